Background: an optimization exercise with open tools, aiming at small area, a short achievable clock period and few clock cycles. Do not read the settings as production practice.
RTL that was checked went through simulation tests only; none was proved equivalent to the original.
Order is by start time. A run may have started before the one above it ended, and the first run may already hold edits.
The series may have gaps, and a smaller design here may also do less where the tests do not look.
Only the layout flow was run in runs 2 to 6, 11 to 16, 18, 19, 21, 25, 30, 31 and 34 to 39; the RTL was not checked for function there.
Power figures rest on the tool's default switching activity, not on a simulated workload.

--- design/flow/run.sh ---
#!/bin/bash
# synth_recipe.tcl (not shown) runs the flow's synth.tcl, then flattens the netlist and writes it again
# the make line also repeats each setting of config.mk as NAME=value (left out here)
make -C /OpenROAD-flow-scripts/flow DESIGN_CONFIG=/design/flow/config.mk WORK_HOME=/design/flow/orfs CLKGATE_MAP_FILE= SYNTH_SCRIPT=/design/flow/synth_recipe.tcl finish
--- design/flow/config.mk ---
export PLATFORM = sky130hd
export DESIGN_NAME = taylor_sine
export DESIGN_NICKNAME = taylor_sine
export VERILOG_FILES = /design/flow/design.v
export SDC_FILE = /design/flow/constraint.sdc
export NUM_CORES = 4
export LEC_CHECK = 0
export CAP_MARGIN = 20
export CORE_MARGIN = 2
export CORE_UTILIZATION = 40
export SLEW_MARGIN = 20
--- design/flow/constraint.sdc ---
create_clock -name core_clock -period 10.0 [get_ports {clock}]
set_input_delay 2.0000 -clock core_clock [delete_from_list [all_inputs] [get_ports {clock}]]
set_output_delay 2.0000 -clock core_clock [all_outputs]
set_load 0.01 [all_outputs]
--- design/flow/design.v ---
`timescale 1ns / 1ps
module taylor_sine(
    input clock,
    input reset,
    input start_in,
    input signed [11:0] x_in,  
    output reg ready_out,  
    output reg signed [11:0] sin_out  
);
parameter FXP_SCALE = 1024;  
parameter FXP_SHIFT = 10;  
parameter integer W = 12;
parameter S1 = 4'h1, S2 = 4'h2, S3 = 4'h3, S4 = 4'h4, S5 = 4'h5,
          S6 = 4'h6, S7 = 4'h7, S8 = 4'h8, S9 = 4'h9, S10 = 4'ha,
          S11 = 4'hb, S12 = 4'hc;
reg [3:0] state;
reg signed [W-1:0] sin;
reg signed [W-1:0] x_base, n_x_2, x_tmp;
reg signed [2*W-1:0] n_x_2_mul, x_tmp_mul;
reg [2:0] i;
reg [0:0] sum_rdy;
reg signed [W-1:0] i_coef;
always @(*) begin
    case (i)
        3'd0: i_coef = 12'sd171;
        3'd1: i_coef = 12'sd51;
        3'd2: i_coef = 12'sd24;
        3'd3: i_coef = 12'sd14;
        default: i_coef = 12'sd9;
    endcase
end
always @(posedge clock) begin
    if (reset == 1'b1) begin
        ready_out <= 1'b0;
        state <= S1;
    end else begin
        case(state)
            S1: begin
                if (start_in == 1'b1) 
                begin
                    ready_out <= 0;
                    state <= S2;
                end
                else 
                    state <= S1;
            end
            S2: begin
                x_base <= x_in;
                sin <= 0;             
                state <= S3;
            end
            S3: begin
                n_x_2_mul <= x_base * x_base;
                sin <= x_base;
                state <= S4;
            end
            S4: begin
                n_x_2_mul <= ~n_x_2_mul;
                state <= S5;
            end
            S5: begin
                n_x_2 <= n_x_2_mul >>> FXP_SHIFT;
                state <= S6;
            end
            S6: begin                
                x_tmp_mul <= x_base * n_x_2;
                i <= 0;
                sum_rdy <= 0;
                state <= S7;
            end
            S7: begin
                x_tmp <= x_tmp_mul >>> FXP_SHIFT;
                if (sum_rdy == 1)
                    state <= S10;
                else
                    state <= S8;
            end
            S8: begin
                x_tmp_mul <= x_tmp * i_coef;
                sum_rdy <= 1;
                state <= S7;
            end
            S9: begin
                x_tmp_mul <= x_tmp * n_x_2;
                state <= S7;
            end
            S10: begin
                sin <= sin + x_tmp;  
                i <= i + 1;
                sum_rdy <= 0;
                if (i < 4)
                    state <= S9;
                else
                    state <= S11;
            end
            S11: begin
                sin_out <= sin;
                ready_out <= 1;
                state <= S12;
            end
            S12: begin
                if (start_in == 1'b0) 
                    state <= S1; 
                else 
                    state <= S12;
            end
        endcase
    end
end
endmodule
==> qor.csv, run 1 <==
metric,value,unit
synthesis.area,20850,sq um
p_leak,10.74,nW
rsz0062_at_grt,no,
met3_usage,1.658,%
critical_path_arrival,6710,ps
outcome,"complete, no violations",
ctsHoldBuffers,0,
worst_path_max_delay_cell,nand3b_1,
drc,0,
period_share,66.01,%
drv_cap,0,
numCtsBuffers,9,
insertion_delay,370,ps
async_flop_share,0,%
cts_setup_buffers,0,
dr.first_iter.drc_count,618,
initial_utilization,40.57,%
post-place-ws,3387,ps
vdd_drop_max,0.0001859,V
gr-usage-met2,32.19,%
synth-edff-count,88,
yosys_warnings,1,
gp_congestion,0.7815,
crit_fanout,25,
critPathTopFamily,adder cells,
ant_nets,0,
num_vias,14130,
critPathLaunch,i[0],
final_cell_mix,"537 x inv_1, 429 x fa_1, 276 x nand2_1, 195 x ha_1, 158 x and2_1",
seq_area_frac_synth,13.15,%
h-tree-depth,3,
use_met1,23.91,%
p_per_area,190.8,nW/um^2
worstSetupEndpointType,register,
dieHeight,232.3,um
io_pins,28,
worstPathCellList,ha_1 > ha_1 > nand3b_1 > and2_1 > fa_1 > fa_1 > fa_1 > inv_1 > fa_1 > inv_1 > ha_1 > nand4_1 > a211oi_1 > nor2_1 > a211oi_1 > a21bo_1 > a21oi_1 > xnor2_1 > nand2_1 > o221ai_1,
synth_flop_cell,edfxtp_1,
finalMaxSlewViolations,0,
synthTopCellsByArea,"fa_1 41%, edfxtp_1 13%, ha_1 12%",
die_area,53980,sq um
critical_path.max_stage_delay,610,ps
fillCellCount,5005,
multi_input_area,15760,sq um
dp_hpwl,34320,um
syn_nets,2842,
min_from,x_tmp_mul[10],
vias_per_cell,4.947,
num_rows,83,
core-area,51410,sq um
antenna_found_initial,0,
grt_max_degree,34,
max_freq,151.5,MHz
root_buffer,clkbuf_16,
ys_ff_latch,93,
fin_nets,2811,
reg2reg_from,i[0],
die_w,232.3,um
setup_viol,0,
layout.area.seq,2743,sq um
dp_cells,2838,
antenna_cells,0,
grt_pass1_wl,78410,um
setup_slack,3399,ps
hold_viol,0,
ctsResizeCount,0,
drtPass1Iterations,5,
required,10110,ps
overflow,0,
synthesis.instances,2203,
wl_per_cell,15.37,um
wl,43920,um
tightest_slew,1098,ps
yosys.area.top_type,fa_1,
cts_sinks,93,
busiest_layer,met2,
slew_headroom,26.81,%
stdcell_count,2857,
cp_num_buf_inv,2,
period_needed,6601,ps
start_kind,register,
tns,0,ps
grt_pass1_vias,15770,
synthToLayoutAreaGrowth,6.168,%
synth_cell_types,63,
synth.avg_cell_area,9.466,sq um
finalClockSkew,20.01,ps
cpMostUsedCell,fa_1,
synth_top_area_share,41.18,%
worst-setup-path-type,reg -> reg,
hold_class,reg -> reg,
grt_usage,18.10,%
tritoncts,yes,
drive_gt1_share,2.618,%
port_buffers,27,
final_common_cell,inv_1,
clk_pin_slew_worst_paths,90,ps
clock_tree.buffer_depth,2,
[logic make-up (layout without fill, tap and decap cells)]
| family | Yosys count | in the layout | synth area share [%] |
|---|---|---|---|
| adders and majority gates | 624 | 624 | 52.88 |
| muxes | 4 | 4 | 0.1980 |
| and+or+nand+nor | 596 | 596 | 13.61 |
| xor gates and xnor gates | 80 | 80 | 3.360 |
| AOI/OAI and AO/OA | 174 | 174 | 5.418 |
| buffers and inverters | 632 | 606 | 11.38 |
| DFF | 93 | 93 | 13.15 |
[cells in the mapped netlist, drive strengths merged (3+ instances only)]
library cell  number
o31ai              7
xor2              16
clkbuf            91
fa               429
dfxtp              5
o22ai              4
a21o              12
o221ai             3
and3               7
ha               195
a21oi             51
inv              539
a211oi             9
nor2              70
o21a              12
and2             158
nand3              6
a31oi              4
nand2b            15
nor2b             14
o21ai             48
nand4              3
xnor2             64
nand2            276
edfxtp            88
nor3              28
o211ai             4
mux2i              3
or3                8
[final cells by class]
class,count,area share [%]
multi-input combinational,1478,71.20
sequential,93,12.39
inverter,539,9.138
tap,680,3.843
timing repair buffer,51,2.136
clock buffer,9,1.017
clock inverter,7,0.2826
[path summary, 6_finish.rpt]
path	cells past startpoint	end	slack, ps
max	20	x_tmp_mul[20]	3400
min	0	x_tmp[0]	420
max reg2reg	20	x_tmp_mul[20]	3400
min reg2reg	0	x_tmp[0]	420
[worst reg2reg max path, delay by kind of cell (launching register included)]
family | cells | cell delay (ps)
adders and majority gates | 7 | 2970
buffers and inverters | 2 | 90
AOI/OAI and AO/OA | 5 | 1310
xor gates and xnor gates | 1 | 130
and+or+nand+nor | 5 | 1390
DFF | 1 | 450
[state kept, by name, indices dropped and copies added (netlist names)]
| name | cells |
|---|---|
| state | 4 |
| n_x_2_mul | 12 |
| x_tmp_mul | 12 |
| i | 3 |
| x_base | 12 |
| n_x_2 | 12 |
| sin | 12 |
| sin_out | 12 |
| sum_rdy | 1 |
| x_tmp | 12 |
| ready_out | 1 |
[layer usage]
layer	vias to the layer above	part of all wire [%]	wire length, um
li1	6527	-	-
met1	7315	44	19410
met2	251	51	22200
met3	40	3.4	1499
met4	0	1.8	805
met5	-	0	0
[metrics by stage]
step	power [mW]	area, sq um	hold slack, ps	utilization [%]
finish	4.224	22140	417.1	43.07
global route	4.810	22140	418.7	43.07
CTS	4.300	22090	421.3	42.98
detailed placement	3.930	21800	405.2	42.42
global placement	3.852	21800	400.7	42.42
floorplan	3.192	20850	400.3	-
[power breakdown]
group	internal [mW]	leakage [nW]	switching, mW
combinational	1.47	9.76	1.79
sequential	0.574	0.840	0.0410
clock	0.175	0.145	0.173
total	2.22	10.7	2.01
Testbench counts, summed over its fixed seeds: cycles 51,192.
==> run 2, diff against run 1 <==
==> design/flow/design.v (replaced) <==
module taylor_sine(
    input clock,
    input reset,
    input start_in,
    input signed [11:0] x_in,
    output reg ready_out,
    output signed [11:0] sin_out
);
reg armed;
reg signed [11:0] x_r, n2_r;
reg signed [9:0]  c0_r;
wire signed [23:0] sq  = x_in * x_in;
wire signed [23:0] nsq = ~sq;
wire signed [11:0] n2  = nsq[21:10];
wire signed [23:0] m0  = x_in * n2;
wire signed [11:0] p0  = m0[21:10];
wire signed [21:0] m0c = p0 * 10'sd171;
wire signed [9:0]  c0  = m0c[19:10];
always @(posedge clock) begin
    if (reset) begin
        ready_out <= 1'b0;
        armed <= 1'b1;
    end else if (armed && start_in) begin
        ready_out <= 1'b1;
        armed <= 1'b0;
    end else if (!start_in) begin
        armed <= 1'b1;
    end
end
always @(posedge clock) begin
    if (!reset && armed && start_in) begin
        x_r  <= x_in;
        n2_r <= n2;
        c0_r <= c0;
    end
end
wire signed [21:0] m1  = c0_r * n2_r;
wire signed [10:0] p1  = m1[20:10];
wire signed [17:0] m1c = p1 * 8'sd51;
wire signed [5:0]  c1  = m1c[15:10];
wire signed [17:0] m2  = c1 * n2_r;
wire signed [6:0]  p2  = m2[16:10];
wire signed [1:0]  c2  = (p2 >= 7'sd43) ? 2'sd1 :
                         (p2 >= 7'sd0)  ? 2'sd0 :
                         (p2 >= -7'sd42) ? -2'sd1 : -2'sd2;
wire n2_pos = !n2_r[11] && (n2_r != 12'sd0);
wire n2_neg = n2_r[11];
wire signed [1:0]  tl  = (c2[1] && n2_pos) ? -2'sd2 :
                         (c2 == 2'sd1 && n2_neg) ? -2'sd1 : 2'sd0;
assign sin_out = x_r + c0_r + c1 + c2 + tl;
endmodule
==> run 2 against run 1 <==
  * Now fails the layout checks on setup timing
  * Synthesized cell count up 1.3%
  * Non-clock buffer count up 426
  * Cell area up 21%
  * Wire length up 8.9%
  * Critical path type is now reg -> out
  * Largest cell class unchanged
==> qor.csv, run 2 <==
metric,value,unit,change
outcome,finished with violations,,"was complete, no violations"
violations,setup timing,,
antenna_found_initial,0,,unchanged
synth.avg_cell_area,9.452,sq um,was 9.466 sq um
required,8000,ps,was 10110 ps
holdPathStages,1,,was 0
final_common_cell,inv_1,,unchanged
setup_viol,22,,was 0
gp_congestion,0.8693,,was 0.7815
clock_tree.buffer_depth,2,,unchanged
dr.first_iter.drc_count,492,,was 618
syn_nets,2983,,was 2842
initial_utilization,40.31,%,was 40.57%
max_freq,57.10,MHz,was 151.5 MHz
synth_flop_cell,edfxtp_1,,unchanged
synthToLayoutAreaGrowth,27.12,%,was 6.168%
vias_per_cell,4.733,,was 4.947
dp_hpwl,41900,um,was 34320 um
grt_pass1_wl,83960,um,was 78410 um
ant_nets,0,,unchanged
dieHeight,233.7,um,was 232.3 um
start_kind,register,,unchanged
wl,47840,um,was 43920 um
rsz0062_at_grt,yes,,was no
period_needed,17510,ps,was 6601 ps
grt_max_degree,36,,was 34
crit_fanout,5,,was 25
ys_ff_latch,36,,was 93
synthTopCellsByCount,"549 x inv_1, 455 x fa_1, 281 x ha_1, 204 x nand2_1, 172 x and2_1",,"was 537 x inv_1, 429 x fa_1, 276 x nand2_1, 195 x ha_1, 158 x and2_1"
cpMostUsedCell,fa_1,,unchanged
synth_cell_types,71,,was 63
die_w,233.7,um,was 232.3 um
gr-usage-met2,35.15,%,was 32.19%
final_cell_mix,"533 x inv_1, 442 x fa_1, 423 x buf_4, 244 x ha_1, 190 x nand2_1",,"was 537 x inv_1, 429 x fa_1, 276 x nand2_1, 195 x ha_1, 158 x and2_1"
grt_usage,18.78,%,was 18.10%
tritoncts,yes,,unchanged
met3_usage,0.6836,%,was 1.658%
drc,0,,unchanged
h-tree-depth,2,,was 3
die_area,54590,sq um,was 53980 sq um
tightest_slew,493.0,ps,was 1098 ps
setup_slack,-7513,ps,was 3399 ps
rrSetupSlack,8780,ps,was 3400 ps
critical_path_arrival,15510,ps,was 6710 ps
yosys_warnings,1,,unchanged
ctsHoldBuffers,0,,unchanged
worst-setup-path-type,reg -> out,,was reg -> reg
antenna_cells,0,,unchanged
overflow,0,,unchanged
synth_top_area_share,43.18,%,was 41.18%
insertion_delay,290,ps,was 370 ps
slew_headroom,67.13,%,was 26.81%
yosysMostFrequentCell,inv_1,,unchanged
r2r_end,x_r[10],,was x_tmp_mul[20]
period_share,175.1,%,was 66.01%
numCtsBuffers,5,,was 9
busiest_layer,met2,,unchanged
fin_nets,3402,,was 2811
worstSetupEndpointType,output port,,was register
drive_gt1_share,27.19,%,was 2.618%
synthTopCellsByArea,"fa_1 43%, ha_1 17%, inv_1 9.8%",,"was fa_1 41%, edfxtp_1 13%, ha_1 12%"
synthesis.area,21100,sq um,was 20850 sq um
io_pins,28,,unchanged
grt_pass1_vias,17910,,was 15770
synthesis.instances,2232,,was 2203
seq_area_frac_synth,5.029,%,was 13.15%
hold_viol,0,,unchanged
root_buffer,clkbuf_16,,unchanged
min_from,ready_out,,was x_tmp_mul[10]
finalClockSkew,6.713,ps,was 20.01 ps
drtPass1Iterations,5,,unchanged
async_flop_share,0,%,unchanged
hold_class,reg -> reg,,unchanged
critical_path.max_stage_delay,560,ps,was 610 ps
port_buffers,27,,unchanged
reg2reg_from,armed,,was i[0]
yosys.area.top_type,fa_1,,unchanged
clk_pin_slew_worst_paths,60,ps,was 90 ps
largestRegisters,"n2_r: 12 flops, x_r: 12 flops, c0_r: 10 flops",,
use_met1,23.42,%,was 23.91%
cts_sinks,36,,was 93
num_vias,15810,,was 14130
worst_path_max_delay_cell,fa_1,,was nand3b_1
synth-edff-count,34,,was 88
drv_cap,0,,unchanged
num_rows,84,,was 83
core-area,52340,sq um,was 51410 sq um
reg2reg_depth,2,,was 20
hold_end,ready_out,,was x_tmp[0]
wl_per_cell,14.32,um,was 15.37 um
post-place-ws,-7891,ps,was 3387 ps
finalMaxSlewViolations,0,,unchanged
## run 2: changes by cell type in the layout (fill, tap and decap cells not counted), sizes merged, moves of 12 or more
cell / change
edfxtp: -54
fa: +26
clkdlybuf4s50: -24
o21ai: -29
xnor2: +23
and2: +15
nor3: -12
nand2: -72
ha: +86
xor2: +16
buf: +446
a21o: +16
## run 2: how the worst max path moves through the flow
| stage | start | endpoint | depth (start not counted) |
|---|---|---|---|
| floorplan | n2_r[5] | sin_out[11] | 69 |
| global placement | c0_r[3] | sin_out[11] | 67 |
| detailed placement | c0_r[3] | sin_out[11] | 67 |
| CTS | c0_r[1] | sin_out[11] | 66 |
| global route | c0_r[2] | sin_out[11] | 69 |
| finish | n2_r[6] | sin_out[11] | 63 |
## run 2: critical path, delay by kind of cell, from the launching register on
family,cells,cell delay (ps)
and+or+nand+nor,4,750
buffers and inverters,12,1180
xor gates and xnor gates,9,1590
adders and majority gates,19,7670
AOI/OAI and AO/OA,19,3530
DFF,1,480
## run 2: stage by stage
stage | cells | setup TNS, ps | utilization (%) | cell area [sq um] | hold WS (ps)
floorplan | 2232 | -114610 | - | 21660 | 497.3
global placement | 3277 | -125800 | 48.52 | 25390 | 439.3
detailed placement | 3277 | -130370 | 48.52 | 25390 | 463.2
CTS | 3327 | -116750 | 50.24 | 26300 | 476.8
global route | 3340 | -128570 | 51.24 | 26820 | 488.5
finish | 3340 | -116110 | 51.24 | 26820 | 470.3
## run 2: area by class of cell
| cell class | instances | area [sq um] |
|---|---|---|
| multi-input combinational | 1578 | 18970 |
| timing repair buffer | 477 | 3696 |
| clock inverter | 3 | 18.77 |
| sequential | 36 | 1061 |
| fill | 4779 | 25520 |
| clock buffer | 5 | 125.1 |
| inverter | 553 | 2082 |
| tap | 688 | 860.8 |
## run 2: what timing repair did
item                       4_1_cts  5_1_grt
setup endpoints to repair       22       22
resized for setup              222       93
pin swaps                      107       66
cloned                           1        0
buffers inserted                42       13
## run 2: layer usage
layer	share of wire, %	routed length, um
met1	42	20320
met2	53	25260
met3	1.9	917
met4	2.8	1345
met5	0	0
## run 2: cells by family after synthesis
group	after synthesis	synth area share [%]
compound gates	169	5.593
xor+xnor	121	5.225
fa+ha+maj	736	59.84
buf+inv	618	11.05
flops	36	5.029
mux	6	0.3202
simple gates	546	12.94
Power of run 2 is left out: the tool's default activity adds up to more than one toggle a clock period on the data nets, which glitch-free logic cannot reach.
==> run 3, diff against run 2 <==
==> design/flow/design.v (replaced) <==
module taylor_sine(
    input clock,
    input reset,
    input start_in,
    input signed [11:0] x_in,
    output reg ready_out,
    output signed [11:0] sin_out
);
reg armed;
reg [2:0] st;
reg signed [11:0] t, n2, s;
reg signed [11:0] mb;
always @(*) begin
    case (st)
        3'd1: mb = t;
        3'd3: mb = 12'sd171;
        3'd5: mb = 12'sd51;
        default: mb = n2;
    endcase
end
wire signed [23:0] prod = t * mb;
wire signed [11:0] ph = prod[21:10];
always @(posedge clock) begin
    if (reset) begin
        ready_out <= 1'b0;
        armed <= 1'b1;
        st <= 3'd0;
    end else begin
        case (st)
            3'd0: begin
                if (armed && start_in) begin
                    ready_out <= 1'b0;
                    armed <= 1'b0;
                    st <= 3'd1;
                end else if (!start_in) begin
                    armed <= 1'b1;
                end
            end
            3'd6: begin
                ready_out <= 1'b1;
                st <= 3'd0;
            end
            default: st <= st + 3'd1;
        endcase
    end
end
always @(posedge clock) begin
    case (st)
        3'd0: if (armed && start_in) begin
            t <= x_in;
            s <= x_in;
        end
        3'd1: n2 <= ~ph;
        3'd2, 3'd3, 3'd5: t <= ph;
        3'd4, 3'd6: begin
            t <= ph;
            s <= s + t;
        end
        default: ;
    endcase
end
wire signed [6:0] p2 = t[6:0];
wire signed [1:0] c2 = (p2 >= 7'sd43) ? 2'sd1 :
                       (p2 >= 7'sd0)  ? 2'sd0 :
                       (p2 >= -7'sd42) ? -2'sd1 : -2'sd2;
wire n2_pos = !n2[11] && (n2 != 12'sd0);
wire n2_neg = n2[11];
wire signed [1:0] tl = (c2[1] && n2_pos) ? -2'sd2 :
                       (c2 == 2'sd1 && n2_neg) ? -2'sd1 : 2'sd0;
assign sin_out = s + c2 + tl;
endmodule
==> run 3 against run 2 <==
  * Now clean on timing, DRC and antenna
  * Critical path depth decreased by 45
  * Cell count fell by 67%
  * Global-route usage down 0.24 points
  * Clock-buffer cell count stayed put
  * Non-clock buffer count is 444 lower
  * Cell area fell by 68%
  * Synthesized area shrank 63%
  * Wire length is 64% lower
  * Die area decreased by 62%
  * Flip-flop and latch count grew 5
  * Largest cell class unchanged
==> qor.csv, run 3 <==
metric,value,unit,change
holdPathStages,2,,was 1
cpMostUsedCell,o21ai_0,,was fa_1
initial_utilization,40.44,%,was 40.31%
core-area,19270,sq um,was 52340 sq um
cts_setup_buffers,0,,was 42
wl_per_cell,15.58,um,was 14.32 um
die_w,143.6,um,was 233.7 um
fillCellCount,1945,,was 4779
ctsHoldBuffers,0,,unchanged
clock_tree.buffer_depth,2,,unchanged
ys_ff_latch,41,,was 36
synthToLayoutAreaGrowth,9.281,%,was 27.12%
tns,0,ps,was -116110 ps
synthTopCellsByCount,"164 x inv_1, 139 x fa_1, 111 x nand2_1, 71 x ha_1, 57 x and2_1",,"was 549 x inv_1, 455 x fa_1, 281 x ha_1, 204 x nand2_1, 172 x and2_1"
synth_cell_types,52,,was 71
overflow,0,,unchanged
synth.avg_cell_area,9.468,sq um,was 9.452 sq um
yosys_warnings,1,,unchanged
numCtsBuffers,5,,unchanged
drtPass1Iterations,5,,unchanged
outcome,"complete, no violations",,was finished with violations
die_area,20610,sq um,was 54590 sq um
dp_hpwl,13890,um,was 41900 um
port_buffers,27,,unchanged
tritoncts,yes,,unchanged
multi_input_area,5866,sq um,was 18970 sq um
ant_nets,0,,unchanged
synthesis.instances,823,,was 2232
grt_pass1_vias,5880,,was 17910
rsz0062_at_grt,no,,was yes
cts_sinks,41,,was 36
reg2reg_depth,21,,was 2
worstPathCellList,a21oi_1 > nor2b_1 > o21ai_0 > nor3b_1 > a21o_1 > fa_1 > ha_1 > inv_1 > fa_1 > nor2b_1 > o21ai_0 > a21boi_0 > o21ai_0 > nand2b_1 > a31oi_1 > o21ai_0 > xor2_1 > clkdlybuf4s50_1,,
drive_gt1_share,3.717,%,was 27.19%
io_pins,28,,unchanged
dr.first_iter.drc_count,268,,was 492
reg2reg_from,st[1],,was armed
synthesis.area,7792,sq um,was 21100 sq um
h-tree-depth,2,,unchanged
synth-edff-count,36,,was 34
finalMaxSlewViolations,0,,unchanged
drv_cap,0,,unchanged
ctsResizeCount,0,,was 222
crit_fanout,16,,was 5
antenna_found_initial,0,,unchanged
critPathLaunch,t[1],,was n2_r[6]
syn_nets,1048,,was 2983
num_vias,5376,,was 15810
wl,17130,um,was 47840 um
synthTopCellsByArea,"fa_1 36%, edfxtp_1 14%, ha_1 11%",,"was fa_1 43%, ha_1 17%, inv_1 9.8%"
fin_nets,1058,,was 3402
finalClockSkew,8.862,ps,was 6.713 ps
grt_max_degree,28,,was 36
largestRegisters,"n2: 12 flops, s: 12 flops, t: 12 flops",,"was n2_r: 12 flops, x_r: 12 flops, c0_r: 10 flops"
rrSetupSlack,3270,ps,was 8780 ps
grt_pass1_wl,29990,um,was 83960 um
seq_area_frac_synth,15.16,%,was 5.029%
grt_usage,18.54,%,was 18.78%
critical_path_arrival,5200,ps,was 15510 ps
hold_viol,0,,unchanged
insertion_delay,290,ps,about the same
hold_end,ready_out,,unchanged
setup_viol,0,,was 22
yosysMostFrequentCell,inv_1,,unchanged
layout.area.seq,1181,sq um,was 1061 sq um
worst_path_max_delay_cell,edfxtp_1,,was fa_1
setup_slack,2800,ps,was -7513 ps
drc,0,,unchanged
r2r_end,t[11],,was x_r[10]
num_rows,51,,was 84
period_share,72.00,%,was 175.1%
worstSetupEndpointType,output port,,unchanged
yosys.area.top_type,fa_1,,unchanged
dieHeight,143.6,um,was 233.7 um
final_common_cell,inv_1,,unchanged
final_cell_mix,"164 x inv_1, 139 x fa_1, 111 x nand2_1, 71 x ha_1, 57 x and2_1",,"was 533 x inv_1, 442 x fa_1, 423 x buf_4, 244 x ha_1, 190 x nand2_1"
antenna_cells,0,,unchanged
min_from,ready_out,,unchanged
root_buffer,clkbuf_16,,unchanged
synth_flop_cell,edfxtp_1,,unchanged
hold_class,reg -> reg,,unchanged
clk_pin_slew_worst_paths,60,ps,about the same
vias_per_cell,4.892,,was 4.733
slew_headroom,32.10,%,was 67.13%
post-place-ws,3161,ps,was -7891 ps
max_freq,138.9,MHz,was 57.10 MHz
synth_top_area_share,35.71,%,was 43.18%
tightest_slew,1018,ps,was 493.0 ps
period_needed,7200,ps,was 17510 ps
critical_path.max_stage_delay,670,ps,was 560 ps
required,8000,ps,about the same
worst-setup-path-type,reg -> out,,unchanged
gp_congestion,0.8219,,was 0.8693
async_flop_share,0,%,unchanged
start_kind,register,,unchanged
## run 3: cell types whose count changed after synthesis, sizes merged, moves of 27 or more
| cell | change |
|---|---|
| fa | -316 |
| ha | -210 |
| nand2 | -92 |
| a21oi | -27 |
| clkbuf | -29 |
| xnor2 | -62 |
| nor2 | -50 |
| and2 | -116 |
| inv | -384 |
## run 3: logic make-up after synthesis
family,after synthesis,synth area share [%]
simple gates,222,13.66
flops,41,15.16
xor+xnor,42,4.721
mux,3,0.4014
buf+inv,197,9.650
fa+ha+maj,210,47.11
compound gates,108,9.297
## run 3: final cells by class
cell class | count | area share [%]
Timing Repair Buffer | 33 | 3.703
Tap cell | 265 | 3.894
Clock inverter | 3 | 0.7640
Inverter | 167 | 7.420
Clock buffer | 5 | 1.469
Multi-Input combinational cell | 585 | 68.88
Sequential cell | 41 | 13.87
## run 3: critical path: cells and delay by family (launching register included)
family / cells / cell delay (ps)
buffers and inverters: 2 / 620
AND/OR/NAND/NOR: 4 / 740
adder cells (fa/ha/maj): 3 / 940
XOR/XNOR: 1 / 160
AO/OA/AOI/OAI: 8 / 1760
flip-flops: 1 / 670
## run 3: routing by layer
layer | share of wire, % | global-route usage (%)
met2 | 47 | 30.60
met4 | 0.66 | 2.167
met5 | 0 | 0
met3 | 4.3 | 2.599
met1 | 48 | 26.88
## run 3: how the worst max path moves through the flow
stage,endpoint,depth (start not counted)
floorplan,t[11],23
global placement,sin_out[11],18
detailed placement,sin_out[11],18
CTS,sin_out[11],18
global route,sin_out[11],18
finish,sin_out[11],18
## run 3: stage by stage
step | std cells | hold WS (ps) | cell area [sq um] | utilization [%]
2_1_floorplan | 823 | 459.2 | 7792 | -
3_5_place_dp | 1091 | 480.6 | 8325 | 43.20
5_1_grt | 1099 | 506.3 | 8516 | 44.19
6_report | 1099 | 476.5 | 8516 | 44.19
4_1_cts | 1099 | 489.4 | 8516 | 44.19
3_3_place_gp | 1091 | 476.5 | 8325 | 43.20
Power of run 3 is left out for the same reason.
==> run 4, diff against run 3 <==
==> design/flow/design.v (replaced) <==
module taylor_sine(
    input clock,
    input reset,
    input start_in,
    input signed [11:0] x_in,
    output reg ready_out,
    output signed [11:0] sin_out
);
reg armed;
reg [5:1] ph;           
reg signed [11:0] t, n2, s;
wire idle = ~|ph;
wire acc  = idle && armed && start_in;
wire signed [11:0] mb = ph[3] ? 12'sd171 : ph[5] ? 12'sd51 : n2;
reg [21:0] prod;
reg [12:0] v, e;
reg one, two, neg, bm1;
integer i;
always @(*) begin
    prod = 22'h2ab000;   
    for (i = 0; i < 6; i = i + 1) begin
        bm1 = (i == 0) ? 1'b0 : mb[2*i-1];
        one = mb[2*i] ^ bm1;
        two = (mb[2*i+1] & ~mb[2*i] & ~bm1) | (~mb[2*i+1] & mb[2*i] & bm1);
        neg = mb[2*i+1];
        v = one ? {t[11], t} : two ? {t, 1'b0} : 13'd0;
        e = v ^ {13{neg}};
        prod = prod + ({9'd0, ~e[12], e[11:0]} << (2*i)) + ({21'd0, neg} << (2*i));
    end
end
wire signed [11:0] res = prod[21:10];
always @(posedge clock) begin
    if (reset) begin
        ready_out <= 1'b0;
        armed <= 1'b1;
        ph <= 5'd0;
    end else begin
        ph <= {ph[4:1], acc};
        if (acc) begin
            ready_out <= 1'b0;
            armed <= 1'b0;
        end else if (ph[5]) begin
            ready_out <= 1'b1;
        end else if (idle && !start_in) begin
            armed <= 1'b1;
        end
    end
end
always @(posedge clock) begin
    if (acc) begin
        t  <= x_in;
        n2 <= x_in;
        s  <= x_in;
    end
    if (ph[1]) n2 <= ~res;
    if (ph[2] | ph[3] | ph[4] | ph[5]) t <= res;
    if (ph[4]) s <= s + t;
end
wire c1_neg = t[11];
wire c1_pos = !t[11] && (t[10:0] != 11'd0);
wire n2_neg = n2[11];
wire n2_pos = !n2[11] && (n2[10:0] != 11'd0);
wire [10:0] nn2 = ~n2[10:0];    
reg big;
always @(*) begin
    case (t[4:0])
        5'd22: big = nn2 >= 11'd1954;
        5'd23: big = nn2 >= 11'd1869;
        5'd24: big = nn2 >= 11'd1792;
        5'd25: big = nn2 >= 11'd1720;
        5'd26: big = nn2 >= 11'd1654;
        5'd27: big = nn2 >= 11'd1592;
        5'd28: big = nn2 >= 11'd1536;
        5'd29: big = nn2 >= 11'd1483;
        5'd30: big = nn2 >= 11'd1433;
        5'd31: big = nn2 >= 11'd1387;
        default: big = 1'b0;
    endcase
end
wire signed [2:0] corr = (c1_neg && n2_pos) ? -3'sd3 :
                         (c1_pos && n2_neg) ? (big ? -3'sd2 : -3'sd1) : 3'sd0;
assign sin_out = s + t + corr;
endmodule
==> run 4 against run 3 <==
  * Still clean on timing, DRC and antenna
  * First-iteration DRC count up 140%
  * Clock-buffer cell count unchanged
  * Hold slack improved by 23 ps
  * Wire length increased by 27%
  * Register-to-register slack lost 90 ps
  * Non-clock buffer count increased by 12
  * Sequential share of layout area is 1.3 points higher
  * Maximum frequency rose by 0.71%
  * Cell area decreased by 5.4%
  * Synthesized cell count rose by 17%
  * Critical path depth rose by 2
  * Worst setup slack improved by 51 ps
  * Critical path type unchanged
  * Largest cell class unchanged
==> qor.csv, run 4 <==
metric,value,unit,change
outcome,"complete, no violations",,unchanged
synth_cell_types,64,,was 52
fin_nets,1066,,was 1058
period_share,71.49,%,was 72.00%
antenna_found_initial,0,,unchanged
largestRegisters,"n2: 12 flops, s: 12 flops, t: 12 flops",,unchanged
worstSetupEndpointType,output port,,unchanged
vias_per_cell,5.924,,was 4.892
dieHeight,141.0,um,was 143.6 um
final_cell_area,8059,sq um,was 8516 sq um
clk_pin_slew_worst_paths,70,ps,was 60 ps
grt_usage,21.95,%,was 18.54%
required,8000,ps,about the same
drc,0,,unchanged
die_area,19870,sq um,was 20610 sq um
ant_nets,0,,unchanged
grt_pass1_vias,6358,,was 5880
critical_path_arrival,5150,ps,was 5200 ps
dr.first_iter.drc_count,632,,was 268
dp_cells,1162,,was 1091
synth_flop_cell,edfxtp_1,,unchanged
hold_viol,0,,unchanged
num_vias,6931,,was 5376
period_needed,7149,ps,was 7200 ps
multi_input_area,5685,sq um,was 5866 sq um
die_w,141.0,um,was 143.6 um
finalMaxSlewViolations,0,,unchanged
synthTopCellsByArea,"edfxtp_1 14%, ha_1 13%, fa_1 11%",,"was fa_1 36%, edfxtp_1 14%, ha_1 11%"
seq_area_frac_synth,16.27,%,was 15.16%
worst-setup-path-type,reg -> out,,unchanged
cts_setup_buffers,0,,unchanged
numCtsBuffers,5,,unchanged
wl,21670,um,was 17130 um
synth.avg_cell_area,7.784,sq um,was 9.468 sq um
overflow,0,,unchanged
slew_headroom,27.44,%,was 32.10%
grt_pass1_wl,34960,um,was 29990 um
synth-edff-count,36,,unchanged
start_kind,register,,unchanged
ys_ff_latch,43,,was 41
drtPass1Iterations,7,,was 5
hold_class,reg -> reg,,unchanged
layout.area.seq,1221,sq um,was 1181 sq um
yosys.area.top_type,edfxtp_1,,was fa_1
post-place-ws,3183,ps,was 3161 ps
gp_congestion,0.9476,,was 0.8219
finalClockSkew,9.984,ps,was 8.862 ps
final_common_cell,o21ai_0,,was inv_1
tritoncts,yes,,unchanged
clock_tree.buffer_depth,2,,unchanged
synthesis.area,7503,sq um,was 7792 sq um
rsz0062_at_grt,no,,unchanged
root_buffer,clkbuf_16,,unchanged
yosys_warnings,1,,unchanged
num_rows,50,,was 51
dp_hpwl,15860,um,was 13890 um
tns,0,ps,unchanged
h-tree-depth,2,,unchanged
async_flop_share,0,%,unchanged
synthesis.instances,964,,was 823
drive_gt1_share,6.197,%,was 3.717%
tightest_slew,1088,ps,was 1018 ps
wl_per_cell,18.52,um,was 15.58 um
placed_area,7886,sq um,was 8325 sq um
drv_cap,0,,unchanged
fillCellCount,1873,,was 1945
max_freq,139.9,MHz,was 138.9 MHz
final_cell_mix,"91 x o21ai_0, 90 x nand2_1, 89 x nor2_1, 75 x ha_1, 74 x inv_1",,"was 164 x inv_1, 139 x fa_1, 111 x nand2_1, 71 x ha_1, 57 x and2_1"
ctsHoldBuffers,0,,unchanged
synth_top_area_share,14.41,%,was 35.71%
crit_fanout,33,,was 16
antenna_cells,0,,unchanged
grt_max_degree,35,,was 28
io_pins,28,,unchanged
stdcell_count,1170,,was 1099
initial_utilization,40.38,%,was 40.44%
setup_viol,0,,unchanged
cts_sinks,43,,was 41
syn_nets,1095,,was 1048
setup_slack,2851,ps,was 2800 ps
synthToLayoutAreaGrowth,7.404,%,was 9.281%
synthTopCellsByCount,"92 x o21ai_0, 90 x nand2_1, 89 x nor2_1, 75 x ha_1, 74 x inv_1",,"was 164 x inv_1, 139 x fa_1, 111 x nand2_1, 71 x ha_1, 57 x and2_1"
ctsResizeCount,0,,unchanged
yosysMostFrequentCell,o21ai_0,,was inv_1
core-area,18580,sq um,was 19270 sq um
port_buffers,27,,unchanged
insertion_delay,290,ps,about the same
-- run 4: metrics by stage --
stage	hold WS (ps)	utilization (%)
after floorplan	453.0	-
after global placement	472.6	42.44
after detailed placement	483.6	42.44
after CTS	493.0	43.37
after global routing	509.2	43.37
final	499.1	43.37
-- run 4: critical path: stages (launching register included) --
cell and delay (ps):
edfxtp_1 1040, inv_1 180, o21ai_0 250, maj3_1 200, a31oi_1 80, a31oi_1 180
o22ai_1 110, a311o_1 370, nand2_1 70, ha_1 160, inv_1 50, fa_1 400
nor2b_1 120, o21ai_0 90, a21boi_0 260, o21ai_0 140, a21oi_1 200, o21a_1 190
nand3_1 80, o211ai_1 90, clkdlybuf4s50_1 560
-- run 4: layer usage --
metal	vias to the layer above	wire length (um)	share of wire [%]	global-route usage (%)
met1	3310	10260	47	32.93
met4	0	281	1.3	3.842
met5	-	0	0	0
met2	236	9883	46	34.27
met3	21	1242	5.7	2.649
li1	3364	-	-	-
-- run 4: final timing paths --
| kind | startpoint | endpoint | slack, ps | depth (start not counted) |
|---|---|---|---|---|
| max | n2[3] | sin_out[10] | 2850 | 20 |
| min | ph[2] | ph[3] | 500 | 1 |
| max reg2reg | ph[5] | t[11] | 3180 | 22 |
| min reg2reg | ph[2] | ph[3] | 500 | 1 |
-- run 4: kinds of logic after synthesis --
logic type | Yosys count | share of synthesized area, %
AOI/OAI and AO/OA | 294 | 24.70
and+or+nand+nor | 263 | 15.92
buffers and inverters | 156 | 8.021
adders and majority gates | 117 | 23.58
xor gates and xnor gates | 59 | 6.887
DFF | 43 | 16.27
muxes | 32 | 4.619
-- run 4: cell type report --
| cell class | instances | share of cell area (%) |
|---|---|---|
| multi-input cells | 765 | 70.55 |
| flip-flops and latches | 43 | 15.15 |
| repair buffers | 45 | 5.030 |
| well taps | 234 | 3.633 |
| inverters | 75 | 3.493 |
| clock buffers | 5 | 1.553 |
| clock inverters | 3 | 0.5900 |
Power of run 4 is left out for the same reason.
==> run 5, diff against run 4 <==
--- a/design/flow/design.v
+++ b/design/flow/design.v
@@ -14,8 +14,9 @@
 wire signed [11:0] mb = ph[3] ? 12'sd171 : ph[5] ? 12'sd51 : n2;
-reg [21:0] prod;
+reg [21:0] r0, r1, r2, r3, r4, r5, rc;
 reg [12:0] v, e;
 reg one, two, neg, bm1;
+reg [5:0] negs;
+reg [21:0] pp [0:5];
 integer i;
 always @(*) begin
-    prod = 22'h2ab000;   
     for (i = 0; i < 6; i = i + 1) begin
@@ -27,5 +28,23 @@
         e = v ^ {13{neg}};
-        prod = prod + ({9'd0, ~e[12], e[11:0]} << (2*i)) + ({21'd0, neg} << (2*i));
+        negs[i] = neg;
+        pp[i] = {9'd0, ~e[12], e[11:0]} << (2*i);
     end
+    r0 = pp[0];
+    r1 = pp[1] | {21'd0, negs[0]};
+    r2 = pp[2] | ({21'd0, negs[1]} << 2);
+    r3 = pp[3] | ({21'd0, negs[2]} << 4);
+    r4 = pp[4] | ({21'd0, negs[3]} << 6);
+    r5 = pp[5] | ({21'd0, negs[4]} << 8);
+    rc = 22'h2ab000 | ({21'd0, negs[5]} << 10);
 end
+function [43:0] csa(input [21:0] a, input [21:0] b, input [21:0] c);
+    csa = {a ^ b ^ c, ((a & b) | (a & c) | (b & c)) << 1};
+endfunction
+wire [21:0] s1, c1, s2, c2, s3, c3, s4, c4, s5, c5;
+assign {s1, c1} = csa(r0, r1, r2);
+assign {s2, c2} = csa(r3, r4, r5);
+assign {s3, c3} = csa(s1, c1, rc);
+assign {s4, c4} = csa(s2, c2, s3);
+assign {s5, c5} = csa(s4, c4, c3);
+wire [21:0] prod = s5 + c5;
 wire signed [11:0] res = prod[21:10];
==> run 5 against run 4 <==
  * Still clean on timing, DRC and antenna
  * Hold slack worse by 10 ps
  * Sequential share of layout area down 0.14 points
  * Non-clock buffer count down 3
  * Flip-flop and latch count unchanged
  * Worst setup slack better by 230 ps
  * Cell area up 0.90%
==> qor.csv, run 5 <==
metric,value,unit,change
outcome,"complete, no violations",,unchanged
fillCellCount,1887,,was 1873
synth_cell_types,79,,was 64
ctsHoldBuffers,0,,unchanged
final_core_util,43.47,%,was 43.37%
clk_pin_slew_worst_paths,60,ps,was 70 ps
dr.first_iter.drc_count,693,,was 632
io_pins,28,,unchanged
wl_per_cell,19.23,um,was 18.52 um
grt_pass1_vias,6211,,was 6358
final_common_cell,nor2_1,,was o21ai_0
insertion_delay,290,ps,about the same
period_share,69.22,%,was 71.49%
initial_utilization,40.72,%,was 40.38%
final_cell_mix,"95 x nor2_1, 94 x inv_1, 78 x nand2_1, 70 x ha_1, 68 x a21oi_1",,"was 91 x o21ai_0, 90 x nand2_1, 89 x nor2_1, 75 x ha_1, 74 x inv_1"
worst-setup-path-type,reg -> out,,unchanged
synth_top_family_by_area,adder cells,,was compound AO/OA/AOI/OAI gates
hold_class,reg -> reg,,unchanged
worstSetupEndpointType,output port,,unchanged
ant_nets,0,,unchanged
h-tree-depth,2,,unchanged
cts_sinks,43,,unchanged
ctsResizeCount,0,,unchanged
core-area,18710,sq um,was 18580 sq um
synthesis.instances,961,,was 964
vias_per_cell,5.885,,was 5.924
hold_viol,0,,unchanged
dieHeight,142.0,um,was 141.0 um
drtPass1Iterations,6,,was 7
yosys.area.top_type,edfxtp_1,,unchanged
synthesis.area,7617,sq um,was 7503 sq um
ys_ff_latch,43,,unchanged
slew_headroom,30.20,%,was 27.44%
fin_nets,1062,,was 1066
grt_usage,22.49,%,was 21.95%
numCtsBuffers,5,,unchanged
period_needed,6922,ps,was 7149 ps
wl,22510,um,was 21670 um
setup_viol,0,,unchanged
synth_fa_ha_area_share,23.19,%,was 23.58%
synthXorXnorAreaFrac,8.049,%,was 6.887%
grt_pass1_wl,35100,um,was 34960 um
yosysMostFrequentCell,nor2_1,,was o21ai_0
start_kind,register,,unchanged
synth_flop_cell,edfxtp_1,,unchanged
num_vias,6891,,was 6931
port_buffers,27,,unchanged
hold_slack,488.7,ps,was 499.1 ps
synth_compound_area_share,22.06,%,was 24.70%
finalClockSkew,3.466,ps,was 9.984 ps
synthTopCellsByArea,"edfxtp_1 14%, ha_1 11%, fa_1 11%",,"was edfxtp_1 14%, ha_1 13%, fa_1 11%"
yosys_warnings,2,,was 1
num_rows,50,,unchanged
yosys.area_share.simple,16.85,%,was 15.92%
die_area,20160,sq um,was 19870 sq um
synthToLayoutAreaGrowth,6.751,%,was 7.404%
muxShareOfSynthArea,5.043,%,was 4.619%
drc,0,,unchanged
antenna_cells,0,,unchanged
dp_hpwl,16820,um,was 15860 um
synthTopCellsByCount,"95 x nor2_1, 94 x inv_1, 78 x nand2_1, 70 x ha_1, 68 x a21oi_1",,"was 92 x o21ai_0, 90 x nand2_1, 89 x nor2_1, 75 x ha_1, 74 x inv_1"
tns,0,ps,unchanged
rsz0062_at_grt,no,,unchanged
antenna_found_initial,0,,unchanged
largestRegisters,"n2: 12 flops, s: 12 flops, t: 12 flops",,unchanged
clock_tree.buffer_depth,2,,unchanged
gp_congestion,0.8953,,was 0.9476
syn_nets,1087,,was 1095
required,8000,ps,about the same
max_freq,144.5,MHz,was 139.9 MHz
critical_path_arrival,4920,ps,was 5150 ps
cts_setup_buffers,0,,unchanged
synth.avg_cell_area,7.926,sq um,was 7.784 sq um
synth_top_area_share,14.19,%,was 14.41%
tightest_slew,1047,ps,was 1088 ps
root_buffer,clkbuf_16,,unchanged
drv_cap,0,,unchanged
tritoncts,yes,,unchanged
seq_area_frac_synth,16.03,%,was 16.27%
finalMaxSlewViolations,0,,unchanged
crit_fanout,22,,was 33
synth-edff-count,36,,unchanged
multi_input_area,5733,sq um,was 5685 sq um
drive_gt1_share,6.403,%,was 6.197%
grt_max_degree,33,,was 35
overflow,0,,unchanged
async_flop_share,0,%,unchanged
die_w,142.0,um,was 141.0 um
layout.area.seq,1221,sq um,unchanged
[run 5: final timing paths]
| path | endpoint | cells past startpoint | slack [ps] | start |
|---|---|---|---|---|
| worst max-delay path | sin_out[10] | 18 | 3080 | n2[1] |
| worst max register to register | t[11] | 21 | 3400 | n2[1] |
| worst min-delay path | ph[3] | 1 | 490 | ph[2] |
| worst min register to register | ph[3] | 1 | 490 | ph[2] |
[run 5: stage by stage]
stage	setup WS, ps	cell area, sq um	std cells
6_report	3078	8132	1171
5_1_grt	2650	8132	1171
4_1_cts	3077	8132	1171
3_5_place_dp	3405	7990	1163
3_3_place_gp	3430	7990	1163
2_1_floorplan	4481	7617	961
[run 5: cell families (layout without fill, tap and decap cells)]
group	count (synthesis)	count (layout)
AND/OR/NAND/NOR	272	272
AO/OA/AOI/OAI	252	252
buffers and inverters	170	146
adder cells (fa/ha/maj)	118	118
XOR/XNOR	70	70
flip-flops	43	43
multiplexers	36	36
[run 5: cell type report]
cell class                 instances  share of cell area [%]
clock buffer                       6                   1.585
clock inverter                     2                  0.1539
inverter                          96                   4.431
multi-input combinational        748                   70.50
sequential                        43                   15.02
tap                              234                   3.601
timing repair buffer              42                   4.708
[run 5: metal layers]
metal	vias to the layer above	GRT usage (%)	wire [um]
met1	3284	31.48	10110
met5	-	0	0
li1	3316	-	-
met3	37	3.297	1532
met4	0	6.684	551
met2	254	36.03	10320
[run 5: worst max-delay path, cell delays in order (launching register included)]
cell and delay [ps]:
edfxtp_1 750, a311o_1 480, a41oi_1 210, a31oi_1 60, nor3b_1 190, o21ai_0 90
a2111oi_0 470, o21ai_1 130, ha_1 230, inv_1 70, fa_1 200, nor2b_1 50
o21ai_0 190, a21boi_0 150, o21ai_0 240, a21oi_1 150, o21a_1 220, o211ai_1 170
clkdlybuf4s50_1 560
Power of run 5 is left out for the same reason.
==> run 6, diff against run 5 <==
==> design/flow/design.v (replaced) <==
module taylor_sine(
    input clock,
    input reset,
    input start_in,
    input signed [11:0] x_in,
    output reg ready_out,
    output [11:0] sin_out
);
reg armed;
reg [5:1] ph;           
reg signed [11:0] t, n2, acc;
reg [1:0] m;
wire idle = ~|ph;
wire go   = idle && armed && start_in;
function in_range(input signed [11:0] v, input signed [11:0] lo, input signed [11:0] hi);
    in_range = (v >= lo) && (v <= hi);
endfunction
wire m3 = in_range(x_in, -12'sd2047, -12'sd1716) | in_range(x_in, 12'sd1449, 12'sd1715);
wire m2 = in_range(x_in, -12'sd1417, -12'sd1415) | (x_in == -12'sd1401) |
          in_range(x_in, -12'sd1399, -12'sd1384) | in_range(x_in, -12'sd1381, -12'sd1302) |
          in_range(x_in, -12'sd1292, -12'sd1290);
wire m1 = in_range(x_in, -12'sd1448, -12'sd1290) | in_range(x_in, 12'sd670, 12'sd1289);
wire [1:0] m_x = m3 ? 2'd3 : m2 ? 2'd2 : m1 ? 2'd1 : 2'd0;
wire [11:0] mb = ph[3] ? 12'd171 : ph[5] ? 12'd51 : n2;
reg [21:0] r0, r1, r2, r3, r4, r5, rc, ra, rm;
reg [12:0] v, e;
reg one, two, neg, bm1;
reg [5:0] negs;
reg [21:0] pp [0:5];
integer i;
always @(*) begin
    for (i = 0; i < 6; i = i + 1) begin
        bm1 = (i == 0) ? 1'b0 : mb[2*i-1];
        one = mb[2*i] ^ bm1;
        two = (mb[2*i+1] & ~mb[2*i] & ~bm1) | (~mb[2*i+1] & mb[2*i] & bm1);
        neg = mb[2*i+1];
        v = one ? {t[11], t} : two ? {t, 1'b0} : 13'd0;
        e = v ^ {13{neg}};
        negs[i] = neg;
        pp[i] = {9'd0, ~e[12], e[11:0]} << (2*i);
    end
    r0 = pp[0];
    r1 = pp[1] | {21'd0, negs[0]};
    r2 = pp[2] | ({21'd0, negs[1]} << 2);
    r3 = pp[3] | ({21'd0, negs[2]} << 4);
    r4 = pp[4] | ({21'd0, negs[3]} << 6);
    r5 = pp[5] | ({21'd0, negs[4]} << 8);
    ra = {acc, 10'd0};
    rm = ({20'd0, ~m} + {21'd0, negs[5]}) << 10;
    rc = 22'h2aa400;
end
function [43:0] csa(input [21:0] a, input [21:0] b, input [21:0] c);
    csa = {a ^ b ^ c, ((a & b) | (a & c) | (b & c)) << 1};
endfunction
wire [21:0] s1, c1, s2, c2, s3, c3, s4, c4, s5, c5, s6, c6;
assign {s1, c1} = csa(r0, r1, r2);
assign {s2, c2} = csa(r3, r4, r5);
assign {s3, c3} = csa(rc, ra, rm);
assign {s4, c4} = csa(s1, c1, s2);
assign {s5, c5} = csa(c2, s3, c3);
assign {s6, c6} = csa(s4, c4, s5);
wire [21:0] s7, c7;
assign {s7, c7} = csa(s6, c6, c5);
wire [21:0] prod = s7 + c7;
wire [11:0] res = prod[21:10];
always @(posedge clock) begin
    if (reset) begin
        ready_out <= 1'b0;
        armed <= 1'b1;
        ph <= 5'd0;
    end else begin
        ph <= {ph[4:1], go};
        if (go) begin
            ready_out <= 1'b0;
            armed <= 1'b0;
        end else if (ph[5]) begin
            ready_out <= 1'b1;
        end else if (idle && !start_in) begin
            armed <= 1'b1;
        end
    end
end
always @(posedge clock) begin
    if (go) begin
        t   <= x_in;
        n2  <= x_in;
        acc <= 12'd0;
        m   <= 2'd0;
    end
    if (ph[1]) n2 <= ~res;
    if (ph[2] | ph[3] | ph[4] | ph[5]) t <= res;
    if (ph[4]) begin
        acc <= x_in + t;
        m   <= m_x;
    end
end
assign sin_out = t;
endmodule
==> run 6 against run 5 <==
  * Critical path depth up 2
  * Clock-buffer cell count down 1
  * Maximum frequency down 5.1%
  * Clock skew up 8.9 ps
  * Via count down 7.6%
  * Cell count down 2.9%
  * Flip-flop and latch count up 2
  * Wire length down 2.4%
  * Synthesized area down 1.9%
  * Non-clock buffer count down 1
  * Die area down 1.8%
  * Synthesized cell count down 4.6%
  * Critical path type is now reg -> reg
  * Highest routed layer unchanged
==> qor.csv, run 6 <==
metric,value,unit,change
syn_nets,1047,,was 1087
synth_cell_types,68,,was 79
port_buffers,27,,unchanged
cts_setup_buffers,0,,unchanged
num_rows,49,,was 50
drc,0,,unchanged
root_buffer,clkbuf_16,,unchanged
finalClockSkew,12.40,ps,was 3.466 ps
slew_headroom,34.23,%,was 30.20%
synth.avg_cell_area,8.153,sq um,was 7.926 sq um
seq_area_frac_synth,17.14,%,was 16.03%
finalMaxSlewViolations,0,,unchanged
wl_per_cell,19.32,um,was 19.23 um
largestRegisters,"acc: 12 flops, n2: 12 flops, t: 12 flops",,"was n2: 12 flops, s: 12 flops, t: 12 flops"
synthToLayoutAreaGrowth,8.100,%,was 6.751%
max_freq,137.1,MHz,was 144.5 MHz
ant_nets,0,,unchanged
antenna_found_initial,0,,unchanged
drtPass1Iterations,6,,unchanged
grt_max_degree,27,,was 33
synth-edff-count,38,,was 36
dieHeight,140.7,um,was 142.0 um
ctsHoldBuffers,0,,unchanged
period_share,72.96,%,was 69.22%
insertion_delay,290,ps,about the same
dr.first_iter.drc_count,420,,was 693
ys_ff_latch,45,,was 43
multi_input_area,5568,sq um,was 5733 sq um
rsz0062_at_grt,no,,unchanged
dp_hpwl,16510,um,was 16820 um
start_kind,register,,unchanged
antenna_cells,0,,unchanged
tightest_slew,986.5,ps,was 1047 ps
die_area,19800,sq um,was 20160 sq um
grt_pass1_vias,6172,,was 6211
drive_gt1_share,5.286,%,was 6.403%
h-tree-depth,2,,unchanged
gp_congestion,0.9182,,was 0.8953
yosysMostFrequentCell,inv_1,,was nor2_1
tritoncts,yes,,unchanged
cts_sinks,45,,was 43
async_flop_share,0,%,unchanged
num_vias,6368,,was 6891
final_cell_mix,"105 x inv_1, 94 x nor2_1, 74 x nand2_1, 63 x a21oi_1, 60 x xnor2_1",,"was 95 x nor2_1, 94 x inv_1, 78 x nand2_1, 70 x ha_1, 68 x a21oi_1"
fin_nets,1037,,was 1062
yosys.area.top_type,edfxtp_1,,unchanged
layout.area.seq,1281,sq um,was 1221 sq um
crit_fanout,22,,unchanged
synthTopCellsByArea,"edfxtp_1 15%, fa_1 15%, ha_1 9.9%",,"was edfxtp_1 14%, ha_1 11%, fa_1 11%"
hold_viol,0,,unchanged
die_w,140.7,um,was 142.0 um
fillCellCount,1820,,was 1887
worst-setup-path-type,reg -> reg,,was reg -> out
clock_tree.buffer_depth,2,,unchanged
io_pins,28,,unchanged
wl,21970,um,was 22510 um
clk_pin_slew_worst_paths,70,ps,was 60 ps
critical_path_arrival,7340,ps,was 4920 ps
grt_usage,22.83,%,was 22.49%
worstSetupEndpointType,register,,was output port
grt_pass1_wl,35330,um,was 35100 um
synthesis.instances,917,,was 961
synth_top_area_share,15.26,%,was 14.19%
numCtsBuffers,5,,unchanged
period_needed,7296,ps,was 6922 ps
setup_viol,0,,unchanged
synthesis.area,7476,sq um,was 7617 sq um
vias_per_cell,5.601,,was 5.885
initial_utilization,41.20,%,was 40.72%
hold_class,reg -> reg,,unchanged
synthTopCellsByCount,"105 x inv_1, 94 x nor2_1, 74 x nand2_1, 64 x a21oi_1, 60 x xnor2_1",,"was 95 x nor2_1, 94 x inv_1, 78 x nand2_1, 70 x ha_1, 68 x a21oi_1"
final_common_cell,inv_1,,was nor2_1
synth_flop_cell,edfxtp_1,,unchanged
core-area,18150,sq um,was 18710 sq um
tns,0,ps,unchanged
ctsResizeCount,0,,unchanged
drv_cap,0,,unchanged
overflow,0,,unchanged
outcome,"complete, no violations",,unchanged
required,10040,ps,was 8000 ps
yosys_warnings,2,,unchanged
-- run 6: path summary, 6_finish.rpt --
check | depth (start not counted) | slack (ps) | start | endpoint
max | 20 | 2700 | ph[5] | n2[9]
min | 1 | 500 | ph[2] | ph[3]
max reg2reg | 20 | 2700 | ph[5] | n2[9]
min reg2reg | 1 | 500 | ph[2] | ph[3]
-- run 6: metal layers --
metal  vias to the layer above  share of wire (%)  GRT usage (%)
met1                      3036                 47          32.32
met4                         0                2.1          6.684
met3                        33                4.5          2.344
li1                       3107                  -              -
met5                         -                  0              0
met2                       192                 46          37.10
-- run 6: final cells by class --
class / count / area share [%]
clock buffer: 5 / 1.548
clock inverter: 3 / 0.5883
timing repair buffer: 41 / 4.645
tap: 229 / 3.545
sequential: 45 / 15.85
multi-input combinational: 708 / 68.90
inverter: 106 / 4.923
-- run 6: critical path: stages (launching register included) --
cell and delay, ps:
dfxtp_1 410, or2_2 580, nor2_2 790, nand2_1 120
a21oi_1 650, a22oi_1 180, xor2_1 200, fa_1 530
inv_1 60, fa_1 510, fa_1 520, fa_1 560
inv_1 50, ha_1 370, nand2_1 60, o21ai_0 370
a21oi_1 180, a41oi_2 310, o22ai_1 130, xor2_1 180
mux2_4 270
-- run 6: cell families after synthesis --
kind of cell	after synthesis	synth area share, %
AO/OA/AOI/OAI	210	18.11
XOR/XNOR	78	9.138
adder cells (fa/ha/maj)	121	25.67
buffers and inverters	164	8.435
flip-flops	45	17.14
multiplexers	37	5.238
AND/OR/NAND/NOR	262	16.27
-- run 6: through the flow --
step / instance area (sq um) / worst slack, ps / hold WS, ps / instances / util [%]
2_1_floorplan: 7476 / 4100 / 453.1 / 917 / -
3_3_place_gp: 7909 / 2901 / 474.0 / 1129 / 43.58
3_5_place_dp: 7909 / 2858 / 482.3 / 1129 / 43.58
4_1_cts: 8082 / 2804 / 491.6 / 1137 / 44.53
5_1_grt: 8082 / 2321 / 512.9 / 1137 / 44.53
6_report: 8082 / 2704 / 495.5 / 1137 / 44.53
Power of run 6 is left out for the same reason.
==> run 7, diff against run 6 <==
--- a/design/flow/design.v
+++ b/design/flow/design.v
@@ -10,4 +10,5 @@
 reg [5:1] ph;           
-reg signed [11:0] t, n2, acc;
+reg [11:0] t, n2, acc;
 reg [1:0] m;
+reg [5:0] b_one, b_two, b_neg;    
 wire idle = ~|ph;
@@ -23,8 +24,5 @@
 wire [1:0] m_x = m3 ? 2'd3 : m2 ? 2'd2 : m1 ? 2'd1 : 2'd0;
-wire [11:0] mb = ph[3] ? 12'd171 : ph[5] ? 12'd51 : n2;
-reg [21:0] r0, r1, r2, r3, r4, r5, rc, ra, rm;
-reg [12:0] v, e;
-reg one, two, neg, bm1;
-reg [5:0] negs;
-reg [21:0] pp [0:5];
+wire [11:0] bnext = (idle | ph[1]) ? x_in : ph[2] ? 12'd171 : ph[3] ? n2 : 12'd51;
+reg [5:0] e_one, e_two, e_neg;
+reg bm1;
 integer i;
@@ -32,9 +30,15 @@
     for (i = 0; i < 6; i = i + 1) begin
-        bm1 = (i == 0) ? 1'b0 : mb[2*i-1];
-        one = mb[2*i] ^ bm1;
-        two = (mb[2*i+1] & ~mb[2*i] & ~bm1) | (~mb[2*i+1] & mb[2*i] & bm1);
-        neg = mb[2*i+1];
-        v = one ? {t[11], t} : two ? {t, 1'b0} : 13'd0;
-        e = v ^ {13{neg}};
-        negs[i] = neg;
+        bm1 = (i == 0) ? 1'b0 : bnext[2*i-1];
+        e_one[i] = bnext[2*i] ^ bm1;
+        e_two[i] = (bnext[2*i+1] & ~bnext[2*i] & ~bm1) | (~bnext[2*i+1] & bnext[2*i] & bm1);
+        e_neg[i] = bnext[2*i+1];
+    end
+end
+reg [21:0] r0, r1, r2, r3, r4, r5, rc, ra, rm;
+reg [12:0] v, e;
+reg [21:0] pp [0:5];
+always @(*) begin
+    for (i = 0; i < 6; i = i + 1) begin
+        v = b_one[i] ? {t[11], t} : b_two[i] ? {t, 1'b0} : 13'd0;
+        e = v ^ {13{b_neg[i]}};
         pp[i] = {9'd0, ~e[12], e[11:0]} << (2*i);
@@ -42,9 +46,9 @@
     r0 = pp[0];
-    r1 = pp[1] | {21'd0, negs[0]};
-    r2 = pp[2] | ({21'd0, negs[1]} << 2);
-    r3 = pp[3] | ({21'd0, negs[2]} << 4);
-    r4 = pp[4] | ({21'd0, negs[3]} << 6);
-    r5 = pp[5] | ({21'd0, negs[4]} << 8);
+    r1 = pp[1] | {21'd0, b_neg[0]};
+    r2 = pp[2] | ({21'd0, b_neg[1]} << 2);
+    r3 = pp[3] | ({21'd0, b_neg[2]} << 4);
+    r4 = pp[4] | ({21'd0, b_neg[3]} << 6);
+    r5 = pp[5] | ({21'd0, b_neg[4]} << 8);
     ra = {acc, 10'd0};
-    rm = ({20'd0, ~m} + {21'd0, negs[5]}) << 10;
+    rm = ({20'd0, ~m} + {21'd0, b_neg[5]}) << 10;
     rc = 22'h2aa400;
@@ -54,3 +58,3 @@
 endfunction
-wire [21:0] s1, c1, s2, c2, s3, c3, s4, c4, s5, c5, s6, c6;
+wire [21:0] s1, c1, s2, c2, s3, c3, s4, c4, s5, c5, s6, c6, s7, c7;
 assign {s1, c1} = csa(r0, r1, r2);
@@ -61,3 +65,2 @@
 assign {s6, c6} = csa(s4, c4, s5);
-wire [21:0] s7, c7;
 assign {s7, c7} = csa(s6, c6, c5);
@@ -83,5 +86,7 @@
 always @(posedge clock) begin
+    b_one <= e_one;
+    b_two <= e_two;
+    b_neg <= e_neg;
     if (go) begin
         t   <= x_in;
-        n2  <= x_in;
         acc <= 12'd0;
@@ -90,3 +95,3 @@
     if (ph[1]) n2 <= ~res;
-    if (ph[2] | ph[3] | ph[4] | ph[5]) t <= res;
+    if (ph[1] | ph[2] | ph[3] | ph[4] | ph[5]) t <= res ^ {12{ph[1]}};
     if (ph[4]) begin
==> run 7 against run 6 <==
  * Maximum frequency rose by 24%
  * Register-to-register slack improved by 1400 ps
  * Synthesized area decreased by 2.7%
  * Via count decreased by 8.7%
  * Sequential share of layout area grew 4.9 points
  * Clock-buffer cell count increased by 6
  * Critical endpoint is now t[10]
  * Critical path type unchanged
  * Wire length shrank 12%
  * Cell area fell by 2.1%
  * Still clean on timing, DRC and antenna
  * Die area down 2.6%
  * Global-route usage down 2.2 points
==> qor.csv, run 7 <==
metric,value,unit,change
fin_nets,968,,was 1037
dieHeight,138.9,um,was 140.7 um
wl_per_cell,18.13,um,was 19.32 um
drtPass1Iterations,7,,was 6
synth_top_area_share,15.69,%,was 15.26%
rsz0062_at_grt,no,,unchanged
slew_headroom,37.97,%,was 34.23%
ctsHoldBuffers,0,,unchanged
dp_hpwl,14340,um,was 16510 um
cts_sinks,63,,was 45
tightest_slew,927.0,ps,was 986.5 ps
io_pins,28,,unchanged
crit_fanout,18,,was 22
clock_tree.buffer_depth,2,,unchanged
ant_nets,0,,unchanged
final_cell_mix,"107 x nand2_1, 107 x inv_1, 68 x o21ai_0, 58 x xnor2_1, 58 x ha_1",,"was 105 x inv_1, 94 x nor2_1, 74 x nand2_1, 63 x a21oi_1, 60 x xnor2_1"
worstSetupEndpointType,register,,unchanged
antenna_cells,0,,unchanged
wl,19430,um,was 21970 um
synth_cell_types,63,,was 68
vias_per_cell,5.421,,was 5.601
dr.first_iter.drc_count,457,,was 420
ctsResizeCount,0,,unchanged
synthToLayoutAreaGrowth,8.772,%,was 8.100%
ys_ff_latch,63,,was 45
max_freq,169.4,MHz,was 137.1 MHz
finalMaxSlewViolations,0,,unchanged
port_buffers,27,,unchanged
grt_usage,20.66,%,was 22.83%
antenna_found_initial,0,,unchanged
period_needed,5902,ps,was 7296 ps
clk_pin_slew_worst_paths,60,ps,was 70 ps
gp_congestion,0.8741,,was 0.9182
overflow,0,,unchanged
root_buffer,clkbuf_16,,unchanged
insertion_delay,340,ps,was 290 ps
synthTopCellsByCount,"107 x inv_1, 107 x nand2_1, 68 x o21ai_0, 58 x ha_1, 58 x xnor2_1",,"was 105 x inv_1, 94 x nor2_1, 74 x nand2_1, 64 x a21oi_1, 60 x xnor2_1"
initial_utilization,40.63,%,was 41.20%
synthTopCellsByArea,"fa_1 16%, edfxtp_1 16%, ha_1 10%",,"was edfxtp_1 15%, fa_1 15%, ha_1 9.9%"
drc,0,,unchanged
fillCellCount,1806,,was 1820
yosys_warnings,2,,unchanged
synth.avg_cell_area,8.548,sq um,was 8.153 sq um
required,10100,ps,was 10040 ps
grt_pass1_vias,5697,,was 6172
synthesis.instances,851,,was 917
outcome,"complete, no violations",,unchanged
drive_gt1_share,3.321,%,was 5.286%
h-tree-depth,3,,was 2
finalClockSkew,5.818,ps,was 12.40 ps
grt_max_degree,30,,was 27
num_rows,49,,unchanged
hold_viol,0,,unchanged
cts_setup_buffers,0,,unchanged
synth_flop_cell,edfxtp_1,,unchanged
tritoncts,yes,,unchanged
die_w,138.9,um,was 140.7 um
critical_path_arrival,6000,ps,was 7340 ps
synthesis.area,7274,sq um,was 7476 sq um
worst-setup-path-type,reg -> reg,,unchanged
tns,0,ps,unchanged
numCtsBuffers,9,,was 5
synth-edff-count,38,,unchanged
holdPathStages,1,,unchanged
syn_nets,981,,was 1047
drv_cap,0,,unchanged
seq_area_frac_synth,22.57,%,was 17.14%
largestRegisters,"acc: 12 flops, n2: 12 flops, t: 12 flops",,unchanged
num_vias,5811,,was 6368
reg2reg_depth,18,,was 20
hold_class,reg -> reg,,unchanged
start_kind,register,,unchanged
yosys.area.top_type,fa_1,,was edfxtp_1
grt_pass1_wl,31620,um,was 35330 um
core-area,17900,sq um,was 18150 sq um
period_share,59.02,%,was 72.96%
async_flop_share,0,%,unchanged
die_area,19280,sq um,was 19800 sq um
setup_viol,0,,unchanged
[run 7: worst paths after layout]
path                  from         to  slack [ps]
setup / recovery  b_one[1]      t[10]        4100
hold / removal       armed  ready_out         510
setup reg to reg  b_one[1]      t[10]        4100
hold reg to reg      armed  ready_out         510
[run 7: cells by family after synthesis]
family / synth area share [%]
compound gates: 16.91
xor+xnor: 12.16
fa+ha+maj: 25.66
buf+inv: 8.703
flops: 22.57
mux: 0.4472
simple gates: 13.55
[run 7: worst max-delay path, cell delays in order (launching register included)]
cell	delay, ps
dfxtp_1	510
nor2b_1	580
a22oi_1	160
xnor2_1	190
fa_1	530
inv_1	50
fa_1	500
fa_1	510
fa_1	550
inv_1	60
ha_1	310
a21oi_1	190
nor3b_1	70
a31oi_1	270
a21oi_1	140
o31a_1	270
or3_1	340
a32o_1	250
a21o_1	140
[run 7: area by class of cell]
class                           count  area, sq um  share of cell area (%)
Multi-Input combinational cell    627         5000                   63.19
Timing Repair Buffer               29        285.3                   3.605
Sequential cell                    63         1642                   20.75
Inverter                          108        405.4                   5.123
Clock buffer                       11        254.0                   3.210
Clock inverter                      5        40.04                  0.5060
Tap cell                          229        286.5                   3.621
[run 7: routing by layer]
layer	GRT usage [%]	vias to the layer above	part of all wire [%]
li1	-	2825	-
met1	30.46	2785	47
met2	31.71	174	45
met3	2.452	27	5.2
met4	6.645	0	2.4
met5	0	-	0
[run 7: per-stage QoR]
| stage | std cells | area, sq um | setup WS [ps] | hold slack [ps] | util (%) |
|---|---|---|---|---|---|
| 6_report | 1072 | 7913 | 4098 | 514.2 | 44.20 |
| 5_1_grt | 1072 | 7913 | 3685 | 523.5 | 44.20 |
| 4_1_cts | 1072 | 7913 | 4112 | 512.5 | 44.20 |
| 3_5_place_dp | 1056 | 7619 | 4157 | 500.4 | 42.56 |
| 3_3_place_gp | 1056 | 7619 | 4136 | 501.0 | 42.56 |
| 2_1_floorplan | 851 | 7274 | 4652 | 458.6 | - |
Testbench counts for the RTL of run 7, summed over its fixed seeds: cycles 11,192.
Power of run 7 is left out for the same reason.
==> run 8, diff against run 7 <==
--- a/design/flow/config.mk
+++ b/design/flow/config.mk
@@ -10,2 +10,3 @@
 export CORE_UTILIZATION = 40
+export SETUP_SLACK_MARGIN = 4
 export SLEW_MARGIN = 20
==> run 8 against run 7 <==
  * Largest cell class unchanged
  * Core utilization up 0.89 points
  * Synthesized area unchanged
  * Critical endpoint unchanged
  * Hold slack got worse by 5.1 ps
  * Clock-buffer cell count unchanged
  * Wire length is 0.77% higher
  * Maximum frequency is 4.4% higher
  * Critical path depth shrank 1
==> qor.csv, run 8 <==
metric,value,unit,change
path_depth,17,,was 18
slew_headroom,35.60,%,was 37.97%
grt_pass1_wl,31620,um,unchanged
gp_congestion,0.8741,,unchanged
crit_fanout,14,,was 18
cp_num_buf_inv,2,,unchanged
outcome,"complete, no violations",,unchanged
synth_cell_types,63,,unchanged
holdPathStages,1,,unchanged
grt_usage,20.66,%,unchanged
dp_hpwl,14340,um,unchanged
io_pins,28,,unchanged
antenna_cells,0,,unchanged
critPathTopFamily,adder cells,,unchanged
drc,0,,unchanged
ant_nets,0,,unchanged
synth_flop_cell,edfxtp_1,,unchanged
numCtsBuffers,9,,unchanged
hold_viol,0,,unchanged
ys_ff_latch,63,,unchanged
async_flop_share,0,%,unchanged
synthTopCellsByCount,"107 x inv_1, 107 x nand2_1, 68 x o21ai_0, 58 x ha_1, 58 x xnor2_1",,unchanged
grt_max_degree,30,,unchanged
final_cell_mix,"107 x nand2_1, 107 x inv_1, 68 x o21ai_0, 58 x xnor2_1, 58 x ha_1",,unchanged
root_buffer,clkbuf_16,,unchanged
wl,19580,um,was 19430 um
cpMostUsedCell,fa_1,,unchanged
setup_viol,0,,unchanged
h-tree-depth,3,,unchanged
drtPass1Iterations,6,,was 7
synthToLayoutAreaGrowth,10.96,%,was 8.772%
required,10100,ps,about the same
tightest_slew,962.4,ps,was 927.0 ps
initial_utilization,40.63,%,unchanged
num_rows,49,,unchanged
worstSetupEndpointType,register,,unchanged
antenna_found_initial,0,,unchanged
yosys.area.top_type,fa_1,,unchanged
largestRegisters,"acc: 12 flops, n2: 12 flops, t: 12 flops",,unchanged
dieHeight,138.9,um,unchanged
worstPathCellList,a22oi_1 > xnor2_1 > fa_1 > inv_1 > fa_1 > fa_1 > fa_1 > inv_1 > ha_1 > a21oi_1 > nor3b_1 > a31oi_1 > a21oi_1 > o31a_1 > or3_1 > a32o_1 > a21o_1,,was nor2b_1 > a22oi_1 > xnor2_1 > fa_1 > inv_1 > fa_1 > fa_1 > fa_1 > inv_1 > ha_1 > a21oi_1 > nor3b_1 > a31oi_1 > a21oi_1 > o31a_1 > or3_1 > a32o_1 > a21o_1
worst-setup-path-type,reg -> reg,,unchanged
grt_pass1_vias,5697,,unchanged
fin_nets,981,,was 968
synthTopCellsByArea,"fa_1 16%, edfxtp_1 16%, ha_1 10%",,unchanged
max_freq,176.9,MHz,was 169.4 MHz
finalMaxSlewViolations,0,,unchanged
tns,0,ps,unchanged
synthesis.instances,851,,unchanged
dr.first_iter.drc_count,541,,was 457
drv_cap,0,,unchanged
die_w,138.9,um,unchanged
synth-edff-count,38,,unchanged
synth_top_area_share,15.69,%,unchanged
drive_gt1_share,5.958,%,was 3.321%
port_buffers,27,,unchanged
num_vias,5867,,was 5811
period_needed,5652,ps,was 5902 ps
critical_path.max_stage_delay,820,ps,was 580 ps
overflow,0,,unchanged
core-area,17900,sq um,unchanged
syn_nets,981,,unchanged
clk_pin_slew_worst_paths,60,ps,about the same
rsz0062_at_grt,no,,unchanged
vias_per_cell,5.407,,was 5.421
yosys_warnings,2,,unchanged
synthesis.area,7274,sq um,unchanged
insertion_delay,340,ps,about the same
seq_area_frac_synth,22.57,%,unchanged
finalClockSkew,6.292,ps,was 5.818 ps
die_area,19280,sq um,unchanged
clock_tree.buffer_depth,2,,unchanged
period_share,56.52,%,was 59.02%
reg2reg_depth,17,,was 18
synth.avg_cell_area,8.548,sq um,unchanged
tritoncts,yes,,unchanged
cts_sinks,63,,unchanged
start_kind,register,,unchanged
hold_class,reg -> reg,,unchanged
critical_path_arrival,5750,ps,was 6000 ps
wl_per_cell,18.05,um,was 18.13 um
worst_path_max_delay_cell,edfxtp_1,,was nor2b_1
[run 8: cell counts after synthesis]
No cell type changed its count.
[run 8: final cells by class]
cell class,instances,area (sq um)
clock buffer,11,254.0
clock inverter,5,40.04
fill,1802,9831
inverter,108,405.4
multi-input combinational,627,5017
sequential,63,1648
tap,229,286.5
timing repair buffer,42,420.4
[run 8: per-stage QoR]
| step | setup slack (ps) | utilization [%] | std cells | instance area (sq um) | hold WS, ps |
|---|---|---|---|---|---|
| after global routing | 4004 | 45.09 | 1085 | 8071 | 523.5 |
| final | 4348 | 45.09 | 1085 | 8071 | 509.1 |
| after floorplan | 4652 | - | 851 | 7274 | 458.6 |
| after global placement | 4136 | 42.56 | 1056 | 7619 | 501.0 |
| after CTS | 4112 | 44.20 | 1072 | 7913 | 512.5 |
| after detailed placement | 4157 | 42.56 | 1056 | 7619 | 500.4 |
[run 8: layer usage]
layer / track usage (%) / up-vias / part of all wire, %
li1: - / 2852 / -
met1: 30.46 / 2790 / 47
met2: 31.71 / 195 / 45
met3: 2.452 / 30 / 5.9
met4: 6.645 / 0 / 2.4
met5: 0 / - / 0
[run 8: timing repair]
| item | in CTS | in global routing |
|---|---|---|
| buffers inserted | 0 | 13 |
| endpoints found under the setup margin | 0 | 7 |
| resized for setup | 0 | 11 |
| hold buffers | 0 | 0 |
[run 8: worst paths after layout]
path         startpoint        end  slack [ps]
max reg2reg        t[8]      t[10]        4350
min               armed  ready_out         510
min reg2reg       armed  ready_out         510
max                t[8]      t[10]        4350
[run 8: logic make-up after synthesis]
group                    count (synthesis)  share of synthesized area [%]
adder cells (fa/ha/maj)                115                          25.66
AND/OR/NAND/NOR                        213                          13.55
buffers and inverters                  161                          8.703
AO/OA/AOI/OAI                          195                          16.91
XOR/XNOR                               101                          12.16
flip-flops                              63                          22.57
multiplexers                             3                         0.4472
Power of run 8 is left out for the same reason.
==> run 9, diff against run 8 <==
--- a/design/flow/config.mk
+++ b/design/flow/config.mk
@@ -9,3 +9,3 @@
 export CORE_MARGIN = 2
-export CORE_UTILIZATION = 40
+export CORE_UTILIZATION = 60
 export SETUP_SLACK_MARGIN = 4
==> run 9 against run 8 <==
  * Hold slack worse by 11 ps
  * Die area down 32%
  * Maximum frequency down 0.82%
  * Via count up 3.3%
  * Critical path type unchanged
  * Global-route usage up 11 points
  * Register-to-register slack worse by 50 ps
  * Flip-flop and latch count unchanged
  * Wire length up 1.4%
  * Worst setup slack worse by 47 ps
  * Clock-buffer cell count unchanged
==> qor.csv, run 9 <==
metric,value,unit,change
outcome,"complete, no violations",,unchanged
tns,0,ps,unchanged
gp_congestion,0.9353,,was 0.8741
drive_gt1_share,6.620,%,was 5.958%
vias_per_cell,6.014,,was 5.407
initial_utilization,61.07,%,was 40.63%
crit_fanout,14,,unchanged
ant_nets,0,,unchanged
grt_usage,32.07,%,was 20.66%
largestRegisters,"acc: 12 flops, n2: 12 flops, t: 12 flops",,unchanged
cts_sinks,63,,unchanged
die_area,13020,sq um,was 19280 sq um
num_vias,6062,,was 5867
overflow,0,,unchanged
post-place-ws,4108,ps,was 4157 ps
tritoncts,yes,,unchanged
clock_tree.buffer_depth,2,,unchanged
tightest_slew,886.3,ps,was 962.4 ps
met3_usage,5.453,%,was 2.452%
setup_slack,4301,ps,was 4348 ps
hold_viol,0,,unchanged
root_buffer,clkbuf_16,,unchanged
yosys.area.top_type,fa_1,,unchanged
antenna_cells,0,,unchanged
synthTopCellsByCount,"107 x inv_1, 107 x nand2_1, 68 x o21ai_0, 58 x ha_1, 58 x xnor2_1",,unchanged
grt_pass1_vias,6062,,was 5697
clk_pin_slew_worst_paths,60,ps,about the same
worst_path_max_delay_cell,edfxtp_1,,unchanged
worstPathCellList,a22oi_1 > xnor2_1 > fa_1 > inv_1 > fa_1 > fa_1 > fa_1 > inv_1 > ha_1 > a21oi_1 > nor3b_1 > a31oi_1 > a21oi_1 > o31a_1 > or3_1 > a32o_1 > a21o_1,,unchanged
synth_cell_types,63,,unchanged
drv_cap,0,,unchanged
critical_path.max_stage_delay,800,ps,was 820 ps
required,10090,ps,was 10100 ps
wl,19850,um,was 19580 um
finalClockSkew,5.517,ps,was 6.292 ps
yosys_warnings,2,,unchanged
worst-setup-path-type,reg -> reg,,unchanged
cpMostUsedCell,fa_1,,unchanged
numCtsBuffers,9,,unchanged
synth-edff-count,38,,unchanged
synthToLayoutAreaGrowth,10.84,%,was 10.96%
max_freq,175.5,MHz,was 176.9 MHz
synthTopCellsByArea,"fa_1 16%, edfxtp_1 16%, ha_1 10%",,unchanged
critical_path_arrival,5790,ps,was 5750 ps
io_pins,28,,unchanged
antenna_found_initial,0,,unchanged
final_cell_mix,"107 x nand2_1, 107 x inv_1, 68 x o21ai_0, 58 x xnor2_1, 58 x ha_1",,unchanged
period_needed,5699,ps,was 5652 ps
h-tree-depth,3,,unchanged
gr-usage-met2,52.38,%,was 31.71%
syn_nets,981,,unchanged
synthesis.instances,851,,unchanged
slew_headroom,40.83,%,was 35.60%
cp_num_buf_inv,2,,unchanged
grt_pass1_wl,31860,um,was 31620 um
hold_class,reg -> reg,,unchanged
synth_flop_cell,edfxtp_1,,unchanged
synth_top_area_share,15.69,%,unchanged
dp_hpwl,14800,um,was 14340 um
worstSetupEndpointType,register,,unchanged
rsz0062_at_grt,no,,unchanged
start_kind,register,,unchanged
busiest_layer,met2,,unchanged
dr.first_iter.drc_count,630,,was 541
die_w,114.1,um,was 138.9 um
ctsHoldBuffers,0,,unchanged
num_rows,40,,was 49
grt_max_degree,30,,unchanged
drc,0,,unchanged
fin_nets,986,,was 981
async_flop_share,0,%,unchanged
use_met1,42.72,%,was 30.46%
synthesis.area,7274,sq um,unchanged
finalMaxSlewViolations,0,,unchanged
wl_per_cell,19.69,um,was 18.05 um
ys_ff_latch,63,,unchanged
period_share,56.99,%,was 56.52%
dieHeight,114.1,um,was 138.9 um
seq_area_frac_synth,22.57,%,unchanged
core-area,11910,sq um,was 17900 sq um
insertion_delay,340,ps,about the same
port_buffers,27,,unchanged
critPathTopFamily,adder cells,,unchanged
synth.avg_cell_area,8.548,sq um,unchanged
drtPass1Iterations,5,,was 6
setup_viol,0,,unchanged
[run 9: cell counts after synthesis]
Identical to the previous run, type by type.
[run 9: worst reg2reg max path, cell delays in order (launching register included)]
cell      delay [ps]
edfxtp_1         800
a22oi_1          180
xnor2_1          200
fa_1             550
inv_1             60
fa_1             500
fa_1             520
fa_1             560
inv_1             50
ha_1             310
a21oi_1          180
nor3b_1           70
a31oi_1          310
a21oi_1          160
o31a_1           280
or3_1            340
a32o_1           250
a21o_1           140
[run 9: what timing repair did]
action	in CTS	in global routing
gates resized for setup	0	11
endpoints found under the setup margin	0	6
setup buffers	0	17
[run 9: logic make-up (layout without fill, tap and decap cells)]
group                    after synthesis  after routing  share of synthesized area (%)
adder cells (fa/ha/maj)              115            115                          25.66
AO/OA/AOI/OAI                        195            195                          16.91
buffers and inverters                161            171                          8.703
multiplexers                           3              3                         0.4472
XOR/XNOR                             101            101                          12.16
flip-flops                            63             63                          22.57
AND/OR/NAND/NOR                      213            213                          13.55
[run 9: worst paths after layout]
check              end  slack [ps]      start  cells past startpoint
max reg2reg      t[10]        4300       t[8]                     17
min          ready_out         500  ready_out                      2
max              t[10]        4300       t[8]                     17
min reg2reg  ready_out         500  ready_out                      2
[run 9: cell type report]
type	count	area [sq um]
multi-input cells	627	5017
fillers	991	3849
flip-flops and latches	63	1648
repair buffers	47	457.9
inverters	108	405.4
clock buffers	11	264.0
well taps	147	183.9
clock inverters	5	86.33
[run 9: metrics by stage]
step	area (sq um)	hold WS (ps)	util, %	instances
finish	8063	498.2	67.69	1008
global route	8063	528.0	67.69	1008
CTS	7874	502.4	66.10	991
detailed placement	7523	497.4	63.16	975
global placement	7523	476.4	63.16	975
floorplan	7274	458.6	-	851
[run 9: layer usage]
layer / vias to the layer above / share of wire [%]
met3: 34 / 6.5
met4: 0 / 2.6
met1: 2933 / 42
met5: - / 0
met2: 235 / 49
li1: 2860 / -
Power of run 9 is left out for the same reason.
==> run 10, diff against run 9 <==
--- a/design/flow/config.mk
+++ b/design/flow/config.mk
@@ -9,4 +9,4 @@
 export CORE_MARGIN = 2
-export CORE_UTILIZATION = 60
-export SETUP_SLACK_MARGIN = 4
+export CORE_UTILIZATION = 40
+export SETUP_SLACK_MARGIN = 5
 export SLEW_MARGIN = 20
==> run 10 against run 9 <==
  * Still clean on timing, DRC and antenna
  * Critical path depth up 2
  * Flip-flop and latch count unchanged
  * Sequential share of layout area is 2.2 points lower
  * Wire length up 11%
==> qor.csv, run 10 <==
metric,value,unit,change
num_rows,49,,was 40
setup_viol,0,,unchanged
grt_pass1_wl,33910,um,was 31860 um
cp_num_buf_inv,3,,was 2
period_share,50.99,%,was 56.99%
drc,0,,unchanged
final_cell_mix,"101 x nand2_1, 100 x inv_1, 57 x buf_4, 52 x o21ai_0, 52 x xnor2_1",,"was 107 x nand2_1, 107 x inv_1, 68 x o21ai_0, 58 x xnor2_1, 58 x ha_1"
dieHeight,138.9,um,was 114.1 um
r2r_end,t[10],,unchanged
start_kind,register,,unchanged
finalClockSkew,14.43,ps,was 5.517 ps
fin_nets,1042,,was 986
tns,0,ps,unchanged
outcome,"complete, no violations",,unchanged
critical_path_arrival,5190,ps,was 5790 ps
finalMaxSlewViolations,0,,unchanged
stdcell_count,1146,,was 1008
cpMostUsedCell,fa_1,,unchanged
synth_top_area_share,15.69,%,unchanged
overflow,0,,unchanged
required,10090,ps,about the same
drive_gt1_share,22.25,%,was 6.620%
h-tree-depth,3,,unchanged
synthTopCellsByCount,"107 x inv_1, 107 x nand2_1, 68 x o21ai_0, 58 x ha_1, 58 x xnor2_1",,unchanged
multi_input_area,5535,sq um,was 5017 sq um
min_from,armed,,was ready_out
rrSetupSlack,4900,ps,was 4300 ps
async_flop_share,0,%,unchanged
fillCellCount,1635,,was 991
dr.first_iter.drc_count,425,,was 630
synth.avg_cell_area,8.548,sq um,unchanged
slew_headroom,41.22,%,was 40.83%
hold_class,reg -> reg,,unchanged
cts_sinks,63,,unchanged
worst-setup-path-type,reg -> reg,,unchanged
largestRegisters,"acc: 12 flops, n2: 12 flops, t: 12 flops",,unchanged
die_w,138.9,um,was 114.1 um
reg2reg_depth,19,,was 17
endpoint,t[10],,unchanged
gp_congestion,0.8512,,was 0.9353
synth-edff-count,38,,unchanged
yosys_warnings,2,,unchanged
path_depth,19,,was 17
insertion_delay,340,ps,about the same
synthTopCellsByArea,"fa_1 16%, edfxtp_1 16%, ha_1 10%",,unchanged
tightest_slew,878.5,ps,was 886.3 ps
syn_nets,981,,unchanged
wl_per_cell,19.18,um,was 19.69 um
numCtsBuffers,9,,unchanged
synthesis.area,7274,sq um,unchanged
synth_cell_types,63,,unchanged
critPathTopFamily,adder cells,,unchanged
period_needed,5099,ps,was 5699 ps
ant_nets,0,,unchanged
root_buffer,clkbuf_16,,unchanged
drv_cap,0,,unchanged
hold_viol,0,,unchanged
ctsHoldBuffers,0,,unchanged
final_common_cell,nand2_1,,
clock_tree.buffer_depth,2,,unchanged
antenna_cells,0,,unchanged
layout.area.seq,1682,sq um,was 1648 sq um
clk_pin_slew_worst_paths,60,ps,about the same
max_freq,196.1,MHz,was 175.5 MHz
num_vias,6277,,was 6062
dp_hpwl,14430,um,was 14800 um
grt_pass1_vias,6100,,was 6062
io_pins,28,,unchanged
worst_path_max_delay_cell,fa_1,,was edfxtp_1
synthesis.instances,851,,unchanged
rsz0062_at_grt,yes,,was no
port_buffers,27,,unchanged
seq_area_frac_synth,22.57,%,unchanged
antenna_found_initial,0,,unchanged
die_area,19280,sq um,was 13020 sq um
tritoncts,yes,,unchanged
ys_ff_latch,63,,unchanged
yosys.area.top_type,fa_1,,unchanged
worstSetupEndpointType,register,,unchanged
drtPass1Iterations,5,,unchanged
synthToLayoutAreaGrowth,26.73,%,was 10.84%
dp_cells,1055,,was 975
crit_fanout,3,,was 14
critPathLaunch,t[11],,was t[8]
initial_utilization,40.63,%,was 61.07%
grt_max_degree,30,,unchanged
core-area,17900,sq um,was 11910 sq um
synth_flop_cell,edfxtp_1,,unchanged
vias_per_cell,5.477,,was 6.014
reg2reg_from,t[11],,was t[8]
wl,21990,um,was 19850 um
worstPathCellList,buf_6 > nand2_2 > o21ai_2 > xor2_2 > fa_1 > inv_1 > fa_2 > fa_1 > fa_1 > inv_2 > ha_4 > a21oi_4 > nor3b_2 > a31oi_4 > a21oi_4 > o31a_1 > or3_1 > a32o_1 > a21o_1,,was a22oi_1 > xnor2_1 > fa_1 > inv_1 > fa_1 > fa_1 > fa_1 > inv_1 > ha_1 > a21oi_1 > nor3b_1 > a31oi_1 > a21oi_1 > o31a_1 > or3_1 > a32o_1 > a21o_1
critical_path.max_stage_delay,560,ps,was 800 ps
grt_usage,22.39,%,was 32.07%
==> run 10: layout make-up <==
type,instances,area share [%]
clock buffer,10,2.714
inverter,108,4.397
multi-input combinational,627,60.04
tap,229,3.108
sequential,63,18.24
clock inverter,6,0.6786
timing repair buffer,103,10.82
==> run 10: worst min-delay path by stage <==
stage	to	cells after the start	slack [ps]
floorplan	ready_out	1	460
global placement	ready_out	1	480
detailed placement	b_one[0]	2	490
CTS	ready_out	1	500
global route	ready_out	1	530
finish	ready_out	1	500
==> run 10: timing repair <==
item	CTS	global route
cloned	2	0
endpoints found under the setup margin	22	17
pin swaps	62	30
buffers inserted	66	7
gates resized for setup	103	41
==> run 10: cells by family after synthesis <==
group           Yosys count  synth area share, %
simple gates            213                13.55
mux                       3               0.4472
flops                    63                22.57
compound gates          195                16.91
xor+xnor                101                12.16
fa+ha+maj               115                25.66
buf+inv                 161                8.703
==> run 10: metrics by stage <==
stage	cell area, sq um	setup WS, ps	hold WS, ps	util [%]
floorplan	7442	5005	458.6	-
global placement	7697	4301	479.8	43.00
detailed placement	7697	4321	492.1	43.00
CTS	8994	4936	502.5	50.24
global route	9219	4712	526.9	51.50
finish	9219	4901	504.5	51.50
==> run 10: routing by layer <==
metal / track usage, % / up-vias / wire [um]
met3: 2.831 / 36 / 932
met1: 30.40 / 3077 / 9825
li1: - / 2976 / -
met4: 7.283 / 0 / 527
met2: 37.28 / 188 / 10700
met5: 0 / - / 0
Power of run 10 is left out for the same reason.
==> run 11, diff against run 10 <==
--- a/design/flow/design.v
+++ b/design/flow/design.v
@@ -11,3 +11,3 @@
 reg [11:0] t, n2, acc;
-reg [1:0] m;
+reg [1:0] m;            
 reg [5:0] b_one, b_two, b_neg;    
@@ -36,3 +36,3 @@
 end
-reg [21:0] r0, r1, r2, r3, r4, r5, rc, ra, rm;
+reg [21:0] r0, r1, r2, r3, r4, r5, rn;
 reg [12:0] v, e;
@@ -45,3 +45,4 @@
     end
-    r0 = pp[0];
+    r0 = {1'b1, 1'b0, 1'b1, 1'b0, 1'b1, 1'b0, 1'b1, ~pp[0][12], ~pp[0][12], ~pp[0][12], pp[0][11:0]};
+    r0[14] = pp[0][12];
     r1 = pp[1] | {21'd0, b_neg[0]};
@@ -50,6 +51,4 @@
     r4 = pp[4] | ({21'd0, b_neg[3]} << 6);
-    r5 = pp[5] | ({21'd0, b_neg[4]} << 8);
-    ra = {acc, 10'd0};
-    rm = ({20'd0, ~m} + {21'd0, b_neg[5]}) << 10;
-    rc = 22'h2aa400;
+    r5 = pp[5] | {acc, 10'd0} | ({21'd0, b_neg[4]} << 8);
+    rn = {21'd0, b_neg[5]} << 10;
 end
@@ -58,11 +57,9 @@
 endfunction
-wire [21:0] s1, c1, s2, c2, s3, c3, s4, c4, s5, c5, s6, c6, s7, c7;
+wire [21:0] s1, c1, s2, c2, s3, c3, s4, c4, s5, c5;
 assign {s1, c1} = csa(r0, r1, r2);
 assign {s2, c2} = csa(r3, r4, r5);
-assign {s3, c3} = csa(rc, ra, rm);
-assign {s4, c4} = csa(s1, c1, s2);
-assign {s5, c5} = csa(c2, s3, c3);
-assign {s6, c6} = csa(s4, c4, s5);
-assign {s7, c7} = csa(s6, c6, c5);
-wire [21:0] prod = s7 + c7;
+assign {s3, c3} = csa(s1, c1, s2);
+assign {s4, c4} = csa(c2, rn, s3);
+assign {s5, c5} = csa(s4, c4, c3);
+wire [21:0] prod = s5 + c5;
 wire [11:0] res = prod[21:10];
@@ -89,2 +86,3 @@
     b_neg <= e_neg;
+    m <= m_x;
     if (go) begin
@@ -92,3 +90,2 @@
         acc <= 12'd0;
-        m   <= 2'd0;
     end
@@ -97,4 +94,3 @@
     if (ph[4]) begin
-        acc <= x_in + t;
-        m   <= m_x;
+        acc <= x_in + t - {10'd0, m};
     end
--- a/design/flow/config.mk
+++ b/design/flow/config.mk
@@ -10,3 +10,3 @@
 export CORE_UTILIZATION = 40
-export SETUP_SLACK_MARGIN = 5
+export SETUP_SLACK_MARGIN = 4
 export SLEW_MARGIN = 20
==> run 11 against run 10 <==
  * Worst setup slack got worse by 530 ps
  * Clock skew decreased by 5.9 ps
  * Wire length decreased by 11%
  * Non-clock buffer count decreased by 73
  * Critical path depth decreased by 1
  * Cell area decreased by 13%
  * Via count decreased by 5.6%
  * Cell count decreased by 4.4%
  * Still clean on timing, DRC and antenna
  * Critical path type unchanged
  * Synthesized area increased by 0.19%
==> qor.csv, run 11 <==
metric,value,unit,change
outcome,"complete, no violations",,unchanged
async_flop_share,0,%,unchanged
synth-edff-count,36,,was 38
grt_max_degree,29,,was 30
antenna_cells,0,,unchanged
dieHeight,139.0,um,was 138.9 um
setup_slack,4371,ps,was 4901 ps
cts_setup_buffers,0,,was 66
max_freq,177.6,MHz,was 196.1 MHz
yosys_warnings,2,,unchanged
grt_pass1_vias,5704,,was 6100
synthToLayoutAreaGrowth,9.476,%,was 26.73%
synthesis.instances,874,,was 851
hold_viol,0,,unchanged
hold_class,reg -> reg,,unchanged
ctsHoldBuffers,0,,unchanged
crit_fanout,15,,was 3
reg2reg_from,b_one[4],,was t[11]
syn_nets,997,,was 981
gp_congestion,0.9148,,was 0.8512
dr.first_iter.drc_count,455,,was 425
ys_ff_latch,63,,unchanged
hold_slack,504.0,ps,was 504.5 ps
drv_cap,0,,unchanged
cts_sinks,63,,unchanged
fillCellCount,1812,,was 1635
fin_nets,985,,was 1042
synth_flop_cell,edfxtp_1,,unchanged
synthTopCellsByArea,"edfxtp_1 15%, fa_1 13%, ha_1 11%",,"was fa_1 16%, edfxtp_1 16%, ha_1 10%"
critPathLaunch,b_one[4],,was t[11]
finalClockSkew,8.563,ps,was 14.43 ps
io_pins,28,,unchanged
h-tree-depth,3,,unchanged
tightest_slew,843.7,ps,was 878.5 ps
final_cell_mix,"106 x nand2_1, 105 x inv_1, 68 x xnor2_1, 63 x o21ai_0, 62 x ha_1",,"was 101 x nand2_1, 100 x inv_1, 57 x buf_4, 52 x o21ai_0, 52 x xnor2_1"
synthTopCellsByCount,"106 x nand2_1, 105 x inv_1, 68 x xnor2_1, 63 x o21ai_0, 62 x ha_1",,"was 107 x inv_1, 107 x nand2_1, 68 x o21ai_0, 58 x ha_1, 58 x xnor2_1"
yosys.area.top_type,edfxtp_1,,was fa_1
synth_top_area_share,14.83,%,was 15.69%
overflow,0,,unchanged
wl_per_cell,17.80,um,was 19.18 um
die_area,19320,sq um,was 19280 sq um
period_share,56.29,%,was 50.99%
tns,0,ps,unchanged
clock_tree.buffer_depth,2,,unchanged
antenna_found_initial,0,,unchanged
core-area,17900,sq um,unchanged
grt_pass1_wl,31660,um,was 33910 um
tritoncts,yes,,unchanged
synth.avg_cell_area,8.339,sq um,was 8.548 sq um
worst-setup-path-type,reg -> reg,,unchanged
die_w,139.0,um,was 138.9 um
drtPass1Iterations,5,,unchanged
dp_hpwl,14680,um,was 14430 um
ant_nets,0,,unchanged
num_rows,49,,unchanged
synthesis.area,7288,sq um,was 7274 sq um
final_common_cell,nand2_1,,unchanged
drc,0,,unchanged
critical_path_arrival,5710,ps,was 5190 ps
vias_per_cell,5.408,,was 5.477
clk_pin_slew_worst_paths,60,ps,about the same
rsz0062_at_grt,no,,was yes
synth_cell_types,62,,was 63
rrSetupSlack,4370,ps,was 4900 ps
wl,19510,um,was 21990 um
period_needed,5629,ps,was 5099 ps
port_buffers,27,,unchanged
ctsResizeCount,0,,was 103
slew_headroom,43.75,%,was 41.22%
min_from,ready_out,,was armed
finalMaxSlewViolations,0,,unchanged
grt_usage,20.66,%,was 22.39%
seq_area_frac_synth,22.25,%,was 22.57%
required,10080,ps,was 10090 ps
num_vias,5927,,was 6277
insertion_delay,340,ps,about the same
initial_utilization,40.71,%,was 40.63%
root_buffer,clkbuf_16,,unchanged
post-place-ws,4449,ps,was 4321 ps
yosysMostFrequentCell,nand2_1,,
numCtsBuffers,9,,unchanged
worstSetupEndpointType,register,,unchanged
setup_viol,0,,unchanged
drive_gt1_share,4.729,%,was 22.25%
largestRegisters,"acc: 12 flops, n2: 12 flops, t: 12 flops",,unchanged
start_kind,register,,unchanged
[run 11: cell count changes after synthesis, sizes merged, moves of 5 or more]
cell	before	now
clkbuf	37	46
fa	57	46
o21ai	71	66
buf	16	7
xor2	43	29
xnor2	58	69
nand2b	4	11
nand4	3	10
a22oi	46	40
a21oi	32	46
nor2	34	41
[run 11: worst paths after layout]
| check | end | cells after the start |
|---|---|---|
| min | ready_out | 2 |
| max reg2reg | t[10] | 18 |
| min reg2reg | ready_out | 2 |
| max | t[10] | 18 |
[run 11: area by class of cell]
cell class                 instances  area (sq um)  share of cell area, %
inverter                         108         405.4                  5.081
clock buffer                      12         289.0                  3.622
sequential                        63          1622                  20.32
tap                              229         286.5                  3.591
clock inverter                     4         30.03                 0.3764
multi-input combinational        650          5054                  63.34
timing repair buffer              30         292.8                  3.669
[run 11: cell families after synthesis]
family          count (synthesis)  share of synthesized area, %
simple gates                  235                         15.21
compound gates                206                         18.51
buf+inv                       161                         8.412
fa+ha+maj                     108                         23.28
xor+xnor                       98                         11.88
flops                          63                         22.25
mux                             3                        0.4635
[run 11: worst max-delay path, stage by stage (launching register included)]
cell and delay [ps]:
dfxtp_1 460, nor2b_1 660, a22oi_1 180, xnor2_1 250, fa_1 490, fa_1 500
inv_1 50, fa_1 470, inv_1 60, fa_1 490, ha_1 340, o21ai_0 220
a21oi_1 110, o221ai_1 310, o221ai_2 150, a41oi_2 230, xor2_1 110, a22oi_1 180
o21ai_0 100
[run 11: metrics by stage]
step,util (%),instances,area [sq um]
6_report,44.57,1096,7979
5_1_grt,44.57,1096,7979
4_1_cts,44.57,1096,7979
3_5_place_dp,42.79,1080,7660
3_3_place_gp,42.79,1080,7660
2_1_floorplan,-,874,7288
[run 11: routing by layer]
layer	track usage [%]	routed length (um)	vias to the layer above
met2	33.37	9128	197
met1	28.76	8754	2764
met3	2.831	1206	27
li1	-	-	2939
met5	0	0	-
met4	6.592	424	0
Power of run 11 is left out for the same reason.
==> run 12, diff against run 11 <==
--- a/design/flow/design.v
+++ b/design/flow/design.v
@@ -11,3 +11,2 @@
 reg [11:0] t, n2, acc;
-reg [1:0] m;            
 reg [5:0] b_one, b_two, b_neg;    
@@ -15,11 +14,10 @@
 wire go   = idle && armed && start_in;
-function in_range(input signed [11:0] v, input signed [11:0] lo, input signed [11:0] hi);
-    in_range = (v >= lo) && (v <= hi);
-endfunction
-wire m3 = in_range(x_in, -12'sd2047, -12'sd1716) | in_range(x_in, 12'sd1449, 12'sd1715);
-wire m2 = in_range(x_in, -12'sd1417, -12'sd1415) | (x_in == -12'sd1401) |
-          in_range(x_in, -12'sd1399, -12'sd1384) | in_range(x_in, -12'sd1381, -12'sd1302) |
-          in_range(x_in, -12'sd1292, -12'sd1290);
-wire m1 = in_range(x_in, -12'sd1448, -12'sd1290) | in_range(x_in, 12'sd670, 12'sd1289);
-wire [1:0] m_x = m3 ? 2'd3 : m2 ? 2'd2 : m1 ? 2'd1 : 2'd0;
+wire [10:0] u = ~n2[10:0];
+wire big = (u >= 11'd1624 && u < 11'd1632) || (u >= 11'd1654 && u < 11'd1864) ||
+           (u >= 11'd1868 && u < 11'd1912) || (u >= 11'd1916 && u < 11'd1918) ||
+           (u >= 11'd1954 && u < 11'd1962);
+wire n2_pos = !n2[11] && (n2[10:0] != 11'd0);
+wire m3 = n2_pos && t[11];
+wire m12 = n2[11] && ($signed(t) <= -12'sd49);
+wire [1:0] m = m3 ? 2'd3 : m12 ? (big ? 2'd2 : 2'd1) : 2'd0;
 wire [11:0] bnext = (idle | ph[1]) ? x_in : ph[2] ? 12'd171 : ph[3] ? n2 : 12'd51;
@@ -86,3 +84,2 @@
     b_neg <= e_neg;
-    m <= m_x;
     if (go) begin
==> run 12 against run 11 <==
  * Flip-flop and latch count shrank 2
  * Die area shrank 5.5%
  * Wire length shrank 8.0%
  * Synthesized area shrank 5.7%
  * Worst setup slack lost 27 ps
  * Via count shrank 9.3%
  * First-iteration DRC count shrank 1.8%
  * Synthesized cell count shrank 9.6%
  * Maximum frequency shrank 0.48%
  * Critical endpoint is now t[7]
==> qor.csv, run 12 <==
metric,value,unit,change
use_met1,31.14,%,was 28.76%
tightest_slew,798.1,ps,was 843.7 ps
cp_num_buf_inv,2,,unchanged
yosys.area.top_type,edfxtp_1,,unchanged
tritoncts,yes,,unchanged
min_from,armed,,was ready_out
stdcell_count,1013,,was 1096
final_core_util,45.21,%,was 44.57%
syn_nets,913,,was 997
wl,17950,um,was 19510 um
num_vias,5374,,was 5927
clk_pin_slew_worst_paths,60,ps,about the same
required,10060,ps,was 10080 ps
rsz0062_at_grt,no,,unchanged
synth_cell_types,60,,was 62
yosys_warnings,2,,unchanged
met3_usage,2.477,%,was 2.831%
initial_utilization,41.16,%,was 40.71%
start_kind,register,,unchanged
cpMostUsedCell,fa_1,,unchanged
ant_nets,0,,unchanged
insertion_delay,340,ps,about the same
antenna_found_initial,0,,unchanged
synth.avg_cell_area,8.701,sq um,was 8.339 sq um
hold_end,ph[1],,was ready_out
grt_max_degree,30,,was 29
hold_class,reg -> reg,,unchanged
wl_per_cell,17.72,um,was 17.80 um
hold_viol,0,,unchanged
synthesis.instances,790,,was 874
synth_flop_cell,edfxtp_1,,unchanged
io_pins,28,,unchanged
max_freq,176.8,MHz,was 177.6 MHz
ys_ff_latch,61,,was 63
setup_viol,0,,unchanged
critical_path_arrival,5710,ps,about the same
clock_tree.buffer_depth,2,,unchanged
worstPathCellList,nor2b_1 > a22oi_1 > xnor2_1 > fa_1 > fa_1 > inv_1 > fa_1 > inv_1 > fa_1 > ha_1 > nor2_1 > nor2b_1 > a211oi_1 > nor2_1 > o21ai_1 > o21bai_1 > xnor2_1 > a22oi_1 > o21ai_0,,was nor2b_1 > a22oi_1 > xnor2_1 > fa_1 > fa_1 > inv_1 > fa_1 > inv_1 > fa_1 > ha_1 > o21ai_0 > a21oi_1 > o221ai_1 > o221ai_2 > a41oi_2 > xor2_1 > a22oi_1 > o21ai_0
port_buffers,27,,unchanged
post-place-ws,4457,ps,was 4449 ps
drc,0,,unchanged
reg2reg_depth,19,,was 18
drtPass1Iterations,6,,was 5
grt_pass1_wl,28690,um,was 31660 um
dp_cells,997,,was 1080
slew_headroom,46.72,%,was 43.75%
yosysMostFrequentCell,inv_1,,was nand2_1
ctsHoldBuffers,0,,unchanged
numCtsBuffers,9,,unchanged
worst_path_max_delay_cell,nor2b_1,,unchanged
reg2reg_from,b_one[3],,was b_one[4]
num_rows,47,,was 49
worst-setup-path-type,reg -> reg,,unchanged
synth-edff-count,36,,unchanged
holdPathStages,2,,unchanged
period_needed,5656,ps,was 5629 ps
period_share,56.56,%,was 56.29%
dr.first_iter.drc_count,447,,was 455
gr-usage-met2,31.75,%,was 33.37%
die_area,18250,sq um,was 19320 sq um
synthTopCellsByCount,"99 x inv_1, 89 x nand2_1, 71 x xnor2_1, 62 x ha_1, 56 x o21ai_0",,"was 106 x nand2_1, 105 x inv_1, 68 x xnor2_1, 63 x o21ai_0, 62 x ha_1"
critical_path.max_stage_delay,610,ps,was 660 ps
grt_usage,20.77,%,was 20.66%
gp_congestion,0.9602,,was 0.9148
grt_pass1_vias,5117,,was 5704
cts_sinks,61,,was 63
final_cell_mix,"99 x inv_1, 89 x nand2_1, 71 x xnor2_1, 62 x ha_1, 56 x o21ai_0",,"was 106 x nand2_1, 105 x inv_1, 68 x xnor2_1, 63 x o21ai_0, 62 x ha_1"
worstSetupEndpointType,register,,unchanged
r2r_end,t[7],,was t[10]
async_flop_share,0,%,unchanged
final_common_cell,inv_1,,was nand2_1
synthesis.area,6874,sq um,was 7288 sq um
finalMaxSlewViolations,0,,unchanged
ctsResizeCount,0,,unchanged
critPathTopFamily,adder cells,,unchanged
drive_gt1_share,4.161,%,was 4.729%
die_w,135.1,um,was 139.0 um
setup_slack,4344,ps,was 4371 ps
drv_cap,0,,unchanged
largestRegisters,"acc: 12 flops, n2: 12 flops, t: 12 flops",,unchanged
busiest_layer,met2,,unchanged
overflow,0,,unchanged
fin_nets,911,,was 985
root_buffer,clkbuf_16,,unchanged
core-area,16700,sq um,was 17900 sq um
outcome,"complete, no violations",,unchanged
synth_top_area_share,15.73,%,was 14.83%
h-tree-depth,3,,unchanged
antenna_cells,0,,unchanged
crit_fanout,14,,was 15
rrSetupSlack,4340,ps,was 4370 ps
dp_hpwl,13760,um,was 14680 um
finalClockSkew,9.497,ps,was 8.563 ps
seq_area_frac_synth,23.01,%,was 22.25%
tns,0,ps,unchanged
path_depth,19,,was 18
synthToLayoutAreaGrowth,9.829,%,was 9.476%
cts_setup_buffers,0,,unchanged
dieHeight,135.1,um,was 139.0 um
synthTopCellsByArea,"edfxtp_1 16%, fa_1 13%, ha_1 11%",,"was edfxtp_1 15%, fa_1 13%, ha_1 11%"
vias_per_cell,5.305,,was 5.408
[run 12: layout make-up]
cell class	count	area (sq um)
Timing Repair Buffer	30	292.8
Multi-Input combinational cell	586	4732
Fill cell	1632	9151
Sequential cell	61	1582
Clock buffer	10	229.0
Inverter	100	375.4
Tap cell	220	275.3
Clock inverter	6	63.81
[run 12: cells by family (layout without fill, tap and decap cells)]
family                   Yosys count  in the layout  share of synthesized area, %
buffers and inverters            143            146                         8.154
AO/OA/AOI/OAI                    182            182                         17.26
AND/OR/NAND/NOR                  190            190                         13.32
XOR/XNOR                         104            104                         13.25
multiplexers                       2              2                        0.3276
adder cells (fa/ha/maj)          108            108                         24.68
flip-flops                        61             61                         23.01
[run 12: routing by layer]
| metal | vias to the layer above | wire, um |
|---|---|---|
| met4 | 0 | 284 |
| met2 | 175 | 7892 |
| met5 | - | 0 |
| met3 | 15 | 1084 |
| met1 | 2526 | 8690 |
| li1 | 2658 | - |
[run 12: tightest hold or removal path, cell delays in order, from the launching register on]
cell,delay [ps]
dfxtp_1,330
nand3_1,100
nor2_1,40
[run 12: worst max-delay path by stage]
| stage | startpoint | endpoint | slack [ps] |
|---|---|---|---|
| global placement | b_one[3] | t[9] | 4510 |
| floorplan | b_neg[2] | t[10] | 4820 |
| CTS | b_one[3] | t[10] | 4440 |
| finish | b_one[3] | t[7] | 4340 |
| global route | b_one[3] | t[10] | 4040 |
| detailed placement | b_one[3] | t[10] | 4460 |
[run 12: per-stage QoR]
| step | hold WS (ps) | area [sq um] |
|---|---|---|
| after floorplan | 458.6 | 6874 |
| after global placement | 488.9 | 7257 |
| after detailed placement | 488.5 | 7257 |
| after CTS | 507.9 | 7550 |
| after global routing | 534.9 | 7550 |
| final | 505.4 | 7550 |
Power of run 12 is left out for the same reason.
==> run 13, diff against run 12 <==
--- a/design/flow/design.v
+++ b/design/flow/design.v
@@ -84,11 +84,6 @@
     b_neg <= e_neg;
-    if (go) begin
-        t   <= x_in;
-        acc <= 12'd0;
-    end
+    acc <= ph[4] ? x_in + t - {10'd0, m} : 12'd0;
+    if (go) t <= x_in;
     if (ph[1]) n2 <= ~res;
     if (ph[1] | ph[2] | ph[3] | ph[4] | ph[5]) t <= res ^ {12{ph[1]}};
-    if (ph[4]) begin
-        acc <= x_in + t - {10'd0, m};
-    end
 end
--- a/design/flow/config.mk
+++ b/design/flow/config.mk
@@ -9,3 +9,4 @@
 export CORE_MARGIN = 2
-export CORE_UTILIZATION = 40
+export CORE_UTILIZATION = 65
+export CTS_BUF_LIST = sky130_fd_sc_hd__clkbuf_4
 export SETUP_SLACK_MARGIN = 4
==> run 13 against run 12 <==
  * Worst setup slack lost 6.5 ps
  * First-iteration DRC count increased by 21%
  * Synthesized cell count up 3.4%
  * Global-route usage grew 13 points
  * Sequential share of layout area is 1.2 points lower
  * Maximum frequency fell by 0.11%
  * Non-clock buffer count is 21 higher
  * Highest routed layer unchanged
  * Core utilization is 27 points higher
  * Critical endpoint is now t[10]
  * Cell count fell by 3.3%
  * Clock skew is 13 ps higher
  * Cell area shrank 1.5%
==> qor.csv, run 13 <==
metric,value,unit,change
antenna_cells,0,,unchanged
hold_class,reg -> reg,,unchanged
h-tree-depth,3,,unchanged
tritoncts,yes,,unchanged
rsz0062_at_grt,no,,unchanged
worst-setup-path-type,reg -> reg,,unchanged
num_vias,5921,,was 5374
slew_headroom,27.35,%,was 46.72%
overflow,0,,unchanged
ctsHoldBuffers,0,,unchanged
numCtsBuffers,9,,unchanged
port_buffers,27,,unchanged
critical_path_arrival,5850,ps,was 5710 ps
yosys.area.top_type,fa_1,,was edfxtp_1
post-place-ws,4242,ps,was 4457 ps
fin_nets,962,,was 911
final_cell_mix,"116 x nand2_1, 102 x inv_1, 70 x xnor2_1, 62 x o21ai_0, 62 x ha_1",,"was 99 x inv_1, 89 x nand2_1, 71 x xnor2_1, 62 x ha_1, 56 x o21ai_0"
largestRegisters,"acc: 12 flops, n2: 12 flops, t: 12 flops",,unchanged
die_w,106.0,um,was 135.1 um
grt_usage,33.59,%,was 20.77%
final_cell_area,7437,sq um,was 7550 sq um
hold_viol,0,,unchanged
yosysMostFrequentCell,nand2_1,,was inv_1
dr.first_iter.drc_count,541,,was 447
critical_path.max_stage_delay,550,ps,was 610 ps
core-area,10230,sq um,was 16700 sq um
cpMostUsedCell,fa_1,,unchanged
synthesis.area,6766,sq um,was 6874 sq um
root_buffer,clkbuf_4,,was clkbuf_16
fillCellCount,825,,was 1632
grt_pass1_wl,29190,um,was 28690 um
io_pins,28,,unchanged
synthesis.instances,817,,was 790
clock_tree.buffer_depth,2,,unchanged
finalClockSkew,22.60,ps,was 9.497 ps
cts_sinks,61,,unchanged
synth_flop_cell,dfxtp_1,,was edfxtp_1
max_freq,176.6,MHz,was 176.8 MHz
finalMaxSlewViolations,0,,unchanged
synthTopCellsByCount,"116 x nand2_1, 102 x inv_1, 70 x xnor2_1, 62 x ha_1, 62 x o21ai_0",,"was 99 x inv_1, 89 x nand2_1, 71 x xnor2_1, 62 x ha_1, 56 x o21ai_0"
start_kind,register,,unchanged
synth.avg_cell_area,8.282,sq um,was 8.701 sq um
gp_congestion,0.9599,,was 0.9602
drv_cap,0,,unchanged
syn_nets,940,,was 913
synth_top_area_share,13.61,%,was 15.73%
synth_cell_types,57,,was 60
drive_gt1_share,6.991,%,was 4.161%
vias_per_cell,6.042,,was 5.305
crit_fanout,7,,was 14
drc,0,,unchanged
drtPass1Iterations,5,,was 6
worstPathCellList,nor2b_1 > a22oi_1 > xnor2_1 > fa_1 > fa_1 > inv_1 > fa_1 > inv_1 > fa_1 > ha_1 > a21oi_1 > nand2_1 > o22ai_1 > o2111ai_2 > nor3b_1 > or4_1 > a32oi_1 > o21ai_1,,was nor2b_1 > a22oi_1 > xnor2_1 > fa_1 > fa_1 > inv_1 > fa_1 > inv_1 > fa_1 > ha_1 > nor2_1 > nor2b_1 > a211oi_1 > nor2_1 > o21ai_1 > o21bai_1 > xnor2_1 > a22oi_1 > o21ai_0
ant_nets,0,,unchanged
num_rows,37,,was 47
synthTopCellsByArea,"fa_1 14%, ha_1 11%, dfxtp_1 11%",,"was edfxtp_1 16%, fa_1 13%, ha_1 11%"
worst_path_max_delay_cell,fa_1,,was nor2b_1
antenna_found_initial,0,,unchanged
dieHeight,106.0,um,was 135.1 um
period_needed,5663,ps,was 5656 ps
insertion_delay,450,ps,was 340 ps
setup_viol,0,,unchanged
initial_utilization,66.14,%,was 41.16%
clk_pin_slew_worst_paths,120,ps,was 60 ps
placed_area,7078,sq um,was 7257 sq um
tightest_slew,1088,ps,was 798.1 ps
grt_pass1_vias,5740,,was 5117
synthToLayoutAreaGrowth,9.911,%,was 9.829%
grt_max_degree,28,,was 30
yosys_warnings,2,,unchanged
tns,0,ps,unchanged
required,10190,ps,was 10060 ps
seq_area_frac_synth,21.60,%,was 23.01%
period_share,56.63,%,was 56.56%
die_area,11240,sq um,was 18250 sq um
dp_hpwl,13740,um,was 13760 um
async_flop_share,0,%,unchanged
layout.area.seq,1470,sq um,was 1582 sq um
synth-edff-count,24,,was 36
worstSetupEndpointType,register,,unchanged
ys_ff_latch,61,,unchanged
wl,18110,um,was 17950 um
multi_input_area,4770,sq um,was 4732 sq um
outcome,"complete, no violations",,unchanged
setup_slack,4337,ps,was 4344 ps
final_common_cell,nand2_1,,was inv_1
wl_per_cell,18.48,um,was 17.72 um
-- run 13: changes by cell type in the layout (fill, tap and decap cells not counted), sizes merged, moves of 4 or more --
cell and change:
buf +21, o211ai +4, nand2 +27, nand3 +5, o21ai +5, nor2b -5, edfxtp -12, a21oi +9
a22oi -17, dfxtp +12
-- run 13: logic make-up after synthesis --
logic type | synth area share [%]
simple gates | 15.37
compound gates | 16.12
buf+inv | 7.951
fa+ha+maj | 25.07
xor+xnor | 12.94
flops | 21.60
mux | 0.9430
-- run 13: metal layers --
metal  part of all wire, %  global-route usage (%)
met1                    39                   42.13
met2                    49                   58.06
met3                   7.7                   6.009
met4                   3.6                   12.31
met5                     0                       0
-- run 13: critical path: cells and delay by family, from the launching register on --
kind / cells / cell delay (ps)
fa+ha+maj: 5 / 2310
flops: 1 / 450
xor+xnor: 1 / 200
compound gates: 6 / 1180
simple gates: 4 / 1160
buf+inv: 2 / 110
-- run 13: cell type report --
class / count / area share (%)
clock inverter: 6 / 0.8748
tap: 136 / 2.288
sequential: 61 / 19.77
inverter: 103 / 5.199
clock buffer: 10 / 1.009
multi-input combinational: 613 / 64.13
timing repair buffer: 51 / 6.729
-- run 13: what timing repair did --
| item | CTS | global route |
|---|---|---|
| buffers inserted | 0 | 21 |
| setup endpoints to repair | 0 | 3 |
| gates resized for setup | 0 | 8 |
-- run 13: worst paths after layout --
check | cells past startpoint | slack [ps] | from | to
setup / recovery | 18 | 4340 | b_two[3] | t[10]
setup reg to reg | 18 | 4340 | b_two[3] | t[10]
hold reg to reg | 2 | 480 | armed | ph[1]
hold / removal | 2 | 480 | armed | ph[1]
-- run 13: stage by stage --
step	utilization, %	hold WS, ps	cells
after CTS	70.55	489.4	959
final	72.69	484.4	980
after global placement	69.18	458.6	943
after global routing	72.69	513.9	980
after floorplan	-	436.1	817
after detailed placement	69.18	472.3	943
Power of run 13 is left out for the same reason.
==> run 14, diff against run 13 <==
--- a/design/flow/design.v
+++ b/design/flow/design.v
@@ -34,5 +34,4 @@
 end
-reg [21:0] r0, r1, r2, r3, r4, r5, rn;
-reg [12:0] v, e;
-reg [21:0] pp [0:5];
+reg [12:0] e0, e1, e2, e3, e4, e5;
+reg [12:0] v;
 always @(*) begin
@@ -40,24 +39,137 @@
         v = b_one[i] ? {t[11], t} : b_two[i] ? {t, 1'b0} : 13'd0;
-        e = v ^ {13{b_neg[i]}};
-        pp[i] = {9'd0, ~e[12], e[11:0]} << (2*i);
+        case (i)
+            0: e0 = v ^ {13{b_neg[i]}};
+            1: e1 = v ^ {13{b_neg[i]}};
+            2: e2 = v ^ {13{b_neg[i]}};
+            3: e3 = v ^ {13{b_neg[i]}};
+            4: e4 = v ^ {13{b_neg[i]}};
+            default: e5 = v ^ {13{b_neg[i]}};
+        endcase
     end
-    r0 = {1'b1, 1'b0, 1'b1, 1'b0, 1'b1, 1'b0, 1'b1, ~pp[0][12], ~pp[0][12], ~pp[0][12], pp[0][11:0]};
-    r0[14] = pp[0][12];
-    r1 = pp[1] | {21'd0, b_neg[0]};
-    r2 = pp[2] | ({21'd0, b_neg[1]} << 2);
-    r3 = pp[3] | ({21'd0, b_neg[2]} << 4);
-    r4 = pp[4] | ({21'd0, b_neg[3]} << 6);
-    r5 = pp[5] | {acc, 10'd0} | ({21'd0, b_neg[4]} << 8);
-    rn = {21'd0, b_neg[5]} << 10;
-end
-function [43:0] csa(input [21:0] a, input [21:0] b, input [21:0] c);
-    csa = {a ^ b ^ c, ((a & b) | (a & c) | (b & c)) << 1};
-endfunction
-wire [21:0] s1, c1, s2, c2, s3, c3, s4, c4, s5, c5;
-assign {s1, c1} = csa(r0, r1, r2);
-assign {s2, c2} = csa(r3, r4, r5);
-assign {s3, c3} = csa(s1, c1, s2);
-assign {s4, c4} = csa(c2, rn, s3);
-assign {s5, c5} = csa(s4, c4, c3);
-wire [21:0] prod = s5 + c5;
+end
+wire hs0 = e0[10] ^ e1[8];
+wire hc0 = e0[10] & e1[8];
+wire hs1 = e0[11] ^ e1[9];
+wire hc1 = e0[11] & e1[9];
+wire hs2 = e0[12] ^ e1[10];
+wire hc2 = e0[12] & e1[10];
+wire hs3 = e0[12] ^ e1[11];
+wire hc3 = e0[12] & e1[11];
+wire hs4 = ~e0[12] ^ ~e1[12];
+wire hc4 = ~e0[12] & ~e1[12];
+wire hs5 = e0[6] ^ e1[4];
+wire hc5 = e0[6] & e1[4];
+wire hs6 = e0[7] ^ e1[5];
+wire hc6 = e0[7] & e1[5];
+wire fs7 = e0[8] ^ e1[6] ^ e2[4];
+wire fc7 = (e0[8] & e1[6]) | (e0[8] & e2[4]) | (e1[6] & e2[4]);
+wire hs8 = e3[2] ^ e4[0];
+wire hc8 = e3[2] & e4[0];
+wire fs9 = e0[9] ^ e1[7] ^ e2[5];
+wire fc9 = (e0[9] & e1[7]) | (e0[9] & e2[5]) | (e1[7] & e2[5]);
+wire hs10 = e3[3] ^ e4[1];
+wire hc10 = e3[3] & e4[1];
+wire fs11 = hs0 ^ e2[6] ^ e3[4];
+wire fc11 = (hs0 & e2[6]) | (hs0 & e3[4]) | (e2[6] & e3[4]);
+wire fs12 = e4[2] ^ (e5[0] | acc[0]) ^ b_neg[5];
+wire fc12 = (e4[2] & (e5[0] | acc[0])) | (e4[2] & b_neg[5]) | ((e5[0] | acc[0]) & b_neg[5]);
+wire fs13 = hs1 ^ e2[7] ^ e3[5];
+wire fc13 = (hs1 & e2[7]) | (hs1 & e3[5]) | (e2[7] & e3[5]);
+wire fs14 = e4[3] ^ (e5[1] | acc[1]) ^ hc0;
+wire fc14 = (e4[3] & (e5[1] | acc[1])) | (e4[3] & hc0) | ((e5[1] | acc[1]) & hc0);
+wire fs15 = hs2 ^ e2[8] ^ e3[6];
+wire fc15 = (hs2 & e2[8]) | (hs2 & e3[6]) | (e2[8] & e3[6]);
+wire fs16 = e4[4] ^ (e5[2] | acc[2]) ^ hc1;
+wire fc16 = (e4[4] & (e5[2] | acc[2])) | (e4[4] & hc1) | ((e5[2] | acc[2]) & hc1);
+wire fs17 = hs3 ^ e2[9] ^ e3[7];
+wire fc17 = (hs3 & e2[9]) | (hs3 & e3[7]) | (e2[9] & e3[7]);
+wire fs18 = e4[5] ^ (e5[3] | acc[3]) ^ hc2;
+wire fc18 = (e4[5] & (e5[3] | acc[3])) | (e4[5] & hc2) | ((e5[3] | acc[3]) & hc2);
+wire fs19 = hs4 ^ e2[10] ^ e3[8];
+wire fc19 = (hs4 & e2[10]) | (hs4 & e3[8]) | (e2[10] & e3[8]);
+wire fs20 = e4[6] ^ (e5[4] | acc[4]) ^ hc3;
+wire fc20 = (e4[6] & (e5[4] | acc[4])) | (e4[6] & hc3) | ((e5[4] | acc[4]) & hc3);
+wire fs21 = 1'b1 ^ e2[11] ^ e3[9];
+wire fc21 = (1'b1 & e2[11]) | (1'b1 & e3[9]) | (e2[11] & e3[9]);
+wire fs22 = e4[7] ^ (e5[5] | acc[5]) ^ hc4;
+wire fc22 = (e4[7] & (e5[5] | acc[5])) | (e4[7] & hc4) | ((e5[5] | acc[5]) & hc4);
+wire fs23 = ~e2[12] ^ e3[10] ^ e4[8];
+wire fc23 = (~e2[12] & e3[10]) | (~e2[12] & e4[8]) | (e3[10] & e4[8]);
+wire hs24 = 1'b1 ^ e3[11];
+wire hc24 = 1'b1 & e3[11];
+wire hs25 = e0[4] ^ e1[2];
+wire hc25 = e0[4] & e1[2];
+wire hs26 = e0[5] ^ e1[3];
+wire hc26 = e0[5] & e1[3];
+wire fs27 = hs5 ^ e2[2] ^ e3[0];
+wire fc27 = (hs5 & e2[2]) | (hs5 & e3[0]) | (e2[2] & e3[0]);
+wire fs28 = hs6 ^ e2[3] ^ e3[1];
+wire fc28 = (hs6 & e2[3]) | (hs6 & e3[1]) | (e2[3] & e3[1]);
+wire fs29 = fs7 ^ hs8 ^ b_neg[4];
+wire fc29 = (fs7 & hs8) | (fs7 & b_neg[4]) | (hs8 & b_neg[4]);
+wire fs30 = fs9 ^ hs10 ^ fc7;
+wire fc30 = (fs9 & hs10) | (fs9 & fc7) | (hs10 & fc7);
+wire fs31 = fs11 ^ fs12 ^ fc9;
+wire fc31 = (fs11 & fs12) | (fs11 & fc9) | (fs12 & fc9);
+wire fs32 = fs13 ^ fs14 ^ fc11;
+wire fc32 = (fs13 & fs14) | (fs13 & fc11) | (fs14 & fc11);
+wire fs33 = fs15 ^ fs16 ^ fc13;
+wire fc33 = (fs15 & fs16) | (fs15 & fc13) | (fs16 & fc13);
+wire fs34 = fs17 ^ fs18 ^ fc15;
+wire fc34 = (fs17 & fs18) | (fs17 & fc15) | (fs18 & fc15);
+wire fs35 = fs19 ^ fs20 ^ fc17;
+wire fc35 = (fs19 & fs20) | (fs19 & fc17) | (fs20 & fc17);
+wire fs36 = fs21 ^ fs22 ^ fc19;
+wire fc36 = (fs21 & fs22) | (fs21 & fc19) | (fs22 & fc19);
+wire fs37 = fs23 ^ (e5[6] | acc[6]) ^ fc21;
+wire fc37 = (fs23 & (e5[6] | acc[6])) | (fs23 & fc21) | ((e5[6] | acc[6]) & fc21);
+wire fs38 = hs24 ^ e4[9] ^ (e5[7] | acc[7]);
+wire fc38 = (hs24 & e4[9]) | (hs24 & (e5[7] | acc[7])) | (e4[9] & (e5[7] | acc[7]));
+wire fs39 = ~e3[12] ^ e4[10] ^ (e5[8] | acc[8]);
+wire fc39 = (~e3[12] & e4[10]) | (~e3[12] & (e5[8] | acc[8])) | (e4[10] & (e5[8] | acc[8]));
+wire hs40 = 1'b1 ^ e4[11];
+wire hc40 = 1'b1 & e4[11];
+wire hs41 = e0[2] ^ e1[0];
+wire hc41 = e0[2] & e1[0];
+wire hs42 = e0[3] ^ e1[1];
+wire hc42 = e0[3] & e1[1];
+wire fs43 = hs25 ^ e2[0] ^ b_neg[2];
+wire fc43 = (hs25 & e2[0]) | (hs25 & b_neg[2]) | (e2[0] & b_neg[2]);
+wire fs44 = hs26 ^ e2[1] ^ hc25;
+wire fc44 = (hs26 & e2[1]) | (hs26 & hc25) | (e2[1] & hc25);
+wire fs45 = fs27 ^ b_neg[3] ^ hc26;
+wire fc45 = (fs27 & b_neg[3]) | (fs27 & hc26) | (b_neg[3] & hc26);
+wire fs46 = fs28 ^ hc5 ^ fc27;
+wire fc46 = (fs28 & hc5) | (fs28 & fc27) | (hc5 & fc27);
+wire fs47 = fs29 ^ hc6 ^ fc28;
+wire fc47 = (fs29 & hc6) | (fs29 & fc28) | (hc6 & fc28);
+wire fs48 = fs30 ^ hc8 ^ fc29;
+wire fc48 = (fs30 & hc8) | (fs30 & fc29) | (hc8 & fc29);
+wire fs49 = fs31 ^ hc10 ^ fc30;
+wire fc49 = (fs31 & hc10) | (fs31 & fc30) | (hc10 & fc30);
+wire fs50 = fs32 ^ fc12 ^ fc31;
+wire fc50 = (fs32 & fc12) | (fs32 & fc31) | (fc12 & fc31);
+wire fs51 = fs33 ^ fc14 ^ fc32;
+wire fc51 = (fs33 & fc14) | (fs33 & fc32) | (fc14 & fc32);
+wire fs52 = fs34 ^ fc16 ^ fc33;
+wire fc52 = (fs34 & fc16) | (fs34 & fc33) | (fc16 & fc33);
+wire fs53 = fs35 ^ fc18 ^ fc34;
+wire fc53 = (fs35 & fc18) | (fs35 & fc34) | (fc18 & fc34);
+wire fs54 = fs36 ^ fc20 ^ fc35;
+wire fc54 = (fs36 & fc20) | (fs36 & fc35) | (fc20 & fc35);
+wire fs55 = fs37 ^ fc22 ^ fc36;
+wire fc55 = (fs37 & fc22) | (fs37 & fc36) | (fc22 & fc36);
+wire fs56 = fs38 ^ fc23 ^ fc37;
+wire fc56 = (fs38 & fc23) | (fs38 & fc37) | (fc23 & fc37);
+wire fs57 = fs39 ^ hc24 ^ fc38;
+wire fc57 = (fs39 & hc24) | (fs39 & fc38) | (hc24 & fc38);
+wire fs58 = hs40 ^ (e5[9] | acc[9]) ^ fc39;
+wire fc58 = (hs40 & (e5[9] | acc[9])) | (hs40 & fc39) | ((e5[9] | acc[9]) & fc39);
+wire fs59 = ~e4[12] ^ (e5[10] | acc[10]) ^ hc40;
+wire fc59 = (~e4[12] & (e5[10] | acc[10])) | (~e4[12] & hc40) | ((e5[10] | acc[10]) & hc40);
+wire hs60 = 1'b1 ^ (e5[11] | acc[11]);
+wire hc60 = 1'b1 & (e5[11] | acc[11]);
+wire [21:0] ps = {hs60, fs59, fs58, fs57, fs56, fs55, fs54, fs53, fs52, fs51, fs50, fs49, fs48, fs47, fs46, fs45, fs44, fs43, hs42, hs41, e0[1], e0[0]};
+wire [21:0] pc = {fc59, fc58, fc57, fc56, fc55, fc54, fc53, fc52, fc51, fc50, fc49, fc48, fc47, fc46, fc45, fc44, fc43, hc42, hc41, b_neg[1], 1'b0, b_neg[0]};
+wire [21:0] prod = ps + pc;
 wire [11:0] res = prod[21:10];
--- a/design/flow/config.mk
+++ b/design/flow/config.mk
@@ -10,3 +10,3 @@
 export CORE_UTILIZATION = 65
-export CTS_BUF_LIST = sky130_fd_sc_hd__clkbuf_4
+export CTS_BUF_LIST = sky130_fd_sc_hd__clkbuf_8
 export SETUP_SLACK_MARGIN = 4
==> run 14 against run 13 <==
  * Flip-flop and latch count is the same
  * First-iteration DRC count shrank 15%
  * Wire length grew 2.3%
  * Critical path depth shrank 1
  * Core utilization shrank 1.7 points
  * Worst setup slack gained 360 ps
  * Clock skew shrank 8.5 ps
  * Non-clock buffer count shrank 23
  * Die area shrank 0.57%
  * Maximum frequency grew 6.9%
  * Via count shrank 1.5%
  * Global-route usage grew 1.2 points
==> qor.csv, run 14 <==
metric,value,unit,change
worst_path_max_delay_cell,edfxtp_1,,was fa_1
crit_fanout,14,,was 7
finalClockSkew,14.12,ps,was 22.60 ps
finalMaxSlewViolations,0,,unchanged
fin_nets,950,,was 962
ctsResizeCount,0,,unchanged
min_from,armed,,unchanged
vias_per_cell,5.972,,was 6.042
grt_pass1_wl,29760,um,was 29190 um
critical_path_arrival,5410,ps,was 5850 ps
dp_hpwl,13780,um,was 13740 um
cp_num_buf_inv,2,,unchanged
cts_sinks,61,,unchanged
drtPass1Iterations,5,,unchanged
antenna_found_initial,0,,unchanged
hold_viol,0,,unchanged
tritoncts,yes,,unchanged
yosysMostFrequentCell,nand2_1,,unchanged
synth_cell_types,55,,was 57
wl_per_cell,18.97,um,was 18.48 um
syn_nets,956,,was 940
final_cell_mix,"148 x nand2_1, 93 x inv_1, 78 x o21ai_0, 54 x ha_1, 50 x xor2_1",,"was 116 x nand2_1, 102 x inv_1, 70 x xnor2_1, 62 x o21ai_0, 62 x ha_1"
drc,0,,unchanged
clock_tree.buffer_depth,2,,unchanged
holdPathStages,2,,unchanged
seq_area_frac_synth,21.73,%,was 21.60%
hold_class,reg -> reg,,unchanged
critical_path.max_stage_delay,760,ps,was 550 ps
initial_utilization,66.04,%,was 66.14%
num_vias,5835,,was 5921
worstPathCellList,nand2_1 > o21ai_0 > xor2_1 > ha_1 > fa_1 > inv_1 > fa_1 > inv_1 > fa_1 > ha_1 > a21oi_1 > and2_1 > a22oi_1 > nand2_1 > a211oi_1 > o21ai_1 > o21a_1,,was nor2b_1 > a22oi_1 > xnor2_1 > fa_1 > fa_1 > inv_1 > fa_1 > inv_1 > fa_1 > ha_1 > a21oi_1 > nand2_1 > o22ai_1 > o2111ai_2 > nor3b_1 > or4_1 > a32oi_1 > o21ai_1
grt_pass1_vias,5837,,was 5740
numCtsBuffers,9,,unchanged
async_flop_share,0,%,unchanged
synthesis.instances,842,,was 817
fillCellCount,848,,was 825
ys_ff_latch,61,,unchanged
ctsHoldBuffers,0,,unchanged
overflow,0,,unchanged
synth.avg_cell_area,7.989,sq um,was 8.282 sq um
num_rows,37,,unchanged
outcome,"complete, no violations",,unchanged
max_freq,188.7,MHz,was 176.6 MHz
rsz0062_at_grt,no,,unchanged
worstSetupEndpointType,register,,unchanged
clk_pin_slew_worst_paths,70,ps,was 120 ps
dieHeight,105.7,um,was 106.0 um
synth-edff-count,24,,unchanged
largestRegisters,"acc: 12 flops, n2: 12 flops, t: 12 flops",,unchanged
yosys.area.top_type,fa_1,,unchanged
synthToLayoutAreaGrowth,7.478,%,was 9.911%
yosys_warnings,1,,was 2
synthTopCellsByArea,"fa_1 13%, dfxtp_1 11%, edfxtp_1 11%",,"was fa_1 14%, ha_1 11%, dfxtp_1 11%"
h-tree-depth,3,,unchanged
tightest_slew,1111,ps,was 1088 ps
rrSetupSlack,4700,ps,was 4340 ps
slew_headroom,25.84,%,was 27.35%
drive_gt1_share,2.973,%,was 6.991%
synthesis.area,6726,sq um,was 6766 sq um
synthTopCellsByCount,"148 x nand2_1, 91 x inv_1, 78 x o21ai_0, 54 x ha_1, 50 x xor2_1",,"was 116 x nand2_1, 102 x inv_1, 70 x xnor2_1, 62 x ha_1, 62 x o21ai_0"
synth_top_area_share,13.39,%,was 13.61%
wl,18530,um,was 18110 um
critPathTopFamily,adder cells,,unchanged
die_w,105.7,um,was 106.0 um
core-area,10180,sq um,was 10230 sq um
final_common_cell,nand2_1,,unchanged
reg2reg_depth,17,,was 18
root_buffer,clkbuf_8,,was clkbuf_4
r2r_end,t[11],,was t[10]
reg2reg_from,t[9],,was b_two[3]
grt_max_degree,28,,unchanged
grt_usage,34.79,%,was 33.59%
start_kind,register,,unchanged
synth_flop_cell,dfxtp_1,,unchanged
worst-setup-path-type,reg -> reg,,unchanged
antenna_cells,0,,unchanged
port_buffers,27,,unchanged
die_area,11180,sq um,was 11240 sq um
tns,0,ps,unchanged
hold_end,ph[1],,unchanged
cpMostUsedCell,fa_1,,unchanged
setup_viol,0,,unchanged
ant_nets,0,,unchanged
insertion_delay,360,ps,was 450 ps
dr.first_iter.drc_count,460,,was 541
period_needed,5299,ps,was 5663 ps
cts_setup_buffers,0,,unchanged
io_pins,28,,unchanged
period_share,52.99,%,was 56.63%
drv_cap,0,,unchanged
gp_congestion,0.9398,,was 0.9599
required,10110,ps,was 10190 ps
[run 14: worst reg2reg max path, cell delays in order, from the launching register on]
cell	delay, ps
edfxtp_1	760
nand2_1	100
o21ai_0	210
xor2_1	240
ha_1	300
fa_1	540
inv_1	50
fa_1	530
inv_1	50
fa_1	420
ha_1	420
a21oi_1	130
and2_1	160
a22oi_1	380
nand2_1	160
a211oi_1	380
o21ai_1	110
o21a_1	110
[run 14: area by class of cell]
cell class | count | area [sq um] | share of cell area, %
clock buffers | 11 | 151.4 | 2.094
clock inverters | 5 | 76.32 | 1.056
inverters | 93 | 349.1 | 4.829
multi-input cells | 643 | 4743 | 65.61
flip-flops and latches | 61 | 1461 | 20.21
well taps | 136 | 170.2 | 2.354
repair buffers | 28 | 277.8 | 3.842
[run 14: logic make-up after synthesis]
group,after synthesis,synth area share [%]
multiplexers,3,0.4650
flip-flops,61,21.73
adder cells (fa/ha/maj),99,23.44
XOR/XNOR,97,12.63
AND/OR/NAND/NOR,258,17.63
buffers and inverters,138,7.757
AO/OA/AOI/OAI,186,16.35
[run 14: how the worst max path moves through the flow]
stage / start / endpoint / slack [ps] / depth (start not counted)
final: t[9] / t[11] / 4700 / 17
after global routing: b_one[0] / t[11] / 4400 / 17
after CTS: t[9] / t[11] / 4750 / 17
after detailed placement: t[9] / t[8] / 4760 / 15
after global placement: t[9] / t[8] / 4850 / 16
after floorplan: b_neg[1] / t[8] / 5050 / 17
[run 14: through the flow]
stage / instance area, sq um / instances / utilization [%] / hold WS (ps) / worst slack [ps]
after floorplan: 6726 / 842 / - / 436.1 / 5051
after global placement: 7002 / 961 / 68.75 / 451.8 / 4851
after detailed placement: 7002 / 961 / 68.75 / 476.8 / 4760
after CTS: 7229 / 977 / 70.98 / 491.1 / 4754
after global routing: 7229 / 977 / 70.98 / 549.9 / 4397
final: 7229 / 977 / 70.98 / 492.4 / 4701
[run 14: routing by layer]
layer  track usage, %  share of wire (%)
met4            16.92                4.1
met3            4.947                6.1
met1            42.28                 40
met5                0                  0
met2            60.46                 49
Power of run 14 is left out for the same reason.
==> run 15, diff against run 14 <==
--- a/design/flow/config.mk
+++ b/design/flow/config.mk
@@ -10,3 +10,3 @@
 export CORE_UTILIZATION = 65
-export CTS_BUF_LIST = sky130_fd_sc_hd__clkbuf_8
+export CTS_BUF_LIST = sky130_fd_sc_hd__clkbuf_4 sky130_fd_sc_hd__clkbuf_8
 export SETUP_SLACK_MARGIN = 4
==> run 15 against run 14 <==
  * Synthesized area is the same
  * Core utilization grew 0.074 points
  * Cell area is 0.10% higher
  * Maximum frequency grew 0.15%
  * Cell count is the same
  * Die area did not move
  * Global-route usage stayed put
  * Hold slack is essentially flat
  * Flip-flop and latch count did not move
  * Highest routed layer unchanged
==> qor.csv, run 15 <==
metric,value,unit,change
outcome,"complete, no violations",,unchanged
clock_tree.buffer_depth,2,,unchanged
crit_fanout,14,,unchanged
async_flop_share,0,%,unchanged
tns,0,ps,unchanged
syn_nets,956,,unchanged
multi_input_area,4743,sq um,unchanged
synth-edff-count,24,,unchanged
numCtsBuffers,9,,unchanged
layout.area.seq,1461,sq um,unchanged
tightest_slew,1079,ps,was 1111 ps
synthesis.instances,842,,unchanged
dp_hpwl,13780,um,unchanged
critical_path_arrival,5410,ps,about the same
die_w,105.7,um,unchanged
cpMostUsedCell,fa_1,,unchanged
drtPass1Iterations,5,,unchanged
dr.first_iter.drc_count,476,,was 460
drc,0,,unchanged
final_cell_area,7237,sq um,was 7229 sq um
worstSetupEndpointType,register,,unchanged
drv_cap,0,,unchanged
fin_nets,950,,unchanged
wl,18510,um,was 18530 um
worst_path_max_delay_cell,edfxtp_1,,unchanged
final_core_util,71.06,%,was 70.98%
synthTopCellsByCount,"148 x nand2_1, 91 x inv_1, 78 x o21ai_0, 54 x ha_1, 50 x xor2_1",,unchanged
max_freq,189.0,MHz,was 188.7 MHz
finalMaxSlewViolations,0,,unchanged
hold_slack,492.2,ps,was 492.4 ps
drive_gt1_share,3.210,%,was 2.973%
critPathTopFamily,adder cells,,unchanged
hold_viol,0,,unchanged
placed_area,7002,sq um,unchanged
synthesis.area,6726,sq um,unchanged
final_common_cell,nand2_1,,unchanged
seq_area_frac_synth,21.73,%,unchanged
required,10120,ps,was 10110 ps
synthTopCellsByArea,"fa_1 13%, dfxtp_1 11%, edfxtp_1 11%",,unchanged
clk_pin_slew_worst_paths,80,ps,was 70 ps
start_kind,register,,unchanged
fillCellCount,846,,was 848
cp_num_buf_inv,0,,was 2
grt_pass1_vias,5837,,unchanged
overflow,0,,unchanged
num_vias,5835,,unchanged
ant_nets,0,,unchanged
worst-setup-path-type,reg -> reg,,unchanged
largestRegisters,"acc: 12 flops, n2: 12 flops, t: 12 flops",,unchanged
initial_utilization,66.04,%,unchanged
ys_ff_latch,61,,unchanged
critical_path.max_stage_delay,760,ps,about the same
period_needed,5291,ps,was 5299 ps
ctsResizeCount,0,,unchanged
grt_usage,34.79,%,unchanged
num_rows,37,,unchanged
cts_sinks,61,,unchanged
worstPathCellList,nand2_1 > o21ai_0 > xor2_1 > ha_1 > fa_1 > fa_1 > fa_1 > ha_1 > nand4_1 > a311o_1 > a21oi_1 > o2111a_1 > nor3_1 > or2_1 > a211o_1,,was nand2_1 > o21ai_0 > xor2_1 > ha_1 > fa_1 > inv_1 > fa_1 > inv_1 > fa_1 > ha_1 > a21oi_1 > and2_1 > a22oi_1 > nand2_1 > a211oi_1 > o21ai_1 > o21a_1
finalClockSkew,12.63,ps,was 14.12 ps
grt_max_degree,28,,unchanged
antenna_found_initial,0,,unchanged
synth.avg_cell_area,7.989,sq um,unchanged
synthToLayoutAreaGrowth,7.589,%,was 7.478%
cts_setup_buffers,0,,unchanged
die_area,11180,sq um,unchanged
gp_congestion,0.9398,,unchanged
rsz0062_at_grt,no,,unchanged
tritoncts,yes,,unchanged
vias_per_cell,5.972,,unchanged
dieHeight,105.7,um,unchanged
grt_pass1_wl,29760,um,unchanged
ctsHoldBuffers,0,,unchanged
final_cell_mix,"148 x nand2_1, 91 x inv_1, 78 x o21ai_0, 54 x ha_1, 50 x xor2_1",,"was 148 x nand2_1, 93 x inv_1, 78 x o21ai_0, 54 x ha_1, 50 x xor2_1"
h-tree-depth,3,,unchanged
setup_viol,0,,unchanged
io_pins,28,,unchanged
core-area,10180,sq um,unchanged
port_buffers,27,,unchanged
yosys.area.top_type,fa_1,,unchanged
synth_cell_types,55,,unchanged
yosysMostFrequentCell,nand2_1,,unchanged
yosys_warnings,1,,unchanged
hold_class,reg -> reg,,unchanged
slew_headroom,27.96,%,was 25.84%
synth_flop_cell,dfxtp_1,,unchanged
period_share,52.91,%,was 52.99%
root_buffer,clkbuf_8,,unchanged
synth_top_area_share,13.39,%,unchanged
insertion_delay,360,ps,about the same
antenna_cells,0,,unchanged
wl_per_cell,18.94,um,was 18.97 um
## run 15: final timing paths
check / startpoint / end / slack (ps) / cells after the start
max: t[9] / t[8] / 4710 / 15
min: armed / ph[1] / 490 / 2
max reg2reg: t[9] / t[8] / 4710 / 15
min reg2reg: armed / ph[1] / 490 / 2
## run 15: cells by family after synthesis
| family | Yosys count | share of synthesized area, % |
|---|---|---|
| AOI/OAI and AO/OA | 186 | 16.35 |
| xor gates and xnor gates | 97 | 12.63 |
| adders and majority gates | 99 | 23.44 |
| buffers and inverters | 138 | 7.757 |
| DFF | 61 | 21.73 |
| muxes | 3 | 0.4650 |
| and+or+nand+nor | 258 | 17.63 |
## run 15: layer usage
layer | vias up | GRT usage [%] | part of all wire [%]
li1 | 2771 | - | -
met1 | 2776 | 42.28 | 40
met2 | 243 | 60.46 | 50
met3 | 45 | 4.947 | 6.4
met4 | 0 | 16.92 | 4.0
met5 | - | 0 | 0
## run 15: cell type report
class	instances	share of cell area [%]
multi-input cells	643	65.54
clock inverters	3	0.9509
inverters	93	4.824
flip-flops and latches	61	20.19
well taps	136	2.351
repair buffers	28	3.838
clock buffers	13	2.299
## run 15: tightest hold or removal path, cell delays in order (launching register included)
cell     delay (ps)
dfxtp_1         330
nand2_1          80
nor4_1           40
## run 15: through the flow
step / std cells / setup WS, ps
2_1_floorplan: 842 / 5051
3_3_place_gp: 961 / 4851
3_5_place_dp: 961 / 4760
4_1_cts: 977 / 4754
5_1_grt: 977 / 4397
6_report: 977 / 4709
Power of run 15 is left out for the same reason.
==> run 16, diff against run 15 <==
--- a/design/flow/design.v
+++ b/design/flow/design.v
@@ -173,4 +173,205 @@
 wire [21:0] pc = {fc59, fc58, fc57, fc56, fc55, fc54, fc53, fc52, fc51, fc50, fc49, fc48, fc47, fc46, fc45, fc44, fc43, hc42, hc41, b_neg[1], 1'b0, b_neg[0]};
-wire [21:0] prod = ps + pc;
-wire [11:0] res = prod[21:10];
+wire res_g0 = ps[0] & pc[0];
+wire res_p0 = ps[0] ^ pc[0];
+wire res_g1 = ps[1] & pc[1];
+wire res_p1 = ps[1] ^ pc[1];
+wire res_g2 = ps[2] & pc[2];
+wire res_p2 = ps[2] ^ pc[2];
+wire res_g3 = ps[3] & pc[3];
+wire res_p3 = ps[3] ^ pc[3];
+wire res_g4 = ps[4] & pc[4];
+wire res_p4 = ps[4] ^ pc[4];
+wire res_g5 = ps[5] & pc[5];
+wire res_p5 = ps[5] ^ pc[5];
+wire res_g6 = ps[6] & pc[6];
+wire res_p6 = ps[6] ^ pc[6];
+wire res_g7 = ps[7] & pc[7];
+wire res_p7 = ps[7] ^ pc[7];
+wire res_g8 = ps[8] & pc[8];
+wire res_p8 = ps[8] ^ pc[8];
+wire res_g9 = ps[9] & pc[9];
+wire res_p9 = ps[9] ^ pc[9];
+wire res_g10 = ps[10] & pc[10];
+wire res_p10 = ps[10] ^ pc[10];
+wire res_g11 = ps[11] & pc[11];
+wire res_p11 = ps[11] ^ pc[11];
+wire res_g12 = ps[12] & pc[12];
+wire res_p12 = ps[12] ^ pc[12];
+wire res_g13 = ps[13] & pc[13];
+wire res_p13 = ps[13] ^ pc[13];
+wire res_g14 = ps[14] & pc[14];
+wire res_p14 = ps[14] ^ pc[14];
+wire res_g15 = ps[15] & pc[15];
+wire res_p15 = ps[15] ^ pc[15];
+wire res_g16 = ps[16] & pc[16];
+wire res_p16 = ps[16] ^ pc[16];
+wire res_g17 = ps[17] & pc[17];
+wire res_p17 = ps[17] ^ pc[17];
+wire res_g18 = ps[18] & pc[18];
+wire res_p18 = ps[18] ^ pc[18];
+wire res_g19 = ps[19] & pc[19];
+wire res_p19 = ps[19] ^ pc[19];
+wire res_g20 = ps[20] & pc[20];
+wire res_p20 = ps[20] ^ pc[20];
+wire res_g21 = ps[21] & pc[21];
+wire res_p21 = ps[21] ^ pc[21];
+wire res_G0 = res_g1 | (res_p1 & res_g0);
+wire res_P0 = res_p1 & res_p0;
+wire res_G1 = res_g3 | (res_p3 & res_g2);
+wire res_P1 = res_p3 & res_p2;
+wire res_G2 = res_g5 | (res_p5 & res_g4);
+wire res_P2 = res_p5 & res_p4;
+wire res_G3 = res_g7 | (res_p7 & res_g6);
+wire res_P3 = res_p7 & res_p6;
+wire res_G4 = res_g9 | (res_p9 & res_g8);
+wire res_P4 = res_p9 & res_p8;
+wire res_G5 = res_g11 | (res_p11 & res_g10);
+wire res_P5 = res_p11 & res_p10;
+wire res_G6 = res_g13 | (res_p13 & res_g12);
+wire res_P6 = res_p13 & res_p12;
+wire res_G7 = res_g15 | (res_p15 & res_g14);
+wire res_P7 = res_p15 & res_p14;
+wire res_G8 = res_g17 | (res_p17 & res_g16);
+wire res_P8 = res_p17 & res_p16;
+wire res_G9 = res_g19 | (res_p19 & res_g18);
+wire res_P9 = res_p19 & res_p18;
+wire res_G10 = res_g21 | (res_p21 & res_g20);
+wire res_P10 = res_p21 & res_p20;
+wire res_G11 = res_g2 | (res_p2 & res_G0);
+wire res_P11 = res_p2 & res_P0;
+wire res_G12 = res_G1 | (res_P1 & res_G0);
+wire res_P12 = res_P1 & res_P0;
+wire res_G13 = res_g6 | (res_p6 & res_G2);
+wire res_P13 = res_p6 & res_P2;
+wire res_G14 = res_G3 | (res_P3 & res_G2);
+wire res_P14 = res_P3 & res_P2;
+wire res_G15 = res_g10 | (res_p10 & res_G4);
+wire res_P15 = res_p10 & res_P4;
+wire res_G16 = res_G5 | (res_P5 & res_G4);
+wire res_P16 = res_P5 & res_P4;
+wire res_G17 = res_g14 | (res_p14 & res_G6);
+wire res_P17 = res_p14 & res_P6;
+wire res_G18 = res_G7 | (res_P7 & res_G6);
+wire res_P18 = res_P7 & res_P6;
+wire res_G19 = res_g18 | (res_p18 & res_G8);
+wire res_P19 = res_p18 & res_P8;
+wire res_G20 = res_G9 | (res_P9 & res_G8);
+wire res_P20 = res_P9 & res_P8;
+wire res_G21 = res_g4 | (res_p4 & res_G12);
+wire res_P21 = res_p4 & res_P12;
+wire res_G22 = res_G2 | (res_P2 & res_G12);
+wire res_P22 = res_P2 & res_P12;
+wire res_G23 = res_G13 | (res_P13 & res_G12);
+wire res_P23 = res_P13 & res_P12;
+wire res_G24 = res_G14 | (res_P14 & res_G12);
+wire res_P24 = res_P14 & res_P12;
+wire res_G25 = res_g12 | (res_p12 & res_G16);
+wire res_P25 = res_p12 & res_P16;
+wire res_G26 = res_G6 | (res_P6 & res_G16);
+wire res_P26 = res_P6 & res_P16;
+wire res_G27 = res_G17 | (res_P17 & res_G16);
+wire res_P27 = res_P17 & res_P16;
+wire res_G28 = res_G18 | (res_P18 & res_G16);
+wire res_P28 = res_P18 & res_P16;
+wire res_G29 = res_g20 | (res_p20 & res_G20);
+wire res_P29 = res_p20 & res_P20;
+wire res_G30 = res_G10 | (res_P10 & res_G20);
+wire res_P30 = res_P10 & res_P20;
+wire res_G31 = res_g8 | (res_p8 & res_G24);
+wire res_P31 = res_p8 & res_P24;
+wire res_G32 = res_G4 | (res_P4 & res_G24);
+wire res_P32 = res_P4 & res_P24;
+wire res_G33 = res_G15 | (res_P15 & res_G24);
+wire res_P33 = res_P15 & res_P24;
+wire res_G34 = res_G16 | (res_P16 & res_G24);
+wire res_P34 = res_P16 & res_P24;
+wire res_G35 = res_G25 | (res_P25 & res_G24);
+wire res_P35 = res_P25 & res_P24;
+wire res_G36 = res_G26 | (res_P26 & res_G24);
+wire res_P36 = res_P26 & res_P24;
+wire res_G37 = res_G27 | (res_P27 & res_G24);
+wire res_P37 = res_P27 & res_P24;
+wire res_G38 = res_G28 | (res_P28 & res_G24);
+wire res_P38 = res_P28 & res_P24;
+wire res_G39 = res_g16 | (res_p16 & res_G38);
+wire res_P39 = res_p16 & res_P38;
+wire res_G40 = res_G8 | (res_P8 & res_G38);
+wire res_P40 = res_P8 & res_P38;
+wire res_G41 = res_G19 | (res_P19 & res_G38);
+wire res_P41 = res_P19 & res_P38;
+wire res_G42 = res_G20 | (res_P20 & res_G38);
+wire res_P42 = res_P20 & res_P38;
+wire res_G43 = res_G29 | (res_P29 & res_G38);
+wire res_P43 = res_P29 & res_P38;
+wire res_G44 = res_G30 | (res_P30 & res_G38);
+wire res_P44 = res_P30 & res_P38;
+wire [11:0] res = {(res_p21 ^ res_G43), (res_p20 ^ res_G42), (res_p19 ^ res_G41), (res_p18 ^ res_G40), (res_p17 ^ res_G39), (res_p16 ^ res_G38), (res_p15 ^ res_G37), (res_p14 ^ res_G36), (res_p13 ^ res_G35), (res_p12 ^ res_G34), (res_p11 ^ res_G33), (res_p10 ^ res_G32)};
+wire [11:0] acc_k = {10'h3ff, ~m};
+wire [11:0] acc_a = x_in ^ t ^ acc_k;
+wire [11:0] acc_b = {(x_in[10:0] & t[10:0]) | (x_in[10:0] & acc_k[10:0]) | (t[10:0] & acc_k[10:0]), 1'b0};
+wire acc_sum_g0 = (acc_a[0] & acc_b[0]) | ((acc_a[0] ^ acc_b[0]) & 1'b1);
+wire acc_sum_p0 = acc_a[0] ^ acc_b[0];
+wire acc_sum_g1 = acc_a[1] & acc_b[1];
+wire acc_sum_p1 = acc_a[1] ^ acc_b[1];
+wire acc_sum_g2 = acc_a[2] & acc_b[2];
+wire acc_sum_p2 = acc_a[2] ^ acc_b[2];
+wire acc_sum_g3 = acc_a[3] & acc_b[3];
+wire acc_sum_p3 = acc_a[3] ^ acc_b[3];
+wire acc_sum_g4 = acc_a[4] & acc_b[4];
+wire acc_sum_p4 = acc_a[4] ^ acc_b[4];
+wire acc_sum_g5 = acc_a[5] & acc_b[5];
+wire acc_sum_p5 = acc_a[5] ^ acc_b[5];
+wire acc_sum_g6 = acc_a[6] & acc_b[6];
+wire acc_sum_p6 = acc_a[6] ^ acc_b[6];
+wire acc_sum_g7 = acc_a[7] & acc_b[7];
+wire acc_sum_p7 = acc_a[7] ^ acc_b[7];
+wire acc_sum_g8 = acc_a[8] & acc_b[8];
+wire acc_sum_p8 = acc_a[8] ^ acc_b[8];
+wire acc_sum_g9 = acc_a[9] & acc_b[9];
+wire acc_sum_p9 = acc_a[9] ^ acc_b[9];
+wire acc_sum_g10 = acc_a[10] & acc_b[10];
+wire acc_sum_p10 = acc_a[10] ^ acc_b[10];
+wire acc_sum_g11 = acc_a[11] & acc_b[11];
+wire acc_sum_p11 = acc_a[11] ^ acc_b[11];
+wire acc_sum_G0 = acc_sum_g1 | (acc_sum_p1 & acc_sum_g0);
+wire acc_sum_P0 = acc_sum_p1 & acc_sum_p0;
+wire acc_sum_G1 = acc_sum_g3 | (acc_sum_p3 & acc_sum_g2);
+wire acc_sum_P1 = acc_sum_p3 & acc_sum_p2;
+wire acc_sum_G2 = acc_sum_g5 | (acc_sum_p5 & acc_sum_g4);
+wire acc_sum_P2 = acc_sum_p5 & acc_sum_p4;
+wire acc_sum_G3 = acc_sum_g7 | (acc_sum_p7 & acc_sum_g6);
+wire acc_sum_P3 = acc_sum_p7 & acc_sum_p6;
+wire acc_sum_G4 = acc_sum_g9 | (acc_sum_p9 & acc_sum_g8);
+wire acc_sum_P4 = acc_sum_p9 & acc_sum_p8;
+wire acc_sum_G5 = acc_sum_g11 | (acc_sum_p11 & acc_sum_g10);
+wire acc_sum_P5 = acc_sum_p11 & acc_sum_p10;
+wire acc_sum_G6 = acc_sum_g2 | (acc_sum_p2 & acc_sum_G0);
+wire acc_sum_P6 = acc_sum_p2 & acc_sum_P0;
+wire acc_sum_G7 = acc_sum_G1 | (acc_sum_P1 & acc_sum_G0);
+wire acc_sum_P7 = acc_sum_P1 & acc_sum_P0;
+wire acc_sum_G8 = acc_sum_g6 | (acc_sum_p6 & acc_sum_G2);
+wire acc_sum_P8 = acc_sum_p6 & acc_sum_P2;
+wire acc_sum_G9 = acc_sum_G3 | (acc_sum_P3 & acc_sum_G2);
+wire acc_sum_P9 = acc_sum_P3 & acc_sum_P2;
+wire acc_sum_G10 = acc_sum_g10 | (acc_sum_p10 & acc_sum_G4);
+wire acc_sum_P10 = acc_sum_p10 & acc_sum_P4;
+wire acc_sum_G11 = acc_sum_G5 | (acc_sum_P5 & acc_sum_G4);
+wire acc_sum_P11 = acc_sum_P5 & acc_sum_P4;
+wire acc_sum_G12 = acc_sum_g4 | (acc_sum_p4 & acc_sum_G7);
+wire acc_sum_P12 = acc_sum_p4 & acc_sum_P7;
+wire acc_sum_G13 = acc_sum_G2 | (acc_sum_P2 & acc_sum_G7);
+wire acc_sum_P13 = acc_sum_P2 & acc_sum_P7;
+wire acc_sum_G14 = acc_sum_G8 | (acc_sum_P8 & acc_sum_G7);
+wire acc_sum_P14 = acc_sum_P8 & acc_sum_P7;
+wire acc_sum_G15 = acc_sum_G9 | (acc_sum_P9 & acc_sum_G7);
+wire acc_sum_P15 = acc_sum_P9 & acc_sum_P7;
+wire acc_sum_G16 = acc_sum_g8 | (acc_sum_p8 & acc_sum_G15);
+wire acc_sum_P16 = acc_sum_p8 & acc_sum_P15;
+wire acc_sum_G17 = acc_sum_G4 | (acc_sum_P4 & acc_sum_G15);
+wire acc_sum_P17 = acc_sum_P4 & acc_sum_P15;
+wire acc_sum_G18 = acc_sum_G10 | (acc_sum_P10 & acc_sum_G15);
+wire acc_sum_P18 = acc_sum_P10 & acc_sum_P15;
+wire acc_sum_G19 = acc_sum_G11 | (acc_sum_P11 & acc_sum_G15);
+wire acc_sum_P19 = acc_sum_P11 & acc_sum_P15;
+wire [11:0] acc_sum = {(acc_sum_p11 ^ acc_sum_G18), (acc_sum_p10 ^ acc_sum_G17), (acc_sum_p9 ^ acc_sum_G16), (acc_sum_p8 ^ acc_sum_G15), (acc_sum_p7 ^ acc_sum_G14), (acc_sum_p6 ^ acc_sum_G13), (acc_sum_p5 ^ acc_sum_G12), (acc_sum_p4 ^ acc_sum_G7), (acc_sum_p3 ^ acc_sum_G6), (acc_sum_p2 ^ acc_sum_G0), (acc_sum_p1 ^ acc_sum_g0), (acc_sum_p0 ^ 1'b1)};
 always @(posedge clock) begin
@@ -196,3 +397,3 @@
     b_neg <= e_neg;
-    acc <= ph[4] ? x_in + t - {10'd0, m} : 12'd0;
+    acc <= ph[4] ? acc_sum : 12'd0;
     if (go) t <= x_in;
--- a/design/flow/config.mk
+++ b/design/flow/config.mk
@@ -10,3 +10,3 @@
 export CORE_UTILIZATION = 65
-export CTS_BUF_LIST = sky130_fd_sc_hd__clkbuf_4 sky130_fd_sc_hd__clkbuf_8
+export CTS_BUF_LIST = sky130_fd_sc_hd__clkbuf_8
 export SETUP_SLACK_MARGIN = 4
==> run 16 against run 15 <==
  * Global-route usage fell by 1.7 points
  * Synthesized cell count fell by 9.1%
  * Cell count fell by 7.8%
  * Sequential share of layout area rose by 0.71 points
  * Wire length fell by 7.1%
  * Clock-buffer cell count fell by 4
  * Worst setup slack got worse by 370 ps
  * Critical path type unchanged
==> qor.csv, run 16 <==
metric,value,unit,change
drtPass1Iterations,5,,unchanged
grt_pass1_vias,5257,,was 5837
async_flop_share,0,%,unchanged
grt_usage,33.06,%,was 34.79%
vias_per_cell,6.033,,was 5.972
worstSetupEndpointType,register,,unchanged
gp_congestion,0.9358,,was 0.9398
overflow,0,,unchanged
io_pins,28,,unchanged
drc,0,,unchanged
num_vias,5436,,was 5835
ctsResizeCount,0,,unchanged
wl,17190,um,was 18510 um
synth.avg_cell_area,8.525,sq um,was 7.989 sq um
final_common_cell,inv_1,,was nand2_1
tritoncts,yes,,unchanged
drive_gt1_share,4.297,%,was 3.210%
synthesis.instances,765,,was 842
crit_fanout,15,,was 14
clock_tree.buffer_depth,2,,unchanged
critical_path.max_stage_delay,760,ps,about the same
fillCellCount,787,,was 846
largestRegisters,"acc: 12 flops, n2: 12 flops, t: 12 flops",,unchanged
yosys.area.top_type,fa_1,,unchanged
root_buffer,clkbuf_8,,unchanged
dp_hpwl,13040,um,was 13780 um
grt_max_degree,29,,was 28
grt_pass1_wl,27990,um,was 29760 um
cts_sinks,61,,unchanged
tightest_slew,904.7,ps,was 1079 ps
cts_setup_buffers,0,,unchanged
finalMaxSlewViolations,0,,unchanged
synthTopCellsByCount,"98 x inv_1, 89 x nand2_1, 68 x xnor2_1, 53 x o21ai_0, 51 x ha_1",,"was 148 x nand2_1, 91 x inv_1, 78 x o21ai_0, 54 x ha_1, 50 x xor2_1"
die_w,104.2,um,was 105.7 um
yosys_warnings,1,,unchanged
wl_per_cell,19.08,um,was 18.94 um
drv_cap,0,,unchanged
synth-edff-count,24,,unchanged
start_kind,register,,unchanged
clk_pin_slew_worst_paths,80,ps,about the same
setup_viol,0,,unchanged
ctsHoldBuffers,0,,unchanged
synth_cell_types,56,,was 55
worst_path_max_delay_cell,edfxtp_1,,unchanged
synthToLayoutAreaGrowth,7.195,%,was 7.589%
critical_path_arrival,5740,ps,was 5410 ps
max_freq,176.5,MHz,was 189.0 MHz
antenna_cells,0,,unchanged
critPathTopFamily,adder cells,,unchanged
port_buffers,27,,unchanged
die_area,10850,sq um,was 11180 sq um
synthesis.area,6521,sq um,was 6726 sq um
hold_class,reg -> reg,,unchanged
dieHeight,104.2,um,was 105.7 um
yosysMostFrequentCell,inv_1,,was nand2_1
dp_cells,885,,was 961
fin_nets,879,,was 950
numCtsBuffers,9,,unchanged
finalClockSkew,9.932,ps,was 12.63 ps
layout.area.seq,1461,sq um,unchanged
worst-setup-path-type,reg -> reg,,unchanged
ant_nets,0,,unchanged
multi_input_area,4508,sq um,was 4743 sq um
period_needed,5665,ps,was 5291 ps
h-tree-depth,3,,unchanged
insertion_delay,350,ps,was 360 ps
core-area,9774,sq um,was 10180 sq um
syn_nets,881,,was 956
num_rows,36,,was 37
period_share,56.65,%,was 52.91%
required,10080,ps,was 10120 ps
hold_viol,0,,unchanged
tns,0,ps,unchanged
synth_flop_cell,dfxtp_1,,unchanged
stdcell_count,901,,was 977
seq_area_frac_synth,22.41,%,was 21.73%
worstPathCellList,o21ai_0 > xnor2_1 > inv_1 > ha_1 > fa_1 > inv_1 > fa_1 > inv_1 > fa_1 > ha_1 > and3_1 > and3_1 > nand3_1 > o21ai_0 > a21oi_1 > xor2_1 > a22oi_1 > o21ai_0,,was nand2_1 > o21ai_0 > xor2_1 > ha_1 > fa_1 > fa_1 > fa_1 > ha_1 > nand4_1 > a311o_1 > a21oi_1 > o2111a_1 > nor3_1 > or2_1 > a211o_1
antenna_found_initial,0,,unchanged
outcome,"complete, no violations",,unchanged
initial_utilization,66.72,%,was 66.04%
rsz0062_at_grt,no,,unchanged
cp_num_buf_inv,3,,was 0
slew_headroom,39.60,%,was 27.96%
ys_ff_latch,61,,unchanged
final_cell_mix,"98 x inv_1, 89 x nand2_1, 68 x xnor2_1, 53 x o21ai_0, 51 x ha_1",,"was 148 x nand2_1, 91 x inv_1, 78 x o21ai_0, 54 x ha_1, 50 x xor2_1"
dr.first_iter.drc_count,522,,was 476
synth_top_area_share,15.35,%,was 13.39%
synthTopCellsByArea,"fa_1 15%, dfxtp_1 11%, edfxtp_1 11%",,"was fa_1 13%, dfxtp_1 11%, edfxtp_1 11%"
run 16: worst register-to-register path, cell delays in order, from the launching register on:
cell	delay, ps
edfxtp_1	760
o21ai_0	240
xnor2_1	320
inv_1	100
ha_1	330
fa_1	550
inv_1	60
fa_1	530
inv_1	60
fa_1	470
ha_1	390
and3_1	230
and3_1	190
nand3_1	80
o21ai_0	470
a21oi_1	180
xor2_1	200
a22oi_1	140
o21ai_0	110
run 16: per-layer routing:
layer  part of all wire, %  GRT usage [%]  up-vias
met2                    48          54.65      254
met3                   8.2          3.947       40
li1                      -              -     2530
met5                     0              0        -
met1                    40          44.12     2612
met4                   3.3          13.90        0
run 16: area by class of cell:
class	instances	share of cell area [%]
Multi-Input combinational cell	562	64.49
Timing Repair Buffer	28	3.974
Sequential cell	61	20.91
Clock buffer	9	1.772
Clock inverter	7	1.056
Inverter	101	5.423
Tap cell	133	2.381
run 16: kinds of logic after synthesis:
family,share of synthesized area [%]
DFF,22.41
muxes,0.4797
adders and majority gates,25.13
AOI/OAI and AO/OA,16.12
buffers and inverters,8.461
and+or+nand+nor,14.37
xor gates and xnor gates,13.03
run 16: path summary, 6_finish.rpt:
path | slack, ps | start | end | depth (start not counted)
setup reg to reg | 4340 | t[11] | t[9] | 18
hold reg to reg | 480 | armed | ready_out | 1
hold / removal | 480 | armed | ready_out | 1
setup / recovery | 4340 | t[11] | t[9] | 18
run 16: through the flow:
stage               cell area [sq um]  util (%)  hold WS [ps]  worst slack, ps
floorplan                        6521         -         436.1             4932
global placement                 6793     69.50         454.0             4553
detailed placement               6793     69.50         468.9             4455
CTS                              6990     71.52         480.4             4445
global route                     6990     71.52         509.5             4001
finish                           6990     71.52         480.5             4335
Power of run 16 is left out for the same reason.
==> run 17, diff against run 16 <==
==> design/flow/design.v (replaced) <==
module taylor_sine(
    input clock,
    input reset,
    input start_in,
    input signed [11:0] x_in,
    output reg ready_out,
    output [11:0] sin_out
);
reg armed;
reg [5:1] ph;           
reg [11:0] t, n2, acc;
reg [5:0] b_one, b_two, b_neg;    
wire idle = ~|ph;
wire go   = idle && armed && start_in;
wire [10:0] u = ~n2[10:0];
wire big = (u >= 11'd1624 && u < 11'd1632) || (u >= 11'd1654 && u < 11'd1864) ||
           (u >= 11'd1868 && u < 11'd1912) || (u >= 11'd1916 && u < 11'd1918) ||
           (u >= 11'd1954 && u < 11'd1962);
wire n2_pos = !n2[11] && (n2[10:0] != 11'd0);
wire m3 = n2_pos && t[11];
wire signed [11:0] c0 = t;
wire m12 = n2[11] && (c0 <= -12'sd49);
wire [1:0] m = m3 ? 2'd3 : m12 ? (big ? 2'd2 : 2'd1) : 2'd0;
wire [11:0] bnext = (idle | ph[1]) ? x_in : ph[2] ? 12'd171 : ph[3] ? n2 : 12'd51;
reg [5:0] e_one, e_two, e_neg;
reg bm1;
integer i;
always @(*) begin
    for (i = 0; i < 6; i = i + 1) begin
        bm1 = (i == 0) ? 1'b0 : bnext[2*i-1];
        e_one[i] = bnext[2*i] ^ bm1;
        e_two[i] = (bnext[2*i+1] & ~bnext[2*i] & ~bm1) | (~bnext[2*i+1] & bnext[2*i] & bm1);
        e_neg[i] = bnext[2*i+1];
    end
end
reg [12:0] e0, e1, e2, e3, e4, e5;
reg [12:0] v;
always @(*) begin
    for (i = 0; i < 6; i = i + 1) begin
        v = b_one[i] ? {t[11], t} : b_two[i] ? {t, 1'b0} : 13'd0;
        case (i)
            0: e0 = v ^ {13{b_neg[i]}};
            1: e1 = v ^ {13{b_neg[i]}};
            2: e2 = v ^ {13{b_neg[i]}};
            3: e3 = v ^ {13{b_neg[i]}};
            4: e4 = v ^ {13{b_neg[i]}};
            default: e5 = v ^ {13{b_neg[i]}};
        endcase
    end
end
wire hs0 = e0[10] ^ e1[8];
wire hc0 = e0[10] & e1[8];
wire hs1 = e0[11] ^ e1[9];
wire hc1 = e0[11] & e1[9];
wire hs2 = e0[12] ^ e1[10];
wire hc2 = e0[12] & e1[10];
wire hs3 = e0[12] ^ e1[11];
wire hc3 = e0[12] & e1[11];
wire hs4 = ~e0[12] ^ ~e1[12];
wire hc4 = ~e0[12] & ~e1[12];
wire hs5 = e0[6] ^ e1[4];
wire hc5 = e0[6] & e1[4];
wire hs6 = e0[7] ^ e1[5];
wire hc6 = e0[7] & e1[5];
wire fs7 = e0[8] ^ e1[6] ^ e2[4];
wire fc7 = (e0[8] & e1[6]) | (e0[8] & e2[4]) | (e1[6] & e2[4]);
wire hs8 = e3[2] ^ e4[0];
wire hc8 = e3[2] & e4[0];
wire fs9 = e0[9] ^ e1[7] ^ e2[5];
wire fc9 = (e0[9] & e1[7]) | (e0[9] & e2[5]) | (e1[7] & e2[5]);
wire hs10 = e3[3] ^ e4[1];
wire hc10 = e3[3] & e4[1];
wire fs11 = hs0 ^ e2[6] ^ e3[4];
wire fc11 = (hs0 & e2[6]) | (hs0 & e3[4]) | (e2[6] & e3[4]);
wire fs12 = e4[2] ^ (e5[0] | acc[0]) ^ b_neg[5];
wire fc12 = (e4[2] & (e5[0] | acc[0])) | (e4[2] & b_neg[5]) | ((e5[0] | acc[0]) & b_neg[5]);
wire fs13 = hs1 ^ e2[7] ^ e3[5];
wire fc13 = (hs1 & e2[7]) | (hs1 & e3[5]) | (e2[7] & e3[5]);
wire fs14 = e4[3] ^ (e5[1] | acc[1]) ^ hc0;
wire fc14 = (e4[3] & (e5[1] | acc[1])) | (e4[3] & hc0) | ((e5[1] | acc[1]) & hc0);
wire fs15 = hs2 ^ e2[8] ^ e3[6];
wire fc15 = (hs2 & e2[8]) | (hs2 & e3[6]) | (e2[8] & e3[6]);
wire fs16 = e4[4] ^ (e5[2] | acc[2]) ^ hc1;
wire fc16 = (e4[4] & (e5[2] | acc[2])) | (e4[4] & hc1) | ((e5[2] | acc[2]) & hc1);
wire fs17 = hs3 ^ e2[9] ^ e3[7];
wire fc17 = (hs3 & e2[9]) | (hs3 & e3[7]) | (e2[9] & e3[7]);
wire fs18 = e4[5] ^ (e5[3] | acc[3]) ^ hc2;
wire fc18 = (e4[5] & (e5[3] | acc[3])) | (e4[5] & hc2) | ((e5[3] | acc[3]) & hc2);
wire fs19 = hs4 ^ e2[10] ^ e3[8];
wire fc19 = (hs4 & e2[10]) | (hs4 & e3[8]) | (e2[10] & e3[8]);
wire fs20 = e4[6] ^ (e5[4] | acc[4]) ^ hc3;
wire fc20 = (e4[6] & (e5[4] | acc[4])) | (e4[6] & hc3) | ((e5[4] | acc[4]) & hc3);
wire fs21 = 1'b1 ^ e2[11] ^ e3[9];
wire fc21 = (1'b1 & e2[11]) | (1'b1 & e3[9]) | (e2[11] & e3[9]);
wire fs22 = e4[7] ^ (e5[5] | acc[5]) ^ hc4;
wire fc22 = (e4[7] & (e5[5] | acc[5])) | (e4[7] & hc4) | ((e5[5] | acc[5]) & hc4);
wire fs23 = ~e2[12] ^ e3[10] ^ e4[8];
wire fc23 = (~e2[12] & e3[10]) | (~e2[12] & e4[8]) | (e3[10] & e4[8]);
wire hs24 = 1'b1 ^ e3[11];
wire hc24 = 1'b1 & e3[11];
wire hs25 = e0[4] ^ e1[2];
wire hc25 = e0[4] & e1[2];
wire hs26 = e0[5] ^ e1[3];
wire hc26 = e0[5] & e1[3];
wire fs27 = hs5 ^ e2[2] ^ e3[0];
wire fc27 = (hs5 & e2[2]) | (hs5 & e3[0]) | (e2[2] & e3[0]);
wire fs28 = hs6 ^ e2[3] ^ e3[1];
wire fc28 = (hs6 & e2[3]) | (hs6 & e3[1]) | (e2[3] & e3[1]);
wire fs29 = fs7 ^ hs8 ^ b_neg[4];
wire fc29 = (fs7 & hs8) | (fs7 & b_neg[4]) | (hs8 & b_neg[4]);
wire fs30 = fs9 ^ hs10 ^ fc7;
wire fc30 = (fs9 & hs10) | (fs9 & fc7) | (hs10 & fc7);
wire fs31 = fs11 ^ fs12 ^ fc9;
wire fc31 = (fs11 & fs12) | (fs11 & fc9) | (fs12 & fc9);
wire fs32 = fs13 ^ fs14 ^ fc11;
wire fc32 = (fs13 & fs14) | (fs13 & fc11) | (fs14 & fc11);
wire fs33 = fs15 ^ fs16 ^ fc13;
wire fc33 = (fs15 & fs16) | (fs15 & fc13) | (fs16 & fc13);
wire fs34 = fs17 ^ fs18 ^ fc15;
wire fc34 = (fs17 & fs18) | (fs17 & fc15) | (fs18 & fc15);
wire fs35 = fs19 ^ fs20 ^ fc17;
wire fc35 = (fs19 & fs20) | (fs19 & fc17) | (fs20 & fc17);
wire fs36 = fs21 ^ fs22 ^ fc19;
wire fc36 = (fs21 & fs22) | (fs21 & fc19) | (fs22 & fc19);
wire fs37 = fs23 ^ (e5[6] | acc[6]) ^ fc21;
wire fc37 = (fs23 & (e5[6] | acc[6])) | (fs23 & fc21) | ((e5[6] | acc[6]) & fc21);
wire fs38 = hs24 ^ e4[9] ^ (e5[7] | acc[7]);
wire fc38 = (hs24 & e4[9]) | (hs24 & (e5[7] | acc[7])) | (e4[9] & (e5[7] | acc[7]));
wire fs39 = ~e3[12] ^ e4[10] ^ (e5[8] | acc[8]);
wire fc39 = (~e3[12] & e4[10]) | (~e3[12] & (e5[8] | acc[8])) | (e4[10] & (e5[8] | acc[8]));
wire hs40 = 1'b1 ^ e4[11];
wire hc40 = 1'b1 & e4[11];
wire hs41 = e0[2] ^ e1[0];
wire hc41 = e0[2] & e1[0];
wire hs42 = e0[3] ^ e1[1];
wire hc42 = e0[3] & e1[1];
wire fs43 = hs25 ^ e2[0] ^ b_neg[2];
wire fc43 = (hs25 & e2[0]) | (hs25 & b_neg[2]) | (e2[0] & b_neg[2]);
wire fs44 = hs26 ^ e2[1] ^ hc25;
wire fc44 = (hs26 & e2[1]) | (hs26 & hc25) | (e2[1] & hc25);
wire fs45 = fs27 ^ b_neg[3] ^ hc26;
wire fc45 = (fs27 & b_neg[3]) | (fs27 & hc26) | (b_neg[3] & hc26);
wire fs46 = fs28 ^ hc5 ^ fc27;
wire fc46 = (fs28 & hc5) | (fs28 & fc27) | (hc5 & fc27);
wire fs47 = fs29 ^ hc6 ^ fc28;
wire fc47 = (fs29 & hc6) | (fs29 & fc28) | (hc6 & fc28);
wire fs48 = fs30 ^ hc8 ^ fc29;
wire fc48 = (fs30 & hc8) | (fs30 & fc29) | (hc8 & fc29);
wire fs49 = fs31 ^ hc10 ^ fc30;
wire fc49 = (fs31 & hc10) | (fs31 & fc30) | (hc10 & fc30);
wire fs50 = fs32 ^ fc12 ^ fc31;
wire fc50 = (fs32 & fc12) | (fs32 & fc31) | (fc12 & fc31);
wire fs51 = fs33 ^ fc14 ^ fc32;
wire fc51 = (fs33 & fc14) | (fs33 & fc32) | (fc14 & fc32);
wire fs52 = fs34 ^ fc16 ^ fc33;
wire fc52 = (fs34 & fc16) | (fs34 & fc33) | (fc16 & fc33);
wire fs53 = fs35 ^ fc18 ^ fc34;
wire fc53 = (fs35 & fc18) | (fs35 & fc34) | (fc18 & fc34);
wire fs54 = fs36 ^ fc20 ^ fc35;
wire fc54 = (fs36 & fc20) | (fs36 & fc35) | (fc20 & fc35);
wire fs55 = fs37 ^ fc22 ^ fc36;
wire fc55 = (fs37 & fc22) | (fs37 & fc36) | (fc22 & fc36);
wire fs56 = fs38 ^ fc23 ^ fc37;
wire fc56 = (fs38 & fc23) | (fs38 & fc37) | (fc23 & fc37);
wire fs57 = fs39 ^ hc24 ^ fc38;
wire fc57 = (fs39 & hc24) | (fs39 & fc38) | (hc24 & fc38);
wire fs58 = hs40 ^ (e5[9] | acc[9]) ^ fc39;
wire fc58 = (hs40 & (e5[9] | acc[9])) | (hs40 & fc39) | ((e5[9] | acc[9]) & fc39);
wire fs59 = ~e4[12] ^ (e5[10] | acc[10]) ^ hc40;
wire fc59 = (~e4[12] & (e5[10] | acc[10])) | (~e4[12] & hc40) | ((e5[10] | acc[10]) & hc40);
wire hs60 = 1'b1 ^ (e5[11] | acc[11]);
wire hc60 = 1'b1 & (e5[11] | acc[11]);
wire [21:0] ps = {hs60, fs59, fs58, fs57, fs56, fs55, fs54, fs53, fs52, fs51, fs50, fs49, fs48, fs47, fs46, fs45, fs44, fs43, hs42, hs41, e0[1], e0[0]};
wire [21:0] pc = {fc59, fc58, fc57, fc56, fc55, fc54, fc53, fc52, fc51, fc50, fc49, fc48, fc47, fc46, fc45, fc44, fc43, hc42, hc41, b_neg[1], 1'b0, b_neg[0]};
wire [21:0] prod = ps + pc;
wire [11:0] res = prod[21:10];
always @(posedge clock) begin
    if (reset) begin
        ready_out <= 1'b0;
        armed <= 1'b1;
        ph <= 5'd0;
    end else begin
        ph <= {ph[4:1], go};
        if (go) begin
            ready_out <= 1'b0;
            armed <= 1'b0;
        end else if (ph[5]) begin
            ready_out <= 1'b1;
        end else if (idle && !start_in) begin
            armed <= 1'b1;
        end
    end
end
always @(posedge clock) begin
    b_one <= e_one;
    b_two <= e_two;
    b_neg <= e_neg;
    acc <= ph[4] ? x_in + t - {10'd0, m} : 12'd0;
    if (go) t <= x_in;
    if (ph[1]) n2 <= ~res;
    if (ph[1] | ph[2] | ph[3] | ph[4] | ph[5]) t <= res ^ {12{ph[1]}};
end
assign sin_out = t;
endmodule
==> run 17 against run 16 <==
  * Worst setup slack improved by 370 ps
  * Clock-buffer cell count rose by 2
  * Cell count rose by 8.4%
  * Maximum frequency rose by 6.9%
  * Non-clock buffer count did not move
  * Die area rose by 3.0%
  * First-iteration DRC count fell by 12%
  * Wire length rose by 7.8%
  * Cell area rose by 3.4%
  * Synthesized cell count rose by 10%
==> qor.csv, run 17 <==
metric,value,unit,change
outcome,"complete, no violations",,unchanged
initial_utilization,66.04,%,was 66.72%
vias_per_cell,5.972,,was 6.033
tritoncts,yes,,unchanged
drive_gt1_share,2.973,%,was 4.297%
insertion_delay,360,ps,was 350 ps
synth_flop_cell,dfxtp_1,,unchanged
cts_setup_buffers,0,,unchanged
yosys_warnings,1,,unchanged
grt_pass1_vias,5837,,was 5257
required,10110,ps,was 10080 ps
yosys.area.top_type,fa_1,,unchanged
hold_class,reg -> reg,,unchanged
async_flop_share,0,%,unchanged
period_needed,5299,ps,was 5665 ps
core-area,10180,sq um,was 9774 sq um
synth_top_area_share,13.39,%,was 15.35%
root_buffer,clkbuf_8,,unchanged
drv_cap,0,,unchanged
synthesis.instances,842,,was 765
reg2reg_depth,17,,was 18
antenna_cells,0,,unchanged
antenna_found_initial,0,,unchanged
die_w,105.7,um,was 104.2 um
dp_hpwl,13780,um,was 13040 um
synthTopCellsByCount,"148 x nand2_1, 91 x inv_1, 78 x o21ai_0, 54 x ha_1, 50 x xor2_1",,"was 98 x inv_1, 89 x nand2_1, 68 x xnor2_1, 53 x o21ai_0, 51 x ha_1"
finalMaxSlewViolations,0,,unchanged
clock_tree.buffer_depth,2,,unchanged
ant_nets,0,,unchanged
synthToLayoutAreaGrowth,7.478,%,was 7.195%
io_pins,28,,unchanged
gp_congestion,0.9398,,was 0.9358
grt_max_degree,28,,was 29
cpMostUsedCell,fa_1,,
synth-edff-count,24,,unchanged
drc,0,,unchanged
yosysMostFrequentCell,nand2_1,,was inv_1
port_buffers,27,,unchanged
grt_usage,34.79,%,was 33.06%
overflow,0,,unchanged
setup_viol,0,,unchanged
critPathLaunch,t[9],,was t[11]
final_common_cell,nand2_1,,was inv_1
grt_pass1_wl,29760,um,was 27990 um
final_cell_mix,"148 x nand2_1, 93 x inv_1, 78 x o21ai_0, 54 x ha_1, 50 x xor2_1",,"was 98 x inv_1, 89 x nand2_1, 68 x xnor2_1, 53 x o21ai_0, 51 x ha_1"
critical_path_arrival,5410,ps,was 5740 ps
max_freq,188.7,MHz,was 176.5 MHz
worst-setup-path-type,reg -> reg,,unchanged
worstSetupEndpointType,register,,unchanged
tns,0,ps,unchanged
seq_area_frac_synth,21.73,%,was 22.41%
crit_fanout,14,,was 15
holdPathStages,2,,was 1
dieHeight,105.7,um,was 104.2 um
worst_path_max_delay_cell,edfxtp_1,,unchanged
hold_slack,492.4,ps,was 480.5 ps
num_vias,5835,,was 5436
numCtsBuffers,9,,unchanged
wl_per_cell,18.97,um,was 19.08 um
slew_headroom,25.84,%,was 39.60%
num_rows,37,,was 36
synth_cell_types,55,,was 56
ctsResizeCount,0,,unchanged
synthesis.area,6726,sq um,was 6521 sq um
period_share,52.99,%,was 56.65%
h-tree-depth,3,,unchanged
cts_sinks,61,,unchanged
dr.first_iter.drc_count,460,,was 522
start_kind,register,,unchanged
largestRegisters,"acc: 12 flops, n2: 12 flops, t: 12 flops",,unchanged
final_core_util,70.98,%,was 71.52%
synth.avg_cell_area,7.989,sq um,was 8.525 sq um
ys_ff_latch,61,,unchanged
syn_nets,956,,was 881
fin_nets,950,,was 879
clk_pin_slew_worst_paths,70,ps,was 80 ps
rrSetupSlack,4700,ps,was 4340 ps
drtPass1Iterations,5,,unchanged
die_area,11180,sq um,was 10850 sq um
reg2reg_from,t[9],,was t[11]
r2r_end,t[11],,was t[9]
finalClockSkew,14.12,ps,was 9.932 ps
fillCellCount,848,,was 787
wl,18530,um,was 17190 um
hold_viol,0,,unchanged
critical_path.max_stage_delay,760,ps,about the same
synthTopCellsByArea,"fa_1 13%, dfxtp_1 11%, edfxtp_1 11%",,"was fa_1 15%, dfxtp_1 11%, edfxtp_1 11%"
worstPathCellList,nand2_1 > o21ai_0 > xor2_1 > ha_1 > fa_1 > inv_1 > fa_1 > inv_1 > fa_1 > ha_1 > a21oi_1 > and2_1 > a22oi_1 > nand2_1 > a211oi_1 > o21ai_1 > o21a_1,,was o21ai_0 > xnor2_1 > inv_1 > ha_1 > fa_1 > inv_1 > fa_1 > inv_1 > fa_1 > ha_1 > and3_1 > and3_1 > nand3_1 > o21ai_0 > a21oi_1 > xor2_1 > a22oi_1 > o21ai_0
tightest_slew,1111,ps,was 904.7 ps
ctsHoldBuffers,0,,unchanged
rsz0062_at_grt,no,,unchanged
endpoint,t[11],,was t[9]
## run 17: cell types whose count changed after synthesis, moves of 11 or more
cell     delta
nand2_1    +59
a22oi_1    -41
o21ai_0    +25
xnor2_1    -21
xor2_1     +21
a21oi_1    +11
## run 17: worst min path at each step
stage / start / to / slack, ps
detailed placement: armed / ph[1] / 480
global placement: armed / ready_out / 450
CTS: armed / ph[1] / 490
global route: armed / ph[1] / 550
finish: armed / ph[1] / 490
floorplan: armed / ready_out / 440
## run 17: layout make-up
class	instances	area [sq um]	share of cell area [%]
inverters	93	349.1	4.829
clock buffers	11	151.4	2.094
flip-flops and latches	61	1461	20.21
multi-input cells	643	4743	65.61
well taps	136	170.2	2.354
clock inverters	5	76.32	1.056
repair buffers	28	277.8	3.842
## run 17: worst max-delay path, delay by kind of cell (launching register included)
| family | cells | cell delay, ps |
|---|---|---|
| flops | 1 | 760 |
| simple gates | 3 | 410 |
| buf+inv | 2 | 100 |
| fa+ha+maj | 5 | 2210 |
| compound gates | 6 | 1320 |
| xor+xnor | 1 | 230 |
## run 17: routing by layer
metal / wire length (um) / track usage (%)
met3: 1138 / 4.947
met5: 0 / 0
met4: 758 / 16.92
met1: 7487 / 42.28
met2: 9148 / 60.46
## run 17: metrics by stage
stage / worst slack [ps] / std cells / cell area [sq um]
floorplan: 5051 / 842 / 6726
global placement: 4851 / 961 / 7002
detailed placement: 4760 / 961 / 7002
CTS: 4754 / 977 / 7229
global route: 4397 / 977 / 7229
finish: 4701 / 977 / 7229
## run 17: kinds of logic after synthesis
group | count (synthesis) | synth area share [%]
mux | 3 | 0.4650
simple gates | 258 | 17.63
buf+inv | 138 | 7.757
flops | 61 | 21.73
xor+xnor | 97 | 12.63
fa+ha+maj | 99 | 23.44
compound gates | 186 | 16.35
Testbench counts for the RTL of run 17, summed over its fixed seeds: cycles 11,192.
Power of run 17 is left out for the same reason.
==> run 18, diff against run 17 <==
--- a/design/flow/design.v
+++ b/design/flow/design.v
@@ -23,3 +23,4 @@
 wire [1:0] m = m3 ? 2'd3 : m12 ? (big ? 2'd2 : 2'd1) : 2'd0;
-wire [11:0] bnext = (idle | ph[1]) ? x_in : ph[2] ? 12'd171 : ph[3] ? n2 : 12'd51;
+wire [11:0] bnext = (go | ph[1]) ? x_in : ph[2] ? 12'd171 : ph[3] ? n2 :
+                    ph[4] ? 12'd51 : 12'd1024;
 reg [5:0] e_one, e_two, e_neg;
@@ -176,2 +177,66 @@
 wire [11:0] res = prod[21:10];
+wire [11:0] acc_k = {10'h3ff, ~m};
+wire [11:0] acc_a = x_in ^ t ^ acc_k;
+wire [11:0] acc_b = {(x_in[10:0] & t[10:0]) | (x_in[10:0] & acc_k[10:0]) | (t[10:0] & acc_k[10:0]), 1'b0};
+wire acc_sum_g0 = (acc_a[0] & acc_b[0]) | ((acc_a[0] ^ acc_b[0]) & 1'b1);
+wire acc_sum_p0 = acc_a[0] ^ acc_b[0];
+wire acc_sum_g1 = acc_a[1] & acc_b[1];
+wire acc_sum_p1 = acc_a[1] ^ acc_b[1];
+wire acc_sum_g2 = acc_a[2] & acc_b[2];
+wire acc_sum_p2 = acc_a[2] ^ acc_b[2];
+wire acc_sum_g3 = acc_a[3] & acc_b[3];
+wire acc_sum_p3 = acc_a[3] ^ acc_b[3];
+wire acc_sum_g4 = acc_a[4] & acc_b[4];
+wire acc_sum_p4 = acc_a[4] ^ acc_b[4];
+wire acc_sum_g5 = acc_a[5] & acc_b[5];
+wire acc_sum_p5 = acc_a[5] ^ acc_b[5];
+wire acc_sum_g6 = acc_a[6] & acc_b[6];
+wire acc_sum_p6 = acc_a[6] ^ acc_b[6];
+wire acc_sum_g7 = acc_a[7] & acc_b[7];
+wire acc_sum_p7 = acc_a[7] ^ acc_b[7];
+wire acc_sum_g8 = acc_a[8] & acc_b[8];
+wire acc_sum_p8 = acc_a[8] ^ acc_b[8];
+wire acc_sum_g9 = acc_a[9] & acc_b[9];
+wire acc_sum_p9 = acc_a[9] ^ acc_b[9];
+wire acc_sum_g10 = acc_a[10] & acc_b[10];
+wire acc_sum_p10 = acc_a[10] ^ acc_b[10];
+wire acc_sum_g11 = acc_a[11] & acc_b[11];
+wire acc_sum_p11 = acc_a[11] ^ acc_b[11];
+wire acc_sum_G0 = acc_sum_g1 | (acc_sum_p1 & acc_sum_g0);
+wire acc_sum_P0 = acc_sum_p1 & acc_sum_p0;
+wire acc_sum_G1 = acc_sum_g3 | (acc_sum_p3 & acc_sum_g2);
+wire acc_sum_P1 = acc_sum_p3 & acc_sum_p2;
+wire acc_sum_G2 = acc_sum_g5 | (acc_sum_p5 & acc_sum_g4);
+wire acc_sum_P2 = acc_sum_p5 & acc_sum_p4;
+wire acc_sum_G3 = acc_sum_g7 | (acc_sum_p7 & acc_sum_g6);
+wire acc_sum_P3 = acc_sum_p7 & acc_sum_p6;
+wire acc_sum_G4 = acc_sum_g9 | (acc_sum_p9 & acc_sum_g8);
+wire acc_sum_P4 = acc_sum_p9 & acc_sum_p8;
+wire acc_sum_G5 = acc_sum_g11 | (acc_sum_p11 & acc_sum_g10);
+wire acc_sum_P5 = acc_sum_p11 & acc_sum_p10;
+wire acc_sum_G6 = acc_sum_G1 | (acc_sum_P1 & acc_sum_G0);
+wire acc_sum_P6 = acc_sum_P1 & acc_sum_P0;
+wire acc_sum_G7 = acc_sum_G3 | (acc_sum_P3 & acc_sum_G2);
+wire acc_sum_P7 = acc_sum_P3 & acc_sum_P2;
+wire acc_sum_G8 = acc_sum_G5 | (acc_sum_P5 & acc_sum_G4);
+wire acc_sum_P8 = acc_sum_P5 & acc_sum_P4;
+wire acc_sum_G9 = acc_sum_G7 | (acc_sum_P7 & acc_sum_G6);
+wire acc_sum_P9 = acc_sum_P7 & acc_sum_P6;
+wire acc_sum_G10 = acc_sum_G8 | (acc_sum_P8 & acc_sum_G9);
+wire acc_sum_P10 = acc_sum_P8 & acc_sum_P9;
+wire acc_sum_G11 = acc_sum_G2 | (acc_sum_P2 & acc_sum_G6);
+wire acc_sum_P11 = acc_sum_P2 & acc_sum_P6;
+wire acc_sum_G12 = acc_sum_G4 | (acc_sum_P4 & acc_sum_G9);
+wire acc_sum_P12 = acc_sum_P4 & acc_sum_P9;
+wire acc_sum_G13 = acc_sum_g2 | (acc_sum_p2 & acc_sum_G0);
+wire acc_sum_P13 = acc_sum_p2 & acc_sum_P0;
+wire acc_sum_G14 = acc_sum_g4 | (acc_sum_p4 & acc_sum_G6);
+wire acc_sum_P14 = acc_sum_p4 & acc_sum_P6;
+wire acc_sum_G15 = acc_sum_g6 | (acc_sum_p6 & acc_sum_G11);
+wire acc_sum_P15 = acc_sum_p6 & acc_sum_P11;
+wire acc_sum_G16 = acc_sum_g8 | (acc_sum_p8 & acc_sum_G9);
+wire acc_sum_P16 = acc_sum_p8 & acc_sum_P9;
+wire acc_sum_G17 = acc_sum_g10 | (acc_sum_p10 & acc_sum_G12);
+wire acc_sum_P17 = acc_sum_p10 & acc_sum_P12;
+wire [11:0] acc_sum = {(acc_sum_p11 ^ acc_sum_G17), (acc_sum_p10 ^ acc_sum_G12), (acc_sum_p9 ^ acc_sum_G16), (acc_sum_p8 ^ acc_sum_G9), (acc_sum_p7 ^ acc_sum_G15), (acc_sum_p6 ^ acc_sum_G11), (acc_sum_p5 ^ acc_sum_G14), (acc_sum_p4 ^ acc_sum_G6), (acc_sum_p3 ^ acc_sum_G13), (acc_sum_p2 ^ acc_sum_G0), (acc_sum_p1 ^ acc_sum_g0), (acc_sum_p0 ^ 1'b1)};
 always @(posedge clock) begin
@@ -197,6 +262,5 @@
     b_neg <= e_neg;
-    acc <= ph[4] ? x_in + t - {10'd0, m} : 12'd0;
-    if (go) t <= x_in;
+    acc <= ph[4] ? acc_sum : 12'd0;
     if (ph[1]) n2 <= ~res;
-    if (ph[1] | ph[2] | ph[3] | ph[4] | ph[5]) t <= res ^ {12{ph[1]}};
+    t <= go ? x_in : res ^ {12{ph[1]}};
 end
==> run 18 against run 17 <==
  * Synthesized area is essentially flat
  * Global-route usage grew 0.78 points
  * Wire length grew 1.5%
  * Cell area shrank 1.2%
  * Hold slack gained 2.3 ps
  * Synthesized cell count shrank 3.3%
  * Die area is essentially flat
  * Maximum frequency shrank 4.6%
  * Critical endpoint is now t[10]
==> qor.csv, run 18 <==
metric,value,unit,change
drc,0,,unchanged
ant_nets,0,,unchanged
num_vias,5876,,was 5835
tightest_slew,1065,ps,was 1111 ps
tritoncts,yes,,unchanged
start_kind,register,,unchanged
antenna_found_initial,0,,unchanged
insertion_delay,350,ps,was 360 ps
synthesis.area,6730,sq um,was 6726 sq um
final_cell_mix,"104 x inv_1, 82 x nand2_1, 57 x xnor2_1, 51 x fa_1, 50 x ha_1",,"was 148 x nand2_1, 93 x inv_1, 78 x o21ai_0, 54 x ha_1, 50 x xor2_1"
critical_path.max_stage_delay,740,ps,was 760 ps
synth.avg_cell_area,8.268,sq um,was 7.989 sq um
io_pins,28,,unchanged
overflow,0,,unchanged
outcome,"complete, no violations",,unchanged
finalMaxSlewViolations,0,,unchanged
yosysMostFrequentCell,inv_1,,was nand2_1
hold_class,reg -> reg,,unchanged
period_share,55.53,%,was 52.99%
vias_per_cell,6.225,,was 5.972
hold_viol,0,,unchanged
seq_area_frac_synth,19.93,%,was 21.73%
synth-edff-count,12,,was 24
critical_path_arrival,5800,ps,was 5410 ps
num_rows,37,,unchanged
drv_cap,0,,unchanged
grt_max_degree,29,,was 28
tns,0,ps,unchanged
yosys.area.top_type,fa_1,,unchanged
gp_congestion,0.9445,,was 0.9398
core-area,10180,sq um,unchanged
syn_nets,930,,was 956
crit_fanout,17,,was 14
antenna_cells,0,,unchanged
clk_pin_slew_worst_paths,70,ps,about the same
worstSetupEndpointType,register,,unchanged
die_area,11180,sq um,about the same
ctsHoldBuffers,0,,unchanged
max_freq,180.1,MHz,was 188.7 MHz
numCtsBuffers,9,,unchanged
worstPathCellList,nor2b_2 > a22oi_1 > xnor2_1 > ha_1 > inv_1 > fa_1 > fa_1 > inv_1 > fa_1 > ha_1 > a21oi_1 > o21ai_1 > a2111oi_0 > a21oi_1 > or3_1 > and2_1 > a221o_1,,was nand2_1 > o21ai_0 > xor2_1 > ha_1 > fa_1 > inv_1 > fa_1 > inv_1 > fa_1 > ha_1 > a21oi_1 > and2_1 > a22oi_1 > nand2_1 > a211oi_1 > o21ai_1 > o21a_1
ys_ff_latch,61,,unchanged
dieHeight,105.8,um,was 105.7 um
drtPass1Iterations,5,,unchanged
worst_path_max_delay_cell,dfxtp_1,,was edfxtp_1
period_needed,5553,ps,was 5299 ps
synthTopCellsByCount,"101 x inv_1, 82 x nand2_1, 57 x xnor2_1, 51 x fa_1, 50 x ha_1",,"was 148 x nand2_1, 91 x inv_1, 78 x o21ai_0, 54 x ha_1, 50 x xor2_1"
cts_setup_buffers,0,,unchanged
critPathTopFamily,adder cells,,unchanged
grt_usage,35.57,%,was 34.79%
required,10240,ps,was 10110 ps
clock_tree.buffer_depth,2,,unchanged
yosys_warnings,1,,unchanged
dp_hpwl,14270,um,was 13780 um
wl_per_cell,19.93,um,was 18.97 um
synth_cell_types,66,,was 55
synth_flop_cell,dfxtp_1,,unchanged
dr.first_iter.drc_count,576,,was 460
port_buffers,27,,unchanged
wl,18820,um,was 18530 um
synthesis.instances,814,,was 842
rsz0062_at_grt,no,,unchanged
finalClockSkew,13.30,ps,was 14.12 ps
async_flop_share,0,%,unchanged
cp_num_buf_inv,2,,unchanged
synthTopCellsByArea,"fa_1 15%, dfxtp_1 15%, ha_1 9.3%",,"was fa_1 13%, dfxtp_1 11%, edfxtp_1 11%"
slew_headroom,28.92,%,was 25.84%
largestRegisters,"acc: 12 flops, n2: 12 flops, t: 12 flops",,unchanged
synthToLayoutAreaGrowth,6.172,%,was 7.478%
grt_pass1_vias,5777,,was 5837
synth_top_area_share,15.17,%,was 13.39%
grt_pass1_wl,30430,um,was 29760 um
cts_sinks,61,,unchanged
setup_viol,0,,unchanged
h-tree-depth,3,,unchanged
final_common_cell,inv_1,,was nand2_1
fin_nets,919,,was 950
root_buffer,clkbuf_8,,unchanged
cpMostUsedCell,fa_1,,unchanged
initial_utilization,66.08,%,was 66.04%
ctsResizeCount,0,,unchanged
drive_gt1_share,3.837,%,was 2.973%
die_w,105.8,um,was 105.7 um
worst-setup-path-type,reg -> reg,,unchanged
[run 18: changes by cell type in the layout (fill, tap and decap cells not counted), moves of 7 or more]
cell and change:
a21o_1 -7, a22oi_1 +38, dfxtp_1 +12, edfxtp_1 -12, inv_1 +11, nand2_1 -66, nor2_1 +10, nor2b_1 +9
o21ai_0 -31, xnor2_1 +10, xor2_1 -13
[run 18: per-layer routing]
layer | track usage [%] | vias up | wire, um
met2 | 59.91 | 284 | 9091
met1 | 46.32 | 2827 | 7436
met4 | 13.63 | 0 | 756
met5 | 0 | - | 0
li1 | - | 2703 | -
met3 | 5.195 | 62 | 1534
[run 18: logic make-up after synthesis]
kind of cell             synth area share [%]
XOR/XNOR                                12.23
AND/OR/NAND/NOR                         15.41
adder cells (fa/ha/maj)                 24.47
multiplexers                           0.4648
buffers and inverters                   8.924
AO/OA/AOI/OAI                           18.57
flip-flops                              19.93
[run 18: final timing paths]
check	endpoint	depth (start not counted)	slack (ps)	from
worst max register to register	t[10]	17	4450	b_one[1]
worst min-delay path	ready_out	2	490	ready_out
worst max-delay path	t[10]	17	4450	b_one[1]
worst min register to register	ready_out	2	490	ready_out
[run 18: area by class of cell]
class                   instances  area (sq um)
multi-input cells             600          4791
fillers                       845          3039
flip-flops and latches         61          1341
inverters                     104         391.6
repair buffers                 27         270.3
well taps                     136         170.2
clock buffers                  12         165.2
clock inverters                 4         16.27
[run 18: worst min-delay path: stages (launching register included)]
cell and delay (ps):
dfxtp_1 310, nor2_1 90, nor3_1 50
[run 18: through the flow]
stage / setup slack (ps) / utilization (%) / std cells / area (sq um) / hold slack (ps)
after detailed placement: 4270 / 68.35 / 928 / 6962 / 487.3
after global routing: 4113 / 70.16 / 944 / 7146 / 525.0
final: 4447 / 70.16 / 944 / 7146 / 494.7
after floorplan: 4995 / - / 814 / 6730 / 475.3
after global placement: 4331 / 68.35 / 928 / 6962 / 477.8
after CTS: 4272 / 70.14 / 944 / 7143 / 496.9
Power of run 18 is left out for the same reason.
==> run 19, diff against run 18 <==
--- a/design/flow/design.v
+++ b/design/flow/design.v
@@ -175,4 +175,119 @@
 wire [21:0] pc = {fc59, fc58, fc57, fc56, fc55, fc54, fc53, fc52, fc51, fc50, fc49, fc48, fc47, fc46, fc45, fc44, fc43, hc42, hc41, b_neg[1], 1'b0, b_neg[0]};
-wire [21:0] prod = ps + pc;
-wire [11:0] res = prod[21:10];
+wire res_g0 = ps[0] & pc[0];
+wire res_p0 = ps[0] ^ pc[0];
+wire res_g1 = ps[1] & pc[1];
+wire res_p1 = ps[1] ^ pc[1];
+wire res_g2 = ps[2] & pc[2];
+wire res_p2 = ps[2] ^ pc[2];
+wire res_g3 = ps[3] & pc[3];
+wire res_p3 = ps[3] ^ pc[3];
+wire res_g4 = ps[4] & pc[4];
+wire res_p4 = ps[4] ^ pc[4];
+wire res_g5 = ps[5] & pc[5];
+wire res_p5 = ps[5] ^ pc[5];
+wire res_g6 = ps[6] & pc[6];
+wire res_p6 = ps[6] ^ pc[6];
+wire res_g7 = ps[7] & pc[7];
+wire res_p7 = ps[7] ^ pc[7];
+wire res_g8 = ps[8] & pc[8];
+wire res_p8 = ps[8] ^ pc[8];
+wire res_g9 = ps[9] & pc[9];
+wire res_p9 = ps[9] ^ pc[9];
+wire res_g10 = ps[10] & pc[10];
+wire res_p10 = ps[10] ^ pc[10];
+wire res_g11 = ps[11] & pc[11];
+wire res_p11 = ps[11] ^ pc[11];
+wire res_g12 = ps[12] & pc[12];
+wire res_p12 = ps[12] ^ pc[12];
+wire res_g13 = ps[13] & pc[13];
+wire res_p13 = ps[13] ^ pc[13];
+wire res_g14 = ps[14] & pc[14];
+wire res_p14 = ps[14] ^ pc[14];
+wire res_g15 = ps[15] & pc[15];
+wire res_p15 = ps[15] ^ pc[15];
+wire res_g16 = ps[16] & pc[16];
+wire res_p16 = ps[16] ^ pc[16];
+wire res_g17 = ps[17] & pc[17];
+wire res_p17 = ps[17] ^ pc[17];
+wire res_g18 = ps[18] & pc[18];
+wire res_p18 = ps[18] ^ pc[18];
+wire res_g19 = ps[19] & pc[19];
+wire res_p19 = ps[19] ^ pc[19];
+wire res_g20 = ps[20] & pc[20];
+wire res_p20 = ps[20] ^ pc[20];
+wire res_g21 = ps[21] & pc[21];
+wire res_p21 = ps[21] ^ pc[21];
+wire res_G0 = res_g1 | (res_p1 & res_g0);
+wire res_P0 = res_p1 & res_p0;
+wire res_G1 = res_g3 | (res_p3 & res_g2);
+wire res_P1 = res_p3 & res_p2;
+wire res_G2 = res_g5 | (res_p5 & res_g4);
+wire res_P2 = res_p5 & res_p4;
+wire res_G3 = res_g7 | (res_p7 & res_g6);
+wire res_P3 = res_p7 & res_p6;
+wire res_G4 = res_g9 | (res_p9 & res_g8);
+wire res_P4 = res_p9 & res_p8;
+wire res_G5 = res_g11 | (res_p11 & res_g10);
+wire res_P5 = res_p11 & res_p10;
+wire res_G6 = res_g13 | (res_p13 & res_g12);
+wire res_P6 = res_p13 & res_p12;
+wire res_G7 = res_g15 | (res_p15 & res_g14);
+wire res_P7 = res_p15 & res_p14;
+wire res_G8 = res_g17 | (res_p17 & res_g16);
+wire res_P8 = res_p17 & res_p16;
+wire res_G9 = res_g19 | (res_p19 & res_g18);
+wire res_P9 = res_p19 & res_p18;
+wire res_G10 = res_g21 | (res_p21 & res_g20);
+wire res_P10 = res_p21 & res_p20;
+wire res_G11 = res_G1 | (res_P1 & res_G0);
+wire res_P11 = res_P1 & res_P0;
+wire res_G12 = res_G3 | (res_P3 & res_G2);
+wire res_P12 = res_P3 & res_P2;
+wire res_G13 = res_G5 | (res_P5 & res_G4);
+wire res_P13 = res_P5 & res_P4;
+wire res_G14 = res_G7 | (res_P7 & res_G6);
+wire res_P14 = res_P7 & res_P6;
+wire res_G15 = res_G9 | (res_P9 & res_G8);
+wire res_P15 = res_P9 & res_P8;
+wire res_G16 = res_G12 | (res_P12 & res_G11);
+wire res_P16 = res_P12 & res_P11;
+wire res_G17 = res_G14 | (res_P14 & res_G13);
+wire res_P17 = res_P14 & res_P13;
+wire res_G18 = res_G17 | (res_P17 & res_G16);
+wire res_P18 = res_P17 & res_P16;
+wire res_G19 = res_G13 | (res_P13 & res_G16);
+wire res_P19 = res_P13 & res_P16;
+wire res_G20 = res_G15 | (res_P15 & res_G18);
+wire res_P20 = res_P15 & res_P18;
+wire res_G21 = res_G2 | (res_P2 & res_G11);
+wire res_P21 = res_P2 & res_P11;
+wire res_G22 = res_G4 | (res_P4 & res_G16);
+wire res_P22 = res_P4 & res_P16;
+wire res_G23 = res_G6 | (res_P6 & res_G19);
+wire res_P23 = res_P6 & res_P19;
+wire res_G24 = res_G8 | (res_P8 & res_G18);
+wire res_P24 = res_P8 & res_P18;
+wire res_G25 = res_G10 | (res_P10 & res_G20);
+wire res_P25 = res_P10 & res_P20;
+wire res_G26 = res_g2 | (res_p2 & res_G0);
+wire res_P26 = res_p2 & res_P0;
+wire res_G27 = res_g4 | (res_p4 & res_G11);
+wire res_P27 = res_p4 & res_P11;
+wire res_G28 = res_g6 | (res_p6 & res_G21);
+wire res_P28 = res_p6 & res_P21;
+wire res_G29 = res_g8 | (res_p8 & res_G16);
+wire res_P29 = res_p8 & res_P16;
+wire res_G30 = res_g10 | (res_p10 & res_G22);
+wire res_P30 = res_p10 & res_P22;
+wire res_G31 = res_g12 | (res_p12 & res_G19);
+wire res_P31 = res_p12 & res_P19;
+wire res_G32 = res_g14 | (res_p14 & res_G23);
+wire res_P32 = res_p14 & res_P23;
+wire res_G33 = res_g16 | (res_p16 & res_G18);
+wire res_P33 = res_p16 & res_P18;
+wire res_G34 = res_g18 | (res_p18 & res_G24);
+wire res_P34 = res_p18 & res_P24;
+wire res_G35 = res_g20 | (res_p20 & res_G20);
+wire res_P35 = res_p20 & res_P20;
+wire [11:0] res = {(res_p21 ^ res_G35), (res_p20 ^ res_G20), (res_p19 ^ res_G34), (res_p18 ^ res_G24), (res_p17 ^ res_G33), (res_p16 ^ res_G18), (res_p15 ^ res_G32), (res_p14 ^ res_G23), (res_p13 ^ res_G31), (res_p12 ^ res_G19), (res_p11 ^ res_G30), (res_p10 ^ res_G22)};
 wire [11:0] acc_k = {10'h3ff, ~m};
==> run 19 against run 18 <==
  * Die area is 5.4% lower
  * Critical path depth stayed put
  * Synthesized area is 5.6% lower
  * Cell area is 4.4% lower
  * Cell count is 8.8% lower
  * Flip-flop and latch count stayed put
  * Global-route usage is 2.2 points lower
  * Clock-buffer cell count is 3 lower
==> qor.csv, run 19 <==
metric,value,unit,change
outcome,"complete, no violations",,unchanged
io_pins,28,,unchanged
max_freq,176.0,MHz,was 180.1 MHz
tritoncts,yes,,unchanged
fillCellCount,801,,was 845
yosys.area.top_type,fa_1,,unchanged
largestRegisters,"acc: 12 flops, n2: 12 flops, t: 12 flops",,unchanged
num_vias,5096,,was 5876
antenna_cells,0,,unchanged
ys_ff_latch,61,,unchanged
synth_top_area_share,17.97,%,was 15.17%
async_flop_share,0,%,unchanged
synthTopCellsByArea,"fa_1 18%, dfxtp_1 15%, ha_1 9.7%",,"was fa_1 15%, dfxtp_1 15%, ha_1 9.3%"
synth.avg_cell_area,8.772,sq um,was 8.268 sq um
synthesis.instances,724,,was 814
grt_pass1_wl,26040,um,was 30430 um
seq_area_frac_synth,21.12,%,was 19.93%
rsz0062_at_grt,no,,unchanged
core-area,9639,sq um,was 10180 sq um
required,10240,ps,about the same
drtPass1Iterations,6,,was 5
tightest_slew,1057,ps,was 1065 ps
synth_flop_cell,dfxtp_1,,unchanged
synthTopCellsByCount,"99 x inv_1, 74 x nand2_1, 64 x xnor2_1, 57 x fa_1",,"was 101 x inv_1, 82 x nand2_1, 57 x xnor2_1, 51 x fa_1, 50 x ha_1"
dp_hpwl,12560,um,was 14270 um
hold_class,reg -> reg,,unchanged
grt_max_degree,28,,was 29
final_common_cell,inv_1,,unchanged
h-tree-depth,3,,unchanged
final_cell_mix,"99 x inv_1, 74 x nand2_1, 64 x xnor2_1, 57 x fa_1, 49 x ha_1",,"was 104 x inv_1, 82 x nand2_1, 57 x xnor2_1, 51 x fa_1, 50 x ha_1"
hold_slack,495.6,ps,was 494.7 ps
initial_utilization,65.89,%,was 66.08%
setup_viol,0,,unchanged
grt_pass1_vias,5057,,was 5777
antenna_found_initial,0,,unchanged
tns,0,ps,unchanged
gp_congestion,0.9733,,was 0.9445
ant_nets,0,,unchanged
numCtsBuffers,9,,unchanged
wl,16640,um,was 18820 um
fin_nets,844,,was 919
synth-edff-count,12,,unchanged
synthesis.area,6351,sq um,was 6730 sq um
yosysMostFrequentCell,inv_1,,unchanged
finalClockSkew,9.553,ps,was 13.30 ps
overflow,0,,unchanged
period_needed,5682,ps,was 5553 ps
port_buffers,27,,unchanged
period_share,56.82,%,was 55.53%
synthToLayoutAreaGrowth,7.604,%,was 6.172%
syn_nets,845,,was 930
wl_per_cell,19.33,um,was 19.93 um
drv_cap,0,,unchanged
start_kind,register,,unchanged
hold_viol,0,,unchanged
ctsHoldBuffers,0,,unchanged
insertion_delay,360,ps,was 350 ps
cts_sinks,61,,unchanged
clock_tree.buffer_depth,2,,unchanged
critical_path_arrival,5920,ps,was 5800 ps
yosys_warnings,1,,unchanged
drc,0,,unchanged
die_w,102.8,um,was 105.8 um
slew_headroom,29.46,%,was 28.92%
vias_per_cell,5.919,,was 6.225
finalMaxSlewViolations,0,,unchanged
dieHeight,102.8,um,was 105.8 um
synth_cell_types,56,,was 66
root_buffer,clkbuf_8,,unchanged
num_rows,36,,was 37
die_area,10580,sq um,was 11180 sq um
drive_gt1_share,4.258,%,was 3.837%
crit_fanout,14,,was 17
worst-setup-path-type,reg -> reg,,unchanged
clk_pin_slew_worst_paths,80,ps,was 70 ps
dr.first_iter.drc_count,261,,was 576
grt_usage,33.41,%,was 35.57%
worstSetupEndpointType,register,,unchanged
## run 19: cell types whose count changed after synthesis, moves of 7 or more
cell / previous run / this run
o21ai_0: 47 / 39
mux2i_1: 2 / 11
nand2_1: 82 / 74
a21oi_1: 40 / 24
nand2b_1: 4 / 12
nand3_1: 14 / 6
xnor2_1: 57 / 64
nor2_1: 34 / 19
xor2_1: 37 / 30
## run 19: path summary, 6_finish.rpt
check	endpoint	startpoint	cells past startpoint	slack (ps)
worst max-delay path	t[10]	t[9]	17	4320
worst min-delay path	ready_out	ready_out	2	500
worst max register to register	t[10]	t[9]	17	4320
worst min register to register	ready_out	ready_out	2	500
## run 19: logic make-up (layout without fill, tap and decap cells)
logic type / after synthesis / in the layout / synth area share, %
compound gates: 148 / 148 / 15.60
buf+inv: 143 / 147 / 8.648
simple gates: 159 / 159 / 11.96
mux: 13 / 13 / 2.088
xor+xnor: 94 / 94 / 12.96
flops: 61 / 61 / 21.12
fa+ha+maj: 106 / 106 / 27.62
## run 19: through the flow
step / util (%) / setup WS [ps] / std cells / cell area, sq um
3_3_place_gp: 68.89 / 4131 / 845 / 6640
4_1_cts: 70.83 / 4187 / 861 / 6828
5_1_grt: 70.90 / 4017 / 861 / 6834
6_report: 70.90 / 4318 / 861 / 6834
2_1_floorplan: - / 4765 / 724 / 6351
3_5_place_dp: 68.89 / 4044 / 845 / 6640
## run 19: area by class of cell
cell class | count | area, sq um | share of cell area (%)
Tap cell | 133 | 166.4 | 2.435
Timing Repair Buffer | 30 | 292.8 | 4.284
Clock inverter | 7 | 58.81 | 0.8605
Inverter | 101 | 379.1 | 5.547
Clock buffer | 9 | 123.9 | 1.813
Sequential cell | 61 | 1343 | 19.64
Multi-Input combinational cell | 520 | 4471 | 65.42
## run 19: timing repair
action,in CTS,in global routing
gates resized for setup,1,3
cloned,0,0
buffers inserted,0,0
setup endpoints to repair,1,3
## run 19: per-layer routing
metal | vias up | global-route usage [%] | routed length, um
li1 | 2387 | - | -
met1 | 2447 | 41.54 | 6512
met2 | 206 | 56.86 | 8117
met3 | 56 | 5.085 | 1306
met4 | 0 | 16.60 | 709
met5 | - | 0 | 0
## run 19: critical path: stages, from the launching register on
cell and delay, ps:
dfxtp_1 860, a22oi_1 180, xnor2_1 250, ha_1 290
fa_1 550, inv_1 60, fa_1 530, inv_1 60
fa_1 420, ha_1 350, a21o_1 200, a21o_1 170
a221oi_1 250, o21ai_0 210, a221oi_1 370, fa_1 510
a22oi_1 190, o21ai_0 100
Power of run 19 is left out for the same reason.
==> run 20, diff against run 19 <==
==> design/flow/design.v: back to that of run 17 <==
--- a/design/flow/config.mk
+++ b/design/flow/config.mk
@@ -7,2 +7,3 @@
 export LEC_CHECK = 0
+export ABC_AREA = 1
 export CAP_MARGIN = 20
==> run 20 against run 19 <==
  * Still clean
  * Wire length grew 33%
  * Register-to-register slack better by 420 ps
  * Via count increased by 37%
  * Maximum frequency is 8.1% higher
  * Critical endpoint is now t[7]
==> qor.csv, run 20 <==
metric,value,unit,change
outcome,"complete, no violations",,unchanged
muxShareOfSynthArea,0,%,was 2.088%
async_flop_share,0,%,unchanged
synth_cell_types,55,,was 56
wl_per_cell,18.36,um,was 19.33 um
required,10060,ps,was 10240 ps
grt_usage,36.43,%,was 33.41%
grt_pass1_wl,34960,um,was 26040 um
worst-setup-path-type,reg -> reg,,unchanged
final_core_util,70.42,%,was 70.90%
cts_sinks,61,,unchanged
synth-edff-count,24,,was 12
insertion_delay,350,ps,was 360 ps
period_needed,5258,ps,was 5682 ps
fillCellCount,1018,,was 801
drc,0,,unchanged
grt_max_degree,32,,was 28
io_pins,28,,unchanged
tritoncts,yes,,unchanged
max_freq,190.2,MHz,was 176.0 MHz
ctsResizeCount,0,,was 1
start_kind,register,,unchanged
reg2reg_from,t[4],,was t[9]
crit_fanout,8,,was 14
synthTopCellsByCount,"196 x inv_1, 184 x nand2_1, 158 x o21ai_0, 65 x nand3_1, 65 x xor2_1",,"was 99 x inv_1, 74 x nand2_1, 64 x xnor2_1, 57 x fa_1"
grt_pass1_vias,6678,,was 5057
yosys.area.top_type,fa_1,,unchanged
final_cell_mix,"198 x inv_1, 184 x nand2_1, 158 x o21ai_0, 65 x nand3_1, 65 x xor2_1",,"was 99 x inv_1, 74 x nand2_1, 64 x xnor2_1, 57 x fa_1, 49 x ha_1"
r2r_end,t[7],,was t[10]
synth_top_family_by_area,adder cells,,unchanged
core-area,11370,sq um,was 9639 sq um
setup_viol,0,,unchanged
synthTopCellsByArea,"fa_1 12%, o21ai_0 11%, dfxtp_1 9.8%",,"was fa_1 18%, dfxtp_1 15%, ha_1 9.7%"
rrSetupSlack,4740,ps,was 4320 ps
dr.first_iter.drc_count,670,,was 261
yosysMostFrequentCell,inv_1,,unchanged
num_vias,6968,,was 5096
synthesis.area,7521,sq um,was 6351 sq um
dp_hpwl,17300,um,was 12560 um
synthesis.instances,1053,,was 724
tightest_slew,994.0,ps,was 1057 ps
critical_path_arrival,5320,ps,was 5920 ps
holdPathStages,2,,unchanged
synth_top_area_share,11.98,%,was 17.97%
synthToLayoutAreaGrowth,6.455,%,was 7.604%
cts_setup_buffers,0,,unchanged
hold_end,armed,,was ready_out
wl,22160,um,was 16640 um
drtPass1Iterations,5,,was 6
yosys.area_share.simple,19.58,%,was 11.96%
antenna_cells,0,,unchanged
vias_per_cell,5.773,,was 5.919
hold_class,reg -> reg,,unchanged
clk_pin_slew_worst_paths,80,ps,about the same
die_w,111.6,um,was 102.8 um
rsz0062_at_grt,no,,unchanged
h-tree-depth,3,,unchanged
ant_nets,0,,unchanged
min_from,armed,,was ready_out
finalMaxSlewViolations,0,,unchanged
clock_tree.buffer_depth,2,,unchanged
yosys_warnings,1,,unchanged
slew_headroom,33.65,%,was 29.46%
gp_congestion,1.004,,was 0.9733
hold_viol,0,,unchanged
num_rows,39,,was 36
worstSetupEndpointType,register,,unchanged
ctsHoldBuffers,0,,unchanged
fin_nets,1173,,was 844
dieHeight,111.6,um,was 102.8 um
initial_utilization,66.15,%,was 65.89%
final_common_cell,inv_1,,unchanged
die_area,12450,sq um,was 10580 sq um
port_buffers,27,,unchanged
reg2reg_depth,19,,was 17
synthXorXnorAreaFrac,8.268,%,was 12.96%
root_buffer,clkbuf_8,,unchanged
antenna_found_initial,0,,unchanged
largestRegisters,"acc: 12 flops, n2: 12 flops, t: 12 flops",,unchanged
synth_flop_cell,dfxtp_1,,unchanged
synth_compound_area_share,19.00,%,was 15.60%
seq_area_frac_synth,19.43,%,was 21.12%
syn_nets,1167,,was 845
ys_ff_latch,61,,unchanged
numCtsBuffers,9,,unchanged
tns,0,ps,unchanged
synth.avg_cell_area,7.142,sq um,was 8.772 sq um
drive_gt1_share,4.887,%,was 4.258%
finalClockSkew,16.06,ps,was 9.553 ps
synth_fa_ha_area_share,20.96,%,was 27.62%
period_share,52.58,%,was 56.82%
overflow,0,,unchanged
drv_cap,0,,unchanged
run 20: cell count changes after synthesis, moves of 20 or more:
cell     delta
a21oi_1    +23
a22oi_1    -45
inv_1      +97
nand2_1   +110
nand3_1    +59
nor2_1     +27
nor2b_1    -20
o21ai_0   +119
xnor2_1    -58
xor2_1     +35
run 20: kinds of logic (layout without fill, tap and decap cells):
| logic type | after synthesis | count (layout) |
|---|---|---|
| and+or+nand+nor | 335 | 335 |
| buffers and inverters | 239 | 250 |
| adders and majority gates | 99 | 99 |
| DFF | 61 | 61 |
| xor gates and xnor gates | 71 | 71 |
| AOI/OAI and AO/OA | 248 | 248 |
run 20: worst max-delay path by stage:
stage / start / end / depth (start not counted)
after floorplan: t[10] / t[7] / 23
after global placement: t[11] / t[7] / 20
after detailed placement: t[8] / t[10] / 18
after CTS: t[8] / t[10] / 18
after global routing: t[4] / t[10] / 20
final: t[4] / t[7] / 19
run 20: cell type report:
class | instances | area (sq um) | share of cell area, %
Tap cell | 143 | 178.9 | 2.235
Clock inverter | 5 | 51.30 | 0.6407
Multi-Input combinational cell | 753 | 5100 | 63.70
Inverter | 207 | 793.3 | 9.908
Sequential cell | 61 | 1461 | 18.25
Clock buffer | 11 | 151.4 | 1.891
Timing Repair Buffer | 27 | 270.3 | 3.376
run 20: stage by stage:
step,cells,area (sq um),setup slack (ps),hold WS [ps]
2_1_floorplan,1053,7521,5456,436.2
3_3_place_gp,1191,7804,4872,457.9
3_5_place_dp,1191,7804,4849,463.6
4_1_cts,1207,8006,4816,478.5
5_1_grt,1207,8006,4492,513.0
6_report,1207,8006,4742,473.2
run 20: critical path, cell delays in order, from the launching register on:
cell	delay, ps
edfxtp_1	650
inv_1	330
o21ai_0	220
o21ai_0	140
a21oi_1	170
o21ai_0	140
fa_1	560
inv_1	50
fa_1	510
inv_1	60
fa_1	560
ha_1	490
nand2_2	120
nor2_1	240
nand2_1	110
or2_4	260
nand2_2	70
nand2_1	60
nand3_1	80
nand3_1	130
run 20: layer usage:
layer	GRT usage, %	share of wire (%)	up-vias
met2	58.58	46	300
met3	7.240	8.0	63
li1	-	-	3407
met1	47.64	41	3198
met4	16.95	4.7	0
met5	0	0	-
Testbench counts for the RTL of run 20, summed over its fixed seeds: cycles 11,192.
Power of run 20 is left out for the same reason.
==> run 21, diff against run 20 <==
==> design/flow/design.v: back to that of run 18 <==
==> run 21 against run 20 <==
  * Global-route usage is 0.42 points higher
  * Worst setup slack worse by 350 ps
  * Critical path depth is 2 higher
  * Flip-flop and latch count stayed put
  * Hold slack better by 62 ps
  * Non-clock buffer count stayed put
  * Die area is 2.6% lower
  * Wire length is 4.3% lower
  * Via count is 1.6% lower
  * Maximum frequency is 6.2% lower
==> qor.csv, run 21 <==
metric,value,unit,change
period_needed,5607,ps,was 5258 ps
outcome,"complete, no violations",,unchanged
cts_setup_buffers,0,,unchanged
die_w,110.1,um,was 111.6 um
synth.avg_cell_area,6.987,sq um,was 7.142 sq um
h-tree-depth,3,,unchanged
hold_class,reg -> reg,,unchanged
num_vias,6858,,was 6968
slew_headroom,26.78,%,was 33.65%
synth_cell_types,46,,was 55
max_freq,178.4,MHz,was 190.2 MHz
required,10250,ps,was 10060 ps
synthTopCellsByArea,"fa_1 14%, dfxtp_1 13%, nand2_1 11%",,"was fa_1 12%, o21ai_0 11%, dfxtp_1 9.8%"
vias_per_cell,5.729,,was 5.773
period_share,56.07,%,was 52.58%
dp_hpwl,16680,um,was 17300 um
critical_path_arrival,5860,ps,was 5320 ps
synthToLayoutAreaGrowth,6.516,%,was 6.455%
worstPathCellList,clkinv_1 > o21ai_0 > o21ai_0 > xor2_1 > inv_1 > ha_1 > inv_1 > fa_1 > inv_1 > fa_1 > fa_1 > ha_1 > nand2_1 > nor2_1 > nor3b_1 > nand2_1 > nand2_1 > xor2_1 > inv_1 > nand2_1 > nand3_1,,was inv_1 > o21ai_0 > o21ai_0 > a21oi_1 > o21ai_0 > fa_1 > inv_1 > fa_1 > inv_1 > fa_1 > ha_1 > nand2_2 > nor2_1 > nand2_1 > or2_4 > nand2_2 > nand2_1 > nand3_1 > nand3_1
core-area,10890,sq um,was 11370 sq um
synthTopCellsByCount,"205 x nand2_1, 203 x inv_1, 128 x o21ai_0, 69 x xor2_1, 63 x nor2_1",,"was 196 x inv_1, 184 x nand2_1, 158 x o21ai_0, 65 x nand3_1, 65 x xor2_1"
antenna_cells,0,,unchanged
seq_area_frac_synth,18.33,%,was 19.43%
cts_sinks,61,,unchanged
gp_congestion,0.9864,,was 1.004
finalMaxSlewViolations,0,,unchanged
synthesis.area,7316,sq um,was 7521 sq um
ctsHoldBuffers,0,,unchanged
finalClockSkew,15.66,ps,was 16.06 ps
drtPass1Iterations,6,,was 5
yosys.area.top_type,fa_1,,unchanged
ant_nets,0,,unchanged
ctsResizeCount,0,,unchanged
rsz0062_at_grt,no,,unchanged
tns,0,ps,unchanged
num_rows,38,,was 39
critical_path.max_stage_delay,610,ps,was 650 ps
synth-edff-count,12,,was 24
initial_utilization,67.19,%,was 66.15%
ys_ff_latch,61,,unchanged
setup_viol,0,,unchanged
grt_pass1_vias,6387,,was 6678
drive_gt1_share,3.784,%,was 4.887%
crit_fanout,9,,was 8
start_kind,register,,unchanged
port_buffers,27,,unchanged
worst_path_max_delay_cell,dfxtp_1,,was edfxtp_1
grt_pass1_wl,33100,um,was 34960 um
wl,21200,um,was 22160 um
syn_nets,1163,,was 1167
synthesis.instances,1047,,was 1053
dr.first_iter.drc_count,675,,was 670
synth_top_area_share,13.96,%,was 11.98%
grt_usage,36.85,%,was 36.43%
root_buffer,clkbuf_8,,unchanged
overflow,0,,unchanged
grt_max_degree,26,,was 32
fin_nets,1168,,was 1173
final_common_cell,nand2_1,,was inv_1
synth_flop_cell,dfxtp_1,,unchanged
drv_cap,0,,unchanged
final_cell_mix,"205 x nand2_1, 204 x inv_1, 128 x o21ai_0, 69 x xor2_1, 63 x nor2_1",,"was 198 x inv_1, 184 x nand2_1, 158 x o21ai_0, 65 x nand3_1, 65 x xor2_1"
tritoncts,yes,,unchanged
drc,0,,unchanged
yosys_warnings,1,,unchanged
worst-setup-path-type,reg -> reg,,unchanged
insertion_delay,360,ps,was 350 ps
numCtsBuffers,9,,unchanged
largestRegisters,"acc: 12 flops, n2: 12 flops, t: 12 flops",,unchanged
clock_tree.buffer_depth,2,,unchanged
hold_viol,0,,unchanged
wl_per_cell,17.71,um,was 18.36 um
yosysMostFrequentCell,nand2_1,,was inv_1
dieHeight,110.1,um,was 111.6 um
clk_pin_slew_worst_paths,80,ps,about the same
die_area,12120,sq um,was 12450 sq um
tightest_slew,1097,ps,was 994.0 ps
async_flop_share,0,%,unchanged
worstSetupEndpointType,register,,unchanged
io_pins,28,,unchanged
antenna_found_initial,1,,was 0
==> run 21: cell types whose count changed in the layout (fill, tap and decap cells not counted), sizes merged, moves of 9 or more <==
cell / change
a21oi: -17
dfxtp: +12
edfxtp: -12
nand2: +21
nand3: -9
nor2: +16
o21ai: -35
o22ai: +10
==> run 21: final timing paths <==
path                            cells past startpoint        end  startpoint  slack (ps)
worst max-delay path                               21       t[1]        t[7]        4390
worst min register to register                      2  ready_out   ready_out         530
worst max register to register                     21       t[1]        t[7]        4390
worst min-delay path                                2  ready_out   ready_out         530
==> run 21: metrics by stage <==
step | cell area, sq um | std cells | hold WS (ps) | setup slack [ps] | util (%)
global route | 7792 | 1197 | 582.5 | 4094 | 71.57
CTS | 7792 | 1197 | 540.6 | 4482 | 71.57
detailed placement | 7590 | 1181 | 518.3 | 4522 | 69.71
floorplan | 7316 | 1047 | 462.0 | 5530 | -
finish | 7792 | 1197 | 534.8 | 4393 | 71.57
global placement | 7590 | 1181 | 521.1 | 4540 | 69.71
==> run 21: cell type report <==
cell class	count	area [sq um]
sequential	61	1341
multi-input combinational	736	4986
clock buffer	11	151.4
timing repair buffer	27	270.3
fill	963	3095
clock inverter	5	51.30
inverter	217	817.0
tap	140	175.2
==> run 21: cells by family (layout without fill, tap and decap cells) <==
logic type,after synthesis,count (layout),share of synthesized area [%]
compound gates,193,193,14.33
xor+xnor,75,75,8.979
fa+ha+maj,101,101,22.51
buf+inv,250,260,13.51
flops,61,61,18.33
simple gates,367,367,22.34
==> run 21: metal layers <==
layer / vias up / part of all wire [%] / GRT usage, %
li1: 3301 / - / -
met1: 3144 / 40 / 48.27
met2: 340 / 46 / 59.38
met3: 71 / 9.2 / 7.349
met4: 2 / 4.4 / 15.71
met5: - / 0.090 / 0
==> run 21: critical path: cells and delay by family, from the launching register on <==
kind	cells	cell delay (ps)
DFF	1	610
adders and majority gates	5	2260
and+or+nand+nor	7	960
xor gates and xnor gates	2	550
buffers and inverters	5	700
AOI/OAI and AO/OA	2	390
Power of run 21 is left out for the same reason.
==> run 22, diff against run 21 <==
==> design/flow/design.v: back to that of run 17 <==
--- a/design/flow/config.mk
+++ b/design/flow/config.mk
@@ -7,3 +7,2 @@
 export LEC_CHECK = 0
-export ABC_AREA = 1
 export CAP_MARGIN = 20
@@ -12,3 +11,3 @@
 export CTS_BUF_LIST = sky130_fd_sc_hd__clkbuf_8
-export SETUP_SLACK_MARGIN = 4
+export SETUP_SLACK_MARGIN = 4.5
 export SLEW_MARGIN = 20
==> run 22 against run 21 <==
  * Flip-flop and latch count did not move
  * Synthesized area fell by 8.1%
  * Global-route usage fell by 2.1 points
  * Worst setup slack improved by 400 ps
  * Synthesized cell count fell by 20%
  * Core utilization fell by 0.19 points
  * Hold slack got worse by 42 ps
  * Cell area fell by 6.7%
  * Clock skew barely moved
  * First-iteration DRC count fell by 26%
  * Wire length fell by 13%
  * Critical path type unchanged
==> qor.csv, run 22 <==
metric,value,unit,change
h-tree-depth,3,,unchanged
holdPathStages,2,,unchanged
gp_congestion,0.9398,,was 0.9864
ys_ff_latch,61,,unchanged
hold_end,ph[1],,was ready_out
clk_pin_slew_worst_paths,70,ps,was 80 ps
grt_usage,34.79,%,was 36.85%
final_common_cell,nand2_1,,unchanged
num_vias,5871,,was 6858
tns,0,ps,unchanged
synth_cell_types,55,,was 46
required,10110,ps,was 10250 ps
largestRegisters,"acc: 12 flops, n2: 12 flops, t: 12 flops",,unchanged
worst-setup-path-type,reg -> reg,,unchanged
port_buffers,27,,unchanged
root_buffer,clkbuf_8,,unchanged
cts_sinks,61,,unchanged
yosys_warnings,1,,unchanged
yosysMostFrequentCell,nand2_1,,unchanged
seq_area_frac_synth,21.73,%,was 18.33%
grt_pass1_wl,29760,um,was 33100 um
num_rows,37,,was 38
die_area,11180,sq um,was 12120 sq um
reg2reg_depth,17,,was 21
drc,0,,unchanged
hold_class,reg -> reg,,unchanged
dieHeight,105.7,um,was 110.1 um
clock_tree.buffer_depth,2,,unchanged
synthTopCellsByArea,"fa_1 13%, dfxtp_1 11%, edfxtp_1 11%",,"was fa_1 14%, dfxtp_1 13%, nand2_1 11%"
grt_pass1_vias,5837,,was 6387
worstSetupEndpointType,register,,unchanged
tritoncts,yes,,unchanged
multi_input_area,4743,sq um,was 4986 sq um
hold_viol,0,,unchanged
fin_nets,955,,was 1168
finalClockSkew,15.52,ps,was 15.66 ps
numCtsBuffers,9,,unchanged
layout.area.seq,1464,sq um,was 1341 sq um
outcome,"complete, no violations",,unchanged
wl,18510,um,was 21200 um
antenna_found_initial,0,,was 1
insertion_delay,360,ps,about the same
synth_top_area_share,13.39,%,was 13.96%
reg2reg_from,t[10],,was t[7]
ctsHoldBuffers,0,,unchanged
crit_fanout,14,,was 9
synthesis.area,6726,sq um,was 7316 sq um
final_cell_mix,"148 x nand2_1, 93 x inv_1, 78 x o21ai_0, 54 x ha_1, 50 x xor2_1",,"was 205 x nand2_1, 204 x inv_1, 128 x o21ai_0, 69 x xor2_1, 63 x nor2_1"
antenna_cells,0,,unchanged
tightest_slew,1108,ps,was 1097 ps
synth_flop_cell,dfxtp_1,,unchanged
synthesis.instances,842,,was 1047
rrSetupSlack,4790,ps,was 4390 ps
async_flop_share,0,%,unchanged
start_kind,register,,unchanged
synthTopCellsByCount,"148 x nand2_1, 91 x inv_1, 78 x o21ai_0, 54 x ha_1, 50 x xor2_1",,"was 205 x nand2_1, 203 x inv_1, 128 x o21ai_0, 69 x xor2_1, 63 x nor2_1"
critical_path_arrival,5320,ps,was 5860 ps
wl_per_cell,18.85,um,was 17.71 um
synth.avg_cell_area,7.989,sq um,was 6.987 sq um
rsz0062_at_grt,no,,unchanged
syn_nets,956,,was 1163
finalMaxSlewViolations,0,,unchanged
fillCellCount,843,,was 963
grt_max_degree,28,,was 26
core-area,10180,sq um,was 10890 sq um
drive_gt1_share,3.783,%,was 3.784%
dp_hpwl,13780,um,was 16680 um
min_from,armed,,was ready_out
dr.first_iter.drc_count,501,,was 675
period_share,52.10,%,was 56.07%
initial_utilization,66.04,%,was 67.19%
drv_cap,0,,unchanged
synth-edff-count,24,,was 12
r2r_end,t[11],,was t[1]
max_freq,191.9,MHz,was 178.4 MHz
slew_headroom,26.01,%,was 26.78%
period_needed,5210,ps,was 5607 ps
synthToLayoutAreaGrowth,8.073,%,was 6.516%
overflow,0,,unchanged
vias_per_cell,5.979,,was 5.729
ant_nets,0,,unchanged
io_pins,28,,unchanged
drtPass1Iterations,6,,unchanged
setup_viol,0,,unchanged
die_w,105.7,um,was 110.1 um
yosys.area.top_type,fa_1,,unchanged
## run 22: cell type report
| cell class | instances | area share, % |
|---|---|---|
| clock buffer | 11 | 2.083 |
| timing repair buffer | 33 | 4.337 |
| inverter | 93 | 4.802 |
| multi-input combinational | 643 | 65.25 |
| sequential | 61 | 20.14 |
| clock inverter | 5 | 1.050 |
| tap | 136 | 2.341 |
## run 22: worst max path at each step
stage | endpoint | cells after the start | slack [ps] | from
CTS | t[11] | 17 | 4750 | t[9]
detailed placement | t[8] | 15 | 4760 | t[9]
floorplan | t[8] | 17 | 5050 | b_neg[1]
global route | t[9] | 15 | 4510 | t[6]
global placement | t[8] | 16 | 4850 | t[9]
finish | t[11] | 17 | 4790 | t[10]
## run 22: layer usage
| layer | part of all wire [%] | global-route usage, % | wire, um | vias up |
|---|---|---|---|---|
| li1 | - | - | - | 2780 |
| met1 | 39 | 42.28 | 7286 | 2800 |
| met2 | 49 | 60.46 | 9120 | 238 |
| met3 | 7.0 | 4.947 | 1299 | 53 |
| met4 | 4.3 | 16.92 | 799 | 0 |
| met5 | 0 | 0 | 0 | - |
## run 22: per-stage QoR
stage / utilization, % / instances / hold WS (ps) / worst slack (ps) / area (sq um)
after floorplan: - / 842 / 436.1 / 5051 / 6726
after global placement: 68.75 / 961 / 451.8 / 4851 / 7002
after detailed placement: 68.75 / 961 / 476.8 / 4760 / 7002
after CTS: 70.98 / 977 / 491.1 / 4754 / 7229
after global routing: 71.38 / 982 / 549.9 / 4505 / 7269
final: 71.38 / 982 / 492.3 / 4790 / 7269
## run 22: worst max-delay path, cell delays in order, from the launching register on
cell and delay, ps:
edfxtp_1 670, nand2_1 90, o21ai_0 200, xor2_1 190
ha_1 290, fa_1 550, inv_1 60, fa_1 520
inv_1 60, fa_1 470, ha_1 420, a21oi_1 130
and2_1 170, a22oi_1 380, nand2_1 170, a211oi_1 390
o21ai_1 100, o21a_1 110
## run 22: kinds of logic after synthesis
kind of cell	share of synthesized area (%)
AOI/OAI and AO/OA	16.35
xor gates and xnor gates	12.63
buffers and inverters	7.757
DFF	21.73
adders and majority gates	23.44
and+or+nand+nor	17.63
muxes	0.4650
## run 22: repair_timing
item / in CTS / in global routing
resized for setup: 0 / 2
setup endpoints to repair: 0 / 4
buffers inserted: 0 / 5
Testbench counts for the RTL of run 22, summed over its fixed seeds: cycles 11,192.
Power of run 22 is left out for the same reason.
==> run 23, diff against run 22 <==
--- a/design/flow/config.mk
+++ b/design/flow/config.mk
@@ -11,3 +11,3 @@
 export CTS_BUF_LIST = sky130_fd_sc_hd__clkbuf_8
-export SETUP_SLACK_MARGIN = 4.5
+export SETUP_SLACK_MARGIN = 3.5
 export SLEW_MARGIN = 20
==> run 23 against run 22 <==
  * Global-route usage stayed put
  * Core utilization fell by 0.39 points
  * Cell count decreased by 0.51%
  * Cell area is 0.55% lower
  * Sequential share of layout area increased by 0.077 points
  * Hold slack about the same
  * Synthesized cell count unchanged
  * Maximum frequency shrank 1.7%
  * Wire length grew 0.14%
  * Die area unchanged
==> qor.csv, run 23 <==
metric,value,unit,change
outcome,"complete, no violations",,unchanged
drv_cap,0,,unchanged
grt_max_degree,28,,unchanged
syn_nets,956,,unchanged
setup_viol,0,,unchanged
h-tree-depth,3,,unchanged
period_share,52.99,%,was 52.10%
synthesis.instances,842,,unchanged
r2r_end,t[11],,unchanged
wl_per_cell,18.97,um,was 18.85 um
final_common_cell,nand2_1,,unchanged
largestRegisters,"acc: 12 flops, n2: 12 flops, t: 12 flops",,unchanged
drive_gt1_share,2.973,%,was 3.783%
ctsResizeCount,0,,unchanged
synthToLayoutAreaGrowth,7.478,%,was 8.073%
yosysMostFrequentCell,nand2_1,,unchanged
num_vias,5835,,was 5871
overflow,0,,unchanged
tightest_slew,1111,ps,was 1108 ps
synth.avg_cell_area,7.989,sq um,unchanged
final_cell_mix,"148 x nand2_1, 93 x inv_1, 78 x o21ai_0, 54 x ha_1, 50 x xor2_1",,unchanged
gp_congestion,0.9398,,unchanged
fin_nets,950,,was 955
dp_hpwl,13780,um,unchanged
min_from,armed,,unchanged
max_freq,188.7,MHz,was 191.9 MHz
synthTopCellsByArea,"fa_1 13%, dfxtp_1 11%, edfxtp_1 11%",,unchanged
required,10110,ps,about the same
finalMaxSlewViolations,0,,unchanged
io_pins,28,,unchanged
synth-edff-count,24,,unchanged
core-area,10180,sq um,unchanged
antenna_found_initial,0,,unchanged
post-place-ws,4760,ps,unchanged
synthTopCellsByCount,"148 x nand2_1, 91 x inv_1, 78 x o21ai_0, 54 x ha_1, 50 x xor2_1",,unchanged
insertion_delay,360,ps,about the same
grt_usage,34.79,%,unchanged
port_buffers,27,,unchanged
num_rows,37,,unchanged
final_core_util,70.98,%,was 71.38%
grt_pass1_vias,5837,,unchanged
drtPass1Iterations,5,,was 6
ys_ff_latch,61,,unchanged
grt_pass1_wl,29760,um,unchanged
drc,0,,unchanged
cts_sinks,61,,unchanged
reg2reg_from,t[9],,was t[10]
ctsHoldBuffers,0,,unchanged
setup_slack,4701,ps,was 4790 ps
holdPathStages,2,,unchanged
start_kind,register,,unchanged
slew_headroom,25.84,%,was 26.01%
finalClockSkew,14.12,ps,was 15.52 ps
tritoncts,yes,,unchanged
die_area,11180,sq um,unchanged
synth_top_area_share,13.39,%,unchanged
ant_nets,0,,unchanged
reg2reg_depth,17,,unchanged
fillCellCount,848,,was 843
synth_flop_cell,dfxtp_1,,unchanged
hold_end,ph[1],,unchanged
period_needed,5299,ps,was 5210 ps
worstSetupEndpointType,register,,unchanged
die_w,105.7,um,unchanged
hold_class,reg -> reg,,unchanged
yosys.area.top_type,fa_1,,unchanged
synth_cell_types,55,,unchanged
wl,18530,um,was 18510 um
initial_utilization,66.04,%,unchanged
hold_viol,0,,unchanged
yosys_warnings,1,,unchanged
synthesis.area,6726,sq um,unchanged
root_buffer,clkbuf_8,,unchanged
rrSetupSlack,4700,ps,was 4790 ps
antenna_cells,0,,unchanged
clock_tree.buffer_depth,2,,unchanged
worst-setup-path-type,reg -> reg,,unchanged
rsz0062_at_grt,no,,unchanged
seq_area_frac_synth,21.73,%,unchanged
async_flop_share,0,%,unchanged
tns,0,ps,unchanged
vias_per_cell,5.972,,was 5.979
dieHeight,105.7,um,unchanged
cts_setup_buffers,0,,unchanged
dr.first_iter.drc_count,460,,was 501
clk_pin_slew_worst_paths,70,ps,about the same
crit_fanout,14,,unchanged
critical_path_arrival,5410,ps,was 5320 ps
numCtsBuffers,9,,unchanged
-- run 23: cell counts after synthesis --
No cell type changed its count.
-- run 23: critical path, stage by stage (launching register included) --
cell and delay, ps:
edfxtp_1 760, nand2_1 90, o21ai_0 210, xor2_1 230
ha_1 300, fa_1 540, inv_1 50, fa_1 530
inv_1 50, fa_1 420, ha_1 420, a21oi_1 130
and2_1 160, a22oi_1 380, nand2_1 160, a211oi_1 380
o21ai_1 110, o21a_1 110
-- run 23: worst max-delay path by stage --
stage | start | to | depth (start not counted)
after floorplan | b_neg[1] | t[8] | 17
after global placement | t[9] | t[8] | 16
after detailed placement | t[9] | t[8] | 15
after CTS | t[9] | t[11] | 17
after global routing | b_one[0] | t[11] | 17
final | t[9] | t[11] | 17
-- run 23: per-layer routing --
metal  vias up  track usage (%)  part of all wire, %
met5         -                0                    0
met4         0            16.92                  4.1
met3        45            4.947                  6.1
met2       231            60.46                   49
met1      2789            42.28                   40
li1       2770                -                    -
-- run 23: cells by family (layout without fill, tap and decap cells) --
logic type | count (synthesis) | after routing | share of synthesized area, %
AND/OR/NAND/NOR | 258 | 258 | 17.63
AO/OA/AOI/OAI | 186 | 186 | 16.35
buffers and inverters | 138 | 137 | 7.757
adder cells (fa/ha/maj) | 99 | 99 | 23.44
XOR/XNOR | 97 | 97 | 12.63
flip-flops | 61 | 61 | 21.73
multiplexers | 3 | 3 | 0.4650
-- run 23: through the flow --
step,cells,hold WS (ps),instance area [sq um]
detailed placement,961,476.8,7002
CTS,977,491.1,7229
global placement,961,451.8,7002
global route,977,549.9,7229
floorplan,842,436.1,6726
finish,977,492.4,7229
-- run 23: area by class of cell --
class / count / area (sq um) / area share, %
inverter: 93 / 349.1 / 4.829
clock buffer: 11 / 151.4 / 2.094
timing repair buffer: 28 / 277.8 / 3.842
multi-input combinational: 643 / 4743 / 65.61
clock inverter: 5 / 76.32 / 1.056
tap: 136 / 170.2 / 2.354
sequential: 61 / 1461 / 20.21
Power of run 23 is left out for the same reason.
==> run 24, diff against run 23 <==
--- a/design/flow/config.mk
+++ b/design/flow/config.mk
@@ -9,5 +9,5 @@
 export CORE_MARGIN = 2
-export CORE_UTILIZATION = 65
+export CORE_UTILIZATION = 75
 export CTS_BUF_LIST = sky130_fd_sc_hd__clkbuf_8
-export SETUP_SLACK_MARGIN = 3.5
+export SETUP_SLACK_MARGIN = 4.5
 export SLEW_MARGIN = 20
==> run 24 against run 23 <==
  * Still clean on timing, DRC and antenna
  * Sequential share of layout area about the same
  * Core utilization up 13 points
  * Cell count down 1.5%
  * Synthesized cell count unchanged
  * Via count up 5.6%
  * Global-route usage up 5.0 points
  * Die area down 13%
  * Non-clock buffer count up 13
  * Synthesized area unchanged
  * Clock skew down 4.7 ps
  * Worst setup slack worse by 20 ps
  * Critical path depth unchanged
  * Critical path type unchanged
==> qor.csv, run 24 <==
metric,value,unit,change
outcome,"complete, no violations",,unchanged
numCtsBuffers,9,,unchanged
grt_pass1_vias,6168,,was 5837
holdPathStages,1,,was 2
insertion_delay,350,ps,was 360 ps
vias_per_cell,6.402,,was 5.972
yosysMostFrequentCell,nand2_1,,unchanged
synthTopCellsByCount,"148 x nand2_1, 91 x inv_1, 78 x o21ai_0, 54 x ha_1, 50 x xor2_1",,unchanged
ctsHoldBuffers,0,,unchanged
gp_congestion,0.9501,,was 0.9398
hold_viol,0,,unchanged
final_cell_area,7292,sq um,was 7229 sq um
core-area,8721,sq um,was 10180 sq um
worstSetupEndpointType,register,,unchanged
hold_class,reg -> reg,,unchanged
reg2reg_depth,17,,unchanged
fin_nets,963,,was 950
max_freq,188.0,MHz,was 188.7 MHz
yosys_warnings,1,,unchanged
dieHeight,98.70,um,was 105.7 um
synthToLayoutAreaGrowth,8.408,%,was 7.478%
dr.first_iter.drc_count,491,,was 460
synth.avg_cell_area,7.989,sq um,unchanged
synthesis.instances,842,,unchanged
tritoncts,yes,,unchanged
synthesis.area,6726,sq um,unchanged
grt_pass1_wl,30350,um,was 29760 um
clock_tree.buffer_depth,2,,unchanged
dr_wl_met3,1928,um,was 1138 um
yosys.area.top_type,fa_1,,unchanged
critical_path_arrival,5400,ps,was 5410 ps
final_cell_mix,"148 x nand2_1, 92 x inv_1, 78 x o21ai_0, 54 x ha_1, 49 x xor2_1",,"was 148 x nand2_1, 93 x inv_1, 78 x o21ai_0, 54 x ha_1, 50 x xor2_1"
synth_flop_cell,dfxtp_1,,unchanged
initial_utilization,77.13,%,was 66.04%
hold_slack,482.0,ps,was 492.4 ps
cts_sinks,61,,unchanged
clk_pin_slew_worst_paths,70,ps,about the same
num_rows,34,,was 37
overflow,0,,unchanged
fillCellCount,539,,was 848
tightest_slew,1115,ps,was 1111 ps
reg2reg_from,t[11],,was t[9]
r2r_end,t[10],,was t[11]
placed_area,6967,sq um,was 7002 sq um
period_needed,5319,ps,was 5299 ps
ant_nets,0,,unchanged
setup_viol,0,,unchanged
period_share,53.19,%,was 52.99%
rrSetupSlack,4680,ps,was 4700 ps
min_from,armed,,unchanged
h-tree-depth,3,,unchanged
drtPass1Iterations,5,,unchanged
drv_cap,0,,unchanged
grt_max_degree,28,,unchanged
worst-setup-path-type,reg -> reg,,unchanged
seq_area_frac_synth,21.73,%,unchanged
required,10080,ps,was 10110 ps
dp_hpwl,13450,um,was 13780 um
root_buffer,clkbuf_8,,unchanged
dp_cells,933,,was 961
wl_met1,6915,um,was 7487 um
layout.area.seq,1473,sq um,was 1461 sq um
finalClockSkew,9.367,ps,was 14.12 ps
drive_gt1_share,5.738,%,was 2.973%
ys_ff_latch,61,,unchanged
start_kind,register,,unchanged
stdcell_count,962,,was 977
wl_per_cell,19.98,um,was 18.97 um
multi_input_area,4762,sq um,was 4743 sq um
synthTopCellsByArea,"fa_1 13%, dfxtp_1 11%, edfxtp_1 11%",,unchanged
grt_usage,39.80,%,was 34.79%
largestRegisters,"acc: 12 flops, n2: 12 flops, t: 12 flops",,unchanged
io_pins,28,,unchanged
synth_top_area_share,13.39,%,unchanged
synth_cell_types,55,,unchanged
hold_end,ready_out,,was ph[1]
wl,19220,um,was 18530 um
finalMaxSlewViolations,0,,unchanged
num_vias,6159,,was 5835
rsz0062_at_grt,no,,unchanged
antenna_found_initial,0,,unchanged
drc,0,,unchanged
final_common_cell,nand2_1,,unchanged
tns,0,ps,unchanged
async_flop_share,0,%,unchanged
die_area,9742,sq um,was 11180 sq um
slew_headroom,25.56,%,was 25.84%
wl_met2,9242,um,was 9148 um
synth-edff-count,24,,unchanged
antenna_cells,0,,unchanged
die_w,98.70,um,was 105.7 um
syn_nets,956,,unchanged
routed.top_layer,met4,,unchanged
port_buffers,27,,unchanged
crit_fanout,7,,was 14
run 24: cell type report:
type | instances | share of cell area (%)
well taps | 108 | 1.853
repair buffers | 41 | 5.113
inverters | 93 | 4.787
flip-flops and latches | 61 | 20.20
clock buffers | 10 | 1.887
multi-input cells | 643 | 65.31
clock inverters | 6 | 0.8579
run 24: critical path: stages (launching register included):
cell and delay (ps):
edfxtp_1 530, o21ai_0 170, xnor2_1 340, inv_1 90, ha_1 330, fa_1 550
inv_1 60, fa_1 540, inv_1 70, fa_1 430, ha_1 380, a21oi_1 240
and2_1 210, nand4_1 280, a31oi_1 330, xor2_1 170, a22oi_1 220, o21ai_0 110
run 24: repair_timing:
item,in CTS,in global routing
setup endpoints to repair,0,7
setup buffers,0,13
gates resized for setup,0,11
run 24: per-layer routing:
| layer | vias to the layer above | GRT usage [%] |
|---|---|---|
| met5 | - | 0 |
| met4 | 0 | 24.66 |
| met3 | 93 | 9.078 |
| met2 | 364 | 65.20 |
| met1 | 2907 | 47.64 |
| li1 | 2795 | - |
run 24: worst max-delay path by stage:
stage | from | endpoint | slack (ps) | cells after the start
2_1_floorplan | b_neg[1] | t[8] | 5050 | 17
5_1_grt | t[11] | t[10] | 4340 | 17
3_5_place_dp | b_one[0] | t[11] | 4550 | 17
6_report | t[11] | t[10] | 4680 | 17
4_1_cts | b_one[0] | t[7] | 4520 | 17
3_3_place_gp | b_one[0] | t[11] | 4830 | 17
run 24: cells by family (layout without fill, tap and decap cells):
| kind of cell | count (synthesis) | after routing | synth area share (%) |
|---|---|---|---|
| compound gates | 186 | 186 | 16.35 |
| flops | 61 | 61 | 21.73 |
| xor+xnor | 97 | 97 | 12.63 |
| fa+ha+maj | 99 | 99 | 23.44 |
| mux | 3 | 3 | 0.4650 |
| buf+inv | 138 | 150 | 7.757 |
| simple gates | 258 | 258 | 17.63 |
run 24: through the flow:
stage	utilization, %	setup WS (ps)
floorplan	-	5051
global placement	79.89	4832
detailed placement	79.89	4548
CTS	82.18	4525
global route	83.62	4344
finish	83.62	4681
Power of run 24 is left out for the same reason.
==> run 25, diff against run 24 <==
==> design/flow/design.v: back to that of run 18 <==
==> run 25 against run 24 <==
  * Wire length about the same
  * Clock skew up 3.9 ps
  * Synthesized cell count down 3.3%
  * Worst setup slack better by 8.5 ps
  * Via count down 1.4%
  * Clock-buffer cell count up 1
  * Critical path type unchanged
  * Die area about the same
  * Cell area down 1.7%
  * First-iteration DRC count up 48%
  * Still clean on timing, DRC and antenna
==> qor.csv, run 25 <==
metric,value,unit,change
outcome,"complete, no violations",,unchanged
cts_setup_buffers,0,,unchanged
grt_usage,40.34,%,was 39.80%
grt_max_degree,29,,was 28
synth.avg_cell_area,8.268,sq um,was 7.989 sq um
setup_viol,0,,unchanged
num_rows,34,,unchanged
r2r_end,t[10],,unchanged
yosys_warnings,1,,unchanged
drv_cap,0,,unchanged
layout.area.seq,1360,sq um,was 1473 sq um
dr.first_iter.drc_count,728,,was 491
initial_utilization,77.17,%,was 77.13%
fin_nets,919,,was 963
antenna_found_initial,0,,unchanged
gp_congestion,0.9715,,was 0.9501
final_common_cell,inv_1,,was nand2_1
tns,0,ps,unchanged
largestRegisters,"acc: 12 flops, n2: 12 flops, t: 12 flops",,unchanged
worst-setup-path-type,reg -> reg,,unchanged
hold_viol,0,,unchanged
yosysMostFrequentCell,inv_1,,was nand2_1
period_share,53.10,%,was 53.19%
synthTopCellsByArea,"fa_1 15%, dfxtp_1 15%, ha_1 9.3%",,"was fa_1 13%, dfxtp_1 11%, edfxtp_1 11%"
antenna_cells,0,,unchanged
hold_class,reg -> reg,,unchanged
critPathLaunch,t[7],,was t[11]
synth_top_area_share,15.17,%,was 13.39%
port_buffers,27,,unchanged
ys_ff_latch,61,,unchanged
start_kind,register,,unchanged
seq_area_frac_synth,19.93,%,was 21.73%
multi_input_area,4810,sq um,was 4762 sq um
synth-edff-count,12,,was 24
h-tree-depth,3,,unchanged
finalClockSkew,13.27,ps,was 9.367 ps
fillCellCount,562,,was 539
synthesis.instances,814,,was 842
num_vias,6075,,was 6159
holdPathStages,2,,was 1
drtPass1Iterations,8,,was 5
endpoint,t[10],,unchanged
critical_path_arrival,5540,ps,was 5400 ps
numCtsBuffers,9,,unchanged
root_buffer,clkbuf_8,,unchanged
period_needed,5310,ps,was 5319 ps
required,10230,ps,was 10080 ps
dp_hpwl,14130,um,was 13450 um
io_pins,28,,unchanged
die_w,98.73,um,was 98.70 um
yosys.area.top_type,fa_1,,unchanged
tritoncts,yes,,unchanged
clock_tree.buffer_depth,2,,unchanged
wl,19240,um,was 19220 um
vias_per_cell,6.632,,was 6.402
synth_cell_types,66,,was 55
core-area,8721,sq um,unchanged
cts_sinks,61,,unchanged
grt_pass1_wl,30590,um,was 30350 um
syn_nets,930,,was 956
grt_pass1_vias,6073,,was 6168
drc,0,,unchanged
tightest_slew,1089,ps,was 1115 ps
reg2reg_depth,16,,was 17
synthTopCellsByCount,"101 x inv_1, 82 x nand2_1, 57 x xnor2_1, 51 x fa_1, 50 x ha_1",,"was 148 x nand2_1, 91 x inv_1, 78 x o21ai_0, 54 x ha_1, 50 x xor2_1"
max_freq,188.3,MHz,was 188.0 MHz
drive_gt1_share,5.941,%,was 5.738%
async_flop_share,0,%,unchanged
slew_headroom,27.29,%,was 25.56%
die_area,9748,sq um,was 9742 sq um
final_cell_mix,"102 x inv_1, 82 x nand2_1, 57 x xnor2_1, 51 x fa_1, 50 x ha_1",,"was 148 x nand2_1, 92 x inv_1, 78 x o21ai_0, 54 x ha_1, 49 x xor2_1"
rrSetupSlack,4690,ps,was 4680 ps
clk_pin_slew_worst_paths,80,ps,was 70 ps
dieHeight,98.73,um,was 98.70 um
insertion_delay,340,ps,was 350 ps
reg2reg_from,t[7],,was t[11]
synthToLayoutAreaGrowth,6.525,%,was 8.408%
crit_fanout,14,,was 7
wl_per_cell,21.00,um,was 19.98 um
synthesis.area,6730,sq um,was 6726 sq um
synth_flop_cell,dfxtp_1,,unchanged
rsz0062_at_grt,no,,unchanged
overflow,0,,unchanged
ctsHoldBuffers,0,,unchanged
ant_nets,0,,unchanged
finalMaxSlewViolations,0,,unchanged
worstSetupEndpointType,register,,unchanged
run 25: timing repair:
item | CTS | global route
gates resized for setup | 1 | 20
pin swaps | 0 | 1
setup endpoints to repair | 2 | 8
run 25: final cells by class:
cell class | instances | area share (%)
multi-input cells | 600 | 67.09
flip-flops and latches | 61 | 18.97
inverters | 104 | 5.462
repair buffers | 27 | 3.770
clock buffers | 11 | 2.112
well taps | 108 | 1.885
clock inverters | 5 | 0.7155
run 25: how the worst min path moves through the flow:
stage	start	to	slack, ps
finish	ready_out	ready_out	500
global route	ready_out	ready_out	540
CTS	ready_out	ready_out	490
detailed placement	ready_out	ready_out	480
global placement	ready_out	ready_out	480
floorplan	armed	armed	480
run 25: critical path, cell delays in order, from the launching register on:
cell and delay (ps):
dfxtp_1 830, a22oi_1 180, xnor2_1 180, ha_1 320, inv_1 50, fa_1 530
inv_1 80, fa_1 520, fa_1 500, ha_1 410, nand2_1 150, o21ai_0 440
nand3_1 140, a21oi_1 210, o21ai_0 150, and2_1 190, a221o_1 310
run 25: metal layers:
metal / up-vias / global-route usage [%] / wire length (um)
met5: - / 0 / 0
met1: 2832 / 50.14 / 6882
li1: 2707 / - / -
met2: 435 / 68.13 / 9061
met4: 0 / 19.28 / 1135
met3: 101 / 7.376 / 2159
run 25: cells by family (layout without fill, tap and decap cells):
| logic type | Yosys count | in the layout | synth area share (%) |
|---|---|---|---|
| buffers and inverters | 153 | 147 | 8.924 |
| multiplexers | 3 | 3 | 0.4648 |
| XOR/XNOR | 94 | 94 | 12.23 |
| adder cells (fa/ha/maj) | 101 | 101 | 24.47 |
| AO/OA/AOI/OAI | 191 | 191 | 18.57 |
| flip-flops | 61 | 61 | 19.93 |
| AND/OR/NAND/NOR | 211 | 211 | 15.41 |
run 25: through the flow:
step | hold slack (ps) | std cells | area [sq um] | setup slack [ps] | util, %
6_report | 497.1 | 916 | 7169 | 4690 | 82.21
4_1_cts | 494.9 | 916 | 7132 | 4518 | 81.78
3_5_place_dp | 484.1 | 900 | 6927 | 4381 | 79.43
5_1_grt | 536.5 | 916 | 7169 | 4500 | 82.21
3_3_place_gp | 484.5 | 900 | 6927 | 4433 | 79.43
2_1_floorplan | 475.3 | 814 | 6730 | 4995 | -
Power of run 25 is left out for the same reason.
==> run 26, diff against run 25 <==
==> design/flow/design.v: back to that of run 17 <==
==> design/flow/flow/run.sh (new file) <==
#!/bin/bash
# The standard layout (standard.sh, unchanged steps and settings),
# except that the port buffers that global placement inserts on every
# input and output are the small sky130_fd_sc_hd__buf_1 instead of the
# buffer cell the resizer would pick by default.
set -euo pipefail
export BUFFER_PORTS_ARGS="-buffer_cell sky130_fd_sc_hd__buf_1"
bash standard.sh > standard.log 2>&1
==> design/flow/standard.sh (new file) <==
#!/bin/bash
# synth_recipe.tcl (not shown) runs the flow's synth.tcl, then flattens the netlist and writes it again
# the make line also repeats each setting of config.mk as NAME=value (left out here)
make -C /OpenROAD-flow-scripts/flow DESIGN_CONFIG=/design/flow/config.mk WORK_HOME=/design/flow/orfs CLKGATE_MAP_FILE= SYNTH_SCRIPT=/design/flow/synth_recipe.tcl "${@:-finish}"
--- a/design/flow/config.mk
+++ b/design/flow/config.mk
@@ -9,3 +9,3 @@
 export CORE_MARGIN = 2
-export CORE_UTILIZATION = 75
+export CORE_UTILIZATION = 65
 export CTS_BUF_LIST = sky130_fd_sc_hd__clkbuf_8
removed: design/flow/run.sh
==> run 26 against run 25 <==
  * First-iteration DRC count decreased by 39%
  * Register-to-register slack barely moved
  * Hold slack got worse by 11 ps
  * Flip-flop and latch count unchanged
  * Cell area down 0.86%
  * Synthesized cell count increased by 3.4%
  * Clock skew rose by 2.0 ps
  * Via count shrank 1.5%
  * Global-route usage fell by 5.9 points
  * Die area rose by 15%
  * Synthesized area is essentially flat
==> qor.csv, run 26 <==
metric,value,unit,change
root_buffer,clkbuf_8,,unchanged
tritoncts,yes,,unchanged
worstPathCellList,nand2_1 > o21ai_0 > xor2_1 > ha_1 > fa_1 > inv_1 > fa_1 > inv_1 > fa_1 > ha_1 > a21oi_1 > and2_1 > a22oi_1 > nand2_1 > a211oi_1 > o21ai_1 > o21a_1,,was a22oi_1 > xnor2_1 > ha_1 > inv_1 > fa_1 > inv_1 > fa_1 > fa_1 > ha_1 > nand2_1 > o21ai_0 > nand3_1 > a21oi_1 > o21ai_0 > and2_1 > a221o_1
finalClockSkew,15.28,ps,was 13.27 ps
crit_fanout,12,,was 14
rsz0062_at_grt,no,,unchanged
num_rows,37,,was 34
grt_pass1_wl,29570,um,was 30590 um
drc,0,,unchanged
finalMaxSlewViolations,0,,unchanged
hold_slack,486.2,ps,was 497.1 ps
reg2reg_depth,17,,was 16
synth.avg_cell_area,7.989,sq um,was 8.268 sq um
rrSetupSlack,4690,ps,about the same
slew_headroom,24.00,%,was 27.29%
ctsHoldBuffers,0,,unchanged
largestRegisters,"acc: 12 flops, n2: 12 flops, t: 12 flops",,unchanged
met3_usage,6.679,%,was 7.376%
h-tree-depth,3,,unchanged
core-area,10180,sq um,was 8721 sq um
tns,0,ps,unchanged
critPathLaunch,b_two[1],,was t[7]
r2r_end,t[11],,was t[10]
cpMostUsedCell,fa_1,,unchanged
synthToLayoutAreaGrowth,5.673,%,was 6.525%
io_pins,28,,unchanged
num_vias,5984,,was 6075
insertion_delay,360,ps,was 340 ps
use_met1,43.93,%,was 50.14%
die_w,105.7,um,was 98.73 um
drive_gt1_share,5.029,%,was 5.941%
period_needed,5308,ps,was 5310 ps
syn_nets,956,,was 930
gr-usage-met2,56.91,%,was 68.13%
synthTopCellsByCount,"148 x nand2_1, 91 x inv_1, 78 x o21ai_0, 54 x ha_1, 50 x xor2_1",,"was 101 x inv_1, 82 x nand2_1, 57 x xnor2_1, 51 x fa_1, 50 x ha_1"
min_from,armed,,was ready_out
ys_ff_latch,61,,unchanged
numCtsBuffers,9,,unchanged
reg2reg_from,b_two[1],,was t[7]
grt_usage,34.42,%,was 40.34%
busiest_layer,met2,,unchanged
dp_hpwl,13490,um,was 14130 um
port_buffers,27,,unchanged
synth_cell_types,55,,was 66
hold_viol,0,,unchanged
start_kind,register,,unchanged
synthTopCellsByArea,"fa_1 13%, dfxtp_1 11%, edfxtp_1 11%",,"was fa_1 15%, dfxtp_1 15%, ha_1 9.3%"
critical_path.max_stage_delay,630,ps,was 830 ps
ant_nets,0,,unchanged
synth_flop_cell,dfxtp_1,,unchanged
critical_path_arrival,5430,ps,was 5540 ps
clk_pin_slew_worst_paths,80,ps,about the same
tightest_slew,1138,ps,was 1089 ps
antenna_cells,0,,unchanged
async_flop_share,0,%,unchanged
grt_pass1_vias,5798,,was 6073
worst-setup-path-type,reg -> reg,,unchanged
synthesis.area,6726,sq um,was 6730 sq um
die_area,11180,sq um,was 9748 sq um
yosys.area.top_type,fa_1,,unchanged
yosys_warnings,1,,unchanged
drtPass1Iterations,5,,was 8
initial_utilization,66.04,%,was 77.17%
antenna_found_initial,0,,unchanged
fillCellCount,852,,was 562
worst_path_max_delay_cell,dfxtp_1,,unchanged
required,10120,ps,was 10230 ps
max_freq,188.4,MHz,was 188.3 MHz
synthesis.instances,842,,was 814
outcome,"complete, no violations",,unchanged
clock_tree.buffer_depth,2,,unchanged
cts_sinks,61,,unchanged
fin_nets,964,,was 919
grt_max_degree,28,,was 29
period_share,53.08,%,was 53.10%
final_common_cell,nand2_1,,was inv_1
dr.first_iter.drc_count,445,,was 728
wl,18610,um,was 19240 um
yosysMostFrequentCell,nand2_1,,was inv_1
dieHeight,105.7,um,was 98.73 um
synth_top_area_share,13.39,%,was 15.17%
seq_area_frac_synth,21.73,%,was 19.93%
vias_per_cell,6.038,,was 6.632
final_cell_mix,"148 x nand2_1, 92 x inv_1, 78 x o21ai_0, 54 x ha_1, 50 x xor2_1",,"was 102 x inv_1, 82 x nand2_1, 57 x xnor2_1, 51 x fa_1, 50 x ha_1"
wl_per_cell,18.77,um,was 21.00 um
worstSetupEndpointType,register,,unchanged
endpoint,t[11],,was t[10]
overflow,0,,unchanged
setup_viol,0,,unchanged
synth-edff-count,24,,was 12
drv_cap,0,,unchanged
gp_congestion,0.9302,,was 0.9715
hold_class,reg -> reg,,unchanged
run 26: changes by cell type in the layout (fill, tap and decap cells not counted), sizes merged, moves of 10 or more:
cell and change:
xor2 +13, nor2b -10, o21ai +32, nand2 +66, buf +42, a22oi -38, clkdlybuf4s50 -27, dfxtp -12
edfxtp +12, xnor2 -10
run 26: how the worst min path moves through the flow:
stage                     depth (start not counted)        end
after floorplan                                   1  ready_out
after global placement                            1  ready_out
after detailed placement                          2      ph[1]
after CTS                                         2      ph[1]
after global routing                              2      ph[1]
final                                             2      ph[1]
run 26: repair_timing:
action,in CTS,in global routing
setup buffers,0,14
resized for setup,0,2
setup endpoints to repair,0,6
run 26: area by class of cell:
type                    count  area [sq um]  area share (%)
multi-input cells         643          4743           66.73
flip-flops and latches     61          1465           20.61
inverters                  93         349.1           4.911
repair buffers             42         214.0           3.010
well taps                 136         170.2           2.394
clock buffers               9         123.9           1.743
clock inverters             7         42.54          0.5985
run 26: layer usage:
layer  wire, um  part of all wire, %  vias to the layer above
met4        732                  3.9                        0
li1           -                    -                     2803
met2       8956                   48                      275
met5          0                    0                        -
met3       1597                  8.6                       53
met1       7318                   39                     2853
run 26: cell families (layout without fill, tap and decap cells):
kind of cell,after synthesis,after routing,synth area share [%]
fa+ha+maj,99,99,23.44
simple gates,258,258,17.63
xor+xnor,97,97,12.63
flops,61,61,21.73
buf+inv,138,151,7.757
compound gates,186,186,16.35
mux,3,3,0.4650
run 26: metrics by stage:
stage	cells	setup WS, ps	area [sq um]	util, %
final	991	4692	7108	69.79
after global routing	991	4507	7108	69.79
after CTS	977	4650	6999	68.72
after detailed placement	961	4671	6833	67.09
after global placement	961	4846	6833	67.09
after floorplan	842	5051	6726	-
run 26: worst max-delay path, delay by kind of cell (launching register included):
family / cells / cell delay [ps]
adders and majority gates: 5 / 2260
and+or+nand+nor: 3 / 420
AOI/OAI and AO/OA: 6 / 1420
DFF: 1 / 630
xor gates and xnor gates: 1 / 210
buffers and inverters: 2 / 120
Testbench counts for the RTL of run 26, summed over its fixed seeds: cycles 11,192.
Power of run 26 is left out for the same reason.
==> run 27, diff against run 26 <==
--- a/design/flow/design.v
+++ b/design/flow/design.v
@@ -10,3 +10,4 @@
 reg [5:1] ph;           
-reg [11:0] t, n2, acc;
+reg [11:0] t, h;         
+wire [11:0] n2 = h;
 reg [5:0] b_one, b_two, b_neg;    
@@ -23,3 +24,4 @@
 wire [1:0] m = m3 ? 2'd3 : m12 ? (big ? 2'd2 : 2'd1) : 2'd0;
-wire [11:0] bnext = (idle | ph[1]) ? x_in : ph[2] ? 12'd171 : ph[3] ? n2 : 12'd51;
+wire [11:0] bnext = (go | ph[1]) ? x_in : ph[2] ? 12'd171 : ph[3] ? n2 :
+                    ph[4] ? 12'd51 : 12'd1024;
 reg [5:0] e_one, e_two, e_neg;
@@ -40,2 +42,3 @@
         v = b_one[i] ? {t[11], t} : b_two[i] ? {t, 1'b0} : 13'd0;
+        if (i == 5 && ph[5]) v = {1'b0, h};
         case (i)
@@ -74,24 +77,24 @@
 wire fc11 = (hs0 & e2[6]) | (hs0 & e3[4]) | (e2[6] & e3[4]);
-wire fs12 = e4[2] ^ (e5[0] | acc[0]) ^ b_neg[5];
-wire fc12 = (e4[2] & (e5[0] | acc[0])) | (e4[2] & b_neg[5]) | ((e5[0] | acc[0]) & b_neg[5]);
+wire fs12 = e4[2] ^ e5[0] ^ b_neg[5];
+wire fc12 = (e4[2] & e5[0]) | (e4[2] & b_neg[5]) | (e5[0] & b_neg[5]);
 wire fs13 = hs1 ^ e2[7] ^ e3[5];
 wire fc13 = (hs1 & e2[7]) | (hs1 & e3[5]) | (e2[7] & e3[5]);
-wire fs14 = e4[3] ^ (e5[1] | acc[1]) ^ hc0;
-wire fc14 = (e4[3] & (e5[1] | acc[1])) | (e4[3] & hc0) | ((e5[1] | acc[1]) & hc0);
+wire fs14 = e4[3] ^ e5[1] ^ hc0;
+wire fc14 = (e4[3] & e5[1]) | (e4[3] & hc0) | (e5[1] & hc0);
 wire fs15 = hs2 ^ e2[8] ^ e3[6];
 wire fc15 = (hs2 & e2[8]) | (hs2 & e3[6]) | (e2[8] & e3[6]);
-wire fs16 = e4[4] ^ (e5[2] | acc[2]) ^ hc1;
-wire fc16 = (e4[4] & (e5[2] | acc[2])) | (e4[4] & hc1) | ((e5[2] | acc[2]) & hc1);
+wire fs16 = e4[4] ^ e5[2] ^ hc1;
+wire fc16 = (e4[4] & e5[2]) | (e4[4] & hc1) | (e5[2] & hc1);
 wire fs17 = hs3 ^ e2[9] ^ e3[7];
 wire fc17 = (hs3 & e2[9]) | (hs3 & e3[7]) | (e2[9] & e3[7]);
-wire fs18 = e4[5] ^ (e5[3] | acc[3]) ^ hc2;
-wire fc18 = (e4[5] & (e5[3] | acc[3])) | (e4[5] & hc2) | ((e5[3] | acc[3]) & hc2);
+wire fs18 = e4[5] ^ e5[3] ^ hc2;
+wire fc18 = (e4[5] & e5[3]) | (e4[5] & hc2) | (e5[3] & hc2);
 wire fs19 = hs4 ^ e2[10] ^ e3[8];
 wire fc19 = (hs4 & e2[10]) | (hs4 & e3[8]) | (e2[10] & e3[8]);
-wire fs20 = e4[6] ^ (e5[4] | acc[4]) ^ hc3;
-wire fc20 = (e4[6] & (e5[4] | acc[4])) | (e4[6] & hc3) | ((e5[4] | acc[4]) & hc3);
+wire fs20 = e4[6] ^ e5[4] ^ hc3;
+wire fc20 = (e4[6] & e5[4]) | (e4[6] & hc3) | (e5[4] & hc3);
 wire fs21 = 1'b1 ^ e2[11] ^ e3[9];
 wire fc21 = (1'b1 & e2[11]) | (1'b1 & e3[9]) | (e2[11] & e3[9]);
-wire fs22 = e4[7] ^ (e5[5] | acc[5]) ^ hc4;
-wire fc22 = (e4[7] & (e5[5] | acc[5])) | (e4[7] & hc4) | ((e5[5] | acc[5]) & hc4);
+wire fs22 = e4[7] ^ e5[5] ^ hc4;
+wire fc22 = (e4[7] & e5[5]) | (e4[7] & hc4) | (e5[5] & hc4);
 wire fs23 = ~e2[12] ^ e3[10] ^ e4[8];
@@ -124,8 +127,8 @@
 wire fc36 = (fs21 & fs22) | (fs21 & fc19) | (fs22 & fc19);
-wire fs37 = fs23 ^ (e5[6] | acc[6]) ^ fc21;
-wire fc37 = (fs23 & (e5[6] | acc[6])) | (fs23 & fc21) | ((e5[6] | acc[6]) & fc21);
-wire fs38 = hs24 ^ e4[9] ^ (e5[7] | acc[7]);
-wire fc38 = (hs24 & e4[9]) | (hs24 & (e5[7] | acc[7])) | (e4[9] & (e5[7] | acc[7]));
-wire fs39 = ~e3[12] ^ e4[10] ^ (e5[8] | acc[8]);
-wire fc39 = (~e3[12] & e4[10]) | (~e3[12] & (e5[8] | acc[8])) | (e4[10] & (e5[8] | acc[8]));
+wire fs37 = fs23 ^ e5[6] ^ fc21;
+wire fc37 = (fs23 & e5[6]) | (fs23 & fc21) | (e5[6] & fc21);
+wire fs38 = hs24 ^ e4[9] ^ e5[7];
+wire fc38 = (hs24 & e4[9]) | (hs24 & e5[7]) | (e4[9] & e5[7]);
+wire fs39 = ~e3[12] ^ e4[10] ^ e5[8];
+wire fc39 = (~e3[12] & e4[10]) | (~e3[12] & e5[8]) | (e4[10] & e5[8]);
 wire hs40 = 1'b1 ^ e4[11];
@@ -166,8 +169,8 @@
 wire fc57 = (fs39 & hc24) | (fs39 & fc38) | (hc24 & fc38);
-wire fs58 = hs40 ^ (e5[9] | acc[9]) ^ fc39;
-wire fc58 = (hs40 & (e5[9] | acc[9])) | (hs40 & fc39) | ((e5[9] | acc[9]) & fc39);
-wire fs59 = ~e4[12] ^ (e5[10] | acc[10]) ^ hc40;
-wire fc59 = (~e4[12] & (e5[10] | acc[10])) | (~e4[12] & hc40) | ((e5[10] | acc[10]) & hc40);
-wire hs60 = 1'b1 ^ (e5[11] | acc[11]);
-wire hc60 = 1'b1 & (e5[11] | acc[11]);
+wire fs58 = hs40 ^ e5[9] ^ fc39;
+wire fc58 = (hs40 & e5[9]) | (hs40 & fc39) | (e5[9] & fc39);
+wire fs59 = ~e4[12] ^ e5[10] ^ hc40;
+wire fc59 = (~e4[12] & e5[10]) | (~e4[12] & hc40) | (e5[10] & hc40);
+wire hs60 = 1'b1 ^ e5[11];
+wire hc60 = 1'b1 & e5[11];
 wire [21:0] ps = {hs60, fs59, fs58, fs57, fs56, fs55, fs54, fs53, fs52, fs51, fs50, fs49, fs48, fs47, fs46, fs45, fs44, fs43, hs42, hs41, e0[1], e0[0]};
@@ -176,2 +179,66 @@
 wire [11:0] res = prod[21:10];
+wire [11:0] acc_k = {10'h3ff, ~m};
+wire [11:0] acc_a = x_in ^ t ^ acc_k;
+wire [11:0] acc_b = {(x_in[10:0] & t[10:0]) | (x_in[10:0] & acc_k[10:0]) | (t[10:0] & acc_k[10:0]), 1'b0};
+wire acc_sum_g0 = (acc_a[0] & acc_b[0]) | ((acc_a[0] ^ acc_b[0]) & 1'b1);
+wire acc_sum_p0 = acc_a[0] ^ acc_b[0];
+wire acc_sum_g1 = acc_a[1] & acc_b[1];
+wire acc_sum_p1 = acc_a[1] ^ acc_b[1];
+wire acc_sum_g2 = acc_a[2] & acc_b[2];
+wire acc_sum_p2 = acc_a[2] ^ acc_b[2];
+wire acc_sum_g3 = acc_a[3] & acc_b[3];
+wire acc_sum_p3 = acc_a[3] ^ acc_b[3];
+wire acc_sum_g4 = acc_a[4] & acc_b[4];
+wire acc_sum_p4 = acc_a[4] ^ acc_b[4];
+wire acc_sum_g5 = acc_a[5] & acc_b[5];
+wire acc_sum_p5 = acc_a[5] ^ acc_b[5];
+wire acc_sum_g6 = acc_a[6] & acc_b[6];
+wire acc_sum_p6 = acc_a[6] ^ acc_b[6];
+wire acc_sum_g7 = acc_a[7] & acc_b[7];
+wire acc_sum_p7 = acc_a[7] ^ acc_b[7];
+wire acc_sum_g8 = acc_a[8] & acc_b[8];
+wire acc_sum_p8 = acc_a[8] ^ acc_b[8];
+wire acc_sum_g9 = acc_a[9] & acc_b[9];
+wire acc_sum_p9 = acc_a[9] ^ acc_b[9];
+wire acc_sum_g10 = acc_a[10] & acc_b[10];
+wire acc_sum_p10 = acc_a[10] ^ acc_b[10];
+wire acc_sum_g11 = acc_a[11] & acc_b[11];
+wire acc_sum_p11 = acc_a[11] ^ acc_b[11];
+wire acc_sum_G0 = acc_sum_g1 | (acc_sum_p1 & acc_sum_g0);
+wire acc_sum_P0 = acc_sum_p1 & acc_sum_p0;
+wire acc_sum_G1 = acc_sum_g3 | (acc_sum_p3 & acc_sum_g2);
+wire acc_sum_P1 = acc_sum_p3 & acc_sum_p2;
+wire acc_sum_G2 = acc_sum_g5 | (acc_sum_p5 & acc_sum_g4);
+wire acc_sum_P2 = acc_sum_p5 & acc_sum_p4;
+wire acc_sum_G3 = acc_sum_g7 | (acc_sum_p7 & acc_sum_g6);
+wire acc_sum_P3 = acc_sum_p7 & acc_sum_p6;
+wire acc_sum_G4 = acc_sum_g9 | (acc_sum_p9 & acc_sum_g8);
+wire acc_sum_P4 = acc_sum_p9 & acc_sum_p8;
+wire acc_sum_G5 = acc_sum_g11 | (acc_sum_p11 & acc_sum_g10);
+wire acc_sum_P5 = acc_sum_p11 & acc_sum_p10;
+wire acc_sum_G6 = acc_sum_G1 | (acc_sum_P1 & acc_sum_G0);
+wire acc_sum_P6 = acc_sum_P1 & acc_sum_P0;
+wire acc_sum_G7 = acc_sum_G3 | (acc_sum_P3 & acc_sum_G2);
+wire acc_sum_P7 = acc_sum_P3 & acc_sum_P2;
+wire acc_sum_G8 = acc_sum_G5 | (acc_sum_P5 & acc_sum_G4);
+wire acc_sum_P8 = acc_sum_P5 & acc_sum_P4;
+wire acc_sum_G9 = acc_sum_G7 | (acc_sum_P7 & acc_sum_G6);
+wire acc_sum_P9 = acc_sum_P7 & acc_sum_P6;
+wire acc_sum_G10 = acc_sum_G8 | (acc_sum_P8 & acc_sum_G9);
+wire acc_sum_P10 = acc_sum_P8 & acc_sum_P9;
+wire acc_sum_G11 = acc_sum_G2 | (acc_sum_P2 & acc_sum_G6);
+wire acc_sum_P11 = acc_sum_P2 & acc_sum_P6;
+wire acc_sum_G12 = acc_sum_G4 | (acc_sum_P4 & acc_sum_G9);
+wire acc_sum_P12 = acc_sum_P4 & acc_sum_P9;
+wire acc_sum_G13 = acc_sum_g2 | (acc_sum_p2 & acc_sum_G0);
+wire acc_sum_P13 = acc_sum_p2 & acc_sum_P0;
+wire acc_sum_G14 = acc_sum_g4 | (acc_sum_p4 & acc_sum_G6);
+wire acc_sum_P14 = acc_sum_p4 & acc_sum_P6;
+wire acc_sum_G15 = acc_sum_g6 | (acc_sum_p6 & acc_sum_G11);
+wire acc_sum_P15 = acc_sum_p6 & acc_sum_P11;
+wire acc_sum_G16 = acc_sum_g8 | (acc_sum_p8 & acc_sum_G9);
+wire acc_sum_P16 = acc_sum_p8 & acc_sum_P9;
+wire acc_sum_G17 = acc_sum_g10 | (acc_sum_p10 & acc_sum_G12);
+wire acc_sum_P17 = acc_sum_p10 & acc_sum_P12;
+wire [11:0] acc_sum = {(acc_sum_p11 ^ acc_sum_G17), (acc_sum_p10 ^ acc_sum_G12), (acc_sum_p9 ^ acc_sum_G16), (acc_sum_p8 ^ acc_sum_G9), (acc_sum_p7 ^ acc_sum_G15), (acc_sum_p6 ^ acc_sum_G11), (acc_sum_p5 ^ acc_sum_G14), (acc_sum_p4 ^ acc_sum_G6), (acc_sum_p3 ^ acc_sum_G13), (acc_sum_p2 ^ acc_sum_G0), (acc_sum_p1 ^ acc_sum_g0), (acc_sum_p0 ^ 1'b1)};
 always @(posedge clock) begin
@@ -197,6 +264,5 @@
     b_neg <= e_neg;
-    acc <= ph[4] ? x_in + t - {10'd0, m} : 12'd0;
-    if (go) t <= x_in;
-    if (ph[1]) n2 <= ~res;
-    if (ph[1] | ph[2] | ph[3] | ph[4] | ph[5]) t <= res ^ {12{ph[1]}};
+    if (ph[1]) h <= ~res;
+    if (ph[4]) h <= acc_sum;
+    t <= go ? x_in : res ^ {12{ph[1]}};
 end
--- a/design/flow/config.mk
+++ b/design/flow/config.mk
@@ -10,3 +10,2 @@
 export CORE_UTILIZATION = 65
-export CTS_BUF_LIST = sky130_fd_sc_hd__clkbuf_8
 export SETUP_SLACK_MARGIN = 4.5
==> run 27 against run 26 <==
  * Clock skew is 1.1 ps lower
  * Register-to-register slack better by 60 ps
  * Maximum frequency is 1.2% higher
  * Die area is 5.8% lower
  * Wire length is 8.6% lower
  * Cell count is 10% lower
  * Sequential share of layout area is 3.3 points lower
  * Cell area is 8.5% lower
==> qor.csv, run 27 <==
metric,value,unit,change
outcome,"complete, no violations",,unchanged
hold_class,reg -> reg,,unchanged
critical_path.max_stage_delay,820,ps,was 630 ps
drtPass1Iterations,5,,unchanged
largestRegisters,"h: 12 flops, t: 12 flops",,"was acc: 12 flops, n2: 12 flops, t: 12 flops"
num_vias,5444,,was 5984
placed_area,6360,sq um,was 6833 sq um
hold_viol,0,,unchanged
ant_nets,0,,unchanged
wl,17010,um,was 18610 um
tightest_slew,1126,ps,was 1138 ps
ctsHoldBuffers,0,,unchanged
ys_ff_latch,49,,was 61
critical_path_arrival,5410,ps,was 5430 ps
drive_gt1_share,6.439,%,was 5.029%
h-tree-depth,2,,was 3
muxShareOfSynthArea,1.643,%,was 0.4650%
clock_tree.buffer_depth,2,,unchanged
finalMaxSlewViolations,0,,unchanged
yosysMostFrequentCell,nand2_1,,unchanged
synth_top_family_by_area,adder cells,,unchanged
slew_headroom,24.96,%,was 24.00%
dieHeight,102.6,um,was 105.7 um
dp_hpwl,12960,um,was 13490 um
synth_cell_types,54,,was 55
cpMostUsedCell,fa_1,,unchanged
finalClockSkew,14.17,ps,was 15.28 ps
synth_fa_ha_area_share,25.73,%,was 23.44%
cp_num_buf_inv,2,,unchanged
dr.first_iter.drc_count,368,,was 445
synthToLayoutAreaGrowth,2.870,%,was 5.673%
worst_path_max_delay_cell,dfxtp_1,,unchanged
final_cell_area,6504,sq um,was 7108 sq um
final_common_cell,nand2_1,,unchanged
num_rows,35,,was 37
setup_viol,0,,unchanged
worstSetupEndpointType,register,,unchanged
drv_cap,0,,unchanged
synth_compound_area_share,18.74,%,was 16.35%
antenna_found_initial,0,,unchanged
antenna_cells,0,,unchanged
worstPathCellList,a22oi_1 > xnor2_1 > ha_1 > fa_1 > inv_1 > fa_1 > inv_1 > fa_1 > ha_1 > nand2_1 > nor3_1 > nor2_1 > a31oi_1 > nand2_1 > o21bai_1 > xnor2_1 > a22oi_1 > o21ai_0,,was nand2_1 > o21ai_0 > xor2_1 > ha_1 > fa_1 > inv_1 > fa_1 > inv_1 > fa_1 > ha_1 > a21oi_1 > and2_1 > a22oi_1 > nand2_1 > a211oi_1 > o21ai_1 > o21a_1
worst-setup-path-type,reg -> reg,,unchanged
grt_max_degree,27,,was 28
required,10160,ps,was 10120 ps
seq_area_frac_synth,17.42,%,was 21.73%
yosys.area_share.simple,13.85,%,was 17.63%
tritoncts,yes,,unchanged
synthesis.instances,779,,was 842
synthesis.area,6322,sq um,was 6726 sq um
cts_sinks,49,,was 61
root_buffer,clkbuf_8,,unchanged
yosys.area.top_type,fa_1,,unchanged
io_pins,28,,unchanged
fillCellCount,796,,was 852
clk_pin_slew_worst_paths,110,ps,was 80 ps
fin_nets,875,,was 964
yosys_warnings,1,,unchanged
wl_per_cell,19.11,um,was 18.77 um
synth-edff-count,12,,was 24
overflow,0,,unchanged
initial_utilization,67.78,%,was 66.04%
synth_flop_cell,dfxtp_1,,unchanged
tns,0,ps,unchanged
synth.avg_cell_area,8.116,sq um,was 7.989 sq um
drc,0,,unchanged
synthTopCellsByCount,"101 x nand2_1, 84 x inv_1, 64 x o21ai_0, 60 x xnor2_1",,"was 148 x nand2_1, 91 x inv_1, 78 x o21ai_0, 54 x ha_1, 50 x xor2_1"
start_kind,register,,unchanged
grt_usage,34.58,%,was 34.42%
syn_nets,894,,was 956
grt_pass1_vias,5444,,was 5798
numCtsBuffers,5,,was 9
rsz0062_at_grt,yes,,was no
synth_top_area_share,15.83,%,was 13.39%
crit_fanout,15,,was 12
synthTopCellsByArea,"fa_1 16%, dfxtp_1 12%, ha_1 9.9%",,"was fa_1 13%, dfxtp_1 11%, edfxtp_1 11%"
critPathTopFamily,adder cells,,unchanged
port_buffers,27,,unchanged
core-area,9328,sq um,was 10180 sq um
die_w,102.6,um,was 105.7 um
rrSetupSlack,4750,ps,was 4690 ps
gp_congestion,0.9548,,was 0.9302
synthXorXnorAreaFrac,13.71,%,was 12.63%
vias_per_cell,6.117,,was 6.038
final_cell_mix,"101 x nand2_1, 84 x inv_1, 64 x o21ai_0, 60 x xnor2_1, 50 x fa_1",,"was 148 x nand2_1, 92 x inv_1, 78 x o21ai_0, 54 x ha_1, 50 x xor2_1"
period_share,52.48,%,was 53.08%
insertion_delay,320,ps,was 360 ps
async_flop_share,0,%,unchanged
die_area,10530,sq um,was 11180 sq um
period_needed,5248,ps,was 5308 ps
grt_pass1_wl,27910,um,was 29570 um
max_freq,190.6,MHz,was 188.4 MHz
[run 27: changes by cell type after synthesis, sizes merged, moves of 7 or more]
| cell | delta |
|---|---|
| a22oi | +40 |
| and2 | -10 |
| o211ai | -8 |
| nand2b | -7 |
| nand2 | -47 |
| edfxtp | -12 |
| xnor2 | +13 |
| o21ai | -15 |
| nor2b | +8 |
| xor2 | -11 |
| a21oi | -7 |
[run 27: final timing paths]
path                            startpoint   endpoint  depth (start not counted)
worst max-delay path                  t[7]      t[10]                         18
worst min-delay path             ready_out  ready_out                          2
worst min register to register   ready_out  ready_out                          2
worst max register to register        t[7]      t[10]                         18
[run 27: cells by family after synthesis]
group	count (synthesis)
multiplexers	10
buffers and inverters	142
flip-flops	49
AO/OA/AOI/OAI	186
adder cells (fa/ha/maj)	100
AND/OR/NAND/NOR	193
XOR/XNOR	99
[run 27: routing by layer]
| metal | GRT usage, % | wire length, um | vias to the layer above |
|---|---|---|---|
| met1 | 45.16 | 6879 | 2602 |
| met4 | 12.00 | 532 | 0 |
| met3 | 5.424 | 1331 | 48 |
| met2 | 58.57 | 8267 | 240 |
| met5 | 0 | 0 | - |
| li1 | - | - | 2554 |
[run 27: area by class of cell]
type                    instances  area, sq um  area share [%]
clock buffers                   6        72.57           1.116
clock inverters                 2        13.76          0.2116
inverters                      88        330.3           5.079
multi-input cells             588         4692           72.14
flip-flops and latches         49         1125           17.30
well taps                     129        161.4           2.482
repair buffers                 28        108.9           1.674
[run 27: worst reg2reg max path, stage by stage (launching register included)]
cell	delay (ps)
dfxtp_1	820
a22oi_1	180
xnor2_1	180
ha_1	310
fa_1	540
inv_1	70
fa_1	540
inv_1	60
fa_1	420
ha_1	430
nand2_1	130
nor3_1	190
nor2_1	110
a31oi_1	330
nand2_1	160
o21bai_1	200
xnor2_1	140
a22oi_1	200
o21ai_0	100
[run 27: per-stage QoR]
| stage | worst slack [ps] | util [%] | instances | hold WS, ps |
|---|---|---|---|---|
| finish | 4752 | 69.73 | 890 | 512.8 |
| detailed placement | 4340 | 68.18 | 882 | 490.6 |
| floorplan | 4857 | - | 779 | 455.5 |
| global route | 4488 | 69.73 | 890 | 576.1 |
| CTS | 4507 | 69.12 | 890 | 511.9 |
| global placement | 4502 | 68.18 | 882 | 470.5 |
[run 27: repair_timing]
action	CTS	global route
endpoints found under the setup margin	1	14
gates resized for setup	1	26
buffers inserted	0	0
endpoints found under the hold margin	0	0
Testbench counts for the RTL of run 27, summed over its fixed seeds: cycles 11,192.
Power of run 27 is left out for the same reason.
==> run 28, diff against run 27 <==
--- a/design/flow/config.mk
+++ b/design/flow/config.mk
@@ -10,2 +10,3 @@
 export CORE_UTILIZATION = 65
+export CTS_BUF_LIST = sky130_fd_sc_hd__clkbuf_8
 export SETUP_SLACK_MARGIN = 4.5
==> run 28 against run 27 <==
  * First-iteration DRC count unchanged
  * Maximum frequency about the same
  * Worst setup slack better by 5.2 ps
  * Core utilization unchanged
  * Synthesized cell count unchanged
  * Cell area unchanged
  * Synthesized area unchanged
==> qor.csv, run 28 <==
metric,value,unit,change
fin_nets,875,,unchanged
yosysMostFrequentCell,nand2_1,,unchanged
gp_congestion,0.9548,,unchanged
critPathTopFamily,adder cells,,unchanged
slew_headroom,24.85,%,was 24.96%
num_rows,35,,unchanged
tritoncts,yes,,unchanged
rsz0062_at_grt,yes,,unchanged
num_vias,5441,,was 5444
cts_sinks,49,,unchanged
root_buffer,clkbuf_8,,unchanged
cts_setup_buffers,0,,unchanged
tns,0,ps,unchanged
drv_cap,0,,unchanged
clk_pin_slew_worst_paths,110,ps,about the same
start_kind,register,,unchanged
synth_top_family_by_area,adder cells,,unchanged
synthTopCellsByArea,"fa_1 16%, dfxtp_1 12%, ha_1 9.9%",,unchanged
ctsHoldBuffers,0,,unchanged
wl_per_cell,19.13,um,was 19.11 um
crit_fanout,15,,unchanged
syn_nets,894,,unchanged
cpMostUsedCell,fa_1,,unchanged
worst_path_max_delay_cell,dfxtp_1,,unchanged
synth_cell_types,54,,unchanged
grt_usage,34.58,%,unchanged
synth_top_area_share,15.83,%,unchanged
busiest_layer,met2,,unchanged
synth_compound_area_share,18.74,%,unchanged
drive_gt1_share,6.439,%,unchanged
hold_viol,0,,unchanged
vias_per_cell,6.113,,was 6.117
antenna_found_initial,0,,unchanged
core-area,9328,sq um,unchanged
muxShareOfSynthArea,1.643,%,unchanged
period_share,52.43,%,was 52.48%
io_pins,28,,unchanged
critPathLaunch,t[7],,unchanged
critical_path.max_stage_delay,820,ps,about the same
synth-edff-count,12,,unchanged
ant_nets,0,,unchanged
ctsResizeCount,1,,unchanged
grt_pass1_wl,27910,um,unchanged
synthXorXnorAreaFrac,13.71,%,unchanged
final_cell_mix,"101 x nand2_1, 85 x inv_1, 64 x o21ai_0, 60 x xnor2_1, 50 x fa_1",,"was 101 x nand2_1, 84 x inv_1, 64 x o21ai_0, 60 x xnor2_1, 50 x fa_1"
synth_fa_ha_area_share,25.73,%,unchanged
use_met1,45.16,%,unchanged
synthTopCellsByCount,"101 x nand2_1, 84 x inv_1, 64 x o21ai_0, 60 x xnor2_1",,unchanged
max_freq,190.7,MHz,was 190.6 MHz
cp_num_buf_inv,2,,unchanged
drc,0,,unchanged
clock_tree.buffer_depth,2,,unchanged
required,10210,ps,was 10160 ps
synthToLayoutAreaGrowth,2.870,%,unchanged
critical_path_arrival,5450,ps,was 5410 ps
worst-setup-path-type,reg -> reg,,unchanged
met3_usage,5.424,%,unchanged
finalMaxSlewViolations,0,,unchanged
dp_hpwl,12960,um,unchanged
antenna_cells,0,,unchanged
largestRegisters,"h: 12 flops, t: 12 flops",,unchanged
die_w,102.6,um,unchanged
die_area,10530,sq um,unchanged
h-tree-depth,2,,unchanged
tightest_slew,1127,ps,was 1126 ps
grt_pass1_vias,5444,,unchanged
period_needed,5243,ps,was 5248 ps
finalClockSkew,14.27,ps,was 14.17 ps
yosys_warnings,1,,unchanged
initial_utilization,67.78,%,unchanged
overflow,0,,unchanged
reg2reg_from,t[7],,unchanged
worstSetupEndpointType,register,,unchanged
dieHeight,102.6,um,unchanged
wl,17030,um,was 17010 um
dr.first_iter.drc_count,368,,unchanged
synth_flop_cell,dfxtp_1,,unchanged
fillCellCount,796,,unchanged
synthesis.area,6322,sq um,unchanged
port_buffers,27,,unchanged
seq_area_frac_synth,17.42,%,unchanged
worstPathCellList,a22oi_1 > xnor2_1 > ha_1 > fa_1 > inv_1 > fa_1 > inv_1 > fa_1 > ha_1 > nand2_1 > nor3_1 > nor2_1 > a31oi_1 > a31oi_1 > o21ai_0 > o211a_1 > mux2i_1 > nand2_1,,was a22oi_1 > xnor2_1 > ha_1 > fa_1 > inv_1 > fa_1 > inv_1 > fa_1 > ha_1 > nand2_1 > nor3_1 > nor2_1 > a31oi_1 > nand2_1 > o21bai_1 > xnor2_1 > a22oi_1 > o21ai_0
yosys.area_share.simple,13.85,%,unchanged
hold_class,reg -> reg,,unchanged
insertion_delay,320,ps,about the same
async_flop_share,0,%,unchanged
setup_viol,0,,unchanged
outcome,"complete, no violations",,unchanged
ys_ff_latch,49,,unchanged
grt_max_degree,27,,unchanged
synthesis.instances,779,,unchanged
min_from,ready_out,,unchanged
yosys.area.top_type,fa_1,,unchanged
drtPass1Iterations,5,,unchanged
gr-usage-met2,58.57,%,unchanged
final_common_cell,nand2_1,,unchanged
numCtsBuffers,5,,unchanged
synth.avg_cell_area,8.116,sq um,unchanged
==> run 28: changes by cell type in the layout (fill, tap and decap cells not counted), sizes merged <==
cell    previous run  this run
inv               89        90
clkbuf             6         5
==> run 28: layer usage <==
| layer | vias up | share of wire (%) |
|---|---|---|
| met5 | - | 0 |
| met3 | 48 | 7.0 |
| li1 | 2553 | - |
| met2 | 210 | 49 |
| met4 | 0 | 2.9 |
| met1 | 2630 | 41 |
==> run 28: cell families (layout without fill, tap and decap cells) <==
| group | after synthesis | in the layout |
|---|---|---|
| flops | 49 | 49 |
| simple gates | 193 | 193 |
| fa+ha+maj | 100 | 100 |
| compound gates | 186 | 186 |
| buf+inv | 142 | 124 |
| xor+xnor | 99 | 99 |
| mux | 10 | 10 |
==> run 28: layout make-up <==
class | instances | area (sq um) | share of cell area, %
multi-input cells | 588 | 4692 | 72.14
flip-flops and latches | 49 | 1125 | 17.30
inverters | 88 | 330.3 | 5.079
well taps | 129 | 161.4 | 2.482
repair buffers | 28 | 108.9 | 1.674
clock buffers | 5 | 68.82 | 1.058
clock inverters | 3 | 17.52 | 0.2693
==> run 28: metrics by stage <==
stage | util (%) | hold slack [ps] | setup WS [ps] | cells | area (sq um)
after floorplan | - | 455.5 | 4857 | 779 | 6322
after global placement | 68.18 | 470.5 | 4502 | 882 | 6360
after detailed placement | 68.18 | 490.6 | 4340 | 882 | 6360
after CTS | 69.12 | 512.0 | 4507 | 890 | 6447
after global routing | 69.73 | 576.1 | 4488 | 890 | 6504
final | 69.73 | 510.9 | 4757 | 890 | 6504
==> run 28: worst paths after layout <==
| path | endpoint | slack, ps | depth (start not counted) |
|---|---|---|---|
| setup / recovery | t[9] | 4760 | 18 |
| hold / removal | ready_out | 510 | 2 |
| setup reg to reg | t[9] | 4760 | 18 |
| hold reg to reg | ready_out | 510 | 2 |
==> run 28: tightest hold or removal path: stages (launching register included) <==
cell	delay (ps)
dfxtp_1	330
nor2_1	100
nor3_1	50
Power of run 28 is left out for the same reason.
==> run 29, diff against run 28 <==
--- a/design/flow/config.mk
+++ b/design/flow/config.mk
@@ -11,3 +11,3 @@
 export CTS_BUF_LIST = sky130_fd_sc_hd__clkbuf_8
-export SETUP_SLACK_MARGIN = 4.5
+export SETUP_SLACK_MARGIN = 5
 export SLEW_MARGIN = 20
==> run 29 against run 28 <==
  * Critical path depth increased by 1
  * Global-route usage increased by 2.7 points
  * Core utilization is 6.2 points higher
  * Still clean
  * Cell area increased by 8.8%
  * Largest cell class unchanged
==> qor.csv, run 29 <==
metric,value,unit,change
synthToLayoutAreaGrowth,11.97,%,was 2.870%
r2r_end,h[10],,was t[9]
crit_fanout,11,,was 15
use_met1,47.30,%,was 45.16%
synthTopCellsByArea,"fa_1 16%, dfxtp_1 12%, ha_1 9.9%",,unchanged
gr-usage-met2,61.09,%,was 58.57%
yosys.area.top_type,fa_1,,unchanged
drv_cap,0,,unchanged
root_buffer,clkbuf_8,,unchanged
port_buffers,27,,unchanged
multi_input_area,4940,sq um,was 4692 sq um
gp_congestion,0.9961,,was 0.9548
required,10160,ps,was 10210 ps
met3_usage,4.610,%,was 5.424%
numCtsBuffers,5,,unchanged
synthesis.area,6322,sq um,unchanged
drc,0,,unchanged
die_w,102.6,um,unchanged
antenna_cells,0,,unchanged
wl_per_cell,20.91,um,was 19.13 um
drive_gt1_share,16.62,%,was 6.439%
hold_class,reg -> reg,,unchanged
final_cell_mix,"100 x nand2_1, 80 x inv_1, 57 x o21ai_0, 53 x xnor2_1, 47 x fa_1",,"was 101 x nand2_1, 85 x inv_1, 64 x o21ai_0, 60 x xnor2_1, 50 x fa_1"
ctsHoldBuffers,0,,unchanged
period_needed,4954,ps,was 5243 ps
synth_cell_types,54,,unchanged
setup_slack,5046,ps,was 4757 ps
critPathLaunch,b_one[1],,was t[7]
synth.avg_cell_area,8.116,sq um,unchanged
worst-setup-path-type,reg -> reg,,unchanged
yosysMostFrequentCell,nand2_1,,unchanged
dr.first_iter.drc_count,661,,was 368
h-tree-depth,2,,unchanged
period_share,49.54,%,was 52.43%
start_kind,register,,unchanged
antenna_found_initial,0,,unchanged
synthTopCellsByCount,"101 x nand2_1, 84 x inv_1, 64 x o21ai_0, 60 x xnor2_1",,unchanged
setup_viol,0,,unchanged
num_vias,5753,,was 5441
worstPathCellList,nor2b_4 > a22oi_2 > xnor2_2 > ha_1 > inv_1 > fa_1 > inv_1 > fa_1 > fa_1 > ha_4 > nand4_1 > nor3_2 > nor2_4 > a31oi_4 > nand2_2 > o21bai_1 > xnor2_1 > nor2_1 > a21oi_1,,was a22oi_1 > xnor2_1 > ha_1 > fa_1 > inv_1 > fa_1 > inv_1 > fa_1 > ha_1 > nand2_1 > nor3_1 > nor2_1 > a31oi_1 > a31oi_1 > o21ai_0 > o211a_1 > mux2i_1 > nand2_1
fin_nets,908,,was 875
finalMaxSlewViolations,0,,unchanged
post-place-ws,4384,ps,was 4340 ps
finalClockSkew,12.03,ps,was 14.27 ps
dieHeight,102.6,um,unchanged
fillCellCount,736,,was 796
vias_per_cell,6.233,,was 6.113
layout.area.seq,1160,sq um,was 1125 sq um
grt_pass1_vias,5605,,was 5444
hold_viol,0,,unchanged
worstSetupEndpointType,register,,unchanged
ant_nets,0,,unchanged
tightest_slew,947.4,ps,was 1127 ps
die_area,10530,sq um,unchanged
num_rows,35,,unchanged
cpMostUsedCell,fa_1,,unchanged
synth-edff-count,12,,unchanged
dp_cells,888,,was 882
worst_path_max_delay_cell,fa_1,,was dfxtp_1
seq_area_frac_synth,17.42,%,unchanged
final_common_cell,nand2_1,,unchanged
cts_sinks,49,,unchanged
grt_max_degree,27,,unchanged
synthesis.instances,779,,unchanged
outcome,"complete, no violations",,unchanged
syn_nets,894,,unchanged
critical_path_arrival,5110,ps,was 5450 ps
endpoint,h[10],,was t[9]
largestRegisters,"h: 12 flops, t: 12 flops",,unchanged
ys_ff_latch,49,,unchanged
initial_utilization,67.78,%,unchanged
busiest_layer,met2,,unchanged
clk_pin_slew_worst_paths,110,ps,about the same
tns,0,ps,unchanged
synth_top_area_share,15.83,%,unchanged
max_freq,201.8,MHz,was 190.7 MHz
synth_flop_cell,dfxtp_1,,unchanged
rrSetupSlack,5050,ps,was 4760 ps
clock_tree.buffer_depth,2,,unchanged
dp_hpwl,13700,um,was 12960 um
core-area,9328,sq um,unchanged
wl,19300,um,was 17030 um
insertion_delay,320,ps,about the same
slew_headroom,36.75,%,was 24.85%
tritoncts,yes,,unchanged
yosys_warnings,1,,unchanged
reg2reg_depth,19,,was 18
drtPass1Iterations,6,,was 5
critical_path.max_stage_delay,540,ps,was 820 ps
grt_usage,37.28,%,was 34.58%
io_pins,28,,unchanged
overflow,0,,unchanged
stdcell_count,923,,was 890
grt_pass1_wl,29460,um,was 27910 um
reg2reg_from,b_one[1],,was t[7]
rsz0062_at_grt,yes,,unchanged
async_flop_share,0,%,unchanged
==> run 29: area by class of cell <==
type | instances | area share (%)
clock buffers | 5 | 0.9721
flip-flops and latches | 49 | 16.38
inverters | 88 | 4.666
well taps | 129 | 2.280
clock inverters | 3 | 0.3535
multi-input cells | 588 | 69.78
repair buffers | 61 | 5.567
==> run 29: routing by layer <==
layer | wire length [um] | share of wire (%)
met4 | 1377 | 7.1
met5 | 0 | 0
met2 | 9128 | 47
met3 | 1665 | 8.6
met1 | 7133 | 37
==> run 29: metrics by stage <==
| step | utilization [%] | hold slack, ps | instance area (sq um) |
|---|---|---|---|
| after global placement | 68.81 | 471.1 | 6419 |
| after detailed placement | 68.81 | 479.6 | 6419 |
| final | 75.90 | 496.2 | 7079 |
| after CTS | 71.88 | 498.2 | 6705 |
| after floorplan | - | 455.5 | 6336 |
| after global routing | 75.90 | 513.4 | 7079 |
==> run 29: worst max-delay path, delay by kind of cell (launching register included) <==
| family | cells | cell delay [ps] |
|---|---|---|
| flops | 1 | 410 |
| simple gates | 6 | 960 |
| buf+inv | 2 | 100 |
| xor+xnor | 2 | 390 |
| fa+ha+maj | 5 | 2200 |
| compound gates | 4 | 750 |
==> run 29: logic make-up after synthesis <==
kind of cell	Yosys count	share of synthesized area (%)
and+or+nand+nor	193	13.85
AOI/OAI and AO/OA	186	18.74
buffers and inverters	142	8.905
adders and majority gates	100	25.73
xor gates and xnor gates	99	13.71
DFF	49	17.42
muxes	10	1.643
==> run 29: how the worst min path moves through the flow <==
stage	end	start	depth (start not counted)
global route	ready_out	ready_out	2
detailed placement	ready_out	ready_out	2
floorplan	armed	armed	2
CTS	ready_out	ready_out	2
global placement	armed	armed	2
finish	ready_out	ready_out	2
==> run 29: repair_timing <==
item | CTS | global route
resized for setup | 41 | 68
buffers inserted | 12 | 15
setup endpoints to repair | 18 | 18
pin swaps | 11 | 29
Power of run 29 is left out for the same reason.
==> run 30, diff against run 29 <==
--- a/design/flow/design.v
+++ b/design/flow/design.v
@@ -177,4 +177,119 @@
 wire [21:0] pc = {fc59, fc58, fc57, fc56, fc55, fc54, fc53, fc52, fc51, fc50, fc49, fc48, fc47, fc46, fc45, fc44, fc43, hc42, hc41, b_neg[1], 1'b0, b_neg[0]};
-wire [21:0] prod = ps + pc;
-wire [11:0] res = prod[21:10];
+wire res_g0 = ps[0] & pc[0];
+wire res_p0 = ps[0] ^ pc[0];
+wire res_g1 = ps[1] & pc[1];
+wire res_p1 = ps[1] ^ pc[1];
+wire res_g2 = ps[2] & pc[2];
+wire res_p2 = ps[2] ^ pc[2];
+wire res_g3 = ps[3] & pc[3];
+wire res_p3 = ps[3] ^ pc[3];
+wire res_g4 = ps[4] & pc[4];
+wire res_p4 = ps[4] ^ pc[4];
+wire res_g5 = ps[5] & pc[5];
+wire res_p5 = ps[5] ^ pc[5];
+wire res_g6 = ps[6] & pc[6];
+wire res_p6 = ps[6] ^ pc[6];
+wire res_g7 = ps[7] & pc[7];
+wire res_p7 = ps[7] ^ pc[7];
+wire res_g8 = ps[8] & pc[8];
+wire res_p8 = ps[8] ^ pc[8];
+wire res_g9 = ps[9] & pc[9];
+wire res_p9 = ps[9] ^ pc[9];
+wire res_g10 = ps[10] & pc[10];
+wire res_p10 = ps[10] ^ pc[10];
+wire res_g11 = ps[11] & pc[11];
+wire res_p11 = ps[11] ^ pc[11];
+wire res_g12 = ps[12] & pc[12];
+wire res_p12 = ps[12] ^ pc[12];
+wire res_g13 = ps[13] & pc[13];
+wire res_p13 = ps[13] ^ pc[13];
+wire res_g14 = ps[14] & pc[14];
+wire res_p14 = ps[14] ^ pc[14];
+wire res_g15 = ps[15] & pc[15];
+wire res_p15 = ps[15] ^ pc[15];
+wire res_g16 = ps[16] & pc[16];
+wire res_p16 = ps[16] ^ pc[16];
+wire res_g17 = ps[17] & pc[17];
+wire res_p17 = ps[17] ^ pc[17];
+wire res_g18 = ps[18] & pc[18];
+wire res_p18 = ps[18] ^ pc[18];
+wire res_g19 = ps[19] & pc[19];
+wire res_p19 = ps[19] ^ pc[19];
+wire res_g20 = ps[20] & pc[20];
+wire res_p20 = ps[20] ^ pc[20];
+wire res_g21 = ps[21] & pc[21];
+wire res_p21 = ps[21] ^ pc[21];
+wire res_G0 = res_g1 | (res_p1 & res_g0);
+wire res_P0 = res_p1 & res_p0;
+wire res_G1 = res_g3 | (res_p3 & res_g2);
+wire res_P1 = res_p3 & res_p2;
+wire res_G2 = res_g5 | (res_p5 & res_g4);
+wire res_P2 = res_p5 & res_p4;
+wire res_G3 = res_g7 | (res_p7 & res_g6);
+wire res_P3 = res_p7 & res_p6;
+wire res_G4 = res_g9 | (res_p9 & res_g8);
+wire res_P4 = res_p9 & res_p8;
+wire res_G5 = res_g11 | (res_p11 & res_g10);
+wire res_P5 = res_p11 & res_p10;
+wire res_G6 = res_g13 | (res_p13 & res_g12);
+wire res_P6 = res_p13 & res_p12;
+wire res_G7 = res_g15 | (res_p15 & res_g14);
+wire res_P7 = res_p15 & res_p14;
+wire res_G8 = res_g17 | (res_p17 & res_g16);
+wire res_P8 = res_p17 & res_p16;
+wire res_G9 = res_g19 | (res_p19 & res_g18);
+wire res_P9 = res_p19 & res_p18;
+wire res_G10 = res_g21 | (res_p21 & res_g20);
+wire res_P10 = res_p21 & res_p20;
+wire res_G11 = res_G1 | (res_P1 & res_G0);
+wire res_P11 = res_P1 & res_P0;
+wire res_G12 = res_G3 | (res_P3 & res_G2);
+wire res_P12 = res_P3 & res_P2;
+wire res_G13 = res_G5 | (res_P5 & res_G4);
+wire res_P13 = res_P5 & res_P4;
+wire res_G14 = res_G7 | (res_P7 & res_G6);
+wire res_P14 = res_P7 & res_P6;
+wire res_G15 = res_G9 | (res_P9 & res_G8);
+wire res_P15 = res_P9 & res_P8;
+wire res_G16 = res_G12 | (res_P12 & res_G11);
+wire res_P16 = res_P12 & res_P11;
+wire res_G17 = res_G14 | (res_P14 & res_G13);
+wire res_P17 = res_P14 & res_P13;
+wire res_G18 = res_G17 | (res_P17 & res_G16);
+wire res_P18 = res_P17 & res_P16;
+wire res_G19 = res_G13 | (res_P13 & res_G16);
+wire res_P19 = res_P13 & res_P16;
+wire res_G20 = res_G15 | (res_P15 & res_G18);
+wire res_P20 = res_P15 & res_P18;
+wire res_G21 = res_G2 | (res_P2 & res_G11);
+wire res_P21 = res_P2 & res_P11;
+wire res_G22 = res_G4 | (res_P4 & res_G16);
+wire res_P22 = res_P4 & res_P16;
+wire res_G23 = res_G6 | (res_P6 & res_G19);
+wire res_P23 = res_P6 & res_P19;
+wire res_G24 = res_G8 | (res_P8 & res_G18);
+wire res_P24 = res_P8 & res_P18;
+wire res_G25 = res_G10 | (res_P10 & res_G20);
+wire res_P25 = res_P10 & res_P20;
+wire res_G26 = res_g2 | (res_p2 & res_G0);
+wire res_P26 = res_p2 & res_P0;
+wire res_G27 = res_g4 | (res_p4 & res_G11);
+wire res_P27 = res_p4 & res_P11;
+wire res_G28 = res_g6 | (res_p6 & res_G21);
+wire res_P28 = res_p6 & res_P21;
+wire res_G29 = res_g8 | (res_p8 & res_G16);
+wire res_P29 = res_p8 & res_P16;
+wire res_G30 = res_g10 | (res_p10 & res_G22);
+wire res_P30 = res_p10 & res_P22;
+wire res_G31 = res_g12 | (res_p12 & res_G19);
+wire res_P31 = res_p12 & res_P19;
+wire res_G32 = res_g14 | (res_p14 & res_G23);
+wire res_P32 = res_p14 & res_P23;
+wire res_G33 = res_g16 | (res_p16 & res_G18);
+wire res_P33 = res_p16 & res_P18;
+wire res_G34 = res_g18 | (res_p18 & res_G24);
+wire res_P34 = res_p18 & res_P24;
+wire res_G35 = res_g20 | (res_p20 & res_G20);
+wire res_P35 = res_p20 & res_P20;
+wire [11:0] res = {(res_p21 ^ res_G35), (res_p20 ^ res_G20), (res_p19 ^ res_G34), (res_p18 ^ res_G24), (res_p17 ^ res_G33), (res_p16 ^ res_G18), (res_p15 ^ res_G32), (res_p14 ^ res_G23), (res_p13 ^ res_G31), (res_p12 ^ res_G19), (res_p11 ^ res_G30), (res_p10 ^ res_G22)};
 wire [11:0] acc_k = {10'h3ff, ~m};
--- a/design/flow/config.mk
+++ b/design/flow/config.mk
@@ -11,3 +11,3 @@
 export CTS_BUF_LIST = sky130_fd_sc_hd__clkbuf_8
-export SETUP_SLACK_MARGIN = 5
+export SETUP_SLACK_MARGIN = 4.5
 export SLEW_MARGIN = 20
==> run 30 against run 29 <==
  * Critical endpoint is now t[7]
  * Synthesized cell count fell by 4.2%
  * Die area fell by 1.1%
  * Non-clock buffer count fell by 24
  * Still clean
==> qor.csv, run 30 <==
metric,value,unit,change
outcome,"complete, no violations",,unchanged
worst_path_max_delay_cell,fa_1,,unchanged
dr.first_iter.drc_count,282,,was 661
drtPass1Iterations,5,,was 6
multi_input_area,4589,sq um,was 4940 sq um
synthTopCellsByCount,"110 x inv_1, 88 x nand2_1, 57 x o21ai_0, 56 x fa_1, 54 x xnor2_1",,"was 101 x nand2_1, 84 x inv_1, 64 x o21ai_0, 60 x xnor2_1"
hold_slack,502.9,ps,was 496.2 ps
async_flop_share,0,%,unchanged
grt_usage,31.48,%,was 37.28%
layout.area.seq,1139,sq um,was 1160 sq um
dieHeight,102.0,um,was 102.6 um
synthesis.instances,746,,was 779
wl,15650,um,was 19300 um
worstPathCellList,nand2_1 > o21ai_0 > xor2_1 > ha_1 > inv_1 > fa_1 > inv_1 > fa_1 > inv_1 > fa_1 > inv_1 > ha_1 > a21o_1 > a21o_1 > o21a_1 > nor2_1 > nand2_1 > fa_1 > xor2_2 > nor2_1 > a221o_1,,was nor2b_4 > a22oi_2 > xnor2_2 > ha_1 > inv_1 > fa_1 > inv_1 > fa_1 > fa_1 > ha_4 > nand4_1 > nor3_2 > nor2_4 > a31oi_4 > nand2_2 > o21bai_1 > xnor2_1 > nor2_1 > a21oi_1
critical_path_arrival,5470,ps,was 5110 ps
required,10200,ps,was 10160 ps
start_kind,register,,unchanged
grt_max_degree,28,,was 27
die_area,10410,sq um,was 10530 sq um
root_buffer,clkbuf_8,,unchanged
grt_pass1_wl,25210,um,was 29460 um
grt_pass1_vias,5022,,was 5605
yosys.area.top_type,fa_1,,unchanged
period_needed,5275,ps,was 4954 ps
tightest_slew,852.7,ps,was 947.4 ps
tritoncts,yes,,unchanged
fin_nets,866,,was 908
hold_class,reg -> reg,,unchanged
synth.avg_cell_area,8.376,sq um,was 8.116 sq um
final_cell_mix,"110 x inv_1, 88 x nand2_1, 56 x fa_1, 55 x o21ai_0, 54 x xnor2_1",,"was 100 x nand2_1, 80 x inv_1, 57 x o21ai_0, 53 x xnor2_1, 47 x fa_1"
insertion_delay,310,ps,was 320 ps
antenna_found_initial,0,,unchanged
rrSetupSlack,4720,ps,was 5050 ps
finalClockSkew,12.89,ps,was 12.03 ps
critical_path.max_stage_delay,530,ps,was 540 ps
vias_per_cell,5.838,,was 6.233
synthToLayoutAreaGrowth,5.947,%,was 11.97%
clk_pin_slew_worst_paths,100,ps,was 110 ps
drv_cap,0,,unchanged
synth-edff-count,12,,unchanged
dp_hpwl,12460,um,was 13700 um
ctsHoldBuffers,0,,unchanged
hold_viol,0,,unchanged
gp_congestion,0.9639,,was 0.9961
ant_nets,0,,unchanged
yosys_warnings,1,,unchanged
final_common_cell,inv_1,,was nand2_1
synthesis.area,6248,sq um,was 6322 sq um
initial_utilization,67.30,%,was 67.78%
num_vias,5114,,was 5753
die_w,102.0,um,was 102.6 um
largestRegisters,"h: 12 flops, t: 12 flops",,unchanged
numCtsBuffers,5,,unchanged
worst-setup-path-type,reg -> reg,,unchanged
seq_area_frac_synth,17.62,%,was 17.42%
synthTopCellsByArea,"fa_1 18%, dfxtp_1 12%, ha_1 9.8%",,"was fa_1 16%, dfxtp_1 12%, ha_1 9.9%"
ys_ff_latch,49,,unchanged
wl_per_cell,17.86,um,was 20.91 um
slew_headroom,43.08,%,was 36.75%
synth_cell_types,54,,unchanged
tns,0,ps,unchanged
crit_fanout,11,,unchanged
drive_gt1_share,8.300,%,was 16.62%
period_share,52.75,%,was 49.54%
core-area,9284,sq um,was 9328 sq um
worstSetupEndpointType,register,,unchanged
synth_top_area_share,17.94,%,was 15.83%
syn_nets,866,,was 894
fillCellCount,805,,was 736
setup_viol,0,,unchanged
synth_flop_cell,dfxtp_1,,unchanged
finalMaxSlewViolations,0,,unchanged
cts_sinks,49,,unchanged
yosysMostFrequentCell,inv_1,,was nand2_1
port_buffers,27,,unchanged
antenna_cells,0,,unchanged
overflow,0,,unchanged
clock_tree.buffer_depth,2,,unchanged
final_core_util,71.31,%,was 75.90%
io_pins,28,,unchanged
rsz0062_at_grt,yes,,unchanged
max_freq,189.6,MHz,was 201.8 MHz
h-tree-depth,2,,unchanged
drc,0,,unchanged
num_rows,35,,unchanged
[run 30: cell types whose count changed in the layout (fill, tap and decap cells not counted), moves of 7 or more]
cell	previous run	this run
a21oi_2	8	0
buf_4	31	9
fa_1	47	56
inv_1	80	110
inv_2	8	1
nand2_1	100	88
o21ai_1	10	2
xnor2_2	7	0
[run 30: path summary, 6_finish.rpt]
path | startpoint | endpoint | cells past startpoint
worst max-delay path | t[10] | t[7] | 21
worst min-delay path | ready_out | ready_out | 2
worst max register to register | t[10] | t[7] | 21
worst min register to register | ready_out | ready_out | 2
[run 30: repair_timing]
item | 4_1_cts | 5_1_grt
gates resized for setup | 11 | 26
endpoints found under the setup margin | 6 | 12
setup buffers | 0 | 8
pin swaps | 0 | 1
[run 30: area by class of cell]
class	count	area share (%)
Timing Repair Buffer	37	2.665
Tap cell	129	2.438
Inverter	111	6.294
Multi-Input combinational cell	542	69.33
Clock buffer	5	1.040
Sequential cell	49	17.20
Clock inverter	3	1.040
[run 30: cells by family after synthesis]
kind of cell    count (synthesis)  share of synthesized area, %
simple gates                  156                         10.87
buf+inv                       155                         9.571
xor+xnor                       94                         13.18
compound gates                166                         17.48
fa+ha+maj                     105                         27.75
mux                            21                         3.524
flops                          49                         17.62
[run 30: worst max-delay path: cells and delay by family (launching register included)]
kind	cells	cell delay, ps
AOI/OAI and AO/OA	5	1040
buffers and inverters	4	200
and+or+nand+nor	4	410
xor gates and xnor gates	2	400
DFF	1	440
adders and majority gates	6	2660
[run 30: through the flow]
step	setup slack [ps]	std cells	area [sq um]
after CTS	4509	868	6504
after detailed placement	4293	860	6345
after global placement	4413	860	6345
after global routing	4465	876	6620
after floorplan	4766	746	6248
final	4725	876	6620
[run 30: layer usage]
layer,vias to the layer above,routed length [um],track usage [%]
met5,-,0,0
met4,0,430,9.846
met3,39,947,4.856
met2,156,7475,52.63
met1,2465,6793,42.34
li1,2454,-,-
Power of run 30 is left out for the same reason.
==> run 31, diff against run 30 <==
--- a/design/flow/design.v
+++ b/design/flow/design.v
@@ -243,53 +243,71 @@
 wire res_P10 = res_p21 & res_p20;
-wire res_G11 = res_G1 | (res_P1 & res_G0);
-wire res_P11 = res_P1 & res_P0;
-wire res_G12 = res_G3 | (res_P3 & res_G2);
-wire res_P12 = res_P3 & res_P2;
-wire res_G13 = res_G5 | (res_P5 & res_G4);
-wire res_P13 = res_P5 & res_P4;
-wire res_G14 = res_G7 | (res_P7 & res_G6);
-wire res_P14 = res_P7 & res_P6;
-wire res_G15 = res_G9 | (res_P9 & res_G8);
-wire res_P15 = res_P9 & res_P8;
-wire res_G16 = res_G12 | (res_P12 & res_G11);
-wire res_P16 = res_P12 & res_P11;
-wire res_G17 = res_G14 | (res_P14 & res_G13);
-wire res_P17 = res_P14 & res_P13;
-wire res_G18 = res_G17 | (res_P17 & res_G16);
-wire res_P18 = res_P17 & res_P16;
-wire res_G19 = res_G13 | (res_P13 & res_G16);
-wire res_P19 = res_P13 & res_P16;
-wire res_G20 = res_G15 | (res_P15 & res_G18);
-wire res_P20 = res_P15 & res_P18;
-wire res_G21 = res_G2 | (res_P2 & res_G11);
-wire res_P21 = res_P2 & res_P11;
-wire res_G22 = res_G4 | (res_P4 & res_G16);
-wire res_P22 = res_P4 & res_P16;
-wire res_G23 = res_G6 | (res_P6 & res_G19);
-wire res_P23 = res_P6 & res_P19;
-wire res_G24 = res_G8 | (res_P8 & res_G18);
-wire res_P24 = res_P8 & res_P18;
-wire res_G25 = res_G10 | (res_P10 & res_G20);
-wire res_P25 = res_P10 & res_P20;
-wire res_G26 = res_g2 | (res_p2 & res_G0);
-wire res_P26 = res_p2 & res_P0;
-wire res_G27 = res_g4 | (res_p4 & res_G11);
-wire res_P27 = res_p4 & res_P11;
-wire res_G28 = res_g6 | (res_p6 & res_G21);
-wire res_P28 = res_p6 & res_P21;
-wire res_G29 = res_g8 | (res_p8 & res_G16);
-wire res_P29 = res_p8 & res_P16;
-wire res_G30 = res_g10 | (res_p10 & res_G22);
-wire res_P30 = res_p10 & res_P22;
-wire res_G31 = res_g12 | (res_p12 & res_G19);
-wire res_P31 = res_p12 & res_P19;
-wire res_G32 = res_g14 | (res_p14 & res_G23);
-wire res_P32 = res_p14 & res_P23;
-wire res_G33 = res_g16 | (res_p16 & res_G18);
-wire res_P33 = res_p16 & res_P18;
-wire res_G34 = res_g18 | (res_p18 & res_G24);
-wire res_P34 = res_p18 & res_P24;
-wire res_G35 = res_g20 | (res_p20 & res_G20);
-wire res_P35 = res_p20 & res_P20;
-wire [11:0] res = {(res_p21 ^ res_G35), (res_p20 ^ res_G20), (res_p19 ^ res_G34), (res_p18 ^ res_G24), (res_p17 ^ res_G33), (res_p16 ^ res_G18), (res_p15 ^ res_G32), (res_p14 ^ res_G23), (res_p13 ^ res_G31), (res_p12 ^ res_G19), (res_p11 ^ res_G30), (res_p10 ^ res_G22)};
+wire res_G11 = res_g2 | (res_p2 & res_G0);
+wire res_P11 = res_p2 & res_P0;
+wire res_G12 = res_G1 | (res_P1 & res_G0);
+wire res_P12 = res_P1 & res_P0;
+wire res_G13 = res_g6 | (res_p6 & res_G2);
+wire res_P13 = res_p6 & res_P2;
+wire res_G14 = res_G3 | (res_P3 & res_G2);
+wire res_P14 = res_P3 & res_P2;
+wire res_G15 = res_g10 | (res_p10 & res_G4);
+wire res_P15 = res_p10 & res_P4;
+wire res_G16 = res_G5 | (res_P5 & res_G4);
+wire res_P16 = res_P5 & res_P4;
+wire res_G17 = res_g14 | (res_p14 & res_G6);
+wire res_P17 = res_p14 & res_P6;
+wire res_G18 = res_G7 | (res_P7 & res_G6);
+wire res_P18 = res_P7 & res_P6;
+wire res_G19 = res_g18 | (res_p18 & res_G8);
+wire res_P19 = res_p18 & res_P8;
+wire res_G20 = res_G9 | (res_P9 & res_G8);
+wire res_P20 = res_P9 & res_P8;
+wire res_G21 = res_g4 | (res_p4 & res_G12);
+wire res_P21 = res_p4 & res_P12;
+wire res_G22 = res_G2 | (res_P2 & res_G12);
+wire res_P22 = res_P2 & res_P12;
+wire res_G23 = res_G13 | (res_P13 & res_G12);
+wire res_P23 = res_P13 & res_P12;
+wire res_G24 = res_G14 | (res_P14 & res_G12);
+wire res_P24 = res_P14 & res_P12;
+wire res_G25 = res_g12 | (res_p12 & res_G16);
+wire res_P25 = res_p12 & res_P16;
+wire res_G26 = res_G6 | (res_P6 & res_G16);
+wire res_P26 = res_P6 & res_P16;
+wire res_G27 = res_G17 | (res_P17 & res_G16);
+wire res_P27 = res_P17 & res_P16;
+wire res_G28 = res_G18 | (res_P18 & res_G16);
+wire res_P28 = res_P18 & res_P16;
+wire res_G29 = res_g20 | (res_p20 & res_G20);
+wire res_P29 = res_p20 & res_P20;
+wire res_G30 = res_G10 | (res_P10 & res_G20);
+wire res_P30 = res_P10 & res_P20;
+wire res_G31 = res_g8 | (res_p8 & res_G24);
+wire res_P31 = res_p8 & res_P24;
+wire res_G32 = res_G4 | (res_P4 & res_G24);
+wire res_P32 = res_P4 & res_P24;
+wire res_G33 = res_G15 | (res_P15 & res_G24);
+wire res_P33 = res_P15 & res_P24;
+wire res_G34 = res_G16 | (res_P16 & res_G24);
+wire res_P34 = res_P16 & res_P24;
+wire res_G35 = res_G25 | (res_P25 & res_G24);
+wire res_P35 = res_P25 & res_P24;
+wire res_G36 = res_G26 | (res_P26 & res_G24);
+wire res_P36 = res_P26 & res_P24;
+wire res_G37 = res_G27 | (res_P27 & res_G24);
+wire res_P37 = res_P27 & res_P24;
+wire res_G38 = res_G28 | (res_P28 & res_G24);
+wire res_P38 = res_P28 & res_P24;
+wire res_G39 = res_g16 | (res_p16 & res_G38);
+wire res_P39 = res_p16 & res_P38;
+wire res_G40 = res_G8 | (res_P8 & res_G38);
+wire res_P40 = res_P8 & res_P38;
+wire res_G41 = res_G19 | (res_P19 & res_G38);
+wire res_P41 = res_P19 & res_P38;
+wire res_G42 = res_G20 | (res_P20 & res_G38);
+wire res_P42 = res_P20 & res_P38;
+wire res_G43 = res_G29 | (res_P29 & res_G38);
+wire res_P43 = res_P29 & res_P38;
+wire res_G44 = res_G30 | (res_P30 & res_G38);
+wire res_P44 = res_P30 & res_P38;
+wire [11:0] res = {(res_p21 ^ res_G43), (res_p20 ^ res_G42), (res_p19 ^ res_G41), (res_p18 ^ res_G40), (res_p17 ^ res_G39), (res_p16 ^ res_G38), (res_p15 ^ res_G37), (res_p14 ^ res_G36), (res_p13 ^ res_G35), (res_p12 ^ res_G34), (res_p11 ^ res_G33), (res_p10 ^ res_G32)};
 wire [11:0] acc_k = {10'h3ff, ~m};
==> run 31 against run 30 <==
  * Synthesized area rose by 0.74%
  * Clock skew rose by 2.4 ps
  * Worst setup slack got worse by 55 ps
  * Flip-flop and latch count did not move
  * Synthesized cell count rose by 3.2%
  * Hold slack improved by 27 ps
  * Critical path depth fell by 5
  * Non-clock buffer count fell by 5
  * Cell area fell by 0.81%
  * Die area rose by 0.72%
  * Sequential share of layout area barely moved
==> qor.csv, run 31 <==
metric,value,unit,change
seq_area_frac_synth,17.49,%,was 17.62%
clk_pin_slew_worst_paths,100,ps,about the same
period_share,53.30,%,was 52.75%
die_area,10490,sq um,was 10410 sq um
synthesis.instances,770,,was 746
final_cell_mix,"104 x inv_1, 99 x nand2_1, 60 x xnor2_1, 56 x o21ai_0, 51 x fa_1",,"was 110 x inv_1, 88 x nand2_1, 56 x fa_1, 55 x o21ai_0, 54 x xnor2_1"
max_freq,187.6,MHz,was 189.6 MHz
rsz0062_at_grt,yes,,unchanged
gp_congestion,0.9648,,was 0.9639
worst_path_max_delay_cell,fa_1,,unchanged
antenna_found_initial,0,,unchanged
drc,0,,unchanged
outcome,"complete, no violations",,unchanged
overflow,0,,unchanged
ant_nets,0,,unchanged
setup_viol,0,,unchanged
finalClockSkew,15.27,ps,was 12.89 ps
ys_ff_latch,49,,unchanged
cpMostUsedCell,fa_1,,
h-tree-depth,2,,unchanged
dr.first_iter.drc_count,402,,was 282
grt_pass1_vias,5143,,was 5022
period_needed,5330,ps,was 5275 ps
drv_cap,0,,unchanged
gr-usage-met2,55.97,%,was 52.63%
hold_class,reg -> reg,,unchanged
tritoncts,yes,,unchanged
num_rows,35,,unchanged
synthesis.area,6295,sq um,was 6248 sq um
clock_tree.buffer_depth,2,,unchanged
tightest_slew,838.4,ps,was 852.7 ps
synth-edff-count,12,,unchanged
vias_per_cell,5.961,,was 5.838
worstSetupEndpointType,register,,unchanged
crit_fanout,4,,was 11
busiest_layer,met2,,unchanged
yosys_warnings,1,,unchanged
cts_sinks,49,,unchanged
critical_path_arrival,5410,ps,was 5470 ps
fin_nets,877,,was 866
placed_area,6385,sq um,was 6345 sq um
synthToLayoutAreaGrowth,4.313,%,was 5.947%
dieHeight,102.4,um,was 102.0 um
numCtsBuffers,5,,unchanged
syn_nets,886,,was 866
root_buffer,clkbuf_8,,unchanged
num_vias,5311,,was 5114
tns,0,ps,unchanged
slew_headroom,44.03,%,was 43.08%
initial_utilization,67.48,%,was 67.30%
insertion_delay,320,ps,was 310 ps
synth.avg_cell_area,8.175,sq um,was 8.376 sq um
antenna_cells,0,,unchanged
io_pins,28,,unchanged
wl,16430,um,was 15650 um
grt_usage,33.29,%,was 31.48%
grt_pass1_wl,26590,um,was 25210 um
met3_usage,3.967,%,was 4.856%
largestRegisters,"h: 12 flops, t: 12 flops",,unchanged
worstPathCellList,buf_1 > inv_1 > fa_1 > inv_1 > fa_1 > a21o_1 > a21oi_1 > o21bai_1 > a21oi_1 > nor2_1 > a211oi_2 > o21a_1 > fa_1 > xnor2_1 > xnor2_1 > mux2_2,,was nand2_1 > o21ai_0 > xor2_1 > ha_1 > inv_1 > fa_1 > inv_1 > fa_1 > inv_1 > fa_1 > inv_1 > ha_1 > a21o_1 > a21o_1 > o21a_1 > nor2_1 > nand2_1 > fa_1 > xor2_2 > nor2_1 > a221o_1
drtPass1Iterations,5,,unchanged
synth_flop_cell,dfxtp_1,,unchanged
critical_path.max_stage_delay,550,ps,was 530 ps
async_flop_share,0,%,unchanged
yosysMostFrequentCell,inv_1,,unchanged
drive_gt1_share,7.087,%,was 8.300%
finalMaxSlewViolations,0,,unchanged
grt_max_degree,27,,was 28
start_kind,input pin,,was register
synth_cell_types,57,,was 54
dp_hpwl,12900,um,was 12460 um
port_buffers,27,,unchanged
core-area,9328,sq um,was 9284 sq um
required,10080,ps,was 10200 ps
synth_top_area_share,16.22,%,was 17.94%
die_w,102.4,um,was 102.0 um
final_common_cell,inv_1,,unchanged
use_met1,45.57,%,was 42.34%
wl_per_cell,18.44,um,was 17.86 um
ctsHoldBuffers,0,,unchanged
hold_viol,0,,unchanged
final_cell_area,6566,sq um,was 6620 sq um
worst-setup-path-type,in -> reg,,was reg -> reg
synthTopCellsByArea,"fa_1 16%, dfxtp_1 12%, ha_1 9.9%",,"was fa_1 18%, dfxtp_1 12%, ha_1 9.8%"
yosys.area.top_type,fa_1,,unchanged
synthTopCellsByCount,"104 x inv_1, 99 x nand2_1, 60 x xnor2_1, 56 x o21ai_0, 51 x fa_1",,"was 110 x inv_1, 88 x nand2_1, 57 x o21ai_0, 56 x fa_1, 54 x xnor2_1"
[run 31: changes by cell type after synthesis, moves of 5 or more]
cell / change
a22oi_1: -6
mux2i_1: -7
inv_1: -6
xnor2_1: +6
fa_1: -5
nand2_1: +11
a21oi_1: +12
[run 31: worst paths after layout]
check	endpoint	cells past startpoint	start	slack, ps
setup / recovery	h[11]	16	x_in[1]	4670
hold / removal	armed	2	armed	530
setup reg to reg	h[10]	18	b_two[1]	4770
hold reg to reg	armed	2	armed	530
[run 31: area by class of cell]
class                   instances  area (sq um)
flip-flops and latches         49          1129
clock inverters                 2         13.76
inverters                     105         394.1
clock buffers                   6         82.58
fillers                       784          2761
well taps                     129         161.4
multi-input cells             568          4647
repair buffers                 32         138.9
[run 31: routing by layer]
metal / routed length [um] / vias up
met5: 0 / -
met4: 286 / 0
met3: 1219 / 27
met2: 7943 / 210
met1: 6980 / 2519
li1: - / 2555
[run 31: metrics by stage]
stage	hold slack, ps	setup WS (ps)	instances	utilization (%)
floorplan	472.5	4807	770	-
global placement	485.4	4348	882	68.45
detailed placement	513.6	4172	882	68.45
CTS	532.3	4519	890	69.77
global route	566.0	4465	891	70.40
finish	530.0	4670	891	70.40
[run 31: logic make-up after synthesis]
family,synth area share (%)
AND/OR/NAND/NOR,12.40
buffers and inverters,9.481
XOR/XNOR,13.64
adder cells (fa/ha/maj),26.16
AO/OA/AOI/OAI,18.98
multiplexers,1.849
flip-flops,17.49
[run 31: critical path: cells and delay by family]
kind	cells	cell delay, ps
adder cells (fa/ha/maj)	3	1190
multiplexers	1	260
AND/OR/NAND/NOR	1	90
buffers and inverters	3	300
AO/OA/AOI/OAI	6	1330
XOR/XNOR	2	220
[run 31: repair_timing]
action,in CTS,in global routing
gates resized for setup,12,19
setup endpoints to repair,7,12
pin swaps,0,1
buffers inserted,0,1
Power of run 31 is left out for the same reason.
==> run 32, diff against run 31 <==
==> design/flow/design.v: back to that of run 27 <==
--- a/design/flow/config.mk
+++ b/design/flow/config.mk
@@ -9,3 +9,3 @@
 export CORE_MARGIN = 2
-export CORE_UTILIZATION = 65
+export CORE_UTILIZATION = 55
 export CTS_BUF_LIST = sky130_fd_sc_hd__clkbuf_8
==> run 32 against run 31 <==
  * Still clean on timing, DRC and antenna
  * Wire length rose by 13%
  * Synthesized cell count rose by 1.2%
  * Global-route usage fell by 2.5 points
  * Flip-flop and latch count did not move
  * Worst setup slack improved by 120 ps
  * Critical path type is now reg -> reg
==> qor.csv, run 32 <==
metric,value,unit,change
outcome,"complete, no violations",,unchanged
dr.first_iter.drc_count,441,,was 402
seq_area_frac_synth,17.42,%,was 17.49%
synth-edff-count,12,,unchanged
synthesis.instances,779,,was 770
yosys_warnings,1,,unchanged
io_pins,28,,unchanged
worst-setup-path-type,reg -> reg,,was in -> reg
max_freq,192.1,MHz,was 187.6 MHz
tightest_slew,1150,ps,was 838.4 ps
stdcell_count,913,,was 891
tns,0,ps,unchanged
hold_class,reg -> reg,,unchanged
drtPass1Iterations,6,,was 5
ant_nets,0,,unchanged
dieHeight,111.2,um,was 102.4 um
worst_path_max_delay_cell,fa_1,,unchanged
root_buffer,clkbuf_8,,unchanged
die_area,12370,sq um,was 10490 sq um
insertion_delay,320,ps,about the same
period_needed,5207,ps,was 5330 ps
gp_congestion,0.9251,,was 0.9648
drive_gt1_share,7.273,%,was 7.087%
yosys.area.top_type,fa_1,,unchanged
period_share,52.07,%,was 53.30%
drc,0,,unchanged
yosysMostFrequentCell,nand2_1,,was inv_1
setup_slack,4793,ps,was 4670 ps
synth_flop_cell,dfxtp_1,,unchanged
tritoncts,yes,,unchanged
rsz0062_at_grt,yes,,unchanged
slew_headroom,23.32,%,was 44.03%
syn_nets,894,,was 886
grt_pass1_wl,29680,um,was 26590 um
num_vias,5334,,was 5311
synthTopCellsByCount,"101 x nand2_1, 84 x inv_1, 64 x o21ai_0, 60 x xnor2_1",,"was 104 x inv_1, 99 x nand2_1, 60 x xnor2_1, 56 x o21ai_0, 51 x fa_1"
ys_ff_latch,49,,unchanged
busiest_layer,met2,,unchanged
multi_input_area,4684,sq um,was 4647 sq um
wl_per_cell,20.34,um,was 18.44 um
setup_viol,0,,unchanged
dp_cells,901,,was 882
synth.avg_cell_area,8.116,sq um,was 8.175 sq um
h-tree-depth,2,,unchanged
cpMostUsedCell,fa_1,,unchanged
fin_nets,884,,was 877
overflow,0,,unchanged
synthTopCellsByArea,"fa_1 16%, dfxtp_1 12%, ha_1 9.9%",,unchanged
clock_tree.buffer_depth,2,,unchanged
critical_path.max_stage_delay,530,ps,was 550 ps
synthesis.area,6322,sq um,was 6295 sq um
critical_path_arrival,5410,ps,about the same
synth_cell_types,54,,was 57
final_common_cell,nand2_1,,was inv_1
post-place-ws,4379,ps,was 4172 ps
finalMaxSlewViolations,0,,unchanged
dp_hpwl,14150,um,was 12900 um
start_kind,register,,was input pin
grt_pass1_vias,5321,,was 5143
ctsHoldBuffers,0,,unchanged
required,10210,ps,was 10080 ps
initial_utilization,55.85,%,was 67.48%
gr-usage-met2,51.30,%,was 55.97%
numCtsBuffers,5,,unchanged
cp_num_buf_inv,3,,unchanged
use_met1,41.37,%,was 45.57%
grt_max_degree,27,,unchanged
die_w,111.2,um,was 102.4 um
hold_viol,0,,unchanged
port_buffers,27,,unchanged
crit_fanout,15,,was 4
worstPathCellList,buf_4 > nand2_1 > o21ai_0 > xor2_1 > ha_1 > inv_1 > fa_1 > inv_1 > fa_1 > fa_1 > ha_1 > nand4_1 > or2_2 > a31oi_1 > a31oi_1 > o21ai_0 > o211a_1 > mux2i_1 > nand2_1,,was buf_1 > inv_1 > fa_1 > inv_1 > fa_1 > a21o_1 > a21oi_1 > o21bai_1 > a21oi_1 > nor2_1 > a211oi_2 > o21a_1 > fa_1 > xnor2_1 > xnor2_1 > mux2_2
core-area,11320,sq um,was 9328 sq um
wl,18570,um,was 16430 um
synth_top_area_share,15.83,%,was 16.22%
largestRegisters,"h: 12 flops, t: 12 flops",,unchanged
cts_sinks,49,,unchanged
final_cell_mix,"101 x nand2_1, 85 x inv_1, 64 x o21ai_0, 60 x xnor2_1, 50 x fa_1",,"was 104 x inv_1, 99 x nand2_1, 60 x xnor2_1, 56 x o21ai_0, 51 x fa_1"
critPathTopFamily,adder cells,,was compound AO/OA/AOI/OAI gates
drv_cap,0,,unchanged
antenna_found_initial,0,,unchanged
layout.area.seq,1130,sq um,was 1129 sq um
vias_per_cell,5.842,,was 5.961
fillCellCount,1068,,was 784
clk_pin_slew_worst_paths,100,ps,about the same
finalClockSkew,13.75,ps,was 15.27 ps
worstSetupEndpointType,register,,unchanged
met3_usage,4.593,%,was 3.967%
async_flop_share,0,%,unchanged
synthToLayoutAreaGrowth,4.176,%,was 4.313%
num_rows,39,,was 35
antenna_cells,0,,unchanged
grt_usage,30.82,%,was 33.29%
[run 32: cell count changes in the layout (fill, tap and decap cells not counted), sizes merged, moves of 5 or more]
cell | previous run | this run
nor2b | 10 | 16
a22oi | 40 | 45
buf | 32 | 37
o21ai | 58 | 68
o21a | 6 | 1
inv | 105 | 90
nor2 | 23 | 29
[run 32: cell families (layout without fill, tap and decap cells)]
family	count (synthesis)	count (layout)	share of synthesized area, %
DFF	49	49	17.42
AOI/OAI and AO/OA	186	186	18.74
xor gates and xnor gates	99	99	13.71
adders and majority gates	100	100	25.73
and+or+nand+nor	193	193	13.85
buffers and inverters	142	133	8.905
muxes	10	10	1.643
[run 32: worst min-delay path, delay by kind of cell, from the launching register on]
kind	cells	cell delay, ps
DFF	1	330
and+or+nand+nor	2	150
[run 32: repair_timing]
| action | CTS | global route |
|---|---|---|
| cloned | 0 | 0 |
| pin swaps | 0 | 1 |
| endpoints found under the setup margin | 7 | 12 |
| buffers inserted | 0 | 4 |
| resized for setup | 4 | 23 |
[run 32: worst paths after layout]
| kind | start | endpoint | slack, ps | cells after the start |
|---|---|---|---|---|
| setup reg to reg | t[10] | t[9] | 4790 | 19 |
| hold / removal | ready_out | ready_out | 500 | 2 |
| hold reg to reg | ready_out | ready_out | 500 | 2 |
| setup / recovery | t[10] | t[9] | 4790 | 19 |
[run 32: area by class of cell]
type | instances | area share, %
clock buffer | 5 | 1.045
clock inverter | 3 | 0.2660
inverter | 88 | 5.015
multi-input combinational | 588 | 71.12
sequential | 49 | 17.15
tap | 143 | 2.717
timing repair buffer | 37 | 2.679
[run 32: through the flow]
stage / util [%] / hold WS (ps) / instance area, sq um
after floorplan: - / 455.5 / 6322
after global placement: 56.66 / 469.4 / 6415
after global routing: 58.18 / 532.0 / 6586
final: 58.18 / 504.9 / 6586
after CTS: 57.49 / 510.5 / 6509
after detailed placement: 56.66 / 484.9 / 6415
[run 32: layer usage]
layer  routed length (um)  vias to the layer above
li1                     -                     2573
met1                 8178                     2542
met2                 8960                      183
met3                  932                       36
met4                  494                        0
met5                    0                        -
Testbench counts for the RTL of run 32, summed over its fixed seeds: cycles 11,192.
Power of run 32 is left out for the same reason.
==> run 33, diff against run 32 <==
==> design/flow/flow/run.sh (replaced) <==
#!/bin/bash
# The standard layout (standard.sh, unchanged steps and settings),
# with two choices of cell size:
# - the port buffers that global placement inserts on every input and
#   output are sky130_fd_sc_hd__buf_1 instead of the resizer's default pick;
# - at the end of floorplanning, the flip-flops of the multiplier operands
#   (t and the Booth digits b_*), which each drive about 13 loads, are given
#   the stronger sky130_fd_sc_hd__dfxtp_4 (same function, more drive).
set -euo pipefail
here=$(cd "$(dirname "$0")" && pwd)
export BUFFER_PORTS_ARGS="-buffer_cell sky130_fd_sc_hd__buf_1"
export POST_FLOORPLAN_TCL="$here/upsize.tcl"
bash standard.sh > standard.log 2>&1
==> design/flow/flow/upsize.tcl (new file) <==
# Sourced at the end of floorplanning: upsize the operand flip-flops.
set master [[ord::get_db] findMaster sky130_fd_sc_hd__dfxtp_4]
set n 0
foreach inst [[ord::get_db_block] getInsts] {
  set name [$inst getName]
  if {[[$inst getMaster] getName] eq "sky130_fd_sc_hd__dfxtp_1" &&
      ([string match {t\[*} $name] || [string match {b_*} $name])} {
    $inst swapMaster $master
    incr n
  }
}
puts "upsize.tcl: $n flip-flops now sky130_fd_sc_hd__dfxtp_4"
--- a/design/flow/config.mk
+++ b/design/flow/config.mk
@@ -9,3 +9,3 @@
 export CORE_MARGIN = 2
-export CORE_UTILIZATION = 55
+export CORE_UTILIZATION = 65
 export CTS_BUF_LIST = sky130_fd_sc_hd__clkbuf_8
==> run 33 against run 32 <==
  * Synthesized cell count is the same
  * Global-route usage up 3.3 points
  * First-iteration DRC count rose by 2.3%
  * Worst setup slack lost 160 ps
  * Maximum frequency shrank 3.0%
  * Hold slack got worse by 1.0 ps
  * Cell area decreased by 0.46%
  * Critical path depth decreased by 1
==> qor.csv, run 33 <==
metric,value,unit,change
period_share,53.66,%,was 52.07%
dr_wl_met3,1197,um,was 932 um
yosysMostFrequentCell,nand2_1,,unchanged
worstPathCellList,o21ai_0 > xnor2_1 > inv_1 > ha_1 > inv_1 > fa_1 > inv_1 > fa_1 > fa_1 > ha_1 > nand4_1 > or2_2 > a31oi_1 > nand2_1 > o21bai_1 > xnor2_1 > a22oi_1 > o21ai_0,,was buf_4 > nand2_1 > o21ai_0 > xor2_1 > ha_1 > inv_1 > fa_1 > inv_1 > fa_1 > fa_1 > ha_1 > nand4_1 > or2_2 > a31oi_1 > a31oi_1 > o21ai_0 > o211a_1 > mux2i_1 > nand2_1
placed_area,6427,sq um,was 6415 sq um
async_flop_share,0,%,unchanged
rrSetupSlack,4630,ps,was 4790 ps
dr.first_iter.drc_count,451,,was 441
num_vias,5451,,was 5334
outcome,"complete, no violations",,unchanged
worstSetupEndpointType,register,,unchanged
syn_nets,894,,unchanged
min_from,ready_out,,unchanged
grt_max_degree,27,,unchanged
synth_top_area_share,15.83,%,unchanged
drc,0,,unchanged
seq_area_frac_synth,17.42,%,unchanged
start_kind,register,,unchanged
synthTopCellsByCount,"101 x nand2_1, 84 x inv_1, 64 x o21ai_0, 60 x xnor2_1",,unchanged
finalMaxSlewViolations,0,,unchanged
io_pins,28,,unchanged
antenna_found_initial,0,,unchanged
port_buffers,27,,unchanged
grt_usage,34.13,%,was 30.82%
die_w,102.6,um,was 111.2 um
clk_pin_slew_worst_paths,120,ps,was 100 ps
r2r_end,t[10],,was t[9]
multi_input_area,4679,sq um,was 4684 sq um
wl_per_cell,19.10,um,was 20.34 um
h-tree-depth,2,,unchanged
cts_setup_buffers,0,,unchanged
hold_end,ready_out,,unchanged
hold_viol,0,,unchanged
critical_path_arrival,5520,ps,was 5410 ps
cts_sinks,49,,unchanged
synthToLayoutAreaGrowth,3.701,%,was 4.176%
hold_class,reg -> reg,,unchanged
final_cell_mix,"101 x nand2_1, 84 x inv_1, 64 x o21ai_0, 60 x xnor2_1, 50 x fa_1",,"was 101 x nand2_1, 85 x inv_1, 64 x o21ai_0, 60 x xnor2_1, 50 x fa_1"
worst_path_max_delay_cell,fa_1,,unchanged
dp_hpwl,13000,um,was 14150 um
largestRegisters,"h: 12 flops, t: 12 flops",,unchanged
ant_nets,0,,unchanged
required,10150,ps,was 10210 ps
yosys.area.top_type,fa_1,,unchanged
core-area,9328,sq um,was 11320 sq um
root_buffer,clkbuf_8,,unchanged
tritoncts,yes,,unchanged
vias_per_cell,6.125,,was 5.842
grt_pass1_vias,5431,,was 5321
antenna_cells,0,,unchanged
synthTopCellsByArea,"fa_1 16%, dfxtp_1 12%, ha_1 9.9%",,unchanged
routed.top_layer,met4,,unchanged
synthesis.area,6322,sq um,unchanged
wl_met1,6869,um,was 8178 um
setup_viol,0,,unchanged
wl,17000,um,was 18570 um
synth_flop_cell,dfxtp_1,,unchanged
tns,0,ps,unchanged
ctsHoldBuffers,0,,unchanged
final_cell_area,6556,sq um,was 6586 sq um
max_freq,186.4,MHz,was 192.1 MHz
insertion_delay,330,ps,was 320 ps
die_area,10530,sq um,was 12370 sq um
gp_congestion,0.9564,,was 0.9251
reg2reg_from,t[11],,was t[10]
slew_headroom,25.89,%,was 23.32%
numCtsBuffers,5,,unchanged
clock_tree.buffer_depth,2,,unchanged
ys_ff_latch,49,,unchanged
drtPass1Iterations,5,,was 6
rsz0062_at_grt,yes,,unchanged
drive_gt1_share,7.622,%,was 7.273%
fillCellCount,838,,was 1068
synth.avg_cell_area,8.116,sq um,unchanged
crit_fanout,15,,unchanged
drv_cap,0,,unchanged
synth_cell_types,54,,unchanged
layout.area.seq,1181,sq um,was 1130 sq um
finalClockSkew,24.33,ps,was 13.75 ps
period_needed,5366,ps,was 5207 ps
num_rows,35,,was 39
worst-setup-path-type,reg -> reg,,unchanged
wl_met2,8342,um,was 8960 um
dieHeight,102.6,um,was 111.2 um
initial_utilization,67.78,%,was 55.85%
yosys_warnings,1,,unchanged
grt_pass1_wl,27470,um,was 29680 um
tightest_slew,1112,ps,was 1150 ps
critical_path.max_stage_delay,540,ps,was 530 ps
synthesis.instances,779,,unchanged
final_common_cell,nand2_1,,unchanged
reg2reg_depth,18,,was 19
synth-edff-count,12,,unchanged
overflow,0,,unchanged
fin_nets,875,,was 884
holdPathStages,2,,unchanged
## run 33: timing repair
item                       in CTS  in global routing
cloned                          0                  0
setup endpoints to repair       4                 14
resized for setup               1                 14
## run 33: kinds of logic (layout without fill, tap and decap cells)
| logic type | Yosys count | in the layout | share of synthesized area, % |
|---|---|---|---|
| and+or+nand+nor | 193 | 193 | 13.85 |
| AOI/OAI and AO/OA | 186 | 186 | 18.74 |
| muxes | 10 | 10 | 1.643 |
| adders and majority gates | 100 | 100 | 25.73 |
| xor gates and xnor gates | 99 | 99 | 13.71 |
| buffers and inverters | 142 | 124 | 8.905 |
| DFF | 49 | 49 | 17.42 |
## run 33: cell type report
cell class                 count  area share (%)
inverter                      88           5.038
clock inverter                 3          0.4008
clock buffer                   5           1.050
sequential                    49           18.02
timing repair buffer          28           1.660
tap                          129           2.462
multi-input combinational    588           71.37
## run 33: worst max path at each step
stage,from,to,slack [ps]
after floorplan,x_in[1],h[11],4860
after global placement,x_in[1],h[11],4480
after detailed placement,x_in[1],h[11],4350
after CTS,b_one[1],t[10],4550
after global routing,t[11],t[9],4480
final,t[11],t[10],4630
## run 33: per-layer routing
layer / vias to the layer above / GRT usage (%)
met5: - / 0
met4: 0 / 13.74
met3: 51 / 4.814
met2: 247 / 58.77
met1: 2602 / 43.30
li1: 2551 / -
## run 33: worst max-delay path, delay by kind of cell (launching register included)
family	cells	cell delay [ps]
buffers and inverters	3	200
AO/OA/AOI/OAI	5	1000
adder cells (fa/ha/maj)	5	2330
flip-flops	1	490
XOR/XNOR	2	430
AND/OR/NAND/NOR	3	740
## run 33: metrics by stage
step	hold WS [ps]	instances	util (%)	setup slack (ps)
floorplan	455.5	779	-	4857
CTS	506.6	890	69.94	4547
global route	556.7	890	70.29	4476
global placement	472.3	882	68.91	4483
detailed placement	489.3	882	68.91	4347
finish	503.9	890	70.29	4634
Power of run 33 is left out for the same reason.
==> run 34: too many edits to list; what changed since run 33 <==
design/flow/design.v: 270 -> 4860 lines; modules unchanged: 0
  taylor_sine: edited, 270 -> 48 lines
  taylor_sine_g: new, 3305 lines, shown in part
  taylor_sine_e: new, 1507 lines, not shown
==> module taylor_sine as of run 34 <==
module taylor_sine(
    input clock,
    input reset,
    input start_in,
    input signed [11:0] x_in,
    output reg ready_out,
    output [11:0] sin_out
);
reg armed;
reg [11:0] xr;           
reg [9:0] gr;            
reg [2:0] er;            
wire neg = x_in[11];
wire [10:0] a = neg ? (~x_in[10:0]) + 11'd1 : x_in[10:0];    
wire [9:0] gv;
wire [2:0] ev;
taylor_sine_g tg (
    .x00(a[10]), .x01(a[9]), .x02(a[8]), .x03(a[7]), .x04(a[6]), .x05(a[5]),
    .x06(a[4]), .x07(a[3]), .x08(a[2]), .x09(a[1]), .x10(a[0]),
    .z0(gv[9]), .z1(gv[8]), .z2(gv[7]), .z3(gv[6]), .z4(gv[5]), .z5(gv[4]),
    .z6(gv[3]), .z7(gv[2]), .z8(gv[1]), .z9(gv[0]));
taylor_sine_e te (
    .x00(a[10]), .x01(a[9]), .x02(a[8]), .x03(a[7]), .x04(a[6]), .x05(a[5]),
    .x06(a[4]), .x07(a[3]), .x08(a[2]), .x09(a[1]), .x10(a[0]),
    .z0(ev[2]), .z1(ev[1]), .z2(ev[0]));
wire go = armed && start_in;
always @(posedge clock) begin
    if (reset) begin
        ready_out <= 1'b0;
        armed <= 1'b1;
    end else if (go) begin
        ready_out <= 1'b1;
        armed <= 1'b0;
    end else if (!start_in) begin
        armed <= 1'b1;
    end
end
always @(posedge clock) begin
    if (!reset && go) begin
        xr <= x_in;
        gr <= gv;
        er <= ev;
    end
end
wire xneg = xr[11];
wire [11:0] v = {{2{gr[9]}}, gr} + (xneg ? {9'd0, er} : 12'd0);
assign sin_out = xr + (v ^ {12{xneg}}) + {11'd0, xneg};
endmodule
==> module taylor_sine_g as of run 34, first 25 of 3305 lines <==
module taylor_sine_g ( 
    x00, x01, x02, x03, x04, x05, x06, x07, x08, x09, x10,
    z0, z1, z2, z3, z4, z5, z6, z7, z8, z9  );
  input  x00, x01, x02, x03, x04, x05, x06, x07, x08, x09, x10;
  output z0, z1, z2, z3, z4, z5, z6, z7, z8, z9;
  wire new_n22, new_n23, new_n24, new_n25, new_n26, new_n27, new_n28,
    new_n29, new_n30, new_n31, new_n32, new_n33, new_n34, new_n35, new_n36,
    new_n37, new_n38, new_n39, new_n40, new_n41, new_n42, new_n43, new_n44,
    new_n45, new_n46, new_n47, new_n48, new_n49, new_n50, new_n51, new_n52,
    new_n53, new_n54, new_n55, new_n56, new_n57, new_n58, new_n60, new_n61,
    new_n62, new_n63, new_n64, new_n65, new_n66, new_n67, new_n68, new_n69,
    new_n70, new_n71, new_n72, new_n73, new_n74, new_n75, new_n76, new_n77,
    new_n78, new_n79, new_n80, new_n81, new_n82, new_n83, new_n84, new_n85,
    new_n86, new_n87, new_n88, new_n89, new_n90, new_n91, new_n92, new_n93,
    new_n94, new_n95, new_n96, new_n97, new_n98, new_n99, new_n100,
    new_n101, new_n102, new_n103, new_n104, new_n105, new_n106, new_n107,
    new_n108, new_n109, new_n110, new_n111, new_n112, new_n113, new_n114,
    new_n115, new_n116, new_n117, new_n118, new_n119, new_n120, new_n121,
    new_n122, new_n123, new_n124, new_n125, new_n126, new_n127, new_n128,
    new_n129, new_n130, new_n131, new_n132, new_n134, new_n135, new_n136,
    new_n137, new_n138, new_n139, new_n140, new_n141, new_n142, new_n143,
    new_n144, new_n145, new_n146, new_n147, new_n148, new_n149, new_n150,
    new_n151, new_n152, new_n153, new_n154, new_n155, new_n156, new_n157,
    new_n158, new_n159, new_n160, new_n161, new_n162, new_n163, new_n164,
    new_n165, new_n166, new_n167, new_n168, new_n169, new_n170, new_n171,
removed: design/flow/flow/upsize.tcl
==> design/flow/flow/run.sh (replaced) <==
#!/bin/bash
# The standard layout (standard.sh, unchanged steps and settings),
# except that the port buffers that global placement inserts on every
# input and output are the small sky130_fd_sc_hd__buf_1 instead of the
# buffer cell the resizer would pick by default.
set -euo pipefail
export BUFFER_PORTS_ARGS="-buffer_cell sky130_fd_sc_hd__buf_1"
bash standard.sh > standard.log 2>&1
--- a/design/flow/config.mk
+++ b/design/flow/config.mk
@@ -7,2 +7,3 @@
 export LEC_CHECK = 0
+export ABC_AREA = 1
 export CAP_MARGIN = 20
@@ -11,3 +12,2 @@
 export CTS_BUF_LIST = sky130_fd_sc_hd__clkbuf_8
-export SETUP_SLACK_MARGIN = 4.5
 export SLEW_MARGIN = 20
==> run 34 against run 33 <==
  * The run now fails in global routing (5_1_grt)
  * Synthesized cell count grew to 4.2 times the previous value
  * Synthesized area grew to 2.6 times the previous value
==> qor.csv, run 34 <==
metric,value,unit,change
synthesis.area,16370,sq um,was 6322 sq um
synth_flop_cell,edfxtp_1,,was dfxtp_1
post-place-ws,2760,ps,was 4347 ps
ctsHoldBuffers,0,,unchanged
synth_compound_area_share,22.36,%,was 18.74%
dp_hpwl,101500,um,was 13000 um
seq_area_frac_synth,4.831,%,was 17.42%
muxShareOfSynthArea,0,%,was 1.643%
synthXorXnorAreaFrac,1.498,%,was 13.71%
synthesis.instances,3277,,was 779
synth_cell_types,52,,was 54
synthTopCellsByCount,"1062 x nand2_1, 418 x nand3_1, 359 x nor2_1, 278 x o21ai_0, 240 x inv_1",,"was 101 x nand2_1, 84 x inv_1, 64 x o21ai_0, 60 x xnor2_1"
yosys.area.top_type,nand2_1,,was fa_1
synthTopCellsByArea,"nand2_1 24%, nand3_1 13%, o21ai_0 8.5%",,"was fa_1 16%, dfxtp_1 12%, ha_1 9.9%"
numCtsBuffers,3,,was 5
firstError,[ERROR GRT-0116] Global routing finished with congestion. Check the congestion regions in the DRC Viewer.,,
port_buffers,27,,unchanged
initial_utilization,65.57,%,was 67.78%
yosys_warnings,1,,unchanged
h-tree-depth,1,,was 2
async_flop_share,0,%,unchanged
clock_tree.buffer_depth,2,,unchanged
ys_ff_latch,27,,was 49
syn_nets,3360,,was 894
yosysMostFrequentCell,nand2_1,,unchanged
yosys.area_share.simple,53.58,%,was 13.85%
root_buffer,clkbuf_8,,unchanged
cts_setup_buffers,0,,unchanged
cts_sinks,27,,was 49
synth_fa_ha_area_share,5.289,%,was 25.73%
synth-edff-count,25,,was 12
grt_max_degree,57,,
outcome,did not finish,,"was complete, no violations"
synth.avg_cell_area,4.995,sq um,was 8.116 sq um
ctsResizeCount,0,,was 1
io_pins,28,,unchanged
gp_congestion,1.990,,was 0.9564
dieHeight,162.7,um,was 102.6 um
synth_top_family_by_area,simple AND/OR/NAND/NOR gates,,was adder cells
lastStage,global routing (5_1_grt),,
die_w,162.7,um,was 102.6 um
num_rows,58,,was 35
synth_top_area_share,24.35,%,was 15.83%
-- run 34: changes by cell type after synthesis, moves of 35 or more --
| cell | before | now |
|---|---|---|
| dfxtp_1 | 37 | 2 |
| inv_1 | 84 | 240 |
| nor3_1 | 8 | 60 |
| fa_1 | 50 | 2 |
| nand3_1 | 9 | 418 |
| a22oi_1 | 45 | 5 |
| xnor2_1 | 60 | 6 |
| o22ai_1 | 2 | 47 |
| o21ai_0 | 64 | 278 |
| nand2_1 | 101 | 1062 |
| buf_2 | 6 | 100 |
| nand4_1 | 7 | 69 |
| nor2_1 | 28 | 359 |
| a21oi_1 | 31 | 187 |
-- run 34: logic make-up after synthesis --
logic type      after synthesis
compound gates              653
xor+xnor                     28
fa+ha+maj                    68
buf+inv                     452
flops                        27
simple gates               2049
-- run 34: how the worst max path moves through the flow --
stage | slack (ps) | start | cells after the start | end
2_1_floorplan | 3930 | x_in[0] | 25 | gr[0]
3_3_place_gp | 2840 | x_in[0] | 18 | er[2]
3_5_place_dp | 2760 | x_in[0] | 18 | er[2]
4_1_cts | 3060 | x_in[0] | 18 | er[2]
-- run 34: through the flow --
stage,util [%],instance area [sq um],cells
floorplan,-,16370,3277
global placement,65.06,16240,3494
detailed placement,65.12,16260,3495
CTS,65.30,16300,3499
==> run 35: too many edits to list; what changed since run 34 <==
design/flow/design.v: 4860 -> 4321 lines; modules unchanged: 1
  taylor_sine: edited, 48 -> 52 lines
  taylor_sine_e: edited, 1507 -> 964 lines, shown in part
==> module taylor_sine, changes in run 35 <==
@@ -13,3 +13,3 @@
 wire neg = x_in[11];
-wire [10:0] a = neg ? (~x_in[10:0]) + 11'd1 : x_in[10:0];    
+wire [10:0] a = x_in[10:0] ^ {11{neg}};    
 wire [9:0] gv;
@@ -46,3 +46,7 @@
 wire [11:0] v = {{2{gr[9]}}, gr} + (xneg ? {9'd0, er} : 12'd0);
-assign sin_out = xr + (v ^ {12{xneg}}) + {11'd0, xneg};
+wire [11:0] sum = xr + (v ^ {12{xneg}}) + {11'd0, xneg};
+assign sin_out = (xr == 12'h94c) ? 12'd2014 :      
+                 (xr == 12'ha57) ? 12'hb32 :       
+                 (xr == 12'haf6) ? 12'h9b9 :       
+                 sum;
 endmodule
==> module taylor_sine_e as of run 35, first 26 of 964 lines <==
module taylor_sine_e ( 
    x00, x01, x02, x03, x04, x05, x06, x07, x08, x09, x10,
    z0, z1, z2  );
  input  x00, x01, x02, x03, x04, x05, x06, x07, x08, x09, x10;
  output z0, z1, z2;
  wire new_n15, new_n16, new_n17, new_n18, new_n19, new_n20, new_n21,
    new_n22, new_n23, new_n24, new_n25, new_n26, new_n27, new_n28, new_n29,
    new_n30, new_n31, new_n32, new_n33, new_n34, new_n35, new_n36, new_n37,
    new_n38, new_n39, new_n40, new_n41, new_n42, new_n43, new_n44, new_n45,
    new_n46, new_n47, new_n48, new_n49, new_n50, new_n51, new_n52, new_n53,
    new_n54, new_n55, new_n56, new_n57, new_n58, new_n59, new_n60, new_n61,
    new_n62, new_n63, new_n64, new_n65, new_n66, new_n67, new_n68, new_n69,
    new_n70, new_n71, new_n72, new_n73, new_n74, new_n75, new_n76, new_n77,
    new_n78, new_n79, new_n80, new_n81, new_n82, new_n83, new_n84, new_n85,
    new_n86, new_n87, new_n88, new_n89, new_n90, new_n91, new_n92, new_n93,
    new_n94, new_n95, new_n96, new_n97, new_n98, new_n99, new_n100,
    new_n101, new_n102, new_n103, new_n104, new_n105, new_n106, new_n107,
    new_n108, new_n109, new_n110, new_n111, new_n112, new_n113, new_n114,
    new_n115, new_n116, new_n117, new_n118, new_n119, new_n120, new_n121,
    new_n122, new_n123, new_n124, new_n125, new_n126, new_n128, new_n129,
    new_n130, new_n131, new_n132, new_n133, new_n134, new_n135, new_n136,
    new_n137, new_n138, new_n139, new_n140, new_n141, new_n142, new_n143,
    new_n144, new_n145, new_n146, new_n147, new_n148, new_n149, new_n150,
    new_n151, new_n152, new_n153, new_n154, new_n155, new_n156, new_n157,
    new_n158, new_n159, new_n160, new_n161, new_n162, new_n163, new_n164,
    new_n165, new_n166, new_n167, new_n168, new_n169, new_n170, new_n171,
==> run 35 against run 34 <==
  * The run again fails in global routing (5_1_grt)
  * Synthesized cell count decreased by 7.4%
  * Synthesized area decreased by 11%
==> qor.csv, run 35 <==
metric,value,unit,change
syn_nets,3067,,was 3360
synthesis.instances,3035,,was 3277
yosysMostFrequentCell,nand2_1,,unchanged
h-tree-depth,1,,unchanged
lastStage,global routing (5_1_grt),,unchanged
synth_compound_area_share,21.46,%,was 22.36%
ys_ff_latch,27,,unchanged
synth_fa_ha_area_share,1.555,%,was 5.289%
yosys.area_share.simple,58.27,%,was 53.58%
synth_top_area_share,28.71,%,was 24.35%
initial_utilization,66.68,%,was 65.57%
gp_congestion,1.997,,was 1.990
firstError,[ERROR GRT-0116] Global routing finished with congestion. Check the congestion regions in the DRC Viewer.,,unchanged
synth_flop_cell,edfxtp_1,,unchanged
synthTopCellsByCount,"1120 x nand2_1, 359 x nand3_1, 346 x nor2_1, 201 x inv_1, 198 x o21ai_0",,"was 1062 x nand2_1, 418 x nand3_1, 359 x nor2_1, 278 x o21ai_0, 240 x inv_1"
cts_sinks,27,,unchanged
ctsHoldBuffers,0,,unchanged
clock_tree.buffer_depth,2,,unchanged
num_rows,54,,was 58
cts_setup_buffers,0,,unchanged
synth_cell_types,53,,was 52
outcome,did not finish,,unchanged
synth.avg_cell_area,4.825,sq um,was 4.995 sq um
synth-edff-count,25,,unchanged
synthXorXnorAreaFrac,1.256,%,was 1.498%
yosys_warnings,1,,unchanged
dieHeight,154.1,um,was 162.7 um
synthesis.area,14640,sq um,was 16370 sq um
async_flop_share,0,%,unchanged
synthTopCellsByArea,"nand2_1 29%, nand3_1 12%, nor2_1 8.9%",,"was nand2_1 24%, nand3_1 13%, o21ai_0 8.5%"
ctsResizeCount,0,,unchanged
synth_top_family_by_area,simple AND/OR/NAND/NOR gates,,unchanged
yosys.area.top_type,nand2_1,,unchanged
grt_max_degree,55,,
io_pins,28,,unchanged
numCtsBuffers,3,,unchanged
seq_area_frac_synth,5.400,%,was 4.831%
port_buffers,27,,unchanged
die_w,154.1,um,was 162.7 um
muxShareOfSynthArea,0,%,unchanged
root_buffer,clkbuf_8,,unchanged
dp_hpwl,85200,um,was 101500 um
[run 35: cells by family after synthesis]
| kind of cell | count (synthesis) |
|---|---|
| flops | 27 |
| buf+inv | 389 |
| compound gates | 557 |
| fa+ha+maj | 17 |
| xor+xnor | 21 |
| simple gates | 2024 |
[run 35: metrics by stage]
step           area, sq um  util, %  hold slack (ps)  std cells  setup slack (ps)
2_1_floorplan        14640        -            444.5       3035              4692
3_3_place_gp         14520    66.11            440.9       3223              3727
3_5_place_dp         14520    66.13            469.1       3223              3867
4_1_cts              14570    66.35            501.9       3227              3942
[run 35: worst max-delay path by stage]
| stage | startpoint | to | cells past startpoint | slack (ps) |
|---|---|---|---|---|
| 2_1_floorplan | xr[11] | sin_out[11] | 20 | 4690 |
| 3_3_place_gp | x_in[11] | gr[1] | 16 | 3730 |
| 3_5_place_dp | x_in[11] | er[0] | 18 | 3870 |
| 4_1_cts | xr[11] | sin_out[11] | 21 | 3940 |
==> run 36, diff against run 35 <==
--- a/design/flow/config.mk
+++ b/design/flow/config.mk
@@ -10,3 +10,3 @@
 export CORE_MARGIN = 2
-export CORE_UTILIZATION = 65
+export CORE_UTILIZATION = 40
 export CTS_BUF_LIST = sky130_fd_sc_hd__clkbuf_8
==> run 36 against run 35 <==
  * The flow again stops in global routing (5_1_grt)
  * Synthesized area unchanged
  * Synthesized cell count is the same
==> qor.csv, run 36 <==
metric,value,unit,change
gp_congestion,1.555,,was 1.997
ctsResizeCount,0,,unchanged
async_flop_share,0,%,unchanged
synth_top_area_share,28.71,%,unchanged
die_w,195.3,um,was 154.1 um
h-tree-depth,1,,unchanged
lastStage,global routing (5_1_grt),,unchanged
port_buffers,27,,unchanged
syn_nets,3067,,unchanged
cts_setup_buffers,0,,unchanged
numCtsBuffers,3,,unchanged
synthesis.instances,3035,,unchanged
outcome,did not finish,,unchanged
yosys.area.top_type,nand2_1,,unchanged
dieHeight,195.3,um,was 154.1 um
ys_ff_latch,27,,unchanged
num_rows,70,,was 54
yosysMostFrequentCell,nand2_1,,unchanged
io_pins,28,,unchanged
initial_utilization,40.29,%,was 66.68%
synth_flop_cell,edfxtp_1,,unchanged
synth.avg_cell_area,4.825,sq um,unchanged
placed_area,15100,sq um,was 14520 sq um
synthTopCellsByCount,"1120 x nand2_1, 359 x nand3_1, 346 x nor2_1, 201 x inv_1, 198 x o21ai_0",,unchanged
clock_tree.buffer_depth,2,,unchanged
seq_area_frac_synth,5.400,%,unchanged
cts_sinks,27,,unchanged
dp_hpwl,114300,um,was 85200 um
grt_max_degree,45,,
synth-edff-count,25,,unchanged
synth_cell_types,53,,unchanged
synthTopCellsByArea,"nand2_1 29%, nand3_1 12%, nor2_1 8.9%",,unchanged
ctsHoldBuffers,0,,unchanged
firstError,[ERROR GRT-0116] Global routing finished with congestion. Check the congestion regions in the DRC Viewer.,,unchanged
yosys_warnings,1,,unchanged
synthesis.area,14640,sq um,unchanged
root_buffer,clkbuf_8,,unchanged
## run 36: how the worst max path moves through the flow
stage / slack [ps] / cells after the start / end / start
floorplan: 4690 / 20 / sin_out[11] / xr[11]
global placement: 3840 / 18 / gr[1] / x_in[11]
detailed placement: 3990 / 18 / gr[1] / x_in[11]
CTS: 3820 / 20 / sin_out[11] / xr[11]
## run 36: through the flow
stage	instances	setup WS [ps]	utilization [%]	hold slack, ps
after CTS	3457	3815	41.67	488.0
after floorplan	3035	4692	-	444.5
after global placement	3452	3844	41.48	448.7
after detailed placement	3453	3988	41.53	457.4
## run 36: kinds of logic after synthesis
family	count (synthesis)	synth area share [%]
AOI/OAI and AO/OA	557	21.46
buffers and inverters	389	12.07
xor gates and xnor gates	21	1.256
DFF	27	5.400
and+or+nand+nor	2024	58.27
adders and majority gates	17	1.555
==> run 37, diff against run 36 <==
--- a/design/flow/config.mk
+++ b/design/flow/config.mk
@@ -10,3 +10,3 @@
 export CORE_MARGIN = 2
-export CORE_UTILIZATION = 40
+export CORE_UTILIZATION = 50
 export CTS_BUF_LIST = sky130_fd_sc_hd__clkbuf_8
==> run 37 against run 36 <==
  * The run again fails in global routing (5_1_grt)
  * Synthesized cell count stayed put
  * Synthesized area stayed put
==> qor.csv, run 37 <==
metric,value,unit,change
outcome,did not finish,,unchanged
lastStage,global routing (5_1_grt),,unchanged
firstError,[ERROR GRT-0116] Global routing finished with congestion. Check the congestion regions in the DRC Viewer.,,unchanged
synth_flop_cell,edfxtp_1,,unchanged
yosys.area.top_type,nand2_1,,unchanged
synthXorXnorAreaFrac,1.256,%,unchanged
synth_compound_area_share,21.46,%,unchanged
synth-edff-count,25,,unchanged
syn_nets,3067,,unchanged
port_buffers,27,,unchanged
synthesis.area,14640,sq um,unchanged
ctsResizeCount,0,,unchanged
synth_top_area_share,28.71,%,unchanged
synth.avg_cell_area,4.825,sq um,unchanged
yosys.area_share.simple,58.27,%,unchanged
die_w,175.1,um,was 195.3 um
initial_utilization,50.88,%,was 40.29%
clock_tree.buffer_depth,2,,unchanged
numCtsBuffers,3,,unchanged
synthTopCellsByArea,"nand2_1 29%, nand3_1 12%, nor2_1 8.9%",,unchanged
async_flop_share,0,%,unchanged
gp_congestion,1.708,,was 1.555
synth_fa_ha_area_share,1.555,%,unchanged
synthTopCellsByCount,"1120 x nand2_1, 359 x nand3_1, 346 x nor2_1, 201 x inv_1, 198 x o21ai_0",,unchanged
ys_ff_latch,27,,unchanged
h-tree-depth,1,,unchanged
root_buffer,clkbuf_8,,unchanged
grt_max_degree,64,,
synth_top_family_by_area,simple AND/OR/NAND/NOR gates,,unchanged
dp_hpwl,101700,um,was 114300 um
muxShareOfSynthArea,0,%,unchanged
seq_area_frac_synth,5.400,%,unchanged
cts_setup_buffers,0,,unchanged
num_rows,62,,was 70
synth_cell_types,53,,unchanged
ctsHoldBuffers,0,,unchanged
dieHeight,175.1,um,was 195.3 um
cts_sinks,27,,unchanged
yosysMostFrequentCell,nand2_1,,unchanged
yosys_warnings,1,,unchanged
io_pins,28,,unchanged
synthesis.instances,3035,,unchanged
[run 37: cell counts after synthesis]
No cell type changed its count.
[run 37: worst min path at each step]
| stage | start | end | depth (start not counted) |
|---|---|---|---|
| floorplan | armed | ready_out | 2 |
| global placement | ready_out | ready_out | 2 |
| detailed placement | ready_out | ready_out | 2 |
| CTS | ready_out | ready_out | 2 |
[run 37: logic make-up after synthesis]
kind of cell,count (synthesis)
AOI/OAI and AO/OA,557
and+or+nand+nor,2024
xor gates and xnor gates,21
buffers and inverters,389
DFF,27
adders and majority gates,17
[run 37: through the flow]
step | utilization, % | setup WS, ps | instance area [sq um] | instances
after floorplan | - | 4692 | 14640 | 3035
after global placement | 51.71 | 3436 | 14880 | 3353
after detailed placement | 51.72 | 3538 | 14890 | 3353
after CTS | 51.90 | 3645 | 14940 | 3357
==> run 38, diff against run 37 <==
--- a/design/flow/config.mk
+++ b/design/flow/config.mk
@@ -10,4 +10,5 @@
 export CORE_MARGIN = 2
-export CORE_UTILIZATION = 50
+export CORE_UTILIZATION = 28
 export CTS_BUF_LIST = sky130_fd_sc_hd__clkbuf_8
+export PLACE_DENSITY = 0.33
 export SLEW_MARGIN = 20
==> run 38 against run 37 <==
  * The run again fails in global routing (5_1_grt)
  * Synthesized cell count did not move
  * Synthesized area did not move
==> qor.csv, run 38 <==
metric,value,unit,change
synthesis.area,14640,sq um,unchanged
clock_tree.buffer_depth,2,,unchanged
synth_flop_cell,edfxtp_1,,unchanged
firstError,[ERROR GRT-0116] Global routing finished with congestion. Check the congestion regions in the DRC Viewer.,,unchanged
yosysMostFrequentCell,nand2_1,,unchanged
synth_cell_types,53,,unchanged
num_rows,83,,was 62
numCtsBuffers,3,,unchanged
outcome,did not finish,,unchanged
root_buffer,clkbuf_8,,unchanged
synth_top_area_share,28.71,%,unchanged
ys_ff_latch,27,,unchanged
dp_hpwl,116200,um,was 101700 um
synth.avg_cell_area,4.825,sq um,unchanged
initial_utilization,28.43,%,was 50.88%
ctsHoldBuffers,0,,unchanged
async_flop_share,0,%,unchanged
synthTopCellsByCount,"1120 x nand2_1, 359 x nand3_1, 346 x nor2_1, 201 x inv_1, 198 x o21ai_0",,unchanged
port_buffers,27,,unchanged
yosys_warnings,1,,unchanged
cts_setup_buffers,0,,unchanged
synth-edff-count,25,,unchanged
cts_sinks,27,,unchanged
yosys.area.top_type,nand2_1,,unchanged
lastStage,global routing (5_1_grt),,unchanged
die_w,232.7,um,was 175.1 um
ctsResizeCount,0,,unchanged
synthesis.instances,3035,,unchanged
syn_nets,3067,,unchanged
io_pins,28,,unchanged
h-tree-depth,1,,unchanged
seq_area_frac_synth,5.400,%,unchanged
gp_congestion,1.551,,was 1.708
synthTopCellsByArea,"nand2_1 29%, nand3_1 12%, nor2_1 8.9%",,unchanged
grt_max_degree,64,,
dieHeight,232.7,um,was 175.1 um
[run 38: through the flow]
step           cell area [sq um]  hold slack [ps]  std cells  utilization [%]  setup slack [ps]
2_1_floorplan              14640            444.5       3035                -              4692
4_1_cts                    15300            538.5       3653            29.70              3648
3_3_place_gp               15250            450.2       3649            29.60              3582
3_5_place_dp               15250            519.4       3649            29.60              3500
[run 38: kinds of logic after synthesis]
group | after synthesis | share of synthesized area, %
adders and majority gates | 17 | 1.555
buffers and inverters | 389 | 12.07
and+or+nand+nor | 2024 | 58.27
DFF | 27 | 5.400
xor gates and xnor gates | 21 | 1.256
AOI/OAI and AO/OA | 557 | 21.46
[run 38: worst min-delay path by stage]
stage	endpoint	slack [ps]	cells after the start
after floorplan	ready_out	440	2
after global placement	ready_out	450	2
after detailed placement	ready_out	520	2
after CTS	ready_out	540	2
==> run 39, diff against run 38 <==
--- a/design/flow/config.mk
+++ b/design/flow/config.mk
@@ -10,5 +10,5 @@
 export CORE_MARGIN = 2
-export CORE_UTILIZATION = 28
+export CORE_UTILIZATION = 35
 export CTS_BUF_LIST = sky130_fd_sc_hd__clkbuf_8
-export PLACE_DENSITY = 0.33
+export PLACE_DENSITY = 0.4
 export SLEW_MARGIN = 20
==> run 39 against run 38 <==
  * The run again fails in global routing (5_1_grt)
  * Synthesized area is the same
  * Synthesized cell count is the same
==> qor.csv, run 39 <==
metric,value,unit,change
outcome,did not finish,,unchanged
lastStage,global routing (5_1_grt),,unchanged
firstError,[ERROR GRT-0116] Global routing finished with congestion. Check the congestion regions in the DRC Viewer.,,unchanged
numCtsBuffers,3,,unchanged
die_w,208.5,um,was 232.7 um
ctsResizeCount,0,,unchanged
num_rows,74,,was 83
cts_sinks,27,,unchanged
grt_max_degree,59,,
initial_utilization,35.62,%,was 28.43%
io_pins,28,,unchanged
synth-edff-count,25,,unchanged
yosys.area.top_type,nand2_1,,unchanged
gp_congestion,1.607,,was 1.551
synthTopCellsByCount,"1120 x nand2_1, 359 x nand3_1, 346 x nor2_1, 201 x inv_1, 198 x o21ai_0",,unchanged
syn_nets,3067,,unchanged
synthesis.instances,3035,,unchanged
dp_hpwl,115100,um,was 116200 um
port_buffers,27,,unchanged
dieHeight,208.5,um,was 232.7 um
ctsHoldBuffers,0,,unchanged
root_buffer,clkbuf_8,,unchanged
synthesis.area,14640,sq um,unchanged
yosysMostFrequentCell,nand2_1,,unchanged
seq_area_frac_synth,5.400,%,unchanged
synth.avg_cell_area,4.825,sq um,unchanged
async_flop_share,0,%,unchanged
synth_top_area_share,28.71,%,unchanged
synthTopCellsByArea,"nand2_1 29%, nand3_1 12%, nor2_1 8.9%",,unchanged
clock_tree.buffer_depth,2,,unchanged
synth_flop_cell,edfxtp_1,,unchanged
h-tree-depth,1,,unchanged
ys_ff_latch,27,,unchanged
synth_cell_types,53,,unchanged
yosys_warnings,1,,unchanged
dp_cells,3502,,was 3649
cts_setup_buffers,0,,unchanged
## run 39: cell counts after synthesis
No cell type changed its count.
## run 39: cells by family after synthesis
logic type	Yosys count	synth area share, %
and+or+nand+nor	2024	58.27
AOI/OAI and AO/OA	557	21.46
buffers and inverters	389	12.07
xor gates and xnor gates	21	1.256
DFF	27	5.400
adders and majority gates	17	1.555
## run 39: stage by stage
step           utilization, %  instance area [sq um]  hold WS [ps]  worst slack (ps)
3_3_place_gp            36.68                  15080         436.2              2586
3_5_place_dp            36.73                  15100         462.6              3522
2_1_floorplan               -                  14640         444.5              4692
4_1_cts                 36.85                  15150         497.6              3673
## run 39: how the worst min path moves through the flow
| stage | to | slack [ps] | cells past startpoint |
|---|---|---|---|
| floorplan | ready_out | 440 | 2 |
| global placement | ready_out | 440 | 2 |
| detailed placement | ready_out | 460 | 2 |
| CTS | ready_out | 500 | 2 |
==> run 40, diff against run 39 <==
==> design/flow/design.v: back to that of run 27 <==
--- a/design/flow/config.mk
+++ b/design/flow/config.mk
@@ -7,8 +7,8 @@
 export LEC_CHECK = 0
-export ABC_AREA = 1
 export CAP_MARGIN = 20
 export CORE_MARGIN = 2
-export CORE_UTILIZATION = 35
+export CORE_UTILIZATION = 65
 export CTS_BUF_LIST = sky130_fd_sc_hd__clkbuf_8
-export PLACE_DENSITY = 0.4
+export PLACE_DENSITY = 0.75
+export SETUP_SLACK_MARGIN = 4.5
 export SLEW_MARGIN = 20
==> run 40 against run 39 <==
  * Now clean on timing, DRC and antenna
  * Synthesized area shrank 57%
  * Synthesized cell count down 74%
==> qor.csv, run 40 <==
metric,value,unit,change
worstSetupEndpointType,register,,
yosysMostFrequentCell,nand2_1,,unchanged
seq_area_frac_synth,17.42,%,was 5.400%
cts_sinks,49,,was 27
die_area,10530,sq um,
synth_flop_cell,dfxtp_1,,was edfxtp_1
setup_viol,0,,
num_rows,35,,was 74
synth-edff-count,12,,was 25
setup_slack,4815,ps,
antenna_found_initial,0,,
dieHeight,102.6,um,was 208.5 um
ant_nets,0,,
hold_viol,0,,
grt_max_degree,27,,
tritoncts,yes,,
root_buffer,clkbuf_8,,unchanged
initial_utilization,67.78,%,was 35.62%
dr.first_iter.drc_count,437,,
min_from,ready_out,,
required,10040,ps,
final_cell_area,6546,sq um,
port_buffers,27,,unchanged
async_flop_share,0,%,unchanged
die_w,102.6,um,was 208.5 um
worstPathCellList,buf_1 > inv_1 > fa_1 > inv_1 > fa_1 > a21o_1 > a21oi_1 > o21bai_1 > a21oi_2 > o21bai_1 > a21oi_1 > nor2_1 > a211oi_2 > fa_1 > xor2_1 > xnor2_1 > mux2i_1,,
tns,0,ps,
io_pins,28,,unchanged
critical_path_arrival,5220,ps,
critical_path.max_stage_delay,530,ps,
yosys_warnings,1,,unchanged
insertion_delay,310,ps,
synthTopCellsByCount,"101 x nand2_1, 84 x inv_1, 64 x o21ai_0, 60 x xnor2_1",,"was 1120 x nand2_1, 359 x nand3_1, 346 x nor2_1, 201 x inv_1, 198 x o21ai_0"
numCtsBuffers,5,,was 3
start_kind,input pin,,
gp_congestion,1.090,,was 1.607
synth_top_area_share,15.83,%,was 28.71%
wl_per_cell,19.43,um,
critPathLaunch,x_in[1],,
cpMostUsedCell,fa_1,,
ys_ff_latch,49,,was 27
core-area,9328,sq um,
grt_pass1_vias,5387,,
post-place-ws,4360,ps,was 3522 ps
overflow,0,,
period_share,51.85,%,
final_cell_mix,"101 x nand2_1, 85 x inv_1, 64 x o21ai_0, 60 x xnor2_1, 50 x fa_1",,
synthesis.area,6322,sq um,was 14640 sq um
hold_class,reg -> reg,,
worst-setup-path-type,in -> reg,,
drv_cap,0,,
finalClockSkew,11.47,ps,
clk_pin_slew_worst_paths,100,ps,
synth_cell_types,54,,was 53
num_vias,5526,,
drc,0,,
synth.avg_cell_area,8.116,sq um,was 4.825 sq um
final_common_cell,nand2_1,,
reg2reg_from,b_two[2],,
ctsHoldBuffers,0,,unchanged
fin_nets,878,,
syn_nets,894,,was 3067
max_freq,192.9,MHz,
grt_pass1_wl,27540,um,
tightest_slew,1105,ps,
synthesis.instances,779,,was 3035
period_needed,5185,ps,
worst_path_max_delay_cell,fa_1,,
dp_hpwl,13130,um,was 115100 um
synthTopCellsByArea,"fa_1 16%, dfxtp_1 12%, ha_1 9.9%",,"was nand2_1 29%, nand3_1 12%, nor2_1 8.9%"
vias_per_cell,6.188,,
rsz0062_at_grt,no,,
grt_usage,34.21,%,
wl,17350,um,
largestRegisters,"h: 12 flops, t: 12 flops",,
clock_tree.buffer_depth,2,,unchanged
outcome,"complete, no violations",,was did not finish
slew_headroom,26.33,%,
finalMaxSlewViolations,0,,
h-tree-depth,2,,was 1
drtPass1Iterations,5,,
synthToLayoutAreaGrowth,3.542,%,
yosys.area.top_type,fa_1,,was nand2_1
crit_fanout,3,,
drive_gt1_share,7.723,%,
placed_area,6367,sq um,was 15100 sq um
antenna_cells,0,,
## run 40: cell types whose count changed after synthesis, sizes merged, moves of 51 or more
cell,previous run,this run
nand2,1164,101
nor2,384,29
nand3,359,9
o21ai,250,68
inv,228,88
buf,149,16
a21oi,159,37
xnor2,7,60
nand4,58,7
## run 40: path summary, 6_finish.rpt
kind / to / slack [ps] / depth (start not counted)
max: h[11] / 4820 / 17
min: ready_out / 500 / 2
max reg2reg: t[4] / 4840 / 17
min reg2reg: ready_out / 500 / 2
## run 40: cell families after synthesis
kind of cell / after synthesis / synth area share (%)
AOI/OAI and AO/OA: 186 / 18.74
xor gates and xnor gates: 99 / 13.71
adders and majority gates: 100 / 25.73
buffers and inverters: 142 / 8.905
DFF: 49 / 17.42
muxes: 10 / 1.643
and+or+nand+nor: 193 / 13.85
## run 40: metal layers
| layer | track usage (%) | up-vias | share of wire (%) |
|---|---|---|---|
| li1 | - | 2557 | - |
| met1 | 44.51 | 2647 | 39 |
| met2 | 59.13 | 264 | 49 |
| met3 | 3.390 | 58 | 8.0 |
| met4 | 12.92 | 0 | 3.7 |
| met5 | 0 | - | 0 |
## run 40: final cells by class
class                   instances  area (sq um)
clock inverters                 3         17.52
flip-flops and latches         49          1136
inverters                      88         330.3
multi-input cells             588          4701
well taps                     129         161.4
repair buffers                 31         131.4
clock buffers                   5         68.82
fillers                       805          2781
## run 40: timing repair
action | 4_1_cts | 5_1_grt
resized for setup | 4 | 32
endpoints found under the setup margin | 6 | 13
pin swaps | 0 | 1
buffers inserted | 0 | 2
## run 40: critical path, delay by kind of cell
family | cells | cell delay (ps)
and+or+nand+nor | 1 | 100
buffers and inverters | 3 | 270
AOI/OAI and AO/OA | 7 | 1250
adders and majority gates | 3 | 1210
xor gates and xnor gates | 2 | 320
muxes | 1 | 80
## run 40: metrics by stage
stage,hold slack (ps),utilization (%),cells
after global placement,473.6,68.26,883
after global routing,517.2,70.18,893
after detailed placement,484.9,68.26,883
after floorplan,455.5,-,779
after CTS,502.8,69.27,891
final,499.8,70.18,893
Testbench counts for the RTL of run 40, summed over its fixed seeds: cycles 11,192.
Power of run 40 is left out for the same reason.
==> run 41, diff against run 40 <==
--- a/design/flow/config.mk
+++ b/design/flow/config.mk
@@ -11,3 +11,3 @@
 export CTS_BUF_LIST = sky130_fd_sc_hd__clkbuf_8
-export PLACE_DENSITY = 0.75
+export PLACE_DENSITY = 0.85
 export SETUP_SLACK_MARGIN = 4.5
==> run 41 against run 40 <==
  * First-iteration DRC count increased by 10%
  * Via count rose by 0.69%
  * Clock skew is 2.5 ps higher
  * Flip-flop and latch count unchanged
  * Die area unchanged
  * Sequential share of layout area fell by 0.094 points
  * Maximum frequency is 1.4% lower
  * Clock-buffer cell count is the same
  * Register-to-register slack worse by 40 ps
  * Critical path depth unchanged
  * Highest routed layer unchanged
==> qor.csv, run 41 <==
metric,value,unit,change
final_cell_mix,"101 x nand2_1, 85 x inv_1, 64 x o21ai_0, 60 x xnor2_1, 50 x fa_1",,unchanged
clock_tree.buffer_depth,2,,unchanged
final_common_cell,nand2_1,,unchanged
cts_sinks,49,,unchanged
required,10040,ps,about the same
rrSetupSlack,4800,ps,was 4840 ps
core-area,9328,sq um,unchanged
start_kind,input pin,,unchanged
overflow,0,,unchanged
die_area,10530,sq um,unchanged
outcome,"complete, no violations",,unchanged
worstSetupEndpointType,register,,unchanged
synth_cell_types,54,,unchanged
syn_nets,894,,unchanged
hold_viol,0,,unchanged
drv_cap,0,,unchanged
gp_congestion,0.9593,,was 1.090
synth_top_area_share,15.83,%,unchanged
tns,0,ps,unchanged
min_from,ready_out,,unchanged
slew_headroom,24.09,%,was 26.33%
drive_gt1_share,6.667,%,was 7.723%
worstPathCellList,buf_1 > inv_1 > fa_1 > inv_1 > fa_1 > a21o_1 > a21oi_1 > o21bai_1 > a21oi_1 > o21bai_1 > a21oi_1 > nor2_1 > a211oi_1 > fa_1 > xor2_1 > xnor2_1 > mux2i_1,,was buf_1 > inv_1 > fa_1 > inv_1 > fa_1 > a21o_1 > a21oi_1 > o21bai_1 > a21oi_2 > o21bai_1 > a21oi_1 > nor2_1 > a211oi_2 > fa_1 > xor2_1 > xnor2_1 > mux2i_1
r2r_end,t[8],,was t[4]
setup_viol,0,,unchanged
grt_usage,33.52,%,was 34.21%
crit_fanout,3,,unchanged
ys_ff_latch,49,,unchanged
num_rows,35,,unchanged
yosys.area.top_type,fa_1,,unchanged
multi_input_area,4687,sq um,was 4701 sq um
finalMaxSlewViolations,0,,unchanged
grt_pass1_wl,27390,um,was 27540 um
synthToLayoutAreaGrowth,3.305,%,was 3.542%
layout.area.seq,1127,sq um,was 1136 sq um
port_buffers,27,,unchanged
io_pins,28,,unchanged
drtPass1Iterations,5,,unchanged
vias_per_cell,6.224,,was 6.188
reg2reg_from,b_one[4],,was b_two[2]
ctsHoldBuffers,0,,unchanged
worst_path_max_delay_cell,fa_1,,unchanged
hold_end,ready_out,,unchanged
synth.avg_cell_area,8.116,sq um,unchanged
critical_path.max_stage_delay,530,ps,about the same
drc,0,,unchanged
clk_pin_slew_worst_paths,100,ps,about the same
insertion_delay,320,ps,was 310 ps
synthTopCellsByCount,"101 x nand2_1, 84 x inv_1, 64 x o21ai_0, 60 x xnor2_1",,unchanged
initial_utilization,67.78,%,unchanged
yosys_warnings,1,,unchanged
period_share,52.56,%,was 51.85%
dr.first_iter.drc_count,481,,was 437
critical_path_arrival,5290,ps,was 5220 ps
largestRegisters,"h: 12 flops, t: 12 flops",,unchanged
reg2reg_depth,17,,unchanged
wl,16810,um,was 17350 um
wl_per_cell,18.81,um,was 19.43 um
worst-setup-path-type,in -> reg,,unchanged
period_needed,5256,ps,was 5185 ps
grt_max_degree,27,,unchanged
yosysMostFrequentCell,nand2_1,,unchanged
synthesis.area,6322,sq um,unchanged
rsz0062_at_grt,no,,unchanged
max_freq,190.3,MHz,was 192.9 MHz
finalClockSkew,14.00,ps,was 11.47 ps
tritoncts,yes,,unchanged
h-tree-depth,2,,unchanged
ant_nets,0,,unchanged
antenna_found_initial,0,,unchanged
synthesis.instances,779,,unchanged
tightest_slew,1139,ps,was 1105 ps
async_flop_share,0,%,unchanged
antenna_cells,0,,unchanged
seq_area_frac_synth,17.42,%,unchanged
fillCellCount,734,,was 805
fin_nets,879,,was 878
dp_hpwl,12520,um,was 13130 um
synth_flop_cell,dfxtp_1,,unchanged
synthTopCellsByArea,"fa_1 16%, dfxtp_1 12%, ha_1 9.9%",,unchanged
die_w,102.6,um,unchanged
root_buffer,clkbuf_8,,unchanged
numCtsBuffers,5,,unchanged
holdPathStages,2,,unchanged
dieHeight,102.6,um,unchanged
synth-edff-count,12,,unchanged
grt_pass1_vias,5503,,was 5387
hold_class,reg -> reg,,unchanged
num_vias,5564,,was 5526
[run 41: cell counts after synthesis]
No cell type changed its count.
[run 41: cell type report]
cell class,instances,area share (%)
clock inverter,3,0.2682
tap,129,2.471
timing repair buffer,32,2.126
multi-input combinational,588,71.76
inverter,88,5.057
clock buffer,5,1.054
sequential,49,17.26
[run 41: worst max-delay path, delay by kind of cell]
family | cells | cell delay (ps)
buffers and inverters | 3 | 270
xor gates and xnor gates | 2 | 300
adders and majority gates | 3 | 1230
and+or+nand+nor | 1 | 70
AOI/OAI and AO/OA | 7 | 1310
muxes | 1 | 90
[run 41: cells by family (layout without fill, tap and decap cells)]
| group | count (synthesis) | in the layout | share of synthesized area (%) |
|---|---|---|---|
| compound gates | 186 | 186 | 18.74 |
| xor+xnor | 99 | 99 | 13.71 |
| fa+ha+maj | 100 | 100 | 25.73 |
| buf+inv | 142 | 128 | 8.905 |
| flops | 49 | 49 | 17.42 |
| mux | 10 | 10 | 1.643 |
| simple gates | 193 | 193 | 13.85 |
[run 41: routing by layer]
metal | share of wire [%] | GRT usage, %
met2 | 49 | 55.96
met1 | 39 | 43.52
met3 | 9.0 | 4.746
met5 | 0 | 0
met4 | 3.3 | 14.67
[run 41: how the worst max path moves through the flow]
stage                     depth (start not counted)      from    end
after CTS                                        17  b_one[0]   h[8]
after global placement                           17   x_in[1]  h[11]
after global routing                             16      t[6]   t[4]
after floorplan                                  16   x_in[1]  h[11]
after detailed placement                         17   x_in[1]  h[11]
final                                            17   x_in[1]  h[11]
[run 41: per-stage QoR]
step	hold WS (ps)	cells	setup slack [ps]	cell area (sq um)	util, %
floorplan	455.5	779	4857	6322	-
global placement	472.2	882	4475	6360	68.18
detailed placement	485.2	882	4389	6360	68.18
CTS	502.3	890	4508	6450	69.15
global route	534.6	894	4479	6531	70.02
finish	504.0	894	4744	6531	70.02
[run 41: timing repair]
action / CTS / global route
resized for setup: 2 / 24
pin swaps: 0 / 1
setup buffers: 0 / 4
endpoints found under the setup margin: 6 / 16
Power of run 41 is left out for the same reason.
==> run 42, diff against run 41 <==
--- a/design/flow/config.mk
+++ b/design/flow/config.mk
@@ -9,5 +9,5 @@
 export CORE_MARGIN = 2
-export CORE_UTILIZATION = 65
+export CORE_UTILIZATION = 70
 export CTS_BUF_LIST = sky130_fd_sc_hd__clkbuf_8
-export PLACE_DENSITY = 0.85
+export PLACE_DENSITY = 0.8
 export SETUP_SLACK_MARGIN = 4.5
==> run 42 against run 41 <==
  * Still clean on timing, DRC and antenna
  * Highest routed layer unchanged
  * Synthesized cell count is the same
  * Sequential share of layout area is essentially flat
  * Critical path depth is the same
  * Cell area grew 0.13%
==> qor.csv, run 42 <==
metric,value,unit,change
placed_area,6349,sq um,was 6360 sq um
yosys_warnings,1,,unchanged
ctsHoldBuffers,0,,unchanged
period_needed,5228,ps,was 5256 ps
antenna_found_initial,0,,unchanged
grt_pass1_vias,5566,,was 5503
gp_congestion,0.9542,,was 0.9593
die_area,9808,sq um,was 10530 sq um
largestRegisters,"h: 12 flops, t: 12 flops",,unchanged
synth_cell_types,54,,unchanged
cts_sinks,49,,unchanged
worstSetupEndpointType,register,,unchanged
synth_top_family_by_area,adder cells,,unchanged
yosys.area.top_type,fa_1,,unchanged
routed.top_layer,met4,,unchanged
min_from,ready_out,,unchanged
synth_flop_cell,dfxtp_1,,unchanged
hold_slack,503.9,ps,was 504.0 ps
initial_utilization,72.50,%,was 67.78%
dp_hpwl,12890,um,was 12520 um
drv_cap,0,,unchanged
num_rows,34,,was 35
post-place-ws,4325,ps,was 4389 ps
synthesis.area,6322,sq um,unchanged
hold_class,reg -> reg,,unchanged
syn_nets,894,,unchanged
numCtsBuffers,5,,unchanged
worst_path_max_delay_cell,fa_1,,unchanged
muxShareOfSynthArea,1.643,%,unchanged
tightest_slew,1150,ps,was 1139 ps
synthTopCellsByArea,"fa_1 16%, dfxtp_1 12%, ha_1 9.9%",,unchanged
port_buffers,27,,unchanged
drive_gt1_share,7.441,%,was 6.667%
synthXorXnorAreaFrac,13.71,%,unchanged
yosysMostFrequentCell,nand2_1,,unchanged
final_cell_mix,"101 x nand2_1, 84 x inv_1, 63 x o21ai_0, 60 x xnor2_1, 50 x fa_1",,"was 101 x nand2_1, 85 x inv_1, 64 x o21ai_0, 60 x xnor2_1, 50 x fa_1"
final_common_cell,nand2_1,,unchanged
ys_ff_latch,49,,unchanged
slew_headroom,23.32,%,was 24.09%
wl_met1,6644,um,was 6584 um
yosys.area_share.simple,13.85,%,unchanged
reg2reg_from,t[11],,was b_one[4]
outcome,"complete, no violations",,unchanged
insertion_delay,320,ps,about the same
wl_per_cell,19.56,um,was 18.81 um
antenna_cells,0,,unchanged
synth_compound_area_share,18.74,%,unchanged
vias_per_cell,6.272,,was 6.224
tns,0,ps,unchanged
critical_path_arrival,5270,ps,was 5290 ps
synthesis.instances,779,,unchanged
grt_pass1_wl,28100,um,was 27390 um
finalClockSkew,16.54,ps,was 14.00 ps
tritoncts,yes,,unchanged
setup_viol,0,,unchanged
root_buffer,clkbuf_8,,unchanged
async_flop_share,0,%,unchanged
critical_path.max_stage_delay,550,ps,was 530 ps
period_share,52.28,%,was 52.56%
synthTopCellsByCount,"101 x nand2_1, 84 x inv_1, 64 x o21ai_0, 60 x xnor2_1",,unchanged
setup_slack,4772,ps,was 4744 ps
synth_top_area_share,15.83,%,unchanged
rsz0062_at_grt,yes,,was no
clk_pin_slew_worst_paths,100,ps,about the same
worstPathCellList,buf_1 > inv_1 > fa_1 > inv_1 > fa_1 > a21o_1 > a21oi_2 > o21bai_1 > a21oi_2 > o21bai_1 > a21oi_2 > nor2_1 > a211oi_1 > fa_1 > xor2_1 > xnor2_1 > mux2i_1,,was buf_1 > inv_1 > fa_1 > inv_1 > fa_1 > a21o_1 > a21oi_1 > o21bai_1 > a21oi_1 > o21bai_1 > a21oi_1 > nor2_1 > a211oi_1 > fa_1 > xor2_1 > xnor2_1 > mux2i_1
ant_nets,0,,unchanged
finalMaxSlewViolations,0,,unchanged
dieHeight,99.04,um,was 102.6 um
seq_area_frac_synth,17.42,%,unchanged
wl_met2,8307,um,was 8174 um
worst-setup-path-type,in -> reg,,unchanged
synth-edff-count,12,,unchanged
grt_max_degree,27,,unchanged
grt_usage,36.26,%,was 33.52%
crit_fanout,3,,unchanged
fin_nets,880,,was 879
h-tree-depth,2,,unchanged
wl,17100,um,was 16810 um
die_w,99.04,um,was 102.6 um
synthToLayoutAreaGrowth,3.443,%,was 3.305%
num_vias,5482,,was 5564
synth.avg_cell_area,8.116,sq um,unchanged
io_pins,28,,unchanged
dr.first_iter.drc_count,391,,was 481
synth_fa_ha_area_share,25.73,%,unchanged
max_freq,191.3,MHz,was 190.3 MHz
dr_wl_met3,1450,um,was 1505 um
drtPass1Iterations,5,,unchanged
start_kind,input pin,,unchanged
clock_tree.buffer_depth,2,,unchanged
required,10040,ps,about the same
critPathLaunch,x_in[1],,unchanged
overflow,0,,unchanged
drc,0,,unchanged
final_cell_area,6540,sq um,was 6531 sq um
core-area,8721,sq um,was 9328 sq um
hold_viol,0,,unchanged
==> run 42: layout make-up <==
type	instances	area, sq um
well taps	108	135.1
fillers	674	2181
clock inverters	3	23.77
clock buffers	5	68.82
flip-flops and latches	49	1130
repair buffers	33	146.4
inverters	88	330.3
multi-input cells	588	4706
==> run 42: critical path: cells and delay by family <==
kind                       cells  cell delay, ps
AOI/OAI and AO/OA              7            1220
xor gates and xnor gates       2             330
adders and majority gates      3            1260
buffers and inverters          3             320
muxes                          1              90
and+or+nand+nor                1              70
==> run 42: cells by family (layout without fill, tap and decap cells) <==
logic type	Yosys count	after routing
and+or+nand+nor	193	193
AOI/OAI and AO/OA	186	186
buffers and inverters	142	129
adders and majority gates	100	100
xor gates and xnor gates	99	99
DFF	49	49
muxes	10	10
==> run 42: final timing paths <==
| check | to | slack [ps] | cells after the start |
|---|---|---|---|
| worst max-delay path | h[11] | 4770 | 17 |
| worst min-delay path | ready_out | 500 | 2 |
| worst max register to register | t[8] | 4770 | 18 |
| worst min register to register | ready_out | 500 | 2 |
==> run 42: repair_timing <==
item | in CTS | in global routing
endpoints found under the setup margin | 6 | 17
setup buffers | 0 | 3
resized for setup | 3 | 30
gates cloned | 0 | 0
pin swaps | 0 | 1
==> run 42: metrics by stage <==
| step | util, % | cells |
|---|---|---|
| 6_report | 74.99 | 874 |
| 5_1_grt | 74.99 | 874 |
| 4_1_cts | 73.92 | 871 |
| 3_5_place_dp | 72.80 | 863 |
| 3_3_place_gp | 72.80 | 863 |
| 2_1_floorplan | - | 779 |
==> run 42: metal layers <==
metal  vias up  track usage (%)
li1       2560                -
met1      2578            47.22
met2       281            62.58
met3        63            2.837
met4         0            14.65
met5         -                0
Power of run 42 is left out for the same reason.
==> run 43, diff against run 42 <==
==> design/flow/run.sh (new file) <==
#!/bin/bash
# synth_recipe.tcl (not shown) runs the flow's synth.tcl, then flattens the netlist and writes it again
# the make line also repeats each setting of config.mk as NAME=value (left out here)
make -C /OpenROAD-flow-scripts/flow DESIGN_CONFIG=/design/flow/config.mk WORK_HOME=/design/flow/orfs CLKGATE_MAP_FILE= SYNTH_SCRIPT=/design/flow/synth_recipe.tcl finish
--- a/design/flow/config.mk
+++ b/design/flow/config.mk
@@ -9,5 +9,4 @@
 export CORE_MARGIN = 2
-export CORE_UTILIZATION = 70
+export CORE_UTILIZATION = 65
 export CTS_BUF_LIST = sky130_fd_sc_hd__clkbuf_8
-export PLACE_DENSITY = 0.8
 export SETUP_SLACK_MARGIN = 4.5
removed: design/flow/flow/run.sh
removed: design/flow/standard.sh
==> run 43 against run 42 <==
  * Sequential share of layout area down 0.48 points
  * Critical path type unchanged
  * Maximum frequency down 2.9%
  * Flip-flop and latch count unchanged
  * Synthesized cell count unchanged
  * Wire length up 0.16%
  * Cell count up 2.3%
  * First-iteration DRC count up 4.6%
  * Largest cell class unchanged
==> qor.csv, run 43 <==
metric,value,unit,change
tns,0,ps,unchanged
largestRegisters,"h: 12 flops, t: 12 flops",,unchanged
synth_top_area_share,15.83,%,unchanged
cts_sinks,49,,unchanged
dieHeight,102.6,um,was 99.04 um
busiest_layer,met2,,unchanged
worst-setup-path-type,in -> reg,,unchanged
synth_top_family_by_area,adder cells,,unchanged
tightest_slew,1123,ps,was 1150 ps
antenna_found_initial,0,,unchanged
drive_gt1_share,7.190,%,was 7.441%
clock_tree.buffer_depth,2,,unchanged
yosys.area_share.simple,13.85,%,unchanged
vias_per_cell,6.140,,was 6.272
worstSetupEndpointType,register,,unchanged
num_rows,35,,was 34
drv_cap,0,,unchanged
num_vias,5489,,was 5482
core-area,9328,sq um,was 8721 sq um
hold_viol,0,,unchanged
root_buffer,clkbuf_8,,unchanged
io_pins,28,,unchanged
synth_compound_area_share,18.74,%,unchanged
dp_hpwl,12920,um,was 12890 um
wl_per_cell,19.16,um,was 19.56 um
grt_pass1_wl,27680,um,was 28100 um
final_common_cell,nand2_1,,unchanged
synthToLayoutAreaGrowth,6.273,%,was 3.443%
clk_pin_slew_worst_paths,110,ps,was 100 ps
slew_headroom,25.13,%,was 23.32%
gr-usage-met2,58.77,%,was 62.58%
port_buffers,27,,unchanged
rsz0062_at_grt,yes,,unchanged
tritoncts,yes,,unchanged
critical_path_arrival,5430,ps,was 5270 ps
yosysMostFrequentCell,nand2_1,,unchanged
crit_fanout,3,,unchanged
fillCellCount,774,,was 674
synth.avg_cell_area,8.116,sq um,unchanged
dr.first_iter.drc_count,409,,was 391
synth-edff-count,12,,unchanged
synthXorXnorAreaFrac,13.71,%,unchanged
synthTopCellsByArea,"fa_1 16%, dfxtp_1 12%, ha_1 9.9%",,unchanged
setup_viol,0,,unchanged
ys_ff_latch,49,,unchanged
overflow,0,,unchanged
muxShareOfSynthArea,1.643,%,unchanged
syn_nets,894,,unchanged
finalMaxSlewViolations,0,,unchanged
ant_nets,0,,unchanged
fin_nets,879,,was 880
period_share,53.83,%,was 52.28%
gp_congestion,0.9531,,was 0.9542
use_met1,44.13,%,was 47.22%
die_area,10530,sq um,was 9808 sq um
initial_utilization,67.78,%,was 72.50%
outcome,"complete, no violations",,unchanged
synth_cell_types,54,,unchanged
insertion_delay,310,ps,was 320 ps
wl,17130,um,was 17100 um
h-tree-depth,2,,unchanged
grt_max_degree,27,,unchanged
die_w,102.6,um,was 99.04 um
numCtsBuffers,5,,unchanged
synth_fa_ha_area_share,25.73,%,unchanged
hold_class,reg -> reg,,unchanged
drtPass1Iterations,5,,unchanged
seq_area_frac_synth,17.42,%,unchanged
synthesis.area,6322,sq um,unchanged
antenna_cells,0,,unchanged
yosys.area.top_type,fa_1,,unchanged
yosys_warnings,1,,unchanged
synthesis.instances,779,,unchanged
grt_pass1_vias,5397,,was 5566
synth_flop_cell,dfxtp_1,,unchanged
grt_usage,34.41,%,was 36.26%
start_kind,input pin,,unchanged
drc,0,,unchanged
finalClockSkew,18.65,ps,was 16.54 ps
period_needed,5383,ps,was 5228 ps
met3_usage,4.407,%,was 2.837%
async_flop_share,0,%,unchanged
required,10050,ps,was 10040 ps
max_freq,185.8,MHz,was 191.3 MHz
final_cell_mix,"101 x nand2_1, 85 x inv_1, 64 x o21ai_0, 60 x xnor2_1, 49 x fa_1",,"was 101 x nand2_1, 84 x inv_1, 63 x o21ai_0, 60 x xnor2_1, 50 x fa_1"
synthTopCellsByCount,"101 x nand2_1, 84 x inv_1, 64 x o21ai_0, 60 x xnor2_1",,unchanged
## run 43: cell count changes in the layout (fill, tap and decap cells not counted), sizes merged
cell and change:
buf -28, dlymetal6s2s +1, clkdlybuf4s50 +26, inv -1, clkinv +1
## run 43: final timing paths
check | startpoint | to | slack, ps | depth (start not counted)
worst max-delay path | x_in[0] | h[11] | 4620 | 17
worst min-delay path | armed | armed | 500 | 2
worst max register to register | t[8] | t[11] | 4680 | 17
worst min register to register | armed | armed | 500 | 2
## run 43: metal layers
metal | up-vias | wire length [um] | share of wire, %
met5 | - | 0 | 0
met4 | 0 | 535 | 3.1
met3 | 46 | 1491 | 8.7
met2 | 292 | 8380 | 49
met1 | 2593 | 6718 | 39
li1 | 2558 | - | -
## run 43: cell families (layout without fill, tap and decap cells)
group,count (synthesis),in the layout
DFF,49,49
adders and majority gates,100,100
buffers and inverters,142,128
AOI/OAI and AO/OA,186,186
muxes,10,10
and+or+nand+nor,193,193
xor gates and xnor gates,99,99
## run 43: what timing repair did
item | in CTS | in global routing
hold buffers | 0 | 0
pin swaps | 0 | 4
buffers inserted | 0 | 3
resized for setup | 7 | 25
endpoints found under the setup margin | 7 | 13
## run 43: through the flow
stage               util [%]  hold WS, ps  cell area [sq um]  setup WS [ps]  instances
floorplan                  -        455.5               6322           4857        779
global placement       70.07        471.9               6536           4090        883
detailed placement     70.07        476.1               6536           4018        883
CTS                    71.20        505.3               6641           4502        891
global route           72.03        531.9               6719           4459        894
finish                 72.03        501.3               6719           4617        894
## run 43: area by class of cell
class,count,area [sq um],area share [%]
Clock buffer,5,68.82,1.024
Clock inverter,3,17.52,0.2607
Timing Repair Buffer,32,310.3,4.618
Multi-Input combinational cell,588,4702,69.98
Tap cell,129,161.4,2.402
Sequential cell,49,1129,16.80
Inverter,88,330.3,4.916
## run 43: worst max-delay path, stage by stage
cell             delay [ps]
clkdlybuf4s50_1         500
inv_1                    70
fa_1                    540
inv_1                    60
fa_1                    400
a21o_1                  210
a21oi_2                 170
o21bai_1                100
a21oi_2                 170
o21bai_1                110
a21oi_2                 160
nor2_1                   80
a211oi_2                210
fa_2                    240
xor2_1                  170
xnor2_1                 130
mux2i_1                  80
Power of run 43 is left out for the same reason.

static timing again, ports no longer ideal:
Ports are ideal in the flow. The routed layouts listed here were re-timed in OpenROAD.
Step 1, drivers: a clkbuf_16 drives clock and a buf_2 each remaining input, both assumed.
Step 2 also shifts input and output timing later by t, the mid clock arrival at the registers, as if the neighbouring blocks saw the same clock.
Three values: ideal ports, drivers, drivers and shift; two values: the first two.
run	t (ns)	slack for setup (ns)	slew at the worst register clock pin (ns)
run 1	0.405	3.399 / 3.399 / 3.399	0.09 / 0.09
run 2	0.329	-7.513 / -7.556 / -7.227	0.06 / 0.06
run 3	0.325	2.800 / 2.760 / 3.084	0.07 / 0.07
run 4	0.328	2.851 / 2.811 / 3.139	0.07 / 0.07
run 5	0.331	3.078 / 3.039 / 3.370	0.06 / 0.06
run 6	0.324	2.704 / 2.704 / 2.704	0.07 / 0.07
run 7	0.369	4.098 / 4.098 / 4.098	0.06 / 0.06
run 8	0.369	4.348 / 4.348 / 4.348	0.06 / 0.06
run 9	0.370	4.301 / 4.301 / 4.301	0.06 / 0.06
run 10	0.371	4.901 / 4.901 / 4.901	0.07 / 0.07
run 11	0.373	4.371 / 4.371 / 4.371	0.06 / 0.06
run 12	0.373	4.344 / 4.344 / 4.344	0.06 / 0.06
run 13	0.464	4.337 / 4.337 / 4.337	0.13 / 0.13
run 14	0.392	4.701 / 4.701 / 4.701	0.08 / 0.08
run 15	0.391	4.709 / 4.709 / 4.709	0.08 / 0.08
run 16	0.375	4.335 / 4.335 / 4.335	0.08 / 0.08
run 17	0.392	4.701 / 4.701 / 4.701	0.08 / 0.08
run 18	0.380	4.447 / 4.447 / 4.425	0.07 / 0.07
run 19	0.384	4.318 / 4.318 / 4.318	0.08 / 0.08
run 20	0.376	4.742 / 4.742 / 4.742	0.08 / 0.08
run 21	0.384	4.393 / 4.393 / 4.393	0.08 / 0.08
run 22	0.391	4.790 / 4.790 / 4.790	0.08 / 0.08
run 23	0.392	4.701 / 4.701 / 4.701	0.08 / 0.08
run 24	0.375	4.681 / 4.681 / 4.681	0.08 / 0.08
run 25	0.370	4.690 / 4.690 / 4.444	0.08 / 0.08
run 26	0.384	4.692 / 4.692 / 4.692	0.08 / 0.08
run 27	0.344	4.752 / 4.752 / 4.442	0.11 / 0.11
run 28	0.344	4.757 / 4.757 / 4.439	0.11 / 0.11
run 29	0.341	5.046 / 5.046 / 4.823	0.11 / 0.11
run 30	0.333	4.725 / 4.725 / 4.725	0.10 / 0.10
run 31	0.342	4.670 / 4.674 / 4.333	0.10 / 0.10
run 32	0.349	4.793 / 4.793 / 4.461	0.10 / 0.10
run 33	0.346	4.634 / 4.634 / 4.395	0.12 / 0.12
run 40	0.331	4.815 / 4.820 / 4.489	0.10 / 0.10
run 41	0.344	4.744 / 4.751 / 4.407	0.11 / 0.11
run 42	0.345	4.772 / 4.774 / 4.439	0.11 / 0.11
run 43	0.337	4.617 / 4.624 / 4.287	0.11 / 0.11
